Source: an optimization exercise on an open RTL-to-GDS flow (aim: small area, a short achievable clock period and few clock cycles per item). Production flows keep margins and buffers that such runs may drop. RTL that was checked went through simulation tests only; none was proved equivalent to the original. The runs stand in the order in which they began. Some may have run side by side, so a run need not build on the results above it, and the first need not be the original design. Not every run is shown, and edits may drop behaviour that the tests do not exercise. Function not checked in runs 15 to 38, 40 to 84, 90 to 99, 101 to 112, 119 to 126, 132 to 135, 145 to 148, 157, 158, 160 and 161: the RTL went through the layout flow alone. Power is estimated from default activity; no workload was simulated.

==> config.mk <==
export PLATFORM = sky130hd
export DESIGN_NAME = sqrt_mult_system
export DESIGN_NICKNAME = sqrt_mult_system
export VERILOG_FILES = /design/flow/design.v
export SDC_FILE = /design/flow/constraint.sdc
export NUM_CORES = 4
export LEC_CHECK = 0
export CAP_MARGIN = 20
export CORE_MARGIN = 2
export CORE_UTILIZATION = 40
export SLEW_MARGIN = 20
==> constraint.sdc <==
create_clock -name core_clock -period 5.0 [get_ports {clk_i}]
set_input_delay 1.0000 -clock core_clock [delete_from_list [all_inputs] [get_ports {clk_i}]]
set_output_delay 1.0000 -clock core_clock [all_outputs]
set_load 0.01 [all_outputs]
==> design.v <==
module sqrt_mult_system (
    input clk_i,
    input rst_i,
    input start_i,
    input [7:0] a_bi,
    input [7:0] b_bi,
    output [15:0] result,
    output done
);
    function [3:0] isqrt;
        input [7:0] x;
        integer k;
        begin
            isqrt = 4'd0;
            for (k = 1; k < 16; k = k + 1)
                if (x >= k * k) isqrt = k;
        end
    endfunction
    reg        done_r;
    reg [11:0] res_r;
    always @(posedge clk_i) begin
        done_r <= start_i & ~rst_i;
        res_r  <= a_bi * isqrt(b_bi);
    end
    assign result = {4'b0, res_r};
    assign done   = done_r;
endmodule
==> run.sh <==
#!/bin/bash
# synth_recipe.tcl (not shown) runs the flow's synth.tcl, then flattens the netlist and writes it again
# the make line also repeats each setting of config.mk as NAME=value (left out here)
make -C /OpenROAD-flow-scripts/flow DESIGN_CONFIG=/design/flow/config.mk WORK_HOME=/design/flow/orfs CLKGATE_MAP_FILE= SYNTH_SCRIPT=/design/flow/synth_recipe.tcl finish
==> results of run 1 <==
## metal layers
metal	vias to the layer above	share of wire, %	GRT usage [%]
met5	-	0	0
met4	0	1.3	7.18
met3	3	3.3	0.704
met2	32	47	24.9
met1	567	49	18.5
li1	639	-	-
## cell usage in the layout (no fill, tap or decap), types with 3 or more instances in the layout
| cell type | instances |
|---|---|
| a21oi_1 | 7 |
| and2_1 | 14 |
| clkbuf_4 | 3 |
| clkdlybuf4s50_1 | 31 |
| conb_1 | 4 |
| dfxtp_1 | 13 |
| fa_1 | 12 |
| ha_1 | 16 |
| inv_1 | 24 |
| nand2_1 | 15 |
| nand3_1 | 4 |
| nor2_1 | 12 |
| nor2b_1 | 7 |
| nor3_1 | 3 |
| o21ai_0 | 9 |
| xnor2_1 | 5 |
## critical path, cell delays in order
cell,delay (ns)
clkdlybuf4s50_1,0.65
nor3b_1,0.24
nor3_1,0.07
a21oi_1,0.43
nand2_1,0.14
fa_1,0.48
fa_1,0.54
inv_1,0.04
ha_1,0.38
nand3_1,0.13
a21boi_0,0.27
nor2_1,0.11
o311ai_0,0.33
## final cells by class
cell class                      instances  share of cell area, %
Sequential cell                        13                   14.4
Clock buffer                            4                   1.45
Inverter                               24                   4.97
Tap cell                               46                   3.18
Multi-Input combinational cell        134                   58.1
Timing Repair Buffer                   33                   18.0
## how the worst max path moves through the flow
stage	end	slack (ns)	cells past startpoint
CTS	res_r[11]	0.40	13
detailed placement	res_r[11]	0.10	13
finish	res_r[11]	0.37	13
global placement	res_r[11]	0.25	13
floorplan	res_r[8]	0.97	15
global route	res_r[11]	0.02	14
## power by group through the flow
stage	logic [mW]	clock network [mW]	registers (mW)
after detailed placement	0.340	0	0.156
after global routing	0.390	0.0711	0.156
after floorplan	0.194	0	0.177
final	0.342	0.0673	0.152
after CTS	0.345	0.0683	0.153
after global placement	0.340	0	0.155
## registers in the layout, indices dropped and copies added, names as in the netlist
signal	flops
done_r	1
res_r	12
## through the flow
| step | utilization [%] | hold WS [ns] | setup WS [ns] |
|---|---|---|---|
| after detailed placement | 52.3 | 1.56 | 0.105 |
| after global routing | 53.0 | 1.28 | 0.0242 |
| after global placement | 52.3 | 1.54 | 0.249 |
| final | 53.0 | 1.26 | 0.375 |
| after floorplan | - | 1.07 | 0.974 |
| after CTS | 53.0 | 1.26 | 0.397 |
## cell families after synthesis
| kind of cell | Yosys count | synth area share [%] |
|---|---|---|
| buffers and inverters | 32 | 10.2 |
| AOI/OAI and AO/OA | 31 | 13.8 |
| other | 1 | 0.259 |
| adders and majority gates | 28 | 30.4 |
| muxes | 1 | 0.691 |
| xor gates and xnor gates | 6 | 3.63 |
| DFF | 13 | 18.0 |
| and+or+nand+nor | 64 | 23.1 |
==> reports/metrics.csv, run 1 <==
stage,metric,value,unit
die,fp.dieArea,4120,µm²
power_and_ir_drop,comb_power_share,60.9,%
die,core_area,3420,µm²
global_route,grt_pass1_wl,4760,µm
synthesis,synthTopCellsByArea,"dfxtp_1, fa_1, ha_1, inv_1, and2_1",
layout,fin_nets,256,
clocking,numCtsBuffers,3,
clocking,htreeDepth,1,
power_and_ir_drop,p_per_area,310,nW/µm²
sta,finalCriticalPeriod,4.63,ns
drt,vias,1241,
power_and_ir_drop,internal-power,0.352,mW
critical_path,crit_required,5.18,ns
synthesis,syn_inst,176,
drt,postRouteAntennaNets,0,
critical_path,worst_setup_path_start_kind,input port,
sta,slew_headroom,64.1,%
critical_path,crit_start,b_bi[7],
synthesis,yosysWarningCount,1,
min_path,min_to,done_r,
clocking,cts_tree,yes,
min_path,worstHoldPathCells,2,
synthesis,synth_top_cell_by_area,dfxtp_1,
layout,seqCellArea,260,µm²
layout,multi_input_area,1050,µm²
power_and_ir_drop,power.net_switching,0.210,mW
placed_design,dpl_cell_area,1790,µm²
drt,drc,0,
power_and_ir_drop,totalPowerFinal,0.562,mW
global_route,grt_pass1_vias,1151,
sta,worst_pin_slew,0.538,ns
sta,finalCritPeriodShare,92.5,%
critical_path,path_class,input port to flop,
drt,detail_route.wl_per_cell,10.6,µm
drt,dr.pass1.iters,4,
power_and_ir_drop,sw_frac_of_total,37.3,%
critical_path,worst_ep_arrival_time,4.80,ns
global_route,antenna_found_initial,0,
synthesis,yosys-top-cells-count,"inv_1, ha_1, nand2_1",
clocking,cts.sinks,13,
synthesis,synth.most_common_cell,inv_1,
synthesis,synthesis.area,1450,µm²
min_path,hold_class,input port to flop,
layout,drive_above_1_share,3.85,%
clocking,clockBufferDepth,2,
synthesis,synth_enable_flop_cells,0,
die,initial_core_util,42.4,%
synthesis,ys.flop_type,dfxtp_1,
run_status,run_status,"complete, no violations",
run,maxCapViolCount,0,
sta,setup-tns-final,0,ns
clocking,cts_resized,0,
layout,fin_cells,254,
layout,num_antenna_cells,0,
die,die_x,64.2,µm
layout,area_growth,25.0,%
min_path,hp-start,rst_i,
global_route,grt-ovfl-total,0,
global_route,grtUsageTotal,14.5,%
global_route,grt_max_degree,12,
die,die_y,64.2,µm
die,rows,21,
critical_path,cp_max_fo,11,
drt,wl,2700,µm
sta,finalSetupViolCount,0,
clocking,root_buffer,clkbuf_4,
sta,slew_viol_final,0,
placed_design,hpwl,2260,µm
power_and_ir_drop,p_clk_share,12.0,%
synthesis,ys_async_sr_fraction,0,%
power_and_ir_drop,pwr-share-seq,27.1,%
clocking,cts_hold_buf,0,
sta,rsz0062_at_grt,no,
synthesis,synth-seq-cells,13,
power_and_ir_drop,power_leakage,0.819,nW
drt,vias_per_cell,4.89,
synthesis,synth.top_cell.area_share,18.0,%
sta,maxClockFrequency,0.216,GHz
clocking,clk_pin_slew,0.08,ns
synthesis,avgSynthCellArea,8.23,µm²
power_and_ir_drop,peakVddDrop,0.0908,mV
placed_design,dp.cells,250,
sta,finalHoldViolCount,0,
placed_design,place_congestion,0.829,
synthesis,seq_area_frac_synth,18.0,%
layout,fin_area,1810,µm²
synthesis,synth_cell_types,38,
clocking,cts_setup_buffers,0,
drt,drt_iter0_drc,36,
placed_design,portBuffers,31,
layout,fillers,321,
critical_path,end_kind,flop,
die,pin_count,36,
Testbench counts, summed over its fixed seeds: cycles 8,000, items 4,000.
==> run 2, diff against run 1 <==
==> flow/run.sh (new file) <==
#!/bin/bash
cp standard.sh standard_sh_copy.log
export BUFFER_PORTS_ARGS="-buffer_cell sky130_fd_sc_hd__buf_1"
bash standard.sh > standard.log 2>&1
==> standard.sh (new file) <==
#!/bin/bash
# synth_recipe.tcl (not shown) runs the flow's synth.tcl, then flattens the netlist and writes it again
# the make line also repeats each setting of config.mk as NAME=value (left out here)
make -C /OpenROAD-flow-scripts/flow DESIGN_CONFIG=/design/flow/config.mk WORK_HOME=/design/flow/orfs CLKGATE_MAP_FILE= SYNTH_SCRIPT=/design/flow/synth_recipe.tcl "${@:-finish}"
removed: run.sh
==> reports/metrics.csv, run 2 <==
stage,metric,value,unit,change
global_route,antenna_found_initial,0,,unchanged
sta,slew_headroom,64.6,%,+0.44 points
critical_path,worst_setup_path_start_kind,input port,,
layout,seqCellArea,260,µm²,unchanged
run,maxCapViolCount,0,,unchanged
layout,num_antenna_cells,0,,unchanged
layout,drive_above_1_share,2.91,%,-0.93 points
placed_design,hpwl,2190,µm,-3.1%
synthesis,yosysWarningCount,1,,unchanged
placed_design,portBuffers,31,,unchanged
power_and_ir_drop,power_sequential,0.152,mW,about the same
synthesis,synthesis.area,1450,µm²,unchanged
layout,largest_reg_flops,12,,unchanged
power_and_ir_drop,internal-power,0.293,mW,-17%
sta,finalSetupViolCount,0,,unchanged
die,rows,21,,unchanged
global_route,grt_use_met2,23.3,%,-1.6 points
critical_path,crit_cells,16,,+3
synthesis,synth-seq-cells,13,,unchanged
die,die_y,64.2,µm,unchanged
drt,drt_iter0_drc,42,,+17%
power_and_ir_drop,pg_clk,0.0625,mW,-7.1%
sta,finalCritPeriodShare,88.3,%,-4.2 points
power_and_ir_drop,power.largest_group,combinational cells,,
critical_path,end_kind,flop,,
layout,final_util,46.9,%,-6.1 points
run_status,run_status,"complete, no violations",,
clocking,clockBufferDepth,2,,unchanged
synthesis,syn_inst,176,,unchanged
die,initial_core_util,42.4,%,unchanged
sta,finalCriticalPeriod,4.42,ns,-0.208 ns
drt,wl_met1,1320,µm,-0.30%
placed_design,place_congestion,0.761,,-8.3%
drt,vias,1206,,-2.8%
## run 2: kinds of logic (layout without fill, tap and decap cells)
| group | after synthesis | in the layout | synth area share [%] |
|---|---|---|---|
| AOI/OAI and AO/OA | 31 | 31 | 13.8 |
| xor gates and xnor gates | 6 | 6 | 3.63 |
| adders and majority gates | 28 | 28 | 30.4 |
| buffers and inverters | 32 | 59 | 10.2 |
| DFF | 13 | 13 | 18.0 |
| muxes | 1 | 1 | 0.691 |
| other | 1 | 4 | 0.259 |
| and+or+nand+nor | 64 | 64 | 23.1 |
## run 2: worst paths after layout
check / end / start / slack [ns]
max: res_r[8] / b_bi[6] / 0.58
min: done_r / rst_i / 0.87
## run 2: layout make-up
class	count	area share (%)
multi-input cells	134	65.7
flip-flops and latches	13	16.2
repair buffers	31	7.26
inverters	24	5.62
well taps	46	3.59
clock buffers	4	1.64
==> run 3, diff against run 2 <==
==> run.sh (new file) <==
#!/bin/bash
# synth_recipe.tcl (not shown) runs the flow's synth.tcl, then flattens the netlist and writes it again
# the make line also repeats each setting of config.mk as NAME=value (left out here)
make -C /OpenROAD-flow-scripts/flow DESIGN_CONFIG=/design/flow/config.mk WORK_HOME=/design/flow/orfs CLKGATE_MAP_FILE= SYNTH_SCRIPT=/design/flow/synth_recipe.tcl finish
--- a/config.mk
+++ b/config.mk
@@ -8,4 +8,5 @@
 export CAP_MARGIN = 20
 export CORE_MARGIN = 2
 export CORE_UTILIZATION = 40
+export SETUP_SLACK_MARGIN = 2.8
 export SLEW_MARGIN = 20
removed: flow/run.sh
removed: standard.sh
==> reports/metrics.csv, run 3 <==
stage,metric,value,unit,change
critical_path,worst_setup_path_start_kind,input port,,
die,die_y,64.2,µm,unchanged
synthesis,synth_xor_area_share,3.63,%,unchanged
synthesis,synth_compound_area_share,13.8,%,unchanged
layout,comb.multi_input.count,134,,unchanged
synthesis,yosysWarningCount,1,,unchanged
layout,area_share_nonclk_buffers,21.8,%,+14 points
synthesis,syn_inst,176,,unchanged
sta,finalSetupViolCount,0,,unchanged
synthesis,synthesis.area,1450,µm²,unchanged
drt,vias,1355,,+12%
power_and_ir_drop,power_sequential,0.153,mW,about the same
placed_design,hpwl,2410,µm,+10%
placed_design,portBuffers,31,,unchanged
layout,clock_cell_area_share,1.18,%,-0.46 points
die,taps,46,,unchanged
synthesis,yosys.area_share.simple,23.1,%,unchanged
synthesis,synth-seq-cells,13,,unchanged
sta,finalCriticalPeriod,3.69,ns,-0.722 ns
power_and_ir_drop,internal-power,0.430,mW,+46%
layout,final_util,65.0,%,+18 points
layout,seqCellArea,260,µm²,unchanged
sta,finalCritPeriodShare,73.9,%,-14 points
critical_path,end_kind,flop,,
synthesis,muxShareOfSynthArea,0.691,%,unchanged
run_status,run_status,"complete, no violations",,
layout,sh_seq_area,11.7,%,-4.5 points
layout,inv_count,24,,unchanged
layout,multi_input_area_share,58.6,%,-7.1 points
placed_design,place_congestion,0.855,,+12%
clocking,clockBufferDepth,2,,unchanged
power_and_ir_drop,pg_clk,0.0676,mW,+8.2%
die,initial_core_util,42.4,%,unchanged
layout,largest_reg_flops,12,,unchanged
run 3: repair_timing:
| item | CTS | global route |
|---|---|---|
| setup buffers | 14 | 2 |
| pin swaps | 35 | 23 |
| setup endpoints to repair | 12 | 11 |
| resized for setup | 86 | 17 |
run 3: metal layers:
| metal | share of wire (%) | GRT usage (%) |
|---|---|---|
| met1 | 45 | 21.3 |
| met2 | 50 | 32.4 |
| met3 | 2.7 | 1.94 |
| met4 | 1.9 | 6.38 |
| met5 | 0 | 0 |
run 3: final timing paths:
kind,startpoint,cells past startpoint,slack [ns],endpoint
worst max-delay path,b_bi[7],17,1.31,res_r[8]
worst min-delay path,rst_i,2,1.25,done_r
run 3: per-stage QoR:
stage,hold slack [ns],power (mW),std cells,cell area [µm²]
2_1_floorplan,1.07,0.403,179,1560
3_3_place_gp,1.54,0.531,249,1850
3_5_place_dp,1.54,0.536,249,1850
4_1_cts,1.24,0.675,267,2130
5_1_grt,1.24,0.750,269,2220
6_report,1.25,0.692,269,2220
## Run 4: large edit since run 3, in outline
design.v: 27 -> 169 lines; modules unchanged: 0
  sqrt_mult_system: edited, 27 -> 169 lines, shown in part
==> module sqrt_mult_system, changes in run 4, first 5 of 155 lines <==
@@ -16,11 +16,153 @@
                 if (x >= k * k) isqrt = k;
         end
     endfunction
+    wire [3:0] s = isqrt(b_bi);
new, not shown: flow/run.sh
new, not shown: flow/synth.tcl
removed: run.sh
==> flow/abc.script (new file) <==
strash
dch
map -a
topo
stime -c
==> flow/params.sh (new file) <==
MY_NOFA=1
PORT_BUFFER=sky130_fd_sc_hd__buf_2
==> standard.sh (new file) <==
#!/bin/bash
# synth_recipe.tcl (not shown) runs the flow's synth.tcl, then flattens the netlist and writes it again
# the make line also repeats each setting of config.mk as NAME=value (left out here)
make -C /OpenROAD-flow-scripts/flow DESIGN_CONFIG=/design/flow/config.mk WORK_HOME=/design/flow/orfs CLKGATE_MAP_FILE= SYNTH_SCRIPT=/design/flow/synth_recipe.tcl "${@:-finish}"
--- a/config.mk
+++ b/config.mk
@@ -8,5 +8,4 @@
 export CAP_MARGIN = 20
 export CORE_MARGIN = 2
 export CORE_UTILIZATION = 40
-export SETUP_SLACK_MARGIN = 2.8
 export SLEW_MARGIN = 20
==> reports/metrics.csv, run 4 <==
stage,metric,value,unit,change
layout,clock_cell_area_share,1.82,%,+0.64 points
critical_path,end_kind,flop,,
power_and_ir_drop,power_sequential,0.146,mW,-5%
layout,seqCellArea,260,µm²,unchanged
min_path,min_to,done_r,,
power_and_ir_drop,internal-power,0.256,mW,-40%
sta,finalCriticalPeriod,3.56,ns,-0.133 ns
layout,inv_count,37,,+54%
placed_design,place_congestion,0.868,,+1.5%
clocking,cts_resized,0,,-100%
die,initial_core_util,41.2,%,-1.3 points
synthesis,synth-seq-cells,13,,unchanged
clocking,cts_setup_buffers,0,,-14
layout,comb.multi_input.count,159,,+19%
layout,multi_input_area_share,56.8,%,-1.7 points
min_path,hp-start,rst_i,,
synthesis,synthesis.area,1240,µm²,-15%
clocking,clockBufferDepth,2,,unchanged
critical_path,worst_setup_path_start_kind,input port,,
critical_path,crit_cells,18,,+1
drt,vias,1384,,+2.1%
placed_design,portBuffers,31,,unchanged
min_path,worstHoldPathCells,2,,unchanged
sta,finalSetupViolCount,0,,unchanged
die,die_y,59.6,µm,-7.2%
critical_path,cp-endpoint,res_r[11],,
die,taps,33,,-28%
power_and_ir_drop,totalPowerFinal,0.425,mW,-38%
layout,area_share_nonclk_buffers,10.8,%,-11 points
synthesis,syn_inst,210,,+19%
power_and_ir_drop,pg_clk,0.0636,mW,-5.9%
synthesis,yosysWarningCount,1,,unchanged
run_status,run_status,"complete, no violations",,
layout,sh_seq_area,18.1,%,+6.3 points
==> run 4: stage by stage <==
step           instance area [µm²]  hold slack [ns]  instances
6_report                      1440            0.866        277
5_1_grt                       1440            0.872        277
4_1_cts                       1440            0.862        277
3_5_place_dp                  1410             1.16        273
3_3_place_gp                  1410             1.16        273
2_1_floorplan                 1250             1.07        213
==> run 4: kinds of logic (layout without fill, tap and decap cells) <==
group / Yosys count / count (layout) / synth area share [%]
other: 1 / 4 / 0.303
adders and majority gates: 1 / 1 / 0.810
xor gates and xnor gates: 15 / 15 / 10.6
buffers and inverters: 41 / 72 / 13.7
AOI/OAI and AO/OA: 48 / 48 / 24.3
DFF: 13 / 13 / 21.1
and+or+nand+nor: 91 / 91 / 29.3
==> run 4: per-layer routing <==
metal  part of all wire [%]  global-route usage, %  up-vias
met4                    2.0                   9.84        0
met2                     45                   28.1       37
li1                       -                      -      757
met3                    3.9                   1.53        5
met1                     49                   23.9      585
met5                      0                      0        -
Testbench counts for the RTL of run 4, summed over its fixed seeds: cycles 8,000, items 4,000.
==> run 5, diff against run 4 <==
==> flow/params.sh (replaced) <==
MY_NOFA=1
PORT_BUFFER=sky130_fd_sc_hd__buf_1
==> reports/metrics.csv, run 5 <==
stage,metric,value,unit,change
critical_path,worst_setup_path_start_kind,input port,,
layout,fin_cells,277,,unchanged
drt,vias,1392,,+0.58%
drt,wl_met1,1390,µm,-0.43%
min_path,worstHoldPathCells,2,,unchanged
die,initial_core_util,41.2,%,unchanged
global_route,top_usage_layer,met2,,
run_status,run_status,"complete, no violations",,
clocking,cts_setup_buffers,0,,unchanged
die,taps,33,,unchanged
die,die_y,59.6,µm,unchanged
placed_design,dpl_cell_area,1380,µm²,-2.7%
min_path,min_to,done_r,,
drt,met3_length,119,µm,+8.2%
sta,finalSetupViolCount,0,,unchanged
layout,area_share_nonclk_buffers,8.30,%,-2.5 points
synthesis,synthesis.area,1240,µm²,unchanged
placed_design,dp.cells,273,,unchanged
drt,wl_met2,1230,µm,-3.2%
synthesis,syn_inst,210,,unchanged
power_and_ir_drop,totalPowerFinal,0.413,mW,-2.8%
drt,highest_layer,met4,,
layout,comb.multi_input.count,159,,unchanged
global_route,use_met1,22.1,%,-1.8 points
placed_design,portBuffers,31,,unchanged
layout,multi_input_area_share,58.4,%,+1.6 points
clocking,cts_resized,0,,unchanged
critical_path,crit_cells,17,,-1
synthesis,yosysWarningCount,1,,unchanged
critical_path,end_kind,flop,,
global_route,grtUsageMet3,0.655,%,-0.87 points
min_path,hp-start,rst_i,,
layout,clock_cell_area_share,1.88,%,+0.051 points
layout,fin_area,1400,µm²,-2.7%
==> run 5: cell counts after synthesis <==
No cell type changed its count.
==> run 5: logic make-up after synthesis <==
family / synth area share, %
fa+ha+maj: 0.810
compound gates: 24.3
simple gates: 29.3
other cells: 0.303
xor+xnor: 10.6
flops: 21.1
buf+inv: 13.7
==> run 5: how the worst max path moves through the flow <==
stage	startpoint	slack, ns	end
3_3_place_gp	a_bi[1]	1.15	res_r[10]
6_report	a_bi[1]	1.40	res_r[10]
2_1_floorplan	a_bi[1]	1.74	res_r[10]
3_5_place_dp	a_bi[1]	1.13	res_r[10]
4_1_cts	a_bi[1]	1.42	res_r[10]
5_1_grt	a_bi[1]	0.95	res_r[10]
==> run 5: where the power goes <==
| group | internal (mW) | switching, mW | total (mW) |
|---|---|---|---|
| Combinational | 0.0736 | 0.130 | 0.204 |
| Sequential | 0.140 | 0.00730 | 0.147 |
| Clock | 0.0310 | 0.0315 | 0.0625 |
==> run 6, diff against run 5 <==
--- a/config.mk
+++ b/config.mk
@@ -8,4 +8,5 @@
 export CAP_MARGIN = 20
 export CORE_MARGIN = 2
 export CORE_UTILIZATION = 40
+export SETUP_SLACK_MARGIN = 1.6
 export SLEW_MARGIN = 20
==> reports/metrics.csv, run 6 <==
stage,metric,value,unit,change
run_status,run_status,"complete, no violations",,
power_and_ir_drop,comb_power_share,52.2,%,+2.9 points
clocking,cts_setup_buffers,1,,+1
min_path,worstHoldPathCells,2,,unchanged
global_route,use_met1,22.1,%,unchanged
critical_path,end_kind,flop,,
synthesis,muxShareOfSynthArea,0,%,unchanged
critical_path,worst_setup_path_start_kind,input port,,
power_and_ir_drop,pwr-share-seq,33.5,%,-2.1 points
synthesis,yosys.area_share.simple,29.3,%,unchanged
min_path,hp-start,rst_i,,
power_and_ir_drop,power.largest_group,combinational cells,,
synthesis,syn_inst,210,,unchanged
power_and_ir_drop,power.net_switching,0.181,mW,+7.3%
power_and_ir_drop,power_sequential,0.147,mW,about the same
power_and_ir_drop,internal-power,0.257,mW,+5.4%
placed_design,dp.cells,273,,unchanged
placed_design,portBuffers,31,,unchanged
synthesis,synth_compound_area_share,24.3,%,unchanged
synthesis,yosysWarningCount,1,,unchanged
clocking,cts_resized,10,,+10
drt,wl_met1,1400,µm,+0.65%
placed_design,dpl_cell_area,1380,µm²,unchanged
drt,wl_met2,1310,µm,+6.4%
drt,vias,1420,,+2.0%
synthesis,synth_top_family_by_area,simple AND/OR/NAND/NOR gates,,
drt,highest_layer,met4,,
drt,met3_length,108,µm,-9.2%
die,initial_core_util,41.2,%,unchanged
synthesis,synthAdderAreaFrac,0.810,%,unchanged
synthesis,synth_xor_area_share,10.6,%,unchanged
min_path,min_to,done_r,,
global_route,grtUsageMet3,0.655,%,unchanged
power_and_ir_drop,pg_clk,0.0627,mW,about the same
==> run 6: changes by cell type in the layout (fill, tap and decap cells not counted), moves of 3 or more <==
cell      previous run  this run
buf_1               31        22
buf_4                0         5
clkbuf_2             0         8
clkinv_1            37        30
inv_2                0         5
nand2_1             40        37
nand2_2              0         3
nor2_1              41        32
nor2_4               0         7
==> run 6: how the worst max path moves through the flow <==
stage	from	cells past startpoint	to
2_1_floorplan	a_bi[1]	17	res_r[10]
3_3_place_gp	a_bi[1]	17	res_r[10]
3_5_place_dp	a_bi[1]	17	res_r[10]
4_1_cts	a_bi[0]	19	res_r[9]
5_1_grt	b_bi[6]	18	res_r[9]
6_report	b_bi[6]	18	res_r[9]
==> run 6: area by class of cell <==
type	instances	area [µm²]
clock buffers	4	26.3
fillers	323	1450
inverters	37	144
multi-input cells	159	916
flip-flops and latches	13	260
well taps	33	41.3
repair buffers	36	168
==> run 7, diff against run 6 <==
--- a/config.mk
+++ b/config.mk
@@ -8,5 +8,5 @@
 export CAP_MARGIN = 20
 export CORE_MARGIN = 2
 export CORE_UTILIZATION = 40
-export SETUP_SLACK_MARGIN = 1.6
+export SETUP_SLACK_MARGIN = 2.0
 export SLEW_MARGIN = 20
==> reports/metrics.csv, run 7 <==
stage,metric,value,unit,change
layout,inv_count,37,,unchanged
synthesis,synth_cell_types,22,,
synthesis,syn_inst,210,,unchanged
placed_design,hpwl,2420,µm,
global_route,top_usage_layer,met2,,
synthesis,seq_area_frac_synth,21.1,%,
drt,drc,0,,
die,core_area,3000,µm²,
layout,n_all_buffers,58,,+61%
drt,vias,1626,,+15%
die,taps,33,,unchanged
power_and_ir_drop,power_sequential,0.146,mW,about the same
power_and_ir_drop,pwr-share-seq,27.5,%,-6.0 points
placed_design,dpl_cell_area,1430,µm²,+4.0%
layout,seq_cell_count,13,,unchanged
placed_design,place_congestion,0.874,,
layout,fillers,242,,-25%
power_and_ir_drop,power.net_switching,0.224,mW,+23%
layout,area_share_nonclk_buffers,19.4,%,+8.6 points
min_path,min_to,done_r,,
sta,finalCritPeriodShare,59.3,%,
critical_path,end_kind,flop,,
power_and_ir_drop,comb_power_share,60.8,%,+8.6 points
layout,multi_input_area,1150,µm²,+25%
global_route,use_met1,24.3,%,+2.2 points
drt,wl_met2,2010,µm,+54%
power_and_ir_drop,pg_clk,0.0627,mW,about the same
synthesis,yosysWarningCount,1,,unchanged
global_route,grtUsageMet3,0.655,%,unchanged
global_route,antenna_found_initial,0,,
min_path,worstHoldPathCells,2,,unchanged
placed_design,portBuffers,31,,unchanged
power_and_ir_drop,internal-power,0.309,mW,+20%
layout,clock_cell_area_share,1.28,%,-0.41 points
die,initial_core_util,41.2,%,unchanged
layout,clkbuf_count,4,,unchanged
die,die_y,59.6,µm,
placed_design,dp.cells,273,,unchanged
layout,sh_seq_area,12.6,%,-4.1 points
layout,seqCellArea,260,µm²,unchanged
run_status,run_status,"complete, no violations",,
layout,comb.multi_input.count,159,,unchanged
critical_path,worst_setup_path_start_kind,input port,,
drt,wl_met1,1570,µm,+12%
clocking,cts.sinks,13,,
global_route,grt_pass1_vias,1342,,
drt,highest_layer,met4,,
drt,met3_length,186,µm,+72%
min_path,hp-start,rst_i,,
==> run 7: logic make-up (layout without fill, tap and decap cells) <==
family | Yosys count | count (layout) | share of synthesized area [%]
xor gates and xnor gates | 15 | 15 | 10.6
and+or+nand+nor | 91 | 91 | 29.3
buffers and inverters | 41 | 99 | 13.7
AOI/OAI and AO/OA | 48 | 48 | 24.3
DFF | 13 | 13 | 21.1
other | 1 | 4 | 0.303
adders and majority gates | 1 | 1 | 0.810
==> run 7: worst max path at each step <==
stage / start / to / cells past startpoint
after CTS: b_bi[6] / res_r[11] / 20
after global routing: b_bi[1] / res_r[9] / 19
after global placement: a_bi[0] / res_r[11] / 20
after floorplan: b_bi[1] / res_r[9] / 17
after detailed placement: a_bi[2] / res_r[11] / 20
final: b_bi[2] / res_r[9] / 17
==> run 7: timing repair <==
action,4_1_cts,5_1_grt
gates resized for setup,54,86
pin swaps,11,33
setup endpoints to repair,7,6
endpoints found under the hold margin,0,0
hold buffers,0,0
buffers inserted,12,15
==> run 8, diff against run 7 <==
--- a/config.mk
+++ b/config.mk
@@ -8,5 +8,5 @@
 export CAP_MARGIN = 20
 export CORE_MARGIN = 2
 export CORE_UTILIZATION = 40
-export SETUP_SLACK_MARGIN = 2.0
+export SETUP_SLACK_MARGIN = 2.4
 export SLEW_MARGIN = 20
==> reports/metrics.csv, run 8 <==
stage,metric,value,unit,change
synthesis,seq_area_frac_synth,21.1,%,unchanged
critical_path,path_class,input port to flop,,
layout,clock_cell_area_share,1.22,%,-0.053 points
synthesis,synth_top_family_by_area,simple AND/OR/NAND/NOR gates,,
layout,seq_cell_count,13,,unchanged
layout,fin_area,2150,µm²,
drt,drc,0,,unchanged
placed_design,hpwl,2370,µm,-2.0%
layout,seqCellArea,260,µm²,unchanged
placed_design,portBuffers,31,,unchanged
layout,multi_input_area_share,53.3,%,
drt,met3_length,204,µm,+9.7%
die,core_area,3000,µm²,unchanged
synthesis,syn_inst,210,,unchanged
placed_design,place_congestion,0.877,,+0.41%
global_route,grt_pass1_vias,1470,,+9.5%
drt,wl_met2,2260,µm,+12%
layout,clkbuf_count,4,,unchanged
synthesis,synth_cell_types,22,,unchanged
layout,fillers,263,,+8.7%
clocking,cts.sinks,13,,unchanged
placed_design,dp.cells,273,,unchanged
run_status,run_status,"complete, no violations",,
layout,n_all_buffers,66,,+14%
global_route,antenna_found_initial,0,,unchanged
global_route,top_usage_layer,met2,,
layout,multi_input_area,1150,µm²,-0.11%
layout,sh_seq_area,12.1,%,-0.52 points
synthesis,yosysWarningCount,1,,unchanged
drt,vias,1659,,+2.0%
global_route,use_met1,25.7,%,+1.4 points
layout,area_share_nonclk_buffers,21.7,%,+2.3 points
critical_path,end_kind,flop,,
sta,finalCritPeriodShare,61.9,%,+2.6 points
die,taps,33,,unchanged
sta,finalCriticalPeriod,3.10,ns,
drt,wl_met1,1630,µm,+3.7%
global_route,grtUsageMet3,1.97,%,+1.3 points
die,initial_core_util,41.2,%,unchanged
layout,inv_count,37,,unchanged
layout,comb.multi_input.count,159,,unchanged
synthesis,synth_compound_area_share,24.3,%,unchanged
synthesis,muxShareOfSynthArea,0,%,unchanged
die,die_y,59.6,µm,unchanged
drt,highest_layer,met4,,
synthesis,yosys.area_share.simple,29.3,%,unchanged
synthesis,synthAdderAreaFrac,0.810,%,unchanged
clocking,cts_hold_buf,0,,unchanged
drt,detail_route.wl_per_cell,13.4,µm,
[run 8: critical path: cells and delay by family]
| kind | cells | cell delay (ns) |
|---|---|---|
| XOR/XNOR | 1 | 0.18 |
| AO/OA/AOI/OAI | 3 | 0.44 |
| AND/OR/NAND/NOR | 10 | 1.17 |
| buffers and inverters | 2 | 0.16 |
| adder cells (fa/ha/maj) | 1 | 0.31 |
[run 8: where the power goes]
group	switching [mW]	leakage, nW	internal [mW]
clock	0.0347	0.0150	0.0311
combinational	0.195	0.812	0.151
sequential	0.00723	0.109	0.140
[run 8: path summary, 6_finish.rpt]
kind / to / slack (ns) / cells after the start / startpoint
max: res_r[9] / 1.90 / 17 / b_bi[2]
min: done_r / 0.86 / 2 / rst_i
[run 8: timing repair]
action,in CTS,in global routing
gates resized for setup,65,50
pin swaps,26,36
setup endpoints to repair,9,8
buffers inserted,24,11
==> run 9, diff against run 8 <==
==> flow/abc.script (replaced) <==
strash
dch
map
topo
stime -c
--- a/config.mk
+++ b/config.mk
@@ -8,5 +8,4 @@
 export CAP_MARGIN = 20
 export CORE_MARGIN = 2
 export CORE_UTILIZATION = 40
-export SETUP_SLACK_MARGIN = 2.4
 export SLEW_MARGIN = 20
==> reports/metrics.csv, run 9 <==
stage,metric,value,unit,change
synthesis,synthAdderAreaFrac,0,%,-0.81 points
run_status,run_status,"complete, no violations",,
global_route,grtUsageMet3,1.00,%,-0.97 points
min_path,hp-start,rst_i,,
synthesis,syn_inst,274,,+30%
drt,met3_length,207,µm,+1.5%
layout,fillers,452,,+72%
synthesis,synth_top_family_by_area,simple AND/OR/NAND/NOR gates,,
drt,wl_met1,2230,µm,+37%
die,core_area,3940,µm²,+31%
synthesis,yosysWarningCount,1,,unchanged
min_path,min_to,done_r,,
synthesis,yosys.area_share.simple,39.0,%,+9.7 points
drt,highest_layer,met4,,
global_route,antenna_found_initial,0,,unchanged
layout,sh_seq_area,14.2,%,+2.1 points
clocking,cts_resized,0,,-100%
drt,detail_route.wl_per_cell,12.7,µm,-5.6%
power_and_ir_drop,pg_clk,0.0888,mW,+35%
die,taps,50,,+52%
synthesis,muxShareOfSynthArea,0,%,unchanged
placed_design,dp.cells,354,,+30%
power_and_ir_drop,power.largest_group,combinational cells,,
synthesis,synth_compound_area_share,34.4,%,+10 points
layout,seq_cell_count,13,,unchanged
drt,drc,0,,unchanged
clocking,cts_hold_buf,0,,unchanged
power_and_ir_drop,internal-power,0.276,mW,-14%
layout,area_share_nonclk_buffers,6.36,%,-15 points
power_and_ir_drop,power_sequential,0.142,mW,-3%
placed_design,place_congestion,0.910,,+3.8%
layout,clock_cell_area_share,2.46,%,+1.2 points
power_and_ir_drop,p_clk_share,18.5,%,+6.7 points
power_and_ir_drop,p_comb,0.249,mW,-28%
[run 9: changes by cell type after synthesis, sizes merged, moves of 4 or more]
| cell | delta |
|---|---|
| a31o | +4 |
| a31oi | +8 |
| clkinv | -12 |
| nand2 | +27 |
| nand3 | +22 |
| nand4 | +11 |
| nor2 | -15 |
| o2111a | +5 |
| o21ai | +11 |
| o221ai | -7 |
| xnor2 | -5 |
| xor2 | -5 |
[run 9: worst max-delay path by stage]
stage / start / to / slack [ns] / cells after the start
6_report: b_bi[4] / res_r[11] / 1.23 / 10
2_1_floorplan: b_bi[4] / res_r[11] / 1.84 / 9
5_1_grt: b_bi[4] / res_r[11] / 0.98 / 10
3_3_place_gp: b_bi[4] / res_r[11] / 1.19 / 10
3_5_place_dp: b_bi[4] / res_r[11] / 1.06 / 10
4_1_cts: b_bi[4] / res_r[11] / 1.31 / 10
==> run 10, diff against run 9 <==
==> flow/abc.script (replaced) <==
strash
dch
map -a
topo
stime -c
--- a/config.mk
+++ b/config.mk
@@ -8,4 +8,5 @@
 export CAP_MARGIN = 20
 export CORE_MARGIN = 2
 export CORE_UTILIZATION = 40
+export SETUP_SLACK_MARGIN = 1.8
 export SLEW_MARGIN = 20
==> reports/metrics.csv, run 10 <==
stage,metric,value,unit,change
placed_design,dp.cells,273,,-23%
synthesis,yosysWarningCount,1,,unchanged
min_path,min_to,done_r,,
placed_design,pre_cts_slack,1.16,ns,
min_path,hp-start,rst_i,,
layout,area_share_nonclk_buffers,13.0,%,+6.6 points
drt,highest_layer,met4,,
drt,drc,0,,unchanged
placed_design,place_congestion,0.863,,-5.2%
synthesis,syn_inst,210,,-23%
layout,fillers,302,,-33%
sta,whs,0.873,ns,
layout,fin_cells,289,,
drt,met3_length,147,µm,-29%
synthesis,synth_top_family_by_area,simple AND/OR/NAND/NOR gates,,
global_route,grt-ovfl-total,0,,
global_route,grt_pass1_vias,1137,,
power_and_ir_drop,peakVddDrop,0.108,mV,
die,pin_count,36,,
critical_path,cp-endpoint,res_r[10],,
layout,seq_cell_count,13,,unchanged
die,initial_core_util,41.2,%,
synthesis,yosys-top-cells-count,"nor2_1, nand2_1, clkinv_1",,
global_route,antenna_found_initial,0,,unchanged
critical_path,crit_cells,19,,+9
synthesis,synthesis.area,1240,µm²,
run,maxCapViolCount,0,,
synthesis,ys.flop_type,dfxtp_1,,
die,core_area,3000,µm²,-24%
synthesis,synthAdderAreaFrac,0.810,%,+0.81 points
sta,fin_ws,1.92,ns,
synthesis,muxShareOfSynthArea,0,%,unchanged
layout,clock_cell_area_share,1.51,%,-0.95 points
die,taps,33,,-34%
layout,sh_seq_area,14.9,%,+0.70 points
synthesis,ys_async_sr_fraction,0,%,
synthesis,synth-seq-cells,13,,
critical_path,crit_start,b_bi[7],,
run_status,run_status,"complete, no violations",,
sta,finalSetupViolCount,0,,
critical_path,worst_setup_path_start_kind,input port,,
synthesis,yosys.area_share.simple,29.3,%,-9.7 points
layout,multi_input_area_share,59.4,%,
clocking,cts_hold_buf,0,,unchanged
synthesis,synth_enable_flop_cells,0,,
layout,mostFrequentLayoutCell,nand2_1,,
drt,detail_route.wl_per_cell,11.0,µm,-13%
drt,wl_met1,1570,µm,-30%
synthesis,synth_compound_area_share,24.3,%,-10 points
run 10: cell types whose count changed after synthesis, sizes merged, moves of 7 or more:
| cell | before | now |
|---|---|---|
| nand2 | 67 | 40 |
| nand3 | 25 | 3 |
| nor2 | 26 | 41 |
| clkinv | 25 | 37 |
| nand4 | 14 | 3 |
| o21ai | 19 | 8 |
| a31oi | 10 | 2 |
| o221ai | 1 | 8 |
run 10: report_power, final:
part | internal [mW] | total (mW) | switching [mW]
Combinational | 0.107 | 0.270 | 0.163
Clock | 0.0308 | 0.0618 | 0.0309
Sequential | 0.140 | 0.146 | 0.00683
Total | 0.278 | 0.478 | 0.200
run 10: timing repair:
item                       4_1_cts  5_1_grt
setup endpoints to repair        6        6
resized for setup               30       62
pin swaps                        4       21
setup buffers                    1       11
run 10: layer usage:
layer | up-vias | track usage, %
met5 | - | 0
met4 | 0 | 3.81
met3 | 4 | 2.18
met2 | 45 | 26.2
met1 | 631 | 26.1
li1 | 786 | -
==> run 11, diff against run 10 <==
==> flow/abc.script (replaced) <==
strash
dch
map -D 2000
topo
stime -c
==> reports/metrics.csv, run 11 <==
stage,metric,value,unit,change
layout,seq_cell_count,13,,unchanged
synthesis,ys_async_sr_fraction,0,%,unchanged
global_route,antenna_found_initial,0,,unchanged
power_and_ir_drop,pg_clk,0.0608,mW,-2%
layout,sh_seq_area,14.6,%,-0.37 points
power_and_ir_drop,power_sequential,0.147,mW,about the same
synthesis,synth-seq-cells,13,,unchanged
critical_path,worst_setup_path_start_kind,input port,,
die,taps,33,,unchanged
drt,detail_route.wl_per_cell,11.9,µm,+8.4%
power_and_ir_drop,power.net_switching,0.200,mW,-0.16%
power_and_ir_drop,p_comb,0.282,mW,+4%
synthesis,muxShareOfSynthArea,0,%,unchanged
synthesis,synth_enable_flop_cells,0,,unchanged
die,pin_count,36,,unchanged
synthesis,synth_top_family_by_area,simple AND/OR/NAND/NOR gates,,
clocking,cts_setup_buffers,6,,+5
synthesis,yosys.area_share.simple,29.7,%,+0.43 points
die,initial_core_util,41.4,%,+0.25 points
power_and_ir_drop,sw_frac_of_total,40.9,%,-1.0 points
synthesis,synthAdderAreaFrac,0,%,-0.81 points
power_and_ir_drop,p_clk_share,12.4,%,-0.5 points
layout,fin_cells,285,,-1.4%
power_and_ir_drop,power.largest_group,combinational cells,,
sta,fin_ws,1.90,ns,-0.0221 ns
synthesis,synth_compound_area_share,27.8,%,+3.5 points
layout,multi_input_area_share,61.2,%,+1.8 points
min_path,min_to,done_r,,
global_route,grt-ovfl-total,0,,unchanged
layout,fillers,299,,-0.99%
placed_design,pre_cts_slack,1.02,ns,-0.132 ns
placed_design,dp.cells,264,,-3.3%
power_and_ir_drop,internal-power,0.289,mW,+4.1%
run_status,run_status,"complete, no violations",,
[run 11: cell types whose count changed after synthesis, sizes merged, moves of 4 or more]
cell and delta:
nor2 -9, nand3 +4, o22ai -4, clkinv -14
a22oi +6, a21oi -5, o21ai +5
[run 11: how the worst max path moves through the flow]
stage / from / endpoint / slack [ns] / cells after the start
6_report: b_bi[5] / res_r[9] / 1.90 / 18
5_1_grt: b_bi[0] / res_r[9] / 1.77 / 18
3_3_place_gp: b_bi[6] / res_r[9] / 0.98 / 17
3_5_place_dp: b_bi[6] / res_r[9] / 1.02 / 17
2_1_floorplan: b_bi[1] / res_r[9] / 1.76 / 14
4_1_cts: a_bi[3] / res_r[9] / 1.76 / 17
[run 11: layer usage]
metal / wire (µm) / part of all wire [%] / GRT usage (%) / up-vias
met1: 1550 / 46 / 24.0 / 674
met3: 102 / 3.0 / 1.08 / 4
met2: 1700 / 50 / 31.1 / 37
met4: 45 / 1.3 / 6.67 / 0
li1: - / - / - / 785
met5: 0 / 0 / 0 / -
==> run 12, diff against run 11 <==
--- a/config.mk
+++ b/config.mk
@@ -8,5 +8,5 @@
 export CAP_MARGIN = 20
 export CORE_MARGIN = 2
 export CORE_UTILIZATION = 40
-export SETUP_SLACK_MARGIN = 1.8
+export SETUP_SLACK_MARGIN = 1.4
 export SLEW_MARGIN = 20
==> reports/metrics.csv, run 12 <==
stage,metric,value,unit,change
run_status,run_status,"complete, no violations",,
critical_path,worst_setup_path_start_kind,input port,,
die,initial_core_util,41.4,%,unchanged
layout,fillers,308,,+3.0%
drt,highest_layer,met4,,
die,pin_count,36,,unchanged
placed_design,pre_cts_slack,0.803,ns,-0.222 ns
power_and_ir_drop,p_clk_share,14.0,%,+1.6 points
global_route,grt-ovfl-total,0,,unchanged
global_route,top_usage_layer,met2,,
synthesis,synth-seq-cells,13,,unchanged
clocking,cts_setup_buffers,0,,-6
drt,detail_route.wl_per_cell,10.8,µm,-9.3%
synthesis,yosys.area_share.simple,29.7,%,unchanged
power_and_ir_drop,internal-power,0.254,mW,-12%
power_and_ir_drop,pg_clk,0.0599,mW,-1%
critical_path,crit_start,b_bi[6],,
global_route,grtUsageMet3,0.649,%,-0.43 points
power_and_ir_drop,power.largest_group,combinational cells,,
power_and_ir_drop,power.net_switching,0.174,mW,-13%
synthesis,synthAdderAreaFrac,0,%,unchanged
power_and_ir_drop,p_comb,0.220,mW,-22%
synthesis,ys_async_sr_fraction,0,%,unchanged
synthesis,synth_top_family_by_area,simple AND/OR/NAND/NOR gates,,
drt,wl_met1,1350,µm,-13%
global_route,grt_use_met2,27.5,%,-3.6 points
global_route,use_met1,22.9,%,-1.2 points
drt,met3_length,113,µm,+11%
global_route,antenna_found_initial,0,,unchanged
power_and_ir_drop,power_sequential,0.148,mW,about the same
drt,vias,1401,,
synthesis,synth_enable_flop_cells,0,,unchanged
synthesis,muxShareOfSynthArea,0,%,unchanged
drt,wl_met2,1400,µm,-18%
run 12: cell counts after synthesis:
Identical to the previous run, type by type.
run 12: metrics by stage:
stage | instances | utilization (%) | hold WS, ns
after floorplan | 204 | - | 1.07
after global placement | 265 | 46.3 | 1.15
after detailed placement | 265 | 46.3 | 1.16
after CTS | 269 | 47.5 | 0.872
after global routing | 270 | 49.8 | 0.900
final | 270 | 49.8 | 0.879
run 12: final cells by class:
| type | instances | area share (%) |
|---|---|---|
| inverters | 23 | 6.03 |
| repair buffers | 33 | 9.12 |
| well taps | 33 | 2.76 |
| flip-flops and latches | 13 | 17.4 |
| multi-input cells | 164 | 62.9 |
| clock buffers | 4 | 1.76 |
run 12: worst max-delay path: cells and delay by family:
family | cells | cell delay [ns]
AOI/OAI and AO/OA | 4 | 0.74
buffers and inverters | 3 | 0.53
and+or+nand+nor | 9 | 1.13
xor gates and xnor gates | 1 | 0.15
==> run 13, diff against run 12 <==
==> flow/abc.script (replaced) <==
strash
dch
map -D 2400
topo
stime -c
buffer -c
upsize -c -D 2400
dnsize -c -D 2400
==> reports/metrics.csv, run 13 <==
stage,metric,value,unit,change
placed_design,dp.cells,272,,+2.6%
power_and_ir_drop,internal-power,0.249,mW,-1.9%
drt,highest_layer,met4,,
power_and_ir_drop,pg_clk,0.0581,mW,-3%
die,initial_core_util,41.4,%,unchanged
sta,whs,0.882,ns,+0.00295 ns
global_route,grt_use_met2,25.5,%,-2.0 points
clocking,cts_setup_buffers,0,,unchanged
power_and_ir_drop,power.largest_group,combinational cells,,
power_and_ir_drop,p_clk_share,13.9,%,about the same
die,pin_count,36,,unchanged
critical_path,path_buf_inv,3,,unchanged
synthesis,ys_async_sr_fraction,0,%,unchanged
layout,fin_cells,278,,+3.0%
critical_path,crit_start,a_bi[1],,
power_and_ir_drop,power.net_switching,0.168,mW,-3.6%
drt,met3_length,131,µm,+16%
drt,detail_route.wl_per_cell,10.0,µm,-7.3%
global_route,antenna_found_initial,0,,unchanged
global_route,grtUsageMet3,1.08,%,+0.43 points
synthesis,synth-seq-cells,13,,unchanged
global_route,grt-ovfl-total,0,,unchanged
critical_path,worst_setup_path_start_kind,input port,,
synthesis,synth_top_family_by_area,simple AND/OR/NAND/NOR gates,,
run_status,run_status,"complete, no violations",,
synthesis,yosys.area_share.simple,29.2,%,-0.50 points
global_route,top_usage_layer,met2,,
placed_design,pre_cts_slack,1.20,ns,+0.402 ns
synthesis,synth_enable_flop_cells,0,,unchanged
drt,vias,1390,,-0.79%
power_and_ir_drop,power_sequential,0.146,mW,about the same
power_and_ir_drop,p_comb,0.213,mW,-3%
global_route,use_met1,22.5,%,-0.33 points
layout,final_util,48.5,%,-1.3 points
[run 13: changes by cell type after synthesis, sizes merged, moves of 4 or more]
cell    change
o22ai       +4
nor2       +10
a21oi       +5
a22oi       -7
o21ai       -5
inv        +36
nand2       -4
clkinv     -23
[run 13: how the worst min path moves through the flow]
stage	from	to	slack (ns)
floorplan	rst_i	done_r	1.07
global placement	rst_i	done_r	1.16
detailed placement	rst_i	done_r	1.16
CTS	rst_i	done_r	0.87
global route	rst_i	done_r	0.88
finish	rst_i	done_r	0.88
[run 13: logic make-up after synthesis]
group	Yosys count
other cells	1
xor+xnor	15
fa+ha+maj	1
compound gates	48
buf+inv	41
simple gates	91
flops	13
[run 13: area by class of cell]
class | instances | share of cell area (%)
well taps | 33 | 2.84
multi-input cells | 159 | 59.1
flip-flops and latches | 13 | 17.9
clock buffers | 4 | 1.80
inverters | 36 | 9.28
repair buffers | 33 | 9.11
==> run 14, diff against run 13 <==
--- a/config.mk
+++ b/config.mk
@@ -8,5 +8,5 @@
 export CAP_MARGIN = 20
 export CORE_MARGIN = 2
 export CORE_UTILIZATION = 40
-export SETUP_SLACK_MARGIN = 1.4
+export SETUP_SLACK_MARGIN = 1.8
 export SLEW_MARGIN = 20
==> reports/metrics.csv, run 14 <==
stage,metric,value,unit,change
layout,area_share_nonclk_buffers,14.3,%,+5.2 points
layout,seq_cell_count,13,,unchanged
clocking,numCtsBuffers,3,,
run_status,run_status,"complete, no violations",,
die,initial_core_util,41.4,%,unchanged
drt,detail_route.wl_per_cell,10.6,µm,+5.5%
synthesis,synth_enable_flop_cells,0,,unchanged
layout,final_util,56.4,%,+7.9 points
layout,n_all_buffers,43,,+30%
power_and_ir_drop,p_clk_share,12.8,%,-1.1 points
placed_design,dpl_cell_area,1390,µm²,
global_route,grtUsageTotal,17.1,%,
global_route,antenna_found_initial,0,,unchanged
power_and_ir_drop,power.largest_group,combinational cells,,
power_and_ir_drop,power.net_switching,0.183,mW,+9.5%
layout,inv_count,36,,unchanged
critical_path,crit_path_top_delay_cell,a221oi_2,,
layout,clock_cell_area_share,1.55,%,-0.25 points
layout,multi_input_area_share,57.8,%,-1.3 points
die,taps,33,,unchanged
synthesis,synth-seq-cells,13,,unchanged
critical_path,path_buf_inv,3,,unchanged
layout,clkbuf_count,4,,unchanged
die,pin_count,36,,unchanged
layout,sh_seq_area,15.4,%,-2.5 points
critical_path,crit_start,a_bi[1],,
synthesis,synth_top_family_by_area,simple AND/OR/NAND/NOR gates,,
global_route,grt-ovfl-total,0,,unchanged
critical_path,worst_setup_path_start_kind,input port,,
synthesis,yosys.area_share.simple,29.2,%,unchanged
power_and_ir_drop,pg_clk,0.0582,mW,about the same
power_and_ir_drop,internal-power,0.269,mW,+8.0%
synthesis,ys_async_sr_fraction,0,%,unchanged
drt,vias,1457,,+4.8%
-- run 14: stage by stage --
| step | instances | setup WS, ns |
|---|---|---|
| 6_report | 288 | 1.92 |
| 5_1_grt | 288 | 1.78 |
| 4_1_cts | 279 | 1.78 |
| 3_5_place_dp | 272 | 1.18 |
| 3_3_place_gp | 272 | 1.14 |
| 2_1_floorplan | 213 | 1.81 |
-- run 14: how the worst min path moves through the flow --
stage | startpoint | endpoint | slack, ns
6_report | rst_i | done_r | 0.88
2_1_floorplan | rst_i | done_r | 1.07
4_1_cts | rst_i | done_r | 0.88
5_1_grt | rst_i | done_r | 0.89
3_3_place_gp | rst_i | done_r | 1.16
3_5_place_dp | rst_i | done_r | 1.16
-- run 14: routing by layer --
metal / vias up / global-route usage, % / share of wire [%]
met5: - / 0 / 0
met4: 0 / 6.98 / 1.3
met3: 4 / 1.08 / 4.0
met2: 39 / 28.7 / 47
met1: 636 / 22.6 / 47
li1: 778 / - / -
--- run 15: outline of the changes from run 14 ---
design.v: 169 -> 189 lines; modules unchanged: 0
  sqrt_mult_system: edited, 169 -> 189 lines, not shown
==> flow/abc.script (replaced) <==
strash
dch
map -a
topo
stime -c
--- a/config.mk
+++ b/config.mk
@@ -8,5 +8,5 @@
 export CAP_MARGIN = 20
 export CORE_MARGIN = 2
 export CORE_UTILIZATION = 40
-export SETUP_SLACK_MARGIN = 1.8
+export SETUP_SLACK_MARGIN = 1.4
 export SLEW_MARGIN = 20
==> reports/metrics.csv, run 15 <==
stage,metric,value,unit,change
run_status,run_status,"complete, no violations",,
synthesis,muxShareOfSynthArea,0,%,
critical_path,crit_chain,buf_1 -> clkinv_1 -> a211oi_1 -> a211oi_1 -> nor2_2 -> o21ai_1 -> nand2_1 -> inv_2 -> nor3_4 -> nor2_1 -> nor4_2 -> o21ai_2 -> a311oi_2 -> xor2_1,,
power_and_ir_drop,power.largest_group,combinational cells,,
die,initial_core_util,41.4,%,about the same
power_and_ir_drop,pg_clk,0.0634,mW,+8.9%
critical_path,cp_max_fo,8,,
drt,detail_route.wl_per_cell,9.96,µm,-5.9%
power_and_ir_drop,sw_frac_of_total,42.0,%,
critical_path,crit_path_top_delay_cell,nor4_2,,
placed_design,dpl_cell_area,1420,µm²,+2.4%
placed_design,dp.cells,289,,+6.3%
critical_path,critPathMostFrequentCell,a211oi_1,,
synthesis,synthAdderAreaFrac,0,%,
sta,finalCritPeriodShare,67.7,%,
clocking,clockBufferDepth,2,,
global_route,grtUsageTotal,17.1,%,-0.067 points
power_and_ir_drop,p_clk_share,14.3,%,+1.5 points
die,fp.dieArea,3600,µm²,
clocking,numCtsBuffers,3,,unchanged
global_route,antenna_found_initial,0,,unchanged
critical_path,worst_setup_path_start_kind,input port,,
drt,vias_per_cell,4.82,,
synthesis,synth_top_family_by_area,simple AND/OR/NAND/NOR gates,,
synthesis,synth_enable_flop_cells,0,,unchanged
power_and_ir_drop,power.net_switching,0.186,mW,+1.4%
synthesis,synth-seq-cells,13,,unchanged
power_and_ir_drop,internal-power,0.256,mW,-4.8%
layout,fin_cells,299,,+3.8%
global_route,grt-ovfl-total,0,,unchanged
layout,num_antenna_cells,0,,
drt,vias,1442,,-1.0%
critical_path,path_buf_inv,3,,unchanged
synthesis,yosys.area_share.simple,31.1,%,+2.0 points
run 15: path summary, 6_finish.rpt:
check / slack, ns / startpoint / depth (start not counted) / to
max: 1.62 / b_bi[7] / 14 / res_r[10]
min: 0.87 / rst_i / 2 / done_r
run 15: area by class of cell:
class | count | area (µm²)
Tap cell | 44 | 55.1
Clock buffer | 4 | 26.3
Multi-Input combinational cell | 165 | 927
Inverter | 36 | 135
Sequential cell | 13 | 260
Timing Repair Buffer | 37 | 164
Fill cell | 326 | 1460
run 15: per-stage QoR:
stage / utilization (%) / setup WS [ns]
2_1_floorplan: - / 1.44
3_3_place_gp: 46.9 / 0.732
3_5_place_dp: 46.9 / 0.661
4_1_cts: 49.3 / 1.42
5_1_grt: 51.8 / 1.38
6_report: 51.8 / 1.62
run 15: routing by layer:
layer | part of all wire (%) | global-route usage [%] | vias to the layer above
met1 | 48 | 22.9 | 601
met3 | 4.2 | 0.649 | 5
met4 | 1.6 | 7.94 | 0
met5 | 0 | 0 | -
met2 | 46 | 28.0 | 44
li1 | - | - | 792
==> run 16, diff against run 15 <==
--- a/config.mk
+++ b/config.mk
@@ -8,5 +8,5 @@
 export CAP_MARGIN = 20
 export CORE_MARGIN = 2
 export CORE_UTILIZATION = 40
-export SETUP_SLACK_MARGIN = 1.4
+export SETUP_SLACK_MARGIN = 1.8
 export SLEW_MARGIN = 20
==> reports/metrics.csv, run 16 <==
stage,metric,value,unit,change
drt,vias,1581,,+9.6%
layout,fin_cells,314,,+5.0%
layout,inv_count,36,,unchanged
global_route,grtUsageMet3,3.90,%,+3.2 points
global_route,antenna_found_initial,0,,unchanged
die,initial_core_util,41.4,%,unchanged
drt,detail_route.wl_per_cell,11.3,µm,+13%
layout,num_antenna_cells,0,,unchanged
die,fp.dieArea,3600,µm²,unchanged
global_route,top_usage_layer,met2,,
layout,final_util,62.4,%,+11 points
placed_design,dp.cells,289,,unchanged
layout,dominant-cell-class,multi-input gates,,
run_status,run_status,"complete, no violations",,
layout,fillers,274,,-16%
clocking,clockBufferDepth,2,,unchanged
drt,wl_met1,1590,µm,+10%
drt,wl_met2,1760,µm,+29%
global_route,grtUsageTotal,20.1,%,+3.0 points
global_route,grt_use_met2,34.5,%,+6.5 points
synthesis,muxShareOfSynthArea,0,%,unchanged
critical_path,crit_chain,clkbuf_4 -> clkinvlp_4 -> a21oi_4 -> a21oi_2 -> nor2_4 -> inv_4 -> a22oi_2 -> o21ai_2 -> nand2_2 -> inv_4 -> nor3_4 -> nor2_4 -> nor4_4 -> o21ai_2 -> a311oi_2 -> xor2_1,,
global_route,use_met1,25.1,%,+2.2 points
layout,clkbuf_count,4,,unchanged
layout,clock_cell_area_share,1.39,%,-0.28 points
sta,finalCritPeriodShare,66.4,%,-1.3 points
synthesis,synth_top_family_by_area,simple AND/OR/NAND/NOR gates,,
drt,met3_length,153,µm,+22%
critical_path,path_buf_inv,4,,+1
global_route,grt-ovfl-total,0,,unchanged
synthesis,synthAdderAreaFrac,0,%,unchanged
synthesis,synth_enable_flop_cells,0,,unchanged
die,taps,44,,unchanged
drt,highest_layer,met4,,
run 16: cell counts after synthesis:
No cell type changed its count.
run 16: per-stage QoR:
| stage | hold slack [ns] | total power, mW | setup WS [ns] | cell area (µm²) |
|---|---|---|---|---|
| floorplan | 1.07 | 0.318 | 1.66 | 1360 |
| global placement | 1.15 | 0.375 | 1.04 | 1500 |
| detailed placement | 1.16 | 0.375 | 0.882 | 1500 |
| CTS | 0.847 | 0.461 | 1.80 | 1620 |
| global route | 0.854 | 0.545 | 1.51 | 1890 |
| finish | 0.842 | 0.504 | 1.68 | 1890 |
run 16: power breakdown:
part	leakage [nW]	internal, mW	switching, mW
Combinational	0.644	0.113	0.171
Clock	0.0150	0.0311	0.0416
Sequential	0.109	0.139	0.00776
run 16: final timing paths:
check,startpoint,endpoint,slack [ns],cells after the start
hold / removal,rst_i,done_r,0.84,2
setup / recovery,b_bi[6],res_r[10],1.68,16
==> run 17, diff against run 16 <==
==> flow/abc.script (replaced) <==
strash
dch
map -D 2000
topo
stime -c
--- a/config.mk
+++ b/config.mk
@@ -8,5 +8,5 @@
 export CAP_MARGIN = 20
 export CORE_MARGIN = 2
 export CORE_UTILIZATION = 40
-export SETUP_SLACK_MARGIN = 1.8
+export SETUP_SLACK_MARGIN = 1.4
 export SLEW_MARGIN = 20
==> reports/metrics.csv, run 17 <==
stage,metric,value,unit,change
layout,num_antenna_cells,0,,unchanged
power_and_ir_drop,p_clk_share,14.9,%,+0.5 points
die,taps,44,,unchanged
power_and_ir_drop,sw_frac_of_total,41.3,%,-2.5 points
placed_design,dp.cells,283,,-2.1%
critical_path,cp-endpoint,res_r[9],,
layout,fin_cells,289,,-8.0%
synthesis,synth_top_family_by_area,simple AND/OR/NAND/NOR gates,,
min_path,min_to,done_r,,
layout,clock_cell_area_share,1.73,%,+0.34 points
synthesis,synth_enable_flop_cells,0,,unchanged
layout,inv_count,26,,-28%
die,initial_core_util,41.7,%,+0.33 points
power_and_ir_drop,internal-power,0.256,mW,-9.7%
critical_path,path_buf_inv,2,,-2
drt,detail_route.wl_per_cell,9.91,µm,-12%
layout,fillers,320,,+17%
critical_path,crit_chain,buf_1 -> nand2_1 -> nor2_1 -> o21ai_1 -> a21oi_1 -> nand3_2 -> a22oi_1 -> nand2_1 -> or2_2 -> nand2_1 -> clkinv_1 -> nand3_1 -> o211ai_1 -> a31o_2 -> a41oi_1 -> xor2_1,,
layout,clkbuf_count,4,,unchanged
global_route,grt-ovfl-total,0,,unchanged
layout,final_util,50.1,%,-12 points
global_route,antenna_found_initial,0,,unchanged
min_path,hp-start,rst_i,,
global_route,grtUsageTotal,17.6,%,-2.5 points
drt,vias,1389,,-12%
sta,finalCritPeriodShare,65.6,%,-0.84 points
layout,fin_area,1520,µm²,-20%
run_status,run_status,"complete, no violations",,
power_and_ir_drop,comb_power_share,51.7,%,-4.8 points
critical_path,crit_cells,16,,unchanged
layout,dominant-cell-class,multi-input gates,,
power_and_ir_drop,pwr-share-seq,33.4,%,+4.3 points
sta,whs,0.858,ns,+0.0151 ns
power_and_ir_drop,power.net_switching,0.180,mW,-18%
[run 17: changes by cell type in the layout (fill, tap and decap cells not counted), moves of 5 or more]
cell / change
a22oi_1: +8
nor2_2: -5
clkinv_2: -6
nand2_1: +6
nand3_1: +5
nor2_4: -5
buf_4: -20
buf_1: +5
[run 17: power groups by stage]
stage / combinational (mW) / sequential [mW] / clock (mW)
2_1_floorplan: 0.139 / 0.169 / 0
3_3_place_gp: 0.215 / 0.148 / 0
3_5_place_dp: 0.215 / 0.148 / 0
4_1_cts: 0.216 / 0.146 / 0.0687
5_1_grt: 0.258 / 0.150 / 0.0735
6_report: 0.225 / 0.145 / 0.0648
[run 17: per-layer routing]
metal / up-vias / global-route usage [%] / wire, µm
met5: - / 0 / 0
met4: 0 / 8.57 / 42
met2: 33 / 26.7 / 1270
met1: 584 / 24.0 / 1430
li1: 768 / - / -
met3: 4 / 2.60 / 118
==> run 18, diff against run 17 <==
--- a/config.mk
+++ b/config.mk
@@ -8,5 +8,5 @@
 export CAP_MARGIN = 20
 export CORE_MARGIN = 2
 export CORE_UTILIZATION = 40
-export SETUP_SLACK_MARGIN = 1.4
+export SETUP_SLACK_MARGIN = 1.8
 export SLEW_MARGIN = 20
==> reports/metrics.csv, run 18 <==
stage,metric,value,unit,change
run_status,run_status,"complete, no violations",,
critical_path,worst_setup_path_start_kind,input port,,
drt,detail_route.wl_per_cell,10.7,µm,+7.8%
die,initial_core_util,41.7,%,unchanged
layout,inv_count,26,,unchanged
critical_path,crit_cells,14,,-2
clocking,clockBufferDepth,2,,
drt,vias,1477,,+6.3%
critical_path,cp-endpoint,res_r[9],,
layout,num_antenna_cells,0,,unchanged
global_route,antenna_found_initial,0,,unchanged
global_route,grt-ovfl-total,0,,unchanged
layout,clkbuf_count,4,,unchanged
layout,dominant-cell-class,multi-input gates,,
synthesis,yosys-top-cells-count,"nand2_1, nor2_1, clkinv_1",,
synthesis,synth_enable_flop_cells,0,,unchanged
layout,fillers,300,,-6.3%
placed_design,dp.cells,283,,unchanged
sta,finalSetupViolCount,0,,
drt,postRouteAntennaNets,0,,
global_route,grtUsageTotal,18.7,%,+1.2 points
die,die_x,60.2,µm,
critical_path,crit_chain,buf_2 -> nor2_4 -> nand2_1 -> nor3_1 -> a21oi_2 -> nand3_2 -> buf_4 -> a22oi_2 -> a21boi_1 -> clkinv_1 -> o211ai_1 -> a31o_2 -> a41oi_2 -> xor2_1,,
min_path,min_to,done_r,,
synthesis,synth_top_cell_by_area,dfxtp_1,,
die,core_area,3030,µm²,
layout,fin_area,1780,µm²,+17%
critical_path,path_buf_inv,3,,+1
die,taps,44,,unchanged
layout,final_util,58.8,%,+8.7 points
layout,sh_seq_area,14.6,%,
sta,whs,0.861,ns,+0.00368 ns
layout,fin_nets,279,,
sta,finalCritPeriodShare,62.5,%,-3.0 points
[run 18: cell families (layout without fill, tap and decap cells)]
family                    after synthesis  count (layout)  synth area share, %
and+or+nand+nor                       100             100                 32.7
buffers and inverters                  30              77                 10.1
AOI/OAI and AO/OA                      49              49                 25.2
other                                   1               4                0.297
DFF                                    13              13                 20.6
xor gates and xnor gates               16              16                 11.1
[run 18: what timing repair did]
action                     in CTS  in global routing
setup buffers                  10                  6
setup endpoints to repair       5                  5
pin swaps                       5                 20
resized for setup              27                 39
cloned                          0                  0
[run 18: per-layer routing]
metal / track usage [%] / wire length [µm]
met2: 29.5 / 1540
met4: 11.7 / 66
met1: 24.3 / 1510
met3: 1.73 / 111
met5: 0 / 0
[run 18: where the power goes]
group / internal [mW] / switching (mW)
clock: 0.0310 / 0.0336
combinational: 0.114 / 0.163
sequential: 0.139 / 0.00649
total: 0.284 / 0.203
==> run 19, diff against run 18 <==
==> flow/abc.script (replaced) <==
strash
dch
map -D 2400
topo
stime -c
buffer -c
upsize -c -D 2400
dnsize -c -D 2400
--- a/config.mk
+++ b/config.mk
@@ -8,5 +8,5 @@
 export CAP_MARGIN = 20
 export CORE_MARGIN = 2
 export CORE_UTILIZATION = 40
-export SETUP_SLACK_MARGIN = 1.8
+export SETUP_SLACK_MARGIN = 1.4
 export SLEW_MARGIN = 20
==> reports/metrics.csv, run 19 <==
stage,metric,value,unit,change
run_status,run_status,"complete, no violations",,
layout,num_antenna_cells,0,,unchanged
critical_path,crit_chain,buf_1 -> nor2_2 -> inv_1 -> nor2_2 -> nor2_1 -> nand2_1 -> nand3_1 -> nor2_4 -> inv_2 -> a22oi_2 -> o21ai_2 -> nand2_2 -> inv_2 -> nor3_4 -> nor2_2 -> nor4_2 -> o21ai_1 -> a311oi_2 -> nand2_1 -> o21ai_0,,
synthesis,yosys-top-cells-count,"nor2_1, nand2_1, inv_1",,
global_route,top_usage_layer,met2,,
drt,met3_length,156,µm,+41%
die,taps,44,,unchanged
layout,sh_seq_area,15.9,%,+1.3 points
synthesis,synth_top_family_by_area,simple AND/OR/NAND/NOR gates,,
placed_design,dp.cells,289,,+2.1%
synthesis,synth_enable_flop_cells,0,,unchanged
synthesis,muxShareOfSynthArea,0,%,unchanged
global_route,antenna_found_initial,0,,unchanged
global_route,grt-ovfl-total,0,,unchanged
layout,clkbuf_count,4,,unchanged
synthesis,synth_compound_area_share,25.4,%,+0.14 points
global_route,grtUsageTotal,16.6,%,-2.1 points
layout,inv_count,36,,+38%
synthesis,synth_top_cell_by_area,dfxtp_1,,
layout,fin_area,1630,µm²,-8.2%
drt,wl_met2,1480,µm,-4.3%
global_route,grt_use_met2,25.0,%,-4.5 points
layout,final_util,53.5,%,-5.2 points
critical_path,path_buf_inv,4,,+1
sta,finalSetupViolCount,0,,unchanged
global_route,use_met1,23.5,%,-0.77 points
drt,wl_met1,1460,µm,-3.7%
drt,postRouteAntennaNets,0,,unchanged
die,die_x,60.7,µm,+0.83%
die,core_area,3050,µm²,+0.83%
die,initial_core_util,42.1,%,+0.40 points
synthesis,yosys.area_share.simple,32.4,%,-0.28 points
sta,finalCritPeriodShare,68.5,%,+5.9 points
synthesis,synthAdderAreaFrac,0,%,unchanged
run 19: cell count changes in the layout (fill, tap and decap cells not counted), moves of 5 or more:
cell      change
clkinv_1     -17
nor2_1       +19
nor2_2        -7
buf_4         -7
buf_2         -5
inv_1        +34
run 19: what timing repair did:
action / CTS / global route
setup endpoints to repair: 0 / 4
resized for setup: 0 / 27
setup buffers: 0 / 9
run 19: worst paths after layout:
kind | end | slack (ns) | depth (start not counted)
setup / recovery | res_r[11] | 1.58 | 20
hold / removal | done_r | 0.87 | 2
run 19: stage by stage:
stage	total power, mW	hold WS [ns]
global placement	0.366	1.16
finish	0.449	0.874
detailed placement	0.363	1.16
floorplan	0.312	1.07
CTS	0.428	0.864
global route	0.493	0.878
run 19: where the power goes:
part	switching (mW)	internal, mW	total, mW
sequential	0.00644	0.139	0.145
clock	0.0317	0.0309	0.0626
combinational	0.150	0.0921	0.242
total	0.188	0.262	0.449
==> run 20, diff against run 19 <==
--- a/config.mk
+++ b/config.mk
@@ -8,5 +8,5 @@
 export CAP_MARGIN = 20
 export CORE_MARGIN = 2
 export CORE_UTILIZATION = 40
-export SETUP_SLACK_MARGIN = 1.4
+export SETUP_SLACK_MARGIN = 1.8
 export SLEW_MARGIN = 20
==> reports/metrics.csv, run 20 <==
stage,metric,value,unit,change
power_and_ir_drop,p_comb,0.322,mW,+33%
layout,num_antenna_cells,0,,unchanged
global_route,top_usage_layer,met2,,
power_and_ir_drop,comb_power_share,60.7,%,+6.9 points
die,die_x,60.7,µm,unchanged
synthesis,synth_top_cell_by_area,dfxtp_1,,
synthesis,synth_enable_flop_cells,0,,unchanged
critical_path,crit_cells,15,,-25%
power_and_ir_drop,pwr-share-seq,27.4,%,-4.9 points
die,initial_core_util,42.1,%,unchanged
synthesis,muxShareOfSynthArea,0,%,unchanged
power_and_ir_drop,sw_frac_of_total,43.0,%,+1.2 points
synthesis,synth_top_family_by_area,simple AND/OR/NAND/NOR gates,,
clocking,cts_setup_buffers,18,,+18
power_and_ir_drop,power.largest_group,combinational cells,,
min_path,min_to,done_r,,
synthesis,synth_compound_area_share,25.4,%,unchanged
sta,finalCritPeriodShare,64.0,%,-4.4 points
min_path,worstHoldPathCells,2,,unchanged
power_and_ir_drop,totalPowerFinal,0.531,mW,+18%
power_and_ir_drop,power.net_switching,0.228,mW,+22%
synthesis,yosys-top-cells-count,"nor2_1, nand2_1, inv_1",,
critical_path,cp-endpoint,res_r[9],,
critical_path,path_buf_inv,2,,-2
drt,wl_met1,1720,µm,+18%
drt,met3_length,223,µm,+43%
power_and_ir_drop,pg_clk,0.0634,mW,+1%
power_and_ir_drop,p_clk_share,11.9,%,-2.0 points
synthesis,yosys.area_share.simple,32.4,%,unchanged
global_route,antenna_found_initial,0,,unchanged
drt,wl_met2,2050,µm,+39%
global_route,use_met1,26.6,%,+3.1 points
run_status,run_status,"complete, no violations",,
global_route,grtUsageTotal,19.6,%,+3.0 points
[run 20: changes by cell type in the layout (fill, tap and decap cells not counted), moves of 5 or more]
cell / change
buf_1: -6
buf_4: +11
buf_6: +9
inv_1: -12
inv_2: +11
nand2_1: -5
nand2_2: +5
nor2_1: -8
nor2_2: +5
[run 20: per-stage QoR]
stage / setup WS [ns] / instances / hold WS (ns) / utilization (%) / cell area [µm²]
2_1_floorplan: 1.82 / 218 / 1.07 / - / 1300
3_3_place_gp: 1.16 / 289 / 1.16 / 47.1 / 1440
3_5_place_dp: 1.21 / 289 / 1.16 / 47.1 / 1440
4_1_cts: 1.77 / 311 / 0.866 / 56.1 / 1710
5_1_grt: 1.65 / 319 / 0.880 / 65.2 / 1990
6_report: 1.80 / 319 / 0.867 / 65.2 / 1990
[run 20: area by class of cell]
class,count,area [µm²]
fillers,298,1060
flip-flops and latches,13,260
multi-input cells,165,1130
repair buffers,57,384
well taps,44,55.1
inverters,36,139
clock buffers,4,26.3
--- run 21: outline of the changes from run 20 ---
design.v: 189 -> 148 lines; modules unchanged: 0
  sqrt_mult_system: edited, 189 -> 148 lines, not shown
==> flow/abc.script (replaced) <==
strash
dch
map -a
topo
stime -c
--- a/config.mk
+++ b/config.mk
@@ -8,5 +8,5 @@
 export CAP_MARGIN = 20
 export CORE_MARGIN = 2
 export CORE_UTILIZATION = 40
-export SETUP_SLACK_MARGIN = 1.8
+export SETUP_SLACK_MARGIN = 1.4
 export SLEW_MARGIN = 20
==> reports/metrics.csv, run 21 <==
stage,metric,value,unit,change
run_status,run_status,"complete, no violations",,
critical_path,cp-endpoint,res_r[10],,
sta,finalCritPeriodShare,69.0,%,+5.0 points
die,taps,31,,-30%
synthesis,synth_compound_area_share,23.8,%,-1.5 points
min_path,min_to,done_r,,
layout,area_share_nonclk_buffers,19.7,%,+0.46 points
global_route,top_usage_layer,met2,,
layout,inv_count,33,,-8.3%
critical_path,crit_cells,22,,+7
synthesis,synth_top_family_by_area,simple AND/OR/NAND/NOR gates,,
global_route,antenna_found_initial,0,,unchanged
synthesis,synth_enable_flop_cells,0,,unchanged
layout,comb.multi_input.count,151,,-8.5%
layout,multi_input_area,1010,µm²,-10%
layout,seq_cell_count,13,,unchanged
layout,seqCellArea,260,µm²,unchanged
power_and_ir_drop,power.largest_group,combinational cells,,
layout,num_antenna_cells,0,,unchanged
power_and_ir_drop,pg_clk,0.0642,mW,+1%
drt,met3_length,107,µm,-52%
power_and_ir_drop,pwr-share-seq,29.6,%,+2.2 points
layout,clkbuf_count,4,,unchanged
placed_design,dpl_cell_area,1340,µm²,-7.1%
global_route,grtUsageTotal,18.3,%,-1.3 points
power_and_ir_drop,power.net_switching,0.203,mW,-11%
layout,fin_area,1840,µm²,-7.7%
critical_path,path_buf_inv,3,,+1
synthesis,yosys-top-cells-count,"nand2_1, clkinv_1, nor2_1",,
synthesis,muxShareOfSynthArea,0,%,unchanged
layout,n_all_buffers,56,,-1.8%
synthesis,synth_top_cell_by_area,dfxtp_1,,
sta,whs,0.861,ns,-0.00562 ns
power_and_ir_drop,comb_power_share,57.3,%,-3.4 points
## run 21: cell count changes after synthesis, sizes merged, moves of 3 or more
| cell | previous run | this run |
|---|---|---|
| clkinv | 0 | 33 |
| inv | 36 | 0 |
| nand3 | 5 | 8 |
| xor2 | 9 | 14 |
| o221ai | 9 | 6 |
| nor2 | 48 | 32 |
## run 21: stage by stage
| stage | instances | setup slack (ns) | utilization (%) | power (mW) |
|---|---|---|---|---|
| floorplan | 201 | 1.41 | - | 0.294 |
| global placement | 259 | 0.783 | 48.0 | 0.345 |
| detailed placement | 259 | 0.654 | 48.0 | 0.347 |
| CTS | 272 | 1.41 | 54.4 | 0.434 |
| global route | 288 | 1.27 | 66.1 | 0.530 |
| finish | 288 | 1.55 | 66.1 | 0.488 |
## run 21: timing repair
| action | CTS | global route |
|---|---|---|
| pin swaps | 6 | 25 |
| buffers inserted | 9 | 16 |
| gates cloned | 0 | 0 |
| endpoints found under the setup margin | 4 | 4 |
| resized for setup | 32 | 60 |
==> run 22, diff against run 21 <==
--- a/config.mk
+++ b/config.mk
@@ -8,5 +8,5 @@
 export CAP_MARGIN = 20
 export CORE_MARGIN = 2
 export CORE_UTILIZATION = 40
-export SETUP_SLACK_MARGIN = 1.4
+export SETUP_SLACK_MARGIN = 1.8
 export SLEW_MARGIN = 20
==> reports/metrics.csv, run 22 <==
stage,metric,value,unit,change
layout,multi_input_area,1030,µm²,+2.0%
die,taps,31,,unchanged
power_and_ir_drop,power.net_switching,0.208,mW,+2.6%
clocking,cts.sinks,13,,
layout,clkbuf_count,4,,unchanged
power_and_ir_drop,comb_power_share,60.3,%,+3.0 points
clocking,cts_resized,54,,+69%
sta,fin_ws,1.63,ns,+0.0816 ns
power_and_ir_drop,power.largest_group,combinational cells,,
layout,n_all_buffers,67,,+20%
power_and_ir_drop,pwr-share-seq,27.6,%,-2.0 points
layout,fin_cells,299,,+3.8%
sta,finalCritPeriodShare,67.4,%,-1.6 points
critical_path,path_buf_inv,7,,+4
placed_design,dpl_cell_area,1400,µm²,+4.7%
layout,inv_count,33,,unchanged
layout,seq_cell_count,13,,unchanged
power_and_ir_drop,pg_clk,0.0636,mW,-0.9%
synthesis,synth_top_cell_by_area,dfxtp_1,,
sta,slew_viol_final,0,,
layout,fin_area,1950,µm²,+6.3%
critical_path,crit_family,simple AND/OR/NAND/NOR gates,,
global_route,top_usage_layer,met2,,
global_route,grt-ovfl-total,0,,
global_route,antenna_found_initial,0,,unchanged
power_and_ir_drop,p_per_area,268,nW/µm²,
layout,comb.multi_input.count,151,,unchanged
drt,highest_layer,met4,,
run_status,run_status,"complete, no violations",,
clocking,cts_setup_buffers,30,,+21
placed_design,pre_cts_slack,0.816,ns,+0.162 ns
global_route,grtUsageTotal,20.6,%,+2.3 points
clocking,clockBufferDepth,2,,
drt,met3_length,141,µm,+32%
==> run 22: cell types whose count changed in the layout (fill, tap and decap cells not counted), sizes merged <==
cell,before,now
buf,53,66
clkinv,21,26
inv,11,7
clkbuf,7,5
clkinvlp,1,0
==> run 22: path summary, 6_finish.rpt <==
path | endpoint | from | cells past startpoint | slack, ns
min | done_r | rst_i | 2 | 0.87
max | res_r[10] | b_bi[6] | 24 | 1.63
==> run 22: cell families after synthesis <==
logic type	Yosys count	synth area share (%)
and+or+nand+nor	84	28.4
AOI/OAI and AO/OA	46	23.8
buffers and inverters	37	13.0
xor gates and xnor gates	17	12.6
DFF	13	21.9
other	1	0.316
==> run 22: through the flow <==
stage | power (mW) | utilization [%] | hold slack (ns)
2_1_floorplan | 0.304 | - | 1.07
3_3_place_gp | 0.355 | 50.3 | 1.15
3_5_place_dp | 0.358 | 50.3 | 1.16
4_1_cts | 0.498 | 65.4 | 0.869
5_1_grt | 0.570 | 70.2 | 0.859
6_report | 0.523 | 70.2 | 0.874
==> run 23, diff against run 22 <==
==> flow/abc.script (replaced) <==
strash
dch
map -D 2000
topo
stime -c
--- a/config.mk
+++ b/config.mk
@@ -8,5 +8,5 @@
 export CAP_MARGIN = 20
 export CORE_MARGIN = 2
 export CORE_UTILIZATION = 40
-export SETUP_SLACK_MARGIN = 1.8
+export SETUP_SLACK_MARGIN = 1.4
 export SLEW_MARGIN = 20
==> reports/metrics.csv, run 23 <==
stage,metric,value,unit,change
run_status,run_status,"complete, no violations",,
power_and_ir_drop,pg_clk,0.0640,mW,+0.6%
global_route,antenna_found_initial,0,,unchanged
clocking,cts_setup_buffers,3,,-90%
sta,fin_ws,1.49,ns,-0.141 ns
synthesis,synth_xor_area_share,15.5,%,+2.9 points
min_path,worstHoldPathCells,2,,unchanged
power_and_ir_drop,comb_power_share,54.4,%,-5.9 points
min_path,min_to,done_r,,
power_and_ir_drop,p_per_area,300,nW/µm²,+12%
global_route,grtUsageTotal,19.3,%,-1.3 points
layout,fin_cells,262,,-12%
layout,final_util,55.6,%,-15 points
layout,fin_area,1550,µm²,-21%
critical_path,cp-endpoint,res_r[8],,
synthesis,synth_top_family_by_area,compound AO/OA/AOI/OAI gates,,
synthesis,synth_top_cell_by_area,dfxtp_1,,
power_and_ir_drop,power.net_switching,0.190,mW,-8.8%
placed_design,dpl_cell_area,1340,µm²,-4.5%
placed_design,pre_cts_slack,0.749,ns,-0.0667 ns
power_and_ir_drop,power_sequential,0.147,mW,
critical_path,crit_cells,19,,-21%
synthesis,yosys.area_share.simple,24.0,%,-4.4 points
sta,slew_viol_final,0,,unchanged
clocking,cts_resized,18,,-67%
power_and_ir_drop,power.largest_group,combinational cells,,
sta,finalCritPeriodShare,70.2,%,+2.8 points
critical_path,crit_start,b_bi[7],,
power_and_ir_drop,totalPowerFinal,0.463,mW,-11%
power_and_ir_drop,pwr-share-seq,31.7,%,+4.1 points
critical_path,crit_family,compound AO/OA/AOI/OAI gates,,
sta,whs,0.863,ns,-0.0104 ns
min_path,hp-start,rst_i,,
synthesis,muxShareOfSynthArea,0,%,unchanged
[run 23: cell count changes in the layout (fill, tap and decap cells not counted), sizes merged, moves of 3 or more]
cell,before,now
buf,66,38
nor2,32,25
nand2,39,33
inv,7,2
a221oi,0,4
o21ai,10,14
a21oi,15,12
clkbuf,5,8
clkinv,26,23
o22ai,7,4
xnor2,3,6
[run 23: metal layers]
| metal | global-route usage (%) | wire length, µm | up-vias |
|---|---|---|---|
| met4 | 6.98 | 47 | 0 |
| li1 | - | - | 724 |
| met2 | 34.7 | 1570 | 48 |
| met1 | 23.2 | 1340 | 646 |
| met5 | 0 | 0 | - |
| met3 | 2.64 | 189 | 6 |
[run 23: cell type report]
class | count | area, µm²
Tap cell | 31 | 38.8
Fill cell | 280 | 1230
Clock buffer | 4 | 26.3
Timing Repair Buffer | 42 | 205
Sequential cell | 13 | 260
Multi-Input combinational cell | 147 | 918
Inverter | 25 | 97.6
==> run 24, diff against run 23 <==
--- a/config.mk
+++ b/config.mk
@@ -8,5 +8,5 @@
 export CAP_MARGIN = 20
 export CORE_MARGIN = 2
 export CORE_UTILIZATION = 40
-export SETUP_SLACK_MARGIN = 1.4
+export SETUP_SLACK_MARGIN = 1.8
 export SLEW_MARGIN = 20
==> reports/metrics.csv, run 24 <==
stage,metric,value,unit,change
critical_path,crit_family,compound AO/OA/AOI/OAI gates,,
sta,rsz0062_at_grt,yes,,
global_route,use_met1,26.0,%,+2.8 points
power_and_ir_drop,peakVddDrop,0.254,mV,
synthesis,synthTopCellsByArea,"dfxtp_1, xor2_1, nand2_1, clkinv_1, nor2_1",,
synthesis,syn_inst,186,,
placed_design,portBuffers,31,,
die,fp.dieArea,3420,µm²,
global_route,grt_max_degree,9,,
synthesis,synth_cell_types,23,,
placed_design,dpl_cell_area,1400,µm²,+4.7%
power_and_ir_drop,totalPowerFinal,0.535,mW,+15%
clocking,htreeDepth,1,,
clocking,cts_setup_buffers,31,,+28
global_route,grtUsageTotal,22.7,%,+3.4 points
global_route,grtUsageMet3,2.42,%,-0.22 points
drt,drc,0,,
clocking,clockBufferDepth,2,,
layout,area_growth,62.0,%,
layout,fin_nets,276,,
die,pin_count,36,,
drt,dr.pass1.iters,4,,
clocking,cts_resized,34,,+16
global_route,top_usage_layer,met2,,
clocking,cts_tree,yes,,
drt,vias_per_cell,5.39,,
layout,fillers,223,,-20%
critical_path,path_class,input port to flop,,
layout,fin_cells,287,,+9.5%
layout,final_util,69.2,%,+14 points
drt,postRouteAntennaNets,0,,
sta,finalCritPeriodShare,65.7,%,-4.5 points
placed_design,place_congestion,0.878,,
sta,slew_viol_final,0,,unchanged
sta,worst_pin_slew,0.531,ns,
power_and_ir_drop,p_per_area,278,nW/µm²,-7.3%
synthesis,synth_top_cell_by_area,dfxtp_1,,
sta,whs,0.866,ns,+0.00228 ns
die,die_x,58.5,µm,
layout,fin_area,1930,µm²,+25%
layout,largest_reg_flops,12,,
drt,vias,1546,,
placed_design,pre_cts_slack,1.08,ns,+0.326 ns
die,rows,19,,
global_route,antenna_found_initial,0,,unchanged
run_status,run_status,"complete, no violations",,
drt,wl,3830,µm,
global_route,grt_use_met2,41.9,%,+7.2 points
sta,fin_ws,1.72,ns,+0.227 ns
[run 24: path summary, 6_finish.rpt]
check	start	to	cells past startpoint
worst max-delay path	b_bi[7]	res_r[9]	17
worst min-delay path	rst_i	done_r	2
[run 24: cell families after synthesis]
| logic type | share of synthesized area, % |
|---|---|
| simple gates | 24.0 |
| compound gates | 27.9 |
| buf+inv | 10.4 |
| xor+xnor | 15.5 |
| flops | 21.9 |
| other cells | 0.315 |
[run 24: final cells by class]
type	instances	area [µm²]	area share, %
multi-input combinational	147	1060	55.0
timing repair buffer	67	433	22.5
sequential	13	260	13.5
inverter	25	108	5.59
tap	31	38.8	2.01
clock buffer	4	26.3	1.36
[run 24: power breakdown]
group	switching, mW	internal, mW	total, mW
logic	0.177	0.149	0.326
clock network	0.0318	0.0310	0.0628
registers	0.00670	0.140	0.147
[run 24: layer usage]
layer  routed length (µm)  vias to the layer above
met5                    0                        -
met2                 1980                       56
met4                   74                        0
met3                  197                        9
met1                 1580                      705
li1                     -                      776
==> run 25, diff against run 24 <==
==> flow/abc.script (replaced) <==
strash
dch
map -D 2400
topo
stime -c
buffer -c
upsize -c -D 2400
dnsize -c -D 2400
--- a/config.mk
+++ b/config.mk
@@ -8,5 +8,5 @@
 export CAP_MARGIN = 20
 export CORE_MARGIN = 2
 export CORE_UTILIZATION = 40
-export SETUP_SLACK_MARGIN = 1.8
+export SETUP_SLACK_MARGIN = 1.4
 export SLEW_MARGIN = 20
==> reports/metrics.csv, run 25 <==
stage,metric,value,unit,change
sta,finalCritPeriodShare,67.8,%,+2.1 points
layout,seqCellArea,260,µm²,unchanged
global_route,grtUsageTotal,14.9,%,-7.8 points
critical_path,crit_cells,24,,+7
power_and_ir_drop,pwr-share-seq,32.9,%,+5.5 points
layout,sh_seq_area,17.0,%,+3.5 points
placed_design,place_congestion,0.787,,-10%
power_and_ir_drop,sw_frac_of_total,41.4,%,+1.2 points
critical_path,path_class,input port to flop,,
global_route,grt_use_met2,27.6,%,-14 points
drt,postRouteAntennaNets,0,,unchanged
sta,slew_viol_final,0,,unchanged
run_status,run_status,"complete, no violations",,
min_path,worstHoldPathCells,2,,unchanged
drt,met3_length,86,µm,-56%
drt,wl_met2,1280,µm,-35%
critical_path,crit_start,b_bi[2],,
layout,comb.multi_input.count,147,,unchanged
global_route,grtUsageMet3,1.09,%,-1.3 points
layout,area_share_nonclk_buffers,8.01,%,-14 points
clocking,clockBufferDepth,2,,unchanged
drt,wl,2720,µm,-29%
synthesis,synth_top_cell_by_area,dfxtp_1,,
die,pin_count,36,,unchanged
global_route,grt_max_degree,9,,unchanged
drt,drc,0,,unchanged
sta,whs,0.877,ns,+0.0109 ns
layout,fin_cells,265,,-7.7%
layout,clock_cell_area_share,1.72,%,+0.35 points
clocking,cts_resized,0,,-100%
layout,largest_reg_flops,12,,unchanged
power_and_ir_drop,p_per_area,291,nW/µm²,+4.8%
layout,n_all_buffers,31,,-54%
min_path,min_to,done_r,,
==> run 25: kinds of logic after synthesis <==
family	Yosys count	synth area share, %
AOI/OAI and AO/OA	44	26.6
other	1	0.276
xor gates and xnor gates	22	15.3
and+or+nand+nor	77	27.5
buffers and inverters	33	11.1
DFF	13	19.2
==> run 25: power by group through the flow <==
stage | clock network (mW) | logic [mW] | registers [mW]
after floorplan | 0 | 0.166 | 0.170
after global placement | 0 | 0.237 | 0.149
final | 0.0603 | 0.239 | 0.147
after CTS | 0.0636 | 0.238 | 0.147
after detailed placement | 0 | 0.237 | 0.150
after global routing | 0.0710 | 0.266 | 0.150
==> run 25: metrics by stage <==
step,setup WS [ns],utilization (%),area [µm²]
3_3_place_gp,1.20,44.8,1480
4_1_cts,1.45,45.6,1510
6_report,1.61,46.2,1530
5_1_grt,1.40,46.2,1530
3_5_place_dp,1.17,44.8,1480
2_1_floorplan,1.65,-,1370
==> run 26, diff against run 25 <==
--- a/config.mk
+++ b/config.mk
@@ -8,5 +8,5 @@
 export CAP_MARGIN = 20
 export CORE_MARGIN = 2
 export CORE_UTILIZATION = 40
-export SETUP_SLACK_MARGIN = 1.4
+export SETUP_SLACK_MARGIN = 1.8
 export SLEW_MARGIN = 20
==> reports/metrics.csv, run 26 <==
stage,metric,value,unit,change
run_status,run_status,"complete, no violations",,
sta,finalCritPeriodShare,64.2,%,-3.6 points
synthesis,synth_top_cell_by_area,dfxtp_1,,
layout,n_all_buffers,65,,+110%
global_route,grt_max_degree,9,,unchanged
global_route,grtUsageMet3,1.45,%,+0.36 points
clocking,clockBufferDepth,2,,unchanged
layout,sh_seq_area,13.8,%,-3.2 points
synthesis,synth_compound_area_share,26.6,%,unchanged
die,pin_count,36,,unchanged
power_and_ir_drop,p_comb,0.315,mW,+32%
clocking,cts_resized,24,,+24
drt,drc,0,,unchanged
power_and_ir_drop,power.largest_group,combinational cells,,
global_route,grt_use_met2,30.0,%,+2.4 points
drt,postRouteAntennaNets,0,,unchanged
synthesis,synth_xor_area_share,15.3,%,unchanged
layout,clock_cell_area_share,1.39,%,-0.32 points
power_and_ir_drop,p_per_area,279,nW/µm²,-4.3%
power_and_ir_drop,pg_clk,0.0628,mW,+4.1%
layout,seqCellArea,260,µm²,unchanged
layout,comb.multi_input.count,147,,unchanged
power_and_ir_drop,sw_frac_of_total,39.7,%,-1.7 points
power_and_ir_drop,pwr-share-seq,28.2,%,-4.7 points
drt,met3_length,154,µm,+79%
sta,slew_viol_final,0,,unchanged
synthesis,synth_top_family_by_area,simple AND/OR/NAND/NOR gates,,
synthesis,yosys.area_share.simple,27.5,%,unchanged
drt,wl_met2,1570,µm,+22%
synthesis,synthAdderAreaFrac,0,%,unchanged
synthesis,muxShareOfSynthArea,0,%,unchanged
drt,wl,3170,µm,+17%
layout,area_share_nonclk_buffers,21.7,%,+14 points
global_route,grtUsageTotal,16.1,%,+1.2 points
-- run 26: changes by cell type in the layout (fill, tap and decap cells not counted), sizes merged --
| cell | change |
|---|---|
| clkbuf | -4 |
| buf | +38 |
-- run 26: metrics by stage --
| step | power [mW] | util [%] | cells | area, µm² | setup WS [ns] |
|---|---|---|---|---|---|
| 2_1_floorplan | 0.336 | - | 193 | 1370 | 1.65 |
| 3_3_place_gp | 0.385 | 44.8 | 261 | 1480 | 1.21 |
| 3_5_place_dp | 0.387 | 44.8 | 261 | 1480 | 1.15 |
| 4_1_cts | 0.502 | 53.5 | 290 | 1770 | 1.80 |
| 5_1_grt | 0.569 | 57.0 | 299 | 1890 | 1.60 |
| 6_report | 0.525 | 57.0 | 299 | 1890 | 1.79 |
-- run 26: path summary, 6_finish.rpt --
check	from	endpoint	slack, ns	cells past startpoint
worst min-delay path	rst_i	done_r	0.87	2
worst max-delay path	b_bi[1]	res_r[11]	1.79	24
--- run 27: outline of the changes from run 26 ---
design.v: 148 -> 165 lines; modules unchanged: 0
  sqrt_mult_system: edited, 148 -> 165 lines, shown in part
==> module sqrt_mult_system as of run 27, first 22 of 165 lines <==
module sqrt_mult_system (
    input clk_i,
    input rst_i,
    input start_i,
    input [7:0] a_bi,
    input [7:0] b_bi,
    output [15:0] result,
    output done
);
    function [3:0] isqrt;
        input [7:0] x;
        integer k;
        begin
            isqrt = 4'd0;
            for (k = 1; k < 16; k = k + 1)
                if (x >= k * k) isqrt = k;
        end
    endfunction
    wire [3:0] s = isqrt(b_bi);
    wire c1 = b_bi >= 8'd1;
    wire c2 = b_bi >= 8'd4;
    wire c3 = b_bi >= 8'd9;
==> flow/abc.script (replaced) <==
strash
dch
map -a
topo
stime -c
--- a/config.mk
+++ b/config.mk
@@ -8,5 +8,5 @@
 export CAP_MARGIN = 20
 export CORE_MARGIN = 2
 export CORE_UTILIZATION = 40
-export SETUP_SLACK_MARGIN = 1.8
+export SETUP_SLACK_MARGIN = 1.4
 export SLEW_MARGIN = 20
==> reports/metrics.csv, run 27 <==
stage,metric,value,unit,change
synthesis,muxShareOfSynthArea,0,%,unchanged
min_path,worstHoldPathCells,2,,unchanged
sta,fin_ws,0.900,ns,-0.892 ns
min_path,hp-start,rst_i,,
global_route,grtUsageTotal,18.2,%,+2.1 points
power_and_ir_drop,p_per_area,289,nW/µm²,+3.7%
placed_design,pre_cts_slack,0.0592,ns,-1.09 ns
synthesis,synth_top_cell_by_area,dfxtp_1,,
drt,postRouteAntennaNets,0,,unchanged
synthesis,synth_top_family_by_area,simple AND/OR/NAND/NOR gates,,
power_and_ir_drop,pwr-share-seq,24.3,%,-3.9 points
layout,comb.multi_input.count,181,,+23%
critical_path,cp-endpoint,res_r[10],,
global_route,grt_use_met2,31.9,%,+1.9 points
synthesis,synthAdderAreaFrac,1.44,%,+1.4 points
min_path,min_to,done_r,,
layout,fin_cells,355,,+19%
layout,sh_seq_area,11.9,%,-1.9 points
power_and_ir_drop,sw_frac_of_total,44.0,%,+4.3 points
placed_design,dp.cells,328,,+26%
layout,clock_cell_area_share,1.20,%,-0.19 points
drt,wl_met2,1970,µm,+26%
placed_design,dpl_cell_area,1700,µm²,+14%
sta,finalCritPeriodShare,82.0,%,+18 points
drt,drc,0,,unchanged
global_route,grtUsageMet3,3.42,%,+2.0 points
layout,fin_area,2190,µm²,+16%
sta,slew_viol_final,0,,unchanged
run_status,run_status,"complete, no violations",,
die,pin_count,36,,unchanged
clocking,clockBufferDepth,2,,unchanged
layout,seqCellArea,260,µm²,unchanged
global_route,grt_max_degree,9,,unchanged
drt,met3_length,202,µm,+31%
==> run 27: cell types whose count changed after synthesis, moves of 4 or more <==
cell,previous run,this run
nor2_1,16,50
a22oi_1,5,0
o21ai_0,2,12
nand2_1,38,49
o22ai_1,5,1
a21oi_1,8,17
inv_2,4,0
o221ai_1,6,0
clkinv_1,1,53
o21ai_1,4,0
nand2_2,7,0
nand3_1,2,7
inv_1,19,0
==> run 27: power groups by stage <==
| stage | Clock [mW] | Sequential (mW) | Combinational (mW) |
|---|---|---|---|
| global route | 0.0744 | 0.158 | 0.453 |
| CTS | 0.0670 | 0.154 | 0.353 |
| detailed placement | 0 | 0.157 | 0.313 |
| floorplan | 0 | 0.179 | 0.219 |
| global placement | 0 | 0.155 | 0.312 |
| finish | 0.0651 | 0.154 | 0.413 |
==> run 27: timing repair <==
action / CTS / global route
gates resized for setup: 33 / 57
setup endpoints to repair: 8 / 8
pin swaps: 23 / 26
setup buffers: 11 / 12
gates cloned: 0 / 0
==> run 28, diff against run 27 <==
--- a/config.mk
+++ b/config.mk
@@ -8,5 +8,5 @@
 export CAP_MARGIN = 20
 export CORE_MARGIN = 2
 export CORE_UTILIZATION = 40
-export SETUP_SLACK_MARGIN = 1.4
+export SETUP_SLACK_MARGIN = 1.8
 export SLEW_MARGIN = 20
==> reports/metrics.csv, run 28 <==
stage,metric,value,unit,change
placed_design,dpl_cell_area,1710,µm²,+0.59%
die,core_area,3340,µm²,
layout,seqCellArea,260,µm²,unchanged
run_status,run_status,"complete, no violations",,
drt,vias,1696,,
layout,sh_seq_area,11.7,%,-0.20 points
sta,fin_ws,0.975,ns,+0.0752 ns
layout,largest_reg_flops,12,,
placed_design,dp.cells,329,,+0.30%
sta,slew_viol_final,0,,unchanged
sta,finalCritPeriodShare,80.5,%,-1.5 points
synthesis,muxShareOfSynthArea,0,%,unchanged
synthesis,synth_top_family_by_area,simple AND/OR/NAND/NOR gates,,
critical_path,crit_required,5.17,ns,
power_and_ir_drop,p_per_area,301,nW/µm²,+4.2%
min_path,hp-start,rst_i,,
layout,fin_area,2220,µm²,+1.7%
global_route,grt_use_met2,34.2,%,+2.3 points
global_route,grt_max_degree,9,,unchanged
sta,finalCriticalPeriod,4.03,ns,
global_route,grtUsageTotal,18.5,%,+0.34 points
layout,comb.multi_input.count,181,,unchanged
synthesis,synthAdderAreaFrac,1.44,%,unchanged
drt,drc,0,,unchanged
layout,dominant-cell-class,multi-input gates,,
drt,postRouteAntennaNets,0,,unchanged
global_route,grtUsageMet3,3.06,%,-0.36 points
layout,final_util,66.6,%,
clocking,clockBufferDepth,2,,unchanged
placed_design,pre_cts_slack,0.0364,ns,-0.0228 ns
die,pin_count,36,,unchanged
layout,fin_cells,353,,-0.56%
die,die_y,62.9,µm,
synthesis,synth_top_cell_by_area,dfxtp_1,,
-- run 28: cell counts after synthesis --
No cell type changed its count.
-- run 28: where the power goes --
part | internal [mW] | switching [mW] | leakage (nW)
logic | 0.197 | 0.250 | 0.827
registers | 0.145 | 0.00810 | 0.109
clock network | 0.0309 | 0.0382 | 0.0150
-- run 28: what timing repair did --
item                       4_1_cts  5_1_grt
setup endpoints to repair        9        9
gates resized for setup         36       78
pin swaps                       17       38
hold buffers                     0        0
setup buffers                   10       10
-- run 28: path summary, 6_finish.rpt --
check,end,slack (ns),cells after the start
worst min-delay path,done_r,0.86,2
worst max-delay path,res_r[10],0.97,24
-- run 28: layer usage --
layer,part of all wire [%],vias to the layer above,wire length [µm]
li1,-,874,-
met1,41,776,1630
met2,55,46,2180
met3,3.7,0,146
met4,0,0,0
met5,0,-,0
==> run 29, diff against run 28 <==
==> flow/abc.script (replaced) <==
strash
dch
map -D 2000
topo
stime -c
--- a/config.mk
+++ b/config.mk
@@ -8,5 +8,5 @@
 export CAP_MARGIN = 20
 export CORE_MARGIN = 2
 export CORE_UTILIZATION = 40
-export SETUP_SLACK_MARGIN = 1.8
+export SETUP_SLACK_MARGIN = 1.4
 export SLEW_MARGIN = 20
==> reports/metrics.csv, run 29 <==
stage,metric,value,unit,change
clocking,clk_pin_slew,0.06,ns,
die,core_area,4060,µm²,+22%
layout,fin_cells,426,,+21%
run_status,run_status,"complete, no violations",,
global_route,grt_max_degree,10,,+1
critical_path,worst_setup_path_start_kind,input port,,
min_path,min_to,done_r,,
placed_design,dp.cells,385,,+17%
drt,drc,0,,unchanged
clocking,cts_hold_buf,0,,unchanged
layout,largest_reg_flops,12,,unchanged
synthesis,avgSynthCellArea,5.58,µm²,
clocking,clockBufferDepth,2,,unchanged
critical_path,crit_chain,buf_6 -> inv_8 -> nand2_8 -> nor2_4 -> nand2_2 -> nand3_4 -> o221ai_1 -> nand3b_1 -> buf_4 -> nand4_1 -> buf_4 -> o2bb2ai_2 -> nand3_4 -> o2bb2ai_4 -> nand3_4 -> nand2_4 -> nor2_4 -> nand4_1 -> a21oi_2 -> o22ai_1 -> nand2_1,,
placed_design,dpl_cell_area,1910,µm²,+12%
die,die_y,69.2,µm,+10%
power_and_ir_drop,p_per_area,274,nW/µm²,-9.0%
drt,postRouteAntennaNets,0,,unchanged
global_route,grtUsageTotal,20.9,%,+2.3 points
min_path,worstHoldPathCells,2,,unchanged
sta,slew_viol_final,0,,unchanged
placed_design,pre_cts_slack,0.617,ns,+0.581 ns
drt,vias,2437,,+44%
layout,comb.multi_input.count,259,,+43%
sta,finalCriticalPeriod,3.74,ns,-0.282 ns
critical_path,crit_required,5.19,ns,+0.02 ns
clocking,numCtsBuffers,3,,
sta,finalCritPeriodShare,74.9,%,-5.6 points
layout,dominant-cell-class,multi-input gates,,
synthesis,synth_top_cell_by_area,nand2_1,,
layout,fin_area,2870,µm²,+29%
layout,multi_input_area,1840,µm²,
min_path,hp-start,rst_i,,
die,pin_count,36,,unchanged
## run 29: worst max-delay path by stage
stage,end,depth (start not counted)
floorplan,res_r[7],16
global placement,res_r[9],17
detailed placement,res_r[10],19
CTS,res_r[9],23
global route,res_r[10],20
finish,res_r[9],21
## run 29: power breakdown
| group | switching [mW] | internal [mW] |
|---|---|---|
| sequential | 0.00818 | 0.142 |
| combinational | 0.323 | 0.220 |
| clock | 0.0373 | 0.0563 |
| total | 0.369 | 0.418 |
## run 29: cell families after synthesis
logic type	share of synthesized area, %
xor+xnor	5.15
other cells	0.220
buf+inv	8.82
compound gates	22.1
simple gates	48.4
flops	15.3
## run 29: per-layer routing
layer  vias up  global-route usage (%)  part of all wire, %
met5         -                       0                    0
met4         0                    13.5                  4.0
met3        29                    1.60                  6.1
met2       120                    35.5                   52
met1      1099                    25.2                   38
li1       1189                       -                    -
## run 29: repair_timing
item | in CTS | in global routing
gates resized for setup | 66 | 108
buffers inserted | 22 | 15
pin swaps | 36 | 56
setup endpoints to repair | 9 | 8
==> run 30, diff against run 29 <==
--- a/config.mk
+++ b/config.mk
@@ -8,5 +8,5 @@
 export CAP_MARGIN = 20
 export CORE_MARGIN = 2
 export CORE_UTILIZATION = 40
-export SETUP_SLACK_MARGIN = 1.4
+export SETUP_SLACK_MARGIN = 1.8
 export SLEW_MARGIN = 20
==> reports/metrics.csv, run 30 <==
stage,metric,value,unit,change
placed_design,dpl_cell_area,1990,µm²,+4.1%
layout,multi_input_area,1700,µm²,-7.8%
global_route,grtUsageMet3,0.436,%,-1.2 points
clocking,cts_hold_buf,0,,unchanged
global_route,grt_use_met2,34.4,%,-1.1 points
clocking,clockBufferDepth,2,,unchanged
power_and_ir_drop,pwr-share-seq,21.0,%,+1.9 points
sta,slew_viol_final,0,,unchanged
drt,postRouteAntennaNets,0,,unchanged
global_route,grt_max_degree,9,,-1
synthesis,synth_top_cell_by_area,nand2_1,,
die,core_area,4060,µm²,unchanged
sta,finalCritPeriodShare,76.2,%,+1.4 points
critical_path,crit_chain,buf_6 -> nor2_4 -> inv_4 -> o21ai_4 -> clkinv_2 -> o211ai_1 -> nand3b_1 -> buf_4 -> nand4_1 -> o211ai_1 -> nand3_4 -> o2bb2ai_4 -> nand3_2 -> nand2_2 -> nor2_2 -> nand4_1 -> a21oi_2 -> o22ai_1 -> nand2_1,,
sta,finalCriticalPeriod,3.81,ns,+0.0694 ns
drt,met3_length,125,µm,-67%
power_and_ir_drop,internal-power,0.390,mW,-6.8%
min_path,hp-start,rst_i,,
critical_path,worst_setup_path_start_kind,input port,,
global_route,top_usage_layer,met2,,
drt,vias,2262,,-7.2%
die,die_y,69.2,µm,unchanged
run_status,run_status,"complete, no violations",,
drt,highest_layer,met4,,
power_and_ir_drop,p_clk_share,12.1,%,+0.2 points
power_and_ir_drop,sw_frac_of_total,45.4,%,-1.4 points
power_and_ir_drop,comb_power_share,66.9,%,-2.1 points
critical_path,crit_cells,19,,-9.5%
drt,drc,0,,unchanged
power_and_ir_drop,power.largest_group,combinational cells,,
power_and_ir_drop,p_per_area,279,nW/µm²,+1.7%
synthesis,muxShareOfSynthArea,0,%,unchanged
synthesis,synth_compound_area_share,22.1,%,unchanged
die,pin_count,36,,unchanged
## run 30: cell count changes in the layout (fill, tap and decap cells not counted), moves of 4 or more
cell / before / now
clkinv_2: 1 / 5
nand2_2: 15 / 6
buf_2: 0 / 4
buf_6: 15 / 4
nand2_1: 69 / 81
nand3_4: 6 / 2
## run 30: through the flow
| stage | instances | power [mW] | worst slack, ns | util, % | hold slack, ns |
|---|---|---|---|---|---|
| final | 415 | 0.714 | 1.19 | 63.1 | 0.923 |
| after CTS | 411 | 0.674 | 1.31 | 58.9 | 0.922 |
| after global routing | 415 | 0.773 | 1.02 | 63.1 | 0.936 |
| after floorplan | 308 | 0.438 | 1.44 | - | 1.07 |
| after detailed placement | 386 | 0.518 | 0.581 | 49.1 | 1.17 |
| after global placement | 386 | 0.517 | 0.564 | 49.1 | 1.16 |
## run 30: what timing repair did
action,4_1_cts,5_1_grt
cloned,0,0
setup endpoints to repair,9,9
resized for setup,55,34
pin swaps,34,27
setup buffers,21,4
==> run 31, diff against run 30 <==
==> flow/abc.script (replaced) <==
strash
dch
map -D 2400
topo
stime -c
buffer -c
upsize -c -D 2400
dnsize -c -D 2400
--- a/config.mk
+++ b/config.mk
@@ -8,5 +8,5 @@
 export CAP_MARGIN = 20
 export CORE_MARGIN = 2
 export CORE_UTILIZATION = 40
-export SETUP_SLACK_MARGIN = 1.8
+export SETUP_SLACK_MARGIN = 1.4
 export SLEW_MARGIN = 20
==> reports/metrics.csv, run 31 <==
stage,metric,value,unit,change
global_route,grt_max_degree,9,,unchanged
drt,drc,0,,unchanged
clocking,clockBufferDepth,2,,unchanged
sta,finalCriticalPeriod,3.82,ns,+0.00445 ns
die,core_area,3720,µm²,-8.4%
critical_path,crit_chain,buf_6 -> or2_4 -> o21ai_4 -> o21ai_2 -> a221oi_2 -> nand3_2 -> or2_4 -> nand4_1 -> nand2_1 -> xor2_2 -> a21o_1 -> nand2_2 -> xnor2_2 -> nand2_2 -> o21ai_2 -> a21oi_4 -> a21oi_4 -> nand3b_1 -> nand2_1,,
clocking,cts_hold_buf,0,,unchanged
global_route,grt_use_met2,34.1,%,-0.28 points
power_and_ir_drop,comb_power_share,65.8,%,-1.1 points
power_and_ir_drop,totalPowerFinal,0.703,mW,-1.5%
power_and_ir_drop,internal-power,0.396,mW,+1.6%
min_path,hp-start,rst_i,,
die,pin_count,36,,unchanged
critical_path,worst_setup_path_start_kind,input port,,
drt,postRouteAntennaNets,0,,unchanged
power_and_ir_drop,p_per_area,327,nW/µm²,+17%
run_status,run_status,"complete, no violations",,
clocking,cts_setup_buffers,15,,-29%
power_and_ir_drop,sw_frac_of_total,43.7,%,-1.7 points
layout,multi_input_area,1360,µm²,-20%
drt,vias,1740,,-23%
clocking,cts_resized,13,,-76%
placed_design,dp.cells,330,,-15%
die,die_y,66.7,µm,-3.6%
clocking,cts_tree,yes,,
drt,met3_length,163,µm,+30%
critical_path,crit_cells,19,,unchanged
layout,fin_cells,358,,-14%
drt,highest_layer,met4,,
layout,final_util,57.8,%,-5.2 points
global_route,grtUsageMet3,1.86,%,+1.4 points
synthesis,muxShareOfSynthArea,0,%,unchanged
synthesis,synth_compound_area_share,20.0,%,-2.1 points
synthesis,synth_top_cell_by_area,dfxtp_1,,
-- run 31: cell count changes after synthesis, sizes merged, moves of 6 or more --
cell | before | now
clkinv | 32 | 0
inv | 0 | 31
nand2 | 91 | 66
nand3 | 36 | 12
nor2 | 32 | 39
xnor2 | 1 | 8
nand4 | 13 | 7
-- run 31: power by group through the flow --
stage	sequential [mW]	clock, mW	combinational (mW)
2_1_floorplan	0.176	0	0.262
3_3_place_gp	0.153	0	0.353
3_5_place_dp	0.153	0	0.354
4_1_cts	0.151	0.0921	0.403
5_1_grt	0.155	0.0963	0.512
6_report	0.151	0.0896	0.463
-- run 31: per-stage QoR --
step / area [µm²] / setup slack (ns) / hold slack [ns]
floorplan: 1590 / 1.38 / 1.07
global placement: 1740 / 0.866 / 1.15
CTS: 1960 / 1.27 / 0.912
finish: 2150 / 1.18 / 0.912
detailed placement: 1740 / 0.873 / 1.16
global route: 2150 / 0.996 / 0.933
==> run 32, diff against run 31 <==
--- a/config.mk
+++ b/config.mk
@@ -8,5 +8,5 @@
 export CAP_MARGIN = 20
 export CORE_MARGIN = 2
 export CORE_UTILIZATION = 40
-export SETUP_SLACK_MARGIN = 1.4
+export SETUP_SLACK_MARGIN = 1.8
 export SLEW_MARGIN = 20
==> reports/metrics.csv, run 32 <==
stage,metric,value,unit,change
drt,highest_layer,met4,,
clocking,root_buffer,clkbuf_8,,
synthesis,ys_async_sr_fraction,0,%,
critical_path,critPathMostFrequentCell,nand2_1,,
layout,area_growth,32.1,%,
clocking,clockBufferDepth,2,,unchanged
synthesis,synth_xor_area_share,10.0,%,
power_and_ir_drop,p_per_area,322,nW/µm²,-1.7%
critical_path,crit_cells,20,,+1
sta,finalCriticalPeriod,3.79,ns,-0.0301 ns
die,die_y,66.7,µm,unchanged
clocking,cts_hold_buf,0,,unchanged
synthesis,muxShareOfSynthArea,0,%,unchanged
sta,whs,0.911,ns,-0.00120 ns
global_route,grtUsageMet3,1.52,%,-0.34 points
drt,vias,1754,,+0.80%
synthesis,synth_compound_area_share,20.0,%,unchanged
clocking,cts_setup_buffers,10,,-5
drt,vias_per_cell,5.00,,
clocking,cts_resized,13,,unchanged
drt,drc,0,,unchanged
critical_path,crit_chain,buf_2 -> inv_2 -> nand2_2 -> nor2_1 -> nor3_2 -> a21oi_2 -> o2111ai_4 -> or2_4 -> nand4_1 -> nand2_1 -> xor2_2 -> a21o_1 -> nand2_1 -> xnor2_2 -> nand3b_1 -> nand4_1 -> nand3b_4 -> a21oi_2 -> nand3b_1 -> nand2_1,,
drt,met3_length,141,µm,-13%
die,pin_count,36,,unchanged
run_status,run_status,"complete, no violations",,
die,core_area,3720,µm²,unchanged
critical_path,worst_ep_arrival_time,3.92,ns,
drt,postRouteAntennaNets,0,,unchanged
min_path,hp-start,rst_i,,
synthesis,synth_top_cell_by_area,dfxtp_1,,
clocking,cts_tree,yes,,
global_route,grt_use_met2,33.3,%,-0.87 points
critical_path,worst_setup_path_start_kind,input port,,
global_route,grt_max_degree,9,,unchanged
[run 32: where the power goes]
part	internal, mW	switching, mW	leakage, nW
Clock	0.0562	0.0354	0.0228
Combinational	0.178	0.249	0.858
Sequential	0.143	0.00773	0.109
Total	0.377	0.292	0.990
[run 32: stage by stage]
| step | cell area, µm² | cells | worst slack, ns | power [mW] |
|---|---|---|---|---|
| floorplan | 1590 | 256 | 1.38 | 0.438 |
| global placement | 1740 | 330 | 0.854 | 0.506 |
| detailed placement | 1740 | 330 | 0.854 | 0.508 |
| CTS | 1920 | 344 | 1.30 | 0.635 |
| global route | 2080 | 351 | 0.971 | 0.730 |
| finish | 2080 | 351 | 1.21 | 0.669 |
[run 32: layout make-up]
cell class / instances / area [µm²]
multi-input cells: 206 / 1340
flip-flops and latches: 13 / 260
clock buffers: 4 / 45.0
repair buffers: 49 / 255
fillers: 390 / 1640
inverters: 31 / 116
well taps: 48 / 60.1
--- run 33: outline of the changes from run 32 ---
design.v: 165 -> 181 lines; modules unchanged: 0
  sqrt_mult_system: edited, 165 -> 181 lines, not shown
==> flow/abc.script (replaced) <==
strash
dch
map -a
topo
stime -c
--- a/config.mk
+++ b/config.mk
@@ -8,5 +8,5 @@
 export CAP_MARGIN = 20
 export CORE_MARGIN = 2
 export CORE_UTILIZATION = 40
-export SETUP_SLACK_MARGIN = 1.8
+export SETUP_SLACK_MARGIN = 1.4
 export SLEW_MARGIN = 20
==> reports/metrics.csv, run 33 <==
stage,metric,value,unit,change
drt,highest_layer,met4,,
sta,finalCriticalPeriod,3.87,ns,+0.0842 ns
critical_path,critPathMostFrequentCell,nor2_4,,
power_and_ir_drop,pg_clk,0.0654,mW,-29%
clocking,cts_tree,yes,,
power_and_ir_drop,internal-power,0.413,mW,+9.5%
power_and_ir_drop,power.largest_group,combinational cells,,
critical_path,crit_cells,27,,+35%
clocking,root_buffer,clkbuf_4,,
layout,area_share_nonclk_buffers,19.0,%,+6.7 points
layout,fin_area,2380,µm²,+15%
power_and_ir_drop,power.net_switching,0.311,mW,+6.4%
placed_design,dpl_cell_area,1660,µm²,-4.3%
synthesis,ys_async_sr_fraction,0,%,unchanged
synthesis,synth_xor_area_share,14.4,%,+4.4 points
drt,vias_per_cell,4.76,,-4.8%
power_and_ir_drop,sw_frac_of_total,42.9,%,-0.70 points
global_route,grtUsageMet3,1.79,%,+0.27 points
power_and_ir_drop,p_clk_share,9.0,%,-4.7 points
run_status,run_status,"complete, no violations",,
layout,dominant-cell-class,multi-input gates,,
power_and_ir_drop,comb_power_share,69.9,%,+6.1 points
clocking,clockBufferDepth,2,,unchanged
sta,whs,0.869,ns,-0.0424 ns
drt,vias,1760,,+0.34%
placed_design,dp.cells,327,,-0.91%
layout,sh_seq_area,10.9,%,-1.6 points
layout,fillers,282,,-28%
layout,clkbuf_count,4,,unchanged
layout,area_growth,70.8,%,
die,die_y,63.1,µm,-5.5%
die,taps,46,,-4.2%
power_and_ir_drop,pwr-share-seq,21.0,%,-1.5 points
die,core_area,3340,µm²,-10%
## run 33: cell types whose count changed after synthesis, moves of 4 or more
| cell | change |
|---|---|
| nand2_2 | -5 |
| inv_2 | -4 |
| nand4_1 | -6 |
| xor2_1 | +5 |
| o21ai_0 | +10 |
| nand3_1 | -8 |
| inv_1 | -27 |
| nor2_2 | -6 |
| nand3b_1 | -4 |
| o22ai_1 | -4 |
| nand2_1 | -10 |
| o21ai_1 | -8 |
| clkinv_1 | +42 |
| nor2_1 | +38 |
## run 33: repair_timing
item / in CTS / in global routing
resized for setup: 61 / 59
pin swaps: 29 / 37
endpoints found under the setup margin: 7 / 8
setup buffers: 26 / 13
## run 33: worst max-delay path by stage
stage | endpoint | slack, ns
2_1_floorplan | res_r[9] | 1.19
5_1_grt | res_r[10] | 0.94
6_report | res_r[11] | 1.13
4_1_cts | res_r[9] | 1.17
3_5_place_dp | res_r[9] | 0.39
3_3_place_gp | res_r[10] | 0.41
==> run 34, diff against run 33 <==
--- a/config.mk
+++ b/config.mk
@@ -8,5 +8,5 @@
 export CAP_MARGIN = 20
 export CORE_MARGIN = 2
 export CORE_UTILIZATION = 40
-export SETUP_SLACK_MARGIN = 1.4
+export SETUP_SLACK_MARGIN = 1.8
 export SLEW_MARGIN = 20
==> reports/metrics.csv, run 34 <==
stage,metric,value,unit,change
synthesis,synth_xor_area_share,14.4,%,unchanged
clocking,cts_tree,yes,,
power_and_ir_drop,power.net_switching,0.333,mW,+7.3%
power_and_ir_drop,pg_clk,0.0667,mW,+2%
synthesis,synth_top_family_by_area,simple AND/OR/NAND/NOR gates,,
clocking,cts_setup_buffers,35,,+35%
run_status,run_status,"complete, no violations",,
power_and_ir_drop,pwr-share-seq,19.9,%,-1.1 points
critical_path,critPathMostFrequentCell,nor2_4,,
sta,fin_ws,1.01,ns,
power_and_ir_drop,p_clk_share,8.7,%,-0.3 points
drt,vias_per_cell,4.75,,about the same
sta,finalHoldViolCount,0,,
synthesis,ys_async_sr_fraction,0,%,unchanged
clocking,cts_resized,70,,+15%
drt,vias,1773,,+0.74%
synthesis,synth_enable_flop_cells,0,,
global_route,antenna_found_initial,0,,
power_and_ir_drop,comb_power_share,71.4,%,+1.5 points
synthesis,synth_compound_area_share,15.3,%,
power_and_ir_drop,internal-power,0.433,mW,+4.9%
placed_design,dp.cells,327,,unchanged
synthesis,synth-seq-cells,13,,
layout,area_growth,78.5,%,
die,core_area,3340,µm²,unchanged
synthesis,yosys-top-cells-count,"nor2_1, nand2_1, clkinv_1",,
layout,fin_area,2490,µm²,+4.5%
min_path,hold_class,input port to flop,,
power_and_ir_drop,power.largest_group,combinational cells,,
clocking,root_buffer,clkbuf_4,,
sta,finalCriticalPeriod,3.99,ns,+0.119 ns
die,die_y,63.1,µm,unchanged
clocking,clockBufferDepth,2,,unchanged
sta,whs,0.865,ns,-0.00376 ns
run 34: worst paths after layout:
check	start	to	cells after the start
max	b_bi[2]	res_r[10]	29
min	rst_i	done_r	2
run 34: cell type report:
| class | count | area, µm² |
|---|---|---|
| Clock buffer | 4 | 26.3 |
| Fill cell | 279 | 847 |
| Inverter | 42 | 213 |
| Multi-Input combinational cell | 195 | 1420 |
| Sequential cell | 13 | 260 |
| Tap cell | 46 | 57.6 |
| Timing Repair Buffer | 73 | 514 |
run 34: metal layers:
metal  routed length (µm)  GRT usage (%)  share of wire (%)
met5                    0              0                  0
met4                   92           8.89                2.1
met3                  104           1.61                2.4
met2                 2280           36.7                 53
met1                 1840           23.5                 43
run 34: worst max-delay path: cells and delay by family:
kind | cells | cell delay, ns
compound gates | 4 | 0.54
simple gates | 16 | 1.51
buf+inv | 6 | 0.54
xor+xnor | 3 | 0.55
==> run 35, diff against run 34 <==
==> flow/abc.script (replaced) <==
strash
dch
map -D 2000
topo
stime -c
--- a/config.mk
+++ b/config.mk
@@ -8,5 +8,5 @@
 export CAP_MARGIN = 20
 export CORE_MARGIN = 2
 export CORE_UTILIZATION = 40
-export SETUP_SLACK_MARGIN = 1.8
+export SETUP_SLACK_MARGIN = 1.4
 export SLEW_MARGIN = 20
==> reports/metrics.csv, run 35 <==
stage,metric,value,unit,change
power_and_ir_drop,pg_clk,0.0891,mW,+34%
synthesis,yosys-top-cells-count,"nand2_1, clkinv_1, nor2_1",,
min_path,hp-start,rst_i,,
power_and_ir_drop,p_clk_share,13.2,%,+4.5 points
drt,met3_length,158,µm,+52%
sta,whs,0.914,ns,+0.0493 ns
layout,seqCellArea,260,µm²,unchanged
synthesis,synth_enable_flop_cells,0,,unchanged
min_path,hold_class,input port to flop,,
clocking,clockBufferDepth,2,,unchanged
synthesis,ys_async_sr_fraction,0,%,unchanged
min_path,worstHoldPathCells,2,,unchanged
layout,fillers,351,,+26%
clocking,cts_setup_buffers,18,,-49%
sta,finalHoldViolCount,0,,unchanged
die,core_area,3740,µm²,+12%
sta,fin_ws,1.31,ns,+0.301 ns
layout,fin_area,2420,µm²,-2.8%
drt,wl_met1,2120,µm,+15%
clocking,root_buffer,clkbuf_8,,
run_status,run_status,"complete, no violations",,
global_route,top_usage_layer,met2,,
power_and_ir_drop,comb_power_share,64.7,%,-6.7 points
drt,highest_layer,met4,,
global_route,use_met1,26.1,%,+2.6 points
drt,wl_met2,2540,µm,+11%
placed_design,dp.cells,368,,+13%
die,die_y,67.1,µm,+6.3%
synthesis,synth-seq-cells,13,,unchanged
clocking,cts_tree,yes,,
min_path,min_to,done_r,,
critical_path,cp-endpoint,res_r[10],,
global_route,grtUsageMet3,1.18,%,-0.42 points
layout,multi_input_area,1520,µm²,+7.4%
## run 35: changes by cell type after synthesis, moves of 7 or more
cell,change
xnor2_1,-7
xor2_1,-10
nand2_1,+35
nand4_1,+10
nor2_1,-33
nand3_1,+32
## run 35: worst max-delay path, delay by kind of cell
family	cells	cell delay (ns)
buffers and inverters	5	0.73
AOI/OAI and AO/OA	6	0.94
and+or+nand+nor	7	1.18
## run 35: layout make-up
type	instances	area share, %
Multi-Input combinational cell	240	63.0
Timing Repair Buffer	58	16.0
Sequential cell	13	10.8
Inverter	36	5.95
Tap cell	48	2.48
Clock buffer	4	1.86
## run 35: cell families (layout without fill, tap and decap cells)
| kind of cell | count (synthesis) | count (layout) | share of synthesized area [%] |
|---|---|---|---|
| AO/OA/AOI/OAI | 51 | 51 | 20.6 |
| XOR/XNOR | 6 | 6 | 3.30 |
| buffers and inverters | 40 | 98 | 10.4 |
| flip-flops | 13 | 13 | 16.4 |
| other | 1 | 4 | 0.236 |
| AND/OR/NAND/NOR | 179 | 179 | 49.1 |
==> run 36, diff against run 35 <==
--- a/config.mk
+++ b/config.mk
@@ -8,5 +8,5 @@
 export CAP_MARGIN = 20
 export CORE_MARGIN = 2
 export CORE_UTILIZATION = 40
-export SETUP_SLACK_MARGIN = 1.4
+export SETUP_SLACK_MARGIN = 1.8
 export SLEW_MARGIN = 20
==> reports/metrics.csv, run 36 <==
stage,metric,value,unit,change
synthesis,ys_async_sr_fraction,0,%,unchanged
sta,fin_ws,1.33,ns,+0.0221 ns
min_path,min_to,done_r,,
sta,finalHoldViolCount,0,,unchanged
run,maxCapViolCount,0,,
power_and_ir_drop,comb_power_share,67.6,%,+2.9 points
synthesis,synth_compound_area_share,20.6,%,unchanged
critical_path,cp-endpoint,res_r[9],,
min_path,hold_class,input port to flop,,
layout,seqCellArea,260,µm²,unchanged
layout,fillers,304,,-13%
global_route,top_usage_layer,met2,,
critical_path,path_buf_inv,2,,-3
global_route,use_met1,26.9,%,+0.88 points
synthesis,synth-seq-cells,13,,unchanged
sta,whs,0.909,ns,-0.00504 ns
synthesis,yosys.area_share.simple,49.1,%,unchanged
synthesis,synth_xor_area_share,3.30,%,unchanged
power_and_ir_drop,pg_clk,0.0903,mW,+1%
die,die_y,67.1,µm,unchanged
min_path,worstHoldPathCells,2,,unchanged
power_and_ir_drop,power_sequential,0.149,mW,
clocking,clockBufferDepth,2,,unchanged
synthesis,synthAdderAreaFrac,0,%,unchanged
layout,fin_area,2720,µm²,+12%
clocking,root_buffer,clkbuf_8,,
layout,multi_input_area,1720,µm²,+13%
run_status,run_status,"complete, no violations",,
synthesis,synth_enable_flop_cells,0,,unchanged
clocking,cts_tree,yes,,
min_path,hp-start,rst_i,,
critical_path,crit_family,simple AND/OR/NAND/NOR gates,,
synthesis,yosys-top-cells-count,"nand2_1, clkinv_1, nor2_1",,
synthesis,synth_top_family_by_area,simple AND/OR/NAND/NOR gates,,
[run 36: layout make-up]
class | instances | area share (%)
Clock buffer | 4 | 1.66
Inverter | 36 | 6.16
Multi-Input combinational cell | 240 | 63.3
Sequential cell | 13 | 9.56
Tap cell | 48 | 2.21
Timing Repair Buffer | 68 | 17.1
[run 36: stage by stage]
stage	total power, mW	util [%]	cells
final	0.737	72.7	409
after global routing	0.798	72.7	409
after CTS	0.667	62.7	400
after detailed placement	0.491	50.2	368
after global placement	0.490	50.2	368
after floorplan	0.416	-	293
[run 36: metal layers]
layer | vias up | routed length [µm] | share of wire, %
met4 | 0 | 96 | 1.8
met1 | 1042 | 2330 | 43
li1 | 1123 | - | -
met3 | 12 | 222 | 4.1
met2 | 60 | 2760 | 51
met5 | - | 0 | 0
[run 36: what timing repair did]
item | in CTS | in global routing
pin swaps | 41 | 36
setup buffers | 28 | 9
cloned | 0 | 0
endpoints found under the setup margin | 9 | 9
gates resized for setup | 57 | 78
==> run 37, diff against run 36 <==
==> flow/abc.script (replaced) <==
strash
dch
map -D 2400
topo
stime -c
buffer -c
upsize -c -D 2400
dnsize -c -D 2400
--- a/config.mk
+++ b/config.mk
@@ -8,5 +8,5 @@
 export CAP_MARGIN = 20
 export CORE_MARGIN = 2
 export CORE_UTILIZATION = 40
-export SETUP_SLACK_MARGIN = 1.8
+export SETUP_SLACK_MARGIN = 1.4
 export SLEW_MARGIN = 20
==> reports/metrics.csv, run 37 <==
stage,metric,value,unit,change
run_status,run_status,"complete, no violations",,
critical_path,crit_family,simple AND/OR/NAND/NOR gates,,
drt,highest_layer,met4,,
global_route,use_met1,20.5,%,-6.4 points
clocking,clockBufferDepth,2,,unchanged
clocking,root_buffer,clkbuf_8,,
clocking,cts_hold_buf,0,,
sta,fin_ws,1.23,ns,-0.104 ns
sta,slew_viol_final,0,,
sta,whs,0.913,ns,+0.00367 ns
die,die_y,70.1,µm,+4.5%
clocking,cts_setup_buffers,18,,-36%
sta,finalCritPeriodShare,75.4,%,
layout,fin_cells,366,,-11%
synthesis,synth-seq-cells,13,,unchanged
power_and_ir_drop,totalPowerFinal,0.749,mW,+1.7%
clocking,cts_resized,31,,-46%
synthesis,yosys.area_share.simple,43.7,%,-5.4 points
clocking,cts_tree,yes,,
run,maxCapViolCount,0,,unchanged
placed_design,dp.cells,336,,-8.7%
drt,wl_met2,2390,µm,-14%
clocking,htreeDepth,1,,
synthesis,synthAdderAreaFrac,0,%,unchanged
synthesis,synth_enable_flop_cells,0,,unchanged
layout,most-common-layout-cells,"nand2_1, buf_1, buf_4",,
layout,final_util,55.6,%,-17 points
global_route,top_usage_layer,met2,,
synthesis,yosys-top-cells-count,"nand2_1, nor2_1, inv_1",,
synthesis,synth_xor_area_share,12.2,%,+8.9 points
drt,met3_length,159,µm,-28%
drt,wl_met1,1840,µm,-21%
min_path,hold_class,input port to flop,,
sta,finalHoldViolCount,0,,unchanged
==> run 37: power by group <==
group	total (mW)	switching [mW]	internal, mW	leakage (nW)
clock	0.0885	0.0325	0.0559	0.0228
combinational	0.509	0.292	0.216	0.987
sequential	0.152	0.00772	0.144	0.109
==> run 37: area by class of cell <==
cell class                 count  area (µm²)
clock buffer                   4        45.0
fill                         424        1910
inverter                      32         120
multi-input combinational    208        1560
sequential                    13         260
tap                           52        65.1
timing repair buffer          57         337
==> run 37: cell families (layout without fill, tap and decap cells) <==
| logic type | Yosys count | in the layout |
|---|---|---|
| AND/OR/NAND/NOR | 144 | 144 |
| AO/OA/AOI/OAI | 39 | 39 |
| buffers and inverters | 39 | 93 |
| XOR/XNOR | 21 | 21 |
| flip-flops | 13 | 13 |
| other | 1 | 4 |
==> run 37: path summary, 6_finish.rpt <==
kind	slack (ns)	depth (start not counted)	start	end
hold / removal	0.91	2	rst_i	done_r
setup / recovery	1.23	22	b_bi[1]	res_r[10]
==> run 38, diff against run 37 <==
--- a/config.mk
+++ b/config.mk
@@ -8,5 +8,5 @@
 export CAP_MARGIN = 20
 export CORE_MARGIN = 2
 export CORE_UTILIZATION = 40
-export SETUP_SLACK_MARGIN = 1.4
+export SETUP_SLACK_MARGIN = 1.8
 export SLEW_MARGIN = 20
==> reports/metrics.csv, run 38 <==
stage,metric,value,unit,change
sta,whs,0.907,ns,-0.00619 ns
layout,multi_input_area,1640,µm²,+5.0%
layout,inv_count,32,,unchanged
clocking,clockBufferDepth,2,,unchanged
layout,seq_cell_count,13,,unchanged
sta,finalHoldViolCount,0,,unchanged
die,taps,52,,unchanged
synthesis,yosys-top-cells-count,"nand2_1, nor2_1, inv_1",,
layout,multi_input_area_share,64.3,%,-1.0 points
synthesis,yosys.area_share.simple,43.7,%,unchanged
layout,most-common-layout-cells,"nand2_1, buf_4, buf_1",,
drt,met3_length,105,µm,-34%
critical_path,crit_start,b_bi[1],,
drt,highest_layer,met4,,
layout,fillers,411,,-3.1%
layout,seqCellArea,260,µm²,unchanged
synthesis,synth_xor_area_share,12.2,%,unchanged
layout,clock_cell_area_share,1.77,%,-0.12 points
layout,fin_cells,371,,+1.4%
die,die_y,70.1,µm,unchanged
clocking,cts_hold_buf,0,,unchanged
run,maxCapViolCount,0,,unchanged
min_path,hold_class,input port to flop,,
synthesis,synthAdderAreaFrac,0,%,unchanged
global_route,use_met1,21.0,%,+0.46 points
layout,sh_seq_area,10.2,%,-0.68 points
layout,area_share_nonclk_buffers,16.2,%,+2.1 points
clocking,root_buffer,clkbuf_8,,
layout,n_all_buffers,62,,+8.8%
layout,final_util,59.3,%,+3.7 points
synthesis,synth-seq-cells,13,,unchanged
sta,slew_viol_final,0,,unchanged
drt,wl_met2,2260,µm,-5.2%
run_status,run_status,"complete, no violations",,
[run 38: repair_timing]
item | CTS | global route
gates resized for setup | 51 | 31
pin swaps | 35 | 21
buffers inserted | 23 | 7
endpoints found under the setup margin | 10 | 9
[run 38: where the power goes]
| group | total, mW | switching, mW | internal (mW) |
|---|---|---|---|
| logic | 0.525 | 0.292 | 0.233 |
| registers | 0.151 | 0.00728 | 0.144 |
| clock network | 0.0900 | 0.0339 | 0.0560 |
[run 38: how the worst min path moves through the flow]
stage / startpoint / endpoint / cells past startpoint / slack (ns)
after floorplan: rst_i / done_r / 1 / 1.07
after global placement: rst_i / done_r / 2 / 1.16
after detailed placement: rst_i / done_r / 2 / 1.16
after CTS: rst_i / done_r / 2 / 0.90
after global routing: rst_i / done_r / 2 / 0.90
final: rst_i / done_r / 2 / 0.91
==> run 39, diff against run 38 <==
==> design.v: back to that of run 4 <==
==> flow/abc.script (replaced) <==
strash
dch
map -a
topo
stime -c
--- a/config.mk
+++ b/config.mk
@@ -8,5 +8,5 @@
 export CAP_MARGIN = 20
 export CORE_MARGIN = 2
 export CORE_UTILIZATION = 40
-export SETUP_SLACK_MARGIN = 1.8
+export SETUP_SLACK_MARGIN = 1.4
 export SLEW_MARGIN = 20
==> reports/metrics.csv, run 39 <==
stage,metric,value,unit,change
power_and_ir_drop,power_sequential,0.147,mW,-3%
clocking,clockBufferDepth,2,,unchanged
min_path,hold_class,input port to flop,,
power_and_ir_drop,p_comb,0.213,mW,-59%
run,maxCapViolCount,0,,unchanged
synthesis,yosys-top-cells-count,"nor2_1, nand2_1, clkinv_1",,
sta,slew_viol_final,0,,unchanged
synthesis,synth-seq-cells,13,,unchanged
power_and_ir_drop,pg_clk,0.0635,mW,-29%
layout,final_util,48.0,%,-11 points
sta,finalHoldViolCount,0,,unchanged
min_path,worstHoldPathCells,2,,unchanged
drt,highest_layer,met4,,
sta,fin_ws,1.67,ns,
power_and_ir_drop,comb_power_share,50.3,%,-18 points
power_and_ir_drop,power.net_switching,0.175,mW,-47%
layout,multi_input_area,851,µm²,-48%
power_and_ir_drop,sw_frac_of_total,41.3,%,-2.2 points
layout,fin_cells,278,,-25%
critical_path,end_kind,flop,,
placed_design,hpwl,2300,µm,
critical_path,max_stage_delay,0.25,ns,
clocking,root_buffer,clkbuf_4,,
sta,whs,0.861,ns,-0.0458 ns
drt,wl_met2,1240,µm,-45%
layout,fillers,337,,-18%
placed_design,pre_cts_slack,1.13,ns,
min_path,hp-start,rst_i,,
power_and_ir_drop,pwr-share-seq,34.7,%,+15 points
placed_design,portBuffers,31,,
run_status,run_status,"complete, no violations",,
layout,seqCellArea,260,µm²,unchanged
layout,most-common-layout-cells,"nand2_1, clkinv_1, nor2_1",,
min_path,min_to,done_r,,
[run 39: kinds of logic (layout without fill, tap and decap cells)]
group,after synthesis,in the layout,synth area share (%)
simple gates,91,91,29.3
flops,13,13,21.1
buf+inv,41,73,13.7
other cells,1,4,0.303
xor+xnor,15,15,10.6
compound gates,48,48,24.3
fa+ha+maj,1,1,0.810
[run 39: cell type report]
| type | instances | share of cell area, % |
|---|---|---|
| Tap cell | 33 | 2.86 |
| Sequential cell | 13 | 18.0 |
| Timing Repair Buffer | 32 | 8.67 |
| Inverter | 37 | 9.63 |
| Clock buffer | 4 | 1.82 |
| Multi-Input combinational cell | 159 | 59.0 |
[run 39: per-layer routing]
metal / up-vias / global-route usage, %
met5: - / 0
met1: 591 / 22.1
li1: 761 / -
met4: 0 / 10.2
met3: 5 / 0.655
met2: 37 / 26.7
[run 39: what timing repair did]
item,CTS,global route
setup endpoints to repair,0,6
hold buffers,0,0
buffers inserted,0,1
gates resized for setup,0,16
endpoints found under the hold margin,0,0
Testbench counts for the RTL of run 39, summed over its fixed seeds: cycles 8,000, items 4,000.
--- run 40: outline of the changes from run 39 ---
design.v: 169 -> 161 lines; modules unchanged: 0
  sqrt_mult_system: edited, 169 -> 161 lines, shown in part
==> module sqrt_mult_system, changes in run 40, first 20 of 198 lines <==
@@ -7,16 +7,6 @@
     output [15:0] result,
     output done
 );
-    function [3:0] isqrt;
-        input [7:0] x;
-        integer k;
-        begin
-            isqrt = 4'd0;
-            for (k = 1; k < 16; k = k + 1)
-                if (x >= k * k) isqrt = k;
-        end
-    endfunction
-    wire [3:0] s = isqrt(b_bi);
     wire t_g1 = a_bi[1] & a_bi[0];
     wire t_p1 = a_bi[1] ^ a_bi[0];
     wire t_g2 = a_bi[2] & a_bi[1];
@@ -56,13 +46,13 @@
     wire t_s2_7p = t_s1_7p & t_s1_3p;
     wire t_s3_8g = a_bi[7] & t_s2_7g;
--- a/config.mk
+++ b/config.mk
@@ -8,5 +8,5 @@
 export CAP_MARGIN = 20
 export CORE_MARGIN = 2
 export CORE_UTILIZATION = 40
-export SETUP_SLACK_MARGIN = 1.4
+export SETUP_SLACK_MARGIN = 2.6
 export SLEW_MARGIN = 20
==> reports/metrics.csv, run 40 <==
stage,metric,value,unit,change
placed_design,hpwl,2390,µm,+3.5%
layout,seq_cell_count,20,,+7
layout,inv_count,41,,+11%
layout,final_util,67.3,%,+19 points
sta,finalHoldViolCount,0,,unchanged
synthesis,synth_compound_area_share,21.8,%,-2.5 points
critical_path,end_kind,output port,,
power_and_ir_drop,sw_frac_of_total,37.8,%,-3.5 points
layout,n_all_buffers,65,,+100%
power_and_ir_drop,power_sequential,0.196,mW,+33%
clocking,cts_hold_buf,0,,unchanged
sta,whs,0.828,ns,-0.0327 ns
layout,comb.multi_input.count,148,,-6.9%
power_and_ir_drop,power.net_switching,0.236,mW,+35%
power_and_ir_drop,p_comb,0.334,mW,+57%
layout,dominant-cell-class,multi-input gates,,
synthesis,muxShareOfSynthArea,0,%,unchanged
run_status,run_status,"complete, no violations",,
power_and_ir_drop,pg_clk,0.0933,mW,+47%
placed_design,pre_cts_slack,1.83,ns,+0.700 ns
synthesis,synth_top_family_by_area,compound AO/OA/AOI/OAI gates,,
layout,multi_input_area_share,48.8,%,-10 points
layout,fin_cells,324,,+17%
clocking,root_buffer,clkbuf_4,,
layout,sh_seq_area,17.7,%,-0.38 points
layout,clkbuf_count,4,,unchanged
critical_path,max_stage_delay,0.37,ns,+0.12 ns
sta,fin_ws,1.75,ns,+0.0802 ns
power_and_ir_drop,pwr-share-seq,31.5,%,-3.2 points
layout,clock_cell_area_share,1.59,%,-0.23 points
layout,multi_input_area,1110,µm²,+31%
synthesis,yosys-top-cells-count,"nor2_1, clkinv_1, nand2_1",,
placed_design,portBuffers,31,,unchanged
synthesis,synthAdderAreaFrac,0.701,%,-0.11 points
-- run 40: cell count changes after synthesis, sizes merged, moves of 2 or more --
| cell | before | now |
|---|---|---|
| nand2 | 40 | 21 |
| buf | 4 | 12 |
| o21ai | 8 | 16 |
| dfxtp | 13 | 20 |
| a21oi | 15 | 9 |
| nor2 | 41 | 47 |
| clkinv | 37 | 41 |
| o22ai | 8 | 4 |
| and2 | 0 | 3 |
| nand4 | 3 | 0 |
| a211oi | 1 | 3 |
| o211ai | 3 | 1 |
| or2 | 2 | 0 |
-- run 40: metal layers --
layer / GRT usage (%) / vias to the layer above / wire (µm)
met3: 1.76 / 15 / 114
met2: 32.6 / 44 / 2040
met5: 0 / - / 0
met1: 23.1 / 720 / 1540
li1: - / 816 / -
met4: 11.4 / 0 / 158
-- run 40: path summary, 6_finish.rpt --
check  cells after the start     start          to  slack (ns)
min                        2     rst_i      done_r        0.83
max                       13  up_hi[0]  result[11]        1.75
==> run 41, diff against run 40 <==
--- a/config.mk
+++ b/config.mk
@@ -8,5 +8,5 @@
 export CAP_MARGIN = 20
 export CORE_MARGIN = 2
 export CORE_UTILIZATION = 40
-export SETUP_SLACK_MARGIN = 2.6
+export SETUP_SLACK_MARGIN = 1.8
 export SLEW_MARGIN = 20
==> reports/metrics.csv, run 41 <==
stage,metric,value,unit,change
drt,highest_layer,met4,,
synthesis,synth_top_family_by_area,compound AO/OA/AOI/OAI gates,,
power_and_ir_drop,pwr-share-seq,38.1,%,+6.6 points
global_route,grtUsageMet3,1.06,%,-0.70 points
global_route,top_usage_layer,met2,,
clocking,cts_hold_buf,0,,unchanged
power_and_ir_drop,p_comb,0.232,mW,-31%
power_and_ir_drop,sw_frac_of_total,37.3,%,-0.45 points
global_route,grt_use_met2,23.3,%,-9.3 points
layout,multi_input_area,870,µm²,-22%
synthesis,muxShareOfSynthArea,0,%,unchanged
layout,fillers,370,,
critical_path,end_kind,output port,,
clocking,numCtsBuffers,3,,
sta,finalHoldViolCount,0,,unchanged
power_and_ir_drop,p_per_area,309,nW/µm²,
power_and_ir_drop,power.net_switching,0.194,mW,-18%
die,initial_core_util,42.2,%,
global_route,use_met1,21.0,%,-2.1 points
synthesis,synthAdderAreaFrac,0.701,%,unchanged
sta,whs,0.837,ns,+0.00869 ns
synthesis,synth_top_cell_by_area,dfxtp_1,,
critical_path,max_stage_delay,0.37,ns,about the same
power_and_ir_drop,power_sequential,0.197,mW,about the same
clocking,root_buffer,clkbuf_4,,
drt,met3_length,140,µm,+23%
synthesis,syn_inst,218,,
drt,wl_met1,1430,µm,-7.3%
run_status,run_status,"complete, no violations",,
power_and_ir_drop,pg_clk,0.0885,mW,-5.1%
drt,wl_met2,1260,µm,-38%
placed_design,portBuffers,31,,unchanged
placed_design,hpwl,2340,µm,-1.9%
synthesis,yosys-top-cells-count,"nor2_1, clkinv_1, nand2_1",,
-- run 41: cell types whose count changed in the layout (fill, tap and decap cells not counted), sizes merged --
cell / delta
clkbuf: -4
buf: -26
inv: -7
clkinv: +7
-- run 41: cell type report --
class,count,share of cell area [%]
Multi-Input combinational cell,148,51.8
Sequential cell,20,24.3
Inverter,41,9.40
Timing Repair Buffer,35,8.87
Tap cell,46,3.43
Clock buffer,4,2.16
-- run 41: final timing paths --
| check | cells after the start | slack [ns] | endpoint | from |
|---|---|---|---|---|
| worst min-delay path | 2 | 0.84 | done_r | rst_i |
| worst max-delay path | 12 | 1.81 | result[11] | up_lo[0] |
-- run 41: through the flow --
step	cell area (µm²)	setup WS, ns	power [mW]	util, %	std cells
floorplan	1440	2.01	0.384	-	221
global placement	1530	1.46	0.398	45.2	287
detailed placement	1530	1.49	0.398	45.2	287
CTS	1650	1.70	0.514	48.5	294
global route	1680	1.68	0.558	49.5	294
finish	1680	1.81	0.518	49.5	294
==> run 42, diff against run 41 <==
--- a/config.mk
+++ b/config.mk
@@ -8,5 +8,5 @@
 export CAP_MARGIN = 20
 export CORE_MARGIN = 2
 export CORE_UTILIZATION = 40
-export SETUP_SLACK_MARGIN = 1.8
+export SETUP_SLACK_MARGIN = 2.2
 export SLEW_MARGIN = 20
==> reports/metrics.csv, run 42 <==
stage,metric,value,unit,change
power_and_ir_drop,p_comb,0.352,mW,+52%
run_status,run_status,"complete, no violations",,
critical_path,max_stage_delay,0.37,ns,about the same
power_and_ir_drop,pg_clk,0.0880,mW,-0.6%
layout,fin_area,2040,µm²,+21%
layout,final_util,60.1,%,+11 points
placed_design,dpl_cell_area,1560,µm²,+1.7%
critical_path,end_kind,output port,,
clocking,numCtsBuffers,3,,unchanged
die,fp.dieArea,4070,µm²,
global_route,use_met1,22.1,%,+1.1 points
global_route,grt_use_met2,30.7,%,+7.4 points
synthesis,synth_top_cell_by_area,dfxtp_1,,
power_and_ir_drop,power.net_switching,0.226,mW,+17%
drt,highest_layer,met4,,
sta,finalHoldViolCount,0,,unchanged
synthesis,synth-seq-cells,20,,
synthesis,synth_top_family_by_area,compound AO/OA/AOI/OAI gates,,
drt,met3_length,146,µm,+4.3%
global_route,grt_pass1_vias,1342,,
synthesis,synthAdderAreaFrac,0.701,%,unchanged
global_route,grtUsageMet3,0.880,%,-0.18 points
synthesis,muxShareOfSynthArea,0,%,unchanged
clocking,cts_hold_buf,0,,unchanged
synthesis,syn_inst,218,,unchanged
placed_design,hpwl,2380,µm,+1.6%
layout,fillers,324,,-12%
drt,wl_met2,1870,µm,+48%
synthesis,yosys-top-cells-count,"nor2_1, clkinv_1, nand2_1",,
drt,wl_met1,1520,µm,+6.1%
placed_design,portBuffers,31,,unchanged
power_and_ir_drop,sw_frac_of_total,35.4,%,-1.9 points
power_and_ir_drop,power_sequential,0.198,mW,about the same
clocking,root_buffer,clkbuf_4,,
[run 42: cell type report]
class                           count  share of cell area, %
Sequential cell                    20                   20.0
Tap cell                           46                   2.82
Clock buffer                        4                   1.78
Multi-Input combinational cell    148                   46.4
Timing Repair Buffer               64                   21.2
Inverter                           41                   7.80
[run 42: per-stage QoR]
step,instances,hold slack (ns),total power [mW],worst slack (ns)
floorplan,221,1.07,0.393,2.11
global placement,287,1.15,0.407,1.65
detailed placement,287,1.16,0.408,1.68
CTS,317,0.833,0.567,1.80
global route,323,0.845,0.681,1.65
finish,323,0.845,0.639,1.78
[run 42: path summary, 6_finish.rpt]
kind,start,to,slack [ns],depth (start not counted)
worst max-delay path,up_lo[0],result[11],1.78,12
worst min-delay path,rst_i,done_r,0.85,2
[run 42: cell families (layout without fill, tap and decap cells)]
logic type / after synthesis / in the layout
flops: 20 / 20
other cells: 1 / 4
compound gates: 49 / 49
buf+inv: 53 / 109
simple gates: 77 / 77
xor+xnor: 17 / 17
fa+ha+maj: 1 / 1
==> run 43, diff against run 42 <==
==> flow/abc.script (replaced) <==
strash
dch
map -D 2000
topo
stime -c
--- a/config.mk
+++ b/config.mk
@@ -8,5 +8,5 @@
 export CAP_MARGIN = 20
 export CORE_MARGIN = 2
 export CORE_UTILIZATION = 40
-export SETUP_SLACK_MARGIN = 2.2
+export SETUP_SLACK_MARGIN = 1.8
 export SLEW_MARGIN = 20
==> reports/metrics.csv, run 43 <==
stage,metric,value,unit,change
layout,final_util,49.5,%,-11 points
power_and_ir_drop,p_comb,0.232,mW,-34%
global_route,grt_use_met2,23.3,%,-7.4 points
layout,fin_area,1680,µm²,-18%
drt,met3_length,140,µm,-4.1%
sta,finalHoldViolCount,0,,unchanged
sta,whs,0.837,ns,-0.00796 ns
clocking,cts_hold_buf,0,,unchanged
global_route,grtUsageMet3,1.06,%,+0.18 points
run_status,run_status,"complete, no violations",,
placed_design,portBuffers,31,,unchanged
critical_path,crit_cells,12,,unchanged
critical_path,crit_start,up_lo[0],,
min_path,worstHoldPathCells,2,,unchanged
die,fp.dieArea,4070,µm²,unchanged
power_and_ir_drop,pg_clk,0.0885,mW,+0.6%
global_route,grt_pass1_vias,1164,,-13%
drt,wl_met1,1430,µm,-5.7%
critical_path,max_stage_delay,0.37,ns,about the same
sta,fin_ws,1.81,ns,+0.0334 ns
layout,fin_cells,294,,-9.0%
synthesis,syn_inst,218,,unchanged
power_and_ir_drop,sw_frac_of_total,37.3,%,+1.9 points
critical_path,cp-endpoint,result[11],,
critical_path,end_kind,output port,,
placed_design,dpl_cell_area,1530,µm²,-1.7%
synthesis,yosys-top-cells-count,"nor2_1, clkinv_1, nand2_1",,
min_path,hp-start,rst_i,,
placed_design,pre_cts_slack,1.49,ns,-0.186 ns
min_path,min_to,done_r,,
placed_design,hpwl,2340,µm,-1.6%
layout,fillers,370,,+14%
power_and_ir_drop,totalPowerFinal,0.518,mW,-19%
drt,wl_met2,1260,µm,-33%
[run 43: cell counts after synthesis]
Identical to the previous run, type by type.
[run 43: logic make-up after synthesis]
family / Yosys count / share of synthesized area (%)
adders and majority gates: 1 / 0.701
other: 1 / 0.262
buffers and inverters: 53 / 17.1
DFF: 20 / 28.0
and+or+nand+nor: 77 / 21.7
xor gates and xnor gates: 17 / 10.4
AOI/OAI and AO/OA: 49 / 21.8
[run 43: repair_timing]
action / 4_1_cts / 5_1_grt
setup endpoints to repair: 4 / 6
pin swaps: 9 / 8
endpoints found under the hold margin: 0 / 0
buffers inserted: 3 / 0
resized for setup: 20 / 9
[run 43: cell type report]
class	instances	area (µm²)	area share, %
multi-input combinational	148	870	51.8
sequential	20	408	24.3
inverter	41	158	9.40
timing repair buffer	35	149	8.87
tap	46	57.6	3.43
clock buffer	4	36.3	2.16
==> run 44, diff against run 43 <==
--- a/config.mk
+++ b/config.mk
@@ -8,5 +8,5 @@
 export CAP_MARGIN = 20
 export CORE_MARGIN = 2
 export CORE_UTILIZATION = 40
-export SETUP_SLACK_MARGIN = 1.8
+export SETUP_SLACK_MARGIN = 2.2
 export SLEW_MARGIN = 20
==> reports/metrics.csv, run 44 <==
stage,metric,value,unit,change
placed_design,pre_cts_slack,1.68,ns,+0.186 ns
power_and_ir_drop,pg_clk,0.0880,mW,-0.6%
synthesis,synthAdderAreaFrac,0.701,%,unchanged
sta,finalHoldViolCount,0,,unchanged
critical_path,end_kind,output port,,
synthesis,syn_inst,218,,unchanged
synthesis,muxShareOfSynthArea,0,%,unchanged
layout,fin_cells,323,,+9.9%
layout,fin_area,2040,µm²,+21%
global_route,grt_pass1_vias,1342,,+15%
synthesis,synth_compound_area_share,21.8,%,unchanged
clocking,cts_setup_buffers,26,,+23
run_status,run_status,"complete, no violations",,
min_path,min_to,done_r,,
power_and_ir_drop,sw_frac_of_total,35.4,%,-1.9 points
clocking,cts_hold_buf,0,,unchanged
placed_design,portBuffers,31,,unchanged
min_path,worstHoldPathCells,2,,unchanged
min_path,hp-start,rst_i,,
layout,fillers,324,,-12%
synthesis,synth_top_family_by_area,compound AO/OA/AOI/OAI gates,,
placed_design,dpl_cell_area,1560,µm²,+1.7%
critical_path,cp-endpoint,result[11],,
layout,final_util,60.1,%,+11 points
critical_path,crit_cells,12,,unchanged
synthesis,synth_cell_types,23,,
synthesis,synth_xor_area_share,10.4,%,unchanged
power_and_ir_drop,p_comb,0.352,mW,+52%
sta,whs,0.845,ns,+0.00796 ns
clocking,numCtsBuffers,3,,
sta,fin_ws,1.78,ns,-0.0334 ns
placed_design,hpwl,2380,µm,+1.6%
critical_path,crit_start,up_lo[0],,
clocking,cts_resized,14,,-30%
-- run 44: kinds of logic (layout without fill, tap and decap cells) --
| family | after synthesis | in the layout |
|---|---|---|
| AO/OA/AOI/OAI | 49 | 49 |
| other | 1 | 4 |
| adder cells (fa/ha/maj) | 1 | 1 |
| flip-flops | 20 | 20 |
| XOR/XNOR | 17 | 17 |
| buffers and inverters | 53 | 109 |
| AND/OR/NAND/NOR | 77 | 77 |
-- run 44: area by class of cell --
class / instances / area (µm²) / area share, %
Inverter: 41 / 159 / 7.80
Clock buffer: 4 / 36.3 / 1.78
Tap cell: 46 / 57.6 / 2.82
Timing Repair Buffer: 64 / 432 / 21.2
Sequential cell: 20 / 408 / 20.0
Multi-Input combinational cell: 148 / 946 / 46.4
-- run 44: routing by layer --
metal | GRT usage (%) | up-vias | part of all wire, %
met3 | 0.880 | 2 | 4.1
met4 | 6.79 | 0 | 0.23
li1 | - | 817 | -
met2 | 30.7 | 37 | 53
met5 | 0 | - | 0
met1 | 22.1 | 680 | 43
==> run 45, diff against run 44 <==
--- a/config.mk
+++ b/config.mk
@@ -8,5 +8,5 @@
 export CAP_MARGIN = 20
 export CORE_MARGIN = 2
 export CORE_UTILIZATION = 40
-export SETUP_SLACK_MARGIN = 2.2
+export SETUP_SLACK_MARGIN = 2.6
 export SLEW_MARGIN = 20
==> reports/metrics.csv, run 45 <==
stage,metric,value,unit,change
run_status,run_status,"complete, no violations",,
layout,fillers,296,,-8.6%
critical_path,end_kind,output port,,
clocking,numCtsBuffers,3,,unchanged
drt,met3_length,114,µm,-22%
clocking,cts_hold_buf,0,,unchanged
min_path,worstHoldPathCells,2,,unchanged
synthesis,ys_async_sr_fraction,0,%,
layout,fin_area,2280,µm²,+12%
placed_design,dpl_cell_area,1670,µm²,+7.2%
synthesis,synth_cell_types,23,,unchanged
global_route,grt_use_met2,32.6,%,+2.0 points
power_and_ir_drop,pg_clk,0.0933,mW,+6.0%
power_and_ir_drop,comb_power_share,53.6,%,
min_path,min_to,done_r,,
placed_design,pre_cts_slack,1.83,ns,+0.158 ns
layout,final_util,67.3,%,+7.2 points
sta,fin_ws,1.75,ns,-0.0223 ns
global_route,use_met1,23.1,%,+1.0 points
global_route,grt_pass1_vias,1452,,+8.2%
power_and_ir_drop,p_comb,0.334,mW,-5%
critical_path,crit_family,simple AND/OR/NAND/NOR gates,,
synthesis,syn_inst,218,,unchanged
min_path,hp-start,rst_i,,
drt,highest_layer,met4,,
layout,fin_cells,324,,+0.31%
global_route,grtUsageMet3,1.76,%,+0.88 points
drt,wl_met1,1540,µm,+1.6%
placed_design,portBuffers,31,,unchanged
sta,finalHoldViolCount,0,,unchanged
critical_path,crit_cells,13,,+1
sta,whs,0.828,ns,-0.0167 ns
placed_design,hpwl,2390,µm,+0.32%
global_route,top_usage_layer,met2,,
## run 45: cell counts after synthesis
Identical to the previous run, type by type.
## run 45: kinds of logic (layout without fill, tap and decap cells)
logic type / after synthesis / after routing / synth area share, %
other cells: 1 / 4 / 0.262
simple gates: 77 / 77 / 21.7
flops: 20 / 20 / 28.0
xor+xnor: 17 / 17 / 10.4
buf+inv: 53 / 110 / 17.1
compound gates: 49 / 49 / 21.8
fa+ha+maj: 1 / 1 / 0.701
## run 45: cell type report
type / instances / area, µm² / share of cell area [%]
clock buffer: 4 / 36.3 / 1.59
inverter: 41 / 234 / 10.3
multi-input combinational: 148 / 1110 / 48.8
sequential: 20 / 403 / 17.7
tap: 46 / 57.6 / 2.52
timing repair buffer: 65 / 438 / 19.2
## run 45: timing repair
| item | 4_1_cts | 5_1_grt |
|---|---|---|
| setup endpoints to repair | 19 | 20 |
| pin swaps | 21 | 18 |
| resized for setup | 61 | 47 |
| hold endpoints to repair | 0 | 0 |
| setup buffers | 21 | 13 |
--- run 46: outline of the changes from run 45 ---
design.v: 161 -> 157 lines; modules unchanged: 0
  sqrt_mult_system: edited, 161 -> 157 lines, not shown
==> flow/abc.script (replaced) <==
strash
dch
map -a
topo
stime -c
--- a/config.mk
+++ b/config.mk
@@ -8,5 +8,5 @@
 export CAP_MARGIN = 20
 export CORE_MARGIN = 2
 export CORE_UTILIZATION = 40
-export SETUP_SLACK_MARGIN = 2.6
+export SETUP_SLACK_MARGIN = 1.8
 export SLEW_MARGIN = 20
==> reports/metrics.csv, run 46 <==
stage,metric,value,unit,change
synthesis,synth_top_cell_by_area,dfxtp_1,,
global_route,grt_pass1_vias,1113,,-23%
synthesis,syn_inst,196,,-10%
clocking,cts_resized,7,,-89%
die,fp.dieArea,3790,µm²,
critical_path,worst_setup_path_start_kind,input port,,
power_and_ir_drop,p_comb,0.215,mW,-36%
run,maxCapViolCount,0,,
clocking,numCtsBuffers,3,,unchanged
layout,fin_area,1560,µm²,-32%
power_and_ir_drop,comb_power_share,45.8,%,-7.8 points
synthesis,synth_cell_types,23,,unchanged
sta,finalHoldViolCount,0,,unchanged
layout,final_util,50.2,%,-17 points
placed_design,hpwl,2140,µm,-10%
critical_path,end_kind,flop,,
clocking,cts_hold_buf,0,,unchanged
sta,setup-tns-final,0,ns,
sta,whs,0.843,ns,+0.0148 ns
sta,fin_ws,1.99,ns,+0.233 ns
power_and_ir_drop,pwr-share-seq,38.9,%,
placed_design,dpl_cell_area,1440,µm²,-14%
placed_design,dp.cells,264,,
clocking,cts_setup_buffers,0,,-100%
power_and_ir_drop,pg_clk,0.0721,mW,-23%
synthesis,synthesis.area,1330,µm²,
synthesis,ys_async_sr_fraction,0,%,unchanged
critical_path,crit_family,buffers and inverters,,
critical_path,path_buf_inv,6,,
placed_design,pre_cts_slack,1.31,ns,-0.521 ns
placed_design,portBuffers,31,,unchanged
run_status,run_status,"complete, no violations",,
layout,drive_above_1_share,12.8,%,
layout,fin_cells,270,,-17%
## run 46: cell type report
class                           instances  area, µm²
Clock buffer                            3       22.5
Inverter                               34        135
Fill cell                             338       1540
Sequential cell                        18        363
Timing Repair Buffer                   34        143
Tap cell                               44       55.1
Multi-Input combinational cell        137        841
## run 46: logic make-up after synthesis
family / count (synthesis) / share of synthesized area (%)
buffers and inverters: 44 / 15.3
DFF: 18 / 27.2
xor gates and xnor gates: 20 / 13.2
and+or+nand+nor: 68 / 20.5
other: 1 / 0.283
adders and majority gates: 3 / 2.26
AOI/OAI and AO/OA: 42 / 21.3
## run 46: worst paths after layout
path	startpoint	cells past startpoint	slack (ns)	endpoint
setup / recovery	b_bi[6]	13	1.99	cy_r
hold / removal	rst_i	2	0.84	done_r
## run 46: layer usage
layer | GRT usage, % | vias up | wire length (µm)
met1 | 20.5 | 585 | 1310
met4 | 5.47 | 0 | 28
met5 | 0 | - | 0
met3 | 2.73 | 4 | 121
met2 | 26.6 | 33 | 1290
li1 | - | 704 | -
==> run 47, diff against run 46 <==
--- a/config.mk
+++ b/config.mk
@@ -8,5 +8,5 @@
 export CAP_MARGIN = 20
 export CORE_MARGIN = 2
 export CORE_UTILIZATION = 40
-export SETUP_SLACK_MARGIN = 1.8
+export SETUP_SLACK_MARGIN = 2.2
 export SLEW_MARGIN = 20
==> reports/metrics.csv, run 47 <==
stage,metric,value,unit,change
run_status,run_status,"complete, no violations",,
drt,wl_met1,1450,µm,+11%
power_and_ir_drop,p_comb,0.270,mW,+26%
clocking,cts_hold_buf,0,,unchanged
placed_design,pre_cts_slack,1.58,ns,+0.271 ns
critical_path,end_kind,output port,,
global_route,use_met1,23.3,%,+2.8 points
power_and_ir_drop,pwr-share-seq,35.6,%,-3.3 points
global_route,grt_pass1_vias,1163,,+4.5%
placed_design,hpwl,2230,µm,+4.2%
synthesis,ys_async_sr_fraction,0,%,unchanged
clocking,cts_setup_buffers,10,,+10
global_route,grtUsageMet3,1.26,%,-1.5 points
layout,final_util,59.4,%,+9.2 points
global_route,top_usage_layer,met2,,
min_path,worstHoldPathCells,2,,unchanged
critical_path,crit_family,flip-flops,,
critical_path,worst_setup_path_start_kind,flop,,
sta,finalHoldViolCount,0,,unchanged
power_and_ir_drop,pg_clk,0.0651,mW,-9.7%
synthesis,synth_top_cell_by_area,dfxtp_1,,
die,fp.dieArea,3790,µm²,unchanged
synthesis,synth_cell_types,23,,unchanged
critical_path,crit_start,up_lo[0],,
critical_path,crit_cells,11,,-2
placed_design,portBuffers,31,,unchanged
run,maxCapViolCount,0,,unchanged
power_and_ir_drop,comb_power_share,51.9,%,+6.1 points
clocking,numCtsBuffers,3,,unchanged
min_path,min_to,done_r,,
drt,met3_length,158,µm,+31%
drt,wl_met2,1660,µm,+29%
sta,fin_ws,2.15,ns,+0.166 ns
global_route,grt_use_met2,28.9,%,+2.3 points
-- run 47: cell counts after synthesis --
No cell type changed its count.
-- run 47: layout make-up --
cell class | count | area, µm² | area share (%)
multi-input combinational | 137 | 975 | 52.8
sequential | 18 | 363 | 19.7
timing repair buffer | 48 | 287 | 15.5
inverter | 34 | 143 | 7.73
tap | 44 | 55.1 | 2.99
clock buffer | 3 | 22.5 | 1.22
-- run 47: through the flow --
step / area, µm² / cells
2_1_floorplan: 1400 / 199
4_1_cts: 1690 / 277
3_5_place_dp: 1490 / 264
6_report: 1840 / 284
3_3_place_gp: 1490 / 264
5_1_grt: 1840 / 284
-- run 47: cell families (layout without fill, tap and decap cells) --
family / count (synthesis) / count (layout) / synth area share [%]
flip-flops: 18 / 18 / 27.2
adder cells (fa/ha/maj): 3 / 3 / 2.26
AO/OA/AOI/OAI: 42 / 42 / 21.3
buffers and inverters: 44 / 85 / 15.3
other: 1 / 4 / 0.283
AND/OR/NAND/NOR: 68 / 68 / 20.5
XOR/XNOR: 20 / 20 / 13.2
==> run 48, diff against run 47 <==
--- a/config.mk
+++ b/config.mk
@@ -8,5 +8,5 @@
 export CAP_MARGIN = 20
 export CORE_MARGIN = 2
 export CORE_UTILIZATION = 40
-export SETUP_SLACK_MARGIN = 2.2
+export SETUP_SLACK_MARGIN = 2.6
 export SLEW_MARGIN = 20
==> reports/metrics.csv, run 48 <==
stage,metric,value,unit,change
placed_design,hpwl,2340,µm,+4.6%
min_path,min_to,done_r,,
run,maxCapViolCount,0,,unchanged
clocking,cts_hold_buf,0,,unchanged
power_and_ir_drop,comb_power_share,57.5,%,+5.6 points
synthesis,ys_async_sr_fraction,0,%,unchanged
power_and_ir_drop,pg_clk,0.0715,mW,+9.8%
synthesis,yosys.area_share.simple,20.5,%,unchanged
synthesis,synth_top_cell_by_area,dfxtp_1,,
clocking,numCtsBuffers,3,,unchanged
synthesis,muxShareOfSynthArea,0,%,unchanged
global_route,grtUsageMet3,3.36,%,+2.1 points
critical_path,crit_family,flip-flops,,
synthesis,synth_xor_area_share,13.2,%,unchanged
placed_design,pre_cts_slack,1.63,ns,+0.0488 ns
layout,fin_cells,308,,+8.5%
layout,seqCellArea,363,µm²,unchanged
power_and_ir_drop,pwr-share-seq,30.6,%,-5.0 points
min_path,worstHoldPathCells,2,,unchanged
synthesis,synth_compound_area_share,21.3,%,unchanged
synthesis,synth_top_family_by_area,compound AO/OA/AOI/OAI gates,,
critical_path,end_kind,output port,,
global_route,grt_use_met2,37.7,%,+8.9 points
global_route,use_met1,24.8,%,+1.5 points
drt,wl_met1,1730,µm,+19%
global_route,top_usage_layer,met2,,
synthesis,synthAdderAreaFrac,2.26,%,unchanged
drt,wl_met2,2120,µm,+28%
sta,finalHoldViolCount,0,,unchanged
layout,multi_input_area,1150,µm²,+18%
critical_path,worst_setup_path_start_kind,flop,,
run_status,run_status,"complete, no violations",,
sta,fin_ws,2.12,ns,-0.0314 ns
die,fp.dieArea,3790,µm²,unchanged
-- run 48: cell counts after synthesis --
Identical to the previous run, type by type.
-- run 48: final cells by class --
class	count	share of cell area, %
flip-flops and latches	18	15.6
inverters	34	9.36
well taps	44	2.37
clock buffers	3	0.968
multi-input cells	137	49.3
repair buffers	72	22.4
-- run 48: stage by stage --
step	hold WS [ns]	util (%)	cell area, µm²
3_3_place_gp	1.15	52.0	1610
3_5_place_dp	1.16	52.0	1610
5_1_grt	0.867	75.0	2330
6_report	0.855	75.0	2330
4_1_cts	0.858	67.6	2100
2_1_floorplan	1.07	-	1520
-- run 48: how the worst max path moves through the flow --
stage / from / to / slack (ns) / depth (start not counted)
floorplan: b_bi[1] / cy_r / 2.07 / 14
global placement: b_bi[6] / cy_r / 1.70 / 12
detailed placement: b_bi[6] / cy_r / 1.63 / 12
CTS: up_lo[0] / result[11] / 2.09 / 11
global route: up_lo[0] / result[11] / 2.01 / 11
finish: up_hi[0] / result[11] / 2.12 / 11
==> run 49, diff against run 48 <==
==> flow/abc.script (replaced) <==
strash
dch
map -D 2000
topo
stime -c
--- a/config.mk
+++ b/config.mk
@@ -8,5 +8,5 @@
 export CAP_MARGIN = 20
 export CORE_MARGIN = 2
 export CORE_UTILIZATION = 40
-export SETUP_SLACK_MARGIN = 2.6
+export SETUP_SLACK_MARGIN = 1.8
 export SLEW_MARGIN = 20
==> reports/metrics.csv, run 49 <==
stage,metric,value,unit,change
sta,fin_ws,1.99,ns,-0.134 ns
synthesis,ys_async_sr_fraction,0,%,unchanged
power_and_ir_drop,pwr-share-seq,38.9,%,+8.3 points
power_and_ir_drop,power.largest_group,combinational cells,,
clocking,numCtsBuffers,3,,unchanged
run,maxCapViolCount,0,,unchanged
synthesis,synth.most_common_cell,nor2_1,,
power_and_ir_drop,power_leakage,0.590,nW,
power_and_ir_drop,comb_power_share,45.8,%,-12 points
layout,fin_cells,270,,-12%
layout,fin_area,1560,µm²,-33%
synthesis,synth_top_cell_by_area,dfxtp_1,,
die,fp.dieArea,3790,µm²,unchanged
drt,detail_route.wl_per_cell,10.2,µm,
layout,final_util,50.2,%,-25 points
placed_design,hpwl,2140,µm,-8.3%
clocking,cts_hold_buf,0,,unchanged
power_and_ir_drop,pg_clk,0.0721,mW,+0.8%
critical_path,worst_setup_path_start_kind,input port,,
min_path,worstHoldPathCells,2,,unchanged
run_status,run_status,"complete, no violations",,
critical_path,crit_chain,clkbuf_2 -> clkinv_1 -> nor2_1 -> clkinv_1 -> a211oi_1 -> clkinv_1 -> nand2_1 -> nand3_1 -> clkinvlp_4 -> buf_4 -> o221ai_1 -> maj3_1 -> maj3_1,,
critical_path,crit_family,buffers and inverters,,
critical_path,end_kind,flop,,
drt,drc,0,,
placed_design,dpl_cell_area,1440,µm²,-11%
synthesis,synth-seq-cells,18,,
critical_path,crit_cells,13,,+2
clocking,htreeDepth,1,,
placed_design,pre_cts_slack,1.31,ns,-0.320 ns
synthesis,syn_inst,196,,
synthesis,seq_area_frac_synth,27.2,%,
synthesis,synthesis.area,1330,µm²,
sta,finalHoldViolCount,0,,unchanged
[run 49: changes by cell type in the layout (fill, tap and decap cells not counted), moves of 9 or more]
cell / change
buf_1: +13
buf_4: -29
nor2_4: -9
clkinv_1: +18
buf_6: -16
nor2_1: +14
[run 49: final timing paths]
| kind | from | to |
|---|---|---|
| setup / recovery | b_bi[6] | cy_r |
| hold / removal | rst_i | done_r |
[run 49: logic make-up after synthesis]
group	count (synthesis)	share of synthesized area (%)
DFF	18	27.2
xor gates and xnor gates	20	13.2
AOI/OAI and AO/OA	42	21.3
buffers and inverters	44	15.3
adders and majority gates	3	2.26
other	1	0.283
and+or+nand+nor	68	20.5
[run 49: per-layer routing]
metal  wire, µm  GRT usage (%)  up-vias
met1       1310           20.5      585
met5          0              0        -
met3        121           2.73        4
met4         28           5.47        0
met2       1290           26.6       33
li1           -              -      704
[run 49: cell type report]
cell class	instances	area, µm²
tap	44	55.1
clock buffer	3	22.5
multi-input combinational	137	841
fill	338	1540
sequential	18	363
timing repair buffer	34	143
inverter	34	135
==> run 50, diff against run 49 <==
--- a/config.mk
+++ b/config.mk
@@ -8,5 +8,5 @@
 export CAP_MARGIN = 20
 export CORE_MARGIN = 2
 export CORE_UTILIZATION = 40
-export SETUP_SLACK_MARGIN = 1.8
+export SETUP_SLACK_MARGIN = 2.2
 export SLEW_MARGIN = 20
==> reports/metrics.csv, run 50 <==
stage,metric,value,unit,change
layout,multi_input_area_share,52.8,%,-1.1 points
run,maxCapViolCount,0,,unchanged
synthesis,synth.most_common_cell,nor2_1,,
min_path,hp-start,rst_i,,
critical_path,end_kind,output port,,
synthesis,ys_async_sr_fraction,0,%,unchanged
run_status,run_status,"complete, no violations",,
critical_path,cp-endpoint,result[11],,
drt,detail_route.wl_per_cell,11.7,µm,+15%
layout,clkbuf_count,3,,unchanged
synthesis,synthesis.area,1330,µm²,unchanged
min_path,min_to,done_r,,
power_and_ir_drop,comb_power_share,51.9,%,+6.1 points
critical_path,crit_start,up_lo[0],,
placed_design,pre_cts_slack,1.58,ns,+0.271 ns
power_and_ir_drop,pwr-share-seq,35.6,%,-3.3 points
layout,dominant-cell-class,multi-input gates,,
critical_path,crit_family,flip-flops,,
power_and_ir_drop,power_leakage,0.748,nW,+27%
synthesis,synth_top_cell_by_area,dfxtp_1,,
synthesis,synth_top_family_by_area,compound AO/OA/AOI/OAI gates,,
sta,fin_ws,2.15,ns,+0.166 ns
critical_path,worst_setup_path_start_kind,flop,,
layout,area_share_nonclk_buffers,15.5,%,+6.4 points
synthesis,yosys.area_share.simple,20.5,%,unchanged
synthesis,synth-seq-cells,18,,unchanged
layout,n_all_buffers,48,,+41%
placed_design,hpwl,2230,µm,+4.2%
sta,finalHoldViolCount,0,,unchanged
layout,sh_seq_area,19.7,%,-3.6 points
power_and_ir_drop,power.largest_group,combinational cells,,
power_and_ir_drop,pg_clk,0.0651,mW,-9.7%
min_path,worstHoldPathCells,2,,unchanged
layout,clock_cell_area_share,1.22,%,-0.22 points
-- run 50: cell counts after synthesis --
No cell type changed its count.
-- run 50: routing by layer --
layer  vias to the layer above  track usage [%]  share of wire, %
li1                        729                -                 -
met1                       638             23.3                44
met2                        48             28.9                50
met3                         6             1.26               4.8
met4                         0             5.47               1.6
met5                         -                0                 0
-- run 50: per-stage QoR --
step	power, mW	cell area, µm²	std cells	hold slack, ns	utilization (%)
2_1_floorplan	0.368	1400	199	1.07	-
3_3_place_gp	0.393	1490	264	1.15	48.1
3_5_place_dp	0.393	1490	264	1.16	48.1
4_1_cts	0.496	1690	277	0.855	54.5
5_1_grt	0.563	1840	284	0.863	59.4
6_report	0.520	1840	284	0.859	59.4
-- run 50: what timing repair did --
| item | 4_1_cts | 5_1_grt |
|---|---|---|
| cloned | 0 | 0 |
| setup buffers | 10 | 7 |
| gates resized for setup | 36 | 36 |
| hold buffers | 0 | 0 |
| pin swaps | 14 | 21 |
| setup endpoints to repair | 7 | 9 |
==> run 51, diff against run 50 <==
--- a/config.mk
+++ b/config.mk
@@ -8,5 +8,5 @@
 export CAP_MARGIN = 20
 export CORE_MARGIN = 2
 export CORE_UTILIZATION = 40
-export SETUP_SLACK_MARGIN = 2.2
+export SETUP_SLACK_MARGIN = 2.6
 export SLEW_MARGIN = 20
==> reports/metrics.csv, run 51 <==
stage,metric,value,unit,change
placed_design,pre_cts_slack,1.63,ns,+0.0488 ns
synthesis,synth_top_family_by_area,compound AO/OA/AOI/OAI gates,,
sta,finalSetupViolCount,0,,
power_and_ir_drop,totalPowerFinal,0.602,mW,+16%
placed_design,dp.cells,264,,unchanged
synthesis,synth_top_cell_by_area,dfxtp_1,,
critical_path,crit_family,flip-flops,,
power_and_ir_drop,power_leakage,0.956,nW,+28%
synthesis,synthesis.area,1330,µm²,unchanged
power_and_ir_drop,power.largest_group,combinational cells,,
min_path,worstHoldPathCells,2,,unchanged
synthesis,synth-seq-cells,18,,unchanged
synthesis,yosys.area_share.simple,20.5,%,unchanged
sta,fin_ws,2.12,ns,-0.0314 ns
min_path,hp-start,rst_i,,
power_and_ir_drop,pwr-share-seq,30.6,%,-5.0 points
drt,detail_route.wl_per_cell,13.6,µm,+17%
synthesis,synth.most_common_cell,nor2_1,,
layout,fin_cells,308,,+8.5%
power_and_ir_drop,pg_clk,0.0715,mW,+9.8%
critical_path,cp_max_fo,3,,
synthesis,ys_async_sr_fraction,0,%,unchanged
run_status,run_status,"complete, no violations",,
critical_path,worst_setup_path_start_kind,flop,,
die,rows,20,,
placed_design,dpl_cell_area,1610,µm²,+8.2%
power_and_ir_drop,comb_power_share,57.5,%,+5.6 points
layout,fin_area,2330,µm²,+26%
placed_design,place_congestion,0.830,,
layout,final_util,75.0,%,+16 points
die,initial_core_util,42.7,%,
power_and_ir_drop,p_comb,0.346,mW,
critical_path,end_kind,output port,,
sta,whs,0.855,ns,-0.00443 ns
-- run 51: cell counts after synthesis --
No cell type changed its count.
-- run 51: final timing paths --
kind / to / slack (ns)
worst min-delay path: done_r / 0.85
worst max-delay path: result[11] / 2.12
-- run 51: metal layers --
layer / share of wire, % / routed length (µm) / up-vias / global-route usage [%]
li1: - / - / 785 / -
met1: 41 / 1730 / 745 / 24.8
met2: 51 / 2120 / 60 / 37.7
met3: 4.1 / 173 / 18 / 3.36
met4: 4.2 / 176 / 0 / 10.3
met5: 0 / 0 / - / 0
-- run 51: final cells by class --
type | count | area (µm²) | area share, %
clock buffers | 3 | 22.5 | 0.968
inverters | 34 | 218 | 9.36
flip-flops and latches | 18 | 363 | 15.6
well taps | 44 | 55.1 | 2.37
multi-input cells | 137 | 1150 | 49.3
repair buffers | 72 | 522 | 22.4
-- run 51: timing repair --
item,in CTS,in global routing
hold buffers,0,0
gates resized for setup,64,47
setup buffers,31,10
pin swaps,26,15
endpoints found under the setup margin,14,17
--- run 52: outline of the changes from run 51 ---
design.v: 157 -> 157 lines; modules unchanged: 0
  sqrt_mult_system: edited, 157 -> 157 lines, not shown
==> flow/abc.script (replaced) <==
strash
dch
map -a
topo
stime -c
--- a/config.mk
+++ b/config.mk
@@ -8,5 +8,5 @@
 export CAP_MARGIN = 20
 export CORE_MARGIN = 2
 export CORE_UTILIZATION = 40
-export SETUP_SLACK_MARGIN = 2.6
+export SETUP_SLACK_MARGIN = 1.8
 export SLEW_MARGIN = 20
==> reports/metrics.csv, run 52 <==
stage,metric,value,unit,change
placed_design,place_congestion,0.933,,+12%
layout,fin_area,1900,µm²,-18%
drt,wl_met2,1690,µm,-21%
power_and_ir_drop,comb_power_share,52.4,%,-5.1 points
drt,wl_met1,1360,µm,-21%
clocking,cts_hold_buf,0,,unchanged
sta,finalSetupViolCount,0,,unchanged
power_and_ir_drop,pwr-share-seq,32.2,%,+1.6 points
drt,met3_length,119,µm,-31%
sta,whs,0.864,ns,+0.00920 ns
placed_design,pre_cts_slack,1.18,ns,-0.449 ns
power_and_ir_drop,totalPowerFinal,0.524,mW,-13%
synthesis,synth.top_cell.area_share,24.6,%,
critical_path,cp_max_fo,5,,+2
synthesis,yosys.area_share.simple,20.6,%,+0.085 points
layout,fin_cells,295,,-4.2%
power_and_ir_drop,power_leakage,0.760,nW,-21%
power_and_ir_drop,power.largest_group,combinational cells,,
placed_design,dp.cells,272,,+3.0%
synthesis,ys_async_sr_fraction,0,%,unchanged
synthesis,synthesis.area,1300,µm²,-1.8%
synthesis,synth_top_cell_by_area,dfxtp_1,,
drt,detail_route.wl_per_cell,10.9,µm,-20%
synthesis,synth_top_family_by_area,compound AO/OA/AOI/OAI gates,,
critical_path,end_kind,flop,,
critical_path,worst_setup_path_start_kind,input port,,
synthesis,synth-seq-cells,16,,-2
power_and_ir_drop,pg_clk,0.0804,mW,+12%
die,rows,20,,unchanged
sta,finalCriticalPeriod,3.24,ns,
sta,fin_ws,1.76,ns,-0.366 ns
run_status,run_status,"complete, no violations",,
die,initial_core_util,42.3,%,-0.42 points
power_and_ir_drop,p_comb,0.275,mW,-21%
==> run 52: logic make-up after synthesis <==
logic type      Yosys count
simple gates             68
flops                    16
xor+xnor                 21
other cells               1
compound gates           47
fa+ha+maj                 4
buf+inv                  45
==> run 52: worst paths after layout <==
check / start / end / slack, ns / depth (start not counted)
min: rst_i / done_r / 0.86 / 2
max: b_bi[7] / cy_r / 1.76 / 16
==> run 52: repair_timing <==
action,in CTS,in global routing
buffers inserted,11,8
gates cloned,0,0
pin swaps,10,18
setup endpoints to repair,2,3
resized for setup,20,48
==> run 52: layer usage <==
metal	vias to the layer above	GRT usage (%)
li1	751	-
met1	652	23.1
met2	44	31.0
met3	4	2.31
met4	0	7.14
met5	-	0
==> run 52: layout make-up <==
cell class | instances | area [µm²]
fill | 294 | 1180
clock buffer | 4 | 36.3
inverter | 37 | 180
tap | 44 | 55.1
timing repair buffer | 50 | 300
sequential | 16 | 320
multi-input combinational | 144 | 1010
==> run 53, diff against run 52 <==
--- a/config.mk
+++ b/config.mk
@@ -8,5 +8,5 @@
 export CAP_MARGIN = 20
 export CORE_MARGIN = 2
 export CORE_UTILIZATION = 40
-export SETUP_SLACK_MARGIN = 1.8
+export SETUP_SLACK_MARGIN = 2.2
 export SLEW_MARGIN = 20
==> reports/metrics.csv, run 53 <==
stage,metric,value,unit,change
run_status,run_status,"complete, no violations",,
sta,finalCritPeriodShare,62.8,%,
power_and_ir_drop,power_leakage,0.791,nW,+4.1%
power_and_ir_drop,totalPowerFinal,0.533,mW,+1.7%
synthesis,ys_async_sr_fraction,0,%,unchanged
power_and_ir_drop,pwr-share-seq,31.7,%,-0.5 points
min_path,worstHoldPathCells,2,,unchanged
drt,detail_route.wl_per_cell,10.8,µm,-0.29%
die,rows,20,,unchanged
placed_design,place_congestion,0.934,,about the same
placed_design,dp.cells,272,,unchanged
global_route,grt_max_degree,10,,
synthesis,synth.top_cell.area_share,24.6,%,unchanged
synthesis,synth-seq-cells,16,,unchanged
sta,finalCriticalPeriod,3.14,ns,-0.106 ns
synthesis,synth_cell_types,21,,
placed_design,pre_cts_slack,1.16,ns,-0.0269 ns
critical_path,worst_setup_path_start_kind,input port,,
clocking,cts_hold_buf,0,,unchanged
critical_path,crit_cells,14,,-2
sta,fin_ws,1.86,ns,+0.106 ns
synthesis,synthesis.area,1300,µm²,unchanged
power_and_ir_drop,pg_clk,0.0791,mW,-2%
layout,fin_cells,300,,+1.7%
critical_path,crit_family,simple AND/OR/NAND/NOR gates,,
sta,finalSetupViolCount,0,,unchanged
power_and_ir_drop,comb_power_share,53.5,%,+1.1 points
critical_path,path_buf_inv,2,,
power_and_ir_drop,p_comb,0.285,mW,+4%
layout,fin_area,1940,µm²,+1.8%
critical_path,end_kind,flop,,
power_and_ir_drop,power.largest_group,combinational cells,,
synthesis,synth_top_cell_by_area,dfxtp_1,,
die,initial_core_util,42.3,%,unchanged
-- run 53: cells by family after synthesis --
group | synth area share (%)
buffers and inverters | 15.3
AOI/OAI and AO/OA | 22.1
other | 0.288
and+or+nand+nor | 20.6
xor gates and xnor gates | 14.1
adders and majority gates | 3.07
DFF | 24.6
-- run 53: routing by layer --
layer  up-vias  share of wire (%)  GRT usage, %
li1        764                  -             -
met1       642                 42          23.2
met2        41                 52          34.8
met3        10                3.2          1.68
met4         0                2.9          10.2
met5         -                  0             0
-- run 53: cell type report --
class	instances	area, µm²
inverters	37	179
flip-flops and latches	16	320
multi-input cells	144	978
clock buffers	4	36.3
fillers	298	1140
well taps	44	55.1
repair buffers	55	367
-- run 53: worst paths after layout --
check	startpoint	end	slack [ns]
setup / recovery	b_bi[2]	cy_r	1.86
hold / removal	rst_i	done_r	0.87
-- run 53: repair_timing --
item                       4_1_cts  5_1_grt
setup endpoints to repair        5       10
setup buffers                   24        0
gates resized for setup         49       16
pin swaps                       25        4
==> run 54, diff against run 53 <==
--- a/config.mk
+++ b/config.mk
@@ -8,5 +8,5 @@
 export CAP_MARGIN = 20
 export CORE_MARGIN = 2
 export CORE_UTILIZATION = 40
-export SETUP_SLACK_MARGIN = 2.2
+export SETUP_SLACK_MARGIN = 2.6
 export SLEW_MARGIN = 20
==> reports/metrics.csv, run 54 <==
stage,metric,value,unit,change
die,rows,20,,unchanged
global_route,grt_max_degree,10,,unchanged
min_path,worstHoldPathCells,2,,unchanged
drt,detail_route.wl_per_cell,10.8,µm,-0.64%
critical_path,crit_cells,14,,unchanged
synthesis,yosys.area_share.simple,20.6,%,unchanged
critical_path,worst_setup_path_start_kind,input port,,
power_and_ir_drop,comb_power_share,54.1,%,+0.6 points
sta,finalSetupViolCount,0,,unchanged
synthesis,ys_async_sr_fraction,0,%,unchanged
placed_design,dp.cells,272,,unchanged
clocking,cts_hold_buf,0,,unchanged
synthesis,synth_compound_area_share,22.1,%,unchanged
synthesis,synth.top_cell.area_share,24.6,%,unchanged
synthesis,synth_top_family_by_area,compound AO/OA/AOI/OAI gates,,
placed_design,pre_cts_slack,1.17,ns,+0.0162 ns
sta,fin_ws,1.84,ns,-0.0170 ns
synthesis,synthAdderAreaFrac,3.07,%,unchanged
synthesis,synth_xor_area_share,14.1,%,unchanged
min_path,min_to,done_r,,
synthesis,synthesis.area,1300,µm²,unchanged
layout,fillers,288,,-3.4%
critical_path,path_buf_inv,2,,unchanged
synthesis,muxShareOfSynthArea,0,%,unchanged
min_path,hp-start,rst_i,,
power_and_ir_drop,power.largest_group,combinational cells,,
layout,fin_cells,309,,+3.0%
power_and_ir_drop,pwr-share-seq,30.8,%,-0.9 points
critical_path,crit_required,5.18,ns,
run_status,run_status,"complete, no violations",,
power_and_ir_drop,pg_clk,0.0827,mW,+4.6%
power_and_ir_drop,totalPowerFinal,0.549,mW,+3.0%
synthesis,synth-seq-cells,16,,unchanged
critical_path,crit_family,simple AND/OR/NAND/NOR gates,,
[run 54: what timing repair did]
action,in CTS,in global routing
gates resized for setup,48,23
buffers inserted,26,7
endpoints found under the setup margin,14,14
pin swaps,24,7
[run 54: how the worst max path moves through the flow]
stage,start,end,slack [ns]
4_1_cts,b_bi[2],cy_r,1.89
2_1_floorplan,b_bi[3],cy_r,1.75
3_3_place_gp,b_bi[6],cy_r,1.18
5_1_grt,b_bi[2],cy_r,1.69
3_5_place_dp,b_bi[6],cy_r,1.17
6_report,b_bi[2],cy_r,1.84
[run 54: layer usage]
metal	wire length, µm	vias up	global-route usage [%]
li1	-	788	-
met1	1420	688	22.9
met2	1680	53	33.9
met3	123	10	1.47
met4	102	0	10.9
met5	0	-	0
[run 54: area by class of cell]
cell class	count	area, µm²	area share (%)
Sequential cell	16	320	16.0
Multi-Input combinational cell	144	976	48.9
Inverter	37	183	9.15
Clock buffer	4	36.3	1.82
Timing Repair Buffer	64	427	21.4
Tap cell	44	55.1	2.76
==> run 55, diff against run 54 <==
==> flow/abc.script (replaced) <==
strash
dch
map -D 2000
topo
stime -c
--- a/config.mk
+++ b/config.mk
@@ -8,5 +8,5 @@
 export CAP_MARGIN = 20
 export CORE_MARGIN = 2
 export CORE_UTILIZATION = 40
-export SETUP_SLACK_MARGIN = 2.6
+export SETUP_SLACK_MARGIN = 1.8
 export SLEW_MARGIN = 20
==> reports/metrics.csv, run 55 <==
stage,metric,value,unit,change
synthesis,synth_top_family_by_area,compound AO/OA/AOI/OAI gates,,
synthesis,synth_compound_area_share,24.4,%,+2.3 points
power_and_ir_drop,pwr-share-seq,31.9,%,+1.1 points
drt,vias_per_cell,5.09,,
synthesis,yosys.area_share.simple,19.0,%,-1.5 points
synthesis,synth_enable_flop_cells,0,,
power_and_ir_drop,power.largest_group,combinational cells,,
placed_design,place_congestion,0.977,,
power_and_ir_drop,pg_clk,0.0606,mW,-27%
clocking,cts_resized,36,,-25%
critical_path,worst_setup_path_start_kind,input port,,
synthesis,synthesis.area,1300,µm²,unchanged
placed_design,pre_cts_slack,1.15,ns,-0.0220 ns
placed_design,dpl_cell_area,1510,µm²,
synthesis,synth_xor_area_share,14.8,%,+0.67 points
critical_path,crit_required,5.16,ns,-0.02 ns
synthesis,synth-seq-cells,16,,unchanged
global_route,grt-ovfl-total,0,,
layout,fin_cells,297,,-3.9%
clocking,cts_hold_buf,0,,unchanged
synthesis,ys_async_sr_fraction,0,%,unchanged
die,rows,20,,unchanged
clocking,cts_setup_buffers,20,,-23%
placed_design,dp.cells,264,,-2.9%
synthesis,muxShareOfSynthArea,0,%,unchanged
synthesis,synthAdderAreaFrac,3.07,%,unchanged
power_and_ir_drop,power_sequential,0.170,mW,
synthesis,synth.top_cell.area_share,24.6,%,unchanged
run_status,run_status,"complete, no violations",,
sta,finalSetupViolCount,0,,unchanged
power_and_ir_drop,comb_power_share,56.7,%,+2.6 points
layout,fillers,283,,-1.7%
critical_path,path_buf_inv,3,,+1
drt,detail_route.wl_per_cell,12.3,µm,+14%
==> run 55: per-layer routing <==
layer,routed length (µm),GRT usage (%)
met5,0,0
met4,60,9.01
met3,205,1.05
met2,1930,36.3
met1,1450,23.6
==> run 55: final timing paths <==
path	slack (ns)	start	to	depth (start not counted)
max	1.68	b_bi[3]	cy_r	14
min	0.87	rst_i	done_r	2
==> run 55: layout make-up <==
cell class | instances | area, µm² | area share [%]
Multi-Input combinational cell | 141 | 1010 | 52.2
Timing Repair Buffer | 61 | 384 | 19.8
Sequential cell | 16 | 320 | 16.5
Inverter | 32 | 146 | 7.54
Tap cell | 44 | 55.1 | 2.84
Clock buffer | 3 | 22.5 | 1.16
==> run 55: cell families (layout without fill, tap and decap cells) <==
kind of cell,after synthesis,count (layout)
AND/OR/NAND/NOR,61,61
adder cells (fa/ha/maj),4,4
other,1,4
flip-flops,16,16
AO/OA/AOI/OAI,50,50
XOR/XNOR,22,22
buffers and inverters,40,96
==> run 56, diff against run 55 <==
--- a/config.mk
+++ b/config.mk
@@ -8,5 +8,5 @@
 export CAP_MARGIN = 20
 export CORE_MARGIN = 2
 export CORE_UTILIZATION = 40
-export SETUP_SLACK_MARGIN = 1.8
+export SETUP_SLACK_MARGIN = 2.2
 export SLEW_MARGIN = 20
==> reports/metrics.csv, run 56 <==
stage,metric,value,unit,change
run_status,run_status,"complete, no violations",,
clocking,htreeDepth,1,,
synthesis,yosys.area_share.simple,19.0,%,unchanged
synthesis,synthAdderAreaFrac,3.07,%,unchanged
power_and_ir_drop,pwr-share-seq,30.9,%,-1.0 points
power_and_ir_drop,comb_power_share,54.4,%,-2.3 points
drt,met3_length,123,µm,-40%
placed_design,dp.cells,264,,unchanged
synthesis,synth-seq-cells,16,,unchanged
critical_path,worst_setup_path_start_kind,input port,,
critical_path,path_buf_inv,4,,+1
synthesis,muxShareOfSynthArea,0,%,unchanged
clocking,cts_hold_buf,0,,unchanged
power_and_ir_drop,power_sequential,0.170,mW,about the same
synthesis,synth_top_family_by_area,compound AO/OA/AOI/OAI gates,,
critical_path,crit_required,5.17,ns,about the same
synthesis,synth_compound_area_share,24.4,%,unchanged
layout,fin_cells,298,,+0.34%
min_path,hold_class,input port to flop,,
global_route,grt-ovfl-total,0,,unchanged
drt,vias_per_cell,5.05,,-0.86%
placed_design,place_congestion,0.883,,-9.7%
sta,finalSetupViolCount,0,,unchanged
synthesis,synth_enable_flop_cells,0,,unchanged
drt,detail_route.wl_per_cell,11.8,µm,-3.9%
drt,wl_met2,1830,µm,-5.0%
placed_design,pre_cts_slack,1.18,ns,+0.0245 ns
synthesis,synth_xor_area_share,14.8,%,unchanged
layout,drive_above_1_share,38.6,%,
synthesis,ys_async_sr_fraction,0,%,unchanged
power_and_ir_drop,power.largest_group,combinational cells,,
synthesis,synthesis.area,1300,µm²,unchanged
die,rows,20,,unchanged
drt,drc,0,,
-- run 56: cell types whose count changed in the layout (fill, tap and decap cells not counted), sizes merged --
cell / before / now
clkbuf: 4 / 5
clkinv: 28 / 26
inv: 4 / 6
-- run 56: area by class of cell --
type / instances / area, µm² / area share, %
multi-input combinational: 141 / 1050 / 52.8
timing repair buffer: 61 / 379 / 19.1
sequential: 16 / 320 / 16.1
inverter: 32 / 149 / 7.48
tap: 44 / 55.1 / 2.77
clock buffer: 4 / 36.3 / 1.82
-- run 56: what timing repair did --
action / CTS / global route
resized for setup: 37 / 36
endpoints found under the setup margin: 6 / 10
pin swaps: 11 / 19
buffers inserted: 21 / 9
-- run 56: worst paths after layout --
check             startpoint  endpoint  slack (ns)  depth (start not counted)
hold / removal         rst_i    done_r        0.86                          2
setup / recovery     b_bi[7]      cy_r        1.83                         16
-- run 56: routing by layer --
metal / vias up / GRT usage (%)
li1: 773 / -
met4: 0 / 8.70
met3: 8 / 1.47
met5: - / 0
met2: 41 / 36.8
met1: 683 / 22.7
==> run 57, diff against run 56 <==
--- a/config.mk
+++ b/config.mk
@@ -8,5 +8,5 @@
 export CAP_MARGIN = 20
 export CORE_MARGIN = 2
 export CORE_UTILIZATION = 40
-export SETUP_SLACK_MARGIN = 2.2
+export SETUP_SLACK_MARGIN = 2.6
 export SLEW_MARGIN = 20
==> reports/metrics.csv, run 57 <==
stage,metric,value,unit,change
run_status,run_status,"complete, no violations",,
synthesis,synthesis.area,1300,µm²,unchanged
placed_design,place_congestion,0.973,,+10%
drt,wl,4300,µm,
min_path,worstHoldPathCells,2,,unchanged
synthesis,synth_xor_area_share,14.8,%,unchanged
drt,drc,0,,unchanged
synthesis,synth_compound_area_share,24.4,%,unchanged
drt,detail_route.wl_per_cell,14.3,µm,+22%
global_route,use_met1,21.9,%,-0.73 points
min_path,hold_class,input port to flop,,
layout,drive_above_1_share,46.9,%,+8.3 points
critical_path,worst_ep_arrival_time,3.35,ns,
clocking,cts_hold_buf,0,,unchanged
synthesis,synth-seq-cells,16,,unchanged
critical_path,crit_required,5.16,ns,about the same
min_path,min_to,done_r,,
synthesis,synth_top_family_by_area,compound AO/OA/AOI/OAI gates,,
drt,met3_length,190,µm,+54%
placed_design,pre_cts_slack,1.16,ns,-0.0176 ns
placed_design,dp.cells,264,,unchanged
global_route,top_usage_layer,met2,,
global_route,grt_use_met2,39.2,%,+2.4 points
clocking,htreeDepth,1,,unchanged
critical_path,crit_path_top_delay_cell,maj3_2,,
synthesis,yosys.area_share.simple,19.0,%,unchanged
synthesis,muxShareOfSynthArea,0,%,unchanged
critical_path,crit_start,b_bi[4],,
synthesis,ys_async_sr_fraction,0,%,unchanged
layout,fin_nets,277,,
drt,vias_per_cell,5.37,,+6.3%
sta,finalSetupViolCount,0,,unchanged
min_path,hp-start,rst_i,,
global_route,grt-ovfl-total,0,,unchanged
-- run 57: cell types whose count changed in the layout (fill, tap and decap cells not counted), sizes merged --
| cell | before | now |
|---|---|---|
| clkinv | 26 | 20 |
| buf | 60 | 62 |
| inv | 6 | 12 |
-- run 57: power breakdown --
part / switching (mW) / internal (mW) / leakage [nW] / total [mW]
Combinational: 0.188 / 0.155 / 0.697 / 0.343
Clock: 0.0339 / 0.0279 / 0.0138 / 0.0618
Sequential: 0.0110 / 0.160 / 0.134 / 0.171
-- run 57: layout make-up --
type,instances,area (µm²),share of cell area (%)
Timing Repair Buffer,64,427,19.8
Tap cell,44,55.1,2.55
Multi-Input combinational cell,141,1180,54.7
Inverter,32,154,7.13
Sequential cell,16,320,14.8
Clock buffer,3,22.5,1.04
-- run 57: repair_timing --
| item | 4_1_cts | 5_1_grt |
|---|---|---|
| endpoints found under the setup margin | 14 | 12 |
| pin swaps | 19 | 22 |
| resized for setup | 57 | 53 |
| buffers inserted | 24 | 9 |
--- run 58: outline of the changes from run 57 ---
design.v: 157 -> 160 lines; modules unchanged: 0
  sqrt_mult_system: edited, 157 -> 160 lines, not shown
==> flow/abc.script (replaced) <==
strash
dch
map -a
topo
stime -c
--- a/config.mk
+++ b/config.mk
@@ -8,5 +8,5 @@
 export CAP_MARGIN = 20
 export CORE_MARGIN = 2
 export CORE_UTILIZATION = 40
-export SETUP_SLACK_MARGIN = 2.6
+export SETUP_SLACK_MARGIN = 1.8
 export SLEW_MARGIN = 20
==> reports/metrics.csv, run 58 <==
stage,metric,value,unit,change
drt,wl,3310,µm,-23%
layout,sh_seq_area,15.2,%,+0.40 points
clocking,cts_hold_buf,0,,unchanged
layout,n_all_buffers,45,,-30%
min_path,hp-start,rst_i,,
layout,area_share_nonclk_buffers,13.6,%,-6.2 points
power_and_ir_drop,sw_frac_of_total,40.2,%,-0.23 points
synthesis,yosys.area_share.simple,26.7,%,+7.7 points
global_route,use_met1,24.2,%,+2.3 points
layout,multi_input_area,1060,µm²,-10%
layout,seq_cell_count,14,,-2
drt,drc,0,,unchanged
critical_path,crit_required,5.15,ns,about the same
drt,detail_route.wl_per_cell,10.7,µm,-25%
min_path,min_to,done_r,,
critical_path,crit_path_top_delay_cell,a211oi_1,,
die,taps,44,,unchanged
global_route,grt-ovfl-total,0,,unchanged
placed_design,dp.cells,291,,+10%
layout,fin_nets,285,,+2.9%
synthesis,synth_top_family_by_area,simple AND/OR/NAND/NOR gates,,
run_status,run_status,"complete, no violations",,
layout,inv_count,38,,+19%
min_path,worstHoldPathCells,2,,unchanged
placed_design,place_congestion,0.915,,-6.0%
synthesis,synth-seq-cells,14,,-2
power_and_ir_drop,pwr-share-seq,30.1,%,+0.4 points
layout,seqCellArea,280,µm²,-12%
drt,met3_length,139,µm,-27%
placed_design,pre_cts_slack,1.14,ns,-0.0149 ns
clocking,htreeDepth,1,,unchanged
layout,comb.multi_input.count,164,,+16%
synthesis,ys_async_sr_fraction,0,%,unchanged
global_route,grt_use_met2,28.0,%,-11 points
==> run 58: cell count changes after synthesis, moves of 4 or more <==
cell and change:
nand2_1 +17, nor2_1 +12, clkinv_1 +6, a22oi_1 +4
maj3_1 -4, o221ai_1 -4
==> run 58: power by group through the flow <==
stage               clock network, mW  logic (mW)  registers (mW)
floorplan                           0       0.151           0.176
global placement                    0       0.222           0.158
detailed placement                  0       0.219           0.158
CTS                            0.0794       0.240           0.156
global route                   0.0863       0.318           0.160
finish                         0.0765       0.283           0.155
==> run 58: worst max-delay path by stage <==
| stage | endpoint | from | cells after the start |
|---|---|---|---|
| after CTS | res_lo[9] | a_bi[1] | 19 |
| final | res_lo[8] | b_bi[0] | 18 |
| after floorplan | res_lo[8] | b_bi[5] | 18 |
| after global routing | res_lo[9] | a_bi[2] | 18 |
| after global placement | res_lo[8] | b_bi[7] | 14 |
| after detailed placement | res_lo[8] | b_bi[7] | 14 |
==> run 59, diff against run 58 <==
--- a/config.mk
+++ b/config.mk
@@ -8,5 +8,5 @@
 export CAP_MARGIN = 20
 export CORE_MARGIN = 2
 export CORE_UTILIZATION = 40
-export SETUP_SLACK_MARGIN = 1.8
+export SETUP_SLACK_MARGIN = 2.2
 export SLEW_MARGIN = 20
==> reports/metrics.csv, run 59 <==
stage,metric,value,unit,change
drt,met3_length,224,µm,+61%
clocking,cts_tree,yes,,
critical_path,path_buf_inv,2,,
critical_path,end_kind,flop,,
synthesis,ys.flop_type,dfxtp_1,,
clocking,htreeDepth,1,,unchanged
synthesis,synth-seq-cells,14,,unchanged
synthesis,avgSynthCellArea,5.99,µm²,
synthesis,synth_top_family_by_area,simple AND/OR/NAND/NOR gates,,
die,rows,20,,
clocking,cts.sinks,14,,
critical_path,path_class,input port to flop,,
layout,mostFrequentLayoutCell,nand2_1,,
die,core_area,3080,µm²,
sta,setup-tns-final,0,ns,
sta,maxClockFrequency,0.324,GHz,
drt,vias,1630,,
layout,final_util,68.4,%,
critical_path,crit_path_top_delay_cell,a21oi_1,,
drt,wl,3930,µm,+19%
synthesis,synth_cell_types,24,,
critical_path,max_stage_delay,0.25,ns,
layout,drive_above_1_share,42.0,%,
sta,fin_ws,1.91,ns,
synthesis,synthesis.area,1310,µm²,
power_and_ir_drop,p_per_area,264,nW/µm²,
global_route,grt-ovfl-total,0,,unchanged
layout,fin_nets,296,,+3.9%
die,die_x,61.3,µm,
placed_design,portBuffers,31,,
clocking,cts_hold_buf,0,,unchanged
die,pin_count,36,,
synthesis,yosys.area_share.simple,26.7,%,unchanged
synthesis,ys_async_sr_fraction,0,%,unchanged
clocking,root_buffer,clkbuf_4,,
global_route,antenna_found_initial,0,,
critical_path,crit_required,5.21,ns,+0.06 ns
sta,finalCriticalPeriod,3.09,ns,
placed_design,place_congestion,0.937,,+2.4%
placed_design,pre_cts_slack,1.25,ns,+0.110 ns
run_status,run_status,"complete, no violations",,
clocking,numCtsBuffers,3,,
drt,dr.pass1.iters,4,,
drt,drc,0,,unchanged
synthesis,synth_top_cell_by_area,dfxtp_1,,
drt,wl_met1,1700,µm,
drt,detail_route.wl_per_cell,12.3,µm,+15%
placed_design,dp.cells,291,,unchanged
synthesis,syn_inst,219,,
## run 59: cell count changes in the layout (fill, tap and decap cells not counted), sizes merged
cell      before  now
buf           39   56
clkbuf        10    4
clkinv        24   28
clkinvlp       0    1
inv           14    9
## run 59: final timing paths
check	startpoint	endpoint	cells after the start
setup / recovery	b_bi[6]	res_lo[9]	14
hold / removal	rst_i	done_r	2
## run 59: power by group
group / total, mW / switching (mW) / internal (mW)
combinational: 0.314 / 0.182 / 0.132
clock: 0.0863 / 0.0420 / 0.0443
sequential: 0.156 / 0.00921 / 0.147
## run 59: layer usage
metal  global-route usage [%]  vias to the layer above
met2                     34.2                       58
met1                     26.2                      736
li1                         -                      829
met4                     6.52                        0
met3                     3.36                        7
met5                        0                        -
## run 59: cell type report
type,instances,area (µm²)
Clock buffer,4,36.3
Fill cell,265,973
Inverter,38,193
Multi-Input combinational cell,164,1170
Sequential cell,14,280
Tap cell,44,55.1
Timing Repair Buffer,56,370
==> run 60, diff against run 59 <==
--- a/config.mk
+++ b/config.mk
@@ -8,5 +8,5 @@
 export CAP_MARGIN = 20
 export CORE_MARGIN = 2
 export CORE_UTILIZATION = 40
-export SETUP_SLACK_MARGIN = 2.2
+export SETUP_SLACK_MARGIN = 2.6
 export SLEW_MARGIN = 20
==> reports/metrics.csv, run 60 <==
stage,metric,value,unit,change
run_status,run_status,"complete, no violations",,
global_route,use_met1,25.8,%,-0.48 points
synthesis,synth_cell_types,24,,unchanged
drt,dr.pass1.iters,4,,unchanged
synthesis,syn_inst,219,,unchanged
layout,dominant-cell-class,multi-input gates,,
layout,seq_cell_count,14,,unchanged
clocking,root_buffer,clkbuf_4,,
layout,mostFrequentLayoutCell,buf_4,,
layout,comb.multi_input.count,164,,unchanged
min_path,worstHoldPathCells,2,,unchanged
layout,final_util,71.7,%,+3.3 points
critical_path,crit_required,5.24,ns,+0.03 ns
critical_path,crit_path_top_delay_cell,o221ai_2,,
min_path,min_to,done_r,,
synthesis,ys.flop_type,dfxtp_1,,
sta,finalCriticalPeriod,3.07,ns,-0.0187 ns
layout,area_share_nonclk_buffers,20.6,%,+3.0 points
layout,inv_count,38,,unchanged
global_route,grt-ovfl-total,0,,unchanged
critical_path,crit_cells,17,,+3
die,taps,44,,unchanged
global_route,top_usage_layer,met2,,
critical_path,path_buf_inv,9,,+7
synthesis,synthesis.area,1310,µm²,unchanged
die,pin_count,36,,unchanged
min_path,hp-start,rst_i,,
power_and_ir_drop,p_per_area,267,nW/µm²,+0.87%
die,rows,20,,unchanged
layout,seqCellArea,280,µm²,unchanged
clocking,cts_hold_buf,0,,unchanged
drt,wl,4430,µm,+13%
layout,clkbuf_count,4,,unchanged
layout,multi_input_area_share,53.3,%,-2.3 points
[run 60: cell counts after synthesis]
No cell type changed its count.
[run 60: through the flow]
stage / total power, mW / std cells / worst slack, ns / cell area [µm²]
6_report: 0.588 / 333 / 1.93 / 2210
5_1_grt: 0.629 / 333 / 1.78 / 2210
4_1_cts: 0.540 / 316 / 2.01 / 1980
3_5_place_dp: 0.396 / 291 / 1.20 / 1600
3_3_place_gp: 0.393 / 291 / 1.19 / 1600
2_1_floorplan: 0.341 / 222 / 1.98 / 1470
[run 60: kinds of logic (layout without fill, tap and decap cells)]
logic type / Yosys count / in the layout / share of synthesized area [%]
flops: 14 / 14 / 21.4
compound gates: 52 / 52 / 24.6
xor+xnor: 19 / 19 / 12.7
simple gates: 89 / 89 / 26.7
buf+inv: 44 / 111 / 14.3
other cells: 1 / 4 / 0.286
[run 60: power breakdown]
part           leakage, nW  internal [mW]  switching, mW
registers            0.118          0.147        0.00945
clock network       0.0210         0.0444         0.0428
logic                0.801          0.149          0.195
==> run 61, diff against run 60 <==
==> flow/abc.script (replaced) <==
strash
dch
map -D 2000
topo
stime -c
--- a/config.mk
+++ b/config.mk
@@ -8,5 +8,5 @@
 export CAP_MARGIN = 20
 export CORE_MARGIN = 2
 export CORE_UTILIZATION = 40
-export SETUP_SLACK_MARGIN = 2.6
+export SETUP_SLACK_MARGIN = 1.8
 export SLEW_MARGIN = 20
==> reports/metrics.csv, run 61 <==
stage,metric,value,unit,change
drt,wl,3580,µm,-19%
power_and_ir_drop,p_comb,0.328,mW,-5%
synthesis,synth_cell_types,23,,-4.2%
critical_path,crit_cells,16,,-1
critical_path,path_buf_inv,2,,-7
run_status,run_status,"complete, no violations",,
sta,finalCriticalPeriod,3.14,ns,+0.0743 ns
critical_path,crit_required,5.20,ns,-0.04 ns
clocking,root_buffer,clkbuf_4,,
power_and_ir_drop,comb_power_share,58.2,%,-0.4 points
power_and_ir_drop,totalPowerFinal,0.563,mW,-4.3%
sta,fin_ws,1.86,ns,-0.0743 ns
layout,fin_area,1960,µm²,-11%
synthesis,synthesis.area,1320,µm²,+0.95%
clocking,cts_tree,yes,,
critical_path,crit_path_top_delay_cell,o32ai_4,,
power_and_ir_drop,pwr-share-seq,28.0,%,+1.4 points
power_and_ir_drop,p_per_area,287,nW/µm²,+7.8%
power_and_ir_drop,sw_frac_of_total,41.3,%,-0.77 points
power_and_ir_drop,power.net_switching,0.232,mW,-6.1%
power_and_ir_drop,power.largest_group,combinational cells,,
synthesis,ys.flop_type,dfxtp_1,,
min_path,min_to,done_r,,
placed_design,dp.cells,290,,-0.34%
layout,fin_cells,313,,-6.0%
synthesis,syn_inst,218,,-0.46%
clocking,cts_hold_buf,0,,unchanged
min_path,hp-start,rst_i,,
placed_design,pre_cts_slack,1.20,ns,+0.00647 ns
power_and_ir_drop,p_clk_share,13.8,%,-1.0 points
power_and_ir_drop,internal-power,0.331,mW,-3.1%
power_and_ir_drop,power_sequential,0.158,mW,about the same
die,rows,20,,unchanged
global_route,grt-ovfl-total,0,,unchanged
==> run 61: cell types whose count changed after synthesis, sizes merged, moves of 4 or more <==
cell	change
a21oi	-4
clkinv	-7
nand2	+9
nand3	+5
nor2	-6
o22ai	-4
==> run 61: cells by family (layout without fill, tap and decap cells) <==
group                     after synthesis  in the layout  share of synthesized area, %
and+or+nand+nor                        99             99                          30.0
AOI/OAI and AO/OA                      46             46                          22.5
buffers and inverters                  37             85                          12.2
xor gates and xnor gates               21             21                          13.9
DFF                                    14             14                          21.2
other                                   1              4                         0.283
==> run 61: cell type report <==
type                       count  area [µm²]  share of cell area (%)
tap                           44        55.1                    2.81
sequential                    14         280                    14.3
multi-input combinational    170        1180                    60.1
timing repair buffer          50         285                    14.6
clock buffer                   4        36.3                    1.85
inverter                      31         124                    6.33
==> run 61: routing by layer <==
metal	vias up	GRT usage [%]	wire length (µm)
li1	813	-	-
met1	686	23.8	1560
met2	57	29.5	1730
met3	10	1.05	198
met4	0	7.60	87
met5	-	0	0
==> run 62, diff against run 61 <==
--- a/config.mk
+++ b/config.mk
@@ -8,5 +8,5 @@
 export CAP_MARGIN = 20
 export CORE_MARGIN = 2
 export CORE_UTILIZATION = 40
-export SETUP_SLACK_MARGIN = 1.8
+export SETUP_SLACK_MARGIN = 2.2
 export SLEW_MARGIN = 20
==> reports/metrics.csv, run 62 <==
stage,metric,value,unit,change
drt,wl_met1,1570,µm,+0.77%
drt,highest_layer,met4,,
synthesis,ys.flop_type,dfxtp_1,,
run_status,run_status,"complete, no violations",,
global_route,grt-ovfl-total,0,,unchanged
synthesis,yosys-top-cells-count,"nand2_1, nor2_1, clkinv_1",,
die,die_y,61.5,µm,
global_route,grtUsageMet3,2.31,%,+1.3 points
power_and_ir_drop,totalPowerFinal,0.563,mW,about the same
critical_path,crit_cells,17,,+1
layout,inv_count,31,,unchanged
layout,fin_cells,320,,+2.2%
global_route,top_usage_layer,met2,,
layout,multi_input_area,1110,µm²,-5.3%
min_path,hp-start,rst_i,,
placed_design,dp.cells,290,,unchanged
layout,clkbuf_count,4,,unchanged
synthesis,synthesis.area,1320,µm²,unchanged
global_route,use_met1,25.2,%,+1.3 points
clocking,root_buffer,clkbuf_4,,
critical_path,path_buf_inv,3,,+1
die,taps,44,,unchanged
layout,sh_seq_area,14.3,%,-0.036 points
sta,finalCriticalPeriod,3.18,ns,+0.0406 ns
critical_path,crit_path_top_delay_cell,or2_4,,
global_route,grt_use_met2,33.2,%,+3.8 points
min_path,min_to,done_r,,
layout,dominant-cell-class,multi-input gates,,
layout,clock_cell_area_share,1.85,%,-0.0047 points
layout,area_share_nonclk_buffers,18.0,%,+3.4 points
drt,wl_met2,1730,µm,about the same
clocking,cts_hold_buf,0,,unchanged
layout,multi_input_area_share,56.8,%,-3.3 points
clocking,cts_tree,yes,,
## run 62: metrics by stage
| step | cell area, µm² | util, % | setup slack [ns] |
|---|---|---|---|
| floorplan | 1410 | - | 1.88 |
| global placement | 1540 | 49.6 | 1.21 |
| detailed placement | 1540 | 49.6 | 1.22 |
| CTS | 1840 | 59.4 | 1.93 |
| global route | 1960 | 63.3 | 1.65 |
| finish | 1960 | 63.3 | 1.82 |
## run 62: report_power, final
| group | total (mW) | switching, mW | internal (mW) |
|---|---|---|---|
| sequential | 0.158 | 0.00887 | 0.149 |
| combinational | 0.329 | 0.184 | 0.145 |
| clock | 0.0760 | 0.0318 | 0.0442 |
| total | 0.563 | 0.225 | 0.338 |
## run 62: cells by family (layout without fill, tap and decap cells)
group / Yosys count / after routing / synth area share (%)
buf+inv: 37 / 92 / 12.2
simple gates: 99 / 99 / 30.0
compound gates: 46 / 46 / 22.5
flops: 14 / 14 / 21.2
xor+xnor: 21 / 21 / 13.9
other cells: 1 / 4 / 0.283
==> run 63, diff against run 62 <==
--- a/config.mk
+++ b/config.mk
@@ -8,5 +8,5 @@
 export CAP_MARGIN = 20
 export CORE_MARGIN = 2
 export CORE_UTILIZATION = 40
-export SETUP_SLACK_MARGIN = 2.2
+export SETUP_SLACK_MARGIN = 2.6
 export SLEW_MARGIN = 20
==> reports/metrics.csv, run 63 <==
stage,metric,value,unit,change
run_status,run_status,"complete, no violations",,
clocking,cts_tree,yes,,
layout,area_share_nonclk_buffers,17.9,%,-0.042 points
placed_design,pre_cts_slack,1.17,ns,-0.0515 ns
layout,dominant-cell-class,multi-input gates,,
synthesis,ys.flop_type,dfxtp_1,,
power_and_ir_drop,sw_frac_of_total,40.9,%,+0.90 points
clocking,root_buffer,clkbuf_4,,
layout,fin_cells,318,,-0.63%
layout,final_util,65.9,%,+2.6 points
layout,multi_input_area,1180,µm²,+5.5%
critical_path,path_buf_inv,2,,-1
power_and_ir_drop,pg_clk,0.0780,mW,+3%
layout,fin_area,2040,µm²,+4.1%
power_and_ir_drop,power_sequential,0.158,mW,about the same
sta,fin_ws,1.92,ns,+0.0984 ns
placed_design,dp.cells,290,,unchanged
sta,finalCriticalPeriod,3.08,ns,-0.0984 ns
layout,multi_input_area_share,57.5,%,+0.74 points
layout,clkbuf_count,4,,unchanged
power_and_ir_drop,totalPowerFinal,0.572,mW,+1.7%
power_and_ir_drop,internal-power,0.339,mW,+0.14%
synthesis,yosys-top-cells-count,"nand2_1, nor2_1, clkinv_1",,
placed_design,dpl_cell_area,1550,µm²,+0.89%
layout,clock_cell_area_share,1.77,%,-0.074 points
power_and_ir_drop,p_comb,0.337,mW,+2%
power_and_ir_drop,pwr-share-seq,27.6,%,-0.4 points
critical_path,crit_path_top_delay_cell,o32ai_4,,
layout,inv_count,31,,unchanged
clocking,cts_hold_buf,0,,unchanged
min_path,hp-start,rst_i,,
power_and_ir_drop,power.net_switching,0.234,mW,+4.0%
power_and_ir_drop,p_clk_share,13.6,%,about the same
power_and_ir_drop,comb_power_share,58.8,%,+0.3 points
## run 63: routing by layer
metal / part of all wire (%) / track usage (%) / wire (µm)
met2: 49 / 33.8 / 1830
met5: 0 / 0 / 0
met3: 6.2 / 0.630 / 235
met4: 2.7 / 7.60 / 103
met1: 42 / 25.6 / 1600
## run 63: worst paths after layout
path	to	slack [ns]	cells after the start
hold / removal	done_r	0.86	2
setup / recovery	cy_r	1.92	17
## run 63: kinds of logic (layout without fill, tap and decap cells)
logic type	Yosys count	after routing	synth area share [%]
and+or+nand+nor	99	99	30.0
xor gates and xnor gates	21	21	13.9
other	1	4	0.283
DFF	14	14	21.2
AOI/OAI and AO/OA	46	46	22.5
buffers and inverters	37	90	12.2
## run 63: timing repair
action | CTS | global route
pin swaps | 24 | 22
setup buffers | 16 | 8
setup endpoints to repair | 11 | 10
resized for setup | 31 | 44
==> run 64: too many edits to list; what changed since run 63 <==
design.v: 160 -> 417 lines; modules unchanged: 0
  sqrt_mult_system: edited, 160 -> 417 lines, shown in part
==> module sqrt_mult_system as of run 64, first 31 of 417 lines <==
module sqrt_mult_system (
    input clk_i,
    input rst_i,
    input start_i,
    input [7:0] a_bi,
    input [7:0] b_bi,
    output [15:0] result,
    output done
);
    wire [16:0] d;
    wire p000;
    wire p001;
    wire p002;
    wire p003;
    wire p004;
    wire p005;
    wire p006;
    wire p007;
    wire p008;
    wire p009;
    wire p010;
    wire p011;
    wire p012;
    wire p013;
    wire p014;
    wire p015;
    wire p016;
    wire p017;
    wire p018;
    wire p019;
    wire p020;
==> flow/abc.script (replaced) <==
strash
dch
map -D 1300
topo
stime -c
--- a/config.mk
+++ b/config.mk
@@ -8,5 +8,5 @@
 export CAP_MARGIN = 20
 export CORE_MARGIN = 2
 export CORE_UTILIZATION = 40
-export SETUP_SLACK_MARGIN = 2.6
+export SETUP_SLACK_MARGIN = 2.2
 export SLEW_MARGIN = 20
==> reports/metrics.csv, run 64 <==
stage,metric,value,unit,change
power_and_ir_drop,sw_frac_of_total,37.1,%,-3.7 points
placed_design,dpl_cell_area,1540,µm²,-1.0%
power_and_ir_drop,p_comb,0.238,mW,-29%
global_route,use_met1,23.0,%,-2.6 points
sta,finalCriticalPeriod,3.25,ns,+0.163 ns
min_path,min_to,done_r,,
min_path,worstHoldPathCells,2,,unchanged
placed_design,pre_cts_slack,1.69,ns,+0.519 ns
critical_path,crit_path_top_delay_cell,dfxtp_2,,
global_route,grt_use_met2,29.5,%,-4.4 points
layout,fin_cells,292,,-8.2%
power_and_ir_drop,internal-power,0.318,mW,-5.9%
synthesis,yosys-top-cells-count,"nand2_1, clkinv_1, dfxtp_1, nor2_1, a21oi_1",,
global_route,top_usage_layer,met2,,
clocking,cts_hold_buf,0,,unchanged
clocking,cts_resized,17,,-45%
synthesis,ys.flop_type,dfxtp_1,,
clocking,cts_tree,yes,,
sta,fin_ws,1.75,ns,-0.163 ns
placed_design,dp.cells,272,,-6.2%
layout,most-common-layout-cells,"nand2_1, buf_1, clkinv_1",,
power_and_ir_drop,pg_clk,0.0900,mW,+15%
power_and_ir_drop,comb_power_share,47.0,%,-12 points
global_route,grtUsageMet3,2.34,%,+1.7 points
run_status,run_status,"complete, no violations",,
layout,final_util,55.6,%,-10 points
clocking,root_buffer,clkbuf_4,,
min_path,hp-start,rst_i,,
clocking,cts_setup_buffers,6,,-10
placed_design,portBuffers,31,,
power_and_ir_drop,totalPowerFinal,0.506,mW,-12%
power_and_ir_drop,p_clk_share,17.8,%,+4.2 points
synthesis,synth.top_cell.area_share,26.4,%,
power_and_ir_drop,power_sequential,0.178,mW,+13%
run 64: cells by family after synthesis:
family / synth area share [%]
compound gates: 22.9
simple gates: 26.0
buf+inv: 11.8
fa+ha+maj: 2.94
flops: 26.4
xor+xnor: 9.63
other cells: 0.275
run 64: cell type report:
cell class                 instances  area [µm²]
clock buffer                       4        36.3
fill                             344        1470
inverter                          23        87.6
multi-input combinational        154        1030
sequential                        18         363
tap                               46        57.6
timing repair buffer              47         267
run 64: worst max path at each step:
stage | end | slack, ns | cells after the start
floorplan | result[11] | 2.13 | 7
global placement | res_lo[4] | 1.68 | 12
detailed placement | res_lo[4] | 1.69 | 12
CTS | result[11] | 1.74 | 7
global route | result[11] | 1.64 | 7
finish | result[11] | 1.75 | 7
run 64: metal layers:
metal  vias up  part of all wire (%)  wire, µm
met1       672                    44      1540
li1        772                     -         -
met4         0                  0.94        33
met2        42                    51      1780
met5         -                     0         0
met3         5                   4.2       146
==> run 65, diff against run 64 <==
==> flow/abc.script (replaced) <==
strash
dch
map -a
topo
stime -c
==> reports/metrics.csv, run 65 <==
stage,metric,value,unit,change
layout,area_share_nonclk_buffers,19.9,%,+5.4 points
layout,clock_cell_area_share,1.31,%,-0.66 points
drt,wl_met1,1350,µm,-12%
synthesis,yosys-top-cells-count,"nand2_1, clkinv_1, dfxtp_1",,
power_and_ir_drop,comb_power_share,49.6,%,+2.6 points
layout,clkbuf_count,3,,-1
clocking,cts_resized,34,,+17
sta,fin_ws,1.81,ns,+0.0546 ns
layout,multi_input_area,847,µm²,-18%
layout,n_all_buffers,56,,+19%
layout,most-common-layout-cells,"buf_4, buf_1, nand2_1",,
power_and_ir_drop,power_sequential,0.184,mW,+3%
placed_design,portBuffers,31,,unchanged
placed_design,dp.cells,230,,-15%
run_status,run_status,"complete, no violations",,
power_and_ir_drop,p_clk_share,14.2,%,-3.6 points
global_route,top_usage_layer,met2,,
layout,comb.multi_input.count,124,,-19%
critical_path,crit_path_top_delay_cell,dfxtp_2,,
drt,highest_layer,met4,,
global_route,grtUsageMet3,2.40,%,+0.059 points
layout,inv_count,24,,+4.3%
drt,wl_met2,1690,µm,-5.5%
layout,fillers,293,,-15%
layout,dominant-cell-class,multi-input gates,,
clocking,root_buffer,clkbuf_4,,
layout,multi_input_area_share,49.3,%,-6.6 points
power_and_ir_drop,p_comb,0.251,mW,+5%
sta,finalCriticalPeriod,3.19,ns,-0.0546 ns
power_and_ir_drop,pg_clk,0.0716,mW,-20%
global_route,use_met1,23.6,%,+0.57 points
power_and_ir_drop,totalPowerFinal,0.506,mW,about the same
power_and_ir_drop,sw_frac_of_total,36.9,%,-0.16 points
synthesis,ys.flop_type,dfxtp_1,,
## run 65: cell count changes in the layout (fill, tap and decap cells not counted), sizes merged, moves of 2 or more
cell	change
a22oi	+5
a21oi	-7
buf	+12
o211ai	-6
o2bb2ai	-2
o21ai	+10
nand2	-15
clkbuf	-4
xor2	+2
nand3	-8
xnor2	+3
o22ai	-3
## run 65: kinds of logic (layout without fill, tap and decap cells)
kind of cell | after synthesis | after routing | share of synthesized area (%)
and+or+nand+nor | 52 | 52 | 16.3
AOI/OAI and AO/OA | 44 | 44 | 23.0
buffers and inverters | 34 | 83 | 13.5
xor gates and xnor gates | 20 | 20 | 14.3
DFF | 18 | 18 | 29.4
adders and majority gates | 4 | 4 | 3.27
other | 1 | 4 | 0.306
## run 65: final timing paths
check	startpoint	end	slack, ns	cells after the start
setup / recovery	up_hi[0]	result[11]	1.81	7
hold / removal	rst_i	done_r	0.85	2
==> run 66, diff against run 65 <==
--- a/config.mk
+++ b/config.mk
@@ -8,5 +8,5 @@
 export CAP_MARGIN = 20
 export CORE_MARGIN = 2
 export CORE_UTILIZATION = 40
-export SETUP_SLACK_MARGIN = 2.2
+export SETUP_SLACK_MARGIN = 1.8
 export SLEW_MARGIN = 20
==> reports/metrics.csv, run 66 <==
stage,metric,value,unit,change
clocking,root_buffer,clkbuf_4,,
run_status,run_status,"complete, no violations",,
layout,most-common-layout-cells,"buf_1, nand2_1, clkinv_1",,
layout,comb.multi_input.count,124,,unchanged
critical_path,crit_cells,7,,unchanged
clocking,clk_pin_slew,0.10,ns,
layout,mostFrequentLayoutCell,buf_1,,
drt,wl_met1,1210,µm,-11%
clocking,cts_resized,11,,-68%
sta,finalCriticalPeriod,3.22,ns,+0.0271 ns
layout,n_all_buffers,47,,-16%
clocking,numCtsBuffers,3,,
sta,finalSetupViolCount,0,,
layout,clock_cell_area_share,2.29,%,+0.98 points
synthesis,yosys-top-cells-count,"nand2_1, clkinv_1, dfxtp_1",,
drt,postRouteAntennaNets,0,,
synthesis,ys.flop_type,dfxtp_1,,
layout,area_share_nonclk_buffers,15.3,%,-4.6 points
critical_path,crit_start,up_hi[0],,
global_route,use_met1,20.1,%,-3.4 points
global_route,top_usage_layer,met2,,
drt,wl_met2,1450,µm,-14%
critical_path,crit_path_top_delay_cell,dfxtp_2,,
layout,inv_count,24,,unchanged
placed_design,dp.cells,230,,unchanged
placed_design,portBuffers,31,,unchanged
power_and_ir_drop,power_leakage,0.675,nW,
power_and_ir_drop,peakVddDrop,0.193,mV,
layout,clkbuf_count,4,,+1
layout,multi_input_area,810,µm²,-4.4%
layout,fillers,289,,-1.4%
global_route,grtUsageMet3,4.59,%,+2.2 points
drt,highest_layer,met4,,
min_path,hp-start,rst_i,,
## run 66: where the power goes
part	switching (mW)	internal (mW)	leakage [nW]	total (mW)
combinational	0.121	0.0983	0.503	0.219
clock	0.0461	0.0445	0.0210	0.0906
sequential	0.0126	0.172	0.151	0.184
## run 66: metrics by stage
stage                     cell area (µm²)  setup WS (ns)  power (mW)  utilization, %
after detailed placement             1370           1.24       0.366            46.0
after floorplan                      1290           1.81       0.343               -
after CTS                            1510           1.75       0.480            50.6
after global routing                 1580           1.68       0.529            53.1
after global placement               1370           1.40       0.364            46.0
final                                1580           1.78       0.494            53.1
## run 66: final timing paths
kind | end | slack [ns]
max | result[11] | 1.78
min | done_r | 0.84
## run 66: cells by family after synthesis
family,after synthesis,share of synthesized area (%)
and+or+nand+nor,52,16.3
AOI/OAI and AO/OA,44,23.0
buffers and inverters,34,13.5
xor gates and xnor gates,20,14.3
DFF,18,29.4
adders and majority gates,4,3.27
other,1,0.306
==> run 67, diff against run 66 <==
==> flow/abc.script (replaced) <==
strash
dch
map -D 1300
topo
stime -c
==> reports/metrics.csv, run 67 <==
stage,metric,value,unit,change
run_status,run_status,"complete, no violations",,
global_route,use_met1,21.0,%,+0.86 points
critical_path,crit_path_top_delay_cell,maj3_2,,
power_and_ir_drop,peakVddDrop,0.103,mV,-47%
critical_path,worst_ep_arrival_time,2.20,ns,
layout,final_util,48.9,%,-4.2 points
critical_path,cp-endpoint,result[11],,
synthesis,ys.flop_type,dfxtp_1,,
sta,fin_ws,1.80,ns,+0.0213 ns
global_route,grt_max_degree,10,,
sta,finalSetupViolCount,0,,unchanged
drt,wl_met1,1480,µm,+22%
drt,postRouteAntennaNets,0,,unchanged
drt,wl_met2,1420,µm,-2.1%
placed_design,portBuffers,31,,unchanged
min_path,min_to,done_r,,
min_path,hp-start,rst_i,,
critical_path,crit_start,cy_r,,
critical_path,crit_required,4.00,ns,
layout,mostFrequentLayoutCell,nand2_1,,
global_route,top_usage_layer,met2,,
clocking,cts_resized,10,,-1
sta,finalCriticalPeriod,3.20,ns,-0.0213 ns
layout,most-common-layout-cells,"nand2_1, buf_1, clkinv_1",,
power_and_ir_drop,totalPowerFinal,0.456,mW,-7.8%
sta,slew_headroom,54.2,%,
layout,fin_area,1620,µm²,+2.5%
placed_design,dpl_cell_area,1470,µm²,+7.6%
drt,highest_layer,met4,,
global_route,grtUsageMet3,1.80,%,-2.8 points
synthesis,yosys-top-cells-count,"nand2_1, clkinv_1, dfxtp_1, nor2_1, a21oi_1",,
clocking,root_buffer,clkbuf_4,,
critical_path,crit_cells,7,,unchanged
clocking,numCtsBuffers,3,,unchanged
==> run 67: cell types whose count changed after synthesis, moves of 2 or more <==
cell | before | now
o2bb2ai_1 | 0 | 2
xnor2_1 | 6 | 3
xor2_1 | 14 | 12
nand3_1 | 2 | 10
a22oi_1 | 6 | 1
o211ai_1 | 0 | 6
o22ai_1 | 2 | 5
a21oi_1 | 6 | 13
nand2_1 | 31 | 46
o21ai_0 | 17 | 7
==> run 67: power breakdown <==
part	internal (mW)	switching [mW]
sequential	0.168	0.0102
combinational	0.0923	0.117
clock	0.0280	0.0408
==> run 67: kinds of logic after synthesis <==
logic type | synth area share, %
xor gates and xnor gates | 9.63
AOI/OAI and AO/OA | 22.9
adders and majority gates | 2.94
and+or+nand+nor | 26.0
DFF | 26.4
buffers and inverters | 11.8
other | 0.275
==> run 67: layout make-up <==
type,instances,area (µm²)
repair buffers,40,186
inverters,23,86.3
flip-flops and latches,18,364
fillers,347,1690
multi-input cells,154,903
well taps,46,57.6
clock buffers,3,22.5
--- run 68: outline of the changes from run 67 ---
design.v: 417 -> 443 lines; modules unchanged: 0
  sqrt_mult_system: edited, 417 -> 443 lines, shown in part
==> module sqrt_mult_system, changes in run 68, first 45 of 495 lines <==
@@ -7,7 +7,7 @@
     output [15:0] result,
     output done
 );
-    wire [16:0] d;
+    wire [14:0] d;
     wire p000;
     wire p001;
     wire p002;
@@ -164,207 +164,253 @@
     wire p153;
     wire p154;
     wire p155;
+    wire p156;
+    wire p157;
+    wire p158;
+    wire p159;
+    wire p160;
+    wire p161;
+    wire p162;
+    wire p163;
+    wire p164;
+    wire p165;
+    wire p166;
+    wire p167;
+    wire p168;
+    wire p169;
+    wire p170;
+    wire p171;
+    wire p172;
+    wire p173;
+    wire p174;
+    wire p175;
+    wire p176;
+    wire p177;
+    wire p178;
+    wire p179;
+    wire p180;
     wire fl_p0;
     wire hv9;
     wire hv8;
     wire hv7;
     wire hv6;
-    wire hv5;
-    wire hv4;
==> flow/abc.script (replaced) <==
strash
dch
map -a
topo
stime -c
==> reports/metrics.csv, run 68 <==
stage,metric,value,unit,change
synthesis,synth_xor_area_share,12.4,%,+2.7 points
synthesis,synth_compound_area_share,23.8,%,+0.87 points
clocking,root_buffer,clkbuf_4,,
drt,postRouteAntennaNets,0,,unchanged
synthesis,synthAdderAreaFrac,2.49,%,-0.44 points
power_and_ir_drop,pwr-share-seq,34.3,%,-4.8 points
power_and_ir_drop,power_sequential,0.168,mW,-6%
layout,fillers,297,,-14%
synthesis,muxShareOfSynthArea,0,%,unchanged
run_status,run_status,"complete, no violations",,
power_and_ir_drop,power.net_switching,0.185,mW,+10%
critical_path,crit_path_top_delay_cell,maj3_2,,
synthesis,yosys-top-cells-count,"nor2_1, clkinv_1, nand2_1",,
power_and_ir_drop,comb_power_share,47.3,%,+1.4 points
layout,most-common-layout-cells,"buf_1, nor2_1, clkinv_1",,
placed_design,portBuffers,31,,unchanged
power_and_ir_drop,totalPowerFinal,0.489,mW,+7.3%
layout,final_util,57.5,%,+8.6 points
synthesis,synth_top_family_by_area,compound AO/OA/AOI/OAI gates,,
sta,finalSetupViolCount,0,,unchanged
clocking,cts_resized,13,,+3
global_route,grt_max_degree,10,,unchanged
power_and_ir_drop,p_clk_share,18.4,%,+3.3 points
critical_path,cp_max_fo,5,,
power_and_ir_drop,power.largest_group,combinational cells,,
power_and_ir_drop,peakVddDrop,0.145,mV,+42%
layout,mostFrequentLayoutCell,buf_1,,
critical_path,crit_required,5.19,ns,+1.19 ns
synthesis,yosys.area_share.simple,20.7,%,-5.3 points
placed_design,dpl_cell_area,1350,µm²,-8.5%
critical_path,worst_ep_arrival_time,3.57,ns,+1.37 ns
sta,fin_ws,1.61,ns,-0.189 ns
sta,finalCriticalPeriod,3.39,ns,+0.189 ns
power_and_ir_drop,sw_frac_of_total,37.8,%,+1.0 points
[run 68: changes by cell type in the layout (fill, tap and decap cells not counted), sizes merged, moves of 3 or more]
cell,delta
buf,+10
o211ai,-3
o221ai,-4
a221oi,+4
nand3,-5
xnor2,+3
clkinv,+3
o21ai,+4
nand2,-23
a31oi,-3
nor2,+14
[run 68: final cells by class]
cell class / instances / area [µm²] / area share, %
Inverter: 28 / 111 / 6.90
Multi-Input combinational cell: 132 / 831 / 51.5
Timing Repair Buffer: 50 / 275 / 17.1
Clock buffer: 4 / 36.3 / 2.25
Sequential cell: 16 / 320 / 19.9
Tap cell: 31 / 38.8 / 2.40
[run 68: final timing paths]
path / startpoint / endpoint / slack (ns) / cells after the start
worst max-delay path: b_bi[7] / res_lo[7] / 1.61 / 18
worst min-delay path: rst_i / done_r / 0.84 / 2
[run 68: metal layers]
layer  wire length (µm)  vias up  global-route usage (%)
met1               1320      613                    20.6
met4                 36        0                    9.42
met2               1490       64                    32.1
met3                219        6                    4.18
met5                  0        -                       0
li1                   -      692                       -
==> run 69, diff against run 68 <==
--- a/config.mk
+++ b/config.mk
@@ -8,5 +8,5 @@
 export CAP_MARGIN = 20
 export CORE_MARGIN = 2
 export CORE_UTILIZATION = 40
-export SETUP_SLACK_MARGIN = 1.8
+export SETUP_SLACK_MARGIN = 2.2
 export SLEW_MARGIN = 20
==> reports/metrics.csv, run 69 <==
stage,metric,value,unit,change
run_status,run_status,"complete, no violations",,
global_route,use_met1,23.6,%,+3.0 points
power_and_ir_drop,p_clk_share,13.5,%,-4.9 points
placed_design,dpl_cell_area,1350,µm²,unchanged
clocking,cts_resized,23,,+10
power_and_ir_drop,pwr-share-seq,32.3,%,-2.0 points
global_route,top_usage_layer,met2,,
layout,n_all_buffers,67,,+34%
drt,postRouteAntennaNets,0,,unchanged
layout,final_util,64.9,%,+7.4 points
critical_path,crit_path_top_delay_cell,maj3_2,,
critical_path,crit_cells,16,,-2
clocking,root_buffer,clkbuf_4,,
sta,finalCriticalPeriod,3.31,ns,-0.0777 ns
drt,highest_layer,met4,,
power_and_ir_drop,totalPowerFinal,0.518,mW,+6.0%
layout,comb.multi_input.count,132,,unchanged
layout,area_share_nonclk_buffers,22.9,%,+5.8 points
sta,finalSetupViolCount,0,,unchanged
layout,seq_cell_count,16,,unchanged
layout,multi_input_area,901,µm²,+8.4%
synthesis,synth_compound_area_share,23.8,%,unchanged
layout,clkbuf_count,3,,-1
layout,seqCellArea,320,µm²,unchanged
layout,sh_seq_area,17.6,%,-2.3 points
synthesis,yosys.area_share.simple,20.7,%,unchanged
layout,inv_count,28,,unchanged
layout,mostFrequentLayoutCell,buf_4,,
synthesis,muxShareOfSynthArea,0,%,unchanged
critical_path,worst_ep_arrival_time,3.49,ns,-0.08 ns
power_and_ir_drop,sw_frac_of_total,38.2,%,+0.34 points
placed_design,portBuffers,31,,unchanged
global_route,grt_use_met2,36.8,%,+4.8 points
drt,wl_met1,1460,µm,+11%
[run 69: cell counts after synthesis]
No cell type changed its count.
[run 69: worst paths after layout]
kind	from	endpoint	slack, ns
setup / recovery	b_bi[1]	res_lo[7]	1.69
hold / removal	rst_i	done_r	0.85
[run 69: cell families (layout without fill, tap and decap cells)]
| logic type | Yosys count | in the layout |
|---|---|---|
| xor gates and xnor gates | 17 | 17 |
| other | 1 | 4 |
| adders and majority gates | 3 | 3 |
| buffers and inverters | 36 | 98 |
| DFF | 16 | 16 |
| AOI/OAI and AO/OA | 45 | 45 |
| and+or+nand+nor | 63 | 63 |
[run 69: power by group through the flow]
stage	clock network, mW	logic [mW]	registers, mW
after floorplan	0	0.141	0.181
after global placement	0	0.184	0.169
after detailed placement	0	0.186	0.171
after CTS	0.0730	0.245	0.168
after global routing	0.0759	0.308	0.170
final	0.0701	0.281	0.168
==> run 70, diff against run 69 <==
==> flow/abc.script (replaced) <==
strash
dch
map -D 1300
topo
stime -c
--- a/config.mk
+++ b/config.mk
@@ -8,5 +8,5 @@
 export CAP_MARGIN = 20
 export CORE_MARGIN = 2
 export CORE_UTILIZATION = 40
-export SETUP_SLACK_MARGIN = 2.2
+export SETUP_SLACK_MARGIN = 1.8
 export SLEW_MARGIN = 20
==> reports/metrics.csv, run 70 <==
stage,metric,value,unit,change
layout,seqCellArea,320,µm²,unchanged
clocking,root_buffer,clkbuf_4,,
layout,multi_input_area,925,µm²,+2.6%
power_and_ir_drop,sw_frac_of_total,39.9,%,+1.8 points
drt,drt_iter0_drc,61,,
drt,postRouteAntennaNets,0,,unchanged
power_and_ir_drop,totalPowerFinal,0.461,mW,-11%
drt,highest_layer,met4,,
drt,vias_per_cell,5.25,,
placed_design,dpl_cell_area,1460,µm²,+8.0%
die,pin_count,36,,
layout,final_util,51.2,%,-14 points
synthesis,yosys.area_share.simple,23.6,%,+3.0 points
sta,finalCriticalPeriod,3.04,ns,-0.273 ns
synthesis,synthesis.area,1330,µm²,
power_and_ir_drop,power.largest_group,combinational cells,,
critical_path,crit_path_top_delay_cell,a31oi_2,,
power_and_ir_drop,pwr-share-seq,35.6,%,+3.3 points
run_status,run_status,"complete, no violations",,
synthesis,synth_enable_flop_cells,0,,
critical_path,worst_ep_arrival_time,3.28,ns,-0.21 ns
layout,mostFrequentLayoutCell,nand2_1,,
synthesis,synth_compound_area_share,29.9,%,+6.1 points
sta,setup-tns-final,0,ns,
power_and_ir_drop,p_comb,0.205,mW,-27%
clocking,cts_resized,2,,-91%
layout,fin_area,1590,µm²,
placed_design,portBuffers,31,,unchanged
drt,wl_met1,1580,µm,+8.2%
synthesis,muxShareOfSynthArea,0,%,unchanged
power_and_ir_drop,p_clk_share,20.0,%,+6.5 points
sta,finalSetupViolCount,0,,unchanged
drt,drc,0,,
die,initial_core_util,43.0,%,
-- run 70: cell count changes after synthesis, moves of 3 or more --
cell	before	now
o21bai_1	1	4
o21ai_0	11	17
nor3_1	1	4
a21oi_1	11	23
a221oi_1	4	1
nand3_1	5	9
nand2_1	23	40
nor2_1	32	20
-- run 70: layout make-up --
| cell class | count | share of cell area [%] |
|---|---|---|
| sequential | 16 | 20.2 |
| timing repair buffer | 35 | 9.53 |
| inverter | 27 | 6.38 |
| multi-input combinational | 162 | 58.2 |
| clock buffer | 4 | 2.28 |
| tap | 44 | 3.46 |
-- run 70: layer usage --
layer / up-vias / global-route usage (%)
met5: - / 0
met4: 0 / 7.29
met3: 5 / 2.48
met2: 54 / 26.9
met1: 672 / 26.0
li1: 780 / -
-- run 70: final timing paths --
| kind | start | cells after the start | slack [ns] | endpoint |
|---|---|---|---|---|
| worst max-delay path | b_bi[1] | 12 | 1.96 | cy_r |
| worst min-delay path | rst_i | 2 | 0.83 | done_r |
==> run 71, diff against run 70 <==
--- a/config.mk
+++ b/config.mk
@@ -8,5 +8,5 @@
 export CAP_MARGIN = 20
 export CORE_MARGIN = 2
 export CORE_UTILIZATION = 40
-export SETUP_SLACK_MARGIN = 1.8
+export SETUP_SLACK_MARGIN = 2.2
 export SLEW_MARGIN = 20
==> reports/metrics.csv, run 71 <==
stage,metric,value,unit,change
drt,postRouteAntennaNets,0,,unchanged
synthesis,synth_compound_area_share,29.9,%,unchanged
synthesis,yosys.area_share.simple,23.6,%,unchanged
synthesis,muxShareOfSynthArea,0,%,unchanged
synthesis,yosys-top-cells-count,"nand2_1, clkinv_1, a21oi_1",,
min_path,worstHoldPathCells,2,,unchanged
synthesis,yosysWarningCount,1,,
sta,setup-tns-final,0,ns,unchanged
critical_path,crit_start,b_bi[1],,
run,maxCapViolCount,0,,
critical_path,worst_ep_arrival_time,3.07,ns,-0.21 ns
layout,final_util,62.2,%,+11 points
min_path,min_to,done_r,,
placed_design,portBuffers,31,,unchanged
sta,finalSetupViolCount,0,,unchanged
power_and_ir_drop,totalPowerFinal,0.490,mW,+6.4%
layout,mostFrequentLayoutCell,nand2_1,,
sta,whs,0.855,ns,
critical_path,crit_required,5.24,ns,
critical_path,cp-endpoint,cy_r,,
synthesis,synthesis.area,1330,µm²,unchanged
global_route,grt_max_degree,9,,
synthesis,synth_top_cell_by_area,dfxtp_1,,
placed_design,dpl_cell_area,1500,µm²,+2.9%
die,initial_core_util,43.0,%,unchanged
synthesis,synth_enable_flop_cells,0,,unchanged
run_status,run_status,"complete, no violations",,
layout,fin_area,1930,µm²,+21%
drt,vias_per_cell,5.39,,+2.8%
sta,finalCriticalPeriod,2.83,ns,-0.205 ns
critical_path,crit_path_top_delay_cell,o211ai_1,,
layout,drive_above_1_share,36.0,%,
clocking,root_buffer,clkbuf_4,,
drt,drt_iter0_drc,71,,+16%
==> run 71: worst max-delay path, delay by kind of cell <==
family | cells | cell delay, ns
simple gates | 7 | 0.83
compound gates | 6 | 1.13
buf+inv | 1 | 0.11
==> run 71: area by class of cell <==
type                            instances  area, µm²  area share (%)
Multi-Input combinational cell        162       1150            59.4
Inverter                               27        120            6.22
Clock buffer                            3       22.5            1.17
Sequential cell                        16        320            16.6
Tap cell                               44       55.1            2.85
Timing Repair Buffer                   45        267            13.8
==> run 71: routing by layer <==
layer	wire, µm	share of wire (%)	GRT usage [%]
met2	1970	50	36.1
met3	295	7.4	4.76
met4	74	1.9	4.86
met1	1630	41	26.2
met5	0	0	0
==> run 71: power breakdown <==
group	switching [mW]	leakage, nW	total (mW)	internal (mW)
Clock	0.0412	0.0138	0.0692	0.0280
Combinational	0.152	0.637	0.257	0.105
Sequential	0.00976	0.134	0.164	0.154
==> run 71: timing repair <==
item                       CTS  global route
setup endpoints to repair    5             6
gates resized for setup     52            43
pin swaps                   20            16
setup buffers                8             6
--- run 72: outline of the changes from run 71 ---
design.v: 443 -> 429 lines; modules unchanged: 0
  sqrt_mult_system: edited, 443 -> 429 lines, shown in part
==> module sqrt_mult_system, changes in run 72, first 31 of 493 lines <==
@@ -7,7 +7,7 @@
     output [15:0] result,
     output done
 );
-    wire [14:0] d;
+    wire [16:0] d;
     wire p000;
     wire p001;
     wire p002;
@@ -170,247 +170,213 @@
     wire p159;
     wire p160;
     wire p161;
-    wire p162;
-    wire p163;
-    wire p164;
-    wire p165;
-    wire p166;
-    wire p167;
-    wire p168;
-    wire p169;
-    wire p170;
-    wire p171;
-    wire p172;
-    wire p173;
-    wire p174;
-    wire p175;
-    wire p176;
-    wire p177;
-    wire p178;
-    wire p179;
==> flow/abc.script (replaced) <==
strash
dch
map -a
topo
stime -c
--- a/config.mk
+++ b/config.mk
@@ -8,5 +8,5 @@
 export CAP_MARGIN = 20
 export CORE_MARGIN = 2
 export CORE_UTILIZATION = 40
-export SETUP_SLACK_MARGIN = 2.2
+export SETUP_SLACK_MARGIN = 1.8
 export SLEW_MARGIN = 20
==> reports/metrics.csv, run 72 <==
stage,metric,value,unit,change
critical_path,cp-endpoint,result[11],,
power_and_ir_drop,comb_power_share,43.8,%,-8.6 points
sta,setup-tns-final,0,ns,unchanged
min_path,min_to,done_r,,
synthesis,synthesis.area,1250,µm²,-6.6%
critical_path,crit_required,4.00,ns,-1.24 ns
critical_path,crit_cells,7,,-7
synthesis,muxShareOfSynthArea,0,%,unchanged
global_route,grt_use_met2,28.4,%,-7.7 points
power_and_ir_drop,sw_frac_of_total,37.2,%,-4.3 points
min_path,worstHoldPathCells,2,,unchanged
synthesis,synth_enable_flop_cells,0,,unchanged
drt,postRouteAntennaNets,0,,unchanged
drt,wl_met2,1410,µm,-28%
sta,finalSetupViolCount,0,,unchanged
clocking,cts_setup_buffers,1,,-7
sta,finalCriticalPeriod,3.24,ns,+0.407 ns
synthesis,synth_top_cell_by_area,dfxtp_1,,
global_route,use_met1,20.0,%,-6.2 points
critical_path,path_buf_inv,1,,unchanged
drt,wl_met1,1190,µm,-27%
synthesis,yosysWarningCount,1,,unchanged
sta,whs,0.846,ns,-0.00888 ns
critical_path,worst_ep_arrival_time,2.24,ns,-0.83 ns
clocking,cts_resized,7,,-87%
drt,met3_length,125,µm,-58%
synthesis,synth_compound_area_share,21.2,%,-8.7 points
run_status,run_status,"complete, no violations",,
global_route,top_usage_layer,met2,,
synthesis,yosys-top-cells-count,"nor2_1, nand2_1, clkinv_1",,
layout,mostFrequentLayoutCell,buf_1,,
layout,final_util,47.2,%,-15 points
synthesis,yosys.area_share.simple,19.4,%,-4.3 points
critical_path,crit_start,up_hi[0],,
[run 72: changes by cell type in the layout (fill, tap and decap cells not counted), sizes merged, moves of 3 or more]
cell / before / now
a21oi: 23 / 9
nand2: 40 / 27
nor2: 20 / 29
buf: 41 / 34
nand3: 9 / 2
o221ai: 2 / 7
xor2: 9 / 14
clkbuf: 7 / 3
o21bai: 4 / 0
inv: 3 / 0
o21ai: 17 / 14
[run 72: final cells by class]
class	count	area [µm²]	share of cell area [%]
repair buffers	34	141	9.98
multi-input cells	132	762	53.8
well taps	33	41.3	2.92
clock buffers	3	22.5	1.59
flip-flops and latches	18	363	25.6
inverters	23	86.3	6.10
[run 72: power groups by stage]
stage | Sequential, mW | Combinational [mW] | Clock [mW]
2_1_floorplan | 0.193 | 0.152 | 0
6_report | 0.184 | 0.198 | 0.0698
3_5_place_dp | 0.187 | 0.180 | 0
4_1_cts | 0.184 | 0.188 | 0.0708
5_1_grt | 0.188 | 0.221 | 0.0782
3_3_place_gp | 0.185 | 0.179 | 0
==> run 73, diff against run 72 <==
--- a/config.mk
+++ b/config.mk
@@ -8,5 +8,5 @@
 export CAP_MARGIN = 20
 export CORE_MARGIN = 2
 export CORE_UTILIZATION = 40
-export SETUP_SLACK_MARGIN = 1.8
+export SETUP_SLACK_MARGIN = 2.2
 export SLEW_MARGIN = 20
==> reports/metrics.csv, run 73 <==
stage,metric,value,unit,change
layout,multi_input_area,807,µm²,+5.9%
min_path,worstHoldPathCells,2,,unchanged
drt,postRouteAntennaNets,0,,unchanged
layout,dominant-cell-class,multi-input gates,,
synthesis,muxShareOfSynthArea,0,%,unchanged
power_and_ir_drop,comb_power_share,46.5,%,+2.7 points
synthesis,yosys.area_share.simple,19.4,%,unchanged
critical_path,crit_start,up_hi[0],,
synthesis,yosysWarningCount,1,,unchanged
placed_design,hpwl,2210,µm,
layout,sh_seq_area,24.1,%,-1.5 points
min_path,min_to,done_r,,
layout,seq_cell_count,18,,unchanged
layout,mostFrequentLayoutCell,buf_1,,
layout,clkbuf_count,3,,unchanged
sta,setup-tns-final,0,ns,unchanged
run_status,run_status,"complete, no violations",,
layout,n_all_buffers,40,,+18%
power_and_ir_drop,sw_frac_of_total,36.6,%,-0.60 points
sta,finalSetupViolCount,0,,unchanged
critical_path,cp-endpoint,result[11],,
layout,multi_input_area_share,53.4,%,-0.40 points
synthesis,synth_compound_area_share,21.2,%,unchanged
synthesis,synthesis.area,1250,µm²,unchanged
sta,finalCriticalPeriod,3.17,ns,-0.0717 ns
synthesis,synth_top_cell_by_area,dfxtp_1,,
layout,comb.multi_input.count,132,,unchanged
synthesis,yosys-top-cells-count,"nor2_1, nand2_1, clkinv_1",,
layout,inv_count,23,,unchanged
critical_path,worst_ep_arrival_time,2.17,ns,-0.07 ns
critical_path,crit_required,4.00,ns,about the same
die,taps,33,,unchanged
global_route,grtUsageTotal,15.9,%,
layout,seqCellArea,364,µm²,+0.34%
run 73: per-layer routing:
layer | wire [µm] | global-route usage [%] | vias to the layer above
met5 | 0 | 0 | -
met4 | 36 | 4.76 | 0
met3 | 180 | 1.95 | 4
met2 | 1470 | 30.1 | 52
met1 | 1040 | 18.3 | 582
li1 | - | - | 663
run 73: power by group through the flow:
stage | Sequential, mW | Clock (mW) | Combinational (mW)
after floorplan | 0.194 | 0 | 0.157
after global placement | 0.186 | 0 | 0.184
after detailed placement | 0.187 | 0 | 0.185
after CTS | 0.184 | 0.0690 | 0.207
after global routing | 0.187 | 0.0764 | 0.245
final | 0.184 | 0.0667 | 0.218
run 73: stage by stage:
stage                     hold slack [ns]  area, µm²
final                               0.866       1510
after global routing                0.868       1510
after CTS                           0.865       1450
after detailed placement             1.17       1360
after global placement               1.15       1360
after floorplan                      1.07       1270
run 73: timing repair:
action	in CTS	in global routing
setup endpoints to repair	5	7
gates cloned	0	0
gates resized for setup	12	17
setup buffers	5	4
pin swaps	5	10
==> run 74, diff against run 73 <==
==> flow/abc.script (replaced) <==
strash
dch
map -D 1300
topo
stime -c
--- a/config.mk
+++ b/config.mk
@@ -8,5 +8,5 @@
 export CAP_MARGIN = 20
 export CORE_MARGIN = 2
 export CORE_UTILIZATION = 40
-export SETUP_SLACK_MARGIN = 2.2
+export SETUP_SLACK_MARGIN = 1.8
 export SLEW_MARGIN = 20
==> reports/metrics.csv, run 74 <==
stage,metric,value,unit,change
run_status,run_status,"complete, no violations",,
critical_path,crit_start,up_lo[0],,
sta,finalCriticalPeriod,3.24,ns,+0.0705 ns
critical_path,crit_required,4.00,ns,about the same
synthesis,synth_top_cell_by_area,dfxtp_1,,
min_path,worstHoldPathCells,2,,unchanged
drt,highest_layer,met4,,
sta,setup-tns-final,0,ns,unchanged
min_path,min_to,done_r,,
layout,fin_area,1490,µm²,-1.7%
clocking,clk_pin_slew,0.11,ns,
drt,dr.pass1.iters,4,,
global_route,use_met1,21.0,%,+2.7 points
placed_design,hpwl,2370,µm,+7.5%
synthesis,yosys-top-cells-count,"nand2_1, nor2_1, clkinv_1",,
critical_path,cp-endpoint,result[11],,
critical_path,worst_ep_arrival_time,2.24,ns,+0.07 ns
synthesis,synthesis.area,1270,µm²,+1.8%
global_route,grtUsageTotal,17.9,%,+2.0 points
global_route,grtUsageMet3,4.33,%,+2.4 points
drt,met3_length,217,µm,+21%
synthesis,synth_compound_area_share,22.3,%,+1.1 points
global_route,grt_use_met2,29.8,%,-0.31 points
global_route,top_usage_layer,met2,,
sta,whs,0.831,ns,-0.0349 ns
drt,wl_met2,1530,µm,+3.9%
synthesis,yosys.area_share.simple,21.6,%,+2.2 points
drt,wl_met1,1220,µm,+17%
sta,finalSetupViolCount,0,,unchanged
layout,mostFrequentLayoutCell,buf_1,,
synthesis,muxShareOfSynthArea,0,%,unchanged
drt,postRouteAntennaNets,0,,unchanged
synthesis,yosysWarningCount,1,,unchanged
placed_design,dpl_cell_area,1380,µm²,+1.5%
-- run 74: changes by cell type after synthesis, moves of 3 or more --
cell      before  now
o21ai_0       14    9
nand3_1        2    6
clkinv_1      23   20
nor2_1        29   23
a21oi_1        9   13
-- run 74: repair_timing --
| action | in CTS | in global routing |
|---|---|---|
| endpoints found under the setup margin | 5 | 5 |
| buffers inserted | 5 | 2 |
| gates resized for setup | 10 | 3 |
| pin swaps | 2 | 2 |
-- run 74: report_power, final --
group          internal, mW  total, mW  switching, mW  leakage [nW]
Clock                0.0445     0.0928         0.0483        0.0210
Combinational        0.0848      0.201          0.116         0.423
Sequential            0.171      0.182         0.0116         0.151
Total                 0.300      0.476          0.176         0.595
-- run 74: final cells by class --
class                      instances  area (µm²)  area share, %
clock buffer                       4        36.3           2.44
inverter                          20        75.1           5.05
multi-input combinational        135         786           52.9
sequential                        18         363           24.4
tap                               44        55.1           3.70
timing repair buffer              38         171           11.5
==> run 75, diff against run 74 <==
--- a/config.mk
+++ b/config.mk
@@ -8,5 +8,5 @@
 export CAP_MARGIN = 20
 export CORE_MARGIN = 2
 export CORE_UTILIZATION = 40
-export SETUP_SLACK_MARGIN = 1.8
+export SETUP_SLACK_MARGIN = 2.2
 export SLEW_MARGIN = 20
==> reports/metrics.csv, run 75 <==
stage,metric,value,unit,change
critical_path,crit_required,4.00,ns,about the same
clocking,clk_pin_slew,0.09,ns,-0.02 ns
run_status,run_status,"complete, no violations",,
global_route,grtUsageMet3,1.95,%,-2.4 points
synthesis,synthesis.area,1270,µm²,unchanged
synthesis,yosysWarningCount,1,,unchanged
drt,wl_met1,1270,µm,+4.5%
power_and_ir_drop,internal-power,0.318,mW,+6.0%
power_and_ir_drop,peakVddDrop,0.0774,mV,
sta,setup-tns-final,0,ns,unchanged
global_route,use_met1,22.6,%,+1.7 points
global_route,top_usage_layer,met2,,
power_and_ir_drop,comb_power_share,46.1,%,+3.9 points
drt,dr.pass1.iters,4,,unchanged
placed_design,dpl_cell_area,1420,µm²,+3.4%
synthesis,synth_top_cell_by_area,dfxtp_1,,
placed_design,hpwl,2290,µm,-3.6%
layout,mostFrequentLayoutCell,buf_1,,
power_and_ir_drop,pg_clk,0.0871,mW,-6.1%
power_and_ir_drop,power_sequential,0.181,mW,about the same
sta,finalSetupViolCount,0,,unchanged
layout,seqCellArea,363,µm²,unchanged
global_route,grt_pass1_wl,4710,µm,
sta,finalCriticalPeriod,3.21,ns,-0.0236 ns
global_route,grtUsageTotal,17.2,%,-0.69 points
sta,whs,0.847,ns,+0.0153 ns
power_and_ir_drop,sw_frac_of_total,36.1,%,-0.84 points
global_route,grt_use_met2,28.1,%,-1.7 points
drt,highest_layer,met4,,
drt,met3_length,140,µm,-35%
power_and_ir_drop,pwr-share-seq,36.4,%,-1.9 points
critical_path,worst_ep_arrival_time,2.21,ns,-0.03 ns
critical_path,max_stage_delay,0.34,ns,
power_and_ir_drop,power.largest_group,combinational cells,,
-- run 75: worst paths after layout --
check | from | end | slack, ns | cells past startpoint
setup / recovery | cy_r | result[11] | 1.79 | 7
hold / removal | rst_i | done_r | 0.85 | 2
-- run 75: what timing repair did --
| item | in CTS | in global routing |
|---|---|---|
| hold buffers | 0 | 0 |
| buffers inserted | 7 | 5 |
| pin swaps | 3 | 9 |
| resized for setup | 11 | 17 |
| hold endpoints to repair | 0 | 0 |
| setup endpoints to repair | 7 | 6 |
-- run 75: final cells by class --
type,count,area share [%]
Tap cell,44,3.35
Inverter,20,4.57
Clock buffer,4,2.21
Multi-Input combinational cell,135,54.9
Timing Repair Buffer,43,12.9
Sequential cell,18,22.1
-- run 75: cells by family after synthesis --
group / after synthesis / synth area share, %
compound gates: 44 / 22.3
xor+xnor: 18 / 12.4
buf+inv: 30 / 11.8
other cells: 1 / 0.296
flops: 18 / 28.4
simple gates: 65 / 21.6
fa+ha+maj: 4 / 3.16
==> run 76: too many edits to list; what changed since run 75 <==
design.v: 429 -> 404 lines; modules unchanged: 0
  sqrt_mult_system: edited, 429 -> 404 lines, shown in part
==> module sqrt_mult_system, changes in run 76, first 31 of 484 lines <==
@@ -7,7 +7,7 @@
     output [15:0] result,
     output done
 );
-    wire [16:0] d;
+    wire [12:0] d;
     wire p000;
     wire p001;
     wire p002;
@@ -170,260 +170,235 @@
     wire p159;
     wire p160;
     wire p161;
+    wire p162;
+    wire p163;
+    wire p164;
+    wire p165;
+    wire p166;
+    wire p167;
+    wire p168;
+    wire p169;
+    wire p170;
+    wire p171;
+    wire p172;
+    wire p173;
+    wire fl_s2_7g;
+    wire lv0;
     wire fl_p0;
     wire hv9;
     wire hv8;
-    wire hv7;
==> flow/abc.script (replaced) <==
strash
dch
map -a
topo
stime -c
--- a/config.mk
+++ b/config.mk
@@ -8,5 +8,5 @@
 export CAP_MARGIN = 20
 export CORE_MARGIN = 2
 export CORE_UTILIZATION = 40
-export SETUP_SLACK_MARGIN = 2.2
+export SETUP_SLACK_MARGIN = 1.8
 export SLEW_MARGIN = 20
==> reports/metrics.csv, run 76 <==
stage,metric,value,unit,change
critical_path,worst_ep_arrival_time,3.43,ns,+1.22 ns
synthesis,synthesis.area,1160,µm²,-8.5%
run_status,run_status,"complete, no violations",,
drt,highest_layer,met4,,
global_route,use_met1,22.2,%,-0.39 points
sta,finalSetupViolCount,0,,unchanged
drt,wl_met1,1280,µm,+0.47%
clocking,cts_setup_buffers,9,,+2
synthesis,synth_top_cell_by_area,dfxtp_1,,
clocking,clk_pin_slew,0.07,ns,-0.02 ns
power_and_ir_drop,comb_power_share,56.0,%,+9.9 points
critical_path,cp-endpoint,res_lo[9],,
layout,mostFrequentLayoutCell,nor2_1,,
power_and_ir_drop,sw_frac_of_total,39.9,%,+3.8 points
drt,dr.pass1.iters,4,,unchanged
critical_path,crit_start,b_bi[0],,
sta,setup-tns-final,0,ns,unchanged
global_route,grtUsageMet3,1.79,%,-0.16 points
critical_path,crit_required,5.15,ns,+1.15 ns
critical_path,crit_cells,19,,+12
critical_path,max_stage_delay,0.28,ns,-0.06 ns
clocking,cts_hold_buf,0,,unchanged
synthesis,yosysWarningCount,1,,unchanged
placed_design,hpwl,2270,µm,-0.85%
placed_design,dpl_cell_area,1380,µm²,-2.7%
drt,met3_length,125,µm,-11%
power_and_ir_drop,pwr-share-seq,32.0,%,-4.4 points
power_and_ir_drop,internal-power,0.291,mW,-8.5%
min_path,min_to,done_r,,
layout,most-common-layout-cells,"nor2_1, buf_1, nand2_1",,
clocking,cts_resized,33,,+22
min_path,worstHoldPathCells,2,,unchanged
global_route,grt_use_met2,36.7,%,+8.6 points
sta,finalCriticalPeriod,3.28,ns,+0.0620 ns
[run 76: power by group through the flow]
stage	registers, mW	clock network, mW	logic, mW
2_1_floorplan	0.176	0	0.139
5_1_grt	0.159	0.0654	0.299
6_report	0.155	0.0577	0.271
3_3_place_gp	0.158	0	0.205
4_1_cts	0.155	0.0587	0.238
3_5_place_dp	0.158	0	0.207
[run 76: cells by family after synthesis]
group,after synthesis,synth area share (%)
other,1,0.323
xor gates and xnor gates,21,15.8
AOI/OAI and AO/OA,37,20.9
and+or+nand+nor,77,25.9
buffers and inverters,34,12.9
DFF,14,24.1
[run 76: area by class of cell]
| class | count | area (µm²) | area share [%] |
|---|---|---|---|
| Timing Repair Buffer | 48 | 274 | 15.9 |
| Sequential cell | 14 | 280 | 16.3 |
| Clock buffer | 3 | 22.5 | 1.31 |
| Inverter | 28 | 135 | 7.84 |
| Tap cell | 31 | 38.8 | 2.25 |
| Multi-Input combinational cell | 139 | 973 | 56.5 |
==> run 77, diff against run 76 <==
--- a/config.mk
+++ b/config.mk
@@ -8,5 +8,5 @@
 export CAP_MARGIN = 20
 export CORE_MARGIN = 2
 export CORE_UTILIZATION = 40
-export SETUP_SLACK_MARGIN = 1.8
+export SETUP_SLACK_MARGIN = 2.2
 export SLEW_MARGIN = 20
==> reports/metrics.csv, run 77 <==
stage,metric,value,unit,change
power_and_ir_drop,comb_power_share,56.1,%,about the same
critical_path,max_stage_delay,0.28,ns,about the same
critical_path,crit_required,5.15,ns,about the same
global_route,grt_use_met2,36.7,%,unchanged
drt,dr.pass1.iters,4,,unchanged
sta,finalCriticalPeriod,3.28,ns,+0.00167 ns
die,pin_count,36,,
clocking,cts_resized,33,,unchanged
layout,fillers,260,,
power_and_ir_drop,power_sequential,0.155,mW,about the same
synthesis,avgSynthCellArea,6.31,µm²,
drt,highest_layer,met4,,
layout,most-common-layout-cells,"nor2_1, buf_1, nand2_1",,
placed_design,dpl_cell_area,1380,µm²,unchanged
power_and_ir_drop,pg_clk,0.0573,mW,-0.7%
power_and_ir_drop,internal-power,0.291,mW,about the same
sta,finalSetupViolCount,0,,unchanged
run_status,run_status,"complete, no violations",,
placed_design,hpwl,2270,µm,unchanged
layout,mostFrequentLayoutCell,nor2_1,,
clocking,cts_hold_buf,0,,unchanged
synthesis,synth_top_cell_by_area,dfxtp_1,,
placed_design,place_congestion,0.898,,
drt,wl_met1,1270,µm,-0.78%
drt,met3_length,122,µm,-2.4%
global_route,grtUsageMet3,1.79,%,unchanged
power_and_ir_drop,power.largest_group,combinational cells,,
global_route,use_met1,22.1,%,-0.14 points
clocking,cts_setup_buffers,9,,unchanged
power_and_ir_drop,pwr-share-seq,32.1,%,about the same
sta,setup-tns-final,0,ns,unchanged
synthesis,yosysWarningCount,1,,unchanged
clocking,numCtsBuffers,3,,
clocking,clk_pin_slew,0.07,ns,about the same
## run 77: cell counts after synthesis
Identical to the previous run, type by type.
## run 77: cells by family (layout without fill, tap and decap cells)
kind of cell / after synthesis / count (layout) / synth area share [%]
buffers and inverters: 34 / 79 / 12.9
and+or+nand+nor: 77 / 77 / 25.9
xor gates and xnor gates: 21 / 21 / 15.8
AOI/OAI and AO/OA: 37 / 37 / 20.9
other: 1 / 4 / 0.323
DFF: 14 / 14 / 24.1
## run 77: cell type report
| class | instances | area, µm² | area share, % |
|---|---|---|---|
| Clock buffer | 3 | 22.5 | 1.31 |
| Timing Repair Buffer | 48 | 274 | 15.9 |
| Inverter | 28 | 135 | 7.84 |
| Multi-Input combinational cell | 139 | 973 | 56.5 |
| Sequential cell | 14 | 280 | 16.3 |
| Tap cell | 31 | 38.8 | 2.25 |
## run 77: path summary, 6_finish.rpt
check	startpoint	endpoint	slack, ns	cells after the start
worst max-delay path	b_bi[0]	res_lo[9]	1.72	19
worst min-delay path	rst_i	done_r	0.88	2
==> run 78, diff against run 77 <==
==> flow/abc.script (replaced) <==
strash
dch
map -D 1300
topo
stime -c
--- a/config.mk
+++ b/config.mk
@@ -8,5 +8,5 @@
 export CAP_MARGIN = 20
 export CORE_MARGIN = 2
 export CORE_UTILIZATION = 40
-export SETUP_SLACK_MARGIN = 2.2
+export SETUP_SLACK_MARGIN = 1.8
 export SLEW_MARGIN = 20
==> reports/metrics.csv, run 78 <==
stage,metric,value,unit,change
run_status,run_status,"complete, no violations",,
power_and_ir_drop,power.largest_group,combinational cells,,
synthesis,avgSynthCellArea,5.99,µm²,-5.2%
layout,clock_cell_area_share,1.92,%,+0.61 points
critical_path,crit_required,5.20,ns,+0.05 ns
layout,multi_input_area,1140,µm²,+17%
die,pin_count,36,,unchanged
critical_path,max_stage_delay,0.24,ns,-0.04 ns
layout,comb.multi_input.count,182,,+31%
layout,dominant-cell-class,multi-input gates,,
layout,seq_cell_count,14,,unchanged
synthesis,yosysWarningCount,1,,unchanged
layout,multi_input_area_share,60.2,%,+3.8 points
critical_path,cp-endpoint,cy_r,,
layout,n_all_buffers,44,,-8.3%
sta,finalSetupViolCount,0,,unchanged
layout,fillers,350,,+35%
placed_design,place_congestion,0.929,,+3.4%
clocking,cts_setup_buffers,6,,-3
power_and_ir_drop,pwr-share-seq,30.9,%,-1.2 points
layout,clkbuf_count,4,,+1
clocking,cts_resized,19,,-42%
power_and_ir_drop,power_sequential,0.151,mW,-3%
power_and_ir_drop,pg_clk,0.0774,mW,+35%
drt,dr.pass1.iters,5,,+1
layout,area_share_nonclk_buffers,13.5,%,-2.4 points
critical_path,crit_start,b_bi[7],,
synthesis,synth_top_cell_by_area,dfxtp_1,,
clocking,cts_hold_buf,0,,unchanged
critical_path,crit_cells,16,,-3
placed_design,hpwl,2810,µm,+24%
min_path,worstHoldPathCells,2,,unchanged
layout,mostFrequentLayoutCell,nand2_1,,
layout,seqCellArea,280,µm²,unchanged
-- run 78: kinds of logic (layout without fill, tap and decap cells) --
| kind of cell | after synthesis | count (layout) | synth area share (%) |
|---|---|---|---|
| flops | 14 | 14 | 20.3 |
| simple gates | 112 | 112 | 34.4 |
| other cells | 1 | 4 | 0.271 |
| compound gates | 50 | 50 | 23.0 |
| buf+inv | 38 | 80 | 11.9 |
| xor+xnor | 16 | 16 | 10.1 |
-- run 78: stage by stage --
stage	cells	util, %	hold WS, ns	setup WS, ns	power [mW]
6_report	322	56.7	0.869	1.94	0.489
3_5_place_dp	305	45.6	1.16	1.07	0.360
3_3_place_gp	305	45.6	1.16	1.11	0.361
4_1_cts	315	49.6	0.867	1.80	0.458
5_1_grt	322	56.7	0.870	1.75	0.532
2_1_floorplan	234	-	1.07	1.83	0.310
-- run 78: routing by layer --
metal	vias to the layer above	GRT usage [%]	routed length, µm
li1	864	-	-
met1	693	26.8	1800
met2	43	27.6	1610
met3	2	1.08	166
met4	0	5.83	25
met5	-	0	0
==> run 79, diff against run 78 <==
--- a/config.mk
+++ b/config.mk
@@ -8,5 +8,5 @@
 export CAP_MARGIN = 20
 export CORE_MARGIN = 2
 export CORE_UTILIZATION = 40
-export SETUP_SLACK_MARGIN = 1.8
+export SETUP_SLACK_MARGIN = 2.2
 export SLEW_MARGIN = 20
==> reports/metrics.csv, run 79 <==
stage,metric,value,unit,change
global_route,grt_pass1_wl,6150,µm,
power_and_ir_drop,totalPowerFinal,0.498,mW,+1.9%
placed_design,hpwl,2790,µm,-0.64%
global_route,use_met1,25.5,%,-1.3 points
critical_path,crit_required,5.17,ns,-0.03 ns
sta,setup-tns-final,0,ns,
power_and_ir_drop,pwr-share-seq,30.2,%,-0.7 points
drt,dr.pass1.iters,4,,-1
drt,highest_layer,met4,,
layout,fillers,354,,+1.1%
critical_path,end_kind,flop,,
drt,met3_length,130,µm,-22%
critical_path,max_stage_delay,0.25,ns,about the same
synthesis,synth_top_cell_by_area,dfxtp_1,,
layout,seqCellArea,280,µm²,unchanged
placed_design,dp.cells,305,,unchanged
layout,mostFrequentLayoutCell,nand2_1,,
global_route,grt_use_met2,31.3,%,+3.8 points
global_route,grtUsageMet3,1.26,%,+0.18 points
layout,fin_area,1890,µm²,
power_and_ir_drop,pg_clk,0.0777,mW,about the same
power_and_ir_drop,power_sequential,0.151,mW,about the same
synthesis,yosysWarningCount,1,,unchanged
die,pin_count,36,,unchanged
sta,finalSetupViolCount,0,,unchanged
layout,multi_input_area,1100,µm²,-3.2%
placed_design,place_congestion,0.886,,-4.7%
sta,whs,0.871,ns,+0.00241 ns
placed_design,pre_cts_slack,1.24,ns,+0.165 ns
global_route,top_usage_layer,met2,,
layout,final_util,56.8,%,+0.11 points
sta,fin_ws,1.96,ns,+0.0228 ns
layout,fin_cells,327,,+1.6%
run_status,run_status,"complete, no violations",,
run 79: cell types whose count changed in the layout (fill, tap and decap cells not counted), sizes merged:
cell	previous run	this run
buf	41	48
inv	5	2
clkinv	27	30
clkbuf	7	5
run 79: layout make-up:
cell class	instances	share of cell area, %
inverters	32	6.94
clock buffers	4	1.92
multi-input cells	182	58.2
well taps	46	3.04
repair buffers	49	15.1
flip-flops and latches	14	14.8
run 79: path summary, 6_finish.rpt:
check               start  slack (ns)         to  depth (start not counted)
setup / recovery  b_bi[7]        1.96  res_lo[9]                         17
hold / removal      rst_i        0.87     done_r                          2
run 79: what timing repair did:
action	in CTS	in global routing
hold buffers	0	0
endpoints found under the setup margin	7	6
resized for setup	38	19
setup buffers	12	6
pin swaps	15	19
run 79: kinds of logic (layout without fill, tap and decap cells):
family,Yosys count,after routing,synth area share [%]
xor gates and xnor gates,16,16,10.1
and+or+nand+nor,112,112,34.4
other,1,4,0.271
DFF,14,14,20.3
buffers and inverters,38,85,11.9
AOI/OAI and AO/OA,50,50,23.0
## Run 80: large edit since run 79, in outline
design.v: 404 -> 975 lines; modules unchanged: 0
  sqrt_mult_system: edited, 404 -> 975 lines, shown in part
==> module sqrt_mult_system, changes in run 80, first 30 of 1010 lines <==
@@ -7,7 +7,7 @@
     output [15:0] result,
     output done
 );
-    wire [12:0] d;
+    wire [18:0] d;
     wire p000;
     wire p001;
     wire p002;
@@ -182,223 +182,794 @@
     wire p171;
     wire p172;
     wire p173;
-    wire fl_s2_7g;
+    wire p174;
+    wire p175;
+    wire p176;
+    wire p177;
+    wire p178;
+    wire p179;
+    wire p180;
+    wire p181;
+    wire p182;
+    wire p183;
+    wire p184;
+    wire p185;
+    wire p186;
+    wire p187;
+    wire p188;
+    wire p189;
==> flow/abc.script (replaced) <==
strash
dch
map -D 1000
topo
stime -c
--- a/config.mk
+++ b/config.mk
@@ -8,5 +8,5 @@
 export CAP_MARGIN = 20
 export CORE_MARGIN = 2
 export CORE_UTILIZATION = 40
-export SETUP_SLACK_MARGIN = 2.2
+export SETUP_SLACK_MARGIN = 2.0
 export SLEW_MARGIN = 20
==> reports/metrics.csv, run 80 <==
stage,metric,value,unit,change
critical_path,crit_required,4.00,ns,-1.17 ns
power_and_ir_drop,totalPowerFinal,0.531,mW,+6.7%
layout,fillers,377,,+6.5%
layout,clock_cell_area_share,3.38,%,+1.5 points
placed_design,dp.cells,276,,-9.5%
layout,comb.multi_input.count,156,,-14%
drt,dr.pass1.iters,5,,+1
layout,mostFrequentLayoutCell,nand2_1,,
sta,rsz0062_at_grt,no,,
layout,multi_input_area,808,µm²,-27%
clocking,cts_hold_buf,0,,unchanged
clocking,root_buffer,clkbuf_4,,
layout,inv_count,22,,-31%
synthesis,synth_top_cell_by_area,dfxtp_1,,
layout,area_share_nonclk_buffers,9.02,%,-6.1 points
placed_design,hpwl,2300,µm,-17%
layout,seqCellArea,412,µm²,+47%
die,taps,46,,unchanged
layout,fin_cells,282,,-14%
clocking,cts_setup_buffers,0,,-12
critical_path,max_stage_delay,0.39,ns,+0.14 ns
sta,finalSetupViolCount,0,,unchanged
power_and_ir_drop,pwr-share-seq,37.6,%,+7.4 points
layout,multi_input_area_share,52.1,%,-6.1 points
run_status,run_status,"complete, no violations",,
die,fp.dieArea,3880,µm²,
power_and_ir_drop,power_sequential,0.200,mW,+32%
layout,sh_seq_area,26.5,%,+12 points
layout,fin_area,1550,µm²,-18%
layout,dominant-cell-class,multi-input gates,,
power_and_ir_drop,pg_clk,0.136,mW,+75%
global_route,grt_pass1_wl,5270,µm,-14%
synthesis,yosysWarningCount,1,,unchanged
die,pin_count,36,,unchanged
run 80: logic make-up after synthesis:
group / synth area share [%]
other cells: 0.276
flops: 29.5
xor+xnor: 8.38
simple gates: 27.6
buf+inv: 12.7
compound gates: 21.5
run 80: final timing paths:
| kind | slack (ns) | start | end | cells after the start |
|---|---|---|---|---|
| setup / recovery | 2.19 | cy_r | result[11] | 8 |
| hold / removal | 0.81 | rst_i | done_r | 2 |
run 80: layer usage:
metal / wire length [µm] / global-route usage (%)
met3: 171 / 3.08
met2: 1230 / 25.5
met5: 0 / 0
met1: 1430 / 22.6
met4: 48 / 6.67
run 80: per-stage QoR:
stage / hold slack, ns / setup WS (ns) / utilization (%)
global placement: 1.15 / 2.13 / 44.1
CTS: 0.811 / 2.01 / 45.9
detailed placement: 1.15 / 2.05 / 44.1
finish: 0.811 / 2.19 / 46.9
global route: 0.799 / 1.99 / 46.9
floorplan: 1.07 / 2.36 / -
==> run 81, diff against run 80 <==
--- a/config.mk
+++ b/config.mk
@@ -8,5 +8,5 @@
 export CAP_MARGIN = 20
 export CORE_MARGIN = 2
 export CORE_UTILIZATION = 40
-export SETUP_SLACK_MARGIN = 2.0
+export SETUP_SLACK_MARGIN = 2.5
 export SLEW_MARGIN = 20
==> reports/metrics.csv, run 81 <==
stage,metric,value,unit,change
die,pin_count,36,,unchanged
sta,whs,0.838,ns,+0.0271 ns
power_and_ir_drop,totalPowerFinal,0.553,mW,+4.1%
synthesis,synth_top_cell_by_area,dfxtp_1,,
clocking,cts_setup_buffers,3,,+3
sta,rsz0062_at_grt,yes,,
placed_design,place_congestion,0.868,,
layout,fin_area,1640,µm²,+5.7%
layout,mostFrequentLayoutCell,nand2_1,,
placed_design,dp.cells,275,,-0.36%
power_and_ir_drop,pg_clk,0.130,mW,-4%
sta,finalSetupViolCount,0,,unchanged
layout,fin_cells,285,,+1.1%
critical_path,crit_required,4.00,ns,about the same
placed_design,pre_cts_slack,1.96,ns,-0.0955 ns
min_path,hp-start,rst_i,,
critical_path,crit_start,cy_r,,
clocking,cts_hold_buf,0,,unchanged
layout,final_util,49.6,%,+2.7 points
layout,fillers,362,,-4.0%
power_and_ir_drop,p_clk_share,23.6,%,
power_and_ir_drop,power_sequential,0.202,mW,about the same
placed_design,hpwl,2290,µm,-0.74%
power_and_ir_drop,p_per_area,337,nW/µm²,
synthesis,synth.most_common_cell,nand2_1,,
die,fp.dieArea,3880,µm²,unchanged
critical_path,max_stage_delay,0.39,ns,about the same
global_route,use_met1,22.3,%,-0.29 points
sta,fin_ws,2.20,ns,+0.0101 ns
drt,dr.pass1.iters,4,,-1
critical_path,crit_chain,o22ai_2 -> o21ai_2 -> nand2_2 -> a211oi_4 -> nand3b_1 -> nand2_1 -> xnor2_1 -> buf_2,,
global_route,grt_pass1_wl,5220,µm,-1.0%
run_status,run_status,"complete, no violations",,
layout,area_growth,20.8,%,
==> run 81: metal layers <==
layer / up-vias / wire length [µm]
li1: 746 / -
met1: 604 / 1460
met2: 34 / 1300
met3: 5 / 129
met4: 0 / 48
met5: - / 0
==> run 81: cell type report <==
type	instances	area [µm²]	share of cell area, %
clock buffers	3	22.5	1.37
clock inverters	1	30.0	1.83
inverters	22	82.6	5.03
multi-input cells	156	866	52.7
flip-flops and latches	20	413	25.2
well taps	46	57.6	3.51
repair buffers	37	170	10.4
==> run 81: kinds of logic after synthesis <==
group / count (synthesis) / share of synthesized area [%]
buffers and inverters: 34 / 12.7
AOI/OAI and AO/OA: 47 / 21.5
other: 1 / 0.276
DFF: 20 / 29.5
xor gates and xnor gates: 13 / 8.38
and+or+nand+nor: 92 / 27.6
==> run 81: path summary, 6_finish.rpt <==
check / endpoint / slack [ns] / cells past startpoint
worst max-delay path: result[10] / 2.20 / 8
worst min-delay path: done_r / 0.84 / 2
==> run 82, diff against run 81 <==
--- a/config.mk
+++ b/config.mk
@@ -8,5 +8,4 @@
 export CAP_MARGIN = 20
 export CORE_MARGIN = 2
 export CORE_UTILIZATION = 40
-export SETUP_SLACK_MARGIN = 2.5
 export SLEW_MARGIN = 20
==> reports/metrics.csv, run 82 <==
stage,metric,value,unit,change
power_and_ir_drop,p_clk_share,26.1,%,+2.5 points
power_and_ir_drop,totalPowerFinal,0.517,mW,-6.5%
power_and_ir_drop,power_sequential,0.198,mW,-2%
drt,dr.pass1.iters,5,,+1
clocking,clk_pin_slew,0.12,ns,
drt,wl_met2,1220,µm,-5.8%
placed_design,dp.cells,276,,+0.36%
power_and_ir_drop,pg_clk,0.135,mW,+4%
drt,highest_layer,met4,,
clocking,clockBufferDepth,2,,
synthesis,synth_top_cell_by_area,dfxtp_1,,
die,pin_count,36,,unchanged
die,die_y,62.3,µm,
power_and_ir_drop,p_per_area,342,nW/µm²,+1.4%
global_route,grt_pass1_wl,5290,µm,+1.3%
sta,rsz0062_at_grt,no,,
critical_path,crit_chain,a21oi_1 -> o21ai_0 -> nand2_1 -> a211oi_1 -> nand3b_1 -> nand2_1 -> xnor2_1 -> buf_1,,
critical_path,max_stage_delay,0.43,ns,+0.04 ns
global_route,use_met1,22.9,%,+0.62 points
sta,finalSetupViolCount,0,,unchanged
critical_path,crit_required,4.00,ns,about the same
drt,met3_length,172,µm,+33%
placed_design,hpwl,2300,µm,+0.75%
die,fp.dieArea,3880,µm²,unchanged
layout,area_growth,11.4,%,
sta,whs,0.817,ns,-0.0202 ns
layout,fin_cells,280,,-1.8%
clocking,cts_hold_buf,0,,unchanged
placed_design,pre_cts_slack,2.05,ns,+0.0955 ns
placed_design,place_congestion,0.844,,-2.8%
synthesis,synth.most_common_cell,nand2_1,,
run_status,run_status,"complete, no violations",,
critical_path,crit_family,compound AO/OA/AOI/OAI gates,,
sta,fin_ws,1.81,ns,-0.383 ns
-- run 82: cell counts after synthesis --
No cell type changed its count.
-- run 82: layout make-up --
| cell class | count | area (µm²) |
|---|---|---|
| Clock buffer | 3 | 22.5 |
| Fill cell | 374 | 1800 |
| Tap cell | 46 | 57.6 |
| Inverter | 22 | 82.6 |
| Clock inverter | 1 | 30.0 |
| Sequential cell | 20 | 400 |
| Timing Repair Buffer | 32 | 124 |
| Multi-Input combinational cell | 156 | 797 |
-- run 82: path summary, 6_finish.rpt --
kind / startpoint / cells after the start / end
setup / recovery: cy_r / 8 / result[10]
hold / removal: rst_i / 2 / done_r
-- run 82: cells by family (layout without fill, tap and decap cells) --
| group | count (synthesis) | after routing | synth area share [%] |
|---|---|---|---|
| and+or+nand+nor | 92 | 92 | 27.6 |
| AOI/OAI and AO/OA | 47 | 47 | 21.5 |
| DFF | 20 | 20 | 29.5 |
| xor gates and xnor gates | 13 | 13 | 8.38 |
| other | 1 | 4 | 0.276 |
| buffers and inverters | 34 | 58 | 12.7 |
==> run 83, diff against run 82 <==
==> flow/abc.script (replaced) <==
strash
dch
map -a
topo
stime -c
--- a/config.mk
+++ b/config.mk
@@ -8,4 +8,5 @@
 export CAP_MARGIN = 20
 export CORE_MARGIN = 2
 export CORE_UTILIZATION = 40
+export SETUP_SLACK_MARGIN = 2.0
 export SLEW_MARGIN = 20
==> reports/metrics.csv, run 83 <==
stage,metric,value,unit,change
die,pin_count,36,,unchanged
drt,met3_length,114,µm,-34%
clocking,cts_hold_buf,0,,unchanged
die,die_y,61.6,µm,-1.1%
placed_design,hpwl,2120,µm,-7.7%
placed_design,place_congestion,0.842,,-0.21%
clocking,clockBufferDepth,2,,unchanged
global_route,grt_pass1_wl,4710,µm,-11%
layout,seqCellArea,409,µm²,+2.2%
placed_design,pre_cts_slack,2.01,ns,-0.0458 ns
power_and_ir_drop,p_per_area,351,nW/µm²,+2.8%
critical_path,max_stage_delay,0.38,ns,-0.05 ns
synthesis,synth.most_common_cell,nor2_1,,
critical_path,crit_family,compound AO/OA/AOI/OAI gates,,
min_path,min_to,done_r,,
min_path,worstHoldPathCells,2,,unchanged
sta,whs,0.824,ns,+0.00662 ns
drt,dr.pass1.iters,4,,-1
power_and_ir_drop,p_clk_share,24.8,%,-1.3 points
critical_path,crit_required,4.00,ns,about the same
layout,fin_cells,275,,-1.8%
sta,rsz0062_at_grt,yes,,
drt,wl_met2,1170,µm,-4.2%
sta,fin_ws,2.08,ns,+0.265 ns
critical_path,crit_chain,a21oi_2 -> nor2_1 -> a21oi_1 -> inv_2 -> nand2_2 -> inv_4 -> nor3_4 -> nor2_2 -> o21ai_2 -> nor2_1 -> xor2_1 -> buf_2,,
global_route,use_met1,22.9,%,-0.031 points
drt,highest_layer,met4,,
layout,fillers,351,,-6.1%
clocking,clk_pin_slew,0.13,ns,about the same
critical_path,crit_start,up_lo[0],,
power_and_ir_drop,totalPowerFinal,0.547,mW,+5.7%
die,fp.dieArea,3800,µm²,-2.2%
layout,area_growth,17.2,%,
run_status,run_status,"complete, no violations",,
-- run 83: logic make-up after synthesis --
logic type	count (synthesis)	share of synthesized area, %
compound gates	45	21.3
flops	20	30.2
other cells	1	0.282
buf+inv	38	14.1
simple gates	81	24.2
xor+xnor	15	9.90
-- run 83: timing repair --
action,4_1_cts,5_1_grt
setup buffers,4,1
resized for setup,13,6
setup endpoints to repair,3,4
pin swaps,3,8
gates cloned,0,0
hold endpoints to repair,0,0
-- run 83: cell type report --
type	count	area share (%)
tap	44	3.54
clock buffer	3	1.45
clock inverter	1	1.93
multi-input combinational	145	50.3
inverter	26	6.43
timing repair buffer	36	10.0
sequential	20	26.3
-- run 83: power by group through the flow --
stage / Combinational, mW / Clock (mW) / Sequential (mW)
2_1_floorplan: 0.170 / 0 / 0.202
3_3_place_gp: 0.184 / 0 / 0.201
3_5_place_dp: 0.183 / 0 / 0.201
4_1_cts: 0.205 / 0.137 / 0.199
5_1_grt: 0.242 / 0.147 / 0.203
6_report: 0.212 / 0.136 / 0.199
==> run 84, diff against run 83 <==
--- a/config.mk
+++ b/config.mk
@@ -8,5 +8,5 @@
 export CAP_MARGIN = 20
 export CORE_MARGIN = 2
 export CORE_UTILIZATION = 40
-export SETUP_SLACK_MARGIN = 2.0
+export SETUP_SLACK_MARGIN = 2.5
 export SLEW_MARGIN = 20
==> reports/metrics.csv, run 84 <==
stage,metric,value,unit,change
layout,area_growth,21.7,%,
die,pin_count,36,,unchanged
power_and_ir_drop,power.largest_group,combinational cells,,
placed_design,pre_cts_slack,2.04,ns,+0.0319 ns
placed_design,hpwl,2190,µm,+3.1%
layout,clkbuf_count,4,,+1
power_and_ir_drop,totalPowerFinal,0.522,mW,-4.5%
layout,clock_cell_area_share,2.25,%,-1.1 points
power_and_ir_drop,p_clk_share,17.9,%,-6.9 points
critical_path,crit_required,4.00,ns,about the same
synthesis,synth_compound_area_share,21.3,%,unchanged
clocking,clk_pin_slew,0.12,ns,about the same
die,die_y,61.6,µm,unchanged
layout,fin_cells,276,,+0.36%
die,taps,44,,unchanged
clocking,clockBufferDepth,2,,unchanged
drt,met3_length,156,µm,+37%
power_and_ir_drop,power_sequential,0.199,mW,about the same
global_route,grt_pass1_wl,4690,µm,-0.28%
layout,sh_seq_area,25.2,%,-1.1 points
synthesis,synth_xor_area_share,9.90,%,unchanged
power_and_ir_drop,p_comb,0.230,mW,+8%
drt,wl_met2,1260,µm,+7.4%
layout,seq_cell_count,20,,unchanged
synthesis,synth.most_common_cell,nor2_1,,
synthesis,yosys.area_share.simple,24.2,%,unchanged
run_status,run_status,"complete, no violations",,
power_and_ir_drop,p_per_area,323,nW/µm²,-8.0%
sta,whs,0.853,ns,+0.0287 ns
layout,seqCellArea,407,µm²,-0.61%
synthesis,synthAdderAreaFrac,0,%,unchanged
power_and_ir_drop,pg_clk,0.0935,mW,-31%
sta,fin_ws,2.14,ns,+0.0580 ns
die,fp.dieArea,3800,µm²,unchanged
-- run 84: cell types whose count changed in the layout (fill, tap and decap cells not counted), sizes merged --
cell    before  now
clkinv      24   21
inv          2    5
clkbuf       3    5
bufinv       1    0
-- run 84: timing repair --
item | CTS | global route
setup endpoints to repair | 8 | 9
hold buffers | 0 | 0
pin swaps | 4 | 4
buffers inserted | 4 | 2
resized for setup | 18 | 21
-- run 84: worst max-delay path, cell delays in order (launching register included) --
cell     delay [ns]
dfxtp_4        0.38
a21oi_2        0.14
nor2_1         0.06
a21oi_1        0.14
inv_2          0.05
nand2_2        0.07
inv_4          0.04
nor3_4         0.13
nor2_2         0.06
o21ai_2        0.15
nor2_1         0.07
xor2_1         0.13
buf_2          0.14
-- run 84: final timing paths --
path	from	end	cells past startpoint
setup / recovery	cy_r	result[11]	12
hold / removal	rst_i	done_r	2
-- run 84: cell families after synthesis --
family / Yosys count
compound gates: 45
xor+xnor: 15
buf+inv: 38
flops: 20
other cells: 1
simple gates: 81
==> run 85: too many edits to list; what changed since run 84 <==
design.v: 975 -> 1043 lines; modules unchanged: 0
  sqrt_mult_system: edited, 975 -> 1043 lines, shown in part
==> module sqrt_mult_system, changes in run 85, first 20 of 352 lines <==
@@ -350,7 +350,7 @@
     wire lv0;
     wire hv8;
     wire fl_p0;
-    wire fl_r1g;
+    wire fl_k0_1g;
     wire hv9;
     wire fl_x1;
     assign p245 = ~b_bi[5];
@@ -692,13 +692,13 @@
     assign p259 = ~p258;
     assign p260 = p249 & p237;
     assign p261 = ~p260;
-    assign fl_r1g = p261 & p259;
+    assign fl_k0_1g = p261 & p259;
     assign hv9 = p114 & p276;
     assign p262 = p255 & p223;
     assign p263 = ~p262;
     assign p264 = p263 & p259;
     assign fl_x1 = ~p264;
==> flow/abc.script (replaced) <==
strash
dch
map -D 1000
topo
stime -c
--- a/config.mk
+++ b/config.mk
@@ -8,5 +8,4 @@
 export CAP_MARGIN = 20
 export CORE_MARGIN = 2
 export CORE_UTILIZATION = 40
-export SETUP_SLACK_MARGIN = 2.5
 export SLEW_MARGIN = 20
==> reports/metrics.csv, run 85 <==
stage,metric,value,unit,change
run_status,run_status,"complete, no violations",,
layout,sh_seq_area,26.8,%,+1.6 points
clocking,clockBufferDepth,2,,unchanged
clocking,cts_hold_buf,0,,unchanged
die,taps,46,,+4.5%
critical_path,path_buf_inv,1,,-2
die,pin_count,36,,unchanged
layout,multi_input_area,798,µm²,
placed_design,hpwl,2320,µm,+5.9%
die,fp.dieArea,3910,µm²,+3.1%
power_and_ir_drop,totalPowerFinal,0.447,mW,-14%
layout,area_growth,9.12,%,
layout,clock_cell_area_share,1.51,%,-0.74 points
critical_path,crit_required,4.00,ns,about the same
synthesis,ys_async_sr_fraction,0,%,
sta,whs,0.839,ns,-0.0138 ns
critical_path,max_stage_delay,0.41,ns,+0.03 ns
layout,n_all_buffers,32,,
power_and_ir_drop,p_per_area,299,nW/µm²,-7.5%
drt,dr.pass1.iters,4,,
global_route,grt_pass1_wl,4940,µm,+5.3%
placed_design,pre_cts_slack,2.01,ns,-0.0260 ns
critical_path,crit_chain,maj3_1 -> nand3_1 -> nand2_1 -> a21oi_1 -> o21bai_1 -> a21oi_1 -> a21oi_1 -> buf_1,,
clocking,cts_resized,0,,-18
critical_path,crit_path_top_delay_cell,maj3_1,,
synthesis,synth.most_common_cell,nand2_1,,
critical_path,crit_family,compound AO/OA/AOI/OAI gates,,
die,die_y,62.6,µm,+1.5%
clocking,cts_setup_buffers,0,,-4
layout,mostFrequentLayoutCell,nand2_1,,
layout,fin_cells,283,,+2.5%
sta,fin_ws,2.05,ns,-0.0808 ns
critical_path,critPathMostFrequentCell,a21oi_1,,
clocking,clk_pin_slew,0.09,ns,-0.03 ns
run 85: worst paths after layout:
check,from,endpoint,slack [ns],cells past startpoint
setup / recovery,cy_r,result[11],2.05,8
hold / removal,rst_i,done_r,0.84,2
run 85: metal layers:
layer / up-vias / share of wire [%]
li1: 748 / -
met1: 591 / 47
met2: 39 / 47
met3: 5 / 4.3
met4: 0 / 2.0
met5: - / 0
run 85: where the power goes:
part           total, mW  switching, mW  internal [mW]
sequential         0.193         0.0110          0.182
combinational      0.184          0.115         0.0689
clock             0.0707         0.0426         0.0281
total              0.447          0.168          0.279
run 85: cell families after synthesis:
| group | count (synthesis) | share of synthesized area [%] |
|---|---|---|
| compound gates | 49 | 21.8 |
| xor+xnor | 10 | 6.39 |
| fa+ha+maj | 1 | 0.730 |
| buf+inv | 37 | 13.4 |
| flops | 20 | 29.2 |
| other cells | 1 | 0.273 |
| simple gates | 93 | 28.2 |
Testbench counts for the RTL of run 85, summed over its fixed seeds: cycles 8,000, items 4,000.
==> run 86, diff against run 85 <==
--- a/config.mk
+++ b/config.mk
@@ -8,4 +8,5 @@
 export CAP_MARGIN = 20
 export CORE_MARGIN = 2
 export CORE_UTILIZATION = 40
+export SETUP_SLACK_MARGIN = 2.5
 export SLEW_MARGIN = 20
==> reports/metrics.csv, run 86 <==
stage,metric,value,unit,change
layout,area_growth,24.7,%,
drt,wl_met1,1350,µm,+2.0%
layout,multi_input_area,910,µm²,+14%
synthesis,synth_compound_area_share,21.8,%,unchanged
drt,highest_layer,met4,,
placed_design,pre_cts_slack,1.91,ns,-0.0991 ns
critical_path,crit_required,4.00,ns,about the same
clocking,clockBufferDepth,2,,unchanged
critical_path,crit_chain,maj3_2 -> nand3_2 -> nand2_4 -> a21oi_4 -> o21bai_4 -> xor2_1 -> buf_2,,
power_and_ir_drop,p_per_area,313,nW/µm²,+4.8%
clocking,cts_hold_buf,0,,unchanged
sta,fin_ws,2.27,ns,+0.212 ns
layout,fin_cells,293,,+3.5%
critical_path,max_stage_delay,0.35,ns,-0.06 ns
synthesis,ys_async_sr_fraction,0,%,unchanged
drt,wl_met2,1550,µm,+17%
drt,dr.pass1.iters,4,,unchanged
synthesis,yosys.area_share.simple,28.2,%,unchanged
power_and_ir_drop,p_clk_share,16.9,%,+1.1 points
run_status,run_status,"complete, no violations",,
synthesis,synth_xor_area_share,6.39,%,unchanged
power_and_ir_drop,pwr-share-seq,36.6,%,-6.6 points
drt,met3_length,119,µm,-2.5%
layout,mostFrequentLayoutCell,nand2_1,,
placed_design,hpwl,2370,µm,+2.2%
critical_path,path_buf_inv,1,,unchanged
synthesis,synthAdderAreaFrac,0.730,%,unchanged
clocking,cts_setup_buffers,4,,+4
clocking,clk_pin_slew,0.10,ns,about the same
power_and_ir_drop,internal-power,0.338,mW,+21%
clocking,cts_resized,19,,+19
power_and_ir_drop,comb_power_share,46.4,%,+5.4 points
global_route,grt_pass1_wl,5440,µm,+10%
die,pin_count,36,,unchanged
run 86: per-stage QoR:
stage	cell area (µm²)	power [mW]	hold slack, ns
after floorplan	1380	0.366	1.07
after global placement	1470	0.381	1.15
after detailed placement	1470	0.382	1.16
after CTS	1570	0.495	0.835
after global routing	1710	0.576	0.831
final	1710	0.536	0.838
run 86: area by class of cell:
class                           instances  share of cell area (%)
Multi-Input combinational cell        157                    53.2
Sequential cell                        20                    23.8
Timing Repair Buffer                   41                    12.0
Inverter                               25                    5.49
Tap cell                               46                    3.37
Clock buffer                            4                    2.12
run 86: worst paths after layout:
path | startpoint | end | cells after the start | slack [ns]
max | cy_r | result[10] | 7 | 2.27
min | rst_i | done_r | 2 | 0.84
run 86: power groups by stage:
stage	clock, mW	sequential (mW)	combinational (mW)
after floorplan	0	0.198	0.167
after global placement	0	0.197	0.184
after detailed placement	0	0.198	0.185
after CTS	0.0937	0.194	0.207
after global routing	0.0994	0.199	0.278
final	0.0908	0.196	0.249
==> run 87, diff against run 86 <==
==> flow/abc.script (replaced) <==
strash
dch
map -a
topo
stime -c
--- a/config.mk
+++ b/config.mk
@@ -8,5 +8,4 @@
 export CAP_MARGIN = 20
 export CORE_MARGIN = 2
 export CORE_UTILIZATION = 40
-export SETUP_SLACK_MARGIN = 2.5
 export SLEW_MARGIN = 20
==> reports/metrics.csv, run 87 <==
stage,metric,value,unit,change
run_status,run_status,"complete, no violations",,
clocking,clk_pin_slew,0.10,ns,about the same
critical_path,crit_chain,maj3_1 -> a311o_2 -> a31oi_1 -> o21bai_1 -> a21oi_1 -> a21oi_1 -> buf_1,,
drt,wl_met2,1240,µm,-20%
critical_path,path_buf_inv,1,,unchanged
clocking,clockBufferDepth,2,,unchanged
layout,sh_seq_area,27.4,%,+3.5 points
power_and_ir_drop,p_per_area,318,nW/µm²,+1.5%
drt,dr.pass1.iters,4,,unchanged
critical_path,crit_start,cy_r,,
min_path,hp-start,rst_i,,
clocking,cts_setup_buffers,0,,-4
layout,inv_count,25,,unchanged
die,pin_count,36,,unchanged
critical_path,crit_required,4.00,ns,about the same
global_route,grt_pass1_wl,4480,µm,-18%
layout,fin_cells,269,,-8.2%
layout,multi_input_area,761,µm²,-16%
placed_design,dpl_cell_area,1430,µm²,-2.7%
layout,multi_input_area_share,52.0,%,-1.2 points
layout,n_all_buffers,31,,-24%
critical_path,max_stage_delay,0.42,ns,+0.07 ns
layout,comb.multi_input.count,145,,-7.6%
clocking,cts_resized,0,,-19
die,taps,44,,-4.3%
layout,clock_cell_area_share,2.48,%,+0.36 points
clocking,cts_hold_buf,0,,unchanged
placed_design,pre_cts_slack,2.03,ns,+0.118 ns
layout,clkbuf_count,4,,unchanged
layout,area_share_nonclk_buffers,7.96,%,-4.0 points
layout,area_growth,9.66,%,
layout,fin_area,1460,µm²,-14%
sta,whs,0.838,ns,-0.000368 ns
power_and_ir_drop,totalPowerFinal,0.465,mW,-13%
[run 87: cell count changes after synthesis, sizes merged, moves of 3 or more]
| cell | change |
|---|---|
| o22ai | +3 |
| a21oi | -4 |
| nand3 | -5 |
| or2 | -4 |
| nand2 | -20 |
| nor2 | +15 |
[run 87: cells by family (layout without fill, tap and decap cells)]
logic type	count (synthesis)	after routing	synth area share (%)
AOI/OAI and AO/OA	48	48	22.8
xor gates and xnor gates	12	12	7.88
adders and majority gates	1	1	0.750
buffers and inverters	37	60	13.8
DFF	20	20	30.0
other	1	4	0.281
and+or+nand+nor	80	80	24.5
[run 87: power by group]
| group | internal (mW) | switching, mW | total (mW) |
|---|---|---|---|
| registers | 0.183 | 0.0106 | 0.194 |
| clock network | 0.0444 | 0.0449 | 0.0893 |
| logic | 0.0683 | 0.114 | 0.182 |
| total | 0.296 | 0.169 | 0.465 |
[run 87: final timing paths]
path | slack [ns] | endpoint | cells past startpoint
worst max-delay path | 1.81 | result[11] | 7
worst min-delay path | 0.84 | done_r | 2
==> run 88, diff against run 87 <==
--- a/config.mk
+++ b/config.mk
@@ -8,4 +8,5 @@
 export CAP_MARGIN = 20
 export CORE_MARGIN = 2
 export CORE_UTILIZATION = 40
+export SETUP_SLACK_MARGIN = 2.0
 export SLEW_MARGIN = 20
==> reports/metrics.csv, run 88 <==
stage,metric,value,unit,change
synthesis,synth_compound_area_share,22.8,%,unchanged
critical_path,crit_chain,maj3_2 -> a311o_2 -> a31oi_4 -> o21bai_4 -> a21oi_1 -> a21oi_1 -> buf_1,,
layout,comb.multi_input.count,145,,unchanged
global_route,grt_pass1_wl,4480,µm,unchanged
power_and_ir_drop,power.net_switching,0.177,mW,+4.6%
synthesis,synthAdderAreaFrac,0.750,%,unchanged
critical_path,path_buf_inv,1,,unchanged
layout,multi_input_area_share,52.3,%,+0.31 points
power_and_ir_drop,internal-power,0.307,mW,+3.7%
critical_path,max_stage_delay,0.41,ns,about the same
die,taps,44,,unchanged
synthesis,synth_xor_area_share,7.88,%,unchanged
synthesis,muxShareOfSynthArea,0,%,unchanged
min_path,min_to,done_r,,
drt,wl_met2,1260,µm,+1.5%
layout,area_growth,13.3,%,
power_and_ir_drop,comb_power_share,41.3,%,+2.2 points
layout,area_share_nonclk_buffers,8.77,%,+0.82 points
layout,inv_count,25,,unchanged
synthesis,synth_top_family_by_area,simple AND/OR/NAND/NOR gates,,
run_status,run_status,"complete, no violations",,
layout,n_all_buffers,33,,+6.5%
power_and_ir_drop,p_comb,0.200,mW,+9.9%
min_path,worstHoldPathCells,2,,unchanged
power_and_ir_drop,sw_frac_of_total,36.6,%,+0.19 points
layout,multi_input_area,791,µm²,+3.9%
power_and_ir_drop,pwr-share-seq,40.3,%,-1.4 points
drt,dr.pass1.iters,4,,unchanged
critical_path,crit_required,4.00,ns,about the same
placed_design,dpl_cell_area,1430,µm²,unchanged
clocking,clk_pin_slew,0.10,ns,about the same
power_and_ir_drop,p_per_area,320,nW/µm²,+0.66%
power_and_ir_drop,p_clk_share,18.4,%,-0.8 points
power_and_ir_drop,power.largest_group,combinational cells,,
==> run 88: through the flow <==
step	setup slack, ns	power, mW	cells
after floorplan	2.26	0.366	202
after global placement	2.12	0.379	265
after detailed placement	2.03	0.380	265
after CTS	2.03	0.477	269
after global routing	1.94	0.525	271
final	2.04	0.484	271
==> run 88: worst max-delay path by stage <==
stage / startpoint / end / slack, ns / depth (start not counted)
after CTS: cy_r / result[11] / 2.03 / 7
after floorplan: up_hi[0] / result[11] / 2.26 / 7
final: cy_r / result[11] / 2.04 / 7
after global routing: up_hi[0] / result[11] / 1.94 / 7
after detailed placement: b_bi[7] / cy_r / 2.03 / 8
after global placement: b_bi[3] / cy_r / 2.12 / 11
==> run 88: repair_timing <==
item / in CTS / in global routing
hold buffers: 0 / 0
pin swaps: 1 / 3
buffers inserted: 0 / 2
endpoints found under the setup margin: 3 / 2
gates resized for setup: 4 / 6
==> run 89, diff against run 88 <==
--- a/config.mk
+++ b/config.mk
@@ -8,5 +8,5 @@
 export CAP_MARGIN = 20
 export CORE_MARGIN = 2
 export CORE_UTILIZATION = 40
-export SETUP_SLACK_MARGIN = 2.0
+export SETUP_SLACK_MARGIN = 2.5
 export SLEW_MARGIN = 20
==> reports/metrics.csv, run 89 <==
stage,metric,value,unit,change
layout,area_growth,26.8,%,
layout,fin_cells,281,,+3.7%
synthesis,synth_top_family_by_area,simple AND/OR/NAND/NOR gates,,
critical_path,crit_chain,maj3_2 -> a311o_2 -> a31oi_4 -> o21bai_4 -> a21oi_2 -> a21oi_1 -> buf_2,,
synthesis,synth_xor_area_share,7.88,%,unchanged
power_and_ir_drop,p_comb,0.243,mW,+21%
run_status,run_status,"complete, no violations",,
power_and_ir_drop,totalPowerFinal,0.567,mW,+17%
power_and_ir_drop,power.net_switching,0.192,mW,+8.8%
placed_design,dpl_cell_area,1450,µm²,+1.5%
clocking,cts_hold_buf,0,,unchanged
synthesis,muxShareOfSynthArea,0,%,unchanged
placed_design,pre_cts_slack,2.02,ns,-0.00511 ns
power_and_ir_drop,comb_power_share,42.9,%,+1.6 points
drt,dr.pass1.iters,5,,+1
sta,finalCritPeriodShare,58.0,%,
synthesis,ys.flop_type,dfxtp_1,,
sta,fin_ws,2.10,ns,+0.0622 ns
power_and_ir_drop,p_per_area,335,nW/µm²,+4.7%
critical_path,cp-endpoint,result[11],,
global_route,grt_pass1_wl,4820,µm,+7.7%
critical_path,max_stage_delay,0.36,ns,-0.05 ns
power_and_ir_drop,p_clk_share,22.4,%,+4.0 points
critical_path,crit_required,4.00,ns,about the same
synthesis,synthAdderAreaFrac,0.750,%,unchanged
clocking,clk_pin_slew,0.11,ns,about the same
power_and_ir_drop,sw_frac_of_total,33.9,%,-2.6 points
critical_path,crit_start,cy_r,,
power_and_ir_drop,power.largest_group,combinational cells,,
critical_path,path_buf_inv,1,,unchanged
critical_path,crit_cells,7,,unchanged
power_and_ir_drop,internal-power,0.374,mW,+22%
power_and_ir_drop,pwr-share-seq,34.8,%,-5.5 points
synthesis,avgSynthCellArea,6.70,µm²,
run 89: per-layer routing:
metal / up-vias / routed length [µm] / global-route usage [%]
met2: 38 / 1470 / 30.5
li1: 733 / - / -
met4: 0 / 70 / 8.51
met1: 600 / 1330 / 20.1
met5: - / 0 / 0
met3: 6 / 104 / 0.828
run 89: worst min path at each step:
stage	from	to	slack [ns]	cells after the start
floorplan	rst_i	done_r	1.07	1
global placement	rst_i	done_r	1.15	2
detailed placement	rst_i	done_r	1.16	2
CTS	rst_i	done_r	0.83	2
global route	rst_i	done_r	0.82	2
finish	rst_i	done_r	0.83	2
run 89: cell type report:
type	count	area, µm²	share of cell area, %
Multi-Input combinational cell	145	861	50.9
Sequential cell	20	409	24.2
Timing Repair Buffer	43	219	12.9
Inverter	25	95.1	5.62
Tap cell	44	55.1	3.25
Clock inverter	1	30.0	1.78
Clock buffer	3	22.5	1.33
run 89: timing repair:
action	CTS	global route
setup endpoints to repair	9	10
resized for setup	21	19
cloned	0	0
pin swaps	2	5
setup buffers	6	6
==> run 90: too many edits to list; what changed since run 89 <==
design.v: 1043 -> 1064 lines; modules unchanged: 0
  sqrt_mult_system: edited, 1043 -> 1064 lines, shown in part
==> module sqrt_mult_system, changes in run 90, first 33 of 1072 lines <==
@@ -7,7 +7,7 @@
     output [15:0] result,
     output done
 );
-    wire [18:0] d;
+    wire [19:0] d;
     wire p000;
     wire p001;
     wire p002;
@@ -321,394 +321,369 @@
     wire p310;
     wire p311;
     wire p312;
-    wire p313;
-    wire p314;
-    wire p315;
-    wire p316;
-    wire p317;
-    wire p318;
-    wire p319;
-    wire p320;
-    wire p321;
-    wire p322;
-    wire p323;
-    wire p324;
-    wire p325;
-    wire hv7;
-    wire hv6;
     wire hv5;
     wire hv4;
     wire hv3;
+    wire hv0;
     wire hv2;
==> flow/abc.script (replaced) <==
strash
dch
map -D 1000
topo
stime -c
--- a/config.mk
+++ b/config.mk
@@ -8,5 +8,4 @@
 export CAP_MARGIN = 20
 export CORE_MARGIN = 2
 export CORE_UTILIZATION = 40
-export SETUP_SLACK_MARGIN = 2.5
 export SLEW_MARGIN = 20
==> reports/metrics.csv, run 90 <==
stage,metric,value,unit,change
critical_path,crit_required,4.00,ns,about the same
clocking,cts_setup_buffers,0,,-6
sta,finalCritPeriodShare,62.8,%,+4.8 points
synthesis,yosys-top-cells-count,"nand2_1, nor2_1, clkinv_1",,
layout,fin_cells,274,,-2.5%
power_and_ir_drop,p_clk_share,16.2,%,-6.2 points
power_and_ir_drop,power.largest_group,registers,,
global_route,grt_use_met2,24.1,%,-6.4 points
global_route,top_usage_layer,met2,,
drt,highest_layer,met4,,
layout,area_growth,7.60,%,
drt,dr.pass1.iters,4,,-1
power_and_ir_drop,sw_frac_of_total,37.7,%,+3.8 points
drt,wl_met2,1160,µm,-21%
placed_design,dpl_cell_area,1500,µm²,+3.3%
min_path,worstHoldPathCells,2,,unchanged
power_and_ir_drop,internal-power,0.289,mW,-23%
min_path,hp-start,rst_i,,
placed_design,pre_cts_slack,2.18,ns,+0.158 ns
power_and_ir_drop,totalPowerFinal,0.465,mW,-18%
power_and_ir_drop,p_per_area,305,nW/µm²,-8.9%
global_route,use_met1,19.5,%,-0.58 points
synthesis,ys.flop_type,dfxtp_1,,
critical_path,path_class,flop to output port,,
power_and_ir_drop,p_comb,0.190,mW,-22%
clocking,cts_resized,0,,-100%
drt,met3_length,96,µm,-7.7%
global_route,grtUsageMet3,1.07,%,+0.24 points
power_and_ir_drop,comb_power_share,40.8,%,-2.1 points
critical_path,crit_start,up_lo[6],,
clocking,clk_pin_slew,0.11,ns,about the same
drt,wl_met1,1350,µm,+1.2%
run_status,run_status,"complete, no violations",,
global_route,grt_pass1_wl,4950,µm,+2.6%
==> run 90: layout make-up <==
type                       instances  area, µm²
fill                             386       1840
timing repair buffer              31        116
tap                               46       57.6
clock inverter                     1       5.00
clock buffer                       3       22.5
multi-input combinational        150        818
sequential                        21        420
inverter                          22       82.6
==> run 90: cell families after synthesis <==
family	after synthesis	synth area share, %
AOI/OAI and AO/OA	49	22.6
xor gates and xnor gates	16	9.90
buffers and inverters	36	13.3
DFF	21	29.7
other	1	0.265
and+or+nand+nor	81	24.2
==> run 90: critical path, stage by stage (launching register included) <==
cell	delay, ns
dfxtp_1	0.33
and2_2	0.20
nor2_1	0.15
clkinv_1	0.14
nor3_1	0.27
a221oi_1	0.15
o21ai_0	0.28
xor2_1	0.17
buf_1	0.16
==> run 90: path summary, 6_finish.rpt <==
| path | to | slack [ns] |
|---|---|---|
| min | done_r | 0.84 |
| max | result[11] | 1.86 |
==> run 91, diff against run 90 <==
--- a/config.mk
+++ b/config.mk
@@ -8,4 +8,5 @@
 export CAP_MARGIN = 20
 export CORE_MARGIN = 2
 export CORE_UTILIZATION = 40
+export SETUP_SLACK_MARGIN = 2.0
 export SLEW_MARGIN = 20
==> reports/metrics.csv, run 91 <==
stage,metric,value,unit,change
run_status,run_status,"complete, no violations",,
placed_design,pre_cts_slack,2.18,ns,unchanged
critical_path,crit_path_top_delay_cell,dfxtp_1,,
layout,multi_input_area,888,µm²,+8.6%
critical_path,max_stage_delay,0.32,ns,about the same
placed_design,dpl_cell_area,1500,µm²,unchanged
power_and_ir_drop,peakVddDrop,0.0823,mV,
sta,finalCritPeriodShare,56.9,%,-5.9 points
layout,fin_cells,275,,+0.36%
synthesis,synth_xor_area_share,9.90,%,unchanged
drt,drc,0,,
drt,met3_length,100,µm,+4.2%
drt,dr.pass1.iters,4,,unchanged
synthesis,yosys.area_share.simple,24.2,%,unchanged
layout,area_growth,13.4,%,
global_route,grt_pass1_wl,5020,µm,+1.4%
synthesis,synth_top_family_by_area,simple AND/OR/NAND/NOR gates,,
critical_path,crit_family,simple AND/OR/NAND/NOR gates,,
critical_path,crit_chain,or2_2 -> nand2_1 -> o221ai_4 -> and3_2 -> nor2_1 -> xor2_1 -> buf_1,,
synthesis,synthAdderAreaFrac,0,%,unchanged
critical_path,crit_required,4.00,ns,about the same
global_route,grt_use_met2,25.1,%,+1.1 points
drt,highest_layer,met4,,
drt,wl_met1,1350,µm,unchanged
layout,seqCellArea,423,µm²,+0.60%
sta,worst_pin_slew,0.753,ns,
global_route,use_met1,19.3,%,-0.22 points
power_and_ir_drop,p_per_area,305,nW/µm²,about the same
global_route,top_usage_layer,met2,,
synthesis,ys.flop_type,dfxtp_1,,
layout,fillers,381,,-1.3%
synthesis,muxShareOfSynthArea,0,%,unchanged
synthesis,seq_area_frac_synth,29.7,%,
global_route,grtUsageMet3,1.07,%,unchanged
## run 91: cell counts after synthesis
Identical to the previous run, type by type.
## run 91: path summary, 6_finish.rpt
path                  startpoint        end  slack [ns]  depth (start not counted)
worst max-delay path    up_hi[1]  result[8]        2.15                          7
worst min-delay path       rst_i     done_r        0.84                          2
## run 91: timing repair
action | CTS | global route
hold endpoints to repair | 0 | 0
pin swaps | 0 | 2
gates cloned | 0 | 0
setup buffers | 0 | 1
setup endpoints to repair | 3 | 4
gates resized for setup | 3 | 19
## run 91: final cells by class
class | instances | area share (%)
clock buffer | 3 | 1.40
clock inverter | 1 | 0.312
inverter | 22 | 5.15
tap | 46 | 3.59
sequential | 21 | 26.4
timing repair buffer | 32 | 7.80
multi-input combinational | 150 | 55.4
## run 91: power by group
group	switching [mW]	total, mW	internal, mW
Clock	0.0456	0.0754	0.0298
Sequential	0.0121	0.202	0.190
Combinational	0.131	0.212	0.0817
Total	0.189	0.490	0.301
==> run 92, diff against run 91 <==
--- a/config.mk
+++ b/config.mk
@@ -8,5 +8,5 @@
 export CAP_MARGIN = 20
 export CORE_MARGIN = 2
 export CORE_UTILIZATION = 40
-export SETUP_SLACK_MARGIN = 2.0
+export SETUP_SLACK_MARGIN = 2.5
 export SLEW_MARGIN = 20
==> reports/metrics.csv, run 92 <==
stage,metric,value,unit,change
power_and_ir_drop,power.net_switching,0.205,mW,+8.7%
power_and_ir_drop,power_sequential,0.207,mW,+2%
synthesis,ys.flop_type,dfxtp_1,,
power_and_ir_drop,power.largest_group,combinational cells,,
power_and_ir_drop,p_per_area,302,nW/µm²,-1.0%
synthesis,synthAdderAreaFrac,0,%,unchanged
run_status,run_status,"complete, no violations",,
drt,drc,0,,unchanged
critical_path,crit_cells,6,,-1
critical_path,crit_required,4.00,ns,about the same
sta,worst_pin_slew,0.830,ns,+0.0768 ns
critical_path,crit_chain,and2_2 -> o21bai_4 -> a221oi_2 -> o21ai_2 -> a31oi_1 -> buf_2,,
die,fp.dieArea,4030,µm²,
placed_design,dp.cells,270,,
power_and_ir_drop,sw_frac_of_total,37.6,%,-0.93 points
global_route,grt_pass1_wl,5130,µm,+2.2%
power_and_ir_drop,internal-power,0.341,mW,+13%
critical_path,crit_path_top_delay_cell,dfxtp_2,,
sta,finalCritPeriodShare,54.3,%,-2.6 points
placed_design,dpl_cell_area,1500,µm²,+0.34%
power_and_ir_drop,p_clk_share,13.4,%,-2.0 points
critical_path,crit_family,compound AO/OA/AOI/OAI gates,,
synthesis,muxShareOfSynthArea,0,%,unchanged
critical_path,worst_ep_arrival_time,1.71,ns,
global_route,grtUsageTotal,15.5,%,
power_and_ir_drop,peakVddDrop,0.0899,mV,+9.3%
synthesis,synth_top_family_by_area,simple AND/OR/NAND/NOR gates,,
synthesis,synth_xor_area_share,9.90,%,unchanged
min_path,worstHoldPathCells,2,,unchanged
power_and_ir_drop,pg_clk,0.0733,mW,-2.8%
power_and_ir_drop,pwr-share-seq,37.9,%,-3.3 points
power_and_ir_drop,comb_power_share,48.7,%,+5.3 points
layout,fin_cells,289,,+5.1%
drt,dr.pass1.iters,4,,unchanged
[run 92: cell count changes in the layout (fill, tap and decap cells not counted), sizes merged]
cell,before,now
buf,32,45
inv,1,3
clkbuf,3,4
clkinv,22,20
[run 92: routing by layer]
layer  GRT usage, %  routed length, µm
met1           19.7               1380
met4           8.15                 73
met2           26.6               1420
met3          0.536                121
met5              0                  0
[run 92: layout make-up]
| type | instances | area, µm² |
|---|---|---|
| multi-input combinational | 150 | 957 |
| tap | 46 | 57.6 |
| sequential | 21 | 434 |
| timing repair buffer | 46 | 239 |
| fill | 348 | 1560 |
| inverter | 22 | 90.1 |
| clock inverter | 1 | 5.00 |
| clock buffer | 3 | 22.5 |
[run 92: repair_timing]
action                                  in CTS  in global routing
endpoints found under the setup margin       7                 18
setup buffers                               10                  5
pin swaps                                   12                  7
gates resized for setup                     39                 15
[run 92: final timing paths]
check,start,end,slack [ns]
worst max-delay path,up_lo[5],result[10],2.29
worst min-delay path,rst_i,done_r,0.84
==> run 93, diff against run 92 <==
==> flow/abc.script (replaced) <==
strash
dch
map -a
topo
stime -c
--- a/config.mk
+++ b/config.mk
@@ -8,5 +8,4 @@
 export CAP_MARGIN = 20
 export CORE_MARGIN = 2
 export CORE_UTILIZATION = 40
-export SETUP_SLACK_MARGIN = 2.5
 export SLEW_MARGIN = 20
==> reports/metrics.csv, run 93 <==
stage,metric,value,unit,change
layout,comb.multi_input.count,148,,-1.3%
layout,dominant-cell-class,multi-input gates,,
layout,multi_input_area,790,µm²,-18%
global_route,grtUsageTotal,14.2,%,-1.3 points
placed_design,dp.cells,280,,+3.7%
layout,clkbuf_count,4,,+1
synthesis,ys.flop_type,dfxtp_1,,
layout,multi_input_area_share,51.3,%,-1.7 points
critical_path,crit_start,up_lo[6],,
sta,finalCritPeriodShare,60.6,%,+6.3 points
layout,seqCellArea,420,µm²,-3.2%
power_and_ir_drop,peakVddDrop,0.0871,mV,-3.1%
die,taps,46,,unchanged
critical_path,crit_family,simple AND/OR/NAND/NOR gates,,
global_route,grt_pass1_wl,4790,µm,-6.6%
layout,fin_cells,284,,-1.7%
power_and_ir_drop,p_per_area,302,nW/µm²,-0.13%
drt,highest_layer,met4,,
layout,fillers,368,,+5.7%
min_path,min_to,done_r,,
die,fp.dieArea,4070,µm²,+1.1%
global_route,use_met1,19.8,%,+0.067 points
global_route,grtUsageMet3,1.41,%,+0.87 points
critical_path,crit_required,4.00,ns,about the same
layout,inv_count,34,,+55%
layout,area_share_nonclk_buffers,7.57,%,-5.7 points
synthesis,synthAdderAreaFrac,0,%,unchanged
critical_path,crit_path_top_delay_cell,dfxtp_1,,
run_status,run_status,"complete, no violations",,
synthesis,synth_xor_area_share,9.18,%,-0.72 points
layout,n_all_buffers,31,,-33%
global_route,top_usage_layer,met2,,
layout,sh_seq_area,27.3,%,+3.3 points
synthesis,muxShareOfSynthArea,0,%,unchanged
-- run 93: cell types whose count changed after synthesis, sizes merged, moves of 3 or more --
cell,change
o21ai,+3
or2,-3
nand2,-10
nor2,+12
clkinv,+12
-- run 93: power by group --
| part | internal, mW | switching (mW) | total, mW |
|---|---|---|---|
| clock network | 0.0310 | 0.0435 | 0.0745 |
| registers | 0.189 | 0.00976 | 0.199 |
| logic | 0.0695 | 0.121 | 0.191 |
| total | 0.290 | 0.174 | 0.464 |
-- run 93: worst max-delay path by stage --
stage          depth (start not counted)         end  slack [ns]
2_1_floorplan                          8  result[11]        2.46
6_report                               8  result[11]        1.97
4_1_cts                                8  result[11]        1.96
5_1_grt                                8  result[11]        1.65
3_3_place_gp                           8  result[11]        2.27
3_5_place_dp                           8  result[11]        2.29
-- run 93: per-stage QoR --
stage | utilization, % | hold slack (ns)
after global routing | 45.4 | 0.843
after detailed placement | 44.6 | 1.16
after global placement | 44.6 | 1.15
after floorplan | - | 1.07
after CTS | 45.4 | 0.839
final | 45.4 | 0.846
==> run 94, diff against run 93 <==
--- a/config.mk
+++ b/config.mk
@@ -8,4 +8,5 @@
 export CAP_MARGIN = 20
 export CORE_MARGIN = 2
 export CORE_UTILIZATION = 40
+export SETUP_SLACK_MARGIN = 2.0
 export SLEW_MARGIN = 20
==> reports/metrics.csv, run 94 <==
stage,metric,value,unit,change
layout,final_util,46.4,%,+1.0 points
min_path,hp-start,rst_i,,
critical_path,crit_required,4.00,ns,about the same
power_and_ir_drop,p_per_area,301,nW/µm²,-0.23%
global_route,grt-ovfl-total,0,,
min_path,min_to,done_r,,
global_route,grtUsageTotal,14.4,%,+0.11 points
layout,largest_reg_flops,10,,
critical_path,path_class,flop to output port,,
sta,whs,0.846,ns,-0.0000720 ns
layout,fin_cells,284,,unchanged
layout,multi_input_area,825,µm²,+4.4%
critical_path,crit_chain,and2_2 -> nor2_1 -> inv_2 -> nor3_4 -> nand2_1 -> o22ai_2 -> xor2_1 -> buf_1,,
clocking,cts.sinks,21,,
critical_path,crit_start,up_lo[6],,
layout,seqCellArea,420,µm²,unchanged
drt,vias,1388,,
placed_design,place_congestion,0.850,,
critical_path,path_buf_inv,2,,
synthesis,synth_cell_types,21,,
drt,highest_layer,met4,,
clocking,cts_resized,1,,
synthesis,ys.flop_type,dfxtp_1,,
layout,fillers,363,,-1.4%
critical_path,crit_path_top_delay_cell,dfxtp_1,,
global_route,grt_pass1_wl,4820,µm,+0.58%
critical_path,crit_family,simple AND/OR/NAND/NOR gates,,
critical_path,crit_cells,8,,unchanged
die,fp.dieArea,4070,µm²,unchanged
clocking,clockBufferDepth,2,,
power_and_ir_drop,peakVddDrop,0.0875,mV,+0.40%
placed_design,dp.cells,280,,unchanged
run_status,run_status,"complete, no violations",,
critical_path,cp-endpoint,result[11],,
[run 94: cell counts after synthesis]
No cell type changed its count.
[run 94: where the power goes]
group / total [mW] / switching, mW / internal, mW
combinational: 0.200 / 0.127 / 0.0732
clock: 0.0744 / 0.0434 / 0.0310
sequential: 0.199 / 0.00973 / 0.189
total: 0.474 / 0.180 / 0.293
[run 94: layout make-up]
cell class / count / area share (%)
Timing Repair Buffer: 31 / 7.40
Tap cell: 46 / 3.66
Sequential cell: 21 / 26.7
Clock buffer: 4 / 1.67
Inverter: 34 / 8.11
Multi-Input combinational cell: 148 / 52.4
[run 94: cell families after synthesis]
logic type	count (synthesis)	synth area share [%]
DFF	21	29.4
buffers and inverters	48	16.3
xor gates and xnor gates	15	9.18
other	1	0.262
and+or+nand+nor	75	20.9
AOI/OAI and AO/OA	54	24.0
[run 94: per-layer routing]
metal | vias to the layer above | track usage [%]
met3 | 6 | 1.41
met5 | - | 0
met4 | 0 | 7.07
met2 | 44 | 22.3
met1 | 580 | 19.8
li1 | 758 | -
==> run 95, diff against run 94 <==
--- a/config.mk
+++ b/config.mk
@@ -8,5 +8,5 @@
 export CAP_MARGIN = 20
 export CORE_MARGIN = 2
 export CORE_UTILIZATION = 40
-export SETUP_SLACK_MARGIN = 2.0
+export SETUP_SLACK_MARGIN = 2.5
 export SLEW_MARGIN = 20
==> reports/metrics.csv, run 95 <==
stage,metric,value,unit,change
run_status,run_status,"complete, no violations",,
placed_design,dp.cells,280,,unchanged
layout,inv_count,34,,unchanged
global_route,grt_pass1_wl,5290,µm,+9.7%
global_route,grtUsageTotal,15.3,%,+0.93 points
synthesis,synthAdderAreaFrac,0,%,unchanged
layout,n_all_buffers,39,,+26%
placed_design,place_congestion,0.849,,about the same
synthesis,synth_top_family_by_area,compound AO/OA/AOI/OAI gates,,
power_and_ir_drop,p_clk_share,13.7,%,-2.0 points
min_path,min_to,done_r,,
layout,dominant-cell-class,multi-input gates,,
power_and_ir_drop,p_comb,0.258,mW,+29%
global_route,top_usage_layer,met2,,
synthesis,ys.flop_type,dfxtp_1,,
layout,fin_cells,292,,+2.8%
die,taps,46,,unchanged
synthesis,synth_compound_area_share,24.0,%,unchanged
global_route,grtUsageMet3,0.528,%,-0.88 points
power_and_ir_drop,p_per_area,301,nW/µm²,about the same
power_and_ir_drop,power.net_switching,0.210,mW,+17%
layout,sh_seq_area,24.4,%,-2.4 points
layout,largest_reg_flops,10,,unchanged
synthesis,synth_xor_area_share,9.18,%,unchanged
critical_path,crit_required,4.00,ns,about the same
layout,comb.multi_input.count,148,,unchanged
power_and_ir_drop,pg_clk,0.0741,mW,about the same
drt,highest_layer,met4,,
global_route,use_met1,19.9,%,+0.13 points
synthesis,yosys.area_share.simple,20.9,%,unchanged
critical_path,path_class,flop to output port,,
clocking,clockBufferDepth,2,,unchanged
layout,area_share_nonclk_buffers,10.4,%,+3.0 points
layout,multi_input_area,951,µm²,+15%
run 95: metrics by stage:
step | setup slack [ns] | util [%]
5_1_grt | 2.10 | 53.0
4_1_cts | 2.20 | 49.8
6_report | 2.23 | 53.0
2_1_floorplan | 2.55 | -
3_5_place_dp | 2.29 | 44.7
3_3_place_gp | 2.29 | 44.7
run 95: worst max path at each step:
| stage | from | to | slack, ns | depth (start not counted) |
|---|---|---|---|---|
| after floorplan | up_lo[6] | result[11] | 2.55 | 8 |
| after global placement | a_bi[0] | up_hi[6] | 2.29 | 10 |
| after detailed placement | a_bi[0] | up_hi[6] | 2.29 | 10 |
| after CTS | up_hi[6] | result[10] | 2.20 | 9 |
| after global routing | up_lo[6] | result[10] | 2.10 | 9 |
| final | up_lo[6] | result[10] | 2.23 | 7 |
run 95: worst max-delay path, cell delays in order, from the launching register on:
cell      delay [ns]
dfxtp_2         0.35
and2_4          0.16
buf_4           0.13
a221oi_2        0.31
o22ai_2         0.12
buf_4           0.14
a31oi_1         0.11
buf_2           0.14
## Run 96: large edit since run 95, in outline
design.v: 1064 -> 997 lines; modules unchanged: 0
  sqrt_mult_system: edited, 1064 -> 997 lines, shown in part
==> module sqrt_mult_system, changes in run 96, first 33 of 1078 lines <==
@@ -7,7 +7,7 @@
     output [15:0] result,
     output done
 );
-    wire [19:0] d;
+    wire [18:0] d;
     wire p000;
     wire p001;
     wire p002;
@@ -321,369 +321,394 @@
     wire p310;
     wire p311;
     wire p312;
+    wire p313;
+    wire p314;
+    wire p315;
+    wire p316;
+    wire p317;
+    wire p318;
+    wire p319;
+    wire p320;
+    wire p321;
+    wire p322;
+    wire p323;
+    wire p324;
+    wire p325;
+    wire hv7;
+    wire hv6;
     wire hv5;
     wire hv4;
     wire hv3;
-    wire hv0;
     wire hv2;
==> flow/abc.script (replaced) <==
strash
dch
map -D 1000
topo
stime -c
--- a/config.mk
+++ b/config.mk
@@ -8,5 +8,4 @@
 export CAP_MARGIN = 20
 export CORE_MARGIN = 2
 export CORE_UTILIZATION = 40
-export SETUP_SLACK_MARGIN = 2.5
 export SLEW_MARGIN = 20
==> reports/metrics.csv, run 96 <==
stage,metric,value,unit,change
layout,mostFrequentLayoutCell,nand2_1,,
power_and_ir_drop,p_comb,0.179,mW,-31%
synthesis,avgSynthCellArea,6.50,µm²,
clocking,clockBufferDepth,2,,unchanged
drt,drt_iter0_drc,54,,
power_and_ir_drop,p_per_area,331,nW/µm²,+10%
layout,final_util,45.7,%,-7.3 points
sta,whs,0.841,ns,
clocking,clk_pin_slew,0.10,ns,
power_and_ir_drop,power_leakage,0.635,nW,
layout,multi_input_area,779,µm²,-18%
placed_design,dpl_cell_area,1450,µm²,
layout,fin_cells,280,,-4.1%
layout,inv_count,23,,-32%
sta,finalCriticalPeriod,3.01,ns,
die,taps,46,,unchanged
layout,comb.multi_input.count,155,,+4.7%
power_and_ir_drop,power.largest_group,registers,,
critical_path,path_class,flop to output port,,
critical_path,crit_required,4.00,ns,about the same
synthesis,ys.flop_type,dfxtp_1,,
power_and_ir_drop,comb_power_share,36.1,%,
global_route,grt_pass1_vias,1045,,
layout,dominant-cell-class,multi-input gates,,
layout,sh_seq_area,26.7,%,+2.3 points
sta,fin_ws,1.99,ns,-0.242 ns
run_status,run_status,"complete, no violations",,
placed_design,pre_cts_slack,2.03,ns,-0.258 ns
run,maxCapViolCount,0,,
layout,largest_reg_flops,8,,-2
layout,n_all_buffers,32,,-18%
placed_design,place_congestion,0.829,,-2.4%
die,die_x,62.0,µm,
power_and_ir_drop,power.net_switching,0.168,mW,-20%
global_route,grtUsageTotal,15.1,%,-0.21 points
clocking,cts_resized,0,,
drt,wl,2720,µm,
power_and_ir_drop,p_clk_share,25.4,%,+12 points
critical_path,cp_max_fo,3,,
clocking,cts_tree,yes,,
power_and_ir_drop,pg_clk,0.126,mW,+70%
placed_design,dp.cells,276,,-1.4%
layout,area_share_nonclk_buffers,8.26,%,-2.2 points
critical_path,crit_start,cy_r,,
die,rows,21,,
die,core_area,3280,µm²,
critical_path,worst_ep_arrival_time,2.01,ns,
global_route,grt_pass1_wl,4330,µm,-18%
clocking,htreeDepth,1,,
## run 96: logic make-up after synthesis
kind of cell,synth area share [%]
and+or+nand+nor,28.4
AOI/OAI and AO/OA,20.0
buffers and inverters,13.1
DFF,29.8
xor gates and xnor gates,8.47
other,0.279
## run 96: layer usage
metal	vias up	routed length [µm]	global-route usage, %
met5	-	0	0
met4	0	25	6.99
met3	2	104	1.86
met2	32	1310	24.9
met1	598	1280	19.5
li1	729	-	-
## run 96: worst max-delay path, cell delays in order, from the launching register on
cell      delay, ns
dfxtp_1        0.37
clkinv_1       0.06
o21ai_0        0.27
nand2_1        0.09
nand2_1        0.11
a41oi_1        0.18
o22ai_1        0.23
nand2_1        0.10
xnor2_1        0.13
buf_1          0.16
## run 96: path summary, 6_finish.rpt
| kind | endpoint | slack, ns | cells past startpoint |
|---|---|---|---|
| hold / removal | done_r | 0.84 | 2 |
| setup / recovery | result[11] | 1.99 | 9 |
==> run 97, diff against run 96 <==
--- a/config.mk
+++ b/config.mk
@@ -8,4 +8,5 @@
 export CAP_MARGIN = 20
 export CORE_MARGIN = 2
 export CORE_UTILIZATION = 40
+export SETUP_SLACK_MARGIN = 2.0
 export SLEW_MARGIN = 20
==> reports/metrics.csv, run 97 <==
stage,metric,value,unit,change
run_status,run_status,"complete, no violations",,
sta,whs,0.841,ns,-0.000174 ns
layout,largest_reg_flops,8,,unchanged
layout,inv_count,23,,unchanged
synthesis,avgSynthCellArea,6.50,µm²,unchanged
critical_path,crit_family,simple AND/OR/NAND/NOR gates,,
clocking,clockBufferDepth,2,,unchanged
global_route,grtUsageMet3,1.86,%,unchanged
clocking,cts_resized,1,,+1
min_path,min_to,done_r,,
critical_path,path_buf_inv,1,,-1
sta,finalCriticalPeriod,2.86,ns,-0.147 ns
critical_path,worst_ep_arrival_time,1.86,ns,-0.15 ns
layout,fin_cells,280,,unchanged
die,taps,46,,unchanged
clocking,htreeDepth,1,,unchanged
layout,comb.multi_input.count,155,,unchanged
min_path,worstHoldPathCells,2,,unchanged
global_route,use_met1,19.5,%,unchanged
synthesis,synth_compound_area_share,20.0,%,unchanged
global_route,grt_use_met2,24.9,%,unchanged
critical_path,crit_required,4.00,ns,about the same
layout,mostFrequentLayoutCell,nand2_1,,
clocking,cts_tree,yes,,
synthesis,yosys.area_share.simple,28.4,%,unchanged
global_route,grt_pass1_vias,1045,,unchanged
drt,wl,2770,µm,+1.6%
layout,area_share_nonclk_buffers,8.15,%,-0.10 points
placed_design,dpl_cell_area,1450,µm²,unchanged
sta,fin_ws,2.14,ns,+0.147 ns
die,die_x,62.0,µm,unchanged
global_route,top_usage_layer,met2,,
drt,drt_iter0_drc,67,,+24%
layout,dominant-cell-class,multi-input gates,,
run 97: worst max-delay path by stage:
| stage | startpoint | to | cells after the start | slack, ns |
|---|---|---|---|---|
| 6_report | up_hi[3] | result[11] | 8 | 2.14 |
| 5_1_grt | up_hi[3] | result[11] | 8 | 2.00 |
| 4_1_cts | cy_r | result[11] | 9 | 2.00 |
| 3_5_place_dp | b_bi[7] | res_lo[3] | 12 | 2.03 |
| 3_3_place_gp | b_bi[7] | res_lo[3] | 12 | 2.12 |
| 2_1_floorplan | b_bi[4] | res_lo[3] | 11 | 2.36 |
run 97: power by group:
group          internal, mW  total, mW  switching [mW]
sequential            0.182      0.192         0.00955
clock                0.0810      0.126          0.0454
combinational        0.0690      0.186           0.117
total                 0.332      0.505           0.172
run 97: routing by layer:
metal,part of all wire (%),vias up
li1,-,728
met1,47,601
met2,49,30
met3,3.5,2
met4,0.90,0
met5,0,-
==> run 98, diff against run 97 <==
--- a/config.mk
+++ b/config.mk
@@ -8,5 +8,5 @@
 export CAP_MARGIN = 20
 export CORE_MARGIN = 2
 export CORE_UTILIZATION = 40
-export SETUP_SLACK_MARGIN = 2.0
+export SETUP_SLACK_MARGIN = 2.5
 export SLEW_MARGIN = 20
==> reports/metrics.csv, run 98 <==
stage,metric,value,unit,change
global_route,use_met1,20.5,%,+0.93 points
layout,n_all_buffers,40,,
die,initial_core_util,41.0,%,
critical_path,crit_family,compound AO/OA/AOI/OAI gates,,
global_route,top_usage_layer,met2,,
critical_path,worst_ep_arrival_time,1.76,ns,-0.10 ns
clocking,cts_tree,yes,,
drt,wl_met2,1540,µm,+15%
critical_path,path_buf_inv,2,,+1
die,taps,46,,unchanged
drt,wl,3020,µm,+8.9%
layout,inv_count,23,,unchanged
sta,whs,0.844,ns,+0.00349 ns
run,maxCapViolCount,0,,
layout,dominant-cell-class,multi-input gates,,
global_route,grtUsageMet3,0.621,%,-1.2 points
placed_design,dpl_cell_area,1440,µm²,-0.52%
global_route,grtUsageTotal,15.5,%,
global_route,grt_use_met2,26.8,%,+1.9 points
critical_path,crit_required,4.00,ns,about the same
layout,comb.multi_input.count,155,,unchanged
clocking,clockBufferDepth,2,,unchanged
layout,largest_reg_flops,8,,unchanged
layout,mostFrequentLayoutCell,nand2_1,,
global_route,grt_pass1_vias,1121,,+7.3%
synthesis,avgSynthCellArea,6.50,µm²,unchanged
drt,drt_iter0_drc,24,,-64%
critical_path,max_stage_delay,0.33,ns,
layout,fin_cells,288,,+2.9%
run_status,run_status,"complete, no violations",,
drt,highest_layer,met4,,
clocking,htreeDepth,1,,unchanged
layout,area_share_nonclk_buffers,11.6,%,+3.5 points
drt,wl_met1,1380,µm,+6.6%
-- run 98: logic make-up (layout without fill, tap and decap cells) --
logic type / Yosys count / in the layout / synth area share (%)
XOR/XNOR: 13 / 13 / 8.47
AND/OR/NAND/NOR: 94 / 94 / 28.4
other: 1 / 4 / 0.279
flip-flops: 20 / 20 / 29.8
buffers and inverters: 35 / 67 / 13.1
AO/OA/AOI/OAI: 44 / 44 / 20.0
-- run 98: what timing repair did --
| item | in CTS | in global routing |
|---|---|---|
| endpoints found under the setup margin | 10 | 8 |
| buffers inserted | 3 | 6 |
| cloned | 0 | 0 |
| pin swaps | 5 | 11 |
| resized for setup | 17 | 28 |
-- run 98: path summary, 6_finish.rpt --
kind / start / to / slack (ns) / cells past startpoint
max: up_lo[3] / result[10] / 2.24 / 8
min: rst_i / done_r / 0.84 / 2
-- run 98: where the power goes --
part           internal (mW)  switching, mW
Combinational          0.102          0.135
Sequential             0.184         0.0100
Clock                 0.0445         0.0483
==> run 99, diff against run 98 <==
==> flow/abc.script (replaced) <==
strash
dch
map -a
topo
stime -c
--- a/config.mk
+++ b/config.mk
@@ -8,5 +8,4 @@
 export CAP_MARGIN = 20
 export CORE_MARGIN = 2
 export CORE_UTILIZATION = 40
-export SETUP_SLACK_MARGIN = 2.5
 export SLEW_MARGIN = 20
==> reports/metrics.csv, run 99 <==
stage,metric,value,unit,change
run_status,run_status,"complete, no violations",,
min_path,hp-start,rst_i,,
power_and_ir_drop,comb_power_share,36.1,%,-9.2 points
power_and_ir_drop,power.net_switching,0.172,mW,-11%
critical_path,crit_family,simple AND/OR/NAND/NOR gates,,
min_path,worstHoldPathCells,2,,unchanged
power_and_ir_drop,power.largest_group,registers,,
global_route,top_usage_layer,met2,,
power_and_ir_drop,pwr-share-seq,38.4,%,+1.4 points
drt,highest_layer,met4,,
power_and_ir_drop,p_clk_share,25.4,%,+7.7 points
drt,drt_iter0_drc,36,,+50%
power_and_ir_drop,internal-power,0.332,mW,+0.67%
clocking,cts_tree,yes,,
drt,wl_met2,1040,µm,-33%
power_and_ir_drop,pg_clk,0.128,mW,+38%
drt,wl,2520,µm,-17%
die,initial_core_util,40.9,%,about the same
sta,whs,0.845,ns,+0.000914 ns
drt,wl_met1,1350,µm,-2.0%
placed_design,dpl_cell_area,1440,µm²,about the same
global_route,grtUsageTotal,14.2,%,-1.3 points
clocking,htreeDepth,1,,unchanged
global_route,grt_use_met2,22.0,%,-4.8 points
global_route,grt_pass1_vias,1030,,-8.1%
power_and_ir_drop,sw_frac_of_total,34.1,%,-2.9 points
clocking,cts_resized,0,,-17
layout,fin_cells,276,,-4.2%
layout,largest_reg_flops,8,,unchanged
clocking,cts_setup_buffers,0,,-3
synthesis,avgSynthCellArea,6.59,µm²,+1.4%
critical_path,max_stage_delay,0.33,ns,about the same
power_and_ir_drop,power_sequential,0.194,mW,about the same
power_and_ir_drop,p_comb,0.182,mW,-23%
[run 99: layout make-up]
type                    instances  area (µm²)  area share, %
clock inverters                 1        30.0           2.01
repair buffers                 31         116           7.80
flip-flops and latches         20         400           26.8
clock buffers                   3        22.5           1.51
well taps                      46        57.6           3.86
multi-input cells             144         748           50.2
inverters                      31         116           7.80
[run 99: cell families after synthesis]
kind of cell	share of synthesized area, %
AOI/OAI and AO/OA	21.2
xor gates and xnor gates	9.12
buffers and inverters	15.4
DFF	29.8
other	0.279
and+or+nand+nor	24.2
[run 99: how the worst max path moves through the flow]
stage             start    endpoint  slack (ns)  depth (start not counted)
2_1_floorplan  up_lo[0]  result[11]        2.18                         11
3_3_place_gp    b_bi[6]        cy_r        1.97                         14
3_5_place_dp   up_lo[0]  result[11]        1.91                         11
4_1_cts        up_lo[0]  result[11]        1.57                         11
5_1_grt        up_lo[0]  result[11]        1.30                         11
6_report       up_lo[0]  result[11]        1.59                         11
==> run 100, diff against run 99 <==
==> design.v: back to that of run 85 <==
==> flow/abc.script (replaced) <==
strash
dch
map -D 1000
topo
stime -c
--- a/config.mk
+++ b/config.mk
@@ -8,4 +8,5 @@
 export CAP_MARGIN = 20
 export CORE_MARGIN = 2
 export CORE_UTILIZATION = 40
+export SETUP_SLACK_MARGIN = 2.0
 export SLEW_MARGIN = 20
==> reports/metrics.csv, run 100 <==
stage,metric,value,unit,change
sta,rsz0062_at_grt,no,,
clocking,cts_setup_buffers,0,,unchanged
die,pin_count,36,,
placed_design,dpl_cell_area,1470,µm²,+2.4%
clocking,cts_tree,yes,,
global_route,grt_pass1_wl,4940,µm,
clocking,clk_pin_slew,0.09,ns,
synthesis,muxShareOfSynthArea,0,%,unchanged
power_and_ir_drop,power.net_switching,0.172,mW,about the same
clocking,cts_resized,0,,unchanged
layout,fin_cells,284,,+2.9%
power_and_ir_drop,p_clk_share,15.5,%,-9.9 points
global_route,grt_pass1_vias,1261,,+22%
synthesis,yosys.area_share.simple,28.2,%,+4.0 points
drt,wl,2850,µm,+13%
power_and_ir_drop,pwr-share-seq,42.4,%,+4.0 points
power_and_ir_drop,sw_frac_of_total,37.7,%,+3.6 points
synthesis,avgSynthCellArea,6.50,µm²,-1.3%
drt,wl_met1,1350,µm,unchanged
global_route,grt_use_met2,27.2,%,+5.1 points
layout,largest_reg_flops,8,,unchanged
critical_path,crit_family,compound AO/OA/AOI/OAI gates,,
drt,drt_iter0_drc,57,,+58%
power_and_ir_drop,comb_power_share,42.1,%,+6.0 points
synthesis,synthAdderAreaFrac,0.730,%,+0.73 points
power_and_ir_drop,internal-power,0.284,mW,-14%
sta,whs,0.839,ns,-0.00621 ns
run_status,run_status,"complete, no violations",,
drt,wl_met2,1330,µm,+28%
synthesis,synth_xor_area_share,6.39,%,-2.7 points
critical_path,crit_path_top_delay_cell,dfxtp_1,,
drt,highest_layer,met4,,
critical_path,max_stage_delay,0.35,ns,+0.02 ns
synthesis,seq_area_frac_synth,29.2,%,
[run 100: changes by cell type after synthesis, moves of 3 or more]
cell      previous run  this run
a21oi_1              7        14
clkinv_1            31        25
nand2_1             31        51
nand3_1              4        10
nor2_1              41        22
nor3_1               0         3
or2_2                0         4
xor2_1              13         8
[run 100: power by group through the flow]
stage	Combinational, mW	Clock [mW]	Sequential (mW)
2_1_floorplan	0.167	0	0.198
3_3_place_gp	0.185	0	0.197
3_5_place_dp	0.185	0	0.198
4_1_cts	0.185	0.0732	0.194
5_1_grt	0.219	0.0774	0.197
6_report	0.192	0.0707	0.193
[run 100: layout make-up]
cell class / count / area (µm²)
timing repair buffer: 33 / 131
multi-input combinational: 157 / 810
inverter: 25 / 93.8
tap: 46 / 57.6
sequential: 20 / 400
fill: 373 / 1800
clock buffer: 3 / 22.5
[run 100: final timing paths]
path,start,end,slack (ns),depth (start not counted)
setup / recovery,cy_r,result[11],2.22,8
hold / removal,rst_i,done_r,0.84,2
Testbench counts for the RTL of run 100, summed over its fixed seeds: cycles 8,000, items 4,000.
==> run 101, diff against run 100 <==
==> design.v: back to that of run 96 <==
==> flow/abc.script (replaced) <==
strash
dch
map -a
topo
stime -c
==> reports/metrics.csv, run 101 <==
stage,metric,value,unit,change
layout,seqCellArea,403,µm²,+0.62%
critical_path,max_stage_delay,0.35,ns,about the same
synthesis,synthAdderAreaFrac,0,%,-0.73 points
layout,multi_input_area_share,50.2,%,-3.2 points
layout,comb.multi_input.count,144,,-8.3%
layout,area_share_nonclk_buffers,9.23,%,+0.56 points
clocking,clk_pin_slew,0.11,ns,+0.02 ns
die,taps,46,,unchanged
clocking,cts_resized,12,,+12
synthesis,avgSynthCellArea,6.59,µm²,+1.4%
synthesis,muxShareOfSynthArea,0,%,unchanged
layout,multi_input_area,783,µm²,-3.2%
run_status,run_status,"complete, no violations",,
critical_path,cp-endpoint,result[11],,
layout,seq_cell_count,20,,unchanged
sta,whs,0.844,ns,+0.00563 ns
critical_path,crit_family,simple AND/OR/NAND/NOR gates,,
clocking,cts_setup_buffers,2,,+2
drt,drt_iter0_drc,25,,-56%
global_route,grt_pass1_vias,1074,,-15%
synthesis,yosys.area_share.simple,24.2,%,-4.0 points
critical_path,crit_cells,11,,+3
critical_path,crit_start,up_lo[0],,
min_path,hp-start,rst_i,,
layout,fin_cells,279,,-1.8%
synthesis,synth_xor_area_share,9.12,%,+2.7 points
die,initial_core_util,40.9,%,
layout,n_all_buffers,34,,+3.0%
clocking,cts_tree,yes,,
layout,largest_reg_flops,8,,unchanged
sta,rsz0062_at_grt,yes,,
layout,sh_seq_area,25.8,%,-0.58 points
min_path,min_to,done_r,,
min_path,worstHoldPathCells,2,,unchanged
## run 101: cell types whose count changed in the layout (fill, tap and decap cells not counted), moves of 4 or more
cell and delta:
nand3_1 -6, buf_1 -4, clkinv_1 +5, or2_2 -4, buf_2 +4, xor2_1 +5, nor2_1 +18, nand2_1 -21
a21oi_1 -6
## run 101: routing by layer
metal | GRT usage (%) | up-vias | wire (µm)
li1 | - | 712 | -
met1 | 20.8 | 539 | 1350
met2 | 23.1 | 26 | 1120
met3 | 1.66 | 2 | 103
met4 | 3.65 | 0 | 15
met5 | 0 | - | 0
## run 101: power by group
| group | switching, mW | internal [mW] | total [mW] |
|---|---|---|---|
| Sequential | 0.0111 | 0.184 | 0.195 |
| Clock | 0.0473 | 0.0809 | 0.128 |
| Combinational | 0.121 | 0.0816 | 0.203 |
| Total | 0.180 | 0.347 | 0.526 |
## run 101: through the flow
step	utilization [%]	instance area (µm²)
after floorplan	-	1360
after global placement	43.8	1440
after detailed placement	43.8	1440
after CTS	46.7	1530
after global routing	47.5	1560
final	47.5	1560
==> run 102, diff against run 101 <==
--- a/config.mk
+++ b/config.mk
@@ -8,5 +8,5 @@
 export CAP_MARGIN = 20
 export CORE_MARGIN = 2
 export CORE_UTILIZATION = 40
-export SETUP_SLACK_MARGIN = 2.0
+export SETUP_SLACK_MARGIN = 2.5
 export SLEW_MARGIN = 20
==> reports/metrics.csv, run 102 <==
stage,metric,value,unit,change
run_status,run_status,"complete, no violations",,
placed_design,dpl_cell_area,1460,µm²,+1.6%
clocking,cts_resized,16,,+4
global_route,use_met1,19.9,%,-0.86 points
drt,met3_length,93,µm,-9.7%
layout,largest_reg_flops,8,,unchanged
sta,whs,0.833,ns,-0.0110 ns
global_route,grt-ovfl-total,0,,
drt,drt_iter0_drc,29,,+16%
drt,wl_met1,1360,µm,+1.0%
critical_path,crit_chain,nand2_2 -> inv_4 -> nor3b_4 -> nor2_2 -> o21a_1 -> nor4_2 -> a211oi_2 -> o21ai_2 -> and2_4 -> xor2_1 -> buf_2,,
synthesis,synthAdderAreaFrac,0,%,unchanged
clocking,clk_pin_slew,0.10,ns,about the same
synthesis,muxShareOfSynthArea,0,%,unchanged
die,die_y,62.0,µm,
global_route,top_usage_layer,met2,,
die,initial_core_util,40.9,%,unchanged
drt,wl_met2,1500,µm,+34%
synthesis,synth_xor_area_share,9.12,%,unchanged
drt,drc,0,,
global_route,grtUsageTotal,15.7,%,
synthesis,avgSynthCellArea,6.59,µm²,unchanged
critical_path,end_kind,output port,,
critical_path,crit_family,simple AND/OR/NAND/NOR gates,,
global_route,grtUsageMet3,0,%,-1.7 points
clocking,cts_tree,yes,,
sta,maxClockFrequency,0.329,GHz,
layout,final_util,51.0,%,+3.5 points
sta,rsz0062_at_grt,yes,,
critical_path,max_stage_delay,0.34,ns,about the same
synthesis,synth_cell_types,23,,
global_route,grt_pass1_vias,1186,,+10%
drt,highest_layer,met4,,
synthesis,yosys.area_share.simple,24.2,%,unchanged
run 102: final timing paths:
path / cells past startpoint / start / slack (ns) / to
setup / recovery: 11 / up_lo[0] / 1.96 / result[11]
hold / removal: 2 / rst_i / 0.83 / done_r
run 102: area by class of cell:
type / instances / area [µm²] / area share [%]
Sequential cell: 20 / 402 / 24.0
Tap cell: 46 / 57.6 / 3.44
Clock buffer: 3 / 22.5 / 1.34
Multi-Input combinational cell: 144 / 846 / 50.5
Timing Repair Buffer: 44 / 228 / 13.6
Inverter: 31 / 120 / 7.17
run 102: logic make-up after synthesis:
family                 after synthesis
AO/OA/AOI/OAI                       45
XOR/XNOR                            14
buffers and inverters               43
flip-flops                          20
other                                1
AND/OR/NAND/NOR                     81
run 102: where the power goes:
part / switching, mW / internal (mW) / total (mW) / leakage, nW
Sequential: 0.0118 / 0.184 / 0.196 / 0.168
Clock: 0.0431 / 0.0280 / 0.0711 / 0.0138
Combinational: 0.135 / 0.107 / 0.243 / 0.512
--- run 103: outline of the changes from run 102 ---
design.v: 997 -> 1011 lines; modules unchanged: 0
  sqrt_mult_system: edited, 997 -> 1011 lines, shown in part
==> module sqrt_mult_system, changes in run 103, first 31 of 1027 lines <==
@@ -7,7 +7,7 @@
     output [15:0] result,
     output done
 );
-    wire [18:0] d;
+    wire [17:0] d;
     wire p000;
     wire p001;
     wire p002;
@@ -334,381 +334,413 @@
     wire p323;
     wire p324;
     wire p325;
+    wire p326;
+    wire p327;
+    wire p328;
+    wire p329;
+    wire p330;
+    wire p331;
+    wire p332;
+    wire p333;
+    wire p334;
+    wire p335;
+    wire p336;
+    wire p337;
+    wire p338;
+    wire p339;
+    wire p340;
+    wire p341;
+    wire p342;
+    wire fl_p0;
==> flow/abc.script (replaced) <==
strash
dch
map -D 1000
topo
stime -c
--- a/config.mk
+++ b/config.mk
@@ -8,5 +8,5 @@
 export CAP_MARGIN = 20
 export CORE_MARGIN = 2
 export CORE_UTILIZATION = 40
-export SETUP_SLACK_MARGIN = 2.5
+export SETUP_SLACK_MARGIN = 2.0
 export SLEW_MARGIN = 20
==> reports/metrics.csv, run 103 <==
stage,metric,value,unit,change
layout,seqCellArea,383,µm²,-4.7%
die,initial_core_util,41.8,%,+0.86 points
sta,whs,0.828,ns,-0.00555 ns
clocking,clk_pin_slew,0.10,ns,about the same
synthesis,synth_cell_types,27,,+17%
critical_path,crit_chain,inv_2 -> nor2_2 -> o21ai_2 -> o21bai_1 -> o21ai_1 -> nand2_1 -> a21oi_2 -> or2_2 -> a21oi_1 -> buf_2,,
power_and_ir_drop,sw_frac_of_total,38.8,%,+1.5 points
layout,multi_input_area_share,55.1,%,+4.6 points
layout,largest_reg_flops,7,,-1
layout,n_all_buffers,34,,-23%
power_and_ir_drop,pwr-share-seq,40.2,%,+1.8 points
placed_design,dpl_cell_area,1510,µm²,+3.2%
drt,met3_length,156,µm,+68%
layout,final_util,46.7,%,-4.3 points
global_route,grtUsageMet3,2.50,%,+2.5 points
drt,wl_met2,1530,µm,+1.7%
layout,inv_count,26,,-16%
die,taps,46,,unchanged
global_route,grt-ovfl-total,0,,unchanged
global_route,top_usage_layer,met2,,
run_status,run_status,"complete, no violations",,
global_route,grt_pass1_vias,1351,,+14%
global_route,grtUsageTotal,17.3,%,+1.6 points
drt,highest_layer,met4,,
clocking,cts_tree,yes,,
layout,seq_cell_count,19,,-5.0%
layout,sh_seq_area,24.4,%,+0.39 points
sta,rsz0062_at_grt,no,,
sta,maxClockFrequency,0.350,GHz,+6.3%
global_route,use_met1,20.3,%,+0.38 points
synthesis,muxShareOfSynthArea,0,%,unchanged
clocking,cts_resized,4,,-12
power_and_ir_drop,internal-power,0.280,mW,-12%
critical_path,max_stage_delay,0.33,ns,about the same
==> run 103: cell types whose count changed after synthesis, moves of 5 or more <==
| cell | change |
|---|---|
| clkinv_1 | -5 |
| xor2_1 | -5 |
| nor2_1 | -21 |
| nand4_1 | +8 |
| nand2_1 | +18 |
| nand3_1 | +6 |
==> run 103: path summary, 6_finish.rpt <==
kind      from         end  slack, ns  cells after the start
max   up_lo[0]  result[10]       2.14                     10
min      rst_i      done_r       0.83                      2
==> run 103: cells by family after synthesis <==
kind of cell	count (synthesis)
other	1
DFF	19
AOI/OAI and AO/OA	55
and+or+nand+nor	92
xor gates and xnor gates	10
buffers and inverters	37
==> run 103: power by group through the flow <==
stage          combinational, mW  clock, mW  sequential [mW]
6_report                   0.196     0.0771            0.184
5_1_grt                    0.221     0.0899            0.187
4_1_cts                    0.191     0.0809            0.183
3_5_place_dp               0.182          0            0.186
3_3_place_gp               0.182          0            0.186
2_1_floorplan              0.157          0            0.190
==> run 104, diff against run 103 <==
--- a/config.mk
+++ b/config.mk
@@ -8,5 +8,5 @@
 export CAP_MARGIN = 20
 export CORE_MARGIN = 2
 export CORE_UTILIZATION = 40
-export SETUP_SLACK_MARGIN = 2.0
+export SETUP_SLACK_MARGIN = 2.2
 export SLEW_MARGIN = 20
==> reports/metrics.csv, run 104 <==
stage,metric,value,unit,change
run_status,run_status,"complete, no violations",,
global_route,grt_pass1_wl,5700,µm,
synthesis,ys_async_sr_fraction,0,%,
layout,seqCellArea,384,µm²,+0.33%
synthesis,synth.top_cell.area_share,27.1,%,
power_and_ir_drop,pwr-share-seq,39.0,%,-1.2 points
synthesis,synth_top_cell_by_area,dfxtp_1,,
clocking,cts.sinks,19,,
clocking,cts_tree,yes,,
synthesis,ys.flop_type,dfxtp_1,,
power_and_ir_drop,internal-power,0.291,mW,+4.2%
sta,finalSetupViolCount,0,,
clocking,clk_pin_slew,0.10,ns,about the same
layout,largest_reg_flops,7,,unchanged
power_and_ir_drop,power_sequential,0.186,mW,about the same
placed_design,dpl_cell_area,1510,µm²,unchanged
power_and_ir_drop,p_comb,0.214,mW,+9%
global_route,grt_pass1_vias,1370,,+1.4%
sta,maxClockFrequency,0.367,GHz,+4.8%
global_route,grtUsageTotal,17.4,%,+0.11 points
clocking,root_buffer,clkbuf_4,,
critical_path,max_stage_delay,0.36,ns,+0.03 ns
sta,rsz0062_at_grt,yes,,
power_and_ir_drop,power_leakage,0.651,nW,
sta,fin_ws,2.27,ns,
power_and_ir_drop,sw_frac_of_total,38.9,%,+0.12 points
synthesis,synth_cell_types,27,,unchanged
critical_path,crit_chain,inv_4 -> nor2_4 -> o21ai_4 -> o21bai_4 -> o21ai_1 -> nand2_1 -> a21oi_2 -> or2_4 -> a21oi_2 -> buf_2,,
power_and_ir_drop,pg_clk,0.0771,mW,about the same
power_and_ir_drop,power.largest_group,combinational cells,,
global_route,grt-ovfl-total,0,,unchanged
die,initial_core_util,41.8,%,unchanged
critical_path,worst_ep_arrival_time,1.73,ns,
layout,final_util,48.6,%,+1.9 points
run 104: worst paths after layout:
kind | cells past startpoint | to | from
setup / recovery | 10 | result[10] | cy_r
hold / removal | 2 | done_r | rst_i
run 104: cells by family (layout without fill, tap and decap cells):
family	count (synthesis)	count (layout)	share of synthesized area [%]
simple gates	92	92	27.8
compound gates	55	55	25.8
buf+inv	37	66	12.8
flops	19	19	27.1
xor+xnor	10	10	6.23
other cells	1	4	0.267
run 104: layout make-up:
type | count | share of cell area, %
sequential | 19 | 23.5
multi-input combinational | 161 | 55.5
tap | 46 | 3.52
timing repair buffer | 36 | 9.56
inverter | 26 | 6.20
clock inverter | 1 | 0.306
clock buffer | 3 | 1.38
run 104: what timing repair did:
action,CTS,global route
pin swaps,5,6
endpoints found under the setup margin,4,7
buffers inserted,3,2
resized for setup,14,9
run 104: routing by layer:
metal	vias to the layer above	part of all wire, %	global-route usage, %
met5	-	0	0
met4	0	1.6	7.07
met3	5	4.3	2.50
met2	38	48	31.6
met1	653	46	20.3
li1	803	-	-
## Run 105: large edit since run 104, in outline
design.v: 1011 -> 1089 lines; modules unchanged: 0
  sqrt_mult_system: edited, 1011 -> 1089 lines, shown in part
==> module sqrt_mult_system, changes in run 105, first 35 of 1089 lines <==
@@ -7,7 +7,7 @@
     output [15:0] result,
     output done
 );
-    wire [17:0] d;
+    wire [18:0] d;
     wire p000;
     wire p001;
     wire p002;
@@ -351,396 +351,410 @@
     wire p340;
     wire p341;
     wire p342;
-    wire fl_p0;
-    wire hv9;
-    wire hv8;
-    wire hv7;
+    wire p343;
+    wire p344;
+    wire p345;
+    wire p346;
+    wire p347;
+    wire p348;
     wire hv6;
     wire hv5;
     wire hv4;
     wire hv3;
+    wire hv2;
     wire lv9;
     wire lv8;
     wire lv7;
     wire lv6;
     wire lv5;
+    wire lv4;
     wire lv1;
--- a/config.mk
+++ b/config.mk
@@ -8,5 +8,5 @@
 export CAP_MARGIN = 20
 export CORE_MARGIN = 2
 export CORE_UTILIZATION = 40
-export SETUP_SLACK_MARGIN = 2.2
+export SETUP_SLACK_MARGIN = 2.0
 export SLEW_MARGIN = 20
==> reports/metrics.csv, run 105 <==
stage,metric,value,unit,change
run_status,run_status,"complete, no violations",,
placed_design,dpl_cell_area,1540,µm²,+2.2%
synthesis,synth_xor_area_share,6.06,%,-0.18 points
clocking,cts_setup_buffers,2,,-1
layout,final_util,48.1,%,-0.56 points
critical_path,crit_chain,o21ai_1 -> nand2_1 -> a21oi_2 -> o21ai_2 -> a21oi_2 -> nor2_1 -> nor2_1 -> buf_4 -> o22ai_1 -> buf_2,,
drt,met3_length,287,µm,+110%
global_route,grtUsageTotal,17.5,%,+0.14 points
synthesis,synth.top_cell.area_share,27.7,%,+0.61 points
synthesis,synthAdderAreaFrac,0,%,unchanged
global_route,grtUsageMet3,3.17,%,+0.67 points
clocking,cts_resized,5,,-9
clocking,cts_tree,yes,,
global_route,grt_use_met2,28.4,%,-3.3 points
drt,wl_met1,1590,µm,+6.5%
clocking,root_buffer,clkbuf_4,,
global_route,top_usage_layer,met2,,
power_and_ir_drop,power_leakage,0.669,nW,+2.7%
synthesis,muxShareOfSynthArea,0,%,unchanged
global_route,grt_pass1_wl,5910,µm,+3.8%
synthesis,synth_top_cell_by_area,dfxtp_1,,
drt,highest_layer,met4,,
synthesis,ys.flop_type,dfxtp_1,,
die,initial_core_util,42.3,%,+0.57 points
power_and_ir_drop,pwr-share-seq,39.1,%,about the same
critical_path,max_stage_delay,0.36,ns,about the same
clocking,cts.sinks,20,,+1
power_and_ir_drop,internal-power,0.310,mW,+6.5%
clocking,clk_pin_slew,0.10,ns,about the same
sta,maxClockFrequency,0.345,GHz,-5.9%
sta,finalSetupViolCount,0,,unchanged
sta,rsz0062_at_grt,yes,,
global_route,grt-ovfl-total,0,,unchanged
synthesis,ys_async_sr_fraction,0,%,unchanged
run 105: changes by cell type in the layout (fill, tap and decap cells not counted), sizes merged, moves of 3 or more:
cell | before | now
nand2 | 49 | 57
or2 | 1 | 4
nand3 | 10 | 14
nor2 | 20 | 25
a21oi | 10 | 14
run 105: path summary, 6_finish.rpt:
kind	endpoint	cells after the start	startpoint	slack (ns)
worst min-delay path	done_r	2	rst_i	0.84
worst max-delay path	result[11]	10	cy_r	2.10
run 105: power by group through the flow:
stage,logic [mW],registers [mW],clock network [mW]
6_report,0.211,0.193,0.0894
3_5_place_dp,0.188,0.197,0
5_1_grt,0.238,0.196,0.100
4_1_cts,0.198,0.193,0.0939
2_1_floorplan,0.167,0.197,0
3_3_place_gp,0.188,0.196,0
run 105: area by class of cell:
class,instances,area (µm²)
Timing Repair Buffer,36,156
Sequential cell,20,402
Tap cell,46,57.6
Clock buffer,4,36.3
Inverter,25,93.8
Multi-Input combinational cell,173,896
Fill cell,400,1770
==> run 106, diff against run 105 <==
--- a/config.mk
+++ b/config.mk
@@ -8,5 +8,5 @@
 export CAP_MARGIN = 20
 export CORE_MARGIN = 2
 export CORE_UTILIZATION = 40
-export SETUP_SLACK_MARGIN = 2.0
+export SETUP_SLACK_MARGIN = 2.2
 export SLEW_MARGIN = 20
==> reports/metrics.csv, run 106 <==
stage,metric,value,unit,change
global_route,grt_pass1_wl,5970,µm,+0.93%
critical_path,cp-endpoint,result[11],,
synthesis,ys.flop_type,dfxtp_1,,
drt,highest_layer,met3,,
clocking,clk_pin_slew,0.11,ns,about the same
global_route,grtUsageTotal,17.7,%,+0.15 points
min_path,worstHoldPathCells,2,,unchanged
synthesis,ys_async_sr_fraction,0,%,unchanged
sta,rsz0062_at_grt,yes,,
layout,final_util,51.1,%,+3.0 points
layout,seqCellArea,408,µm²,+1.6%
sta,maxClockFrequency,0.355,GHz,+2.8%
synthesis,muxShareOfSynthArea,0,%,unchanged
global_route,grt_use_met2,29.6,%,+1.2 points
layout,multi_input_area,956,µm²,+6.7%
clocking,root_buffer,clkbuf_4,,
clocking,cts_setup_buffers,4,,+2
synthesis,synth.top_cell.area_share,27.7,%,unchanged
clocking,cts.sinks,20,,unchanged
die,initial_core_util,42.3,%,unchanged
critical_path,crit_start,cy_r,,
placed_design,dpl_cell_area,1540,µm²,unchanged
synthesis,synth-seq-cells,20,,
synthesis,synth_top_cell_by_area,dfxtp_1,,
synthesis,synthAdderAreaFrac,0,%,unchanged
drt,wl_met1,1610,µm,+1.6%
global_route,grtUsageMet3,3.35,%,+0.18 points
layout,fillers,395,,-1.3%
global_route,grt-ovfl-total,0,,unchanged
run_status,run_status,"complete, no violations",,
power_and_ir_drop,power_leakage,0.705,nW,+5.4%
clocking,cts_resized,12,,+7
synthesis,yosys.area_share.simple,32.4,%,
sta,finalSetupViolCount,0,,unchanged
==> run 106: cell counts after synthesis <==
Identical to the previous run, type by type.
==> run 106: final cells by class <==
cell class	instances	area share, %
clock buffers	4	2.08
inverters	25	5.38
multi-input cells	173	54.8
flip-flops and latches	20	23.4
well taps	46	3.30
repair buffers	40	11.0
==> run 106: critical path, stage by stage (launching register included) <==
cell	delay (ns)
dfxtp_4	0.38
o21ai_2	0.13
nand2_2	0.09
a21oi_4	0.15
o21ai_2	0.09
a21oi_2	0.17
nor2_2	0.07
nor2_2	0.12
buf_4	0.13
o22ai_2	0.05
buf_2	0.13
==> run 106: power breakdown <==
group	internal [mW]	switching [mW]
Combinational	0.0977	0.138
Clock	0.0444	0.0457
Sequential	0.183	0.0119
==> run 106: worst min-delay path by stage <==
stage                     startpoint  endpoint
after CTS                      rst_i    done_r
after global routing           rst_i    done_r
final                          rst_i    done_r
after global placement         rst_i    done_r
after detailed placement       rst_i    done_r
after floorplan                rst_i    done_r
--- run 107: outline of the changes from run 106 ---
design.v: 1089 -> 1057 lines; modules unchanged: 0
  sqrt_mult_system: edited, 1089 -> 1057 lines, shown in part
==> module sqrt_mult_system, changes in run 107, first 35 of 719 lines <==
@@ -341,22 +341,7 @@
     wire p330;
     wire p331;
     wire p332;
-    wire p333;
-    wire p334;
-    wire p335;
-    wire p336;
-    wire p337;
-    wire p338;
-    wire p339;
-    wire p340;
-    wire p341;
-    wire p342;
-    wire p343;
-    wire p344;
-    wire p345;
-    wire p346;
-    wire p347;
-    wire p348;
+    wire hv7;
     wire hv6;
     wire hv5;
     wire hv4;
@@ -370,380 +355,363 @@
     wire lv4;
     wire lv1;
     wire lv0;
-    wire hv7;
     wire hv8;
-    wire hv9;
     wire fl_p0;
     wire fl_k0_1g;
+    wire hv9;
     wire fl_x1;
--- a/config.mk
+++ b/config.mk
@@ -8,5 +8,5 @@
 export CAP_MARGIN = 20
 export CORE_MARGIN = 2
 export CORE_UTILIZATION = 40
-export SETUP_SLACK_MARGIN = 2.2
+export SETUP_SLACK_MARGIN = 2.0
 export SLEW_MARGIN = 20
==> reports/metrics.csv, run 107 <==
stage,metric,value,unit,change
run_status,run_status,"complete, no violations",,
clocking,cts_resized,3,,-9
critical_path,path_buf_inv,1,,-1
power_and_ir_drop,comb_power_share,43.1,%,-2.1 points
synthesis,synth.top_cell.area_share,27.6,%,-0.095 points
drt,wl_met1,1590,µm,-1.7%
sta,maxClockFrequency,0.353,GHz,-0.34%
layout,final_util,48.5,%,-2.5 points
synthesis,ys_async_sr_fraction,0,%,unchanged
placed_design,dpl_cell_area,1550,µm²,+0.32%
power_and_ir_drop,p_comb,0.217,mW,-8%
drt,highest_layer,met4,,
sta,rsz0062_at_grt,yes,,
power_and_ir_drop,sw_frac_of_total,37.1,%,-0.45 points
global_route,grtUsageTotal,16.9,%,-0.76 points
synthesis,ys.flop_type,dfxtp_1,,
critical_path,crit_chain,o21ai_2 -> nand2_1 -> a21oi_2 -> o21ai_2 -> a21oi_2 -> nor2_2 -> nor2_2 -> nor2_2 -> o22ai_1 -> buf_2,,
power_and_ir_drop,internal-power,0.316,mW,-2.8%
sta,finalSetupViolCount,0,,unchanged
synthesis,synth-seq-cells,20,,unchanged
critical_path,crit_family,compound AO/OA/AOI/OAI gates,,
power_and_ir_drop,power.net_switching,0.186,mW,-4.7%
power_and_ir_drop,p_clk_share,18.2,%,+0.9 points
clocking,cts.sinks,20,,unchanged
die,initial_core_util,42.5,%,+0.15 points
clocking,root_buffer,clkbuf_4,,
power_and_ir_drop,power_leakage,0.667,nW,-5.4%
global_route,grt-ovfl-total,0,,unchanged
power_and_ir_drop,power.largest_group,combinational cells,,
critical_path,max_stage_delay,0.35,ns,-0.03 ns
global_route,grt_use_met2,28.6,%,-0.91 points
clocking,cts_setup_buffers,3,,-1
power_and_ir_drop,pwr-share-seq,38.6,%,+1.1 points
clocking,clk_pin_slew,0.11,ns,about the same
[run 107: cell count changes after synthesis, moves of 2 or more]
cell      delta
clkinv_1     +4
nand2_1     -13
nand4_1      -2
nor2_1       -2
nor3_1       +5
or2_2        +2
[run 107: worst paths after layout]
| kind | startpoint | to | slack [ns] | depth (start not counted) |
|---|---|---|---|---|
| worst max-delay path | cy_r | result[11] | 2.17 | 10 |
| worst min-delay path | rst_i | done_r | 0.83 | 2 |
[run 107: kinds of logic after synthesis]
| group | share of synthesized area [%] |
|---|---|
| buffers and inverters | 13.7 |
| xor gates and xnor gates | 7.24 |
| other | 0.258 |
| AOI/OAI and AO/OA | 20.0 |
| and+or+nand+nor | 31.2 |
| DFF | 27.6 |
[run 107: final cells by class]
type                    instances  area [µm²]
clock buffers                   4        36.3
well taps                      46        57.6
fillers                       394        1760
repair buffers                 37         164
inverters                      29         109
multi-input cells             167         888
flip-flops and latches         20         403
==> run 108, diff against run 107 <==
--- a/config.mk
+++ b/config.mk
@@ -8,5 +8,5 @@
 export CAP_MARGIN = 20
 export CORE_MARGIN = 2
 export CORE_UTILIZATION = 40
-export SETUP_SLACK_MARGIN = 2.0
+export SETUP_SLACK_MARGIN = 2.2
 export SLEW_MARGIN = 20
==> reports/metrics.csv, run 108 <==
stage,metric,value,unit,change
run_status,run_status,"complete, no violations",,
drt,wl_met1,1560,µm,-1.8%
die,initial_core_util,42.5,%,unchanged
power_and_ir_drop,sw_frac_of_total,36.9,%,-0.18 points
drt,highest_layer,met4,,
synthesis,ys_async_sr_fraction,0,%,unchanged
min_path,hp-start,rst_i,,
synthesis,synth-seq-cells,20,,unchanged
layout,final_util,50.0,%,+1.5 points
sta,finalSetupViolCount,0,,unchanged
critical_path,max_stage_delay,0.33,ns,-0.02 ns
global_route,grt_use_met2,28.8,%,+0.13 points
clocking,cts.sinks,20,,unchanged
power_and_ir_drop,power.net_switching,0.191,mW,+2.8%
sta,whs,0.831,ns,
critical_path,crit_family,buffers and inverters,,
clocking,root_buffer,clkbuf_4,,
synthesis,ys.flop_type,dfxtp_1,,
layout,fin_area,1710,µm²,
sta,maxClockFrequency,0.352,GHz,-0.40%
power_and_ir_drop,comb_power_share,45.1,%,+2.0 points
global_route,grtUsageTotal,16.9,%,+0.037 points
critical_path,path_buf_inv,5,,+4
power_and_ir_drop,pwr-share-seq,37.3,%,-1.3 points
critical_path,crit_chain,clkinv_1 -> nor2_4 -> a21oi_4 -> buf_4 -> buf_6 -> buf_4 -> nor4_1 -> a21oi_1 -> xor2_1 -> buf_2,,
global_route,grt-ovfl-total,0,,unchanged
placed_design,dpl_cell_area,1550,µm²,unchanged
clocking,clk_pin_slew,0.11,ns,about the same
global_route,grt_pass1_wl,5690,µm,
power_and_ir_drop,p_clk_share,17.7,%,-0.5 points
synthesis,synth.top_cell.area_share,27.6,%,unchanged
global_route,grtUsageMet3,2.99,%,
power_and_ir_drop,power.largest_group,combinational cells,,
sta,rsz0062_at_grt,yes,,
[run 108: cell types whose count changed in the layout (fill, tap and decap cells not counted), moves of 2 or more]
cell / before / now
buf_4: 6 / 8
nand2_1: 44 / 41
buf_1: 29 / 27
nand2_2: 0 / 3
buf_2: 1 / 4
[run 108: area by class of cell]
class	instances	area [µm²]
inverters	29	109
well taps	46	57.6
clock buffers	4	36.3
flip-flops and latches	20	403
fillers	391	1710
repair buffers	40	193
multi-input cells	167	911
[run 108: worst paths after layout]
path,end,cells past startpoint,slack (ns)
min,done_r,2,0.83
max,result[8],10,2.16
[run 108: cell families (layout without fill, tap and decap cells)]
group,after synthesis,count (layout),synth area share [%]
AND/OR/NAND/NOR,103,103,31.2
AO/OA/AOI/OAI,48,48,20.0
buffers and inverters,41,73,13.7
flip-flops,20,20,27.6
XOR/XNOR,12,12,7.24
other,1,4,0.258
[run 108: timing repair]
item / CTS / global route
gates resized for setup: 9 / 19
setup buffers: 6 / 3
setup endpoints to repair: 3 / 13
pin swaps: 6 / 8
--- run 109: outline of the changes from run 108 ---
design.v: 1057 -> 1051 lines; modules unchanged: 0
  sqrt_mult_system: edited, 1057 -> 1051 lines, shown in part
==> module sqrt_mult_system, changes in run 109, first 26 of 972 lines <==
@@ -334,13 +334,6 @@
     wire p323;
     wire p324;
     wire p325;
-    wire p326;
-    wire p327;
-    wire p328;
-    wire p329;
-    wire p330;
-    wire p331;
-    wire p332;
     wire hv7;
     wire hv6;
     wire hv5;
@@ -362,356 +355,349 @@
     wire fl_x1;
     assign p245 = ~b_bi[5];
     assign p256 = ~b_bi[4];
-    assign p267 = p256 & p245;
-    assign p273 = ~p267;
-    assign p274 = ~b_bi[6];
-    assign p275 = ~b_bi[7];
-    assign p276 = p275 & p274;
-    assign p277 = p276 & p273;
-    assign p278 = p277 & a_bi[7];
-    assign p279 = ~p278;
--- a/config.mk
+++ b/config.mk
@@ -8,5 +8,5 @@
 export CAP_MARGIN = 20
 export CORE_MARGIN = 2
 export CORE_UTILIZATION = 40
-export SETUP_SLACK_MARGIN = 2.2
+export SETUP_SLACK_MARGIN = 2.0
 export SLEW_MARGIN = 20
==> reports/metrics.csv, run 109 <==
stage,metric,value,unit,change
critical_path,crit_cells,9,,-1
synthesis,ys_async_sr_fraction,0,%,unchanged
clocking,cts.sinks,20,,unchanged
sta,rsz0062_at_grt,no,,
synthesis,synth_top_family_by_area,simple AND/OR/NAND/NOR gates,,
global_route,grt_use_met2,26.9,%,-1.9 points
drt,wl_met1,1350,µm,-14%
synthesis,synth.top_cell.area_share,29.5,%,+1.9 points
run_status,run_status,"complete, no violations",,
sta,finalSetupViolCount,0,,unchanged
min_path,hp-start,rst_i,,
power_and_ir_drop,p_clk_share,19.5,%,+1.8 points
critical_path,path_buf_inv,3,,-2
power_and_ir_drop,power.net_switching,0.177,mW,-7.4%
min_path,min_to,done_r,,
global_route,grt-ovfl-total,0,,unchanged
global_route,grtUsageMet3,1.63,%,-1.4 points
global_route,grtUsageTotal,15.3,%,-1.7 points
synthesis,yosys.area_share.simple,27.5,%,-3.7 points
sta,maxClockFrequency,0.349,GHz,-0.92%
layout,final_util,46.3,%,-3.7 points
power_and_ir_drop,comb_power_share,40.4,%,-4.7 points
synthesis,muxShareOfSynthArea,0,%,unchanged
critical_path,crit_family,compound AO/OA/AOI/OAI gates,,
power_and_ir_drop,power.largest_group,combinational cells,,
clocking,clk_pin_slew,0.11,ns,about the same
synthesis,synth_xor_area_share,7.74,%,+0.50 points
layout,multi_input_area,805,µm²,-12%
sta,whs,0.834,ns,+0.00348 ns
placed_design,dpl_cell_area,1460,µm²,-5.6%
die,initial_core_util,41.3,%,-1.2 points
power_and_ir_drop,sw_frac_of_total,37.1,%,+0.25 points
layout,seqCellArea,402,µm²,-0.31%
power_and_ir_drop,pwr-share-seq,40.1,%,+2.8 points
run 109: cell types whose count changed in the layout (fill, tap and decap cells not counted), sizes merged, moves of 3 or more:
cell	previous run	this run
buf	40	33
or2	6	3
o21ai	12	16
nand3	14	9
nor3	7	1
a21oi	15	12
clkinv	28	24
nand4	6	0
nor2	23	27
run 109: timing repair:
item / 4_1_cts / 5_1_grt
endpoints found under the setup margin: 2 / 3
pin swaps: 0 / 1
hold endpoints to repair: 0 / 0
hold buffers: 0 / 0
resized for setup: 2 / 5
buffers inserted: 0 / 1
run 109: area by class of cell:
type | count | share of cell area, %
Multi-Input combinational cell | 155 | 52.9
Tap cell | 46 | 3.78
Timing Repair Buffer | 33 | 8.63
Sequential cell | 20 | 26.4
Inverter | 24 | 5.92
Clock buffer | 4 | 2.38
run 109: kinds of logic after synthesis:
kind of cell              Yosys count
AOI/OAI and AO/OA                  49
xor gates and xnor gates           12
buffers and inverters              36
DFF                                20
other                               1
and+or+nand+nor                    90
==> run 110, diff against run 109 <==
--- a/config.mk
+++ b/config.mk
@@ -8,5 +8,5 @@
 export CAP_MARGIN = 20
 export CORE_MARGIN = 2
 export CORE_UTILIZATION = 40
-export SETUP_SLACK_MARGIN = 2.0
+export SETUP_SLACK_MARGIN = 2.2
 export SLEW_MARGIN = 20
==> reports/metrics.csv, run 110 <==
stage,metric,value,unit,change
run_status,run_status,"complete, no violations",,
power_and_ir_drop,pwr-share-seq,38.5,%,-1.6 points
power_and_ir_drop,sw_frac_of_total,37.5,%,+0.36 points
layout,final_util,48.5,%,+2.2 points
critical_path,crit_cells,8,,-1
global_route,grt_use_met2,27.7,%,+0.82 points
power_and_ir_drop,peakVddDrop,0.0880,mV,
sta,maxClockFrequency,0.371,GHz,+6.5%
layout,area_growth,17.3,%,
synthesis,synth_top_family_by_area,simple AND/OR/NAND/NOR gates,,
synthesis,avgSynthCellArea,6.53,µm²,
power_and_ir_drop,p_clk_share,18.4,%,-1.1 points
die,initial_core_util,41.3,%,unchanged
min_path,min_to,done_r,,
sta,finalSetupViolCount,0,,unchanged
global_route,grtUsageTotal,15.5,%,+0.27 points
drt,wl_met1,1370,µm,+2.1%
power_and_ir_drop,power.largest_group,combinational cells,,
sta,whs,0.835,ns,+0.000509 ns
synthesis,yosys.area_share.simple,27.5,%,unchanged
critical_path,crit_family,simple AND/OR/NAND/NOR gates,,
power_and_ir_drop,power.net_switching,0.189,mW,+6.6%
global_route,grt-ovfl-total,0,,unchanged
placed_design,dpl_cell_area,1460,µm²,unchanged
synthesis,muxShareOfSynthArea,0,%,unchanged
power_and_ir_drop,power_sequential,0.194,mW,
clocking,cts_hold_buf,0,,unchanged
power_and_ir_drop,p_comb,0.217,mW,
min_path,hp-start,rst_i,,
critical_path,crit_path_top_delay_cell,dfxtp_1,,
sta,rsz0062_at_grt,yes,,
synthesis,synth.top_cell.area_share,29.5,%,unchanged
power_and_ir_drop,comb_power_share,43.1,%,+2.7 points
synthesis,ys_async_sr_fraction,0,%,unchanged
[run 110: cell count changes in the layout (fill, tap and decap cells not counted), moves of 2 or more]
cell	change
dfxtp_2	+4
nand2_1	-3
nor2_2	+3
buf_1	-3
dfxtp_1	-4
clkbuf_2	+2
nor2_1	-5
clkinv_1	-3
buf_4	+2
nor2_4	+2
inv_2	+3
nand2_2	+2
[run 110: area by class of cell]
| type | instances | area, µm² | share of cell area [%] |
|---|---|---|---|
| clock buffer | 4 | 36.3 | 2.28 |
| sequential | 20 | 407 | 25.5 |
| inverter | 24 | 90.1 | 5.66 |
| multi-input combinational | 155 | 852 | 53.5 |
| timing repair buffer | 35 | 150 | 9.43 |
| tap | 46 | 57.6 | 3.61 |
[run 110: what timing repair did]
item | in CTS | in global routing
setup buffers | 0 | 3
pin swaps | 1 | 10
hold endpoints to repair | 0 | 0
setup endpoints to repair | 4 | 7
resized for setup | 9 | 21
==> run 111: too many edits to list; what changed since run 110 <==
design.v: 1051 -> 1043 lines; modules unchanged: 0
  sqrt_mult_system: edited, 1051 -> 1043 lines, shown in part
==> module sqrt_mult_system, changes in run 111, first 34 of 1093 lines <==
@@ -7,7 +7,7 @@
     output [15:0] result,
     output done
 );
-    wire [18:0] d;
+    wire [19:0] d;
     wire p000;
     wire p001;
     wire p002;
@@ -305,410 +305,354 @@
     wire p294;
     wire p295;
     wire p296;
-    wire p297;
-    wire p298;
-    wire p299;
-    wire p300;
-    wire p301;
-    wire p302;
-    wire p303;
-    wire p304;
-    wire p305;
-    wire p306;
-    wire p307;
-    wire p308;
-    wire p309;
-    wire p310;
-    wire p311;
-    wire p312;
-    wire p313;
-    wire p314;
-    wire p315;
-    wire p316;
-    wire p317;
--- a/config.mk
+++ b/config.mk
@@ -8,5 +8,5 @@
 export CAP_MARGIN = 20
 export CORE_MARGIN = 2
 export CORE_UTILIZATION = 40
-export SETUP_SLACK_MARGIN = 2.2
+export SETUP_SLACK_MARGIN = 2.0
 export SLEW_MARGIN = 20
==> reports/metrics.csv, run 111 <==
stage,metric,value,unit,change
die,initial_core_util,41.9,%,+0.59 points
die,taps,46,,unchanged
critical_path,worst_setup_path_start_kind,flop,,
layout,multi_input_area_share,53.5,%,about the same
layout,seqCellArea,422,µm²,+3.7%
layout,sh_seq_area,26.9,%,+1.3 points
layout,n_all_buffers,34,,-2.9%
sta,rsz0062_at_grt,no,,
sta,whs,0.840,ns,+0.00565 ns
drt,wl_met2,1320,µm,
synthesis,muxShareOfSynthArea,0,%,unchanged
drt,wl_met1,1350,µm,-1.4%
global_route,grt-ovfl-total,0,,unchanged
layout,comb.multi_input.count,154,,-0.65%
sta,maxClockFrequency,0.353,GHz,-5.0%
layout,area_share_nonclk_buffers,8.93,%,-0.50 points
synthesis,ys_async_sr_fraction,0,%,unchanged
layout,clkbuf_count,3,,-1
layout,dominant-cell-class,multi-input gates,,
layout,clock_cell_area_share,1.75,%,-0.52 points
global_route,grtUsageTotal,15.1,%,-0.44 points
layout,area_growth,12.2,%,
synthesis,synth.most_common_cell,nand2_1,,
clocking,cts_hold_buf,0,,unchanged
run_status,run_status,"complete, no violations",,
layout,seq_cell_count,21,,+5.0%
power_and_ir_drop,totalPowerFinal,0.483,mW,
placed_design,dpl_cell_area,1490,µm²,+1.8%
synthesis,avgSynthCellArea,6.76,µm²,+3.5%
sta,finalSetupViolCount,0,,unchanged
synthesis,synth_top_family_by_area,simple AND/OR/NAND/NOR gates,,
synthesis,synth.top_cell.area_share,30.1,%,+0.56 points
global_route,grt_use_met2,25.5,%,-2.2 points
layout,final_util,47.0,%,-1.5 points
## run 111: cell count changes in the layout (fill, tap and decap cells not counted), moves of 3 or more
cell / delta
and2_2: +3
dfxtp_1: +5
dfxtp_2: -4
nor2_1: +3
xnor2_1: +3
## run 111: worst paths after layout
kind | start | depth (start not counted) | endpoint
worst min-delay path | rst_i | 2 | done_r
worst max-delay path | up_lo[1] | 9 | result[11]
## run 111: repair_timing
item | CTS | global route
pin swaps | 0 | 5
gates resized for setup | 2 | 11
endpoints found under the setup margin | 3 | 4
buffers inserted | 0 | 3
## run 111: critical path, delay by kind of cell, from the launching register on
kind / cells / cell delay, ns
flip-flops: 1 / 0.33
AND/OR/NAND/NOR: 4 / 0.36
AO/OA/AOI/OAI: 2 / 0.49
buffers and inverters: 2 / 0.18
XOR/XNOR: 1 / 0.16
## run 111: report_power, final
group / internal [mW] / switching, mW
logic: 0.0814 / 0.122
clock network: 0.0299 / 0.0508
registers: 0.190 / 0.00928
total: 0.302 / 0.182
==> run 112, diff against run 111 <==
--- a/config.mk
+++ b/config.mk
@@ -8,5 +8,5 @@
 export CAP_MARGIN = 20
 export CORE_MARGIN = 2
 export CORE_UTILIZATION = 40
-export SETUP_SLACK_MARGIN = 2.0
+export SETUP_SLACK_MARGIN = 2.2
 export SLEW_MARGIN = 20
==> reports/metrics.csv, run 112 <==
stage,metric,value,unit,change
global_route,grtUsageTotal,15.7,%,+0.57 points
die,taps,46,,unchanged
layout,area_growth,16.7,%,
power_and_ir_drop,power.largest_group,combinational cells,,
layout,clkbuf_count,3,,unchanged
critical_path,path_buf_inv,2,,unchanged
global_route,grt-ovfl-total,0,,unchanged
synthesis,ys_async_sr_fraction,0,%,unchanged
synthesis,synth-seq-cells,21,,
sta,whs,0.840,ns,-0.000416 ns
layout,n_all_buffers,36,,+5.9%
layout,multi_input_area_share,54.0,%,+0.51 points
sta,finalSetupViolCount,0,,unchanged
layout,area_share_nonclk_buffers,9.66,%,+0.72 points
placed_design,dpl_cell_area,1490,µm²,unchanged
power_and_ir_drop,p_clk_share,15.9,%,-0.8 points
power_and_ir_drop,power.net_switching,0.195,mW,+7.4%
layout,final_util,48.9,%,+1.9 points
layout,seqCellArea,424,µm²,+0.59%
power_and_ir_drop,power_sequential,0.201,mW,about the same
power_and_ir_drop,pg_clk,0.0809,mW,about the same
sta,maxClockFrequency,0.358,GHz,+1.3%
layout,seq_cell_count,21,,unchanged
power_and_ir_drop,pwr-share-seq,39.6,%,-1.7 points
run_status,run_status,"complete, no violations",,
drt,wl,3010,µm,
power_and_ir_drop,totalPowerFinal,0.508,mW,+5.2%
power_and_ir_drop,internal-power,0.313,mW,+3.8%
power_and_ir_drop,p_comb,0.226,mW,+11%
power_and_ir_drop,sw_frac_of_total,38.4,%,+0.79 points
layout,dominant-cell-class,multi-input gates,,
die,initial_core_util,41.9,%,unchanged
critical_path,worst_setup_path_start_kind,flop,,
layout,sh_seq_area,26.0,%,-0.90 points
## run 112: cell counts after synthesis
No cell type changed its count.
## run 112: cells by family (layout without fill, tap and decap cells)
logic type	count (synthesis)	in the layout	synth area share (%)
xor+xnor	16	16	10.0
compound gates	45	45	19.6
buf+inv	35	62	12.9
flops	21	21	30.1
other cells	1	4	0.268
simple gates	89	89	27.2
## run 112: worst paths after layout
check / start / slack, ns / cells after the start / endpoint
max: up_lo[1] / 2.20 / 9 / result[10]
min: rst_i / 0.84 / 2 / done_r
## run 112: layer usage
metal / routed length [µm] / vias up / GRT usage [%]
met3: 93 / 5 / 1.25
li1: - / 730 / -
met1: 1410 / 587 / 19.5
met4: 48 / 0 / 7.22
met2: 1460 / 33 / 27.3
met5: 0 / - / 0
## run 112: repair_timing
action                     CTS  global route
hold buffers                 0             0
buffers inserted             4             1
hold endpoints to repair     0             0
gates cloned                 0             0
resized for setup           16            11
setup endpoints to repair    5             5
pin swaps                    6             9
==> run 113, diff against run 112 <==
==> design.v: back to that of run 85 <==
==> flow/abc.script (replaced) <==
strash
dch
map -D 800
topo
stime -c
--- a/config.mk
+++ b/config.mk
@@ -8,5 +8,5 @@
 export CAP_MARGIN = 20
 export CORE_MARGIN = 2
 export CORE_UTILIZATION = 40
-export SETUP_SLACK_MARGIN = 2.2
+export SETUP_SLACK_MARGIN = 2.0
 export SLEW_MARGIN = 20
==> reports/metrics.csv, run 113 <==
stage,metric,value,unit,change
drt,wl,3170,µm,+5.1%
synthesis,synth-seq-cells,20,,-4.8%
synthesis,ys_async_sr_fraction,0,%,unchanged
drt,wl_met2,1450,µm,-0.21%
global_route,grt_use_met2,28.4,%,+1.1 points
global_route,grtUsageTotal,16.2,%,+0.57 points
synthesis,yosys.area_share.simple,32.9,%,+5.7 points
synthesis,synth_compound_area_share,21.8,%,+2.3 points
clocking,cts_hold_buf,0,,unchanged
global_route,use_met1,20.7,%,+1.2 points
synthesis,synthAdderAreaFrac,0,%,unchanged
synthesis,synth_xor_area_share,5.38,%,-4.6 points
min_path,min_to,done_r,,
placed_design,dpl_cell_area,1560,µm²,+5.1%
synthesis,muxShareOfSynthArea,0,%,unchanged
power_and_ir_drop,pg_clk,0.0921,mW,+14%
power_and_ir_drop,pwr-share-seq,40.3,%,+0.7 points
critical_path,crit_start,up_lo[0],,
drt,wl_met1,1490,µm,+5.5%
clocking,cts_resized,0,,-16
power_and_ir_drop,power.largest_group,combinational cells,,
critical_path,worst_setup_path_start_kind,flop,,
drt,highest_layer,met4,,
clocking,cts_setup_buffers,0,,-4
run_status,run_status,"complete, no violations",,
global_route,grtUsageMet3,0.694,%,-0.56 points
die,initial_core_util,42.9,%,+1.0 points
power_and_ir_drop,p_comb,0.196,mW,-13%
power_and_ir_drop,power_sequential,0.194,mW,-3%
global_route,top_usage_layer,met2,,
power_and_ir_drop,p_clk_share,19.1,%,+3.2 points
drt,met3_length,157,µm,+69%
synthesis,synth_top_family_by_area,simple AND/OR/NAND/NOR gates,,
global_route,grt-ovfl-total,0,,unchanged
run 113: critical path, cell delays in order, from the launching register on:
cell and delay (ns):
dfxtp_1 0.38, o21ai_0 0.09, nand2_1 0.13, nand4_1 0.14, nand4_1 0.10, nand2_1 0.11, o21ai_2 0.17, nand2_1 0.07
a22oi_1 0.13, buf_1 0.17
run 113: layout make-up:
type / count / area [µm²]
tap: 46 / 57.6
inverter: 24 / 90.1
sequential: 20 / 402
fill: 403 / 1810
timing repair buffer: 31 / 116
clock buffer: 4 / 36.3
multi-input combinational: 180 / 901
run 113: through the flow:
step                setup slack [ns]  std cells  hold slack, ns  total power [mW]  utilization (%)
global placement                2.10        301            1.15             0.392             45.7
CTS                             2.03        305           0.829             0.485             46.8
detailed placement              2.10        301            1.16             0.393             45.7
global route                    2.02        305           0.812             0.527             46.9
finish                          2.22        305           0.834             0.482             46.9
floorplan                       2.60        236            1.07             0.373                -
Testbench counts for the RTL of run 113, summed over its fixed seeds: cycles 8,000, items 4,000.
==> run 114, diff against run 113 <==
--- a/config.mk
+++ b/config.mk
@@ -8,5 +8,5 @@
 export CAP_MARGIN = 20
 export CORE_MARGIN = 2
 export CORE_UTILIZATION = 40
-export SETUP_SLACK_MARGIN = 2.0
+export SETUP_SLACK_MARGIN = 2.2
 export SLEW_MARGIN = 20
==> reports/metrics.csv, run 114 <==
stage,metric,value,unit,change
run_status,run_status,"complete, no violations",,
die,initial_core_util,42.9,%,unchanged
synthesis,ys_async_sr_fraction,0,%,unchanged
global_route,use_met1,20.6,%,-0.11 points
drt,wl_met1,1450,µm,-2.5%
critical_path,crit_path_top_delay_cell,dfxtp_2,,
synthesis,synth-seq-cells,20,,unchanged
global_route,grtUsageMet3,0.694,%,unchanged
layout,fin_nets,282,,
sta,finalCritPeriodShare,53.4,%,
layout,final_util,48.6,%,+1.7 points
placed_design,dp.cells,301,,unchanged
placed_design,dpl_cell_area,1560,µm²,unchanged
layout,fillers,400,,-0.74%
drt,wl,3230,µm,+2.1%
drt,wl_met2,1550,µm,+6.7%
clocking,cts_hold_buf,0,,unchanged
sta,fin_ws,2.33,ns,+0.115 ns
layout,fin_cells,308,,+0.98%
critical_path,crit_start,up_hi[1],,
power_and_ir_drop,totalPowerFinal,0.503,mW,+4.4%
drt,detail_route.wl_per_cell,10.5,µm,
drt,met3_length,167,µm,+6.4%
critical_path,crit_family,simple AND/OR/NAND/NOR gates,,
global_route,grtUsageTotal,16.3,%,+0.037 points
drt,highest_layer,met4,,
clocking,cts_setup_buffers,0,,unchanged
critical_path,max_stage_delay,0.34,ns,-0.04 ns
global_route,top_usage_layer,met2,,
sta,whs,0.833,ns,-0.000872 ns
global_route,grt-ovfl-total,0,,unchanged
placed_design,pre_cts_slack,2.10,ns,unchanged
critical_path,worst_setup_path_start_kind,flop,,
global_route,antenna_found_initial,0,,
run 114: cell counts after synthesis:
No cell type changed its count.
run 114: worst paths after layout:
check	to	depth (start not counted)
worst min-delay path	done_r	2
worst max-delay path	result[8]	7
run 114: logic make-up (layout without fill, tap and decap cells):
group	Yosys count	after routing	synth area share, %
AOI/OAI and AO/OA	50	50	21.8
xor gates and xnor gates	9	9	5.38
buffers and inverters	36	62	12.3
DFF	20	20	27.3
other	1	4	0.256
and+or+nand+nor	117	117	32.9
run 114: final cells by class:
type	instances	area (µm²)	share of cell area [%]
repair buffers	34	141	8.52
clock buffers	4	36.3	2.19
flip-flops and latches	20	409	24.6
multi-input cells	180	926	55.8
well taps	46	57.6	3.47
inverters	24	90.1	5.43
run 114: power by group:
part | switching [mW] | internal (mW)
Clock | 0.0479 | 0.0444
Combinational | 0.131 | 0.0833
Sequential | 0.0126 | 0.184
==> run 115, diff against run 114 <==
==> flow/abc.script (replaced) <==
strash
dch
map -D 1000
topo
stime -c
buffer -c
upsize -c -D 1000
dnsize -c -D 1000
--- a/config.mk
+++ b/config.mk
@@ -8,5 +8,5 @@
 export CAP_MARGIN = 20
 export CORE_MARGIN = 2
 export CORE_UTILIZATION = 40
-export SETUP_SLACK_MARGIN = 2.2
+export SETUP_SLACK_MARGIN = 2.0
 export SLEW_MARGIN = 20
==> reports/metrics.csv, run 115 <==
stage,metric,value,unit,change
power_and_ir_drop,power.largest_group,combinational cells,,
clocking,cts_setup_buffers,0,,unchanged
power_and_ir_drop,p_clk_share,19.7,%,+1.3 points
placed_design,pre_cts_slack,2.37,ns,+0.273 ns
synthesis,synth-seq-cells,20,,unchanged
synthesis,synth_top_family_by_area,simple AND/OR/NAND/NOR gates,,
global_route,use_met1,19.1,%,-1.5 points
power_and_ir_drop,power.net_switching,0.180,mW,-6.0%
power_and_ir_drop,power_sequential,0.193,mW,about the same
synthesis,yosys.area_share.simple,30.3,%,-2.7 points
critical_path,crit_start,cy_r,,
sta,finalCritPeriodShare,56.6,%,+3.3 points
global_route,grt-ovfl-total,0,,unchanged
drt,wl_met1,1440,µm,-1.1%
layout,fin_cells,284,,-7.8%
run_status,run_status,"complete, no violations",,
power_and_ir_drop,totalPowerFinal,0.491,mW,-2.4%
placed_design,dp.cells,281,,-6.6%
layout,fin_nets,257,,-8.9%
layout,fillers,385,,-3.8%
synthesis,synth_compound_area_share,22.1,%,+0.23 points
clocking,cts_hold_buf,0,,unchanged
min_path,min_to,done_r,,
drt,wl,3000,µm,-7.3%
power_and_ir_drop,sw_frac_of_total,36.7,%,-1.4 points
global_route,top_usage_layer,met2,,
drt,met3_length,99,µm,-41%
min_path,worstHoldPathCells,2,,unchanged
critical_path,worst_setup_path_start_kind,flop,,
synthesis,synthAdderAreaFrac,0.669,%,+0.67 points
layout,final_util,44.5,%,-4.1 points
sta,fin_ws,2.17,ns,-0.163 ns
power_and_ir_drop,pg_clk,0.0966,mW,+4.7%
die,initial_core_util,41.2,%,-1.7 points
[run 115: cell count changes after synthesis, moves of 7 or more]
cell      before  now
nor2_1        30   19
nand2_2        0    7
inv_1          0   20
clkinv_1      24    0
nand2_1       63   43
nand3_1       14    7
[run 115: area by class of cell]
cell class | instances | area (µm²) | area share (%)
timing repair buffer | 31 | 116 | 7.20
tap | 48 | 60.1 | 3.72
multi-input combinational | 157 | 900 | 55.7
sequential | 20 | 400 | 24.8
inverter | 25 | 98.8 | 6.11
clock buffer | 3 | 41.3 | 2.55
[run 115: critical path: stages, from the launching register on]
cell	delay (ns)
dfxtp_1	0.33
maj3_1	0.41
nand3_1	0.11
nand2_1	0.10
a21oi_2	0.17
o21bai_1	0.13
a21oi_1	0.15
a21oi_1	0.05
buf_1	0.14
[run 115: timing repair]
action,CTS,global route
hold endpoints to repair,0,0
resized for setup,0,1
endpoints found under the setup margin,0,2
==> run 116, diff against run 115 <==
--- a/config.mk
+++ b/config.mk
@@ -8,5 +8,5 @@
 export CAP_MARGIN = 20
 export CORE_MARGIN = 2
 export CORE_UTILIZATION = 40
-export SETUP_SLACK_MARGIN = 2.0
+export SETUP_SLACK_MARGIN = 2.2
 export SLEW_MARGIN = 20
==> reports/metrics.csv, run 116 <==
stage,metric,value,unit,change
synthesis,yosys.area_share.simple,30.3,%,unchanged
synthesis,synth_enable_flop_cells,0,,
global_route,grt-ovfl-total,0,,unchanged
power_and_ir_drop,p_clk_share,19.1,%,-0.6 points
synthesis,synth_compound_area_share,22.1,%,unchanged
drt,wl_met1,1410,µm,-2.1%
placed_design,pre_cts_slack,2.37,ns,unchanged
sta,fin_ws,2.31,ns,+0.142 ns
synthesis,synth_top_family_by_area,simple AND/OR/NAND/NOR gates,,
layout,fin_nets,258,,+0.39%
global_route,grt_max_degree,12,,
run_status,run_status,"complete, no violations",,
drt,vias_per_cell,4.92,,
power_and_ir_drop,pg_clk,0.0971,mW,+0.5%
layout,seqCellArea,400,µm²,unchanged
power_and_ir_drop,power_sequential,0.194,mW,about the same
drt,met3_length,119,µm,+20%
critical_path,worst_setup_path_start_kind,flop,,
layout,multi_input_area,938,µm²,+4.3%
critical_path,crit_path_top_delay_cell,dfxtp_1,,
synthesis,synth-seq-cells,20,,unchanged
die,initial_core_util,41.2,%,unchanged
critical_path,crit_chain,maj3_2 -> nand3_1 -> nand2_2 -> a21oi_4 -> o21bai_4 -> a21oi_1 -> buf_1,,
critical_path,crit_family,compound AO/OA/AOI/OAI gates,,
sta,finalCritPeriodShare,53.8,%,-2.8 points
synthesis,synth_cell_types,40,,
drt,wl,3030,µm,+1.2%
critical_path,max_stage_delay,0.33,ns,-0.08 ns
layout,final_util,45.8,%,+1.3 points
power_and_ir_drop,power.net_switching,0.189,mW,+4.8%
power_and_ir_drop,sw_frac_of_total,37.2,%,+0.47 points
critical_path,path_buf_inv,1,,unchanged
power_and_ir_drop,totalPowerFinal,0.508,mW,+3.4%
layout,fillers,383,,-0.52%
[run 116: path summary, 6_finish.rpt]
path   from    endpoint  slack [ns]  cells past startpoint
min   rst_i      done_r        0.90                      2
max    cy_r  result[11]        2.31                      7
[run 116: repair_timing]
item | CTS | global route
pin swaps | 0 | 3
buffers inserted | 0 | 1
gates resized for setup | 3 | 10
endpoints found under the hold margin | 0 | 0
endpoints found under the setup margin | 2 | 3
hold buffers | 0 | 0
[run 116: layout make-up]
class | instances | area share [%]
sequential | 20 | 24.1
timing repair buffer | 32 | 7.45
clock buffer | 3 | 2.48
tap | 48 | 3.61
multi-input combinational | 157 | 56.4
inverter | 25 | 5.94
[run 116: through the flow]
step	instance area [µm²]	std cells
2_1_floorplan	1510	216
3_3_place_gp	1570	281
3_5_place_dp	1570	281
4_1_cts	1620	284
5_1_grt	1660	285
6_report	1660	285
[run 116: per-layer routing]
metal	vias to the layer above	global-route usage, %
met5	-	0
met4	0	5.99
met3	5	1.54
met2	40	24.7
met1	611	19.1
li1	745	-
==> run 117, diff against run 116 <==
==> flow/abc.script (replaced) <==
strash
dch
map -D 1000
topo
stime -c
==> reports/metrics.csv, run 117 <==
stage,metric,value,unit,change
run_status,run_status,"complete, no violations",,
power_and_ir_drop,sw_frac_of_total,37.7,%,+0.54 points
drt,wl,2880,µm,-4.9%
power_and_ir_drop,power.net_switching,0.178,mW,-5.7%
layout,fin_area,1560,µm²,-5.9%
clocking,cts_setup_buffers,1,,+1
critical_path,worst_setup_path_start_kind,flop,,
synthesis,synth_top_family_by_area,simple AND/OR/NAND/NOR gates,,
global_route,grt-ovfl-total,0,,unchanged
min_path,worstHoldPathCells,2,,unchanged
layout,fillers,370,,-3.4%
critical_path,crit_path_top_delay_cell,dfxtp_2,,
critical_path,crit_chain,maj3_2 -> nand3_2 -> nand2_2 -> a21oi_2 -> o21bai_2 -> a21oi_1 -> a21oi_1 -> buf_2,,
sta,fin_ws,2.25,ns,-0.0570 ns
critical_path,max_stage_delay,0.35,ns,+0.02 ns
synthesis,synth_compound_area_share,21.8,%,-0.27 points
critical_path,crit_cells,8,,+1
die,initial_core_util,41.4,%,+0.24 points
sta,finalCritPeriodShare,54.9,%,+1.1 points
synthesis,synth_cell_types,25,,-38%
synthesis,yosys.area_share.simple,28.2,%,-2.1 points
critical_path,crit_family,compound AO/OA/AOI/OAI gates,,
layout,area_growth,14.1,%,
power_and_ir_drop,totalPowerFinal,0.472,mW,-7.1%
drt,wl_met1,1320,µm,-5.8%
power_and_ir_drop,p_clk_share,15.0,%,-4.1 points
clocking,cts_hold_buf,0,,unchanged
critical_path,path_buf_inv,1,,unchanged
clocking,cts_resized,4,,+1
drt,met3_length,113,µm,-5.0%
synthesis,synth_enable_flop_cells,0,,unchanged
drt,vias_per_cell,4.91,,-0.14%
synthesis,synth-seq-cells,20,,unchanged
placed_design,dpl_cell_area,1470,µm²,-6.2%
run 117: power groups by stage:
stage	Sequential, mW	Combinational [mW]	Clock [mW]
final	0.196	0.205	0.0709
after detailed placement	0.198	0.185	0
after global placement	0.197	0.185	0
after CTS	0.194	0.192	0.0732
after global routing	0.199	0.233	0.0775
after floorplan	0.198	0.167	0
run 117: area by class of cell:
class	count	area, µm²	area share (%)
clock buffers	3	22.5	1.44
inverters	25	93.8	6.00
multi-input cells	157	842	53.8
flip-flops and latches	20	407	26.0
well taps	46	57.6	3.68
repair buffers	34	141	9.04
run 117: layer usage:
| layer | vias to the layer above | global-route usage, % |
|---|---|---|
| met2 | 33 | 27.0 |
| li1 | 754 | - |
| met5 | - | 0 |
| met4 | 0 | 7.50 |
| met3 | 5 | 1.62 |
| met1 | 607 | 18.5 |
run 117: per-stage QoR:
stage	instances	utilization, %
global route	285	47.2
CTS	284	45.7
floorplan	214	-
finish	285	47.2
global placement	280	44.5
detailed placement	280	44.5
==> run 118, diff against run 117 <==
--- a/config.mk
+++ b/config.mk
@@ -7,6 +7,6 @@
 export LEC_CHECK = 0
 export CAP_MARGIN = 20
 export CORE_MARGIN = 2
-export CORE_UTILIZATION = 40
-export SETUP_SLACK_MARGIN = 2.2
+export CORE_UTILIZATION = 60
+export SETUP_SLACK_MARGIN = 2.0
 export SLEW_MARGIN = 20
==> reports/metrics.csv, run 118 <==
stage,metric,value,unit,change
sta,finalCritPeriodShare,56.0,%,+1.1 points
synthesis,synth_enable_flop_cells,0,,unchanged
clocking,cts_hold_buf,0,,unchanged
placed_design,dpl_cell_area,1450,µm²,-1.5%
layout,area_growth,8.12,%,
drt,met3_length,185,µm,+64%
critical_path,worst_setup_path_start_kind,flop,,
synthesis,synth_compound_area_share,21.8,%,unchanged
layout,fin_cells,265,,-7.0%
critical_path,crit_cells,8,,unchanged
layout,most-common-layout-cells,"nand2_1, buf_1, clkinv_1",,
power_and_ir_drop,sw_frac_of_total,38.1,%,+0.38 points
sta,fin_ws,2.20,ns,-0.0555 ns
synthesis,synth_cell_types,25,,unchanged
drt,drc,0,,
drt,wl_met1,1180,µm,-11%
critical_path,crit_chain,maj3_2 -> nand3_1 -> nand2_1 -> a21oi_2 -> o21bai_2 -> a21oi_1 -> a21oi_1 -> buf_1,,
critical_path,max_stage_delay,0.35,ns,about the same
critical_path,path_buf_inv,1,,unchanged
power_and_ir_drop,totalPowerFinal,0.453,mW,-4.0%
synthesis,synthAdderAreaFrac,0.730,%,
min_path,worstHoldPathCells,2,,unchanged
drt,vias_per_cell,5.46,,+11%
die,initial_core_util,62.6,%,+21 points
power_and_ir_drop,power.net_switching,0.173,mW,-3.0%
drt,wl,2930,µm,+1.7%
layout,fin_area,1480,µm²,-5.2%
critical_path,crit_family,compound AO/OA/AOI/OAI gates,,
critical_path,crit_path_top_delay_cell,maj3_2,,
layout,final_util,67.7,%,+20 points
placed_design,dp.cells,262,,-6.4%
synthesis,yosys.area_share.simple,28.2,%,unchanged
run_status,run_status,"complete, no violations",,
synthesis,synth-seq-cells,20,,unchanged
-- run 118: cell counts after synthesis --
No cell type changed its count.
-- run 118: power groups by stage --
stage / clock network [mW] / registers, mW / logic (mW)
floorplan: 0 / 0.198 / 0.167
global placement: 0 / 0.196 / 0.180
detailed placement: 0 / 0.197 / 0.185
CTS: 0.0713 / 0.193 / 0.185
global route: 0.0817 / 0.197 / 0.213
finish: 0.0706 / 0.193 / 0.189
-- run 118: area by class of cell --
| type | count | area (µm²) |
|---|---|---|
| flip-flops and latches | 20 | 400 |
| inverters | 25 | 93.8 |
| clock buffers | 3 | 22.5 |
| multi-input cells | 157 | 807 |
| repair buffers | 32 | 124 |
| fillers | 208 | 708 |
| well taps | 28 | 35.0 |
-- run 118: per-layer routing --
layer | up-vias | track usage [%]
met5 | - | 0
met4 | 0 | 7.89
met3 | 11 | 4.31
met2 | 72 | 47.2
met1 | 615 | 24.2
li1 | 748 | -
==> run 119: too many edits to list; what changed since run 118 <==
design.v: 1043 -> 1069 lines; modules unchanged: 0
  sqrt_mult_system: edited, 1043 -> 1069 lines, shown in part
==> module sqrt_mult_system, changes in run 119, first 27 of 1165 lines <==
@@ -7,7 +7,7 @@
     output [15:0] result,
     output done
 );
-    wire [18:0] d;
+    wire [16:0] d;
     wire p000;
     wire p001;
     wire p002;
@@ -334,381 +334,503 @@
     wire p323;
     wire p324;
     wire p325;
+    wire p326;
+    wire p327;
+    wire p328;
+    wire p329;
+    wire p330;
+    wire p331;
+    wire p332;
+    wire p333;
+    wire p334;
+    wire p335;
+    wire p336;
+    wire p337;
+    wire p338;
+    wire p339;
changed, not shown: flow/run.sh
changed, not shown: flow/synth.tcl
==> flow/abc.script (replaced) <==
strash
dch
map -a
topo
stime -c
==> flow/abc_post.script (new file) <==
strash
dch
map -D 300
topo
stime -c
--- a/config.mk
+++ b/config.mk
@@ -7,6 +7,6 @@
 export LEC_CHECK = 0
 export CAP_MARGIN = 20
 export CORE_MARGIN = 2
-export CORE_UTILIZATION = 60
+export CORE_UTILIZATION = 40
 export SETUP_SLACK_MARGIN = 2.0
 export SLEW_MARGIN = 20
==> reports/metrics.csv, run 119 <==
stage,metric,value,unit,change
layout,final_util,46.8,%,-21 points
layout,multi_input_area,897,µm²,+11%
layout,sh_seq_area,23.1,%,-3.9 points
layout,seqCellArea,360,µm²,-10%
drt,drc,0,,unchanged
layout,n_all_buffers,31,,-3.1%
critical_path,crit_chain,buf_1 -> nor2_1 -> clkinv_1 -> nor2_2 -> o21ai_0 -> a21oi_2 -> nand2_2 -> nand2_1 -> o2111ai_1 -> or2_2 -> nand3_1 -> nand2_1 -> xor2_1,,
layout,multi_input_area_share,57.5,%,+3.0 points
layout,inv_count,28,,+12%
run_status,run_status,"complete, no violations",,
synthesis,synth_enable_flop_cells,0,,unchanged
sta,fin_ws,2.17,ns,-0.0256 ns
critical_path,max_stage_delay,0.33,ns,-0.02 ns
placed_design,dp.cells,286,,+9.2%
layout,fillers,381,,+83%
drt,wl,2960,µm,+0.92%
drt,wl_met1,1460,µm,+24%
die,initial_core_util,41.7,%,-21 points
global_route,grt_use_met2,25.5,%,-22 points
drt,vias_per_cell,5.04,,-7.7%
power_and_ir_drop,totalPowerFinal,0.437,mW,-3.7%
layout,comb.multi_input.count,163,,+3.8%
layout,area_share_nonclk_buffers,7.61,%,-0.74 points
placed_design,dpl_cell_area,1500,µm²,+3.4%
die,taps,46,,+64%
layout,clock_cell_area_share,1.44,%,-0.077 points
layout,clkbuf_count,3,,unchanged
critical_path,crit_family,simple AND/OR/NAND/NOR gates,,
layout,fin_cells,289,,+9.1%
layout,fin_area,1560,µm²,+5.3%
critical_path,worst_setup_path_start_kind,input port,,
layout,seq_cell_count,18,,-10%
drt,met3_length,116,µm,-37%
sta,finalCritPeriodShare,56.5,%,+0.51 points
[run 119: worst paths after layout]
check,end,depth (start not counted)
worst max-delay path,res_lo[5],13
worst min-delay path,done_r,2
[run 119: cell families after synthesis]
logic type | after synthesis | synth area share [%]
AO/OA/AOI/OAI | 54 | 25.2
other | 1 | 0.270
buffers and inverters | 38 | 13.0
flip-flops | 18 | 25.9
XOR/XNOR | 12 | 7.56
AND/OR/NAND/NOR | 93 | 28.1
[run 119: timing repair]
| item | in CTS | in global routing |
|---|---|---|
| setup endpoints to repair | 1 | 4 |
| gates resized for setup | 1 | 11 |
| gates cloned | 0 | 0 |
| hold buffers | 0 | 0 |
[run 119: power by group through the flow]
stage	registers, mW	clock network (mW)	logic, mW
finish	0.180	0.0644	0.192
floorplan	0.190	0	0.153
detailed placement	0.184	0	0.187
global route	0.184	0.0770	0.218
global placement	0.184	0	0.188
CTS	0.181	0.0671	0.188
## Run 120: large edit since run 119, in outline
design.v: 1069 -> 997 lines; modules unchanged: 0
  sqrt_mult_system: edited, 1069 -> 997 lines, shown in part
==> module sqrt_mult_system, changes in run 120, first 42 of 1067 lines <==
@@ -7,7 +7,7 @@
     output [15:0] result,
     output done
 );
-    wire [16:0] d;
+    wire [17:0] d;
     wire p000;
     wire p001;
     wire p002;
@@ -351,52 +351,6 @@
     wire p340;
     wire p341;
     wire p342;
-    wire p343;
-    wire p344;
-    wire p345;
-    wire p346;
-    wire p347;
-    wire p348;
-    wire p349;
-    wire p350;
-    wire p351;
-    wire p352;
-    wire p353;
-    wire p354;
-    wire p355;
-    wire p356;
-    wire p357;
-    wire p358;
-    wire p359;
-    wire p360;
-    wire p361;
-    wire p362;
-    wire p363;
-    wire p364;
-    wire p365;
-    wire p366;
-    wire p367;
-    wire p368;
-    wire p369;
-    wire p370;
-    wire p371;
==> flow/abc_post.script (replaced) <==
strash
dch
map -D 300
topo
stime -c
buffer -c
upsize -c -D 300
dnsize -c -D 300
==> reports/metrics.csv, run 120 <==
stage,metric,value,unit,change
run_status,run_status,"complete, no violations",,
synthesis,synthAdderAreaFrac,0,%,unchanged
layout,final_util,45.7,%,-1.1 points
min_path,hold_class,input port to flop,,
global_route,antenna_found_initial,0,,
power_and_ir_drop,power_sequential,0.192,mW,+7%
layout,fillers,370,,-2.9%
global_route,grt-ovfl-total,0,,
critical_path,max_stage_delay,0.50,ns,+0.17 ns
synthesis,synth_xor_area_share,9.36,%,+1.8 points
synthesis,synth_enable_flop_cells,0,,unchanged
layout,fin_area,1530,µm²,-2.3%
sta,fin_ws,2.30,ns,+0.124 ns
layout,seqCellArea,380,µm²,+5.6%
sta,finalCritPeriodShare,54.1,%,-2.5 points
power_and_ir_drop,p_comb,0.193,mW,about the same
drt,wl,2910,µm,-1.6%
layout,fin_cells,284,,-1.7%
drt,drt_iter0_drc,36,,
placed_design,dpl_cell_area,1490,µm²,-0.50%
synthesis,synth_compound_area_share,23.0,%,-2.2 points
layout,num_antenna_cells,0,,
synthesis,synth_top_family_by_area,simple AND/OR/NAND/NOR gates,,
power_and_ir_drop,totalPowerFinal,0.457,mW,+4.7%
clocking,clk_pin_slew,0.10,ns,
drt,drc,0,,unchanged
critical_path,crit_chain,buf_1 -> clkinv_1 -> nor2_1 -> nor2_1 -> nor2_1 -> nor3_1 -> xor2_1 -> xor2_1 -> a31oi_1,,
clocking,cts_hold_buf,0,,unchanged
synthesis,muxShareOfSynthArea,0,%,unchanged
synthesis,yosys.area_share.simple,25.9,%,-2.2 points
placed_design,dp.cells,280,,-2.1%
power_and_ir_drop,power.largest_group,combinational cells,,
drt,wl_met1,1320,µm,-9.8%
power_and_ir_drop,pg_clk,0.0723,mW,+12%
-- run 120: cell count changes in the layout (fill, tap and decap cells not counted), moves of 4 or more --
cell and delta:
inv_1 +6, a21oi_1 +4, a31oi_1 -4, clkinv_1 -4, xnor2_1 +4
-- run 120: kinds of logic after synthesis --
logic type | after synthesis
buffers and inverters | 41
DFF | 19
other | 1
AOI/OAI and AO/OA | 49
and+or+nand+nor | 87
xor gates and xnor gates | 14
-- run 120: final timing paths --
| path | from | endpoint | slack [ns] | cells after the start |
|---|---|---|---|---|
| max | b_bi[7] | cy_r | 2.30 | 9 |
| min | rst_i | done_r | 0.85 | 2 |
-- run 120: final cells by class --
class / instances / share of cell area, %
clock inverters: 1 / 0.328
inverters: 30 / 7.38
well taps: 46 / 3.77
clock buffers: 3 / 1.48
repair buffers: 31 / 7.63
multi-input cells: 154 / 54.5
flip-flops and latches: 19 / 24.9
==> run 121, diff against run 120 <==
--- a/config.mk
+++ b/config.mk
@@ -8,5 +8,5 @@
 export CAP_MARGIN = 20
 export CORE_MARGIN = 2
 export CORE_UTILIZATION = 40
-export SETUP_SLACK_MARGIN = 2.0
+export SETUP_SLACK_MARGIN = 2.3
 export SLEW_MARGIN = 20
==> reports/metrics.csv, run 121 <==
stage,metric,value,unit,change
global_route,grt-ovfl-total,0,,unchanged
clocking,cts_hold_buf,0,,unchanged
layout,fin_cells,288,,+1.4%
run_status,run_status,"complete, no violations",,
die,die_y,63.0,µm,
clocking,clk_pin_slew,0.10,ns,about the same
layout,fin_nets,262,,
layout,num_antenna_cells,0,,unchanged
critical_path,max_stage_delay,0.33,ns,-0.17 ns
placed_design,dpl_cell_area,1500,µm²,+0.25%
global_route,antenna_found_initial,0,,unchanged
synthesis,synth_enable_flop_cells,0,,unchanged
drt,wl,3080,µm,+5.8%
power_and_ir_drop,totalPowerFinal,0.476,mW,+4.1%
layout,mostFrequentLayoutCell,nor2_1,,
drt,drc,0,,unchanged
sta,finalSetupViolCount,0,,
synthesis,muxShareOfSynthArea,0,%,unchanged
layout,fin_area,1600,µm²,+4.7%
drt,drt_iter0_drc,62,,+72%
drt,vias_per_cell,4.96,,
global_route,grt_max_degree,12,,
synthesis,synthAdderAreaFrac,0,%,unchanged
drt,wl_met1,1400,µm,+5.8%
global_route,grt_pass1_vias,1237,,
layout,area_growth,14.9,%,
critical_path,crit_chain,clkbuf_2 -> nor3_4 -> o21ai_0 -> a22oi_1 -> nand2_4 -> o211ai_1 -> clkinv_1 -> or2_2 -> nand2_1 -> xor2_1,,
placed_design,dp.cells,280,,unchanged
min_path,hold_class,input port to flop,,
sta,finalCritPeriodShare,51.7,%,-2.4 points
synthesis,synth_top_family_by_area,simple AND/OR/NAND/NOR gates,,
sta,fin_ws,2.42,ns,+0.121 ns
synthesis,synth_xor_area_share,9.36,%,unchanged
synthesis,synth_compound_area_share,23.0,%,unchanged
-- run 121: cell counts after synthesis --
No cell type changed its count.
-- run 121: layout make-up --
cell class              count  area [µm²]
flip-flops and latches     19         382
repair buffers             35         150
well taps                  46        57.6
clock buffers               3        22.5
inverters                  30         115
fillers                   370        1740
multi-input cells         154         865
clock inverters             1        5.00
-- run 121: power by group --
group          total [mW]  switching (mW)  leakage (nW)  internal (mW)
clock network      0.0741          0.0444        0.0177         0.0298
registers           0.193          0.0161         0.159          0.177
logic               0.209           0.128         0.495         0.0808
total               0.476           0.188         0.672          0.288
-- run 121: path summary, 6_finish.rpt --
check	start	endpoint	cells after the start
worst min-delay path	rst_i	done_r	2
worst max-delay path	b_bi[5]	res_lo[3]	10
-- run 121: timing repair --
action | CTS | global route
pin swaps | 1 | 3
endpoints found under the setup margin | 2 | 6
hold endpoints to repair | 0 | 0
buffers inserted | 1 | 3
resized for setup | 2 | 18
==> run 122, diff against run 121 <==
==> design.v: back to that of run 119 <==
==> flow/abc_post.script (replaced) <==
strash
dch
map -D 300
topo
stime -c
==> reports/metrics.csv, run 122 <==
stage,metric,value,unit,change
run_status,run_status,"complete, no violations",,
power_and_ir_drop,internal-power,0.288,mW,+0.30%
placed_design,dp.cells,286,,+2.1%
layout,comb.multi_input.count,163,,+5.8%
power_and_ir_drop,p_clk_share,18.1,%,+2.5 points
min_path,hold_class,input port to flop,,
layout,fin_nets,270,,+3.1%
clocking,cts_hold_buf,0,,unchanged
die,die_y,63.0,µm,unchanged
power_and_ir_drop,comb_power_share,43.1,%,-0.7 points
power_and_ir_drop,sw_frac_of_total,38.1,%,-1.4 points
layout,dominant-cell-class,multi-input gates,,
synthesis,synth_enable_flop_cells,0,,unchanged
placed_design,dpl_cell_area,1530,µm²,+2.5%
sta,finalCritPeriodShare,52.3,%,+0.67 points
layout,fillers,392,,+5.9%
layout,multi_input_area_share,56.3,%,+2.1 points
global_route,grt_pass1_vias,1268,,+2.5%
layout,n_all_buffers,37,,+5.7%
drt,wl,3130,µm,+1.5%
power_and_ir_drop,power_sequential,0.181,mW,-6%
clocking,clk_pin_slew,0.10,ns,about the same
drt,drc,0,,unchanged
power_and_ir_drop,p_comb,0.201,mW,-4%
critical_path,crit_chain,buf_1 -> nor2_2 -> clkinv_2 -> nor2_4 -> o21ai_2 -> a21oi_4 -> buf_4 -> nand2_4 -> nand2_1 -> o2111ai_1 -> or2_2 -> nand3_1 -> nand2_1 -> xor2_1,,
layout,num_antenna_cells,0,,unchanged
layout,mostFrequentLayoutCell,nand2_1,,
layout,fin_area,1670,µm²,+4.7%
critical_path,max_stage_delay,0.32,ns,about the same
drt,drt_iter0_drc,51,,-18%
sta,finalSetupViolCount,0,,unchanged
layout,clkbuf_count,4,,+1
power_and_ir_drop,pg_clk,0.0846,mW,+14%
layout,area_growth,20.3,%,
## run 122: path summary, 6_finish.rpt
check / start / end / cells past startpoint
worst max-delay path: b_bi[1] / res_lo[5] / 14
worst min-delay path: rst_i / done_r / 2
## run 122: routing by layer
metal | part of all wire [%] | GRT usage, %
met3 | 2.6 | 1.62
met5 | 0 | 0
met1 | 48 | 21.1
met4 | 1.4 | 8.06
met2 | 48 | 26.1
## run 122: logic make-up (layout without fill, tap and decap cells)
| logic type | after synthesis | in the layout | synth area share [%] |
|---|---|---|---|
| AO/OA/AOI/OAI | 54 | 54 | 25.2 |
| AND/OR/NAND/NOR | 93 | 93 | 28.1 |
| buffers and inverters | 38 | 69 | 13.0 |
| other | 1 | 4 | 0.270 |
| XOR/XNOR | 12 | 12 | 7.56 |
| flip-flops | 18 | 18 | 25.9 |
## run 122: timing repair
action,CTS,global route
endpoints found under the setup margin,4,4
setup buffers,1,5
gates resized for setup,6,16
pin swaps,1,8
==> run 123, diff against run 122 <==
==> design.v: back to that of run 120 <==
==> flow/abc_post.script (replaced) <==
strash
dch
map -D 300
topo
stime -c
buffer -c
upsize -c -D 300
dnsize -c -D 300
--- a/config.mk
+++ b/config.mk
@@ -8,5 +8,5 @@
 export CAP_MARGIN = 20
 export CORE_MARGIN = 2
 export CORE_UTILIZATION = 40
-export SETUP_SLACK_MARGIN = 2.3
+export SETUP_SLACK_MARGIN = 2.6
 export SLEW_MARGIN = 20
==> reports/metrics.csv, run 123 <==
stage,metric,value,unit,change
run_status,run_status,"complete, no violations",,
drt,highest_layer,met3,,
layout,fillers,338,,-14%
global_route,grt_use_met2,29.5,%,+3.5 points
layout,area_growth,36.2,%,
layout,comb.multi_input.count,154,,-5.5%
power_and_ir_drop,peakVddDrop,0.0904,mV,
sta,finalSetupViolCount,0,,unchanged
layout,multi_input_area_share,53.1,%,-3.1 points
layout,area_share_nonclk_buffers,13.2,%,
layout,clkbuf_count,4,,unchanged
drt,wl,3400,µm,+8.9%
synthesis,synth_enable_flop_cells,0,,unchanged
layout,n_all_buffers,45,,+22%
global_route,use_met1,21.0,%,-0.16 points
sta,finalCritPeriodShare,48.4,%,-3.9 points
die,die_y,63.0,µm,unchanged
placed_design,dpl_cell_area,1590,µm²,+3.7%
layout,num_antenna_cells,0,,unchanged
power_and_ir_drop,p_clk_share,13.6,%,-4.5 points
global_route,grtUsageMet3,1.80,%,+0.18 points
die,initial_core_util,41.7,%,
clocking,clk_pin_slew,0.10,ns,about the same
min_path,hold_class,input port to flop,,
global_route,top_usage_layer,met2,,
power_and_ir_drop,internal-power,0.325,mW,+13%
drt,drc,0,,unchanged
drt,met3_length,133,µm,+64%
layout,fin_nets,272,,+0.74%
global_route,grt_pass1_vias,1288,,+1.6%
layout,dominant-cell-class,multi-input gates,,
power_and_ir_drop,comb_power_share,48.8,%,+5.7 points
drt,drt_iter0_drc,38,,-25%
layout,fin_area,1890,µm²,+13%
## run 123: changes by cell type after synthesis, moves of 3 or more
cell,before,now
inv_1,0,6
xnor2_1,0,4
clkinv_1,28,24
and2_2,3,0
xor2_1,12,9
a31oi_1,6,2
## run 123: final timing paths
kind,endpoint,cells after the start,start
min,done_r,2,rst_i
max,res_lo[4],15,b_bi[5]
## run 123: cells by family after synthesis
logic type,share of synthesized area [%]
AOI/OAI and AO/OA,23.0
other,0.270
DFF,27.4
buffers and inverters,14.0
and+or+nand+nor,25.9
xor gates and xnor gates,9.36
## run 123: power groups by stage
stage / registers (mW) / logic [mW] / clock network (mW)
floorplan: 0.199 / 0.177 / 0
global placement: 0.195 / 0.203 / 0
detailed placement: 0.196 / 0.204 / 0
CTS: 0.197 / 0.238 / 0.0769
global route: 0.205 / 0.290 / 0.0835
finish: 0.201 / 0.262 / 0.0731
## run 123: timing repair
item	CTS	global route
setup endpoints to repair	9	11
resized for setup	28	37
setup buffers	9	5
pin swaps	10	16
==> run 124, diff against run 123 <==
==> design.v: back to that of run 119 <==
==> flow/abc_post.script (replaced) <==
strash
dch
map -D 300
topo
stime -c
==> reports/metrics.csv, run 124 <==
stage,metric,value,unit,change
layout,fin_nets,284,,+4.4%
global_route,grtUsageMet3,2.52,%,+0.72 points
layout,num_antenna_cells,0,,unchanged
min_path,worstHoldPathCells,2,,unchanged
sta,finalSetupViolCount,0,,unchanged
critical_path,crit_cells,14,,-1
drt,highest_layer,met4,,
power_and_ir_drop,comb_power_share,49.6,%,+0.8 points
synthesis,synth_enable_flop_cells,0,,unchanged
global_route,grt_pass1_vias,1455,,+13%
layout,fin_area,2040,µm²,+8.0%
power_and_ir_drop,p_clk_share,16.2,%,+2.6 points
layout,area_growth,47.1,%,
drt,wl,3750,µm,+10%
critical_path,crit_path_top_delay_cell,or2_4,,
drt,drt_iter0_drc,45,,+18%
power_and_ir_drop,power_sequential,0.189,mW,-6%
die,die_y,63.0,µm,unchanged
critical_path,cp-endpoint,res_lo[5],,
run_status,run_status,"complete, no violations",,
critical_path,crit_start,b_bi[2],,
min_path,min_to,done_r,,
global_route,grt_use_met2,33.5,%,+4.0 points
min_path,hold_class,input port to flop,,
min_path,hp-start,rst_i,,
power_and_ir_drop,p_comb,0.274,mW,+5%
clocking,clk_pin_slew,0.10,ns,about the same
power_and_ir_drop,internal-power,0.334,mW,+2.8%
power_and_ir_drop,peakVddDrop,0.128,mV,+41%
drt,met3_length,159,µm,+20%
global_route,use_met1,22.0,%,+0.99 points
sta,finalHoldViolCount,0,,
power_and_ir_drop,power.largest_group,combinational cells,,
global_route,top_usage_layer,met2,,
## run 124: changes by cell type after synthesis, sizes merged, moves of 4 or more
| cell | delta |
|---|---|
| a21oi | -4 |
| a31oi | +4 |
| clkinv | +4 |
| inv | -6 |
| xnor2 | -4 |
## run 124: layout make-up
cell class / count / area (µm²)
multi-input combinational: 163 / 1130
tap: 46 / 57.6
sequential: 18 / 372
inverter: 28 / 130
fill: 309 / 1290
clock buffer: 4 / 36.3
timing repair buffer: 51 / 315
## run 124: logic make-up (layout without fill, tap and decap cells)
logic type / Yosys count / in the layout / share of synthesized area [%]
xor gates and xnor gates: 12 / 12 / 7.56
and+or+nand+nor: 93 / 93 / 28.1
DFF: 18 / 18 / 25.9
buffers and inverters: 38 / 83 / 13.0
AOI/OAI and AO/OA: 54 / 54 / 25.2
other: 1 / 4 / 0.270
## run 124: timing repair
item	in CTS	in global routing
hold buffers	0	0
endpoints found under the setup margin	11	10
gates resized for setup	68	44
buffers inserted	13	7
pin swaps	20	21
==> run 125, diff against run 124 <==
==> design.v: back to that of run 120 <==
==> flow/abc_post.script (replaced) <==
strash
dch
map -D 300
topo
stime -c
buffer -c
upsize -c -D 300
dnsize -c -D 300
--- a/config.mk
+++ b/config.mk
@@ -8,5 +8,5 @@
 export CAP_MARGIN = 20
 export CORE_MARGIN = 2
 export CORE_UTILIZATION = 40
-export SETUP_SLACK_MARGIN = 2.6
+export SETUP_SLACK_MARGIN = 2.2
 export SLEW_MARGIN = 20
==> reports/metrics.csv, run 125 <==
stage,metric,value,unit,change
power_and_ir_drop,internal-power,0.289,mW,-14%
power_and_ir_drop,comb_power_share,44.0,%,-5.6 points
sta,finalHoldViolCount,0,,unchanged
power_and_ir_drop,p_comb,0.208,mW,-24%
placed_design,portBuffers,31,,
clocking,clk_pin_slew,0.10,ns,about the same
die,pin_count,36,,
die,initial_core_util,41.7,%,
critical_path,crit_path_top_delay_cell,dfxtp_1,,
layout,fin_area,1620,µm²,-21%
synthesis,synthesis.area,1390,µm²,
power_and_ir_drop,power_sequential,0.192,mW,about the same
min_path,min_to,done_r,,
layout,num_antenna_cells,0,,unchanged
critical_path,cp-endpoint,result[11],,
min_path,worstHoldPathCells,2,,unchanged
global_route,grt_pass1_vias,1266,,-13%
drt,wl,3040,µm,-19%
drt,drt_iter0_drc,46,,+2.2%
layout,area_growth,16.5,%,
sta,finalSetupViolCount,0,,unchanged
power_and_ir_drop,peakVddDrop,0.112,mV,-12%
power_and_ir_drop,p_clk_share,15.4,%,-0.8 points
layout,largest_reg_flops,7,,
run_status,run_status,"complete, no violations",,
synthesis,synth_enable_flop_cells,0,,unchanged
min_path,hp-start,rst_i,,
sta,maxClockFrequency,0.379,GHz,
drt,vias_per_cell,4.94,,
layout,fin_nets,266,,-6.3%
critical_path,crit_start,cy_r,,
die,die_y,63.0,µm,unchanged
min_path,hold_class,input port to flop,,
power_and_ir_drop,power.largest_group,combinational cells,,
[run 125: per-layer routing]
metal,vias up,GRT usage [%],wire length [µm]
li1,764,-,-
met2,54,26.6,1550
met1,625,19.9,1320
met5,-,0,0
met3,0,1.62,171
met4,0,4.17,0
[run 125: timing repair]
action                     4_1_cts  5_1_grt
pin swaps                        0        6
buffers inserted                 0        8
cloned                           0        0
hold buffers                     0        0
setup endpoints to repair        2        6
resized for setup                2       17
[run 125: area by class of cell]
type	instances	area (µm²)
well taps	46	57.6
fillers	365	1720
clock inverters	1	5.00
flip-flops and latches	19	380
repair buffers	39	180
multi-input cells	154	857
inverters	30	116
clock buffers	3	22.5
[run 125: cells by family after synthesis]
group	after synthesis	share of synthesized area [%]
AND/OR/NAND/NOR	87	25.9
XOR/XNOR	14	9.36
other	1	0.270
buffers and inverters	41	14.0
flip-flops	19	27.4
AO/OA/AOI/OAI	49	23.0
==> run 126, diff against run 125 <==
--- a/config.mk
+++ b/config.mk
@@ -8,5 +8,5 @@
 export CAP_MARGIN = 20
 export CORE_MARGIN = 2
 export CORE_UTILIZATION = 40
-export SETUP_SLACK_MARGIN = 2.2
+export SETUP_SLACK_MARGIN = 2.4
 export SLEW_MARGIN = 20
==> reports/metrics.csv, run 126 <==
stage,metric,value,unit,change
layout,multi_input_area,915,µm²,+6.7%
drt,drt_iter0_drc,39,,-15%
layout,fillers,357,,-2.2%
placed_design,portBuffers,31,,unchanged
global_route,grt_pass1_vias,1407,,+11%
die,initial_core_util,41.7,%,unchanged
layout,clock_cell_area_share,1.57,%,-0.13 points
layout,sh_seq_area,23.4,%,-0.10 points
sta,finalSetupViolCount,0,,unchanged
die,taps,46,,unchanged
die,pin_count,36,,unchanged
layout,fin_area,1670,µm²,+3.1%
layout,area_share_nonclk_buffers,9.45,%,-1.7 points
layout,seq_cell_count,19,,unchanged
layout,area_growth,20.1,%,
critical_path,crit_path_top_delay_cell,dfxtp_2,,
layout,fin_nets,262,,-1.5%
layout,multi_input_area_share,54.8,%,+1.9 points
drt,wl,3210,µm,+5.7%
sta,maxClockFrequency,0.402,GHz,+6.0%
layout,comb.multi_input.count,154,,unchanged
layout,n_all_buffers,35,,-10%
min_path,hold_class,input port to flop,,
layout,clkbuf_count,4,,+1
synthesis,synthesis.area,1390,µm²,unchanged
die,die_y,63.0,µm,unchanged
drt,vias_per_cell,5.02,,+1.7%
clocking,clk_pin_slew,0.11,ns,about the same
layout,largest_reg_flops,7,,unchanged
clocking,clockBufferDepth,2,,
run_status,run_status,"complete, no violations",,
min_path,worstHoldPathCells,2,,unchanged
layout,inv_count,30,,unchanged
synthesis,synth_enable_flop_cells,0,,unchanged
## run 126: final timing paths
path / from / end / slack, ns
worst min-delay path: rst_i / done_r / 0.85
worst max-delay path: up_lo[1] / result[9] / 2.51
## run 126: per-layer routing
layer / vias up / share of wire [%] / global-route usage, %
li1: 761 / - / -
met1: 642 / 43 / 18.4
met2: 37 / 52 / 32.6
met3: 7 / 4.2 / 2.70
met4: 0 / 1.2 / 4.72
met5: - / 0 / 0
## run 126: cell families after synthesis
kind of cell,synth area share (%)
xor gates and xnor gates,9.36
other,0.270
and+or+nand+nor,25.9
AOI/OAI and AO/OA,23.0
buffers and inverters,14.0
DFF,27.4
## run 126: power breakdown
group	total (mW)	switching [mW]	internal (mW)
logic	0.221	0.134	0.0871
registers	0.198	0.0185	0.179
clock network	0.0763	0.0453	0.0310
total	0.495	0.198	0.297
## run 126: what timing repair did
action                                  in CTS  in global routing
endpoints found under the setup margin       6                  6
hold buffers                                 0                  0
pin swaps                                    3                  6
buffers inserted                             2                  2
gates resized for setup                     13                 30
==> run 127, diff against run 126 <==
==> design.v: back to that of run 85 <==
==> flow/abc.script (replaced) <==
strash
dch
map -D 1000
topo
stime -c
==> flow/abc_post.script (replaced) <==
strash
dch
map -D 300
topo
stime -c
--- a/config.mk
+++ b/config.mk
@@ -8,5 +8,5 @@
 export CAP_MARGIN = 20
 export CORE_MARGIN = 2
 export CORE_UTILIZATION = 40
-export SETUP_SLACK_MARGIN = 2.4
+export SETUP_SLACK_MARGIN = 2.0
 export SLEW_MARGIN = 20
==> reports/metrics.csv, run 127 <==
stage,metric,value,unit,change
drt,met3_length,181,µm,+33%
critical_path,crit_path_top_delay_cell,dfxtp_1,,
global_route,grt_use_met2,29.6,%,-3.0 points
drt,wl,3400,µm,+5.9%
synthesis,synthesis.area,1510,µm²,+8.8%
sta,maxClockFrequency,0.370,GHz,-8.0%
global_route,grt_max_degree,12,,
drt,wl_met2,1620,µm,-2.3%
critical_path,worst_setup_path_start_kind,flop,,
synthesis,synthAdderAreaFrac,0,%,unchanged
global_route,use_met1,19.1,%,+0.74 points
clocking,cts_hold_buf,0,,unchanged
die,pin_count,36,,unchanged
synthesis,yosys.area_share.simple,31.3,%,+5.4 points
clocking,clockBufferDepth,2,,unchanged
drt,drt_iter0_drc,95,,+140%
sta,finalSetupViolCount,0,,unchanged
layout,largest_reg_flops,8,,+1
clocking,clk_pin_slew,0.07,ns,-0.04 ns
clocking,cts_setup_buffers,0,,-2
drt,wl_met1,1520,µm,+9.6%
die,die_y,65.5,µm,+4.0%
global_route,grt_pass1_vias,1389,,-1.3%
layout,fin_nets,282,,+7.6%
critical_path,crit_start,up_hi[5],,
drt,highest_layer,met4,,
drt,vias_per_cell,5.14,,+2.2%
global_route,top_usage_layer,met2,,
min_path,hold_class,input port to flop,,
synthesis,synth_compound_area_share,24.1,%,+1.0 points
layout,area_growth,10.1,%,
clocking,cts_resized,0,,-13
synthesis,muxShareOfSynthArea,0,%,unchanged
run_status,run_status,"complete, no violations",,
[run 127: cell types whose count changed in the layout (fill, tap and decap cells not counted), sizes merged, moves of 4 or more]
cell    before  now
nor2        36   25
clkinv      21   27
clkbuf      10    4
nand2       35   57
a31oi        2    7
or2          1    5
inv          9    0
o21ai       13   19
xnor2        4    0
[run 127: cell type report]
cell class	count	area (µm²)	area share, %
multi-input combinational	180	932	56.0
clock buffer	4	55.1	3.31
timing repair buffer	31	116	6.99
inverter	27	101	6.09
tap	48	60.1	3.61
sequential	20	400	24.0
[run 127: worst min-delay path by stage]
stage / depth (start not counted) / end / from
floorplan: 1 / done_r / rst_i
global placement: 2 / done_r / rst_i
detailed placement: 2 / done_r / rst_i
CTS: 2 / done_r / rst_i
global route: 2 / done_r / rst_i
finish: 2 / done_r / rst_i
[run 127: power by group]
group          switching (mW)  internal, mW  leakage [nW]
Sequential             0.0151         0.183         0.168
Clock                  0.0492        0.0700        0.0288
Combinational           0.134        0.0787         0.483
Total                   0.198         0.331         0.680
Testbench counts for the RTL of run 127, summed over its fixed seeds: cycles 8,000, items 4,000.
==> run 128, diff against run 127 <==
--- a/config.mk
+++ b/config.mk
@@ -8,5 +8,5 @@
 export CAP_MARGIN = 20
 export CORE_MARGIN = 2
 export CORE_UTILIZATION = 40
-export SETUP_SLACK_MARGIN = 2.0
+export SETUP_SLACK_MARGIN = 2.3
 export SLEW_MARGIN = 20
==> reports/metrics.csv, run 128 <==
stage,metric,value,unit,change
layout,seq_cell_count,20,,unchanged
drt,wl_met2,1640,µm,+1.1%
layout,n_all_buffers,31,,unchanged
clocking,clk_pin_slew,0.07,ns,about the same
drt,vias_per_cell,5.17,,+0.63%
layout,sh_seq_area,23.7,%,-0.37 points
run_status,run_status,"complete, no violations",,
clocking,cts_setup_buffers,0,,unchanged
global_route,use_met1,19.1,%,unchanged
layout,dominant-cell-class,multi-input gates,,
critical_path,worst_setup_path_start_kind,flop,,
die,die_y,65.5,µm,unchanged
drt,met3_length,197,µm,+8.8%
layout,largest_reg_flops,8,,unchanged
critical_path,crit_start,up_hi[5],,
global_route,top_usage_layer,met2,,
layout,seqCellArea,403,µm²,+0.62%
layout,clock_cell_area_share,3.24,%,-0.070 points
drt,drt_iter0_drc,82,,-14%
synthesis,synthesis.area,1510,µm²,unchanged
sta,finalSetupViolCount,0,,unchanged
drt,wl_met1,1500,µm,-0.86%
sta,maxClockFrequency,0.388,GHz,+4.9%
clocking,cts_hold_buf,0,,unchanged
clocking,clockBufferDepth,2,,unchanged
layout,fin_nets,282,,unchanged
drt,highest_layer,met4,,
synthesis,synthAdderAreaFrac,0,%,unchanged
synthesis,synth_compound_area_share,24.1,%,unchanged
min_path,hold_class,input port to flop,,
global_route,grt_use_met2,29.6,%,unchanged
layout,multi_input_area_share,56.7,%,+0.72 points
global_route,grt_max_degree,12,,unchanged
die,taps,48,,unchanged
==> run 128: cell types whose count changed in the layout (fill, tap and decap cells not counted), sizes merged <==
| cell | change |
|---|---|
| buf | -1 |
| clkbuf | +1 |
==> run 128: power by group <==
part / total [mW] / switching, mW / internal (mW)
logic: 0.223 / 0.140 / 0.0832
clock network: 0.119 / 0.0492 / 0.0700
registers: 0.198 / 0.0153 / 0.183
total: 0.541 / 0.204 / 0.336
==> run 128: worst min-delay path by stage <==
stage | start | to | slack (ns) | cells after the start
2_1_floorplan | rst_i | done_r | 1.07 | 1
3_3_place_gp | rst_i | done_r | 1.15 | 2
3_5_place_dp | rst_i | done_r | 1.16 | 2
4_1_cts | rst_i | done_r | 0.88 | 2
5_1_grt | rst_i | done_r | 0.90 | 2
6_report | rst_i | done_r | 0.88 | 2
==> run 128: what timing repair did <==
item                       4_1_cts  5_1_grt
pin swaps                        0        1
setup endpoints to repair        8        7
resized for setup                2       15
==> run 129: too many edits to list; what changed since run 128 <==
design.v: 1043 -> 966 lines; modules unchanged: 0
  sqrt_mult_system: edited, 1043 -> 966 lines, shown in part
==> module sqrt_mult_system, changes in run 129, first 31 of 1190 lines <==
@@ -7,7 +7,146 @@
     output [15:0] result,
     output done
 );
-    wire [18:0] d;
+    wire [5:0] sel;
+    wire s000;
+    wire s001;
+    wire s002;
+    wire s003;
+    wire s004;
+    wire s005;
+    wire s006;
+    wire s007;
+    wire s008;
+    wire s009;
+    wire s010;
+    wire s011;
+    wire s012;
+    wire s013;
+    wire s014;
+    wire s015;
+    wire s016;
+    wire s017;
+    wire s018;
+    wire s019;
+    wire s020;
+    wire s021;
+    wire s022;
+    wire s023;
+    wire s024;
==> flow/abc.script (replaced) <==
strash
dch
map -D 1300
topo
stime -c
--- a/config.mk
+++ b/config.mk
@@ -8,5 +8,5 @@
 export CAP_MARGIN = 20
 export CORE_MARGIN = 2
 export CORE_UTILIZATION = 40
-export SETUP_SLACK_MARGIN = 2.3
+export SETUP_SLACK_MARGIN = 2.2
 export SLEW_MARGIN = 20
==> reports/metrics.csv, run 129 <==
stage,metric,value,unit,change
run_status,run_status,"complete, no violations",,
critical_path,worst_setup_path_start_kind,input port,,
layout,fin_nets,253,,-10%
power_and_ir_drop,power_sequential,0.181,mW,-9%
drt,wl_met2,1190,µm,-27%
power_and_ir_drop,comb_power_share,41.0,%,-0.3 points
power_and_ir_drop,internal-power,0.287,mW,-15%
clocking,clk_pin_slew,0.10,ns,+0.03 ns
power_and_ir_drop,sw_frac_of_total,37.2,%,-0.60 points
die,die_y,61.3,µm,-6.4%
power_and_ir_drop,p_comb,0.187,mW,-16%
clocking,clockBufferDepth,2,,unchanged
global_route,grt_max_degree,11,,-1
power_and_ir_drop,pwr-share-seq,39.7,%,+3.0 points
critical_path,cp_max_fo,7,,
clocking,cts_setup_buffers,0,,unchanged
global_route,top_usage_layer,met2,,
synthesis,synth_compound_area_share,21.2,%,-2.9 points
die,fp.dieArea,3760,µm²,
synthesis,synthAdderAreaFrac,0,%,unchanged
sta,finalSetupViolCount,0,,unchanged
synthesis,yosys.area_share.simple,30.0,%,
power_and_ir_drop,power.largest_group,combinational cells,,
synthesis,synthesis.area,1320,µm²,-13%
synthesis,synth_top_cell_by_area,dfxtp_1,,
clocking,cts_resized,4,,+2
critical_path,crit_start,b_bi[6],,
min_path,hold_class,input port to flop,,
power_and_ir_drop,power.net_switching,0.170,mW,-17%
power_and_ir_drop,p_clk_share,19.3,%,-2.8 points
drt,met3_length,127,µm,-36%
sta,finalCriticalPeriod,2.62,ns,
sta,maxClockFrequency,0.382,GHz,-1.5%
drt,drt_iter0_drc,43,,-48%
[run 129: cell types whose count changed in the layout (fill, tap and decap cells not counted), moves of 3 or more]
cell / change
o21ai_0: -9
clkbuf_8: -3
xnor2_1: +6
o21ai_2: -3
nor2_1: +6
xor2_1: -3
nand2_1: -10
a31oi_1: -5
clkbuf_4: +3
or2_2: -3
[run 129: metrics by stage]
stage | area [µm²] | worst slack, ns
floorplan | 1330 | 2.31
global placement | 1420 | 1.77
CTS | 1470 | 2.27
finish | 1490 | 2.38
detailed placement | 1420 | 1.73
global route | 1490 | 2.18
[run 129: layout make-up]
cell class              count  area [µm²]
clock buffers               4        36.3
fillers                   333        1590
flip-flops and latches     18         360
repair buffers             31         118
multi-input cells         154         821
well taps                  44        55.1
inverters                  26        97.6
[run 129: worst min-delay path by stage]
stage	from	to	cells after the start
finish	rst_i	done_r	2
global route	rst_i	done_r	2
CTS	rst_i	done_r	2
detailed placement	rst_i	done_r	2
global placement	rst_i	done_r	2
floorplan	rst_i	done_r	1
Testbench counts for the RTL of run 129, summed over its fixed seeds: cycles 8,000, items 4,000.
==> run 130, diff against run 129 <==
--- a/config.mk
+++ b/config.mk
@@ -8,5 +8,5 @@
 export CAP_MARGIN = 20
 export CORE_MARGIN = 2
 export CORE_UTILIZATION = 40
-export SETUP_SLACK_MARGIN = 2.2
+export SETUP_SLACK_MARGIN = 2.4
 export SLEW_MARGIN = 20
==> reports/metrics.csv, run 130 <==
stage,metric,value,unit,change
run_status,run_status,"complete, no violations",,
synthesis,yosysWarningCount,1,,
synthesis,synthAdderAreaFrac,0,%,unchanged
critical_path,worst_setup_path_start_kind,input port,,
power_and_ir_drop,p_per_area,301,nW/µm²,
die,fp.dieArea,3760,µm²,unchanged
sta,finalCriticalPeriod,2.51,ns,-0.110 ns
power_and_ir_drop,p_clk_share,18.7,%,-0.6 points
placed_design,pre_cts_slack,1.84,ns,+0.102 ns
synthesis,synthesis.area,1320,µm²,unchanged
sta,finalSetupViolCount,0,,unchanged
drt,met3_length,120,µm,-5.5%
power_and_ir_drop,power.largest_group,combinational cells,,
critical_path,worst_ep_arrival_time,2.70,ns,
synthesis,yosys.area_share.simple,30.0,%,unchanged
power_and_ir_drop,pwr-share-seq,38.7,%,-1.0 points
power_and_ir_drop,comb_power_share,42.6,%,+1.6 points
global_route,grt_max_degree,11,,unchanged
power_and_ir_drop,sw_frac_of_total,37.6,%,+0.35 points
power_and_ir_drop,internal-power,0.294,mW,+2.5%
synthesis,synth_top_cell_by_area,dfxtp_1,,
critical_path,critPathMostFrequentCell,nand2_1,,
critical_path,cp_max_fo,5,,-2
die,die_y,61.3,µm,unchanged
synthesis,synth_compound_area_share,21.2,%,unchanged
layout,fin_area,1560,µm²,+5.0%
power_and_ir_drop,p_comb,0.200,mW,+7%
sta,fin_ws,2.49,ns,+0.110 ns
power_and_ir_drop,power_sequential,0.182,mW,about the same
sta,maxClockFrequency,0.399,GHz,+4.4%
min_path,hold_class,input port to flop,,
drt,drt_iter0_drc,29,,-33%
power_and_ir_drop,power.net_switching,0.177,mW,+4.1%
layout,fin_nets,256,,+1.2%
run 130: cell counts after synthesis:
Identical to the previous run, type by type.
run 130: cell type report:
type / count / area (µm²)
inverters: 26 / 97.6
fillers: 336 / 1520
repair buffers: 34 / 144
multi-input cells: 154 / 868
flip-flops and latches: 18 / 362
well taps: 44 / 55.1
clock buffers: 4 / 36.3
run 130: worst paths after layout:
path / end / slack, ns / cells past startpoint
worst max-delay path: res_lo[5] / 2.49 / 13
worst min-delay path: done_r / 0.84 / 2
run 130: layer usage:
layer | track usage, % | up-vias
li1 | - | 730
met2 | 28.6 | 39
met1 | 19.7 | 600
met5 | 0 | -
met4 | 9.12 | 0
met3 | 2.31 | 8
run 130: what timing repair did:
item,CTS,global route
setup buffers,2,1
pin swaps,2,3
endpoints found under the setup margin,4,5
cloned,0,0
resized for setup,7,21
hold endpoints to repair,0,0
run 130: logic make-up after synthesis:
logic type | Yosys count
and+or+nand+nor | 95
AOI/OAI and AO/OA | 43
buffers and inverters | 36
xor gates and xnor gates | 12
other | 1
DFF | 18
==> run 131, diff against run 130 <==
--- a/config.mk
+++ b/config.mk
@@ -8,5 +8,5 @@
 export CAP_MARGIN = 20
 export CORE_MARGIN = 2
 export CORE_UTILIZATION = 40
-export SETUP_SLACK_MARGIN = 2.4
+export SETUP_SLACK_MARGIN = 2.0
 export SLEW_MARGIN = 20
==> reports/metrics.csv, run 131 <==
stage,metric,value,unit,change
layout,clkbuf_count,4,,unchanged
global_route,grtUsageMet3,2.52,%,+0.21 points
power_and_ir_drop,power_sequential,0.181,mW,about the same
power_and_ir_drop,power.net_switching,0.167,mW,-5.5%
layout,n_all_buffers,31,,-8.8%
power_and_ir_drop,pwr-share-seq,40.1,%,+1.4 points
critical_path,cp-endpoint,cy_r,,
layout,multi_input_area_share,54.6,%,-0.96 points
sta,finalCriticalPeriod,2.74,ns,+0.238 ns
critical_path,crit_cells,11,,-2
min_path,hold_class,input port to flop,,
global_route,top_usage_layer,met2,,
layout,area_share_nonclk_buffers,7.94,%,-1.3 points
critical_path,worst_ep_arrival_time,2.94,ns,+0.24 ns
global_route,use_met1,19.7,%,-0.025 points
synthesis,synthesis.area,1320,µm²,unchanged
synthesis,yosysWarningCount,1,,unchanged
layout,fin_nets,253,,-1.2%
min_path,worstHoldPathCells,2,,unchanged
die,die_y,61.3,µm,unchanged
die,taps,44,,unchanged
run_status,run_status,"complete, no violations",,
layout,seqCellArea,360,µm²,-0.35%
min_path,min_to,done_r,,
power_and_ir_drop,p_comb,0.183,mW,-9%
sta,maxClockFrequency,0.364,GHz,-8.7%
layout,comb.multi_input.count,154,,unchanged
power_and_ir_drop,comb_power_share,40.5,%,-2.1 points
layout,sh_seq_area,24.6,%,+1.4 points
drt,drt_iter0_drc,48,,+66%
clocking,cts_setup_buffers,0,,-2
power_and_ir_drop,power.largest_group,combinational cells,,
synthesis,synth_top_cell_by_area,dfxtp_1,,
critical_path,cp_max_fo,8,,+3
run 131: cell counts after synthesis:
Identical to the previous run, type by type.
run 131: through the flow:
step | utilization (%) | setup WS (ns) | power, mW | area, µm² | hold WS (ns)
2_1_floorplan | - | 2.31 | 0.346 | 1330 | 1.07
3_3_place_gp | 46.2 | 1.77 | 0.369 | 1420 | 1.16
3_5_place_dp | 46.2 | 1.73 | 0.368 | 1420 | 1.16
4_1_cts | 47.4 | 2.04 | 0.454 | 1460 | 0.847
5_1_grt | 47.6 | 2.00 | 0.489 | 1470 | 0.861
6_report | 47.6 | 2.26 | 0.452 | 1470 | 0.849
run 131: kinds of logic (layout without fill, tap and decap cells):
kind of cell | after synthesis | in the layout | share of synthesized area, %
AO/OA/AOI/OAI | 43 | 43 | 21.2
flip-flops | 18 | 18 | 27.4
AND/OR/NAND/NOR | 95 | 95 | 30.0
buffers and inverters | 36 | 61 | 13.1
XOR/XNOR | 12 | 12 | 7.99
other | 1 | 4 | 0.285
==> run 132: too many edits to list; what changed since run 131 <==
design.v: 966 -> 984 lines; modules unchanged: 0
  sqrt_mult_system: edited, 966 -> 984 lines, shown in part
==> module sqrt_mult_system, changes in run 132, first 32 of 883 lines <==
@@ -146,7 +146,7 @@
     assign s064 = ~s063;
     assign sel[0] = s064 & s061;
     assign sel[5] = c12;
-    wire [16:0] d;
+    wire [17:0] d;
     wire p000;
     wire p001;
     wire p002;
@@ -414,23 +414,6 @@
     wire p264;
     wire p265;
     wire p266;
-    wire p267;
-    wire p268;
-    wire p269;
-    wire p270;
-    wire p271;
-    wire p272;
-    wire p273;
-    wire p274;
-    wire p275;
-    wire p276;
-    wire p277;
-    wire p278;
-    wire p279;
-    wire p280;
-    wire p281;
-    wire p282;
-    wire p283;
     wire fl_p0;
     wire hv9;
--- a/config.mk
+++ b/config.mk
@@ -8,5 +8,5 @@
 export CAP_MARGIN = 20
 export CORE_MARGIN = 2
 export CORE_UTILIZATION = 40
-export SETUP_SLACK_MARGIN = 2.0
+export SETUP_SLACK_MARGIN = 2.2
 export SLEW_MARGIN = 20
==> reports/metrics.csv, run 132 <==
stage,metric,value,unit,change
power_and_ir_drop,comb_power_share,43.4,%,+2.9 points
synthesis,muxShareOfSynthArea,0,%,unchanged
layout,sh_seq_area,24.8,%,+0.26 points
global_route,grtUsageMet3,2.69,%,+0.17 points
synthesis,synthesis.area,1340,µm²,+1.9%
layout,fin_nets,253,,unchanged
placed_design,pre_cts_slack,1.68,ns,-0.0512 ns
critical_path,worst_ep_arrival_time,2.77,ns,-0.17 ns
layout,multi_input_area_share,55.3,%,+0.70 points
layout,seqCellArea,380,µm²,+5.6%
critical_path,cp_max_fo,10,,+2
power_and_ir_drop,power.largest_group,combinational cells,,
layout,comb.multi_input.count,154,,unchanged
sta,maxClockFrequency,0.385,GHz,+5.7%
synthesis,yosys.area_share.simple,27.2,%,-2.8 points
critical_path,cp-endpoint,cy_r,,
layout,clkbuf_count,3,,-1
power_and_ir_drop,p_comb,0.205,mW,+12%
critical_path,crit_cells,11,,unchanged
global_route,top_usage_layer,met2,,
power_and_ir_drop,pwr-share-seq,40.8,%,+0.7 points
die,taps,46,,+4.5%
min_path,min_to,done_r,,
synthesis,synth_xor_area_share,9.80,%,+1.8 points
layout,final_util,46.6,%,-1.0 points
synthesis,synthAdderAreaFrac,0,%,unchanged
run_status,run_status,"complete, no violations",,
sta,fin_ws,2.40,ns,+0.147 ns
synthesis,yosysWarningCount,1,,unchanged
power_and_ir_drop,power_sequential,0.193,mW,+7%
power_and_ir_drop,totalPowerFinal,0.472,mW,+4.5%
power_and_ir_drop,power.net_switching,0.184,mW,+10%
global_route,use_met1,19.7,%,+0.079 points
synthesis,synth_compound_area_share,21.8,%,+0.54 points
-- run 132: changes by cell type after synthesis, moves of 2 or more --
cell	delta
nand2_1	+5
nor2_1	-7
clkinv_1	-3
nand3_1	-5
xor2_1	+3
o21bai_1	-2
a31oi_1	+2
a21oi_1	+2
-- run 132: metrics by stage --
| stage | cell area, µm² | hold WS [ns] | std cells |
|---|---|---|---|
| 5_1_grt | 1530 | 0.838 | 279 |
| 3_5_place_dp | 1440 | 1.16 | 273 |
| 2_1_floorplan | 1350 | 1.07 | 207 |
| 3_3_place_gp | 1440 | 1.15 | 273 |
| 4_1_cts | 1490 | 0.832 | 277 |
| 6_report | 1530 | 0.843 | 279 |
-- run 132: cell families after synthesis --
logic type,count (synthesis)
buffers and inverters,34
flip-flops,19
other,1
AND/OR/NAND/NOR,89
AO/OA/AOI/OAI,46
XOR/XNOR,15
-- run 132: timing repair --
action,CTS,global route
pin swaps,0,1
hold buffers,0,0
setup endpoints to repair,5,6
buffers inserted,0,2
gates resized for setup,3,9
==> run 133, diff against run 132 <==
==> flow/abc.script (replaced) <==
strash
dch
map -a
topo
stime -c
==> reports/metrics.csv, run 133 <==
stage,metric,value,unit,change
global_route,top_usage_layer,met2,,
sta,maxClockFrequency,0.383,GHz,-0.41%
die,pin_count,36,,
synthesis,seq_area_frac_synth,28.3,%,
die,taps,46,,unchanged
synthesis,synth_top_cell_by_area,dfxtp_1,,
sta,whs,0.848,ns,+0.00442 ns
sta,finalCritPeriodShare,52.2,%,
synthesis,synthesis.area,1350,µm²,+0.37%
global_route,grtUsageMet3,1.24,%,-1.4 points
power_and_ir_drop,totalPowerFinal,0.456,mW,-3.5%
global_route,use_met1,21.5,%,+1.8 points
layout,multi_input_area_share,53.0,%,-2.3 points
layout,largest_reg_flops,7,,
layout,fin_area,1510,µm²,-1.6%
layout,sh_seq_area,25.2,%,+0.39 points
clocking,cts_hold_buf,0,,unchanged
min_path,min_to,done_r,,
placed_design,dp.cells,276,,+1.1%
drt,vias,1370,,
sta,fin_ws,2.39,ns,-0.0107 ns
placed_design,pre_cts_slack,1.93,ns,+0.244 ns
sta,slew_viol_final,0,,
clocking,clk_pin_slew,0.10,ns,
run_status,run_status,"complete, no violations",,
layout,comb.multi_input.count,150,,-2.6%
critical_path,cp_max_fo,5,,-5
synthesis,yosysWarningCount,1,,unchanged
layout,fin_cells,282,,+1.1%
placed_design,dpl_cell_area,1450,µm²,+0.35%
layout,final_util,45.9,%,-0.72 points
layout,fin_nets,256,,+1.2%
critical_path,worst_ep_arrival_time,1.61,ns,-1.16 ns
layout,seqCellArea,380,µm²,unchanged
## run 133: kinds of logic after synthesis
logic type / share of synthesized area, %
AND/OR/NAND/NOR: 26.8
AO/OA/AOI/OAI: 21.0
buffers and inverters: 14.5
flip-flops: 28.3
XOR/XNOR: 9.12
other: 0.279
## run 133: repair_timing
item                                    CTS  global route
hold endpoints to repair                  0             0
gates cloned                              0             0
pin swaps                                 0             2
endpoints found under the setup margin    1             5
gates resized for setup                   1             7
setup buffers                             0             2
## run 133: worst max-delay path by stage
stage,startpoint,end,slack (ns),cells after the start
3_5_place_dp,b_bi[4],res_lo[4],1.93,13
4_1_cts,b_bi[4],res_lo[4],2.23,13
2_1_floorplan,b_bi[4],res_lo[4],2.39,12
5_1_grt,up_hi[2],result[10],2.20,6
3_3_place_gp,b_bi[4],res_lo[4],1.97,11
6_report,cy_r,result[11],2.39,7
## run 133: power breakdown
part	switching, mW	total, mW	internal (mW)
clock network	0.0407	0.0717	0.0310
registers	0.0143	0.191	0.177
logic	0.118	0.193	0.0748
==> run 134, diff against run 133 <==
==> flow/abc.script (replaced) <==
strash
dch
map -D 1300
topo
stime -c
--- a/config.mk
+++ b/config.mk
@@ -8,5 +8,5 @@
 export CAP_MARGIN = 20
 export CORE_MARGIN = 2
 export CORE_UTILIZATION = 40
-export SETUP_SLACK_MARGIN = 2.2
+export SETUP_SLACK_MARGIN = 2.4
 export SLEW_MARGIN = 20
==> reports/metrics.csv, run 134 <==
stage,metric,value,unit,change
synthesis,synth_top_cell_by_area,dfxtp_1,,
min_path,min_to,done_r,,
power_and_ir_drop,power.largest_group,combinational cells,,
run_status,run_status,"complete, no violations",,
power_and_ir_drop,power.net_switching,0.203,mW,+17%
synthesis,seq_area_frac_synth,28.4,%,+0.11 points
drt,vias,1444,,+5.4%
placed_design,dpl_cell_area,1450,µm²,about the same
power_and_ir_drop,power_sequential,0.203,mW,+6%
clocking,cts_hold_buf,0,,unchanged
sta,slew_viol_final,0,,unchanged
layout,fin_cells,285,,+1.1%
layout,final_util,51.3,%,+5.4 points
power_and_ir_drop,p_clk_share,14.2,%,-1.5 points
layout,fin_nets,259,,+1.2%
power_and_ir_drop,sw_frac_of_total,39.2,%,+1.2 points
layout,fin_area,1680,µm²,+12%
critical_path,crit_start,up_lo[2],,
sta,whs,0.847,ns,-0.000383 ns
critical_path,cp_max_fo,5,,unchanged
placed_design,pre_cts_slack,1.73,ns,-0.193 ns
critical_path,cp-endpoint,result[11],,
power_and_ir_drop,pwr-share-seq,39.2,%,-2.7 points
synthesis,yosysWarningCount,1,,unchanged
critical_path,crit_cells,6,,-1
layout,largest_reg_flops,7,,unchanged
sta,finalCritPeriodShare,50.1,%,-2.1 points
power_and_ir_drop,p_comb,0.241,mW,+25%
power_and_ir_drop,internal-power,0.314,mW,+11%
sta,maxClockFrequency,0.399,GHz,+4.1%
placed_design,dp.cells,273,,-1.1%
clocking,clk_pin_slew,0.10,ns,about the same
die,pin_count,36,,unchanged
power_and_ir_drop,totalPowerFinal,0.517,mW,+13%
-- run 134: cell families (layout without fill, tap and decap cells) --
kind of cell           Yosys count  after routing  synth area share [%]
other                            1              4                 0.280
AND/OR/NAND/NOR                 89             89                  27.2
buffers and inverters           34             66                  12.6
flip-flops                      19             19                  28.4
XOR/XNOR                        15             15                  9.80
AO/OA/AOI/OAI                   46             46                  21.8
-- run 134: final cells by class --
class	count	area [µm²]	area share, %
clock buffers	4	26.3	1.56
inverters	23	86.3	5.13
multi-input cells	154	932	55.3
flip-flops and latches	19	398	23.6
well taps	46	57.6	3.42
repair buffers	39	184	10.9
-- run 134: timing repair --
action / in CTS / in global routing
endpoints found under the hold margin: 0 / 0
pin swaps: 1 / 4
setup buffers: 2 / 6
gates resized for setup: 12 / 38
endpoints found under the setup margin: 8 / 8
-- run 134: layer usage --
metal / track usage [%] / share of wire [%]
met2: 32.6 / 55
met1: 19.4 / 40
met3: 2.48 / 3.6
met4: 3.65 / 1.8
met5: 0 / 0
==> run 135, diff against run 134 <==
==> flow/abc.script (replaced) <==
strash
dch
map -a
topo
stime -c
==> reports/metrics.csv, run 135 <==
stage,metric,value,unit,change
run_status,run_status,"complete, no violations",,
sta,whs,0.835,ns,-0.0122 ns
power_and_ir_drop,totalPowerFinal,0.507,mW,-1.8%
critical_path,end_kind,output port,,
die,pin_count,36,,unchanged
drt,dr.pass1.iters,4,,
synthesis,yosysWarningCount,1,,unchanged
critical_path,crit_chain,a21oi_4 -> o22ai_4 -> buf_4 -> buf_4 -> xor2_1 -> buf_1,,
synthesis,synth_xor_area_share,9.12,%,-0.69 points
min_path,min_to,done_r,,
layout,fin_cells,291,,+2.1%
placed_design,dp.cells,276,,+1.1%
drt,drt_iter0_drc,47,,
clocking,root_buffer,clkbuf_4,,
synthesis,synthAdderAreaFrac,0,%,unchanged
placed_design,pre_cts_slack,1.92,ns,+0.186 ns
clocking,cts_resized,4,,-8
clocking,cts_hold_buf,0,,unchanged
layout,fin_area,1650,µm²,-1.9%
synthesis,synth_top_cell_by_area,dfxtp_1,,
placed_design,dpl_cell_area,1450,µm²,about the same
drt,vias,1412,,-2.2%
sta,finalCritPeriodShare,50.2,%,+0.078 points
power_and_ir_drop,peakVddDrop,0.0811,mV,
synthesis,yosys.area_share.simple,26.8,%,-0.38 points
run,maxCapViolCount,0,,
sta,maxClockFrequency,0.398,GHz,-0.15%
sta,slew_viol_final,0,,unchanged
synthesis,seq_area_frac_synth,28.3,%,-0.11 points
critical_path,cp_max_fo,4,,-1
layout,fin_nets,265,,+2.3%
critical_path,worst_setup_path_start_kind,flop,,
critical_path,crit_cells,6,,unchanged
layout,largest_reg_flops,7,,unchanged
[run 135: cell count changes after synthesis, moves of 2 or more]
cell / change
a21oi_1: -4
a22oi_1: -4
or2_2: -2
nand2_1: -5
o21ai_0: +2
nand3_1: +2
o221ai_1: +5
nor2_1: +5
clkinv_1: +7
[run 135: layout make-up]
cell class                 instances  area [µm²]
clock buffer                       4        26.3
fill                             337        1630
inverter                          30         114
multi-input combinational        150         861
sequential                        19         390
tap                               46        57.6
timing repair buffer              42         204
[run 135: report_power, final]
group	switching (mW)	leakage (nW)	total, mW	internal, mW
clock network	0.0439	0.0150	0.0750	0.0310
logic	0.132	0.495	0.234	0.102
registers	0.0192	0.160	0.198	0.179
total	0.195	0.671	0.507	0.312
[run 135: metal layers]
metal | GRT usage [%] | share of wire (%)
met1 | 20.4 | 45
met2 | 25.3 | 48
met3 | 2.28 | 3.9
met4 | 6.99 | 2.4
met5 | 0 | 0
==> run 136, diff against run 135 <==
==> design.v: back to that of run 129 <==
==> flow/abc.script (replaced) <==
strash
dch
map -D 1300
topo
stime -c
--- a/config.mk
+++ b/config.mk
@@ -8,5 +8,5 @@
 export CAP_MARGIN = 20
 export CORE_MARGIN = 2
 export CORE_UTILIZATION = 40
-export SETUP_SLACK_MARGIN = 2.4
+export SETUP_SLACK_MARGIN = 2.3
 export SLEW_MARGIN = 20
==> reports/metrics.csv, run 136 <==
stage,metric,value,unit,change
run_status,run_status,"complete, no violations",,
layout,n_all_buffers,31,,-26%
layout,clkbuf_count,4,,unchanged
synthesis,synth_top_cell_by_area,dfxtp_1,,
die,pin_count,36,,unchanged
drt,highest_layer,met4,,
drt,wl_met1,1280,µm,-4.0%
power_and_ir_drop,peakVddDrop,0.0932,mV,+15%
run,maxCapViolCount,0,,unchanged
critical_path,worst_setup_path_start_kind,input port,,
drt,drt_iter0_drc,34,,-28%
drt,met3_length,140,µm,+22%
synthesis,yosysWarningCount,1,,unchanged
drt,vias,1304,,-7.6%
layout,area_share_nonclk_buffers,7.84,%,-4.5 points
clocking,cts_resized,5,,+1
layout,fin_area,1520,µm²,-8.3%
die,taps,44,,-4.3%
critical_path,cp_max_fo,7,,+3
layout,multi_input_area_share,55.9,%,+3.9 points
placed_design,dp.cells,273,,-1.1%
layout,clock_cell_area_share,2.39,%,+0.80 points
critical_path,crit_chain,buf_1 -> clkinv_1 -> nand2_1 -> clkinv_1 -> nor2_4 -> nor2_1 -> inv_2 -> o21ai_1 -> and2_2 -> nor2_1 -> a21boi_1 -> o21bai_1 -> nand2_1,,
power_and_ir_drop,totalPowerFinal,0.463,mW,-8.7%
layout,multi_input_area,848,µm²,-1.5%
clocking,root_buffer,clkbuf_4,,
layout,seq_cell_count,18,,-1
layout,seqCellArea,360,µm²,-7.7%
placed_design,dpl_cell_area,1420,µm²,-1.9%
layout,sh_seq_area,23.8,%,+0.14 points
sta,maxClockFrequency,0.394,GHz,-1.1%
placed_design,pre_cts_slack,1.73,ns,-0.185 ns
drt,dr.pass1.iters,4,,unchanged
sta,whs,0.841,ns,+0.00583 ns
-- run 136: worst paths after layout --
path                   endpoint  cells after the start  slack, ns  startpoint
worst min-delay path     done_r                      2       0.84       rst_i
worst max-delay path  res_lo[5]                     13       2.46     b_bi[6]
-- run 136: cell families (layout without fill, tap and decap cells) --
group / count (synthesis) / count (layout) / synth area share (%)
simple gates: 95 / 95 / 30.0
compound gates: 43 / 43 / 21.2
buf+inv: 36 / 61 / 13.1
flops: 18 / 18 / 27.4
xor+xnor: 12 / 12 / 7.99
other cells: 1 / 4 / 0.285
-- run 136: power breakdown --
group | leakage, nW | internal, mW | switching (mW)
clock network | 0.0210 | 0.0444 | 0.0446
logic | 0.452 | 0.0767 | 0.116
registers | 0.151 | 0.168 | 0.0129
total | 0.624 | 0.289 | 0.173
-- run 136: routing by layer --
layer	vias to the layer above	GRT usage, %
li1	719	-
met1	549	19.5
met2	34	26.0
met3	2	2.52
met4	0	6.08
met5	-	0
Testbench counts for the RTL of run 136, summed over its fixed seeds: cycles 8,000, items 4,000.
==> run 137, diff against run 136 <==
--- a/config.mk
+++ b/config.mk
@@ -8,5 +8,7 @@
 export CAP_MARGIN = 20
 export CORE_MARGIN = 2
 export CORE_UTILIZATION = 40
+export GPL_TIMING_DRIVEN = 1
 export SETUP_SLACK_MARGIN = 2.3
 export SLEW_MARGIN = 20
+export TNS_END_PERCENT = 100
==> reports/metrics.csv, run 137 <==
stage,metric,value,unit,change
global_route,grtUsageMet3,2.52,%,unchanged
power_and_ir_drop,sw_frac_of_total,37.5,%,unchanged
placed_design,dp.cells,273,,unchanged
global_route,grt-ovfl-total,0,,
die,pin_count,36,,unchanged
sta,maxClockFrequency,0.394,GHz,unchanged
power_and_ir_drop,pg_clk,0.0890,mW,about the same
drt,wl_met1,1280,µm,unchanged
drt,highest_layer,met4,,
global_route,top_usage_layer,met2,,
clocking,cts_resized,5,,unchanged
run_status,run_status,"complete, no violations",,
critical_path,worst_setup_path_start_kind,input port,,
global_route,use_met1,19.5,%,unchanged
power_and_ir_drop,internal-power,0.289,mW,unchanged
synthesis,synth_top_cell_by_area,dfxtp_1,,
sta,whs,0.841,ns,unchanged
critical_path,crit_cells,13,,unchanged
power_and_ir_drop,p_comb,0.193,mW,about the same
critical_path,cp-endpoint,res_lo[5],,
drt,vias,1304,,unchanged
power_and_ir_drop,pwr-share-seq,39.2,%,about the same
run,maxCapViolCount,0,,unchanged
placed_design,pre_cts_slack,1.73,ns,unchanged
die,die_y,61.3,µm,
power_and_ir_drop,totalPowerFinal,0.463,mW,unchanged
drt,met3_length,140,µm,unchanged
power_and_ir_drop,comb_power_share,41.6,%,about the same
critical_path,crit_chain,buf_1 -> clkinv_1 -> nand2_1 -> clkinv_1 -> nor2_4 -> nor2_1 -> inv_2 -> o21ai_1 -> and2_2 -> nor2_1 -> a21boi_1 -> o21bai_1 -> nand2_1,,
synthesis,yosysWarningCount,1,,unchanged
power_and_ir_drop,power.largest_group,combinational cells,,
critical_path,cp_max_fo,7,,unchanged
drt,dr.pass1.iters,4,,unchanged
clocking,root_buffer,clkbuf_4,,
-- run 137: cell counts in the layout (fill, tap and decap cells not counted) --
Identical to the previous run, type by type.
-- run 137: final cells by class --
class / count / area [µm²]
clock buffers: 4 / 36.3
multi-input cells: 154 / 848
flip-flops and latches: 18 / 360
fillers: 333 / 1560
repair buffers: 31 / 119
inverters: 26 / 97.6
well taps: 44 / 55.1
-- run 137: worst min path at each step --
stage / startpoint / end / slack [ns] / cells past startpoint
detailed placement: rst_i / done_r / 1.16 / 2
finish: rst_i / done_r / 0.84 / 2
global placement: rst_i / done_r / 1.16 / 2
floorplan: rst_i / done_r / 1.07 / 1
CTS: rst_i / done_r / 0.85 / 2
global route: rst_i / done_r / 0.86 / 2
-- run 137: cells by family (layout without fill, tap and decap cells) --
group           after synthesis  after routing  share of synthesized area (%)
compound gates               43             43                           21.2
xor+xnor                     12             12                           7.99
buf+inv                      36             61                           13.1
flops                        18             18                           27.4
other cells                   1              4                          0.285
simple gates                 95             95                           30.0
==> run 138, diff against run 137 <==
==> flow/abc_post.script (replaced) <==
strash
dch
map -D 300
topo
stime -c
buffer -c
upsize -c -D 300
dnsize -c -D 300
--- a/config.mk
+++ b/config.mk
@@ -8,7 +8,5 @@
 export CAP_MARGIN = 20
 export CORE_MARGIN = 2
 export CORE_UTILIZATION = 40
-export GPL_TIMING_DRIVEN = 1
 export SETUP_SLACK_MARGIN = 2.3
 export SLEW_MARGIN = 20
-export TNS_END_PERCENT = 100
==> reports/metrics.csv, run 138 <==
stage,metric,value,unit,change
run_status,run_status,"complete, no violations",,
critical_path,cp_max_fo,4,,-3
power_and_ir_drop,comb_power_share,44.9,%,+3.3 points
synthesis,synth_top_family_by_area,simple AND/OR/NAND/NOR gates,,
drt,dr.pass1.iters,4,,unchanged
drt,met3_length,147,µm,+5.0%
layout,fillers,330,,-0.90%
global_route,grtUsageMet3,2.07,%,-0.45 points
synthesis,synth_xor_area_share,7.89,%,-0.098 points
die,pin_count,36,,unchanged
global_route,use_met1,21.5,%,+2.0 points
critical_path,crit_chain,buf_1 -> clkinv_1 -> or2_2 -> nand2_1 -> nand2_1 -> xor2_1 -> a22oi_1 -> o21ai_1 -> xor2_1 -> nand3_1 -> o21a_1,,
synthesis,yosysWarningCount,1,,unchanged
placed_design,dpl_cell_area,1440,µm²,
placed_design,pre_cts_slack,1.72,ns,-0.0170 ns
synthesis,synth_top_cell_by_area,dfxtp_1,,
sta,maxClockFrequency,0.399,GHz,+1.2%
drt,highest_layer,met4,,
global_route,grt-ovfl-total,0,,unchanged
power_and_ir_drop,totalPowerFinal,0.454,mW,-1.9%
clocking,root_buffer,clkbuf_4,,
power_and_ir_drop,sw_frac_of_total,38.5,%,+1.1 points
placed_design,dp.cells,273,,unchanged
min_path,worstHoldPathCells,2,,unchanged
power_and_ir_drop,internal-power,0.279,mW,-3.6%
power_and_ir_drop,pwr-share-seq,40.1,%,+0.9 points
drt,wl_met1,1320,µm,+3.3%
run,maxCapViolCount,0,,unchanged
power_and_ir_drop,pg_clk,0.0679,mW,-24%
power_and_ir_drop,power.largest_group,combinational cells,,
sta,fin_ws,2.49,ns,
critical_path,worst_setup_path_start_kind,input port,,
clocking,cts.sinks,18,,
die,die_y,61.7,µm,+0.58%
==> run 138: cell types whose count changed after synthesis, moves of 2 or more <==
cell / previous run / this run
clkinv_1: 26 / 22
inv_1: 0 / 4
and2_1: 0 / 2
and2_2: 3 / 1
==> run 138: timing repair <==
| item | in CTS | in global routing |
|---|---|---|
| hold buffers | 0 | 0 |
| pin swaps | 1 | 4 |
| setup buffers | 1 | 4 |
| endpoints found under the setup margin | 3 | 4 |
| gates resized for setup | 4 | 24 |
==> run 138: kinds of logic after synthesis <==
group	count (synthesis)
other	1
DFF	18
buffers and inverters	36
AOI/OAI and AO/OA	43
and+or+nand+nor	95
xor gates and xnor gates	12
==> run 138: path summary, 6_finish.rpt <==
path                    start     end  slack (ns)
worst max-delay path  a_bi[3]    cy_r        2.49
worst min-delay path    rst_i  done_r        0.85
==> run 138: area by class of cell <==
type	count	area share (%)
multi-input combinational	154	55.9
sequential	18	22.9
timing repair buffer	36	10.1
inverter	26	6.20
tap	44	3.49
clock buffer	3	1.43
==> run 139, diff against run 138 <==
==> flow/abc_post.script (replaced) <==
strash
dch
map -D 300
topo
stime -c
--- a/config.mk
+++ b/config.mk
@@ -10,3 +10,4 @@
 export CORE_UTILIZATION = 40
 export SETUP_SLACK_MARGIN = 2.3
 export SLEW_MARGIN = 20
+export TNS_END_PERCENT = 100
==> reports/metrics.csv, run 139 <==
stage,metric,value,unit,change
power_and_ir_drop,power.net_switching,0.173,mW,
global_route,use_met1,19.5,%,-2.0 points
power_and_ir_drop,pg_clk,0.0890,mW,+31%
power_and_ir_drop,totalPowerFinal,0.463,mW,+2.0%
drt,met3_length,140,µm,-4.8%
power_and_ir_drop,internal-power,0.289,mW,+3.8%
min_path,hp-start,rst_i,,
sta,maxClockFrequency,0.394,GHz,-1.2%
min_path,min_to,done_r,,
synthesis,synth_xor_area_share,7.99,%,+0.098 points
critical_path,crit_chain,buf_1 -> clkinv_1 -> nand2_1 -> clkinv_1 -> nor2_4 -> nor2_1 -> inv_2 -> o21ai_1 -> and2_2 -> nor2_1 -> a21boi_1 -> o21bai_1 -> nand2_1,,
power_and_ir_drop,comb_power_share,41.6,%,-3.3 points
die,pin_count,36,,unchanged
drt,wl_met1,1280,µm,-3.2%
global_route,grtUsageMet3,2.52,%,+0.45 points
sta,finalHoldViolCount,0,,
drt,dr.pass1.iters,4,,unchanged
clocking,root_buffer,clkbuf_4,,
critical_path,cp-endpoint,res_lo[5],,
power_and_ir_drop,sw_frac_of_total,37.5,%,-1.1 points
run_status,run_status,"complete, no violations",,
run,maxCapViolCount,0,,unchanged
drt,highest_layer,met4,,
die,die_y,61.3,µm,-0.58%
clocking,cts_hold_buf,0,,unchanged
critical_path,crit_start,b_bi[6],,
critical_path,worst_setup_path_start_kind,input port,,
synthesis,synth_top_cell_by_area,dfxtp_1,,
synthesis,synth_top_family_by_area,simple AND/OR/NAND/NOR gates,,
power_and_ir_drop,power.largest_group,combinational cells,,
global_route,grt-ovfl-total,0,,unchanged
critical_path,cp_max_fo,7,,+3
clocking,cts_setup_buffers,0,,-1
min_path,worstHoldPathCells,2,,unchanged
==> run 139: changes by cell type in the layout (fill, tap and decap cells not counted), sizes merged <==
cell	change
clkinv	+5
clkbuf	-1
inv	-5
buf	-3
==> run 139: layout make-up <==
type	instances	area, µm²
sequential	18	360
timing repair buffer	31	119
tap	44	55.1
fill	333	1560
inverter	26	97.6
clock buffer	4	36.3
multi-input combinational	154	848
==> run 139: metrics by stage <==
stage | setup WS [ns] | hold WS (ns) | area, µm² | cells
2_1_floorplan | 2.31 | 1.07 | 1330 | 208
3_3_place_gp | 1.77 | 1.16 | 1420 | 273
3_5_place_dp | 1.73 | 1.16 | 1420 | 273
4_1_cts | 2.30 | 0.847 | 1470 | 277
5_1_grt | 2.25 | 0.861 | 1520 | 277
6_report | 2.46 | 0.841 | 1520 | 277
==> run 139: repair_timing <==
item,CTS,global route
pin swaps,0,0
endpoints found under the setup margin,3,6
resized for setup,5,17
gates cloned,0,0
==> run 140, diff against run 139 <==
--- a/config.mk
+++ b/config.mk
@@ -8,6 +8,6 @@
 export CAP_MARGIN = 20
 export CORE_MARGIN = 2
 export CORE_UTILIZATION = 40
+export GPL_TIMING_DRIVEN = 1
 export SETUP_SLACK_MARGIN = 2.3
 export SLEW_MARGIN = 20
-export TNS_END_PERCENT = 100
==> reports/metrics.csv, run 140 <==
stage,metric,value,unit,change
sta,maxClockFrequency,0.394,GHz,unchanged
critical_path,cp-endpoint,res_lo[5],,
synthesis,synth_xor_area_share,7.99,%,unchanged
synthesis,synth_top_cell_by_area,dfxtp_1,,
die,die_y,61.3,µm,unchanged
power_and_ir_drop,totalPowerFinal,0.463,mW,unchanged
drt,dr.pass1.iters,4,,unchanged
die,die_x,61.3,µm,
min_path,min_to,done_r,,
power_and_ir_drop,power.largest_group,combinational cells,,
power_and_ir_drop,internal-power,0.289,mW,unchanged
min_path,worstHoldPathCells,2,,unchanged
power_and_ir_drop,comb_power_share,41.6,%,about the same
critical_path,crit_start,b_bi[6],,
min_path,hp-start,rst_i,,
critical_path,crit_required,5.25,ns,
global_route,grt-ovfl-total,0,,unchanged
run,maxCapViolCount,0,,unchanged
layout,seqCellArea,360,µm²,unchanged
synthesis,synth_cell_types,26,,
layout,multi_input_area,848,µm²,unchanged
power_and_ir_drop,sw_frac_of_total,37.5,%,unchanged
power_and_ir_drop,power.net_switching,0.173,mW,unchanged
sta,whs,0.841,ns,unchanged
synthesis,synth_top_family_by_area,simple AND/OR/NAND/NOR gates,,
clocking,root_buffer,clkbuf_4,,
sta,finalHoldViolCount,0,,unchanged
critical_path,worst_setup_path_start_kind,input port,,
critical_path,crit_family,simple AND/OR/NAND/NOR gates,,
layout,fin_area,1520,µm²,unchanged
layout,fillers,333,,unchanged
placed_design,dpl_cell_area,1420,µm²,unchanged
run_status,run_status,"complete, no violations",,
critical_path,cp_max_fo,7,,unchanged
run 140: cell counts in the layout (fill, tap and decap cells not counted):
No cell type changed its count.
run 140: layout make-up:
type                       instances  area share, %
inverter                          26           6.44
timing repair buffer              31           7.84
tap                               44           3.63
multi-input combinational        154           55.9
sequential                        18           23.8
clock buffer                       4           2.39
run 140: per-layer routing:
metal  vias to the layer above  global-route usage [%]  part of all wire (%)
met4                         0                    6.08                   1.2
li1                        719                       -                     -
met3                         2                    2.52                   5.2
met2                        34                    26.0                    46
met5                         -                       0                     0
met1                       549                    19.5                    48
run 140: per-stage QoR:
| step | cells | setup slack (ns) |
|---|---|---|
| 2_1_floorplan | 208 | 2.31 |
| 3_5_place_dp | 273 | 1.73 |
| 4_1_cts | 277 | 2.30 |
| 3_3_place_gp | 273 | 1.77 |
| 6_report | 277 | 2.46 |
| 5_1_grt | 277 | 2.25 |
run 140: repair_timing:
item	CTS	global route
gates resized for setup	5	17
buffers inserted	0	0
hold buffers	0	0
endpoints found under the setup margin	3	6
==> run 141, diff against run 140 <==
==> flow/abc.script (replaced) <==
strash
dch
map -D 1100
topo
stime -c
--- a/config.mk
+++ b/config.mk
@@ -8,6 +8,5 @@
 export CAP_MARGIN = 20
 export CORE_MARGIN = 2
 export CORE_UTILIZATION = 40
-export GPL_TIMING_DRIVEN = 1
 export SETUP_SLACK_MARGIN = 2.3
 export SLEW_MARGIN = 20
==> reports/metrics.csv, run 141 <==
stage,metric,value,unit,change
critical_path,worst_setup_path_start_kind,input port,,
sta,finalHoldViolCount,0,,unchanged
drt,wl_met2,1280,µm,+3.6%
layout,fin_area,1540,µm²,+1.3%
placed_design,dpl_cell_area,1460,µm²,+2.5%
placed_design,pre_cts_slack,1.72,ns,-0.00906 ns
run_status,run_status,"complete, no violations",,
die,die_y,62.0,µm,+1.1%
sta,fin_ws,2.44,ns,-0.0217 ns
power_and_ir_drop,comb_power_share,43.0,%,+1.4 points
drt,highest_layer,met4,,
power_and_ir_drop,internal-power,0.267,mW,-7.7%
power_and_ir_drop,sw_frac_of_total,39.0,%,+1.6 points
layout,multi_input_area,870,µm²,+2.5%
global_route,grtUsageMet3,1.86,%,-0.66 points
global_route,use_met1,22.2,%,+2.6 points
power_and_ir_drop,power.largest_group,combinational cells,,
clocking,cts_hold_buf,0,,unchanged
critical_path,cp_max_fo,6,,-1
drt,wl_met1,1470,µm,+15%
critical_path,crit_required,5.24,ns,about the same
sta,whs,0.842,ns,+0.00155 ns
power_and_ir_drop,totalPowerFinal,0.438,mW,-5.3%
layout,fin_cells,288,,+4.0%
global_route,grt-ovfl-total,0,,unchanged
layout,fillers,369,,+11%
drt,met3_length,132,µm,-5.7%
synthesis,synth_cell_types,24,,-7.7%
sta,maxClockFrequency,0.391,GHz,-0.85%
drt,dr.pass1.iters,4,,unchanged
die,die_x,62.0,µm,+1.1%
power_and_ir_drop,power.net_switching,0.171,mW,-1.4%
placed_design,dp.cells,285,,+4.4%
synthesis,synth_top_cell_by_area,dfxtp_1,,
## run 141: path summary, 6_finish.rpt
kind                     to  startpoint  depth (start not counted)
setup / recovery  res_lo[5]     b_bi[1]                         10
hold / removal       done_r       rst_i                          2
## run 141: cells by family (layout without fill, tap and decap cells)
kind of cell	Yosys count	after routing	share of synthesized area, %
AO/OA/AOI/OAI	35	35	17.6
XOR/XNOR	12	12	7.80
buffers and inverters	39	63	13.6
flip-flops	18	18	26.7
other	1	4	0.278
AND/OR/NAND/NOR	110	110	33.9
## run 141: cell type report
cell class | instances | area share (%)
multi-input cells | 161 | 56.6
flip-flops and latches | 18 | 23.5
repair buffers | 31 | 7.65
inverters | 29 | 7.08
well taps | 46 | 3.75
clock buffers | 3 | 1.47
## run 141: repair_timing
item | 4_1_cts | 5_1_grt
resized for setup | 4 | 11
pin swaps | 0 | 0
setup buffers | 0 | 0
setup endpoints to repair | 4 | 7
==> run 142, diff against run 141 <==
==> flow/abc.script (replaced) <==
strash
dch
map -D 1300
topo
stime -c
--- a/config.mk
+++ b/config.mk
@@ -8,5 +8,6 @@
 export CAP_MARGIN = 20
 export CORE_MARGIN = 2
 export CORE_UTILIZATION = 40
-export SETUP_SLACK_MARGIN = 2.3
+export SETUP_SLACK_MARGIN = 2.2
 export SLEW_MARGIN = 20
+export TNS_END_PERCENT = 100
==> reports/metrics.csv, run 142 <==
stage,metric,value,unit,change
synthesis,synth_top_family_by_area,simple AND/OR/NAND/NOR gates,,
critical_path,cp-endpoint,res_lo[5],,
clocking,cts_hold_buf,0,,unchanged
power_and_ir_drop,p_comb,0.187,mW,
synthesis,yosys.area_share.simple,30.0,%,-3.9 points
critical_path,crit_start,b_bi[6],,
sta,finalHoldViolCount,0,,unchanged
critical_path,cp_max_fo,7,,+1
die,die_y,61.3,µm,-1.1%
global_route,grt-ovfl-total,0,,unchanged
layout,fin_cells,277,,-3.8%
synthesis,synthAdderAreaFrac,0,%,unchanged
drt,dr.pass1.iters,4,,unchanged
sta,maxClockFrequency,0.382,GHz,-2.2%
layout,fin_area,1490,µm²,-3.2%
synthesis,muxShareOfSynthArea,0,%,unchanged
synthesis,synth_cell_types,26,,+8.3%
clocking,cts_setup_buffers,0,,unchanged
placed_design,dp.cells,273,,-4.2%
die,initial_core_util,42.7,%,
synthesis,synth_top_cell_by_area,dfxtp_1,,
min_path,min_to,done_r,,
power_and_ir_drop,internal-power,0.287,mW,+7.3%
synthesis,synth_xor_area_share,7.99,%,+0.19 points
min_path,worstHoldPathCells,2,,unchanged
placed_design,pre_cts_slack,1.73,ns,+0.00906 ns
power_and_ir_drop,power.net_switching,0.170,mW,-0.78%
sta,fin_ws,2.38,ns,-0.0564 ns
critical_path,worst_setup_path_start_kind,input port,,
min_path,hp-start,rst_i,,
power_and_ir_drop,totalPowerFinal,0.456,mW,+4.1%
power_and_ir_drop,power.largest_group,combinational cells,,
synthesis,synth_compound_area_share,21.2,%,+3.6 points
run_status,run_status,"complete, no violations",,
run 142: cell count changes in the layout (fill, tap and decap cells not counted), sizes merged, moves of 5 or more:
cell and change:
nor2 +9, nand2 -17, a22oi +6, nand3 -5
run 142: layout make-up:
type	count	area, µm²	area share [%]
Multi-Input combinational cell	154	821	55.2
Sequential cell	18	360	24.2
Timing Repair Buffer	31	118	7.91
Inverter	26	97.6	6.56
Tap cell	44	55.1	3.70
Clock buffer	4	36.3	2.44
run 142: through the flow:
step	hold slack, ns	utilization, %
after global placement	1.16	46.2
after global routing	0.861	48.3
after CTS	0.847	47.6
final	0.845	48.3
after detailed placement	1.16	46.2
after floorplan	1.07	-
run 142: layer usage:
| metal | global-route usage [%] | part of all wire (%) | vias up |
|---|---|---|---|
| met2 | 26.0 | 45 | 32 |
| met1 | 19.5 | 49 | 544 |
| met4 | 6.08 | 1.4 | 0 |
| met3 | 2.52 | 4.8 | 5 |
| met5 | 0 | 0 | - |
| li1 | - | - | 716 |
==> run 143, diff against run 142 <==
--- a/config.mk
+++ b/config.mk
@@ -8,6 +8,6 @@
 export CAP_MARGIN = 20
 export CORE_MARGIN = 2
 export CORE_UTILIZATION = 40
-export SETUP_SLACK_MARGIN = 2.2
+export GPL_ROUTABILITY_DRIVEN = 0
+export SETUP_SLACK_MARGIN = 2.3
 export SLEW_MARGIN = 20
-export TNS_END_PERCENT = 100
==> reports/metrics.csv, run 143 <==
stage,metric,value,unit,change
layout,sh_seq_area,23.8,%,-0.46 points
global_route,grt-ovfl-total,0,,unchanged
drt,highest_layer,met4,,
layout,area_share_nonclk_buffers,7.84,%,-0.067 points
drt,wl_met1,1280,µm,-0.47%
sta,maxClockFrequency,0.394,GHz,+3.1%
die,die_y,61.3,µm,unchanged
drt,met3_length,140,µm,+10%
layout,seqCellArea,360,µm²,unchanged
layout,final_util,49.3,%,+0.93 points
die,initial_core_util,42.7,%,unchanged
min_path,worstHoldPathCells,2,,unchanged
sta,fin_ws,2.46,ns,+0.0781 ns
layout,dominant-cell-class,multi-input gates,,
power_and_ir_drop,totalPowerFinal,0.463,mW,+1.4%
layout,comb.multi_input.count,154,,unchanged
placed_design,dp.cells,273,,unchanged
min_path,min_to,done_r,,
layout,fin_area,1520,µm²,+1.9%
drt,dr.pass1.iters,4,,unchanged
synthesis,synth_compound_area_share,21.2,%,unchanged
synthesis,synthAdderAreaFrac,0,%,unchanged
layout,inv_count,26,,unchanged
layout,clkbuf_count,4,,unchanged
critical_path,cp_max_fo,7,,unchanged
sta,finalHoldViolCount,0,,unchanged
layout,clock_cell_area_share,2.39,%,-0.046 points
synthesis,yosys.area_share.simple,30.0,%,unchanged
run_status,run_status,"complete, no violations",,
layout,seq_cell_count,18,,unchanged
die,taps,44,,unchanged
layout,n_all_buffers,31,,unchanged
min_path,hp-start,rst_i,,
synthesis,synth_cell_types,26,,unchanged
run 143: cell counts after synthesis:
No cell type changed its count.
run 143: report_power, final:
part           internal, mW  switching (mW)
logic                0.0767           0.116
clock network        0.0444          0.0446
registers             0.168          0.0129
run 143: how the worst max path moves through the flow:
stage | slack [ns] | startpoint | to | cells after the start
detailed placement | 1.73 | b_bi[7] | res_lo[5] | 12
finish | 2.46 | b_bi[6] | res_lo[5] | 13
global route | 2.25 | b_bi[6] | res_lo[5] | 13
CTS | 2.30 | b_bi[7] | res_lo[5] | 13
global placement | 1.77 | b_bi[7] | res_lo[5] | 12
floorplan | 2.31 | b_bi[7] | res_lo[4] | 10
run 143: repair_timing:
action	CTS	global route
setup endpoints to repair	3	6
hold buffers	0	0
resized for setup	5	17
buffers inserted	0	0
run 143: layer usage:
layer	up-vias	GRT usage [%]
met4	0	6.08
met5	-	0
li1	719	-
met1	549	19.5
met2	34	26.0
met3	2	2.52
==> run 144, diff against run 143 <==
--- a/config.mk
+++ b/config.mk
@@ -8,6 +8,6 @@
 export CAP_MARGIN = 20
 export CORE_MARGIN = 2
 export CORE_UTILIZATION = 40
-export GPL_ROUTABILITY_DRIVEN = 0
+export PLACE_DENSITY = 0.75
 export SETUP_SLACK_MARGIN = 2.3
 export SLEW_MARGIN = 20
==> reports/metrics.csv, run 144 <==
stage,metric,value,unit,change
layout,dominant-cell-class,multi-input gates,,
layout,seqCellArea,360,µm²,unchanged
die,taps,44,,unchanged
power_and_ir_drop,internal-power,0.291,mW,+0.54%
drt,dr.pass1.iters,4,,unchanged
layout,clkbuf_count,4,,unchanged
run_status,run_status,"complete, no violations",,
drt,highest_layer,met4,,
layout,comb.multi_input.count,154,,unchanged
power_and_ir_drop,power_sequential,0.181,mW,about the same
clocking,cts_resized,4,,-1
sta,fin_ws,2.44,ns,-0.0199 ns
die,die_y,61.3,µm,unchanged
global_route,grt-ovfl-total,0,,unchanged
clocking,cts_setup_buffers,0,,unchanged
drt,wl_met1,1230,µm,-4.4%
die,initial_core_util,42.7,%,unchanged
power_and_ir_drop,power.net_switching,0.169,mW,-2.6%
sta,finalHoldViolCount,0,,unchanged
power_and_ir_drop,totalPowerFinal,0.460,mW,-0.63%
layout,clock_cell_area_share,2.38,%,-0.0079 points
critical_path,cp_max_fo,7,,unchanged
power_and_ir_drop,pwr-share-seq,39.5,%,+0.3 points
power_and_ir_drop,p_comb,0.194,mW,about the same
layout,inv_count,26,,unchanged
layout,sh_seq_area,23.7,%,-0.078 points
power_and_ir_drop,comb_power_share,42.1,%,+0.5 points
layout,final_util,49.4,%,+0.16 points
power_and_ir_drop,pg_clk,0.0847,mW,-4.8%
layout,seq_cell_count,18,,unchanged
global_route,grt_use_met2,24.3,%,-1.7 points
drt,met3_length,117,µm,-16%
layout,n_all_buffers,34,,+9.7%
power_and_ir_drop,power.largest_group,combinational cells,,
-- run 144: changes by cell type in the layout (fill, tap and decap cells not counted), moves of 2 or more --
cell / delta
buf_4: +3
nor2_1: -2
inv_2: -2
clkinv_1: +2
nor2_2: +3
-- run 144: worst max-delay path by stage --
stage	slack (ns)	cells past startpoint	from	to
after detailed placement	1.81	12	b_bi[7]	res_lo[5]
after global placement	1.91	12	b_bi[7]	res_lo[5]
after CTS	2.32	12	b_bi[6]	cy_r
final	2.44	13	b_bi[5]	res_lo[5]
after global routing	2.24	12	b_bi[6]	cy_r
after floorplan	2.31	10	b_bi[7]	res_lo[4]
-- run 144: kinds of logic (layout without fill, tap and decap cells) --
| family | Yosys count | in the layout | share of synthesized area [%] |
|---|---|---|---|
| simple gates | 95 | 95 | 30.0 |
| compound gates | 43 | 43 | 21.2 |
| buf+inv | 36 | 64 | 13.1 |
| flops | 18 | 18 | 27.4 |
| xor+xnor | 12 | 12 | 7.99 |
| other cells | 1 | 4 | 0.285 |
--- run 145: outline of the changes from run 144 ---
design.v: 966 -> 942 lines; modules unchanged: 0
  sqrt_mult_system: edited, 966 -> 942 lines, shown in part
==> module sqrt_mult_system, changes in run 145, first 28 of 200 lines <==
@@ -842,124 +842,100 @@
     wire q079;
     wire q080;
     wire q081;
-    wire q082;
-    wire q083;
-    wire q084;
-    wire q085;
-    wire q086;
-    wire q087;
-    wire q088;
-    wire q089;
-    wire q090;
-    wire q091;
-    wire q092;
-    wire q093;
     wire fu_x0;
     wire fu_x1;
     wire fu_x2;
     wire fu_x3;
     wire fu_x4;
     wire fu_x5;
-    assign q016 = ~up_lo[0];
-    assign q017 = q016 & up_hi[0];
-    assign q018 = ~q017;
-    assign q019 = ~up_hi[0];
-    assign q020 = up_lo[0] & q019;
+    assign q005 = ~cy_r;
--- a/config.mk
+++ b/config.mk
@@ -8,6 +8,5 @@
 export CAP_MARGIN = 20
 export CORE_MARGIN = 2
 export CORE_UTILIZATION = 40
-export PLACE_DENSITY = 0.75
 export SETUP_SLACK_MARGIN = 2.3
 export SLEW_MARGIN = 20
==> reports/metrics.csv, run 145 <==
stage,metric,value,unit,change
layout,num_antenna_cells,0,,
synthesis,syn_inst,204,,
synthesis,muxShareOfSynthArea,0,%,unchanged
drt,highest_layer,met4,,
critical_path,crit_path_top_delay_cell,dfxtp_1,,
drt,wl,2840,µm,
synthesis,synth_compound_area_share,22.2,%,+0.95 points
synthesis,avgSynthCellArea,6.39,µm²,
layout,fin_nets,256,,
global_route,grt_use_met2,26.4,%,+2.1 points
drt,wl_met1,1300,µm,+6.4%
die,initial_core_util,42.4,%,-0.37 points
synthesis,synth_top_family_by_area,simple AND/OR/NAND/NOR gates,,
run_status,run_status,"complete, no violations",,
critical_path,crit_start,cy_r,,
synthesis,yosys.area_share.simple,29.3,%,-0.70 points
power_and_ir_drop,totalPowerFinal,0.477,mW,+3.6%
sta,finalHoldViolCount,0,,unchanged
synthesis,synthAdderAreaFrac,0,%,unchanged
clocking,cts_tree,yes,,
placed_design,dp.cells,272,,
drt,dr.pass1.iters,4,,unchanged
die,die_y,61.1,µm,-0.40%
drt,met3_length,182,µm,+56%
synthesis,synth_top_cell_by_area,dfxtp_1,,
critical_path,cp_max_fo,5,,-2
placed_design,hpwl,2200,µm,
clocking,clockBufferDepth,2,,
layout,final_util,50.0,%,+0.61 points
sta,setup-tns-final,0,ns,
sta,fin_ws,2.46,ns,+0.0169 ns
global_route,grt-ovfl-total,0,,unchanged
synthesis,synth_xor_area_share,7.39,%,-0.60 points
layout,fin_area,1540,µm²,
## run 145: final cells by class
| class | instances | area, µm² |
|---|---|---|
| Inverter | 26 | 97.6 |
| Timing Repair Buffer | 35 | 153 |
| Fill cell | 352 | 1540 |
| Sequential cell | 18 | 360 |
| Tap cell | 44 | 55.1 |
| Multi-Input combinational cell | 153 | 838 |
| Clock buffer | 4 | 36.3 |
## run 145: what timing repair did
item / 4_1_cts / 5_1_grt
endpoints found under the hold margin: 0 / 0
endpoints found under the setup margin: 3 / 6
hold buffers: 0 / 0
gates resized for setup: 4 / 22
setup buffers: 1 / 3
pin swaps: 1 / 6
cloned: 0 / 0
## run 145: where the power goes
group / leakage (nW) / internal [mW] / total, mW / switching, mW
Sequential: 0.151 / 0.168 / 0.182 / 0.0132
Clock: 0.0210 / 0.0444 / 0.0924 / 0.0480
Combinational: 0.473 / 0.0821 / 0.203 / 0.121
## run 145: path summary, 6_finish.rpt
check / depth (start not counted) / to / slack (ns)
max: 7 / result[10] / 2.46
min: 2 / done_r / 0.82
==> run 146, diff against run 145 <==
--- a/config.mk
+++ b/config.mk
@@ -8,5 +8,5 @@
 export CAP_MARGIN = 20
 export CORE_MARGIN = 2
 export CORE_UTILIZATION = 40
-export SETUP_SLACK_MARGIN = 2.3
+export SETUP_SLACK_MARGIN = 2.4
 export SLEW_MARGIN = 20
==> reports/metrics.csv, run 146 <==
stage,metric,value,unit,change
sta,fin_ws,2.50,ns,+0.0412 ns
die,initial_core_util,42.4,%,unchanged
clocking,cts_tree,yes,,
synthesis,synth_cell_types,26,,
sta,setup-tns-final,0,ns,unchanged
critical_path,max_stage_delay,0.41,ns,
critical_path,cp_max_fo,5,,unchanged
drt,detail_route.wl_per_cell,10.5,µm,
layout,fin_nets,255,,-0.39%
placed_design,dpl_cell_area,1420,µm²,
clocking,clockBufferDepth,2,,unchanged
drt,dr.pass1.iters,4,,unchanged
critical_path,crit_path_top_delay_cell,dfxtp_1,,
synthesis,synth_top_cell_by_area,dfxtp_1,,
drt,wl,2930,µm,+3.0%
clocking,cts_resized,10,,+6
run_status,run_status,"complete, no violations",,
layout,seqCellArea,363,µm²,+0.69%
layout,fillers,343,,-2.6%
synthesis,syn_inst,204,,unchanged
power_and_ir_drop,totalPowerFinal,0.457,mW,-4.1%
die,die_y,61.1,µm,unchanged
global_route,grt-ovfl-total,0,,unchanged
layout,fin_area,1580,µm²,+2.3%
placed_design,hpwl,2250,µm,+2.4%
critical_path,crit_cells,7,,unchanged
layout,multi_input_area,888,µm²,+6.0%
layout,final_util,51.2,%,+1.1 points
sta,finalHoldViolCount,0,,unchanged
placed_design,dp.cells,272,,unchanged
drt,wl_met1,1410,µm,+8.2%
clocking,cts_setup_buffers,1,,unchanged
drt,met3_length,99,µm,-46%
clocking,cts_hold_buf,0,,unchanged
==> run 146: kinds of logic after synthesis <==
| logic type | Yosys count | synth area share (%) |
|---|---|---|
| buf+inv | 36 | 13.2 |
| compound gates | 45 | 22.2 |
| xor+xnor | 11 | 7.39 |
| flops | 18 | 27.6 |
| simple gates | 93 | 29.3 |
| other cells | 1 | 0.288 |
==> run 146: worst paths after layout <==
check | startpoint | endpoint | slack, ns
hold / removal | rst_i | done_r | 0.84
setup / recovery | up_lo[0] | result[10] | 2.50
==> run 146: report_power, final <==
group | internal, mW | total, mW | switching (mW)
logic | 0.0810 | 0.203 | 0.122
registers | 0.169 | 0.183 | 0.0141
clock network | 0.0280 | 0.0701 | 0.0421
==> run 146: cell type report <==
type                    count  area share [%]
clock buffers               3            1.43
inverters                  26            6.20
multi-input cells         153            56.4
flip-flops and latches     18            23.0
well taps                  44            3.49
repair buffers             34            9.45
==> run 147, diff against run 146 <==
--- a/config.mk
+++ b/config.mk
@@ -8,5 +8,5 @@
 export CAP_MARGIN = 20
 export CORE_MARGIN = 2
 export CORE_UTILIZATION = 40
-export SETUP_SLACK_MARGIN = 2.4
+export SETUP_SLACK_MARGIN = 2.2
 export SLEW_MARGIN = 20
==> reports/metrics.csv, run 147 <==
stage,metric,value,unit,change
clocking,clockBufferDepth,2,,unchanged
drt,wl,2790,µm,-4.7%
clocking,cts_tree,yes,,
synthesis,synth_top_cell_by_area,dfxtp_1,,
drt,dr.pass1.iters,4,,unchanged
power_and_ir_drop,pg_clk,0.0914,mW,+30%
synthesis,syn_inst,204,,unchanged
sta,fin_ws,2.43,ns,-0.0707 ns
power_and_ir_drop,p_comb,0.190,mW,-6%
critical_path,crit_path_top_delay_cell,a31oi_2,,
power_and_ir_drop,sw_frac_of_total,38.1,%,-0.94 points
power_and_ir_drop,power_sequential,0.182,mW,about the same
power_and_ir_drop,comb_power_share,41.0,%,-3.5 points
synthesis,yosys.area_share.simple,29.3,%,unchanged
power_and_ir_drop,p_clk_share,19.7,%,+4.4 points
synthesis,synth_cell_types,26,,unchanged
drt,detail_route.wl_per_cell,10.1,µm,-4.0%
power_and_ir_drop,power.largest_group,combinational cells,,
drt,wl_met1,1380,µm,-2.1%
critical_path,cp_max_fo,8,,+3
synthesis,synth_compound_area_share,22.2,%,unchanged
layout,fin_nets,252,,-1.2%
run_status,run_status,"complete, no violations",,
layout,fillers,354,,+3.2%
synthesis,muxShareOfSynthArea,0,%,unchanged
placed_design,hpwl,2200,µm,-2.3%
global_route,grt-ovfl-total,0,,unchanged
sta,setup-tns-final,0,ns,unchanged
layout,multi_input_area,825,µm²,-7.2%
die,initial_core_util,42.4,%,unchanged
synthesis,synth_xor_area_share,7.39,%,unchanged
power_and_ir_drop,internal-power,0.286,mW,+2.9%
critical_path,max_stage_delay,0.23,ns,-0.18 ns
synthesis,synthAdderAreaFrac,0,%,unchanged
## run 147: final cells by class
class	instances	area share, %
Timing Repair Buffer	31	7.89
Multi-Input combinational cell	153	55.3
Clock buffer	4	2.43
Sequential cell	18	24.2
Inverter	26	6.54
Tap cell	44	3.69
## run 147: final timing paths
kind                 from  endpoint  slack (ns)  cells past startpoint
setup / recovery  b_bi[6]      cy_r        2.43                     12
hold / removal      rst_i    done_r        0.83                      2
## run 147: timing repair
item,4_1_cts,5_1_grt
gates cloned,0,0
setup buffers,0,0
resized for setup,4,13
setup endpoints to repair,3,4
hold buffers,0,0
## run 147: per-stage QoR
stage	power [mW]	instance area [µm²]	hold WS (ns)	utilization (%)	std cells
after floorplan	0.343	1320	1.07	-	207
after global placement	0.367	1410	1.15	45.9	272
after detailed placement	0.367	1410	1.16	45.9	272
after CTS	0.458	1460	0.828	47.3	276
after global routing	0.503	1490	0.832	48.5	276
final	0.463	1490	0.826	48.5	276
==> run 148, diff against run 147 <==
==> flow/abc.script (replaced) <==
strash
dch
map -D 1300
topo
stime -c
dnsize -c -D 1300
--- a/config.mk
+++ b/config.mk
@@ -8,5 +8,5 @@
 export CAP_MARGIN = 20
 export CORE_MARGIN = 2
 export CORE_UTILIZATION = 40
-export SETUP_SLACK_MARGIN = 2.2
+export SETUP_SLACK_MARGIN = 2.3
 export SLEW_MARGIN = 20
==> reports/metrics.csv, run 148 <==
stage,metric,value,unit,change
run_status,run_status,"complete, no violations",,
power_and_ir_drop,power_sequential,0.182,mW,about the same
drt,wl_met1,1390,µm,+0.43%
power_and_ir_drop,p_clk_share,16.4,%,-3.3 points
power_and_ir_drop,p_comb,0.199,mW,+5%
layout,fin_nets,256,,+1.6%
power_and_ir_drop,comb_power_share,43.7,%,+2.7 points
sta,slew_viol_final,0,,
drt,dr.pass1.iters,5,,+1
sta,whs,0.836,ns,+0.0102 ns
critical_path,cp_max_fo,6,,-2
power_and_ir_drop,sw_frac_of_total,39.5,%,+1.4 points
critical_path,max_stage_delay,0.25,ns,+0.02 ns
placed_design,dpl_cell_area,1410,µm²,about the same
clocking,cts_hold_buf,0,,unchanged
sta,setup-tns-final,0,ns,unchanged
power_and_ir_drop,totalPowerFinal,0.455,mW,-1.7%
power_and_ir_drop,internal-power,0.275,mW,-3.9%
drt,postRouteAntennaNets,0,,
layout,fin_cells,279,,+1.1%
die,initial_core_util,42.3,%,about the same
power_and_ir_drop,power.largest_group,combinational cells,,
synthesis,synth_cell_types,26,,unchanged
drt,wl,3020,µm,+8.4%
die,rows,20,,
critical_path,crit_path_top_delay_cell,a31oi_2,,
global_route,grtUsageTotal,17.3,%,
synthesis,synth_top_cell_by_area,dfxtp_1,,
drt,detail_route.wl_per_cell,10.8,µm,+7.2%
global_route,grt-ovfl-total,0,,unchanged
layout,final_util,49.6,%,+1.2 points
sta,fin_ws,2.41,ns,-0.0157 ns
placed_design,dp.cells,272,,unchanged
clocking,cts_tree,yes,,
[run 148: timing repair]
item,4_1_cts,5_1_grt
pin swaps,1,2
buffers inserted,1,3
endpoints found under the setup margin,3,6
resized for setup,7,18
[run 148: final timing paths]
path / startpoint / end / slack, ns / cells after the start
setup / recovery: b_bi[6] / cy_r / 2.41 / 12
hold / removal: rst_i / done_r / 0.84 / 2
[run 148: final cells by class]
| cell class | instances | area, µm² |
|---|---|---|
| clock buffers | 3 | 22.5 |
| fillers | 338 | 1550 |
| inverters | 26 | 97.6 |
| multi-input cells | 153 | 843 |
| flip-flops and latches | 18 | 360 |
| well taps | 44 | 55.1 |
| repair buffers | 35 | 149 |
[run 148: cell families (layout without fill, tap and decap cells)]
family	after synthesis	after routing	synth area share [%]
flip-flops	18	18	27.7
buffers and inverters	36	64	13.3
AND/OR/NAND/NOR	93	93	29.2
XOR/XNOR	11	11	7.40
other	1	4	0.288
AO/OA/AOI/OAI	45	45	22.2
==> run 149, diff against run 148 <==
==> design.v: back to that of run 129 <==
==> flow/abc.script (replaced) <==
strash
dch
map -D 1300
topo
stime -c
--- a/config.mk
+++ b/config.mk
@@ -8,5 +8,5 @@
 export CAP_MARGIN = 20
 export CORE_MARGIN = 2
 export CORE_UTILIZATION = 40
-export SETUP_SLACK_MARGIN = 2.3
+export SETUP_SLACK_MARGIN = 2.25
 export SLEW_MARGIN = 20
==> reports/metrics.csv, run 149 <==
stage,metric,value,unit,change
power_and_ir_drop,comb_power_share,41.5,%,-2.2 points
sta,slew_viol_final,0,,unchanged
drt,wl,2670,µm,-12%
layout,fin_cells,277,,-0.72%
synthesis,synth_cell_types,26,,unchanged
layout,final_util,49.1,%,-0.49 points
synthesis,synth_xor_area_share,7.99,%,+0.60 points
synthesis,synth_top_family_by_area,simple AND/OR/NAND/NOR gates,,
min_path,min_to,done_r,,
power_and_ir_drop,sw_frac_of_total,37.4,%,-2.2 points
drt,dr.pass1.iters,4,,-1
global_route,grtUsageTotal,15.4,%,-1.9 points
clocking,cts_tree,yes,,
global_route,grt-ovfl-total,0,,unchanged
synthesis,synth_compound_area_share,21.2,%,-0.97 points
power_and_ir_drop,totalPowerFinal,0.461,mW,+1.4%
die,rows,20,,unchanged
power_and_ir_drop,power.largest_group,combinational cells,,
critical_path,cp_max_fo,8,,+2
synthesis,synth_top_cell_by_area,dfxtp_1,,
sta,setup-tns-final,0,ns,unchanged
sta,fin_ws,2.43,ns,+0.0167 ns
run_status,run_status,"complete, no violations",,
critical_path,max_stage_delay,0.23,ns,-0.02 ns
critical_path,crit_path_top_delay_cell,a31oi_2,,
power_and_ir_drop,power_sequential,0.181,mW,about the same
sta,whs,0.842,ns,+0.00639 ns
power_and_ir_drop,p_comb,0.192,mW,-4%
min_path,worstHoldPathCells,2,,unchanged
clocking,cts_setup_buffers,0,,-1
placed_design,dp.cells,273,,+0.37%
drt,postRouteAntennaNets,0,,unchanged
synthesis,muxShareOfSynthArea,0,%,unchanged
drt,detail_route.wl_per_cell,9.65,µm,-11%
## run 149: worst max-delay path by stage
stage | cells after the start | to | from
after floorplan | 10 | res_lo[4] | b_bi[7]
after global placement | 12 | res_lo[5] | b_bi[7]
after detailed placement | 12 | res_lo[5] | b_bi[7]
after CTS | 11 | cy_r | b_bi[7]
after global routing | 12 | cy_r | b_bi[6]
final | 12 | cy_r | b_bi[6]
## run 149: what timing repair did
| action | CTS | global route |
|---|---|---|
| hold buffers | 0 | 0 |
| setup endpoints to repair | 3 | 4 |
| gates resized for setup | 4 | 16 |
| pin swaps | 0 | 0 |
## run 149: final cells by class
cell class                 instances  area (µm²)
multi-input combinational        154         845
inverter                          26        97.6
timing repair buffer              31         119
fill                             334        1570
clock buffer                       4        36.3
sequential                        18         360
tap                               44        55.1
## run 149: layer usage
layer	track usage [%]	part of all wire (%)	up-vias
met1	19.5	48	540
met3	2.52	5.2	5
met4	6.08	1.6	0
met5	0	0	-
met2	26.0	45	34
li1	-	-	719
Testbench counts for the RTL of run 149, summed over its fixed seeds: cycles 8,000, items 4,000.
==> run 150, diff against run 149 <==
--- a/config.mk
+++ b/config.mk
@@ -8,5 +8,5 @@
 export CAP_MARGIN = 20
 export CORE_MARGIN = 2
 export CORE_UTILIZATION = 40
-export SETUP_SLACK_MARGIN = 2.25
+export SETUP_SLACK_MARGIN = 2.35
 export SLEW_MARGIN = 20
==> reports/metrics.csv, run 150 <==
stage,metric,value,unit,change
drt,wl,2860,µm,+7.1%
sta,setup-tns-final,0,ns,unchanged
critical_path,crit_path_top_delay_cell,dfxtp_1,,
critical_path,cp_max_fo,4,,-4
global_route,top_usage_layer,met2,,
die,initial_core_util,42.7,%,
placed_design,dp.cells,273,,unchanged
clocking,cts_tree,yes,,
global_route,grtUsageMet3,2.31,%,-0.21 points
drt,postRouteAntennaNets,0,,unchanged
global_route,grtUsageTotal,16.3,%,+0.91 points
critical_path,critPathMostFrequentCell,nand2_1,,
layout,fin_area,1560,µm²,
layout,fillers,328,,-1.8%
global_route,antenna_found_initial,0,,
clocking,cts_hold_buf,0,,unchanged
global_route,use_met1,19.2,%,-0.36 points
sta,slew_viol_final,0,,unchanged
sta,fin_ws,2.47,ns,+0.0407 ns
power_and_ir_drop,power_leakage,0.647,nW,
clocking,htreeDepth,1,,
power_and_ir_drop,totalPowerFinal,0.471,mW,+2.0%
die,fp.dieArea,3760,µm²,
drt,dr.pass1.iters,4,,unchanged
clocking,cts_resized,3,,-1
clocking,cts_setup_buffers,1,,+1
run_status,run_status,"complete, no violations",,
synthesis,synth_top_cell_by_area,dfxtp_1,,
synthesis,syn_inst,205,,
layout,final_util,50.7,%,+1.6 points
die,rows,20,,unchanged
global_route,grt_use_met2,28.3,%,+2.3 points
layout,fin_cells,279,,+0.72%
synthesis,synth_cell_types,26,,unchanged
run 150: layout make-up:
class / count / area, µm² / area share, %
multi-input combinational: 154 / 877 / 56.2
sequential: 18 / 360 / 23.1
timing repair buffer: 33 / 135 / 8.65
inverter: 26 / 97.6 / 6.25
tap: 44 / 55.1 / 3.53
clock buffer: 4 / 36.3 / 2.32
run 150: layer usage:
metal | vias to the layer above | share of wire, %
li1 | 731 | -
met1 | 580 | 46
met2 | 39 | 48
met3 | 6 | 4.1
met4 | 0 | 2.3
met5 | - | 0
run 150: report_power, final:
part	internal, mW	switching [mW]
combinational	0.0805	0.120
sequential	0.168	0.0131
clock	0.0444	0.0439
run 150: logic make-up after synthesis:
group	Yosys count	synth area share, %
simple gates	95	30.0
compound gates	43	21.2
buf+inv	36	13.1
flops	18	27.4
xor+xnor	12	7.99
other cells	1	0.285
run 150: final timing paths:
check,to,start,slack (ns),cells after the start
max,result[11],up_lo[2],2.47,7
min,done_r,rst_i,0.84,2
==> run 151, diff against run 150 <==
--- a/config.mk
+++ b/config.mk
@@ -7,6 +7,6 @@
 export LEC_CHECK = 0
 export CAP_MARGIN = 20
 export CORE_MARGIN = 2
-export CORE_UTILIZATION = 40
-export SETUP_SLACK_MARGIN = 2.35
+export CORE_UTILIZATION = 45
+export SETUP_SLACK_MARGIN = 2.3
 export SLEW_MARGIN = 20
==> reports/metrics.csv, run 151 <==
stage,metric,value,unit,change
layout,dominant-cell-class,multi-input gates,,
drt,wl_met1,1380,µm,+6.1%
synthesis,synth_top_cell_by_area,dfxtp_1,,
global_route,grt_use_met2,33.6,%,+5.3 points
die,rows,19,,-5.0%
clocking,cts_tree,yes,,
global_route,top_usage_layer,met2,,
drt,dr.pass1.iters,4,,unchanged
global_route,grtUsageTotal,19.8,%,+3.5 points
power_and_ir_drop,p_clk_share,18.7,%,about the same
power_and_ir_drop,comb_power_share,42.9,%,+0.2 points
drt,highest_layer,met4,,
global_route,grtUsageMet3,3.13,%,+0.81 points
drt,postRouteAntennaNets,0,,unchanged
sta,setup-tns-final,0,ns,unchanged
power_and_ir_drop,pwr-share-seq,38.4,%,-0.2 points
global_route,antenna_found_initial,0,,unchanged
synthesis,synthAdderAreaFrac,0,%,unchanged
clocking,cts_hold_buf,0,,unchanged
layout,inv_count,26,,unchanged
layout,clkbuf_count,4,,unchanged
layout,n_all_buffers,35,,+6.1%
synthesis,muxShareOfSynthArea,0,%,unchanged
drt,met3_length,196,µm,+68%
die,taps,31,,-30%
power_and_ir_drop,sw_frac_of_total,38.3,%,+0.65 points
layout,multi_input_area_share,55.6,%,-0.58 points
layout,multi_input_area,858,µm²,-2.1%
run_status,run_status,"complete, no violations",,
synthesis,synth_xor_area_share,7.99,%,unchanged
power_and_ir_drop,internal-power,0.294,mW,+0.41%
die,initial_core_util,47.7,%,+5.0 points
drt,wl_met2,1560,µm,+14%
synthesis,yosys.area_share.simple,30.0,%,unchanged
run 151: worst paths after layout:
check / from / endpoint / slack [ns] / cells after the start
min: rst_i / done_r / 0.85 / 2
max: a_bi[0] / cy_r / 2.42 / 11
run 151: power by group through the flow:
stage                     combinational [mW]  clock (mW)  sequential, mW
after floorplan                        0.156           0           0.190
after global placement                 0.183           0           0.185
after detailed placement               0.186           0           0.186
after CTS                              0.191      0.0926           0.182
after global routing                   0.232      0.0995           0.185
final                                  0.205      0.0891           0.183
run 151: metrics by stage:
step                      total power, mW  instance area [µm²]  setup WS (ns)  util, %  instances
final                               0.478                 1540           2.42     56.0        268
after global placement              0.368                 1410           1.87     51.0        260
after floorplan                     0.346                 1330           2.31        -        208
after CTS                           0.466                 1470           2.27     53.2        265
after detailed placement            0.372                 1410           1.69     51.0        260
after global routing                0.517                 1540           2.29     56.0        268
run 151: repair_timing:
item / CTS / global route
resized for setup: 7 / 25
setup endpoints to repair: 4 / 7
pin swaps: 1 / 4
setup buffers: 1 / 3
==> run 152, diff against run 151 <==
--- a/config.mk
+++ b/config.mk
@@ -7,6 +7,6 @@
 export LEC_CHECK = 0
 export CAP_MARGIN = 20
 export CORE_MARGIN = 2
-export CORE_UTILIZATION = 45
+export CORE_UTILIZATION = 35
 export SETUP_SLACK_MARGIN = 2.3
 export SLEW_MARGIN = 20
==> reports/metrics.csv, run 152 <==
stage,metric,value,unit,change
run_status,run_status,"complete, no violations",,
power_and_ir_drop,totalPowerFinal,0.498,mW,+4.3%
power_and_ir_drop,internal-power,0.320,mW,+8.7%
drt,postRouteAntennaNets,0,,unchanged
die,rows,22,,+3
clocking,cts_hold_buf,0,,unchanged
placed_design,dpl_cell_area,1430,µm²,+1.5%
power_and_ir_drop,pwr-share-seq,36.6,%,-1.8 points
layout,inv_count,26,,unchanged
layout,final_util,43.6,%,-12 points
critical_path,crit_start,b_bi[2],,
layout,fin_cells,285,,+6.3%
min_path,min_to,done_r,,
die,initial_core_util,36.2,%,-11 points
layout,clkbuf_count,4,,unchanged
clocking,cts_setup_buffers,2,,+1
layout,multi_input_area_share,54.0,%,-1.6 points
power_and_ir_drop,power_sequential,0.182,mW,about the same
global_route,grtUsageTotal,14.7,%,-5.2 points
layout,fin_area,1580,µm²,+2.6%
clocking,cts_resized,10,,+3
clocking,cts_tree,yes,,
power_and_ir_drop,p_comb,0.200,mW,-2%
power_and_ir_drop,comb_power_share,40.1,%,-2.8 points
global_route,antenna_found_initial,0,,unchanged
power_and_ir_drop,sw_frac_of_total,35.8,%,-2.6 points
power_and_ir_drop,pg_clk,0.116,mW,+30%
min_path,worstHoldPathCells,2,,unchanged
layout,n_all_buffers,35,,unchanged
synthesis,synth_top_cell_by_area,dfxtp_1,,
layout,dominant-cell-class,multi-input gates,,
layout,multi_input_area,856,µm²,-0.29%
power_and_ir_drop,p_clk_share,23.3,%,+4.6 points
placed_design,dp.cells,277,,+6.5%
run 152: cell counts after synthesis:
Identical to the previous run, type by type.
run 152: logic make-up after synthesis:
family                    Yosys count  share of synthesized area [%]
buffers and inverters              36                           13.1
AOI/OAI and AO/OA                  43                           21.2
and+or+nand+nor                    95                           30.0
other                               1                          0.285
DFF                                18                           27.4
xor gates and xnor gates           12                           7.99
run 152: layer usage:
metal / vias to the layer above / wire, µm / track usage [%]
li1: 739 / - / -
met1: 609 / 1300 / 17.1
met3: 4 / 138 / 3.08
met4: 0 / 19 / 3.91
met2: 41 / 1460 / 26.9
met5: - / 0 / 0
run 152: worst max-delay path: stages:
cell	delay (ns)
buf_1	0.09
nor2_1	0.17
nand4_1	0.11
a31oi_1	0.21
nor2_2	0.06
buf_4	0.15
buf_4	0.14
nand2_1	0.06
nand3_1	0.11
and2_2	0.21
nor2_2	0.11
a21boi_2	0.20
o21bai_1	0.08
nand2_1	0.05
==> run 153, diff against run 152 <==
--- a/config.mk
+++ b/config.mk
@@ -7,6 +7,7 @@
 export LEC_CHECK = 0
 export CAP_MARGIN = 20
 export CORE_MARGIN = 2
-export CORE_UTILIZATION = 35
+export CORE_UTILIZATION = 40
+export CTS_CLUSTER_SIZE = 20
 export SETUP_SLACK_MARGIN = 2.3
 export SLEW_MARGIN = 20
==> reports/metrics.csv, run 153 <==
stage,metric,value,unit,change
power_and_ir_drop,totalPowerFinal,0.463,mW,-7.1%
clocking,cts_setup_buffers,0,,-2
global_route,top_usage_layer,met2,,
die,initial_core_util,42.7,%,+6.5 points
drt,wl_met2,1240,µm,-15%
synthesis,synthAdderAreaFrac,0,%,unchanged
critical_path,crit_family,simple AND/OR/NAND/NOR gates,,
die,rows,20,,-9.1%
placed_design,dpl_cell_area,1420,µm²,-0.35%
layout,fin_cells,277,,-2.8%
global_route,grtUsageMet3,2.52,%,-0.56 points
drt,highest_layer,met4,,
clocking,cts_tree,yes,,
synthesis,synth_top_cell_by_area,dfxtp_1,,
global_route,use_met1,19.5,%,+2.4 points
layout,fin_area,1520,µm²,-4.3%
global_route,antenna_found_initial,0,,unchanged
placed_design,dp.cells,273,,-1.4%
critical_path,max_stage_delay,0.22,ns,about the same
critical_path,crit_path_top_delay_cell,and2_2,,
clocking,cts_hold_buf,0,,unchanged
drt,postRouteAntennaNets,0,,unchanged
run_status,run_status,"complete, no violations",,
synthesis,yosys.area_share.simple,30.0,%,unchanged
synthesis,muxShareOfSynthArea,0,%,unchanged
drt,met3_length,140,µm,+1.4%
synthesis,synth_compound_area_share,21.2,%,unchanged
global_route,grtUsageTotal,15.4,%,+0.71 points
critical_path,path_buf_inv,4,,+1
critical_path,crit_chain,buf_1 -> clkinv_1 -> nand2_1 -> clkinv_1 -> nor2_4 -> nor2_1 -> inv_2 -> o21ai_1 -> and2_2 -> nor2_1 -> a21boi_1 -> o21bai_1 -> nand2_1,,
synthesis,synth_top_family_by_area,simple AND/OR/NAND/NOR gates,,
critical_path,end_kind,flop,,
drt,wl_met1,1280,µm,-1.1%
synthesis,synth_xor_area_share,7.99,%,unchanged
run 153: cell types whose count changed in the layout (fill, tap and decap cells not counted), moves of 3 or more:
cell	before	now
buf_1	25	29
buf_4	4	0
clkbuf_2	6	2
nor2_2	4	0
clkbuf_4	0	3
clkbuf_8	4	1
nor2_1	26	29
run 153: report_power, final:
group / switching, mW / internal, mW / leakage, nW
logic: 0.116 / 0.0767 / 0.452
clock network: 0.0446 / 0.0444 / 0.0210
registers: 0.0129 / 0.168 / 0.151
total: 0.173 / 0.289 / 0.624
run 153: layout make-up:
cell class	count	area, µm²
flip-flops and latches	18	360
repair buffers	31	119
multi-input cells	154	848
fillers	333	1560
well taps	44	55.1
inverters	26	97.6
clock buffers	4	36.3
run 153: path summary, 6_finish.rpt:
kind  slack (ns)  cells after the start    start         to
min         0.84                      2    rst_i     done_r
max         2.46                     13  b_bi[6]  res_lo[5]
run 153: repair_timing:
item,CTS,global route
setup endpoints to repair,3,6
resized for setup,5,17
cloned,0,0
pin swaps,0,0
==> run 154, diff against run 153 <==
--- a/config.mk
+++ b/config.mk
@@ -8,6 +8,6 @@
 export CAP_MARGIN = 20
 export CORE_MARGIN = 2
 export CORE_UTILIZATION = 40
-export CTS_CLUSTER_SIZE = 20
+export CTS_BUF_LIST = sky130_fd_sc_hd__clkbuf_8
 export SETUP_SLACK_MARGIN = 2.3
 export SLEW_MARGIN = 20
==> reports/metrics.csv, run 154 <==
stage,metric,value,unit,change
layout,clkbuf_count,4,,unchanged
drt,wl_met2,1320,µm,+6.5%
run_status,run_status,"complete, no violations",,
drt,postRouteAntennaNets,0,,unchanged
synthesis,synthAdderAreaFrac,0,%,unchanged
global_route,grtUsageMet3,3.15,%,+0.63 points
die,taps,44,,unchanged
critical_path,crit_family,simple AND/OR/NAND/NOR gates,,
layout,dominant-cell-class,multi-input gates,,
drt,wl_met1,1270,µm,-1.0%
synthesis,synth_top_family_by_area,simple AND/OR/NAND/NOR gates,,
critical_path,path_buf_inv,2,,-2
global_route,antenna_found_initial,0,,unchanged
layout,comb.multi_input.count,154,,unchanged
layout,multi_input_area,862,µm²,+1.6%
synthesis,muxShareOfSynthArea,0,%,unchanged
layout,seq_cell_count,18,,unchanged
layout,inv_count,26,,unchanged
layout,n_all_buffers,32,,+3.2%
die,rows,20,,unchanged
layout,seqCellArea,360,µm²,unchanged
critical_path,max_stage_delay,0.38,ns,+0.16 ns
clocking,cts_setup_buffers,1,,+1
critical_path,crit_chain,clkbuf_2 -> clkinv_1 -> o211ai_1 -> and3_4 -> nand2_1 -> nand3_1 -> and2_2 -> nor2_1 -> a21boi_2 -> o21bai_1 -> nand2_1,,
clocking,cts_tree,yes,,
synthesis,synth_compound_area_share,21.2,%,unchanged
layout,clock_cell_area_share,3.53,%,+1.1 points
synthesis,yosys.area_share.simple,30.0,%,unchanged
clocking,cts_hold_buf,0,,unchanged
die,initial_core_util,42.7,%,unchanged
global_route,grtUsageTotal,15.5,%,+0.17 points
critical_path,crit_path_top_delay_cell,o211ai_1,,
synthesis,synth_top_cell_by_area,dfxtp_1,,
layout,area_share_nonclk_buffers,8.27,%,+0.43 points
[run 154: changes by cell type in the layout (fill, tap and decap cells not counted), moves of 2 or more]
cell / delta
buf_1: -2
clkbuf_2: +2
clkbuf_4: -3
clkbuf_8: +3
nor2_1: -2
nor2_2: +2
[run 154: final timing paths]
check | start | end | cells after the start | slack (ns)
hold / removal | rst_i | done_r | 2 | 0.89
setup / recovery | b_bi[7] | res_lo[5] | 11 | 2.41
[run 154: per-stage QoR]
stage               setup slack, ns  cell area, µm²  utilization (%)  cells  power (mW)
CTS                            2.32            1500             48.8    278       0.487
global placement               1.77            1420             46.2    273       0.369
finish                         2.41            1560             50.7    278       0.496
global route                   2.29            1560             50.7    278       0.532
floorplan                      2.31            1330                -    208       0.346
detailed placement             1.73            1420             46.2    273       0.368
[run 154: power by group]
part | internal (mW) | total (mW) | switching [mW]
Combinational | 0.0789 | 0.197 | 0.118
Clock | 0.0700 | 0.117 | 0.0471
Sequential | 0.169 | 0.182 | 0.0129
==> run 155, diff against run 154 <==
--- a/flow/run.sh
+++ b/flow/run.sh
@@ -15,5 +15,6 @@
 if [ -f "$HERE/flow/abc_post.script" ]; then export MY_ABC_POST_SCRIPT="$HERE/flow/abc_post.script"; fi
 export MY_NOFA
 export BUFFER_PORTS_ARGS="-buffer_cell $PORT_BUFFER"
+if [ "${SKIP_TIE_FANOUT:-0}" = 1 ]; then export SKIP_REPAIR_TIE_FANOUT=1; fi
 sed "s#SYNTH_SCRIPT=[^ ]*#SYNTH_SCRIPT=$HERE/flow/synth.tcl#" standard.sh > my_standard.sh
 bash my_standard.sh finish > flow_make.log 2>&1
==> flow/params.sh (replaced) <==
MY_NOFA=1
PORT_BUFFER=sky130_fd_sc_hd__buf_1
SKIP_TIE_FANOUT=1
--- a/config.mk
+++ b/config.mk
@@ -8,6 +8,5 @@
 export CAP_MARGIN = 20
 export CORE_MARGIN = 2
 export CORE_UTILIZATION = 40
-export CTS_BUF_LIST = sky130_fd_sc_hd__clkbuf_8
 export SETUP_SLACK_MARGIN = 2.3
 export SLEW_MARGIN = 20
==> reports/metrics.csv, run 155 <==
stage,metric,value,unit,change
drt,wl_met1,1300,µm,+2.6%
sta,fin_ws,2.47,ns,+0.0604 ns
drt,wl_met2,1290,µm,-2.4%
power_and_ir_drop,internal-power,0.276,mW,-13%
power_and_ir_drop,power.largest_group,combinational cells,,
power_and_ir_drop,power.net_switching,0.173,mW,-3.1%
run_status,run_status,"complete, no violations",,
placed_design,dpl_cell_area,1410,µm²,-0.79%
power_and_ir_drop,pg_clk,0.0689,mW,-41%
layout,seqCellArea,360,µm²,unchanged
layout,multi_input_area,851,µm²,-1.3%
clocking,cts_hold_buf,0,,unchanged
power_and_ir_drop,power_sequential,0.181,mW,about the same
die,rows,20,,unchanged
layout,fin_area,1520,µm²,-2.3%
global_route,antenna_found_initial,0,,unchanged
power_and_ir_drop,p_comb,0.198,mW,about the same
placed_design,pre_cts_slack,1.76,ns,+0.0286 ns
critical_path,path_buf_inv,1,,-1
drt,postRouteAntennaNets,0,,unchanged
clocking,cts_tree,yes,,
power_and_ir_drop,totalPowerFinal,0.449,mW,-9.5%
critical_path,crit_start,up_lo[2],,
critical_path,crit_chain,and2_2 -> nor2_1 -> nand4_1 -> nand2_1 -> nand2_1 -> nand2_1 -> buf_1,,
global_route,grtUsageTotal,16.2,%,+0.68 points
critical_path,max_stage_delay,0.33,ns,-0.05 ns
global_route,grtUsageMet3,1.89,%,-1.3 points
power_and_ir_drop,sw_frac_of_total,38.5,%,+2.5 points
die,initial_core_util,42.7,%,unchanged
layout,fin_cells,275,,-1.1%
synthesis,synth_enable_flop_cells,0,,
critical_path,crit_path_top_delay_cell,dfxtp_1,,
min_path,hp-start,rst_i,,
placed_design,dp.cells,270,,-1.1%
==> run 155: path summary, 6_finish.rpt <==
path	depth (start not counted)	slack, ns	end
setup / recovery	7	2.47	result[11]
hold / removal	2	0.85	done_r
==> run 155: repair_timing <==
action | in CTS | in global routing
resized for setup | 4 | 26
endpoints found under the setup margin | 3 | 6
pin swaps | 1 | 2
buffers inserted | 1 | 1
==> run 155: cells by family (layout without fill, tap and decap cells) <==
family,after synthesis,after routing,synth area share [%]
and+or+nand+nor,95,95,30.0
DFF,18,18,27.4
buffers and inverters,36,62,13.1
other,1,1,0.285
xor gates and xnor gates,12,12,7.99
AOI/OAI and AO/OA,43,43,21.2
==> run 155: final cells by class <==
type,count,area share [%]
Multi-Input combinational cell,151,55.9
Sequential cell,18,23.7
Timing Repair Buffer,33,8.96
Inverter,26,6.41
Tap cell,44,3.62
Clock buffer,3,1.48
==> run 156, diff against run 155 <==
--- a/flow/run.sh
+++ b/flow/run.sh
@@ -1,5 +1,5 @@
 #!/bin/bash
-# Layout flow: the standard ORFS flow, with two changes.
+# Layout flow: the standard ORFS flow, with three changes.
 #  1. Synthesis is ORFS's own script (with the standard flow's -nofsm -noshare wrapper,
 #     flatten and renaming, as in synth_recipe.tcl), but ABC maps with the
 #     script in flow/abc.script (the logic feeding the output ports first,
@@ -7,6 +7,8 @@
 #     can be skipped.
 #  2. The port buffers inserted during placement are buf cells instead of
 #     the slow clkdlybuf cells that buffer_ports picks by default.
+#  3. With SKIP_TIE_FANOUT=1, the one tie cell from synthesis drives all
+#     constant outputs (floorplan does not make a tie cell per output).
 # Settings come from flow/params.sh. Each tool's output goes to its own log.
 set -euo pipefail
 HERE=$(pwd)
--- a/config.mk
+++ b/config.mk
@@ -8,5 +8,5 @@
 export CAP_MARGIN = 20
 export CORE_MARGIN = 2
 export CORE_UTILIZATION = 40
-export SETUP_SLACK_MARGIN = 2.3
+export SETUP_SLACK_MARGIN = 2.2
 export SLEW_MARGIN = 20
==> reports/metrics.csv, run 156 <==
stage,metric,value,unit,change
run_status,run_status,"complete, no violations",,
power_and_ir_drop,power.largest_group,combinational cells,,
power_and_ir_drop,totalPowerFinal,0.443,mW,-1.2%
die,initial_core_util,42.7,%,unchanged
placed_design,pre_cts_slack,1.76,ns,unchanged
clocking,cts_tree,yes,,
layout,fin_area,1500,µm²,-1.6%
critical_path,crit_path_top_delay_cell,dfxtp_1,,
critical_path,worst_setup_path_start_kind,flop,,
clocking,cts_resized,4,,unchanged
clocking,cts_setup_buffers,0,,-1
drt,wl_met2,1260,µm,-2.3%
power_and_ir_drop,power_sequential,0.181,mW,about the same
clocking,clk_pin_slew,0.10,ns,
clocking,cts_hold_buf,0,,unchanged
power_and_ir_drop,pwr-share-seq,40.9,%,
critical_path,max_stage_delay,0.39,ns,+0.06 ns
power_and_ir_drop,pg_clk,0.0679,mW,-1%
power_and_ir_drop,internal-power,0.273,mW,-1.0%
critical_path,crit_family,compound AO/OA/AOI/OAI gates,,
clocking,htreeDepth,1,,
sta,fin_ws,2.39,ns,-0.0856 ns
critical_path,crit_chain,a21oi_1 -> o22ai_1 -> nand4_1 -> nand2_1 -> nand2_1 -> nand2_1 -> buf_1,,
synthesis,synth_enable_flop_cells,0,,unchanged
power_and_ir_drop,power.net_switching,0.170,mW,-1.6%
power_and_ir_drop,p_comb,0.194,mW,-2%
drt,postRouteAntennaNets,0,,unchanged
placed_design,dp.cells,270,,unchanged
die,rows,20,,unchanged
synthesis,synthesis.area,1320,µm²,
drt,wl_met1,1320,µm,+1.7%
layout,fin_cells,274,,-0.36%
critical_path,cp_max_fo,4,,
global_route,antenna_found_initial,0,,unchanged
-- run 156: cell counts after synthesis --
Identical to the previous run, type by type.
-- run 156: final cells by class --
class	count	area [µm²]	area share (%)
Inverter	26	97.6	6.51
Multi-Input combinational cell	151	838	55.9
Tap cell	44	55.1	3.67
Clock buffer	3	22.5	1.50
Timing Repair Buffer	32	125	8.35
Sequential cell	18	360	24.0
-- run 156: kinds of logic (layout without fill, tap and decap cells) --
logic type      count (synthesis)  in the layout  synth area share [%]
simple gates                   95             95                  30.0
compound gates                 43             43                  21.2
buf+inv                        36             61                  13.1
flops                          18             18                  27.4
xor+xnor                       12             12                  7.99
other cells                     1              1                 0.285
-- run 156: worst paths after layout --
path / startpoint / to / depth (start not counted)
worst max-delay path: cy_r / result[11] / 7
worst min-delay path: rst_i / done_r / 2
-- run 156: per-layer routing --
metal  vias to the layer above  global-route usage [%]
met5                         -                       0
met4                         0                    5.47
met3                         2                    1.89
met2                        35                    28.0
met1                       557                    21.0
li1                        726                       -
==> run 157, diff against run 156 <==
==> design.v: back to that of run 145 <==
--- a/config.mk
+++ b/config.mk
@@ -8,5 +8,5 @@
 export CAP_MARGIN = 20
 export CORE_MARGIN = 2
 export CORE_UTILIZATION = 40
-export SETUP_SLACK_MARGIN = 2.2
+export SETUP_SLACK_MARGIN = 2.3
 export SLEW_MARGIN = 20
==> reports/metrics.csv, run 157 <==
stage,metric,value,unit,change
die,initial_core_util,42.4,%,-0.37 points
layout,n_all_buffers,35,,+9.4%
layout,dominant-cell-class,multi-input gates,,
global_route,use_met1,23.6,%,+2.5 points
critical_path,cp_max_fo,8,,+4
synthesis,synth_enable_flop_cells,0,,unchanged
run_status,run_status,"complete, no violations",,
power_and_ir_drop,totalPowerFinal,0.453,mW,+2.3%
critical_path,crit_family,simple AND/OR/NAND/NOR gates,,
layout,comb.multi_input.count,150,,-0.66%
synthesis,synthesis.area,1300,µm²,-0.86%
global_route,antenna_found_initial,0,,unchanged
placed_design,pre_cts_slack,1.70,ns,-0.0622 ns
power_and_ir_drop,p_comb,0.199,mW,+3%
min_path,worstHoldPathCells,2,,unchanged
critical_path,cp-endpoint,res_lo[5],,
global_route,top_usage_layer,met2,,
layout,fin_area,1520,µm²,+1.3%
critical_path,worst_setup_path_start_kind,input port,,
clocking,cts_tree,yes,,
layout,sh_seq_area,23.8,%,-0.23 points
layout,fin_cells,276,,+0.73%
drt,postRouteAntennaNets,0,,unchanged
clocking,cts_setup_buffers,1,,+1
layout,seq_cell_count,18,,unchanged
layout,multi_input_area_share,54.8,%,-1.1 points
placed_design,dp.cells,269,,-0.37%
power_and_ir_drop,pg_clk,0.0721,mW,+6.2%
die,taps,44,,unchanged
power_and_ir_drop,power.net_switching,0.177,mW,+4.0%
layout,multi_input_area,832,µm²,-0.75%
clocking,htreeDepth,1,,unchanged
layout,clock_cell_area_share,1.48,%,-0.020 points
global_route,grt_use_met2,25.8,%,-2.1 points
==> run 157: changes by cell type after synthesis, sizes merged, moves of 2 or more <==
cell	change
nor2	-3
a21oi	+2
and2	-2
nand2	+2
xnor2	-2
==> run 157: worst min path at each step <==
stage | slack [ns] | endpoint | startpoint
2_1_floorplan | 1.07 | done_r | rst_i
3_3_place_gp | 1.15 | done_r | rst_i
3_5_place_dp | 1.16 | done_r | rst_i
4_1_cts | 0.82 | done_r | rst_i
5_1_grt | 0.84 | done_r | rst_i
6_report | 0.83 | done_r | rst_i
==> run 157: cell families (layout without fill, tap and decap cells) <==
logic type | count (synthesis) | after routing | synth area share [%]
AOI/OAI and AO/OA | 45 | 45 | 22.2
xor gates and xnor gates | 11 | 11 | 7.39
buffers and inverters | 36 | 64 | 13.2
DFF | 18 | 18 | 27.6
other | 1 | 1 | 0.288
and+or+nand+nor | 93 | 93 | 29.3
==> run 158, diff against run 157 <==
--- a/config.mk
+++ b/config.mk
@@ -8,5 +8,5 @@
 export CAP_MARGIN = 20
 export CORE_MARGIN = 2
 export CORE_UTILIZATION = 40
-export SETUP_SLACK_MARGIN = 2.3
+export SETUP_SLACK_MARGIN = 2.2
 export SLEW_MARGIN = 20
==> reports/metrics.csv, run 158 <==
stage,metric,value,unit,change
layout,multi_input_area,800,µm²,-3.9%
synthesis,synth_enable_flop_cells,0,,unchanged
power_and_ir_drop,power.net_switching,0.173,mW,-2.2%
synthesis,synth-seq-cells,18,,
global_route,antenna_found_initial,0,,unchanged
layout,clock_cell_area_share,1.54,%,+0.060 points
drt,postRouteAntennaNets,0,,unchanged
layout,seq_cell_count,18,,unchanged
critical_path,worst_setup_path_start_kind,input port,,
synthesis,synth_cell_types,26,,
clocking,htreeDepth,1,,unchanged
layout,inv_count,26,,
power_and_ir_drop,pg_clk,0.0722,mW,about the same
run_status,run_status,"complete, no violations",,
synthesis,synthesis.area,1300,µm²,unchanged
min_path,hp-start,rst_i,,
die,initial_core_util,42.4,%,unchanged
layout,sh_seq_area,24.7,%,+0.87 points
placed_design,pre_cts_slack,1.70,ns,unchanged
power_and_ir_drop,power_sequential,0.182,mW,
drt,dr.pass1.iters,4,,
die,taps,44,,unchanged
layout,comb.multi_input.count,150,,unchanged
layout,multi_input_area_share,54.8,%,about the same
placed_design,dp.cells,269,,unchanged
layout,n_all_buffers,32,,-8.6%
layout,fin_area,1460,µm²,-3.9%
power_and_ir_drop,totalPowerFinal,0.443,mW,-2.4%
critical_path,crit_required,5.26,ns,
critical_path,cp_max_fo,8,,unchanged
layout,fin_cells,273,,-1.1%
layout,dominant-cell-class,multi-input gates,,
clocking,cts_tree,yes,,
power_and_ir_drop,p_comb,0.188,mW,-6%
-- run 158: cell counts after synthesis --
No cell type changed its count.
-- run 158: repair_timing --
action                                  4_1_cts  5_1_grt
pin swaps                                     0        1
buffers inserted                              0        1
endpoints found under the setup margin        3        4
gates resized for setup                       4        9
-- run 158: layer usage --
layer | track usage, % | vias up | share of wire [%]
met5 | 0 | - | 0
met4 | 7.45 | 0 | 2.0
met3 | 2.52 | 5 | 6.1
met2 | 25.8 | 44 | 44
met1 | 23.6 | 582 | 48
li1 | - | 722 | -
-- run 158: path summary, 6_finish.rpt --
kind   endpoint  cells past startpoint  slack (ns)
max   res_lo[5]                     13        2.32
min      done_r                      2        0.83
-- run 158: cell families (layout without fill, tap and decap cells) --
family,Yosys count,after routing,share of synthesized area [%]
buf+inv,36,61,13.2
other cells,1,1,0.288
flops,18,18,27.6
simple gates,93,93,29.3
compound gates,45,45,22.2
xor+xnor,11,11,7.39
==> run 159, diff against run 158 <==
==> design.v: back to that of run 129 <==
--- a/config.mk
+++ b/config.mk
@@ -8,5 +8,5 @@
 export CAP_MARGIN = 20
 export CORE_MARGIN = 2
 export CORE_UTILIZATION = 40
-export SETUP_SLACK_MARGIN = 2.2
+export SETUP_SLACK_MARGIN = 2.25
 export SLEW_MARGIN = 20
==> reports/metrics.csv, run 159 <==
stage,metric,value,unit,change
synthesis,synth_xor_area_share,7.99,%,+0.60 points
critical_path,cp_max_fo,4,,-4
power_and_ir_drop,totalPowerFinal,0.449,mW,+1.5%
synthesis,synthAdderAreaFrac,0,%,unchanged
global_route,grt_use_met2,28.0,%,+2.1 points
layout,fin_area,1550,µm²,+6.1%
global_route,grtUsageMet3,1.89,%,-0.63 points
clocking,cts_setup_buffers,0,,unchanged
power_and_ir_drop,power.net_switching,0.172,mW,-0.31%
critical_path,crit_required,4.00,ns,-1.26 ns
synthesis,synthesis.area,1320,µm²,+0.86%
layout,fin_cells,278,,+1.8%
clocking,htreeDepth,1,,unchanged
global_route,top_usage_layer,met2,,
drt,highest_layer,met4,,
drt,dr.pass1.iters,4,,unchanged
synthesis,muxShareOfSynthArea,0,%,unchanged
die,initial_core_util,42.7,%,+0.37 points
critical_path,worst_setup_path_start_kind,flop,,
run_status,run_status,"complete, no violations",,
global_route,use_met1,21.0,%,-2.5 points
drt,wl_met2,1360,µm,+13%
synthesis,synth_enable_flop_cells,0,,unchanged
synthesis,synth_cell_types,26,,unchanged
drt,wl_met1,1330,µm,-0.60%
power_and_ir_drop,pg_clk,0.0679,mW,-6.0%
drt,postRouteAntennaNets,0,,unchanged
clocking,cts_tree,yes,,
min_path,hp-start,rst_i,,
power_and_ir_drop,power_sequential,0.181,mW,about the same
synthesis,synth_compound_area_share,21.2,%,-0.95 points
synthesis,yosys.area_share.simple,30.0,%,+0.70 points
sta,setup-tns-final,0,ns,
synthesis,synth-seq-cells,18,,unchanged
run 159: changes by cell type in the layout (fill, tap and decap cells not counted), moves of 3 or more:
| cell | previous run | this run |
|---|---|---|
| inv_2 | 0 | 4 |
| buf_4 | 1 | 5 |
| a21oi_1 | 11 | 8 |
| nor2_2 | 0 | 3 |
| nand2_1 | 47 | 44 |
| clkinv_1 | 26 | 22 |
run 159: how the worst max path moves through the flow:
stage	cells past startpoint	endpoint	start	slack, ns
final	7	result[11]	cy_r	2.38
after global routing	11	res_lo[5]	b_bi[7]	2.19
after CTS	13	res_lo[5]	b_bi[7]	2.26
after detailed placement	12	res_lo[5]	b_bi[7]	1.76
after global placement	12	res_lo[5]	b_bi[7]	1.79
after floorplan	10	res_lo[4]	b_bi[7]	2.31
run 159: area by class of cell:
type	count	area (µm²)	share of cell area (%)
clock buffers	3	22.5	1.45
inverters	26	97.6	6.30
multi-input cells	151	856	55.3
flip-flops and latches	18	360	23.3
well taps	44	55.1	3.55
repair buffers	36	158	10.2
Testbench counts for the RTL of run 159, summed over its fixed seeds: cycles 8,000, items 4,000.
--- run 160: outline of the changes from run 159 ---
design.v: 966 -> 984 lines; modules unchanged: 0
  sqrt_mult_system: edited, 966 -> 984 lines, shown in part
==> module sqrt_mult_system, changes in run 160, first 33 of 714 lines <==
@@ -431,6 +431,27 @@
     wire p281;
     wire p282;
     wire p283;
+    wire p284;
+    wire p285;
+    wire p286;
+    wire p287;
+    wire p288;
+    wire p289;
+    wire p290;
+    wire p291;
+    wire p292;
+    wire p293;
+    wire p294;
+    wire p295;
+    wire p296;
+    wire p297;
+    wire p298;
+    wire p299;
+    wire p300;
+    wire p301;
+    wire p302;
+    wire p303;
+    wire p304;
     wire fl_p0;
     wire hv9;
     wire hv8;
@@ -448,85 +469,84 @@
     wire fl_x1;
     wire fl_x2;
     wire fl_x3;
-    assign p208 = ~sel[3];
--- a/config.mk
+++ b/config.mk
@@ -8,5 +8,5 @@
 export CAP_MARGIN = 20
 export CORE_MARGIN = 2
 export CORE_UTILIZATION = 40
-export SETUP_SLACK_MARGIN = 2.25
+export SETUP_SLACK_MARGIN = 2.3
 export SLEW_MARGIN = 20
==> reports/metrics.csv, run 160 <==
stage,metric,value,unit,change
run_status,run_status,"complete, no violations",,
layout,fin_area,1560,µm²,+0.89%
clocking,clk_pin_slew,0.11,ns,
critical_path,crit_required,5.20,ns,+1.20 ns
synthesis,synth_cell_types,25,,-3.8%
synthesis,synth-seq-cells,18,,unchanged
synthesis,yosys.area_share.simple,26.7,%,-3.3 points
critical_path,cp_max_fo,7,,+3
die,rows,20,,
placed_design,dpl_cell_area,1400,µm²,
global_route,top_usage_layer,met2,,
synthesis,synth_enable_flop_cells,0,,unchanged
drt,dr.pass1.iters,4,,unchanged
die,die_x,61.1,µm,
synthesis,synthesis.area,1300,µm²,-0.86%
power_and_ir_drop,totalPowerFinal,0.466,mW,+3.6%
drt,highest_layer,met4,,
synthesis,synth_xor_area_share,7.39,%,-0.60 points
synthesis,muxShareOfSynthArea,0,%,unchanged
drt,postRouteAntennaNets,0,,unchanged
global_route,grtUsageMet3,2.52,%,+0.63 points
synthesis,synth_compound_area_share,24.2,%,+3.0 points
critical_path,crit_start,b_bi[7],,
clocking,htreeDepth,1,,unchanged
global_route,grtUsageTotal,17.0,%,
layout,fin_cells,274,,-1.4%
min_path,hp-start,rst_i,,
drt,wl_met1,1500,µm,+12%
drt,wl_met2,1410,µm,+4.4%
clocking,cts_tree,yes,,
die,initial_core_util,42.4,%,-0.37 points
critical_path,crit_cells,11,,+4
critical_path,cp-endpoint,cy_r,,
global_route,use_met1,23.1,%,+2.1 points
-- run 160: cell types whose count changed after synthesis, moves of 4 or more --
cell / before / now
a22oi_1: 7 / 1
a21oi_1: 9 / 13
nor2_1: 32 / 26
o221ai_1: 4 / 8
-- run 160: power by group --
part / total (mW) / internal (mW) / switching [mW]
Clock: 0.0729 / 0.0280 / 0.0448
Combinational: 0.210 / 0.0823 / 0.128
Sequential: 0.183 / 0.169 / 0.0137
-- run 160: area by class of cell --
type / instances / area [µm²] / area share [%]
Clock buffer: 3 / 22.5 / 1.44
Inverter: 28 / 106 / 6.81
Multi-Input combinational cell: 146 / 865 / 55.3
Sequential cell: 18 / 363 / 23.2
Tap cell: 44 / 55.1 / 3.52
Timing Repair Buffer: 35 / 151 / 9.69
-- run 160: what timing repair did --
action | in CTS | in global routing
pin swaps | 2 | 5
endpoints found under the hold margin | 0 | 0
resized for setup | 9 | 23
setup buffers | 2 | 2
setup endpoints to repair | 4 | 7
==> run 161, diff against run 160 <==
--- a/config.mk
+++ b/config.mk
@@ -8,5 +8,5 @@
 export CAP_MARGIN = 20
 export CORE_MARGIN = 2
 export CORE_UTILIZATION = 40
-export SETUP_SLACK_MARGIN = 2.3
+export SETUP_SLACK_MARGIN = 2.2
 export SLEW_MARGIN = 20
==> reports/metrics.csv, run 161 <==
stage,metric,value,unit,change
layout,mostFrequentLayoutCell,nand2_1,,
critical_path,crit_required,5.25,ns,+0.05 ns
drt,highest_layer,met4,,
power_and_ir_drop,pg_clk,0.0901,mW,+24%
power_and_ir_drop,pwr-share-seq,38.6,%,-0.6 points
synthesis,synthesis.area,1300,µm²,unchanged
die,rows,20,,unchanged
clocking,clk_pin_slew,0.10,ns,about the same
clocking,htreeDepth,1,,unchanged
drt,wl_met2,1320,µm,-6.9%
power_and_ir_drop,internal-power,0.291,mW,+4.1%
clocking,cts_setup_buffers,0,,-2
power_and_ir_drop,power_sequential,0.182,mW,about the same
die,die_x,61.1,µm,unchanged
power_and_ir_drop,power.net_switching,0.180,mW,-3.2%
global_route,grtUsageTotal,16.3,%,-0.65 points
power_and_ir_drop,power.largest_group,combinational cells,,
min_path,hp-start,rst_i,,
power_and_ir_drop,p_clk_share,19.1,%,+3.5 points
synthesis,synth_enable_flop_cells,0,,unchanged
clocking,cts_resized,5,,-4
critical_path,crit_start,b_bi[7],,
synthesis,synth-seq-cells,18,,unchanged
layout,fin_area,1510,µm²,-3.1%
drt,postRouteAntennaNets,0,,unchanged
power_and_ir_drop,p_comb,0.199,mW,-5%
clocking,cts_tree,yes,,
die,initial_core_util,42.4,%,unchanged
drt,dr.pass1.iters,4,,unchanged
power_and_ir_drop,sw_frac_of_total,38.3,%,-1.7 points
placed_design,dpl_cell_area,1400,µm²,-0.18%
global_route,grtUsageMet3,2.52,%,unchanged
drt,wl_met1,1390,µm,-6.8%
run_status,run_status,"complete, no violations",,
## run 161: final cells by class
type / instances / area (µm²)
Fill cell: 329 / 1560
Inverter: 28 / 105
Timing Repair Buffer: 34 / 140
Tap cell: 44 / 55.1
Multi-Input combinational cell: 146 / 817
Clock buffer: 4 / 36.3
Sequential cell: 18 / 360
## run 161: critical path, delay by kind of cell
family	cells	cell delay, ns
simple gates	2	0.39
compound gates	5	1.22
buf+inv	2	0.33
## run 161: kinds of logic (layout without fill, tap and decap cells)
group,Yosys count,after routing,synth area share (%)
AND/OR/NAND/NOR,85,85,26.7
XOR/XNOR,11,11,7.39
AO/OA/AOI/OAI,49,49,24.2
other,1,1,0.288
buffers and inverters,38,66,13.8
flip-flops,18,18,27.6
## run 161: per-stage QoR
stage	utilization [%]	cells	power (mW)
final	49.2	274	0.471
after global routing	49.2	274	0.507
after CTS	47.4	271	0.464
after detailed placement	45.5	267	0.370
after global placement	45.5	267	0.371
after floorplan	-	202	0.346

## separate check: timing with driven ports
Ports are ideal in the flow. The routed layouts listed here were re-timed in OpenROAD.
Step 1: set_driving_cell puts a clkbuf_16 on clk_i and a buf_2 on each other input, an assumption about the parent block.
Step 2 moves the port delays by t, midway between the first and last clock arrival at a register: inputs arrive t later, outputs are due t later. That takes back most of the time a late clock gives input paths.
a / b / c = ideal / step 1 / step 2; a / b = the first two.
run | shift t [ns] | slack for setup (ns) | slew at the worst register clock pin (ns)
run 1 | 0.307 | 0.375 / 0.371 / 0.064 | 0.08 / 0.08
run 2 | 0.291 | 0.583 / 0.578 / 0.287 | 0.07 / 0.07
run 3 | 0.303 | 1.305 / 1.276 / 0.973 | 0.09 / 0.09
run 4 | 0.295 | 1.439 / 1.439 / 1.144 | 0.07 / 0.07
run 5 | 0.293 | 1.404 / 1.403 / 1.110 | 0.07 / 0.07
run 6 | 0.293 | 1.854 / 1.851 / 1.558 | 0.07 / 0.07
run 7 | 0.290 | 2.035 / 2.006 / 1.716 | 0.07 / 0.07
run 8 | 0.304 | 1.905 / 1.906 / 1.602 | 0.07 / 0.07
run 9 | 0.258 | 1.230 / 1.234 / 0.976 | 0.05 / 0.05
run 10 | 0.284 | 1.918 / 1.918 / 1.633 | 0.07 / 0.07
run 11 | 0.285 | 1.896 / 1.892 / 1.607 | 0.07 / 0.07
run 12 | 0.282 | 1.668 / 1.668 / 1.385 | 0.07 / 0.07
run 13 | 0.279 | 1.643 / 1.642 / 1.363 | 0.07 / 0.07
run 14 | 0.277 | 1.916 / 1.915 / 1.638 | 0.07 / 0.07
run 15 | 0.292 | 1.615 / 1.614 / 1.322 | 0.08 / 0.08
run 16 | 0.314 | 1.680 / 1.679 / 1.366 | 0.09 / 0.09
run 17 | 0.302 | 1.721 / 1.717 / 1.415 | 0.07 / 0.07
run 18 | 0.297 | 1.873 / 1.875 / 1.577 | 0.08 / 0.08
run 19 | 0.291 | 1.576 / 1.578 / 1.287 | 0.07 / 0.07
run 20 | 0.297 | 1.799 / 1.767 / 1.470 | 0.07 / 0.07
run 21 | 0.288 | 1.548 / 1.543 / 1.255 | 0.08 / 0.08
run 22 | 0.293 | 1.630 / 1.617 / 1.324 | 0.08 / 0.08
run 23 | 0.292 | 1.489 / 1.486 / 1.194 | 0.08 / 0.08
run 24 | 0.294 | 1.716 / 1.713 / 1.418 | 0.07 / 0.07
run 25 | 0.282 | 1.610 / 1.610 / 1.327 | 0.07 / 0.07
run 26 | 0.287 | 1.792 / 1.769 / 1.482 | 0.07 / 0.07
run 27 | 0.293 | 0.900 / 0.877 / 0.584 | 0.08 / 0.08
run 28 | 0.299 | 0.975 / 0.973 / 0.674 | 0.09 / 0.09
run 29 | 0.268 | 1.257 / 1.244 / 0.976 | 0.06 / 0.06
run 30 | 0.253 | 1.188 / 1.180 / 0.927 | 0.05 / 0.05
run 31 | 0.258 | 1.183 / 1.176 / 0.918 | 0.05 / 0.05
run 32 | 0.264 | 1.213 / 1.218 / 0.954 | 0.05 / 0.05
run 33 | 0.296 | 1.129 / 1.121 / 0.824 | 0.08 / 0.08
run 34 | 0.301 | 1.010 / 1.002 / 0.700 | 0.08 / 0.08
run 35 | 0.256 | 1.311 / 1.296 / 1.041 | 0.05 / 0.05
run 36 | 0.262 | 1.333 / 1.318 / 1.056 | 0.05 / 0.05
run 37 | 0.257 | 1.230 / 1.233 / 0.976 | 0.05 / 0.05
run 38 | 0.257 | 1.370 / 1.357 / 1.100 | 0.05 / 0.05
run 39 | 0.296 | 1.674 / 1.674 / 1.377 | 0.07 / 0.07
run 40 | 0.327 | 1.755 / 1.732 / 2.059 | 0.10 / 0.10
run 41 | 0.310 | 1.810 / 1.789 / 1.742 | 0.10 / 0.10
run 42 | 0.304 | 1.777 / 1.758 / 2.052 | 0.10 / 0.10
run 43 | 0.310 | 1.810 / 1.789 / 1.742 | 0.10 / 0.10
run 44 | 0.304 | 1.777 / 1.758 / 2.052 | 0.10 / 0.10
run 45 | 0.327 | 1.755 / 1.732 / 2.059 | 0.10 / 0.10
run 46 | 0.311 | 1.988 / 1.967 / 1.674 | 0.10 / 0.10
run 47 | 0.296 | 2.153 / 2.130 / 1.872 | 0.09 / 0.09
run 48 | 0.312 | 2.122 / 2.100 / 1.861 | 0.10 / 0.10
run 49 | 0.311 | 1.988 / 1.967 / 1.674 | 0.10 / 0.10
run 50 | 0.296 | 2.153 / 2.130 / 1.872 | 0.09 / 0.09
run 51 | 0.312 | 2.122 / 2.100 / 1.861 | 0.10 / 0.10
run 52 | 0.293 | 1.756 / 1.747 / 1.453 | 0.09 / 0.09
run 53 | 0.291 | 1.861 / 1.832 / 1.541 | 0.08 / 0.08
run 54 | 0.307 | 1.844 / 1.827 / 1.520 | 0.09 / 0.09
run 55 | 0.293 | 1.683 / 1.665 / 1.372 | 0.08 / 0.08
run 56 | 0.294 | 1.831 / 1.820 / 1.526 | 0.08 / 0.08
run 57 | 0.293 | 1.814 / 1.811 / 1.518 | 0.08 / 0.08
run 58 | 0.285 | 1.825 / 1.823 / 1.538 | 0.08 / 0.08
run 59 | 0.307 | 1.913 / 1.917 / 1.610 | 0.11 / 0.11
run 60 | 0.316 | 1.932 / 1.925 / 1.609 | 0.10 / 0.10
run 61 | 0.289 | 1.858 / 1.838 / 1.549 | 0.08 / 0.08
run 62 | 0.285 | 1.817 / 1.805 / 1.519 | 0.07 / 0.07
run 63 | 0.297 | 1.915 / 1.905 / 1.607 | 0.08 / 0.08
run 64 | 0.317 | 1.753 / 1.731 / 1.894 | 0.10 / 0.10
run 65 | 0.310 | 1.808 / 1.785 / 1.652 | 0.10 / 0.10
run 66 | 0.328 | 1.780 / 1.755 / 1.571 | 0.10 / 0.10
run 67 | 0.309 | 1.802 / 1.779 / 1.678 | 0.10 / 0.10
run 68 | 0.311 | 1.613 / 1.618 / 1.307 | 0.11 / 0.11
run 69 | 0.307 | 1.691 / 1.681 / 1.373 | 0.10 / 0.10
run 70 | 0.322 | 1.964 / 1.965 / 1.643 | 0.11 / 0.11
run 71 | 0.308 | 2.168 / 2.159 / 1.851 | 0.10 / 0.10
run 72 | 0.311 | 1.761 / 1.739 / 1.783 | 0.09 / 0.09
run 73 | 0.299 | 1.833 / 1.810 / 2.062 | 0.09 / 0.09
run 74 | 0.322 | 1.762 / 1.740 / 1.614 | 0.11 / 0.11
run 75 | 0.314 | 1.786 / 1.763 / 1.990 | 0.09 / 0.09
run 76 | 0.283 | 1.724 / 1.720 / 1.437 | 0.07 / 0.07
run 77 | 0.283 | 1.722 / 1.717 / 1.434 | 0.07 / 0.07
run 78 | 0.293 | 1.937 / 1.913 / 1.620 | 0.08 / 0.08
run 79 | 0.290 | 1.959 / 1.943 / 1.653 | 0.08 / 0.08
run 80 | 0.337 | 2.185 / 2.163 / 2.045 | 0.12 / 0.12
run 81 | 0.320 | 2.196 / 2.173 / 2.401 | 0.11 / 0.11
run 82 | 0.332 | 1.812 / 1.790 / 2.046 | 0.12 / 0.12
run 83 | 0.330 | 2.077 / 2.056 / 2.085 | 0.13 / 0.13
run 84 | 0.317 | 2.135 / 2.113 / 2.367 | 0.12 / 0.12
run 85 | 0.315 | 2.054 / 2.032 / 2.006 | 0.09 / 0.09
run 86 | 0.317 | 2.266 / 2.245 / 2.380 | 0.10 / 0.10
run 87 | 0.311 | 1.814 / 1.793 / 2.040 | 0.10 / 0.10
run 88 | 0.312 | 2.037 / 2.016 / 2.046 | 0.10 / 0.10
run 89 | 0.314 | 2.099 / 2.076 / 2.330 | 0.11 / 0.11
run 90 | 0.315 | 1.860 / 1.836 / 2.151 | 0.11 / 0.11
run 91 | 0.315 | 2.155 / 2.131 / 2.266 | 0.11 / 0.11
run 92 | 0.308 | 2.285 / 2.263 / 2.329 | 0.10 / 0.10
run 93 | 0.308 | 1.971 / 1.950 / 2.258 | 0.10 / 0.10
run 94 | 0.308 | 2.219 / 2.197 / 2.275 | 0.10 / 0.10
run 95 | 0.304 | 2.234 / 2.215 / 2.380 | 0.11 / 0.11
run 96 | 0.314 | 1.992 / 1.969 / 2.047 | 0.10 / 0.10
run 97 | 0.314 | 2.140 / 2.116 / 2.043 | 0.10 / 0.10
run 98 | 0.319 | 2.241 / 2.223 / 2.384 | 0.11 / 0.11
run 99 | 0.309 | 1.594 / 1.573 / 1.883 | 0.11 / 0.11
run 100 | 0.316 | 2.220 / 2.198 / 2.014 | 0.09 / 0.09
run 101 | 0.310 | 1.876 / 1.856 / 1.958 | 0.11 / 0.11
run 102 | 0.306 | 1.960 / 1.943 / 2.249 | 0.10 / 0.10
run 103 | 0.326 | 2.141 / 2.117 / 2.069 | 0.10 / 0.10
run 104 | 0.326 | 2.272 / 2.249 / 2.088 | 0.10 / 0.10
run 105 | 0.309 | 2.100 / 2.082 / 1.920 | 0.10 / 0.10
run 106 | 0.310 | 2.181 / 2.162 / 2.068 | 0.11 / 0.11
run 107 | 0.320 | 2.171 / 2.149 / 2.086 | 0.11 / 0.11
run 108 | 0.320 | 2.160 / 2.137 / 2.196 | 0.11 / 0.11
run 109 | 0.324 | 2.133 / 2.111 / 2.035 | 0.11 / 0.11
run 110 | 0.324 | 2.308 / 2.286 / 2.145 | 0.11 / 0.11
run 111 | 0.327 | 2.166 / 2.144 / 2.295 | 0.12 / 0.12
run 112 | 0.328 | 2.203 / 2.180 / 2.304 | 0.12 / 0.12
run 113 | 0.320 | 2.217 / 2.195 / 2.057 | 0.11 / 0.11
run 114 | 0.320 | 2.332 / 2.311 / 2.172 | 0.11 / 0.11
run 115 | 0.272 | 2.169 / 2.144 / 2.380 | 0.06 / 0.06
run 116 | 0.273 | 2.311 / 2.285 / 2.374 | 0.06 / 0.06
run 117 | 0.316 | 2.254 / 2.232 / 2.196 | 0.09 / 0.09
run 118 | 0.314 | 2.198 / 2.177 / 2.019 | 0.10 / 0.10
run 119 | 0.292 | 2.173 / 2.173 / 1.881 | 0.09 / 0.09
run 120 | 0.300 | 2.296 / 2.296 / 1.996 | 0.10 / 0.10
run 121 | 0.312 | 2.417 / 2.419 / 2.107 | 0.10 / 0.10
run 122 | 0.302 | 2.384 / 2.386 / 2.084 | 0.10 / 0.10
run 123 | 0.301 | 2.579 / 2.558 / 2.276 | 0.10 / 0.10
run 124 | 0.308 | 2.551 / 2.551 / 2.244 | 0.11 / 0.11
run 125 | 0.300 | 2.364 / 2.343 / 2.075 | 0.10 / 0.10
run 126 | 0.310 | 2.513 / 2.491 / 2.209 | 0.11 / 0.11
run 127 | 0.278 | 2.295 / 2.272 / 2.035 | 0.07 / 0.07
run 128 | 0.279 | 2.422 / 2.399 / 2.259 | 0.07 / 0.07
run 129 | 0.311 | 2.384 / 2.378 / 2.074 | 0.10 / 0.10
run 130 | 0.317 | 2.493 / 2.500 / 2.183 | 0.10 / 0.10
run 131 | 0.307 | 2.255 / 2.259 / 1.952 | 0.10 / 0.10
run 132 | 0.309 | 2.402 / 2.389 / 2.093 | 0.10 / 0.10
run 133 | 0.302 | 2.392 / 2.372 / 2.186 | 0.10 / 0.10
run 134 | 0.308 | 2.494 / 2.472 / 2.231 | 0.10 / 0.10
run 135 | 0.309 | 2.490 / 2.470 / 2.283 | 0.11 / 0.11
run 136 | 0.315 | 2.462 / 2.462 / 2.149 | 0.10 / 0.10
run 137 | 0.315 | 2.462 / 2.462 / 2.149 | 0.10 / 0.10
run 138 | 0.309 | 2.493 / 2.490 / 2.181 | 0.09 / 0.09
run 139 | 0.315 | 2.462 / 2.462 / 2.149 | 0.10 / 0.10
run 140 | 0.315 | 2.462 / 2.462 / 2.149 | 0.10 / 0.10
run 141 | 0.312 | 2.440 / 2.439 / 2.127 | 0.09 / 0.09
run 142 | 0.311 | 2.384 / 2.378 / 2.074 | 0.10 / 0.10
run 143 | 0.315 | 2.462 / 2.462 / 2.149 | 0.10 / 0.10
run 144 | 0.304 | 2.442 / 2.447 / 2.143 | 0.10 / 0.10
run 145 | 0.318 | 2.459 / 2.437 / 2.164 | 0.12 / 0.12
run 146 | 0.307 | 2.500 / 2.478 / 2.215 | 0.10 / 0.10
run 147 | 0.314 | 2.429 / 2.429 / 2.116 | 0.12 / 0.12
run 148 | 0.319 | 2.414 / 2.414 / 2.096 | 0.10 / 0.10
run 149 | 0.314 | 2.430 / 2.432 / 2.119 | 0.10 / 0.10
run 150 | 0.317 | 2.471 / 2.445 / 2.185 | 0.10 / 0.10
run 151 | 0.315 | 2.415 / 2.415 / 2.100 | 0.10 / 0.10
run 152 | 0.272 | 2.429 / 2.432 / 2.161 | 0.07 / 0.07
run 153 | 0.315 | 2.462 / 2.462 / 2.149 | 0.10 / 0.10
run 154 | 0.275 | 2.410 / 2.410 / 2.135 | 0.06 / 0.06
run 155 | 0.305 | 2.471 / 2.448 / 2.189 | 0.10 / 0.10
run 156 | 0.301 | 2.385 / 2.362 / 2.106 | 0.10 / 0.10
run 157 | 0.321 | 2.460 / 2.459 / 2.138 | 0.10 / 0.10
run 158 | 0.324 | 2.323 / 2.324 / 2.001 | 0.10 / 0.10
run 159 | 0.302 | 2.384 / 2.361 / 2.101 | 0.10 / 0.10
run 160 | 0.313 | 2.384 / 2.385 / 2.072 | 0.11 / 0.11
run 161 | 0.318 | 2.298 / 2.295 / 1.977 | 0.10 / 0.10
After both steps setup and hold are still met in every run listed. For run 3, which loses most, drivers alone change the setup slack by -0.029 ns; drivers and shift together by -0.332 ns.
